From an optimization exercise on the open Yosys and OpenROAD flow, aimed at small area and a short achievable clock period; shortcuts taken in it are not production practice. At most, simulation tests tie the RTL to the original design; equivalence was not proved. The runs stand in the order in which they began. Some may have run side by side, so a run need not build on the results above it, and the first need not be the original design. Some runs may be left out. An edit can pass the tests and still lose a function that they never use. Only the layout flow was run in runs 2 to 7, 9, 13, 14, 19, 21 to 23 and 25; the RTL was not checked for function there. Power and IR drop assume default switching activity.

$ cat flow/run.sh
#!/bin/bash
# synth_recipe.tcl (not shown) runs the flow's synth.tcl, then flattens the netlist and writes it again
# the make line also repeats each setting of config.mk as NAME=value (left out here)
make -C /OpenROAD-flow-scripts/flow DESIGN_CONFIG=/design/flow/config.mk WORK_HOME=/design/flow/orfs CLKGATE_MAP_FILE= SYNTH_SCRIPT=/design/flow/synth_recipe.tcl finish
$ cat flow/config.mk
export PLATFORM = sky130hd
export DESIGN_NAME = lab4_2
export DESIGN_NICKNAME = lab4_2
export VERILOG_FILES = /design/flow/design.v
export SDC_FILE = /design/flow/constraint.sdc
export NUM_CORES = 4
export LEC_CHECK = 0
export CAP_MARGIN = 20
export CORE_MARGIN = 2
export CORE_UTILIZATION = 40
export SLEW_MARGIN = 20
$ cat flow/constraint.sdc
create_clock -name core_clock -period 13.0 [get_ports {CLK}]
set_input_delay 2.6000 -clock core_clock [delete_from_list [all_inputs] [get_ports {CLK}]]
set_output_delay 2.6000 -clock core_clock [all_outputs]
set_load 0.01 [all_outputs]
$ cat flow/design.v
`timescale 1ns / 1ps
module lab4_2(
  input [1:0] mode,
  input [2:0] n_gasoline_pumps,       
  input [2:0] n_diesel_pumps,         
  input [3:0] fuel_amount,            
  input fuel_type,                    
  input CLK, 
  input rst,                          
  output reg [0:5] pump_status,                 
  output reg is_gasoline_queue_not_full,        
  output reg is_diesel_queue_not_full,          
  output reg [3:0] n_cars_in_gasoline_queue,    
  output reg [3:0] n_cars_in_diesel_queue,      
  output reg [7:0] total_gasoline_needed,       
  output reg [7:0] total_diesel_needed,         
  output reg invalid_gasoline_car,              
  output reg invalid_diesel_car,                
  output reg invalid_setup_params               
);
reg [3:0] memoryForPump [0:5];
reg [3:0] queueForDiesel [7:0];
reg [3:0] queueForGasoline [7:0];
reg [3:0] frontForGasoline;
reg [3:0] backForGasoline;
reg [3:0] backForDiesel;
reg [3:0] frontForDiesel;
reg [2:0] gasolinePump;
reg [2:0] dieselPump;
reg setupDoneFlag;
reg added;
integer j;
always@(posedge CLK)
	begin
	if(rst)
		begin
		added = 0;
		memoryForPump[0] = 0;
		memoryForPump[1] = 0;
		memoryForPump[2] = 0;
		memoryForPump[3] = 0;
		memoryForPump[4] = 0;
		memoryForPump[5] = 0;
		pump_status = 6'b000000;
		is_gasoline_queue_not_full = 0;
		is_diesel_queue_not_full = 0;
		n_cars_in_gasoline_queue = 4'b1111;
		n_cars_in_diesel_queue = 4'b1111;
		total_gasoline_needed = 8'b11111111;
		total_diesel_needed = 8'b11111111;
		invalid_gasoline_car = 0;
		invalid_diesel_car = 0;
		invalid_setup_params = 0;
		queueForDiesel[7] = 0;
		queueForDiesel[6] = 0;
		queueForDiesel[5] = 0;
		queueForDiesel[4] = 0;
		queueForDiesel[3] = 0;
		queueForDiesel[2] = 0;
		queueForDiesel[1] = 0;
		queueForDiesel[0] = 0;
		queueForGasoline[7] = 0;
		queueForGasoline[6] = 0;
		queueForGasoline[5] = 0;
		queueForGasoline[4] = 0;
		queueForGasoline[3] = 0;
		queueForGasoline[2] = 0;
		queueForGasoline[1] = 0;
		queueForGasoline[0] = 0;
		frontForDiesel = 0;
		backForDiesel = 7;
		frontForGasoline = 0;
		backForGasoline = 7;
		setupDoneFlag = 0;
		gasolinePump = 0;
		dieselPump = 0;
		end
	else if(mode == 2'b10 || mode == 2'b11)
		begin
			if(n_gasoline_pumps > 6)
				begin
				invalid_diesel_car =0;
				invalid_gasoline_car=0;
				invalid_setup_params = 1;
				end
			else if(n_diesel_pumps > 6)
				begin
				invalid_diesel_car =0;
				invalid_gasoline_car=0;
				invalid_setup_params = 1;
				end
			else if(n_diesel_pumps+n_gasoline_pumps == 0 || n_diesel_pumps+n_gasoline_pumps > 6)
				begin
				invalid_diesel_car =0;
				invalid_gasoline_car=0;
				invalid_setup_params = 1;
				end
			else 
				begin
				for(j=0;j<6;j=j+1)
					begin
					pump_status[j] = 0;
					end
				invalid_setup_params = 0;
				invalid_diesel_car =0;
				invalid_gasoline_car=0;
				for(j=0;j<6;j=j+1)
					begin
						if(j < (n_gasoline_pumps+n_diesel_pumps))
							begin
							pump_status[j] = 1;
							end
					end
				queueForDiesel[7] = 0;
				queueForDiesel[6] = 0;
				queueForDiesel[5] = 0;
				queueForDiesel[4] = 0;
				queueForDiesel[3] = 0;
				queueForDiesel[2] = 0;
				queueForDiesel[1] = 0;
				queueForDiesel[0] = 0;
				queueForGasoline[7] = 0;
				queueForGasoline[6] = 0;
				queueForGasoline[5] = 0;
				queueForGasoline[4] = 0;
				queueForGasoline[3] = 0;
				queueForGasoline[2] = 0;
				queueForGasoline[1] = 0;
				queueForGasoline[0] = 0;
				memoryForPump[0] = 0;
				memoryForPump[1] = 0;
				memoryForPump[2] = 0;
				memoryForPump[3] = 0;
				memoryForPump[4] = 0;
				memoryForPump[5] = 0;
				if(n_diesel_pumps == 0)
					begin
						n_cars_in_diesel_queue = 4'b1111;
						total_diesel_needed = 8'b11111111;
						is_gasoline_queue_not_full= 1;
						n_cars_in_gasoline_queue = 0;
						is_diesel_queue_not_full= 0;
						total_gasoline_needed = 0;
						setupDoneFlag=1;
					end
				else if(n_gasoline_pumps == 0)
					begin
						n_cars_in_gasoline_queue = 4'b1111;
						total_gasoline_needed = 8'b11111111;
						is_gasoline_queue_not_full=0;
						is_diesel_queue_not_full=1;
						n_cars_in_diesel_queue = 0;
						total_diesel_needed = 0;
						setupDoneFlag=1;
					end
				else
					begin
						is_gasoline_queue_not_full=1;
						is_diesel_queue_not_full=1;
						n_cars_in_gasoline_queue = 0;
						n_cars_in_diesel_queue = 0;
						total_gasoline_needed = 0;
						total_diesel_needed = 0;
						setupDoneFlag=1;
					end
				gasolinePump = n_gasoline_pumps;
				dieselPump = n_diesel_pumps;
				frontForGasoline = 0;
				frontForDiesel = 0;
				backForGasoline = 7;
				backForDiesel = 7;
				end
		end
	else if(mode == 2'b00)
		begin
		if(setupDoneFlag)
			begin
			invalid_setup_params = 0;
			invalid_gasoline_car = 0;
			invalid_diesel_car = 0;
			for(j=0;j<6;j=j+1)
				begin
				if(j<gasolinePump)
					begin
					if(pump_status[j] == 0)
						begin
						memoryForPump[j] = memoryForPump[j] - 1;
						total_gasoline_needed = total_gasoline_needed - 1;
						if(memoryForPump[j] == 0) 
							begin
							pump_status[j] = 1;
							end
						end
					else if(pump_status[j] == 1)
						begin
							if(n_cars_in_gasoline_queue>0)
							begin
							pump_status[j] = 0;
							memoryForPump[j] = queueForGasoline[frontForGasoline];
							frontForGasoline = (frontForGasoline+1);
							if(frontForGasoline == 8) frontForGasoline = 0;
							n_cars_in_gasoline_queue = n_cars_in_gasoline_queue - 1;
							is_gasoline_queue_not_full = 1;
							end
						end
					end	
				end
				for(j=0;j<6;j=j+1)
				begin
				if(j>=gasolinePump && (j < dieselPump+gasolinePump))
					begin
					if(pump_status[j] == 0)
						begin
						memoryForPump[j] = memoryForPump[j] - 1;
						total_diesel_needed = total_diesel_needed - 1;
						if(memoryForPump[j] == 0)
							begin
							pump_status[j] = 1;
							end
						end
					else if(pump_status[j] == 1)
						begin
						if(n_cars_in_diesel_queue>0)
							begin
							pump_status[j] = 0;
							memoryForPump[j] = queueForDiesel[frontForDiesel];
							frontForDiesel = (frontForDiesel+1);
							if(frontForDiesel == 8) frontForDiesel = 0;
							n_cars_in_diesel_queue = n_cars_in_diesel_queue -1 ;
							is_diesel_queue_not_full = 1;
							end
						end
					end			
				end
			end
		end
	else if(mode == 2'b01)
		begin
		invalid_gasoline_car = 0;
		invalid_diesel_car = 0;
		added = 0;	
		if(setupDoneFlag)
			begin
			if(gasolinePump == 0 && fuel_type == 0) invalid_gasoline_car = 1;
			else if(fuel_type == 0 && fuel_amount == 0) invalid_gasoline_car = 1;
			else if(fuel_type == 0 && fuel_amount > 8) invalid_gasoline_car = 1;
			else if(dieselPump == 0 && fuel_type == 1) invalid_diesel_car = 1;
			else if(fuel_type == 1 && fuel_amount == 0) invalid_diesel_car = 1;
			else if(fuel_type == 1 && fuel_amount > 8) invalid_diesel_car = 1;
			for(j=0;j<6;j=j+1)
				begin
				if(j<gasolinePump)
					begin
					if(pump_status[j] == 0)
						begin
						memoryForPump[j] = memoryForPump[j] - 1;
						total_gasoline_needed = total_gasoline_needed - 1;
						if(memoryForPump[j] == 0) 
							begin
							pump_status[j] = 1;
							end
						end
					else if(pump_status[j] == 1)
						begin
							if(n_cars_in_gasoline_queue>0)
							begin
							pump_status[j] = 0;
							memoryForPump[j] = queueForGasoline[frontForGasoline];
							frontForGasoline = (frontForGasoline+1);
							if(frontForGasoline == 8) frontForGasoline = 0;
							n_cars_in_gasoline_queue = n_cars_in_gasoline_queue - 1;
							is_gasoline_queue_not_full = 1;
							end
							else if(n_cars_in_gasoline_queue == 0 && added == 0 && fuel_type == 0 && invalid_gasoline_car == 0)
							begin
							pump_status[j] =0;
							memoryForPump[j] = fuel_amount;
							total_gasoline_needed = total_gasoline_needed + fuel_amount;
							added = 1;
							end
						end
					end
				end
			for(j=0;j<6;j=j+1)
				begin
				if(j>=gasolinePump && (j < dieselPump+gasolinePump))
					begin
					if(pump_status[j] == 0)
						begin
						memoryForPump[j] = memoryForPump[j] - 1;
						total_diesel_needed = total_diesel_needed - 1;
						if(memoryForPump[j] == 0)
							begin
							pump_status[j] = 1;
							end
						end
					else if(pump_status[j] == 1)
						begin
						if(n_cars_in_diesel_queue>0)
							begin
							pump_status[j] = 0;
							memoryForPump[j] = queueForDiesel[frontForDiesel];
							frontForDiesel = (frontForDiesel+1);
							if(frontForDiesel == 8) frontForDiesel = 0;
							n_cars_in_diesel_queue = n_cars_in_diesel_queue -1 ;
							is_diesel_queue_not_full = 1;
							end
						else if(n_cars_in_diesel_queue == 0 && added == 0 && fuel_type == 1 && invalid_diesel_car == 0)
							begin
							pump_status[j] = 0;
							memoryForPump[j] = fuel_amount;
							total_diesel_needed = total_diesel_needed + fuel_amount;
							added = 1;
							end
						end
					end	
				end
			if(fuel_type == 0 && n_cars_in_gasoline_queue == 8) invalid_gasoline_car=1;
			else if(fuel_type == 1 && n_cars_in_diesel_queue == 8) invalid_diesel_car = 1;
			if(fuel_type == 0 && invalid_gasoline_car == 0 && added == 0) 
				begin
				backForGasoline = (backForGasoline+1);
				if(backForGasoline == 8) backForGasoline = 0;
				queueForGasoline[backForGasoline] = fuel_amount;
				total_gasoline_needed = total_gasoline_needed +fuel_amount;
				n_cars_in_gasoline_queue = n_cars_in_gasoline_queue + 1;
				if(n_cars_in_gasoline_queue == 8) is_gasoline_queue_not_full = 0;
				else is_gasoline_queue_not_full = 1;
				end
			else if(fuel_type == 1 && invalid_diesel_car == 0 && added == 0)
				begin
				backForDiesel = (backForDiesel+1);
				if(backForDiesel == 8) backForDiesel = 0;
				queueForDiesel[backForDiesel] = fuel_amount;
				total_diesel_needed = total_diesel_needed + fuel_amount;
				n_cars_in_diesel_queue = n_cars_in_diesel_queue + 1;
				if(n_cars_in_diesel_queue == 8) is_diesel_queue_not_full = 0;
				else is_diesel_queue_not_full = 1;
				end					
			end
		end	
	end
endmodule
==> impl_results.md, run 1 <==
* Headroom to the max-slew limit at 0.0892
* # IOs at 50
* Max_cap viols at 0
* Reg2reg setup slack at 1.26 ns
* Most common cell in the netlist: nand2_1
* Worst Setup End Kind: flip-flop
* Drt pass-1 iters at 10
* Routed WL at 123,000 um
* Crit share post-route at 0.949
* Global-route wire length before repair at 184,000 um
* PwrDens at 107 nW/um^2
* Initial antenna violation count at 6
* CTS root buf: clkbuf_16
* Clk buf depth at 2
* Vias in the first global route at 29.3k
* Worst-Margin Slew at 1.35 ns
* Finished Core Util at 0.433
* WL met1 at 50,500 um
* Max IR drop VDD at 0.0909 mV
* Post-route insts no fill at 4,865
* Fin nets at 4,201
* Crit path arrival time at 12.70 ns
* Resize count post-CTS at 0
* Footprint of the multi-input gates at 23,600 um^2
* Hold Path Class: flip-flop to flip-flop
* CTS buffer count at 17
* Critical path class: input pin to flip-flop
* Initial Util at 0.404
* GP Congestion at 1.02
* Status: complete, no violations
* Tot GR Track Use at 0.324
* Post-Syn Nets at 4,272
* Top post-synthesis cells by count: nand2_1 (428), nor2_1 (349), a21oi_1 (286)
* ANT nets after route at 0
* Met2 WL at 50,600 um
* Clock Pin Slew Worst Setup and Hold Paths at 0.08 ns
* Required time of the critical path at 13.37 ns
* Mean Syn Cell Area at 7.11 um^2
* Maximum fanout along the worst path at 17
* Vias at 32.3k
* Num rows at 97
* Number of DRC markers in iteration 0 at 4,265
* Async SR Flop Fraction at 0
* Sequential-to-total area share from yosys stat at 0.103
* Fmax at 0.0811 GHz
* Clock sink count at 146
* Crit path largest cell delay at 0.62 ns
* Crit path launch type: input pin
* Worst path slowest cell: a222oi_1
* Hold_buf cts at 0
* # DRC at 0
* Ys Warns at 4
* Metal3 WL at 14,100 um
* Vias per cell at 6.63
* Cell count after synthesis at 3,982
* Number of flops mapped to enable cells by yosys at 0
* Largest net degree at the start of global routing at 89
* Core area at 70,000 um^2
* Placed Cells at 4,832
* Top area cells in the synthesized netlist: ha_1 (11%), dfxtp_1 (10%), nand2_1 (5.7%), xnor2_1 (5.1%), a21oi_1 (5.1%)
* Highest Signal Layer: met5
* Sequential Area at 2920 um^2
* Most frequent CP cell: ha_1
* Synth top area share at 0.114
* Tmin final at 12.33 ns
* RSZ-0062 raised after global routing: no
* Htree depth at 4
* Cell Area, Synth at 28,300 um^2
* Die Wd at 270 um
* FILL cells at 7,329
* Post-detail-place hpwl at 92,900 um
* Area Overhead vs Synth at 7.16%
* Fin. max-slew vios at 0
* Fin Hold WS at 0.508 ns
* P_leak at 11.3 nW
* Synth area leader: ha_1
* Library cells used by synthesis at 129
* IO Port Bufs at 49
* Yosys reg bits at 146
* Total grt overflow at 0
* Setup Buffers After CTS at 0
* Final Hold Viols at 0
* Die area at 72,900 um^2
* WL per Instance at 25.3 um
* Worst Setup Slack, final at 0.669 ns
* CTS tree: done
* Die H at 270 um
* Final Skew at 0.0182 ns
* Clock latency on the worst-skew pair at 0.50 ns
* Pre-CTS worst setup slack at 0.354 ns
* Layout cells sized above 1 at 0.0869
* Ys flop type: dfxtp_1
* Setup tns final at 0 ns
* Final setup fails at 0
-- through the flow --
step | total power [mW] | area (um^2)
global route | 3.45 | 30300
global placement | 2.64 | 29700
detailed placement | 2.64 | 29700
finish | 3.23 | 30300
CTS | 3.17 | 30300
floorplan | 2.07 | 28300
-- where the power goes --
group	total, mW	internal (mW)	switching [mW]
Combinational	2.17	0.779	1.39
Sequential	0.547	0.475	0.0717
Clock	0.515	0.268	0.246
-- path summary, 6_finish.rpt --
check                                                      endpoint                          from  depth (start not counted)
worst max-delay path            total_diesel_needed[7]$_SDFFE_PP1P_                fuel_amount[0]                         39
worst min-delay path                     dieselPump[0]$_SDFFE_PP0P_    dieselPump[0]$_SDFFE_PP0P_                          2
worst max register to register  total_diesel_needed[7]$_SDFFE_PP1P_  gasolinePump[1]$_SDFFE_PP0P_                         45
worst min register to register           dieselPump[0]$_SDFFE_PP0P_    dieselPump[0]$_SDFFE_PP0P_                          2
-- area by class of cell --
cell class,count,share of cell area
multi-input combinational,3382,0.778
sequential,146,0.0964
antenna,1,0.0000825
inverter,206,0.0255
tap,940,0.0388
clock buffer,17,0.0140
timing repair buffer,158,0.0424
clock inverter,15,0.00495
-- worst max-delay path, delay by kind of cell --
| family | cells | cell delay, ns |
|---|---|---|
| XOR/XNOR | 3 | 0.48 |
| buffers and inverters | 5 | 1.18 |
| AO/OA/AOI/OAI | 12 | 2.63 |
| AND/OR/NAND/NOR | 11 | 3.07 |
| adder cells (fa/ha/maj) | 7 | 2.58 |
| multiplexers | 1 | 0.15 |
-- routing by layer --
layer,vias up,track usage
li1,14800,-
met2,1935,0.482
met5,-,0
met4,6,0.174
met1,15100,0.431
met3,407,0.0756
-- cell usage in the layout (no fill, tap or decap), types with 36 or more instances in the layout --
cell type | synthesis | routed
mux2_2 | 40 | 40
nor3_1 | 120 | 119
xor2_1 | 60 | 60
nor2_1 | 349 | 346
and3_1 | 40 | 40
nand2_1 | 428 | 428
a22oi_1 | 41 | 41
nand4_1 | 48 | 48
buf_4 | 10 | 110
nor2b_1 | 42 | 40
or3_1 | 36 | 36
o211ai_1 | 42 | 42
xnor2_1 | 165 | 165
clkdlybuf4s50_1 | 0 | 44
inv_1 | 197 | 197
dfxtp_1 | 146 | 146
a31oi_1 | 65 | 65
o21ai_0 | 226 | 224
ha_1 | 259 | 259
nand3_1 | 125 | 125
a21oi_1 | 286 | 286
a222oi_1 | 52 | 52
a221oi_1 | 93 | 93
mux2i_1 | 130 | 130
-- registers in the layout (all words and copies together) (netlist names), 6 cells and up --
signal	flops
queueForDiesel	32
memoryForPump	24
queueForGasoline	32
total_diesel_needed	8
total_gasoline_needed	8
pump_status	6
-- logic make-up after synthesis --
group	Yosys count	share of synthesized area
AOI/OAI and AO/OA	1300	0.329
xor gates and xnor gates	230	0.0725
and+or+nand+nor	1404	0.242
buffers and inverters	454	0.0644
muxes	173	0.0634
DFF	146	0.103
adders and majority gates	275	0.126
==> run 2, diff against run 1 <==
==> flow/design.v (replaced) <==
`timescale 1ns / 1ps
module lab4_2(
  input [1:0] mode,
  input [2:0] n_gasoline_pumps,
  input [2:0] n_diesel_pumps,
  input [3:0] fuel_amount,
  input fuel_type,
  input CLK,
  input rst,
  output [0:5] pump_status,
  output is_gasoline_queue_not_full,
  output is_diesel_queue_not_full,
  output [3:0] n_cars_in_gasoline_queue,
  output [3:0] n_cars_in_diesel_queue,
  output [7:0] total_gasoline_needed,
  output [7:0] total_diesel_needed,
  output reg invalid_gasoline_car,
  output reg invalid_diesel_car,
  output reg invalid_setup_params
);
reg [2:0] g;             
reg [2:0] s;             
reg [5:0] idle;          
reg [2:0] rem [0:5];     
reg [2:0] qg [0:7];      
reg [2:0] qd [0:7];      
reg [2:0] fg, fd;        
reg [3:0] cg, cd;        
reg [7:0] tg, td;        
wire g_none = (g == 3'd0);
wire d_none = (s == g);
wire set_up = (s != 3'd0);
assign n_cars_in_gasoline_queue = cg | {4{g_none}};
assign n_cars_in_diesel_queue   = cd | {4{d_none}};
assign total_gasoline_needed    = tg | {8{g_none}};
assign total_diesel_needed      = td | {8{d_none}};
assign is_gasoline_queue_not_full = ~g_none & ~cg[3];
assign is_diesel_queue_not_full   = ~d_none & ~cd[3];
reg [5:0] gas, inuse;
integer j, k;
always @* begin
  for (j = 0; j < 6; j = j + 1) begin
    gas[j]   = (g > j);
    inuse[j] = (s > j);
  end
end
wire [5:0] dsl = inuse & ~gas;
genvar gj;
generate for (gj = 0; gj < 6; gj = gj + 1) begin : ps
  assign pump_status[gj] = idle[gj] & inuse[gj];
end endgenerate
wire add_mode = (mode == 2'b01);
wire amt_ok = (fuel_amount != 4'd0) && (fuel_amount <= 4'd8);
wire [2:0] amt_m1 = fuel_amount[2:0] - 3'd1;
wire vg0 = add_mode & ~fuel_type & amt_ok & ~g_none;
wire vd0 = add_mode &  fuel_type & amt_ok & ~d_none;
wire [5:0] ig_m = idle & gas;
wire [5:0] id_m = idle & dsl;
wire [5:0] bg_m = ~idle & gas;
wire [5:0] bd_m = ~idle & dsl;
reg [2:0] rk_g [0:5];
reg [2:0] rk_d [0:5];
reg [2:0] n_ig, n_id, n_bg, n_bd;
always @* begin
  n_ig = 0; n_id = 0; n_bg = 0; n_bd = 0;
  for (j = 0; j < 6; j = j + 1) begin
    rk_g[j] = n_ig;
    rk_d[j] = n_id;
    n_ig = n_ig + ig_m[j];
    n_id = n_id + id_m[j];
    n_bg = n_bg + bg_m[j];
    n_bd = n_bd + bd_m[j];
  end
end
reg [2:0] rg [0:5];
reg [2:0] rd [0:5];
always @* begin
  for (k = 0; k < 6; k = k + 1) begin
    rg[k] = qg[fg + k];
    rd[k] = qd[fd + k];
  end
end
wire direct_g = vg0 & ({1'b0, n_ig} > cg);
wire direct_d = vd0 & ({1'b0, n_id} > cd);
wire full_g = cg[3] & (n_ig == 3'd0);
wire full_d = cd[3] & (n_id == 3'd0);
wire acc_g = vg0 & ~full_g;
wire acc_d = vd0 & ~full_d;
wire enq_g = acc_g & ~direct_g;
wire enq_d = acc_d & ~direct_d;
wire [2:0] deq_g = ({1'b0, n_ig} < cg) ? n_ig : cg[2:0];
wire [2:0] deq_d = ({1'b0, n_id} < cd) ? n_id : cd[2:0];
wire valid_setup = ({1'b0, n_gasoline_pumps} + {1'b0, n_diesel_pumps} != 4'd0) &&
                   ({1'b0, n_gasoline_pumps} + {1'b0, n_diesel_pumps} <= 4'd6);
always @(posedge CLK) begin
  if (rst) begin
    g <= 0;
    s <= 0;
    invalid_gasoline_car <= 0;
    invalid_diesel_car <= 0;
    invalid_setup_params <= 0;
  end else if (mode[1]) begin
    invalid_gasoline_car <= 0;
    invalid_diesel_car <= 0;
    invalid_setup_params <= ~valid_setup;
    if (valid_setup) begin
      g <= n_gasoline_pumps;
      s <= n_gasoline_pumps + n_diesel_pumps;
      idle <= 6'b111111;
      cg <= 0;
      cd <= 0;
      tg <= 0;
      td <= 0;
    end
  end else begin
    if (set_up) begin
      if (!mode[0]) invalid_setup_params <= 0;
      invalid_gasoline_car <= add_mode & ~fuel_type & ~acc_g;
      invalid_diesel_car   <= add_mode &  fuel_type & ~acc_d;
    end else if (mode[0]) begin
      invalid_gasoline_car <= 0;
      invalid_diesel_car <= 0;
    end
    for (j = 0; j < 6; j = j + 1) begin
      if (bg_m[j] | bd_m[j]) begin
        if (rem[j] == 3'd0) idle[j] <= 1'b1;
        else rem[j] <= rem[j] - 3'd1;
      end else if (ig_m[j]) begin
        if ({1'b0, rk_g[j]} < cg) begin
          idle[j] <= 1'b0;
          rem[j] <= rg[rk_g[j]];
        end else if (({1'b0, rk_g[j]} == cg) & vg0) begin
          idle[j] <= 1'b0;
          rem[j] <= amt_m1;
        end
      end else if (id_m[j]) begin
        if ({1'b0, rk_d[j]} < cd) begin
          idle[j] <= 1'b0;
          rem[j] <= rd[rk_d[j]];
        end else if (({1'b0, rk_d[j]} == cd) & vd0) begin
          idle[j] <= 1'b0;
          rem[j] <= amt_m1;
        end
      end
    end
    fg <= fg + deq_g;
    fd <= fd + deq_d;
    cg <= cg - deq_g + enq_g;
    cd <= cd - deq_d + enq_d;
    if (enq_g) qg[fg + cg[2:0]] <= amt_m1;
    if (enq_d) qd[fd + cd[2:0]] <= amt_m1;
    tg <= tg - n_bg + (acc_g ? fuel_amount : 4'd0);
    td <= td - n_bd + (acc_d ? fuel_amount : 4'd0);
  end
end
endmodule
==> impl_results.md, run 2 <==
* Die area at 30,800 um^2 (-58%)
* N_diodes at 0 (-1)
* GP Congestion at 0.897 (-12%)
* Synth area leader: edfxtp_1
* Mean Syn Cell Area at 9.76 um^2 (+37%)
* Tot GR Track Use at 0.223 (-0.101)
* PwrDens at 191 nW/um^2 (+79%)
* Sequential-to-total area share from yosys stat at 0.286 (+0.182)
* Top post-synthesis cells by count: inv_1 (125), nor2_1 (110), ha_1 (104)
* Sequential Area at 3360 um^2 (+15%)
* Dpl cell area at 12,600 um^2 (-58%)
* Setup tns final at 0 ns (unchanged)
* Final setup fails at 0 (unchanged)
* Hold_buf cts at 0 (unchanged)
* IO Port Bufs at 49 (unchanged)
* Initial antenna violation count at 0 (-6)
* Top area cells in the synthesized netlist: edfxtp_1 (26%), ha_1 (11%), mux4_2 (9.2%), fa_1 (5.3%), inv_1 (4.0%)
* Htree depth at 4 (unchanged)
* Cell Area, Synth at 11,800 um^2 (-58%)
* Simple-gate portion of the synthesized area at 0.156 (-0.0863)
* Status: complete, no violations
* Tmin final at 8.24 ns (-4.09 ns)
* Hold Path Class: flip-flop to flip-flop
* Ys flop type: edfxtp_1
* Setup Buffers After CTS at 0 (unchanged)
* Max_cap viols at 0 (unchanged)
* Crit path arrival time at 8.41 ns (-4.29 ns)
* Clock latency on the worst-skew pair at 0.43 ns (-0.07 ns)
* Maximum fanout along the worst path at 19 (+2)
* Number of flops mapped to enable cells by yosys at 102 (+102)
* Post-Synth Adder-Cell Area at 0.163 (+0.0374)
* Cell count after synthesis at 1,206 (-70%)
* CTS root buf: clkbuf_16
* Fin. max-slew vios at 0 (unchanged)
* CTS tree: done
* Most common cell in the netlist: inv_1
* Commonest non-fill, non-tap cell in the layout: inv_1
* Die Wd at 176 um (-35%)
* Most frequent cells in the layout: inv_1 (125), nor2_1 (110), ha_1 (104)
* Number of DRC markers in iteration 0 at 957 (-78%)
* Yosys reg bits at 117 (-20%)
* Clk buf depth at 2 (unchanged)
* Clock Pin Slew Worst Setup and Hold Paths at 0.07 ns (about the same)
* RSZ-0062 raised after global routing: no
* Footprint of the multi-input gates at 7720 um^2 (-67%)
* Most frequent CP cell: ha_1
* ANT nets after route at 0 (unchanged)
* CTS buffer count at 17 (unchanged)
* # DRC at 0 (unchanged)
* Mux cell area share after synthesis at 0.164 (+0.101)
* Routed WL at 33,700 um (-73%)
* Initial Util at 0.408 (+0.00385)
* Async SR Flop Fraction at 0 (unchanged)
* Clock sink count at 117 (-20%)
* Post-Syn Nets at 1,356 (-68%)
* Main combinational cell family by area after synthesis: multiplexers
* Worst path slowest cell: clkdlybuf4s50_1
* Final Hold Viols at 0 (unchanged)
* Required time of the critical path at 13.17 ns (-0.20 ns)
* Post-synthesis compound-gate area fraction at 0.128 (-0.201)
* Layout cells sized above 1 at 0.0969 (+0.00998)
* Finished Core Util at 0.455 (+0.0217)
* Crit path largest cell delay at 0.81 ns (+0.19 ns)
* Library cells used by synthesis at 75 (-42%)
* Ys Warns at 6 (+2)
* Crit path launch type: input pin
* Headroom to the max-slew limit at 0.272 (+0.183)
* Critical path class: input pin to flip-flop
* Worst Setup End Kind: flip-flop
* Total grt overflow at 0 (unchanged)
* Resize count post-CTS at 0 (unchanged)
* Largest net degree at the start of global routing at 45 (-49%)
* FILL cells at 2,747 (-63%)
* Reg2reg setup slack at 4.77 ns (+3.51 ns)
* Synth top area share at 0.260 (+0.146)
* Vias at 9,564 (-70%)
* WL per Instance at 20.6 um (-18%)
* Worst-Margin Slew at 1.08 ns (-0.275 ns)
* Cell Chain, Critical Path: clkdlybuf4s50_1 > inv_1 > ha_1 > nor2b_1 > xnor2_1 > nand4_1 > nor2_1 > nand2_1 > ha_1 > fa_1 > fa_1 > inv_1 > ha_1 > a21o_1 > a21o_1 > a21oi_1 > o21bai_1 > a21oi_1 > xnor2_1 > nor2_1
* Crit share post-route at 0.634 (-0.315)
* Drt pass-1 iters at 5 (-5)
* Vias per cell at 5.86 (-12%)
* Design area at 13,100 um^2 (-57%)
* Num rows at 62 (-36%)
* # IOs at 50 (unchanged)
* Vias in the first global route at 9,161 (-69%)
* Final Skew at 0.0167 ns (-0.00155 ns)
* P_leak at 5.26 nW (-54%)
* Max IR drop VDD at 0.101 mV (+11%)
* Core area at 28,900 um^2 (-59%)
* Fmax at 0.121 GHz (+50%)
* XOR/XNOR Fraction of Synth Area at 0.0455 (-0.0270)
* Die H at 176 um (-35%)
* Global-route wire length before repair at 52,800 um (-71%)
* Area Overhead vs Synth at 11.5%
* Post-detail-place hpwl at 25,800 um (-72%)
* Total power at 2.50 mW (-23%)
* Fin nets at 1,386 (-67%)
==> run 2: cell types whose count changed in the layout (fill, tap and decap cells not counted), sizes merged, moves of 131 or more <==
cell | before | now
dfxtp | 146 | 15
nor2 | 363 | 110
ha | 259 | 104
o21ai | 268 | 56
a21oi | 299 | 60
nand2 | 430 | 98
==> run 2: final timing paths <==
kind              cells after the start                                 to                         startpoint
setup / recovery                     20                td[7]$_SDFFCE_PP0P_                     fuel_amount[0]
hold / removal                        2  invalid_gasoline_car$_SDFFE_PN0P_  invalid_gasoline_car$_SDFFE_PN0P_
hold reg to reg                       2  invalid_gasoline_car$_SDFFE_PN0P_  invalid_gasoline_car$_SDFFE_PN0P_
setup reg to reg                     24                tg[6]$_SDFFCE_PP0P_                  g[2]$_SDFFE_PP0P_
==> run 2: worst max-delay path, delay by kind of cell <==
kind                       cells  cell delay (ns)
adders and majority gates      5             2.06
buffers and inverters          3             1.36
and+or+nand+nor                5             1.23
AOI/OAI and AO/OA              5             0.81
xor gates and xnor gates       2             0.36
==> run 2: routing by layer <==
metal  part of all wire  global-route usage  up-vias
li1                   -                   -     4461
met1               0.44               0.305     4650
met2               0.46               0.352      383
met3              0.076              0.0448       70
met4              0.030              0.0785        0
met5                  0                   0        -
==> run 2: per-stage QoR <==
stage / hold WS [ns] / setup slack, ns / instances
after floorplan: 0.524 / 5.81 / 1206
after global placement: 0.492 / 4.52 / 1601
after detailed placement: 0.505 / 4.32 / 1601
after CTS: 0.523 / 4.78 / 1633
after global routing: 0.580 / 4.25 / 1633
final: 0.509 / 4.76 / 1633
==> run 2: area by class of cell <==
cell class | instances | share of cell area
multi-input combinational | 917 | 0.589
sequential | 117 | 0.256
timing repair buffer | 57 | 0.0419
tap | 384 | 0.0366
inverter | 126 | 0.0360
clock buffer | 17 | 0.0324
clock inverter | 15 | 0.00829
==> run 2: where the power goes <==
group | leakage, nW | total [mW] | internal (mW) | switching, mW
logic | 3.94 | 1.47 | 0.668 | 0.800
registers | 1.07 | 0.597 | 0.508 | 0.0886
clock network | 0.256 | 0.439 | 0.244 | 0.195
total | 5.26 | 2.50 | 1.42 | 1.08
==> run 2: kinds of logic (layout without fill, tap and decap cells) <==
logic type               count (synthesis)  after routing
AO/OA/AOI/OAI                          233            233
XOR/XNOR                                53             53
adder cells (fa/ha/maj)                135            135
buffers and inverters                  172            215
flip-flops                             117            117
multiplexers                           116            116
AND/OR/NAND/NOR                        380            380
==> run 3, diff against run 2 <==
==> flow/design.v (replaced) <==
`timescale 1ns / 1ps
module lab4_2(
  input [1:0] mode,
  input [2:0] n_gasoline_pumps,
  input [2:0] n_diesel_pumps,
  input [3:0] fuel_amount,
  input fuel_type,
  input CLK,
  input rst,
  output [0:5] pump_status,
  output is_gasoline_queue_not_full,
  output is_diesel_queue_not_full,
  output [3:0] n_cars_in_gasoline_queue,
  output [3:0] n_cars_in_diesel_queue,
  output [7:0] total_gasoline_needed,
  output [7:0] total_diesel_needed,
  output reg invalid_gasoline_car,
  output reg invalid_diesel_car,
  output reg invalid_setup_params
);
reg [2:0] g;             
reg [2:0] s;             
reg [5:0] idle;          
reg [2:0] rem [0:5];     
reg [2:0] qg [0:7];      
reg [2:0] qd [0:7];      
reg [3:0] cg, cd;        
reg [7:0] tg, td;        
wire g_none = (g == 3'd0);
wire d_none = (s == g);
wire set_up = (s != 3'd0);
assign n_cars_in_gasoline_queue = cg | {4{g_none}};
assign n_cars_in_diesel_queue   = cd | {4{d_none}};
assign total_gasoline_needed    = tg | {8{g_none}};
assign total_diesel_needed      = td | {8{d_none}};
assign is_gasoline_queue_not_full = ~g_none & ~cg[3];
assign is_diesel_queue_not_full   = ~d_none & ~cd[3];
reg [5:0] gas, inuse;
integer j, k;
always @* begin
  for (j = 0; j < 6; j = j + 1) begin
    gas[j]   = (g > j);
    inuse[j] = (s > j);
  end
end
wire [5:0] dsl = inuse & ~gas;
genvar gj;
generate for (gj = 0; gj < 6; gj = gj + 1) begin : ps
  assign pump_status[gj] = idle[gj] & inuse[gj];
end endgenerate
wire proc = ~mode[1];    
wire add_mode = (mode == 2'b01);
wire amt_ok = fuel_amount[3] ? (fuel_amount[2:0] == 3'd0) : (fuel_amount[2:0] != 3'd0);
wire [2:0] amt = fuel_amount[2:0];
wire vg0 = add_mode & ~fuel_type & amt_ok & ~g_none;
wire vd0 = add_mode &  fuel_type & amt_ok & ~d_none;
wire [5:0] ig_m = idle & gas & {6{proc}};
wire [5:0] id_m = idle & dsl & {6{proc}};
wire [5:0] busy = ~idle & inuse;
wire [5:0] bg_m = busy & gas;
wire [5:0] bd_m = busy & dsl;
function [2:0] popc6(input [5:0] v);
  popc6 = {2'b0, v[0]} + v[1] + v[2] + v[3] + v[4] + v[5];
endfunction
wire [2:0] n_ig = popc6(ig_m);
wire [2:0] n_id = popc6(id_m);
wire [2:0] n_bg = popc6(bg_m & {6{proc}});
wire [2:0] n_bd = popc6(bd_m & {6{proc}});
reg [2:0] hg [0:5];      
reg [2:0] hd [0:5];
reg [2:0] lg [0:7];
reg [2:0] ld [0:7];
reg [5:0] vg, vd;        
reg [5:0] wg, wd;        
reg [5:0] tq_g, tq_d;    
reg [5:0] tn_g, tn_d;    
always @* begin
  for (k = 0; k < 8; k = k + 1) begin
    lg[k] = qg[k];
    ld[k] = qd[k];
  end
  for (k = 0; k < 6; k = k + 1) begin
    vg[k] = (cg > k);
    vd[k] = (cd > k);
    wg[k] = (cg > k) | (vg0 & (cg == k));
    wd[k] = (cd > k) | (vd0 & (cd == k));
  end
  for (j = 0; j < 6; j = j + 1) begin
    hg[j] = lg[0];
    hd[j] = ld[0];
    tq_g[j] = ig_m[j] & vg[0];
    tq_d[j] = id_m[j] & vd[0];
    tn_g[j] = ig_m[j] & ~vg[0] & wg[0];
    tn_d[j] = id_m[j] & ~vd[0] & wd[0];
    if (ig_m[j]) begin
      for (k = 0; k < 7; k = k + 1) lg[k] = lg[k + 1];
      for (k = 0; k < 5; k = k + 1) begin vg[k] = vg[k + 1]; wg[k] = wg[k + 1]; end
      vg[5] = 1'b0; wg[5] = 1'b0;
    end
    if (id_m[j]) begin
      for (k = 0; k < 7; k = k + 1) ld[k] = ld[k + 1];
      for (k = 0; k < 5; k = k + 1) begin vd[k] = vd[k + 1]; wd[k] = wd[k + 1]; end
      vd[5] = 1'b0; wd[5] = 1'b0;
    end
  end
end
wire direct_g = |tn_g;
wire direct_d = |tn_d;
wire full_g = cg[3] & (n_ig == 3'd0);
wire full_d = cd[3] & (n_id == 3'd0);
wire acc_g = vg0 & ~full_g;
wire acc_d = vd0 & ~full_d;
wire enq_g = acc_g & ~direct_g;
wire enq_d = acc_d & ~direct_d;
wire [3:0] left_g = ({1'b0, n_ig} < cg) ? cg - n_ig : 4'd0;
wire [3:0] left_d = ({1'b0, n_id} < cd) ? cd - n_id : 4'd0;
wire [3:0] setup_sum = {1'b0, n_gasoline_pumps} + {1'b0, n_diesel_pumps};
wire valid_setup = (setup_sum != 4'd0) && (setup_sum <= 4'd6);
wire do_setup = mode[1] & valid_setup;
always @(posedge CLK) begin
  if (rst) begin
    g <= 0;
    s <= 0;
    invalid_gasoline_car <= 0;
    invalid_diesel_car <= 0;
    invalid_setup_params <= 0;
  end else if (mode[1]) begin
    invalid_gasoline_car <= 0;
    invalid_diesel_car <= 0;
    invalid_setup_params <= ~valid_setup;
    if (valid_setup) begin
      g <= n_gasoline_pumps;
      s <= setup_sum[2:0];
    end
  end else begin
    if (set_up) begin
      if (!mode[0]) invalid_setup_params <= 0;
      invalid_gasoline_car <= add_mode & ~fuel_type & ~acc_g;
      invalid_diesel_car   <= add_mode &  fuel_type & ~acc_d;
    end else if (mode[0]) begin
      invalid_gasoline_car <= 0;
      invalid_diesel_car <= 0;
    end
  end
end
always @(posedge CLK) begin
  for (j = 0; j < 6; j = j + 1) begin
    if (do_setup) idle[j] <= 1'b1;
    else if (busy[j]) begin
      if (proc & (rem[j] == 3'd1)) idle[j] <= 1'b1;
    end else if (tq_g[j] | tq_d[j] | tn_g[j] | tn_d[j]) idle[j] <= 1'b0;
    if (busy[j]) rem[j] <= rem[j] - proc;
    else rem[j] <= tq_g[j] ? hg[j] : tq_d[j] ? hd[j] : amt;
  end
  for (k = 0; k < 8; k = k + 1) begin
    qg[k] <= (enq_g && left_g == k) ? amt : lg[k];
    qd[k] <= (enq_d && left_d == k) ? amt : ld[k];
  end
  cg <= do_setup ? 4'd0 : left_g + enq_g;
  cd <= do_setup ? 4'd0 : left_d + enq_d;
  tg <= do_setup ? 8'd0 : tg - n_bg + (acc_g ? fuel_amount : 4'd0);
  td <= do_setup ? 8'd0 : td - n_bd + (acc_d ? fuel_amount : 4'd0);
end
endmodule
==> impl_results.md, run 3 <==
* Crit path arrival time at 10.04 ns (+1.63 ns)
* Internal power at 1.21 mW (-15%)
* Ys Warns at 8 (+2)
* Synth top area share at 0.186 (-0.0744)
* Yosys reg bits at 105 (-10%)
* Die H at 167 um (-4.7%)
* Total grt overflow at 0 (unchanged)
* Tot GR Track Use at 0.246 (+0.0233)
* Max_cap viols at 0 (unchanged)
* Required time of the critical path at 13.26 ns (+0.09 ns)
* CTS root buf: clkbuf_16
* Commonest non-fill, non-tap cell in the layout: nand2_1
* Htree depth at 3 (-1)
* Power share of the clock group at 0.130 (-0.045)
* Fin. max-slew vios at 0 (unchanged)
* Resize count post-CTS at 0 (unchanged)
* Worst-Margin Slew at 0.984 ns (-0.0924 ns)
* Routed WL at 34,800 um (+3.3%)
* Drt pass-1 iters at 26 (+21)
* Largest net degree at the start of global routing at 37 (-18%)
* Fin Hold WS at 0.471 ns (-0.0381 ns)
* PwrDens at 195 nW/um^2 (+2.2%)
* Max IR drop VDD at 0.0799 mV (-21%)
* Post-route insts no fill at 1,700 (+4.1%)
* Number of DRC markers in iteration 0 at 1,146 (+20%)
* Clock Pin Slew Worst Setup and Hold Paths at 0.08 ns (about the same)
* Vias at 10.5k (+9.8%)
* Ys flop type: dfxtp_1
* Cell count after synthesis at 1,370 (+14%)
* Fin nets at 1,453 (+4.8%)
* Initial antenna violation count at 0 (unchanged)
* Post-detail-place hpwl at 25,600 um (-0.71%)
* GP Congestion at 0.927 (+3.3%)
* N_diodes at 0 (unchanged)
* Reg power frac at 0.266 (+0.028)
* Post-Syn Nets at 1,463 (+7.9%)
* CTS buffer count at 9 (-8)
* Async SR Flop Fraction at 0 (unchanged)
* Critical path class: input pin to flip-flop
* Library cells used by synthesis at 87 (+16%)
* Hold_buf cts at 0 (unchanged)
* Vias in the first global route at 9,925 (+8.3%)
* Final Skew at 0.00625 ns (-0.0104 ns)
* Core area at 26,100 um^2 (-9.4%)
* Headroom to the max-slew limit at 0.338 (+0.0657)
* Sw Ratio at 0.470 (+0.0372)
* Setup tns final at 0 ns (unchanged)
* Clock latency on the worst-skew pair at 0.38 ns (-0.05 ns)
* Clock sink count at 105 (-10%)
* Sequential Area at 2160 um^2 (-36%)
* Status: complete, no violations
* Worst Setup End Kind: flip-flop
* Tmin final at 9.77 ns (+1.54 ns)
* Sequential-to-total area share from yosys stat at 0.203 (-0.0830)
* Psw at 1.07 mW (-1.3%)
* Maximum fanout along the worst path at 26 (+7)
* Top area cells in the synthesized netlist: dfxtp_1 (19%), mux2i_1 (8.1%), nand2_1 (5.9%), ha_1 (5.7%), fa_1 (5.4%)
* CTS tree: done
* Number of flops mapped to enable cells by yosys at 6 (-94%)
* Crit share post-route at 0.752 (+0.118)
* Area Overhead vs Synth at 9.44%
* Most frequent cells in the layout: nand2_1 (167), nor2_1 (116), dfxtp_1 (99)
* Footprint of the multi-input gates at 7830 um^2 (+1.4%)
* Final setup fails at 0 (unchanged)
* P_leak at 4.64 nW (-12%)
* Synth area leader: dfxtp_1
* Crit path launch type: input pin
* FILL cells at 2,630 (-4.3%)
* Most common cell in the netlist: nand2_1
* Vias per cell at 6.18 (+5.5%)
* Dpl cell area at 11,400 um^2 (-9.7%)
* Mean Syn Cell Area at 7.79 um^2 (-20%)
* Top post-synthesis cells by count: nand2_1 (167), nor2_1 (116), dfxtp_1 (99)
* IO Port Bufs at 49 (unchanged)
* # DRC at 0 (unchanged)
* Placed Cells at 1,684 (+5.2%)
* Fmax at 0.102 GHz (-16%)
* WL per Instance at 20.5 um (-0.76%)
* Initial Util at 0.408 (about the same)
* Die Wd at 167 um (-4.7%)
* Finished Core Util at 0.447 (-0.00806)
* RSZ-0062 raised after global routing: no
* Clk buf depth at 2 (unchanged)
* Hold Path Class: flip-flop to flip-flop
* Cell Area, Synth at 10,700 um^2 (-9.4%)
* Num rows at 59 (-4.8%)
* Logic gate share of total power at 0.604 (+0.018)
* Layout cells sized above 1 at 0.105 (+0.00788)
* Global-route wire length before repair at 55,200 um (+4.7%)
* Final Hold Viols at 0 (unchanged)
* # IOs at 50 (unchanged)
* Setup Buffers After CTS at 0 (unchanged)
* Design area at 11,700 um^2 (-11%)
* ANT nets after route at 0 (unchanged)
* Die area at 28,000 um^2 (-9.2%)
run 3: power groups by stage:
| stage | clock, mW | combinational (mW) | sequential, mW |
|---|---|---|---|
| global placement | 0 | 1.34 | 0.606 |
| finish | 0.296 | 1.37 | 0.606 |
| CTS | 0.300 | 1.36 | 0.597 |
| detailed placement | 0 | 1.36 | 0.603 |
| floorplan | 0 | 1.06 | 0.516 |
| global route | 0.311 | 1.53 | 0.616 |
run 3: critical path, stage by stage:
cell and delay [ns]:
clkdlybuf4s50_1 0.41, buf_4 0.22, nand2b_1 0.27, a21oi_1 0.18, nand3_1 0.52, inv_1 0.89, fa_1 0.55, ha_1 0.21
inv_1 0.06, fa_1 0.46, a41oi_1 0.50, nand2_1 0.14, fa_1 0.46, fa_1 0.40, fa_1 0.57, inv_1 0.06
ha_1 0.29, a21o_1 0.16, a21oi_1 0.17, nor2b_1 0.08, nor3b_1 0.34, o21bai_1 0.12, a21oi_1 0.19, xnor2_1 0.13
nor2_1 0.05
run 3: final timing paths:
path	start	to	slack [ns]	cells after the start
setup / recovery	mode[1]	td[7]$_SDFF_PP0_	3.23	25
hold / removal	invalid_gasoline_car$_SDFFE_PP0P_	invalid_gasoline_car$_SDFFE_PP0P_	0.47	2
setup reg to reg	g[2]$_SDFFE_PP0P_	td[7]$_SDFF_PP0_	5.05	24
hold reg to reg	invalid_gasoline_car$_SDFFE_PP0P_	invalid_gasoline_car$_SDFFE_PP0P_	0.47	2
run 3: final cells by class:
type | count | share of cell area
clock inverters | 6 | 0.00461
well taps | 335 | 0.0359
repair buffers | 64 | 0.0517
clock buffers | 10 | 0.0214
multi-input cells | 1086 | 0.671
flip-flops and latches | 105 | 0.185
inverters | 94 | 0.0304
run 3: metal layers:
| layer | vias to the layer above | routed length, um | track usage |
|---|---|---|---|
| met4 | 0 | 996 | 0.0832 |
| met3 | 65 | 2840 | 0.0385 |
| met1 | 4983 | 15600 | 0.343 |
| met2 | 481 | 15400 | 0.388 |
| met5 | - | 0 | 0 |
| li1 | 4975 | - | - |
run 3: through the flow:
stage	power (mW)	worst slack [ns]
floorplan	1.58	3.61
global placement	1.95	3.05
detailed placement	1.96	2.86
CTS	2.26	3.26
global route	2.46	2.78
finish	2.28	3.23
run 3: logic make-up after synthesis:
family,share of synthesized area
compound gates,0.233
xor+xnor,0.0263
fa+ha+maj,0.117
buf+inv,0.0654
flops,0.203
mux,0.137
simple gates,0.219
==> run 4, diff against run 3 <==
==> flow/design.v (replaced) <==
`timescale 1ns / 1ps
module lab4_2(
  input [1:0] mode,
  input [2:0] n_gasoline_pumps,
  input [2:0] n_diesel_pumps,
  input [3:0] fuel_amount,
  input fuel_type,
  input CLK,
  input rst,
  output [0:5] pump_status,
  output is_gasoline_queue_not_full,
  output is_diesel_queue_not_full,
  output [3:0] n_cars_in_gasoline_queue,
  output [3:0] n_cars_in_diesel_queue,
  output [7:0] total_gasoline_needed,
  output [7:0] total_diesel_needed,
  output reg invalid_gasoline_car,
  output reg invalid_diesel_car,
  output reg invalid_setup_params
);
reg [2:0] g;             
reg [2:0] s;             
reg [5:0] idle;          
reg [2:0] rem [0:5];     
wire [3:0] cg, cd;       
wire [7:0] tg, td;       
integer j;
wire g_none = (g == 3'd0);
wire d_none = (s == g);
wire set_up = (s != 3'd0);
assign n_cars_in_gasoline_queue = cg | {4{g_none}};
assign n_cars_in_diesel_queue   = cd | {4{d_none}};
assign total_gasoline_needed    = tg | {8{g_none}};
assign total_diesel_needed      = td | {8{d_none}};
assign is_gasoline_queue_not_full = ~g_none & ~cg[3];
assign is_diesel_queue_not_full   = ~d_none & ~cd[3];
reg [5:0] gas, inuse;
always @* begin
  for (j = 0; j < 6; j = j + 1) begin
    gas[j]   = (g > j);
    inuse[j] = (s > j);
  end
end
wire [5:0] dsl = inuse & ~gas;
genvar gj;
generate for (gj = 0; gj < 6; gj = gj + 1) begin : ps
  assign pump_status[gj] = idle[gj] & inuse[gj];
end endgenerate
wire proc = ~mode[1];    
wire amt_ok = fuel_amount[3] ? (fuel_amount[2:0] == 3'd0) : (fuel_amount[2:0] != 3'd0);
wire [2:0] amt = fuel_amount[2:0];
wire vg0 = mode[0] & ~fuel_type & amt_ok & ~g_none;
wire vd0 = mode[0] &  fuel_type & amt_ok & ~d_none;
wire [5:0] busy = ~idle & inuse;
wire [3:0] setup_sum = {1'b0, n_gasoline_pumps} + {1'b0, n_diesel_pumps};
wire valid_setup = (setup_sum != 4'd0) && (setup_sum <= 4'd6);
wire do_setup = mode[1] & valid_setup;
wire [5:0] tq_g, tq_d, tn_g, tn_d;
wire [17:0] hg, hd;
wire acc_g, acc_d;
lab4_2_fuel fuel_g (
  .CLK(CLK), .proc(proc), .clear(do_setup), .take_m(idle & gas),
  .busy_m(busy & gas), .v(vg0), .amount(fuel_amount),
  .tq(tq_g), .tn(tn_g), .h(hg), .acc(acc_g), .cnt(cg), .total(tg));
lab4_2_fuel fuel_d (
  .CLK(CLK), .proc(proc), .clear(do_setup), .take_m(idle & dsl),
  .busy_m(busy & dsl), .v(vd0), .amount(fuel_amount),
  .tq(tq_d), .tn(tn_d), .h(hd), .acc(acc_d), .cnt(cd), .total(td));
always @(posedge CLK) begin
  if (rst) begin
    g <= 0;
    s <= 0;
    invalid_gasoline_car <= 0;
    invalid_diesel_car <= 0;
    invalid_setup_params <= 0;
  end else if (mode[1]) begin
    invalid_gasoline_car <= 0;
    invalid_diesel_car <= 0;
    invalid_setup_params <= ~valid_setup;
    if (valid_setup) begin
      g <= n_gasoline_pumps;
      s <= setup_sum[2:0];
    end
  end else begin
    if (set_up) begin
      if (!mode[0]) invalid_setup_params <= 0;
      invalid_gasoline_car <= mode[0] & ~fuel_type & ~acc_g;
      invalid_diesel_car   <= mode[0] &  fuel_type & ~acc_d;
    end else if (mode[0]) begin
      invalid_gasoline_car <= 0;
      invalid_diesel_car <= 0;
    end
  end
end
reg [5:0] idle_run;
reg [2:0] rem_run [0:5];
always @* begin
  for (j = 0; j < 6; j = j + 1) begin
    if (busy[j]) begin
      idle_run[j] = (rem[j] == 3'd1);
      rem_run[j] = rem[j] - 3'd1;
    end else begin
      idle_run[j] = idle[j] & ~(tq_g[j] | tq_d[j] | tn_g[j] | tn_d[j]);
      rem_run[j] = tq_g[j] ? hg[3*j +: 3] : tq_d[j] ? hd[3*j +: 3] : amt;
    end
  end
end
always @(posedge CLK) begin
  for (j = 0; j < 6; j = j + 1) begin
    if (proc) begin
      idle[j] <= idle_run[j];
      rem[j] <= rem_run[j];
    end else if (do_setup) idle[j] <= 1'b1;
  end
end
endmodule
module lab4_2_fuel (
  input CLK,
  input proc,                
  input clear,               
  input [5:0] take_m,        
  input [5:0] busy_m,        
  input v,                   
  input [3:0] amount,
  output reg [5:0] tq,       
  output reg [5:0] tn,       
  output reg [17:0] h,       
  output acc,                
  output reg [3:0] cnt,
  output reg [7:0] total
);
reg [2:0] q [0:7];
integer j, k;
reg [5:0] t;
reg [5:0] r;
reg [6:0] seen;
always @* begin
  for (k = 0; k < 6; k = k + 1) t[k] = (cnt > k);
  r = 6'b1;
  seen[0] = 1'b0;
  for (j = 0; j < 6; j = j + 1) begin
    tq[j] = take_m[j] & t[0];
    h[3*j +: 3] = 3'd0;
    for (k = 0; k <= j; k = k + 1)
      h[3*j +: 3] = h[3*j +: 3] | ({3{r[k]}} & q[k]);
    seen[j + 1] = seen[j] | (take_m[j] & ~t[0]);
    if (take_m[j]) begin
      t = {1'b0, t[5:1]};
      r = {r[4:0], 1'b0};
    end
  end
end
wire none_left = seen[6];    
always @* begin
  for (j = 0; j < 6; j = j + 1) tn[j] = take_m[j] & ~tq[j] & ~seen[j] & v;
end
wire [2:0] n = {2'b0, take_m[0]} + take_m[1] + take_m[2] + take_m[3] + take_m[4] + take_m[5];
wire [2:0] nb = {2'b0, busy_m[0]} + busy_m[1] + busy_m[2] + busy_m[3] + busy_m[4] + busy_m[5];
wire full = cnt[3] & (take_m == 6'd0);
assign acc = v & ~full;
wire enq = acc & ~none_left;
wire [3:0] left = none_left ? 4'd0 : cnt - n;
wire [3:0] left1 = none_left ? 4'd1 : cnt - n + 4'd1;
reg [2:0] a [0:7];
reg [2:0] b [0:7];
reg [2:0] c [0:7];
always @* begin
  for (k = 0; k < 8; k = k + 1) a[k] = (n[0] && k < 7) ? q[k + 1] : q[k];
  for (k = 0; k < 8; k = k + 1) b[k] = (n[1] && k < 6) ? a[k + 2] : a[k];
  for (k = 0; k < 8; k = k + 1) c[k] = (n[2] && k < 4) ? b[k + 4] : b[k];
end
wire [3:0] dlo = {1'b0, total[2:0]} - {1'b0, nb};
wire [4:0] thi = total[7:3];
wire [4:0] thi_m1 = thi - 5'd1;
wire [7:0] base = {dlo[3] ? thi_m1 : thi, dlo[2:0]};
wire [4:0] slo = {1'b0, base[3:0]} + {1'b0, amount};
wire [3:0] bhi_p1 = base[7:4] + 4'd1;
wire [7:0] with_car = {slo[4] ? bhi_p1 : base[7:4], slo[3:0]};
always @(posedge CLK) begin
  if (proc) begin
    for (k = 0; k < 8; k = k + 1)
      q[k] <= (enq && left == k) ? amount[2:0] : c[k];
    cnt <= enq ? left1 : left;
    total <= acc ? with_car : base;
  end else if (clear) begin
    cnt <= 4'd0;
    total <= 8'd0;
  end
end
endmodule
==> impl_results.md, run 4 <==
* Status: complete, no violations
* Max_cap viols at 0 (unchanged)
* Fin nets at 1,259 (-13%)
* Design area at 11,300 um^2 (-3.5%)
* Dpl cell area at 11,000 um^2 (-3.5%)
* Post-Synth Adder-Cell Area at 0.0940 (-0.0225)
* Core area at 25,300 um^2 (-3.4%)
* Vias in the first global route at 8,645 (-13%)
* Die area at 27,100 um^2 (-3.3%)
* Synth top area share at 0.280 (+0.0938)
* Reg2reg setup slack at 6.73 ns (+1.68 ns)
* GP Congestion at 0.948 (+2.3%)
* Commonest non-fill, non-tap cell in the layout: nand2_1
* Worst Min Path Start: invalid_diesel_car$_SDFFE_PP0P_
* Routed WL at 31,400 um (-9.7%)
* Cell count after synthesis at 1,179 (-14%)
* Tot GR Track Use at 0.236 (-0.00986)
* Ys Warns at 8 (unchanged)
* Maximum fanout along the worst path at 36 (+38%)
* Htree depth at 3 (unchanged)
* Clock Pin Slew Worst Setup and Hold Paths at 0.08 ns (about the same)
* Crit path arrival time at 6.31 ns (-3.73 ns)
* Clk buf depth at 2 (unchanged)
* Simple-gate portion of the synthesized area at 0.178 (-0.0412)
* IO Port Bufs at 49 (unchanged)
* Library cells used by synthesis at 92 (+5.7%)
* Layout cells sized above 1 at 0.0887 (-0.0161)
* # IOs at 50 (unchanged)
* Area Overhead vs Synth at 9.22%
* Drt pass-1 iters at 6 (-77%)
* Mux cell area share after synthesis at 0.125 (-0.0115)
* Tmin final at 6.27 ns (-3.51 ns)
* Crit share post-route at 0.482 (-0.270)
* PwrDens at 190 nW/um^2 (-2.8%)
* Die H at 165 um (-1.6%)
* Resize count post-CTS at 0 (unchanged)
* Initial antenna violation count at 0 (unchanged)
* WL per Instance at 20.7 um (+1.4%)
* Main combinational cell family by area after synthesis: compound AO/OA/AOI/OAI gates
* Setup tns final at 0 ns (unchanged)
* Post-synthesis compound-gate area fraction at 0.209 (-0.0241)
* Most frequent cells in the layout: nand2_1 (129), nor2_1 (103), edfxtp_1 (96)
* RSZ-0062 raised after global routing: no
* N_diodes at 0 (unchanged)
* Final Skew at 0.00872 ns (+0.00247 ns)
* Top area cells in the synthesized netlist: edfxtp_1 (28%), mux2i_1 (7.4%), ha_1 (5.7%), nand2_1 (4.7%), mux2_2 (3.8%)
* Number of flops mapped to enable cells by yosys at 96 (+90)
* Yosys reg bits at 105 (unchanged)
* Final setup fails at 0 (unchanged)
* Clock sink count at 105 (unchanged)
* Worst Setup End Kind: flip-flop
* CP Launch Point: g[1]$_SDFFE_PP0P_
* Finished Core Util at 0.446 (-0.000809)
* Mean Syn Cell Area at 8.75 um^2 (+12%)
* Vias at 9,207 (-12%)
* Hold Path Class: flip-flop to flip-flop
* Critical path class: flip-flop to flip-flop
* Headroom to the max-slew limit at 0.416 (+0.0779)
* Total grt overflow at 0 (unchanged)
* Ys flop type: edfxtp_1
* Placed Cells at 1,498 (-11%)
* # DRC at 0 (unchanged)
* XOR/XNOR Fraction of Synth Area at 0.0357 (+0.00940)
* Initial Util at 0.408 (about the same)
* Crit path launch type: flip-flop
* Async SR Flop Fraction at 0 (unchanged)
* Die Wd at 165 um (-1.6%)
* Top post-synthesis cells by count: nand2_1 (129), nor2_1 (103), edfxtp_1 (96)
* Final Hold Viols at 0 (unchanged)
* Post-route insts no fill at 1,514 (-11%)
* FILL cells at 2,492 (-5.2%)
* Max IR drop VDD at 0.112 mV (+40%)
* Sequential-to-total area share from yosys stat at 0.297 (+0.0944)
* Worst-Margin Slew at 0.870 ns (-0.114 ns)
* Setup Buffers After CTS at 0 (unchanged)
* CTS root buf: clkbuf_16
* Num rows at 58 (-1.7%)
* Fin Hold WS at 0.465 ns (-0.00602 ns)
* Required time of the critical path at 13.05 ns (-0.21 ns)
* Cell Area, Synth at 10,300 um^2 (-3.3%)
* Most common cell in the netlist: nand2_1
* Global-route wire length before repair at 49,600 um (-10%)
* Synth area leader: edfxtp_1
* Post-Syn Nets at 1,259 (-14%)
* Vias per cell at 6.08 (-1.6%)
* CTS tree: done
* CTS buffer count at 9 (unchanged)
* Fmax at 0.160 GHz (+56%)
* Post-detail-place hpwl at 22,800 um (-11%)
* P_leak at 4.41 nW (-4.9%)
* Reg2reg start: g[1]$_SDFFE_PP0P_
* Fin. max-slew vios at 0 (unchanged)
* Largest net degree at the start of global routing at 54 (+46%)
* Number of DRC markers in iteration 0 at 1,119 (-2.4%)
* Clock latency on the worst-skew pair at 0.37 ns (about the same)
* Hold_buf cts at 0 (unchanged)
* ANT nets after route at 0 (unchanged)
==> run 4: final cells by class <==
type	instances	area [um^2]	area share
inverters	82	308	0.0273
clock buffers	9	225	0.0200
multi-input cells	921	6620	0.588
repair buffers	60	573	0.0509
clock inverters	7	61.3	0.00544
well taps	330	413	0.0367
flip-flops and latches	105	3060	0.272
==> run 4: worst paths after layout <==
kind,to,depth (start not counted)
setup reg to reg,fuel_d.q[1][0]$_DFFE_PP_,15
setup / recovery,fuel_d.q[1][0]$_DFFE_PP_,15
hold reg to reg,invalid_diesel_car$_SDFFE_PP0P_,2
hold / removal,invalid_diesel_car$_SDFFE_PP0P_,2
==> run 4: logic make-up after synthesis <==
kind of cell | Yosys count
xor gates and xnor gates | 42
muxes | 117
DFF | 105
adders and majority gates | 67
buffers and inverters | 153
AOI/OAI and AO/OA | 308
and+or+nand+nor | 387
==> run 4: through the flow <==
stage / worst slack [ns] / total power [mW]
6_report: 6.73 / 2.13
5_1_grt: 6.31 / 2.30
3_5_place_dp: 6.84 / 1.83
2_1_floorplan: 7.64 / 1.51
4_1_cts: 6.81 / 2.12
3_3_place_gp: 6.93 / 1.83
==> run 4: where the power goes <==
group / internal [mW] / switching (mW) / total, mW
clock network: 0.135 / 0.147 / 0.282
logic: 0.510 / 0.673 / 1.18
registers: 0.511 / 0.159 / 0.670
==> run 4: critical path: stages (launching register included) <==
cell and delay [ns]:
dfxtp_1 0.51, nor3_2 0.66, and2_1 0.44, ha_1 0.48, fa_1 0.58, fa_1 0.44, fa_1 0.49, buf_4 0.35
inv_1 0.10, maj3_1 0.34, a21oi_1 0.18, xnor2_1 0.18, nand2_1 0.24, a2111oi_2 0.43, nand2_1 0.22, a21oi_1 0.30
==> run 4: per-layer routing <==
layer  routed length (um)  vias to the layer above  GRT usage
met5                    0                        -          0
met2                14300                      383      0.378
li1                     -                     4364          -
met3                 1940                       71     0.0367
met1                14100                     4389      0.322
met4                 1070                        0     0.0889
==> run 5, diff against run 4 <==
--- a/flow/design.v
+++ b/flow/design.v
@@ -18,30 +18,22 @@
   output reg invalid_diesel_car,
   output reg invalid_setup_params
 );
-reg [2:0] g;             
-reg [2:0] s;             
+reg [5:0] gas;           
+reg [5:0] dsl;           
+reg g_none, d_none;      
 reg [5:0] idle;          
 reg [2:0] rem [0:5];     
 wire [3:0] cg, cd;       
 wire [7:0] tg, td;       
 integer j;
-wire g_none = (g == 3'd0);
-wire d_none = (s == g);
-wire set_up = (s != 3'd0);
+wire set_up = gas[0] | dsl[0];
+wire [5:0] inuse = gas | dsl;
 assign n_cars_in_gasoline_queue = cg | {4{g_none}};
 assign n_cars_in_diesel_queue   = cd | {4{d_none}};
 assign total_gasoline_needed    = tg | {8{g_none}};
 assign total_diesel_needed      = td | {8{d_none}};
 assign is_gasoline_queue_not_full = ~g_none & ~cg[3];
 assign is_diesel_queue_not_full   = ~d_none & ~cd[3];
-reg [5:0] gas, inuse;
-always @* begin
-  for (j = 0; j < 6; j = j + 1) begin
-    gas[j]   = (g > j);
-    inuse[j] = (s > j);
-  end
-end
-wire [5:0] dsl = inuse & ~gas;
 genvar gj;
 generate for (gj = 0; gj < 6; gj = gj + 1) begin : ps
   assign pump_status[gj] = idle[gj] & inuse[gj];
@@ -55,21 +47,30 @@
 wire [3:0] setup_sum = {1'b0, n_gasoline_pumps} + {1'b0, n_diesel_pumps};
 wire valid_setup = (setup_sum != 4'd0) && (setup_sum <= 4'd6);
 wire do_setup = mode[1] & valid_setup;
+reg [5:0] gas_new, use_new;
+always @* begin
+  for (j = 0; j < 6; j = j + 1) begin
+    gas_new[j] = (n_gasoline_pumps > j);
+    use_new[j] = (setup_sum > j);
+  end
+end
 wire [5:0] tq_g, tq_d, tn_g, tn_d;
 wire [17:0] hg, hd;
 wire acc_g, acc_d;
 lab4_2_fuel fuel_g (
   .CLK(CLK), .proc(proc), .clear(do_setup), .take_m(idle & gas),
-  .busy_m(busy & gas), .v(vg0), .amount(fuel_amount),
+  .busy_m(~idle & gas), .v(vg0), .amount(fuel_amount),
   .tq(tq_g), .tn(tn_g), .h(hg), .acc(acc_g), .cnt(cg), .total(tg));
 lab4_2_fuel fuel_d (
   .CLK(CLK), .proc(proc), .clear(do_setup), .take_m(idle & dsl),
-  .busy_m(busy & dsl), .v(vd0), .amount(fuel_amount),
+  .busy_m(~idle & dsl), .v(vd0), .amount(fuel_amount),
   .tq(tq_d), .tn(tn_d), .h(hd), .acc(acc_d), .cnt(cd), .total(td));
 always @(posedge CLK) begin
   if (rst) begin
-    g <= 0;
-    s <= 0;
+    gas <= 0;
+    dsl <= 0;
+    g_none <= 1;
+    d_none <= 1;
     invalid_gasoline_car <= 0;
     invalid_diesel_car <= 0;
     invalid_setup_params <= 0;
@@ -78,8 +79,10 @@
     invalid_diesel_car <= 0;
     invalid_setup_params <= ~valid_setup;
     if (valid_setup) begin
-      g <= n_gasoline_pumps;
-      s <= setup_sum[2:0];
+      gas <= gas_new;
+      dsl <= use_new & ~gas_new;
+      g_none <= (n_gasoline_pumps == 3'd0);
+      d_none <= (n_diesel_pumps == 3'd0);
     end
   end else begin
     if (set_up) begin
@@ -132,21 +135,21 @@
 reg [2:0] q [0:7];
 integer j, k;
 reg [5:0] t;
-reg [5:0] r;
+reg [2:0] l [0:5];
 reg [6:0] seen;
 always @* begin
-  for (k = 0; k < 6; k = k + 1) t[k] = (cnt > k);
-  r = 6'b1;
+  for (k = 0; k < 6; k = k + 1) begin
+    t[k] = (cnt > k);
+    l[k] = q[k];
+  end
   seen[0] = 1'b0;
   for (j = 0; j < 6; j = j + 1) begin
     tq[j] = take_m[j] & t[0];
-    h[3*j +: 3] = 3'd0;
-    for (k = 0; k <= j; k = k + 1)
-      h[3*j +: 3] = h[3*j +: 3] | ({3{r[k]}} & q[k]);
+    h[3*j +: 3] = l[0];
     seen[j + 1] = seen[j] | (take_m[j] & ~t[0]);
     if (take_m[j]) begin
       t = {1'b0, t[5:1]};
-      r = {r[4:0], 1'b0};
+      for (k = 0; k < 5; k = k + 1) l[k] = l[k + 1];
     end
   end
 end
@@ -154,13 +157,32 @@
 always @* begin
   for (j = 0; j < 6; j = j + 1) tn[j] = take_m[j] & ~tq[j] & ~seen[j] & v;
 end
-wire [2:0] n = {2'b0, take_m[0]} + take_m[1] + take_m[2] + take_m[3] + take_m[4] + take_m[5];
-wire [2:0] nb = {2'b0, busy_m[0]} + busy_m[1] + busy_m[2] + busy_m[3] + busy_m[4] + busy_m[5];
-wire full = cnt[3] & (take_m == 6'd0);
+function [6:0] cnt6(input [5:0] m);
+  reg [3:0] a, b;
+  integer x, y;
+  begin
+    a = {m[0] & m[1] & m[2],
+         (m[0] & m[1] & ~m[2]) | (m[0] & ~m[1] & m[2]) | (~m[0] & m[1] & m[2]),
+         (m[0] & ~m[1] & ~m[2]) | (~m[0] & m[1] & ~m[2]) | (~m[0] & ~m[1] & m[2]),
+         ~m[0] & ~m[1] & ~m[2]};
+    b = {m[3] & m[4] & m[5],
+         (m[3] & m[4] & ~m[5]) | (m[3] & ~m[4] & m[5]) | (~m[3] & m[4] & m[5]),
+         (m[3] & ~m[4] & ~m[5]) | (~m[3] & m[4] & ~m[5]) | (~m[3] & ~m[4] & m[5]),
+         ~m[3] & ~m[4] & ~m[5]};
+    cnt6 = 7'd0;
+    for (x = 0; x < 4; x = x + 1)
+      for (y = 0; y < 4; y = y + 1)
+        cnt6[x + y] = cnt6[x + y] | (a[x] & b[y]);
+  end
+endfunction
+wire [6:0] n_oh = cnt6(take_m);
+wire [6:0] nb_oh = cnt6(busy_m);
+wire [2:0] n = {n_oh[4] | n_oh[5] | n_oh[6], n_oh[2] | n_oh[3] | n_oh[6], n_oh[1] | n_oh[3] | n_oh[5]};
+wire full = cnt[3] & n_oh[0];
 assign acc = v & ~full;
 wire enq = acc & ~none_left;
-wire [3:0] left = none_left ? 4'd0 : cnt - n;
-wire [3:0] left1 = none_left ? 4'd1 : cnt - n + 4'd1;
+wire [3:0] left = cnt - n;      
+wire [3:0] left1 = left + 4'd1;
 reg [2:0] a [0:7];
 reg [2:0] b [0:7];
 reg [2:0] c [0:7];
@@ -169,18 +191,20 @@
   for (k = 0; k < 8; k = k + 1) b[k] = (n[1] && k < 6) ? a[k + 2] : a[k];
   for (k = 0; k < 8; k = k + 1) c[k] = (n[2] && k < 4) ? b[k + 4] : b[k];
 end
-wire [3:0] dlo = {1'b0, total[2:0]} - {1'b0, nb};
-wire [4:0] thi = total[7:3];
-wire [4:0] thi_m1 = thi - 5'd1;
-wire [7:0] base = {dlo[3] ? thi_m1 : thi, dlo[2:0]};
+reg [7:0] base;
+always @* begin
+  base = total;
+  for (k = 1; k < 7; k = k + 1)
+    if (nb_oh[k]) base = total - k;
+end
 wire [4:0] slo = {1'b0, base[3:0]} + {1'b0, amount};
 wire [3:0] bhi_p1 = base[7:4] + 4'd1;
 wire [7:0] with_car = {slo[4] ? bhi_p1 : base[7:4], slo[3:0]};
 always @(posedge CLK) begin
   if (proc) begin
     for (k = 0; k < 8; k = k + 1)
-      q[k] <= (enq && left == k) ? amount[2:0] : c[k];
-    cnt <= enq ? left1 : left;
+      q[k] <= (none_left || k >= left) ? amount[2:0] : c[k];
+    cnt <= enq ? (none_left ? 4'd1 : left1) : (none_left ? 4'd0 : left);
     total <= acc ? with_car : base;
   end else if (clear) begin
     cnt <= 4'd0;
==> impl_results.md, run 5 <==
* Initial Util at 0.405 (-0.00315)
* Synth area leader: edfxtp_1
* PwrDens at 195 nW/um^2 (+2.6%)
* ANT nets after route at 0 (unchanged)
* Met1 Track Usage GR at 0.302 (-0.0198)
* Yosys reg bits at 113 (+7.6%)
* Hold Path Class: flip-flop to flip-flop
* Final Hold Viols at 0 (unchanged)
* CTS buffer count at 17 (+8)
* Most frequent cells in the layout: nand2_1 (151), nor2_1 (148), o21ai_0 (97)
* Max_cap viols at 0 (unchanged)
* Tot GR Track Use at 0.220 (-0.0165)
* Post-route insts no fill at 1,780 (+18%)
* GP Congestion at 0.893 (-5.8%)
* Core area at 28,600 um^2 (+13%)
* Fin. max-slew vios at 0 (unchanged)
* Synth top area share at 0.249 (-0.0310)
* Largest net degree at the start of global routing at 61 (+13%)
* Crit path arrival time at 5.65 ns (-0.66 ns)
* Clock Pin Slew Worst Setup and Hold Paths at 0.06 ns (-0.02 ns)
* Crit share post-route at 0.422 (-0.0601)
* Async SR Flop Fraction at 0 (unchanged)
* Fin nets at 1,461 (+16%)
* Number of DRC markers in iteration 0 at 1,176 (+5.1%)
* Final setup fails at 0 (unchanged)
* # IOs at 50 (unchanged)
* WL per Instance at 18.7 um (-9.7%)
* Top post-synthesis cells by count: nand2_1 (151), nor2_1 (148), o21ai_0 (98)
* N_diodes at 0 (unchanged)
* Vias in the first global route at 10.1k (+17%)
* Top area cells in the synthesized netlist: edfxtp_1 (25%), ha_1 (6.1%), mux2i_1 (5.4%), nand2_1 (4.9%), nor2_1 (4.8%)
* Die Wd at 174 um (+5.9%)
* Worst-Margin Slew at 0.973 ns (+0.103 ns)
* Clk buf depth at 2 (unchanged)
* Global-route wire length before repair at 53,800 um (+8.6%)
* P_leak at 5.02 nW (+14%)
* Setup tns final at 0 ns (unchanged)
* Worst Setup End Kind: flip-flop
* Fmax at 0.182 GHz (+14%)
* Library cells used by synthesis at 105 (+14%)
* Ys flop type: edfxtp_1
* Resize count post-CTS at 0 (unchanged)
* Total grt overflow at 0 (unchanged)
* Die area at 30,400 um^2 (+12%)
* Cell count after synthesis at 1,388 (+18%)
* Vias at 10.5k (+14%)
* Initial antenna violation count at 0 (unchanged)
* Most common cell in the netlist: nand2_1
* Tmin final at 5.49 ns (-0.781 ns)
* Sequential-to-total area share from yosys stat at 0.278 (-0.0191)
* Layout cells sized above 1 at 0.115 (+0.0266)
* Critical path class: input pin to flip-flop
* Vias per cell at 5.90 (-2.9%)
* Maximum fanout along the worst path at 15 (-58%)
* Die H at 174 um (+5.9%)
* Crit path launch type: input pin
* RSZ-0062 raised after global routing: no
* GR Util met3 at 0.0221 (-0.0146)
* Routed WL at 33,300 um (+6.2%)
* Drt pass-1 iters at 6 (unchanged)
* Placed Cells at 1,749 (+17%)
* Post-Syn Nets at 1,465 (+16%)
* CTS root buf: clkbuf_16
* Footprint of the multi-input gates at 7700 um^2 (+16%)
* Ys Warns at 9 (+1)
* Required time of the critical path at 13.16 ns (+0.11 ns)
* Htree depth at 4 (+1)
* Number of flops mapped to enable cells by yosys at 96 (unchanged)
* Area Overhead vs Synth at 10.4%
* IO Port Bufs at 49 (unchanged)
* Post-detail-place hpwl at 24,300 um (+6.5%)
* Max IR drop VDD at 0.0944 mV (-15%)
* Mean Syn Cell Area at 8.36 um^2 (-4.5%)
* Headroom to the max-slew limit at 0.351 (-0.0646)
* Cell Area, Synth at 11,600 um^2 (+12%)
* Commonest non-fill, non-tap cell in the layout: nand2_1
* Fin Hold WS at 0.542 ns (+0.0774 ns)
* Total power at 2.49 mW (+17%)
* Num rows at 62 (+6.9%)
* Hold_buf cts at 0 (unchanged)
* Clock latency on the worst-skew pair at 0.42 ns (+0.05 ns)
* Status: complete, no violations
* FILL cells at 2,792 (+12%)
* Clock sink count at 113 (+7.6%)
* CTS tree: done
* Sequential Area at 3220 um^2 (+5.2%)
* Most used routing layer: met2
* Met2 usage at 0.359 (-0.0188)
* # DRC at 0 (unchanged)
* Final Skew at 0.00992 ns (+0.00120 ns)
* Setup Buffers After CTS at 0 (unchanged)
==> run 5: path summary, 6_finish.rpt <==
check,cells past startpoint,slack (ns),endpoint,start
max,10,7.51,fuel_d.total[7]$_SDFFCE_PP0P_,fuel_amount[1]
max reg2reg,14,7.86,fuel_d.q[6][1]$_DFFE_PN_,idle[0]$_SDFFCE_PP1P_
min,2,0.54,invalid_setup_params$_SDFFE_PP0P_,invalid_setup_params$_SDFFE_PP0P_
min reg2reg,2,0.54,invalid_setup_params$_SDFFE_PP0P_,invalid_setup_params$_SDFFE_PP0P_
==> run 5: cell type report <==
cell class	instances	area share
clock buffer	18	0.0335
clock inverter	13	0.0113
inverter	70	0.0205
multi-input combinational	1123	0.601
sequential	113	0.252
tap	384	0.0375
timing repair buffer	59	0.0441
==> run 5: cell families after synthesis <==
logic type,after synthesis,share of synthesized area
XOR/XNOR,51,0.0434
flip-flops,113,0.278
AO/OA/AOI/OAI,418,0.258
multiplexers,88,0.0790
AND/OR/NAND/NOR,502,0.210
adder cells (fa/ha/maj),64,0.0718
buffers and inverters,152,0.0595
==> run 5: per-layer routing <==
metal	up-vias	routed length [um]
li1	5086	-
met1	5051	15600
met2	317	15400
met3	52	1470
met4	0	835
met5	-	0
==> run 5: stage by stage <==
stage	area, um^2	setup WS, ns	utilization
detailed placement	12200	7.12	0.427
global placement	12200	7.15	0.427
finish	12800	7.51	0.448
CTS	12800	7.55	0.447
global route	12800	7.23	0.448
floorplan	11600	7.85	-
==> run 5: power by group <==
part,total (mW),switching [mW],internal (mW)
Clock,0.476,0.180,0.297
Sequential,0.755,0.170,0.585
Combinational,1.26,0.728,0.532
Total,2.49,1.08,1.41
==> run 5: worst max-delay path: stages <==
cell	delay, ns
clkdlybuf4s50_1	0.39
buf_4	0.22
nor3_1	0.26
xnor2_1	0.15
nand2_1	0.09
nor3b_1	0.63
nand2_1	0.49
a21oi_1	0.47
and4bb_1	0.27
mux2i_1	0.07
==> run 6, diff against run 5 <==
==> flow/flow/run.sh (new file) <==
#!/bin/bash
# Own layout flow: the standard flow, with two changes:
#  - synthesis maps with an area-oriented ABC script (flow/area.abc) instead
#    of ORFS's speed script; everything else in synthesis is the standard flow's
#    synth_recipe.tcl unchanged (same registers, names and cell types);
#  - the timing repair steps aim for a setup slack margin (SETUP_MARGIN below)
#    so that the critical paths get sized up after the area-oriented mapping.
# Each tool's full output goes to a log file in this folder.
set -euo pipefail
here=$(pwd)
SETUP_MARGIN=${SETUP_MARGIN:-8}
{
  echo "proc abc {args} {"
  echo "  set i [lsearch -exact \$args -script]"
  echo "  if {\$i >= 0} { set args [lreplace \$args [expr {\$i + 1}] [expr {\$i + 1}] $here/flow/area.abc] }"
  echo "  yosys abc {*}\$args"
  echo "}"
  cat synth_recipe.tcl
} > own_synth.tcl
bash standard.sh SYNTH_SCRIPT=$here/own_synth.tcl SETUP_SLACK_MARGIN=$SETUP_MARGIN finish > flow_make.log 2>&1
cp -r orfs/logs/*/*/base orfs_logs 2>/dev/null || true
==> flow/flow/area.abc (new file) <==
strash
ifraig
scorr
dc2
strash
&get -n
&dch -f
&nf -R 1000
&put
buffer -c
topo
stime -c
upsize -c
dnsize -c
==> flow/standard.sh (new file) <==
#!/bin/bash
# synth_recipe.tcl (not shown) runs the flow's synth.tcl, then flattens the netlist and writes it again
# the make line also repeats each setting of config.mk as NAME=value (left out here)
make -C /OpenROAD-flow-scripts/flow DESIGN_CONFIG=/design/flow/config.mk WORK_HOME=/design/flow/orfs CLKGATE_MAP_FILE= SYNTH_SCRIPT=/design/flow/synth_recipe.tcl "${@:-finish}"
removed: flow/run.sh
==> impl_results.md, run 6 <==
* Status: complete, no violations
* Worst Setup Slack, final at 8.16 ns (+0.645 ns)
* Library cells used by synthesis at 88 (-16%)
* Max_cap viols at 0 (unchanged)
* Finished Core Util at 0.466 (+0.0182)
* # DRC at 0 (unchanged)
* # IOs at 50 (unchanged)
* Crit path arrival time at 5.01 ns (-0.64 ns)
* Layout cells sized above 1 at 0.120 (+0.00479)
* Tmin final at 4.84 ns (-0.645 ns)
* CP Launch Point: fuel_amount[0]
* Post-Syn Nets at 1,387 (-5.3%)
* R2R cell count at 17 (+3)
* Sequential-to-total area share from yosys stat at 0.302 (+0.0244)
* WL per Instance at 19.2 um (+2.3%)
* Num rows at 59 (-4.8%)
* Hold Path Class: flip-flop to flip-flop
* Final setup fails at 0 (unchanged)
* Clock Pin Slew Worst Setup and Hold Paths at 0.06 ns (about the same)
* Routed WL at 32,400 um (-2.8%)
* Fin Hold WS at 0.519 ns (-0.0229 ns)
* Hold_buf cts at 0 (unchanged)
* Yosys reg bits at 113 (unchanged)
* Final Skew at 0.00996 ns (+0.0000389 ns)
* Pre-CTS worst setup slack at 7.08 ns (-0.0348 ns)
* Ys Warns at 9 (unchanged)
* Cell count after synthesis at 1,310 (-5.6%)
* Reg2reg start: idle[2]$_SDFFCE_PP1P_
* Fmax at 0.207 GHz (+13%)
* Crit path launch type: input pin
* N_diodes at 0 (unchanged)
* CTS buffer count at 17 (unchanged)
* IO Port Bufs at 49 (unchanged)
* PwrDens at 213 nW/um^2 (+9.5%)
* Fin. max-slew vios at 0 (unchanged)
* P_leak at 4.86 nW (-3.3%)
* Final Hold Viols at 0 (unchanged)
* CTS root buf: clkbuf_16
* ANT nets after route at 0 (unchanged)
* Htree depth at 4 (unchanged)
* CTS tree: done
* Cell Area, Synth at 10,700 um^2 (-8.1%)
* Total grt overflow at 0 (unchanged)
* CP endpoint: fuel_g.total[7]$_SDFFCE_PP0P_
* Die H at 167 um (-4.0%)
* Initial antenna violation count at 0 (unchanged)
* Clock latency on the worst-skew pair at 0.43 ns (about the same)
* Dpl cell area at 11,400 um^2 (-7.1%)
* Vias per cell at 5.87 (-0.57%)
* Placed Cells at 1,645 (-5.9%)
* Required time of the critical path at 13.17 ns (about the same)
* Maximum fanout along the worst path at 14 (-1)
* Vias in the first global route at 9,153 (-9.6%)
* Critical path class: input pin to flip-flop
* Setup tns final at 0 ns (unchanged)
* Ys flop type: edfxtp_1
* Mean Syn Cell Area at 8.14 um^2 (-2.6%)
* Drt pass-1 iters at 17 (+11)
* Clk buf depth at 2 (unchanged)
* Global-route wire length before repair at 50,800 um (-5.6%)
* Worst-Margin Slew at 0.942 ns (-0.0310 ns)
* Async SR Flop Fraction at 0 (unchanged)
* GP Congestion at 0.895 (+0.27%)
* Max IR drop VDD at 0.138 mV (+46%)
* Die area at 28,000 um^2 (-7.9%)
* FILL cells at 2,571 (-7.9%)
* Synth top area share at 0.270 (+0.0218)
* RSZ-0062 raised after global routing: no
* Initial Util at 0.408 (+0.00283)
* Total power at 2.59 mW (+4.1%)
* Worst Setup End Kind: flip-flop
* Number of DRC markers in iteration 0 at 1,194 (+1.5%)
* Synth area leader: edfxtp_1
* Most frequent cells in the layout: nand2_1 (151), nor2_1 (145), a21oi_1 (130)
* Clock sink count at 113 (unchanged)
* Top post-synthesis cells by count: nand2_1 (154), nor2_1 (148), a21oi_1 (130)
* FF-to-FF End: fuel_d.q[1][2]$_DFFE_PP_
* Design area at 12,200 um^2 (-5.0%)
* Fin nets at 1,421 (-2.7%)
* Largest net degree at the start of global routing at 61 (unchanged)
* Number of flops mapped to enable cells by yosys at 96 (unchanged)
* Tot GR Track Use at 0.229 (+0.00948)
* Core area at 26,100 um^2 (-8.7%)
* Top area cells in the synthesized netlist: edfxtp_1 (27%), mux2i_1 (6.9%), ha_1 (6.7%), a21oi_1 (6.1%), nand2_1 (5.4%)
* Area Overhead vs Synth at 14.1%
* Post-route insts no fill at 1,692 (-4.9%)
* Crit share post-route at 0.372 (-0.0496)
* Headroom to the max-slew limit at 0.372 (+0.0207)
* Vias at 9,930 (-5.5%)
* Die Wd at 167 um (-4.0%)
* Commonest non-fill, non-tap cell in the layout: nand2_1
* Reg2reg setup slack at 8.30 ns (+0.44 ns)
* Post-detail-place hpwl at 23,900 um (-1.7%)
* Most common cell in the netlist: nand2_1
## run 6: how the worst min path moves through the flow
stage                                 startpoint                                 to  slack [ns]  cells after the start
3_3_place_gp                 dsl[5]$_SDFFE_PP0P_                dsl[5]$_SDFFE_PP0P_        0.51                      2
3_5_place_dp   invalid_setup_params$_SDFFE_PP0P_  invalid_setup_params$_SDFFE_PP0P_        0.51                      2
5_1_grt        invalid_setup_params$_SDFFE_PP0P_  invalid_setup_params$_SDFFE_PP0P_        0.54                      2
6_report       invalid_setup_params$_SDFFE_PP0P_  invalid_setup_params$_SDFFE_PP0P_        0.52                      2
2_1_floorplan                dsl[1]$_SDFFE_PP0P_                dsl[1]$_SDFFE_PP0P_        0.47                      2
4_1_cts        invalid_setup_params$_SDFFE_PP0P_  invalid_setup_params$_SDFFE_PP0P_        0.52                      2
## run 6: report_power, final
group	switching (mW)	total [mW]	internal [mW]
Clock	0.195	0.479	0.285
Sequential	0.158	0.755	0.596
Combinational	0.823	1.36	0.536
## run 6: what timing repair did
item | in CTS | in global routing
resized for setup | 11 | 18
setup endpoints to repair | 69 | 99
setup buffers | 2 | 13
pin swaps | 1 | 2
## run 6: cell families after synthesis
logic type                 synth area share
muxes                                0.0847
AOI/OAI and AO/OA                     0.238
DFF                                   0.302
and+or+nand+nor                       0.214
adders and majority gates            0.0763
xor gates and xnor gates             0.0401
buffers and inverters                0.0447
## run 6: area by class of cell
cell class | count | area (um^2) | area share
multi-input cells | 1082 | 7050 | 0.579
flip-flops and latches | 113 | 3220 | 0.265
repair buffers | 70 | 661 | 0.0543
clock buffers | 18 | 429 | 0.0353
well taps | 335 | 419 | 0.0344
inverters | 60 | 229 | 0.0188
clock inverters | 14 | 160 | 0.0132
## run 6: critical path, cell delays in order
cell and delay [ns]:
clkdlybuf4s50_1 0.47, buf_6 0.20, nor3_2 0.07, xor2_1 0.16, or4b_4 0.60, a21oi_1 0.15, buf_4 0.22, o21a_1 0.19
nand4_1 0.13, o21ai_1 0.15, a21oi_1 0.06
## run 6: routing by layer
layer	vias to the layer above	share of wire	track usage	wire length, um
met3	55	0.061	0.0317	1960
met2	380	0.45	0.353	14500
li1	4846	-	-	-
met5	-	0	0	0
met1	4649	0.47	0.330	15100
met4	0	0.026	0.0813	834
==> run 7, diff against run 6 <==
--- a/flow/design.v
+++ b/flow/design.v
@@ -21,7 +21,7 @@
 reg [5:0] gas;           
 reg [5:0] dsl;           
 reg g_none, d_none;      
-reg [5:0] idle;          
+reg [5:0] st;            
 reg [2:0] rem [0:5];     
 wire [3:0] cg, cd;       
 wire [7:0] tg, td;       
@@ -36,14 +36,14 @@
 assign is_diesel_queue_not_full   = ~d_none & ~cd[3];
 genvar gj;
 generate for (gj = 0; gj < 6; gj = gj + 1) begin : ps
-  assign pump_status[gj] = idle[gj] & inuse[gj];
+  assign pump_status[gj] = st[gj];
 end endgenerate
 wire proc = ~mode[1];    
 wire amt_ok = fuel_amount[3] ? (fuel_amount[2:0] == 3'd0) : (fuel_amount[2:0] != 3'd0);
 wire [2:0] amt = fuel_amount[2:0];
 wire vg0 = mode[0] & ~fuel_type & amt_ok & ~g_none;
 wire vd0 = mode[0] &  fuel_type & amt_ok & ~d_none;
-wire [5:0] busy = ~idle & inuse;
+wire [5:0] busy = ~st & inuse;
 wire [3:0] setup_sum = {1'b0, n_gasoline_pumps} + {1'b0, n_diesel_pumps};
 wire valid_setup = (setup_sum != 4'd0) && (setup_sum <= 4'd6);
 wire do_setup = mode[1] & valid_setup;
@@ -58,12 +58,12 @@
 wire [17:0] hg, hd;
 wire acc_g, acc_d;
 lab4_2_fuel fuel_g (
-  .CLK(CLK), .proc(proc), .clear(do_setup), .take_m(idle & gas),
-  .busy_m(~idle & gas), .v(vg0), .amount(fuel_amount),
+  .CLK(CLK), .proc(proc), .clear(do_setup), .take_m(st & gas),
+  .busy_m(~st & gas), .v(vg0), .amount(fuel_amount),
   .tq(tq_g), .tn(tn_g), .h(hg), .acc(acc_g), .cnt(cg), .total(tg));
 lab4_2_fuel fuel_d (
-  .CLK(CLK), .proc(proc), .clear(do_setup), .take_m(idle & dsl),
-  .busy_m(~idle & dsl), .v(vd0), .amount(fuel_amount),
+  .CLK(CLK), .proc(proc), .clear(do_setup), .take_m(st & dsl),
+  .busy_m(~st & dsl), .v(vd0), .amount(fuel_amount),
   .tq(tq_d), .tn(tn_d), .h(hd), .acc(acc_d), .cnt(cd), .total(td));
 always @(posedge CLK) begin
   if (rst) begin
@@ -95,26 +95,25 @@
     end
   end
 end
-reg [5:0] idle_run;
+reg [5:0] st_run;
 reg [2:0] rem_run [0:5];
 always @* begin
   for (j = 0; j < 6; j = j + 1) begin
     if (busy[j]) begin
-      idle_run[j] = (rem[j] == 3'd1);
+      st_run[j] = (rem[j] == 3'd1);
       rem_run[j] = rem[j] - 3'd1;
     end else begin
-      idle_run[j] = idle[j] & ~(tq_g[j] | tq_d[j] | tn_g[j] | tn_d[j]);
+      st_run[j] = st[j] & ~(tq_g[j] | tq_d[j] | tn_g[j] | tn_d[j]);
       rem_run[j] = tq_g[j] ? hg[3*j +: 3] : tq_d[j] ? hd[3*j +: 3] : amt;
     end
   end
 end
 always @(posedge CLK) begin
-  for (j = 0; j < 6; j = j + 1) begin
-    if (proc) begin
-      idle[j] <= idle_run[j];
-      rem[j] <= rem_run[j];
-    end else if (do_setup) idle[j] <= 1'b1;
-  end
+  if (rst) st <= 6'd0;
+  else if (proc) st <= st_run;
+  else if (do_setup) st <= use_new;
+  for (j = 0; j < 6; j = j + 1)
+    if (proc) rem[j] <= rem_run[j];
 end
 endmodule
 module lab4_2_fuel (
@@ -130,9 +129,11 @@
   output reg [17:0] h,       
   output acc,                
   output reg [3:0] cnt,
-  output reg [7:0] total
+  output [7:0] total
 );
 reg [2:0] q [0:7];
+reg [6:0] tot;           
+assign total = {1'b0, tot};
 integer j, k;
 reg [5:0] t;
 reg [2:0] l [0:5];
@@ -177,8 +178,8 @@
 endfunction
 wire [6:0] n_oh = cnt6(take_m);
 wire [6:0] nb_oh = cnt6(busy_m);
-wire [2:0] n = {n_oh[4] | n_oh[5] | n_oh[6], n_oh[2] | n_oh[3] | n_oh[6], n_oh[1] | n_oh[3] | n_oh[5]};
-wire full = cnt[3] & n_oh[0];
+wire [2:0] n = {2'b0, take_m[0]} + take_m[1] + take_m[2] + take_m[3] + take_m[4] + take_m[5];
+wire full = cnt[3] & (take_m == 6'd0);
 assign acc = v & ~full;
 wire enq = acc & ~none_left;
 wire [3:0] left = cnt - n;      
@@ -191,24 +192,25 @@
   for (k = 0; k < 8; k = k + 1) b[k] = (n[1] && k < 6) ? a[k + 2] : a[k];
   for (k = 0; k < 8; k = k + 1) c[k] = (n[2] && k < 4) ? b[k + 4] : b[k];
 end
-reg [7:0] base;
-always @* begin
-  base = total;
-  for (k = 1; k < 7; k = k + 1)
-    if (nb_oh[k]) base = total - k;
-end
-wire [4:0] slo = {1'b0, base[3:0]} + {1'b0, amount};
-wire [3:0] bhi_p1 = base[7:4] + 4'd1;
-wire [7:0] with_car = {slo[4] ? bhi_p1 : base[7:4], slo[3:0]};
+wire [2:0] nb = {2'b0, busy_m[0]} + busy_m[1] + busy_m[2] + busy_m[3] + busy_m[4] + busy_m[5];
+wire [3:0] p = {1'b0, tot[2:0]} - {1'b0, nb};             
+wire [4:0] sw = {p[3], p} + {2'b0, amount[2:0]};            
+wire [3:0] thi = tot[6:3];
+wire [3:0] thi_m1 = thi - 4'd1;
+wire [3:0] thi_p1 = thi + 4'd1;
+wire up_w = (sw[4:3] == 2'b01) | ((sw[4:3] == 2'b00) & amount[3]);
+wire dn_w = (sw[4:3] == 2'b11) & ~amount[3];
+wire [6:0] with_car = {up_w ? thi_p1 : dn_w ? thi_m1 : thi, sw[2:0]};
+wire [6:0] base = {p[3] ? thi_m1 : thi, p[2:0]};
 always @(posedge CLK) begin
   if (proc) begin
     for (k = 0; k < 8; k = k + 1)
       q[k] <= (none_left || k >= left) ? amount[2:0] : c[k];
     cnt <= enq ? (none_left ? 4'd1 : left1) : (none_left ? 4'd0 : left);
-    total <= acc ? with_car : base;
+    tot <= acc ? with_car : base;
   end else if (clear) begin
     cnt <= 4'd0;
-    total <= 8'd0;
+    tot <= 7'd0;
   end
 end
 endmodule
==> flow/flow/run.sh (replaced) <==
#!/bin/bash
# Own layout flow: the standard flow (standard.sh), with three changes:
#  - synthesis maps with an area-oriented ABC script (flow/area.abc) instead
#    of ORFS's speed script; everything else in synthesis is the standard flow's
#    synth_recipe.tcl unchanged (same registers, names and cell types);
#  - Yosys's full-adder extraction is left out (ADDER_MAP_FILE empty), so ABC
#    maps the adders along with the rest of the logic;
#  - ports are buffered with buf_2 cells, and timing repair may resize
#    cells across footprints (MATCH_CELL_FOOTPRINT 0);
#  - the timing repair steps aim for a setup slack margin (SETUP_MARGIN) so
#    that the critical paths get sized up after the area-oriented mapping.
# Each tool's full output goes to a log file in this folder.
set -euo pipefail
here=$(pwd)
SETUP_MARGIN=${SETUP_MARGIN:-9}
{
  echo "proc abc {args} {"
  echo "  set i [lsearch -exact \$args -script]"
  echo "  if {\$i >= 0} { set args [lreplace \$args [expr {\$i + 1}] [expr {\$i + 1}] $here/flow/area.abc] }"
  echo "  yosys abc {*}\$args"
  echo "}"
  cat synth_recipe.tcl
} > own_synth.tcl
bash standard.sh SYNTH_SCRIPT=$here/own_synth.tcl ADDER_MAP_FILE= SETUP_SLACK_MARGIN=$SETUP_MARGIN MATCH_CELL_FOOTPRINT=0 "BUFFER_PORTS_ARGS=-inputs -outputs -buffer_cell sky130_fd_sc_hd__buf_2" finish > flow_make.log 2>&1
==> flow/flow/area.abc (replaced) <==
strash
ifraig
scorr
dc2
strash
&get -n
&dch -f
&nf -R 1000
&put
--- a/flow/config.mk
+++ b/flow/config.mk
@@ -8,4 +8,5 @@
 export CAP_MARGIN = 20
 export CORE_MARGIN = 2
 export CORE_UTILIZATION = 40
+export CTS_BUF_LIST = sky130_fd_sc_hd__clkbuf_4 sky130_fd_sc_hd__clkbuf_8
 export SLEW_MARGIN = 20
==> impl_results.md, run 7 <==
* Status: complete, no violations
* Critical path class: input pin to flip-flop
* Top area cells in the synthesized netlist: edfxtp_1 (30%), mux2i_1 (8.6%), o21ai_0 (6.8%), nand2_1 (6.2%), a21oi_1 (6.1%)
* Required time of the critical path at 13.30 ns (+0.13 ns)
* CTS buffer count at 9 (-8)
* WL per Instance at 19.9 um (+3.9%)
* Crit path launch type: input pin
* Number of flops mapped to enable cells by yosys at 88 (-8.3%)
* Clock latency on the worst-skew pair at 0.41 ns (-0.02 ns)
* Global-route wire length before repair at 44,200 um (-13%)
* Most frequent CP cell: nor3_4
* Clock sink count at 111 (-1.8%)
* Final setup fails at 0 (unchanged)
* Fin. max-slew vios at 0 (unchanged)
* Initial antenna violation count at 0 (unchanged)
* N_diodes at 0 (unchanged)
* Maximum fanout along the worst path at 3 (-11)
* RSZ-0062 raised after global routing: yes
* Most common cell in the netlist: nand2_1
* Max IR drop VDD at 0.151 mV (+9.3%)
* Crit share post-route at 0.334 (-0.0379)
* Most frequent cells in the layout: nand2_1 (126), nor2_1 (121), o21ai_0 (92), a21oi_1 (92), edfxtp_1 (88)
* Vias at 8,622 (-13%)
* Area Overhead vs Synth at 30.3%
* Min-Delay Path Depth at 2 (unchanged)
* Fin Hold WS at 0.532 ns (+0.0131 ns)
* Hold_buf cts at 0 (unchanged)
* Vias in the first global route at 7,740 (-15%)
* IO Port Bufs at 49 (unchanged)
* Pre-CTS worst setup slack at 7.62 ns (+0.532 ns)
* FILL cells at 2,038 (-21%)
* Hold Path Class: flip-flop to flip-flop
* Async SR Flop Fraction at 0 (unchanged)
* Psw at 559 uW (-52%)
* Worst Setup End Kind: flip-flop
* Placed Cells at 1,380 (-16%)
* Vias per cell at 5.79 (-1.3%)
* Tmin final at 4.35 ns (-0.492 ns)
* Final Skew at 0.0101 ns (+0.000128 ns)
* Routed WL at 29,600 um (-8.6%)
* Reg2reg setup slack at 8.92 ns (+0.62 ns)
* Cell Chain, Critical Path: buf_16 > nor3_4 > xor2_2 > buf_4 > nor3_4 > nand2_2 > a211oi_4 > o21ai_2 > nor3_2 > a31oi_1 > nand3_1 > o31ai_2 > a221oi_1 > nor2_1
* Footprint of the multi-input gates at 6460 um^2 (-8.4%)
* Synth area leader: edfxtp_1
* Htree depth at 3 (-1)
* Largest net degree at the start of global routing at 61 (unchanged)
* Fmax at 0.230 GHz (+11%)
* Reg power frac at 0.382 (+0.091)
* Post-Syn Nets at 1,064 (-23%)
* Number of DRC markers in iteration 0 at 766 (-36%)
* Ys flop type: edfxtp_1
* Layout cells sized above 1 at 0.261 (+0.141)
* P_leak at 4.05 nW (-17%)
* Commonest non-fill, non-tap cell in the layout: nand2_1
* Yosys reg bits at 111 (-1.8%)
* Post-route insts no fill at 1,488 (-12%)
* GP Congestion at 0.886 (-1.0%)
* Internal power at 822 uW (-42%)
* Die H at 152 um (-9.4%)
* Sequential Area at 3130 um^2 (-2.9%)
* FF-to-FF End: fuel_d.q[0][2]$_DFFE_PP_
* Mean Syn Cell Area at 8.31 um^2 (+2.1%)
* Drt pass-1 iters at 5 (-12)
* Worst path slowest cell: a211oi_4
* Synth top area share at 0.303 (+0.0329)
* CTS tree: done
* Library cells used by synthesis at 45 (-49%)
* ANT nets after route at 0 (unchanged)
* Clock Pin Slew Worst Setup and Hold Paths at 0.12 ns (+0.06 ns)
* Reg2reg start: st[0]$_SDFFE_PP0P_
* Die Wd at 152 um (-9.4%)
* Core area at 21,600 um^2 (-17%)
* Total power at 1.38 mW (-47%)
* Crit path largest cell delay at 0.28 ns (-0.32 ns)
* CP Launch Point: fuel_amount[2]
* Die area at 23,000 um^2 (-18%)
* Sw Ratio at 0.405 (-0.0488)
* R2R cell count at 18 (+1)
* CTS root buf: clkbuf_8
* Worst Setup Slack, final at 8.65 ns (+0.492 ns)
* Cell count after synthesis at 1,049 (-20%)
* Num rows at 54 (-8.5%)
* Ys Warns at 9 (unchanged)
* Post-detail-place hpwl at 19,600 um (-18%)
* Setup tns final at 0 ns (unchanged)
* Top post-synthesis cells by count: nand2_1 (143), nor2_1 (140), o21ai_0 (119)
* # DRC at 0 (unchanged)
* Total grt overflow at 0 (unchanged)
* Initial Util at 0.403 (-0.00496)
* Fin nets at 1,218 (-14%)
* CP endpoint: st[4]$_SDFFE_PP0P_
* Final Hold Viols at 0 (unchanged)
* Max_cap viols at 0 (unchanged)
* PwrDens at 122 nW/um^2 (-43%)
* # IOs at 50 (unchanged)
* Sequential-to-total area share from yosys stat at 0.356 (+0.0538)
* Crit path arrival time at 4.64 ns (-0.37 ns)
* Worst-Margin Slew at 0.803 ns (-0.139 ns)
* Cell Area, Synth at 8710 um^2 (-18%)
* Logic gate share of total power at 0.465 (-0.059)
* Clk buf depth at 2 (unchanged)
* Power share of the clock group at 0.153 (-0.032)
* Tot GR Track Use at 0.253 (+0.0234)
* Headroom to the max-slew limit at 0.463 (+0.0914)
[run 7: changes by cell type in the layout (fill, tap and decap cells not counted), sizes merged, moves of 14 or more]
cell | previous run | this run
inv | 58 | 7
o22ai | 29 | 9
a21oi | 136 | 107
mux2 | 12 | 30
xnor2 | 23 | 43
buf | 21 | 140
nor2 | 157 | 141
ha | 57 | 0
nor3 | 39 | 21
clkdlybuf4s50 | 47 | 0
maj3 | 0 | 15
nand2 | 157 | 143
[run 7: stage by stage]
stage	instance area [um^2]	util
floorplan	9100	-
global placement	9710	0.449
detailed placement	9710	0.449
CTS	10500	0.483
global route	11400	0.525
finish	11400	0.525
[run 7: how the worst min path moves through the flow]
stage,startpoint,to,slack (ns)
floorplan,dsl[3]$_SDFFE_PP0P_,dsl[3]$_SDFFE_PP0P_,0.48
global placement,invalid_setup_params$_SDFFE_PP0P_,invalid_setup_params$_SDFFE_PP0P_,0.50
detailed placement,invalid_setup_params$_SDFFE_PP0P_,invalid_setup_params$_SDFFE_PP0P_,0.51
CTS,invalid_setup_params$_SDFFE_PP0P_,invalid_setup_params$_SDFFE_PP0P_,0.53
global route,invalid_setup_params$_SDFFE_PP0P_,invalid_setup_params$_SDFFE_PP0P_,0.59
finish,invalid_setup_params$_SDFFE_PP0P_,invalid_setup_params$_SDFFE_PP0P_,0.53
[run 7: kinds of logic after synthesis]
kind of cell | Yosys count | share of synthesized area
buf+inv | 15 | 0.00732
mux | 105 | 0.125
compound gates | 318 | 0.209
simple gates | 420 | 0.217
fa+ha+maj | 15 | 0.0172
xor+xnor | 65 | 0.0685
flops | 111 | 0.356
[run 7: area by class of cell]
class,count,share of cell area
clock buffers,9,0.0109
clock inverters,7,0.00485
inverters,13,0.00496
multi-input cells,924,0.569
flip-flops and latches,111,0.276
well taps,280,0.0309
repair buffers,144,0.104
[run 7: timing repair]
action	CTS	global route
hold endpoints to repair	0	0
gates cloned	3	1
setup buffers	29	59
pin swaps	24	47
gates resized for setup	71	105
setup endpoints to repair	139	111
[run 7: critical path: cells and delay by family]
family                    cells  cell delay, ns
buffers and inverters         2            0.26
AOI/OAI and AO/OA             5            0.78
xor gates and xnor gates      1            0.09
and+or+nand+nor               6            0.88
[run 7: per-layer routing]
layer,part of all wire,global-route usage
met1,0.45,0.359
met2,0.47,0.399
met3,0.061,0.0443
met4,0.020,0.0648
met5,0,0
[run 7: power by group through the flow]
stage	combinational [mW]	clock, mW	sequential (mW)
after floorplan	0.391	0	0.514
after global placement	0.495	0	0.538
after detailed placement	0.500	0	0.539
after CTS	0.554	0.214	0.526
after global routing	0.703	0.227	0.534
final	0.643	0.211	0.527
==> run 8, diff against run 7 <==
--- a/flow/design.v
+++ b/flow/design.v
@@ -21,7 +21,7 @@
 reg [5:0] gas;           
 reg [5:0] dsl;           
 reg g_none, d_none;      
-reg [5:0] st;            
+reg [5:0] idle;          
 reg [2:0] rem [0:5];     
 wire [3:0] cg, cd;       
 wire [7:0] tg, td;       
@@ -36,14 +36,14 @@
 assign is_diesel_queue_not_full   = ~d_none & ~cd[3];
 genvar gj;
 generate for (gj = 0; gj < 6; gj = gj + 1) begin : ps
-  assign pump_status[gj] = st[gj];
+  assign pump_status[gj] = idle[gj] & inuse[gj];
 end endgenerate
 wire proc = ~mode[1];    
 wire amt_ok = fuel_amount[3] ? (fuel_amount[2:0] == 3'd0) : (fuel_amount[2:0] != 3'd0);
 wire [2:0] amt = fuel_amount[2:0];
 wire vg0 = mode[0] & ~fuel_type & amt_ok & ~g_none;
 wire vd0 = mode[0] &  fuel_type & amt_ok & ~d_none;
-wire [5:0] busy = ~st & inuse;
+wire [5:0] busy = ~idle & inuse;
 wire [3:0] setup_sum = {1'b0, n_gasoline_pumps} + {1'b0, n_diesel_pumps};
 wire valid_setup = (setup_sum != 4'd0) && (setup_sum <= 4'd6);
 wire do_setup = mode[1] & valid_setup;
@@ -58,12 +58,12 @@
 wire [17:0] hg, hd;
 wire acc_g, acc_d;
 lab4_2_fuel fuel_g (
-  .CLK(CLK), .proc(proc), .clear(do_setup), .take_m(st & gas),
-  .busy_m(~st & gas), .v(vg0), .amount(fuel_amount),
+  .CLK(CLK), .proc(proc), .clear(do_setup), .take_m(idle & gas),
+  .busy_m(~idle & gas), .v(vg0), .amount(fuel_amount),
   .tq(tq_g), .tn(tn_g), .h(hg), .acc(acc_g), .cnt(cg), .total(tg));
 lab4_2_fuel fuel_d (
-  .CLK(CLK), .proc(proc), .clear(do_setup), .take_m(st & dsl),
-  .busy_m(~st & dsl), .v(vd0), .amount(fuel_amount),
+  .CLK(CLK), .proc(proc), .clear(do_setup), .take_m(idle & dsl),
+  .busy_m(~idle & dsl), .v(vd0), .amount(fuel_amount),
   .tq(tq_d), .tn(tn_d), .h(hd), .acc(acc_d), .cnt(cd), .total(td));
 always @(posedge CLK) begin
   if (rst) begin
@@ -95,25 +95,26 @@
     end
   end
 end
-reg [5:0] st_run;
+reg [5:0] idle_run;
 reg [2:0] rem_run [0:5];
 always @* begin
   for (j = 0; j < 6; j = j + 1) begin
     if (busy[j]) begin
-      st_run[j] = (rem[j] == 3'd1);
+      idle_run[j] = (rem[j] == 3'd1);
       rem_run[j] = rem[j] - 3'd1;
     end else begin
-      st_run[j] = st[j] & ~(tq_g[j] | tq_d[j] | tn_g[j] | tn_d[j]);
+      idle_run[j] = idle[j] & ~(tq_g[j] | tq_d[j] | tn_g[j] | tn_d[j]);
       rem_run[j] = tq_g[j] ? hg[3*j +: 3] : tq_d[j] ? hd[3*j +: 3] : amt;
     end
   end
 end
 always @(posedge CLK) begin
-  if (rst) st <= 6'd0;
-  else if (proc) st <= st_run;
-  else if (do_setup) st <= use_new;
-  for (j = 0; j < 6; j = j + 1)
-    if (proc) rem[j] <= rem_run[j];
+  for (j = 0; j < 6; j = j + 1) begin
+    if (proc) begin
+      idle[j] <= idle_run[j];
+      rem[j] <= rem_run[j];
+    end else if (do_setup) idle[j] <= 1'b1;
+  end
 end
 endmodule
 module lab4_2_fuel (
@@ -129,11 +130,9 @@
   output reg [17:0] h,       
   output acc,                
   output reg [3:0] cnt,
-  output [7:0] total
+  output reg [7:0] total
 );
 reg [2:0] q [0:7];
-reg [6:0] tot;           
-assign total = {1'b0, tot};
 integer j, k;
 reg [5:0] t;
 reg [2:0] l [0:5];
@@ -178,8 +177,8 @@
 endfunction
 wire [6:0] n_oh = cnt6(take_m);
 wire [6:0] nb_oh = cnt6(busy_m);
-wire [2:0] n = {2'b0, take_m[0]} + take_m[1] + take_m[2] + take_m[3] + take_m[4] + take_m[5];
-wire full = cnt[3] & (take_m == 6'd0);
+wire [2:0] n = {n_oh[4] | n_oh[5] | n_oh[6], n_oh[2] | n_oh[3] | n_oh[6], n_oh[1] | n_oh[3] | n_oh[5]};
+wire full = cnt[3] & n_oh[0];
 assign acc = v & ~full;
 wire enq = acc & ~none_left;
 wire [3:0] left = cnt - n;      
@@ -192,25 +191,25 @@
   for (k = 0; k < 8; k = k + 1) b[k] = (n[1] && k < 6) ? a[k + 2] : a[k];
   for (k = 0; k < 8; k = k + 1) c[k] = (n[2] && k < 4) ? b[k + 4] : b[k];
 end
-wire [2:0] nb = {2'b0, busy_m[0]} + busy_m[1] + busy_m[2] + busy_m[3] + busy_m[4] + busy_m[5];
-wire [3:0] p = {1'b0, tot[2:0]} - {1'b0, nb};             
+wire [2:0] nb = {nb_oh[4] | nb_oh[5] | nb_oh[6], nb_oh[2] | nb_oh[3] | nb_oh[6], nb_oh[1] | nb_oh[3] | nb_oh[5]};
+wire [3:0] p = {1'b0, total[2:0]} - {1'b0, nb};           
 wire [4:0] sw = {p[3], p} + {2'b0, amount[2:0]};            
-wire [3:0] thi = tot[6:3];
-wire [3:0] thi_m1 = thi - 4'd1;
-wire [3:0] thi_p1 = thi + 4'd1;
+wire [4:0] thi = total[7:3];
+wire [4:0] thi_m1 = thi - 5'd1;
+wire [4:0] thi_p1 = thi + 5'd1;
 wire up_w = (sw[4:3] == 2'b01) | ((sw[4:3] == 2'b00) & amount[3]);
 wire dn_w = (sw[4:3] == 2'b11) & ~amount[3];
-wire [6:0] with_car = {up_w ? thi_p1 : dn_w ? thi_m1 : thi, sw[2:0]};
-wire [6:0] base = {p[3] ? thi_m1 : thi, p[2:0]};
+wire [7:0] with_car = {up_w ? thi_p1 : dn_w ? thi_m1 : thi, sw[2:0]};
+wire [7:0] base = {p[3] ? thi_m1 : thi, p[2:0]};
 always @(posedge CLK) begin
   if (proc) begin
     for (k = 0; k < 8; k = k + 1)
       q[k] <= (none_left || k >= left) ? amount[2:0] : c[k];
     cnt <= enq ? (none_left ? 4'd1 : left1) : (none_left ? 4'd0 : left);
-    tot <= acc ? with_car : base;
+    total <= acc ? with_car : base;
   end else if (clear) begin
     cnt <= 4'd0;
-    tot <= 7'd0;
+    total <= 8'd0;
   end
 end
 endmodule
==> flow/flow/run.sh (replaced) <==
#!/bin/bash
# Own layout flow: the standard flow (standard.sh), with three changes:
#  - synthesis maps with an area-oriented ABC script (flow/area.abc) instead
#    of ORFS's speed script; everything else in synthesis is the standard flow's
#    synth_recipe.tcl unchanged (same registers, names and cell types);
#  - Yosys's full-adder extraction is left out (ADDER_MAP_FILE empty), so ABC
#    maps the adders along with the rest of the logic;
#  - the timing repair steps aim for a setup slack margin (SETUP_MARGIN) so
#    that the critical paths get sized up after the area-oriented mapping.
# Each tool's full output goes to a log file in this folder.
set -euo pipefail
here=$(pwd)
SETUP_MARGIN=${SETUP_MARGIN:-8.5}
{
  echo "proc abc {args} {"
  echo "  set i [lsearch -exact \$args -script]"
  echo "  if {\$i >= 0} { set args [lreplace \$args [expr {\$i + 1}] [expr {\$i + 1}] $here/flow/area.abc] }"
  echo "  yosys abc {*}\$args"
  echo "}"
  cat synth_recipe.tcl
} > own_synth.tcl
bash standard.sh SYNTH_SCRIPT=$here/own_synth.tcl ADDER_MAP_FILE= SETUP_SLACK_MARGIN=$SETUP_MARGIN finish > flow_make.log 2>&1
--- a/flow/config.mk
+++ b/flow/config.mk
@@ -8,5 +8,4 @@
 export CAP_MARGIN = 20
 export CORE_MARGIN = 2
 export CORE_UTILIZATION = 40
-export CTS_BUF_LIST = sky130_fd_sc_hd__clkbuf_4 sky130_fd_sc_hd__clkbuf_8
 export SLEW_MARGIN = 20
==> impl_results.md, run 8 <==
* Design area at 11,200 um^2 (-1.5%)
* GP Congestion at 0.930 (+5.0%)
* Vias per cell at 6.09 (+5.2%)
* Synth area leader: edfxtp_1
* Tot GR Track Use at 0.248 (-0.00495)
* Worst Path Buf+Inv at 2 (unchanged)
* WL per Instance at 20.0 um (+0.27%)
* Cell count after synthesis at 1,074 (+2.4%)
* ANT nets after route at 0 (unchanged)
* Internal power at 1.29 mW (+57%)
* P_leak at 4.13 nW (+2.1%)
* Synth top area share at 0.323 (+0.0193)
* CTS root buf: clkbuf_16
* Crit path arrival time at 1.85 ns (-2.79 ns)
* Worst Setup End Kind: output pin
* Power share of the clock group at 0.244 (+0.091)
* Setup tns final at 0 ns (unchanged)
* CTS tree: done
* Global-route wire length before repair at 46,100 um (+4.3%)
* Footprint of the multi-input gates at 6030 um^2 (-6.6%)
* IO Port Bufs at 49 (unchanged)
* Final setup fails at 0 (unchanged)
* Die area at 23,600 um^2 (+2.5%)
* Maximum fanout along the worst path at 18 (+15)
* Main combinational cell family by area after synthesis: simple AND/OR/NAND/NOR gates
* Fmax at 0.224 GHz (-2.4%)
* Critical path class: flip-flop to output pin
* Post-Syn Nets at 1,089 (+2.3%)
* Post-detail-place hpwl at 20,400 um (+4.3%)
* Sequential-to-total area share from yosys stat at 0.361 (+0.00457)
* CTS buffer count at 17 (+8)
* Initial Util at 0.408 (+0.00520)
* Async SR Flop Fraction at 0 (unchanged)
* Worst Setup Slack, final at 8.55 ns (-0.106 ns)
* Sw Ratio at 0.411 (+0.00668)
* # IOs at 50 (unchanged)
* Routed WL at 29,400 um (-0.68%)
* Cell Chain, Critical Path: buf_4 > nand2_4 > nand2_1 > clkdlybuf4s50_1
* Num rows at 54 (unchanged)
* Yosys reg bits at 113 (+1.8%)
* Crit path largest cell delay at 0.50 ns (+0.22 ns)
* Total power at 2.19 mW (+58%)
* Top Family by Delay on Critical Path: buffers and inverters
* Clk buf depth at 2 (unchanged)
* Clock latency on the worst-skew pair at 0.43 ns (+0.02 ns)
* Mean Syn Cell Area at 8.32 um^2 (+0.17%)
* Post-Synth Adder-Cell Area at 0.0146 (-0.00267)
* # DRC at 0 (unchanged)
* Htree depth at 4 (+1)
* Max IR drop VDD at 0.0967 mV (-36%)
* Final Hold Viols at 0 (unchanged)
* Fin Hold WS at 0.507 ns (-0.0250 ns)
* Post-synthesis compound-gate area fraction at 0.222 (+0.0130)
* Sequential Area at 3230 um^2 (+3.2%)
* Largest net degree at the start of global routing at 57 (-6.6%)
* Status: complete, no violations
* Hold_buf cts at 0 (unchanged)
* Worst-Margin Slew at 0.985 ns (+0.182 ns)
* Logic gate share of total power at 0.451 (-0.014)
* Psw at 900 uW (+61%)
* Most common cell in the netlist: nor2_1
* Most frequent cells in the layout: nor2_1 (138), nand2_1 (125), edfxtp_1 (96)
* Top post-synthesis cells by count: nor2_1 (155), nand2_1 (135), o21ai_0 (101)
* Number of flops mapped to enable cells by yosys at 96 (+9.1%)
* Mux cell area share after synthesis at 0.115 (-0.0101)
* Simple-gate portion of the synthesized area at 0.229 (+0.0120)
* XOR/XNOR Fraction of Synth Area at 0.0549 (-0.0136)
* Clock Pin Slew Worst Setup and Hold Paths at 0.06 ns (-0.06 ns)
* Vias in the first global route at 8,384 (+8.3%)
* Ys Warns at 9 (unchanged)
* Total grt overflow at 0 (unchanged)
* Crit path launch type: flip-flop
* Vias at 8,982 (+4.2%)
* Die Wd at 153 um (+1.2%)
* Ys flop type: edfxtp_1
* Required time of the critical path at 10.40 ns (-2.90 ns)
* Dpl cell area at 9910 um^2 (+2.0%)
* Max_cap viols at 0 (unchanged)
* Clock sink count at 113 (+1.8%)
* Core area at 21,900 um^2 (+1.3%)
* Placed Cells at 1,416 (+2.6%)
* Number of DRC markers in iteration 0 at 928 (+21%)
* Drt pass-1 iters at 5 (unchanged)
* Top area cells in the synthesized netlist: edfxtp_1 (32%), mux2i_1 (9.0%), nor2_1 (6.5%), nand2_1 (5.7%), o21ai_0 (5.7%)
* Library cells used by synthesis at 44 (-2.2%)
* Reg power frac at 0.306 (-0.076)
* Cell Area, Synth at 8940 um^2 (+2.6%)
* Fin. max-slew vios at 0 (unchanged)
* Fin nets at 1,196 (-1.8%)
* Finished Core Util at 0.511 (-0.0141)
* Area Overhead vs Synth at 25.2%
* Worst path slowest cell: clkdlybuf4s50_1
* Hold Path Class: flip-flop to flip-flop
* Initial antenna violation count at 0 (unchanged)
* N_diodes at 0 (unchanged)
* Pre-CTS worst setup slack at 7.10 ns (-0.516 ns)
* Crit share post-route at 0.343 (+0.00819)
* FILL cells at 2,108 (+3.4%)
* RSZ-0062 raised after global routing: yes
* PwrDens at 196 nW/um^2 (+61%)
* Die H at 153 um (+1.2%)
* Headroom to the max-slew limit at 0.338 (-0.125)
* Post-route insts no fill at 1,474 (-0.94%)
* Final Skew at 0.0151 ns (+0.00501 ns)
* Tmin final at 4.45 ns (+0.106 ns)
* Layout cells sized above 1 at 0.123 (-0.138)
* Commonest non-fill, non-tap cell in the layout: nor2_1
-- run 8: cell types whose count changed after synthesis, moves of 6 or more --
cell,delta
a21boi_0,-6
a21oi_1,-16
a221oi_1,+8
dfxtp_1,-6
edfxtp_1,+8
mux2_1,-10
nand2_1,-8
nand3_1,+7
nor2_1,+15
nor3_1,+23
o21ai_0,-18
o22ai_1,+22
xnor2_1,-8
-- run 8: worst register-to-register path: stages (launching register included) --
cell and delay (ns):
edfxtp_1 0.51, buf_4 0.21, nand2b_1 0.16, or2_0 0.27, nand2_1 0.10, nand2_1 0.07, nor2_1 0.28, o22ai_1 0.19
a31oi_1 0.32, clkinv_1 0.19, maj3_1 0.42, xnor2_1 0.19, maj3_1 0.38, maj3_2 0.36, o21ai_0 0.18, a31oi_1 0.07
a211oi_1 0.23
-- run 8: cells by family after synthesis --
| kind of cell | count (synthesis) |
|---|---|
| AO/OA/AOI/OAI | 328 |
| XOR/XNOR | 56 |
| adder cells (fa/ha/maj) | 13 |
| buffers and inverters | 10 |
| flip-flops | 113 |
| multiplexers | 100 |
| AND/OR/NAND/NOR | 454 |
-- run 8: metal layers --
metal  GRT usage  vias up  wire length, um
li1            -     4295                -
met4      0.0756        0              545
met2       0.392      349            13500
met3      0.0439       35             1860
met1       0.346     4303            13500
met5           0        -                0
-- run 8: worst paths after layout --
kind	from	end	slack, ns	cells after the start
max	idle[1]$_SDFFCE_PP1P_	pump_status[1]	8.55	4
max reg2reg	idle[3]$_SDFFCE_PP1P_	fuel_g.total[6]$_SDFFCE_PP0P_	8.71	16
min reg2reg	invalid_setup_params$_SDFFE_PP0P_	invalid_setup_params$_SDFFE_PP0P_	0.51	2
min	invalid_setup_params$_SDFFE_PP0P_	invalid_setup_params$_SDFFE_PP0P_	0.51	2
-- run 8: area by class of cell --
type	instances	area share
Timing Repair Buffer	87	0.0782
Clock inverter	12	0.0190
Multi-Input combinational cell	952	0.539
Inverter	10	0.00459
Sequential cell	113	0.289
Tap cell	280	0.0313
Clock buffer	20	0.0390
-- run 8: power by group through the flow --
stage	registers (mW)	logic, mW	clock network [mW]
after floorplan	0.624	0.656	0
after global placement	0.676	0.873	0
after detailed placement	0.676	0.881	0
after CTS	0.669	0.928	0.536
after global routing	0.682	1.09	0.551
final	0.669	0.986	0.533
-- run 8: repair_timing --
action	CTS	global route
resized for setup	67	61
gates cloned	2	1
setup buffers	17	6
setup endpoints to repair	123	95
pin swaps	6	2
==> run 9, diff against run 8 <==
==> flow/design.v (replaced) <==
`timescale 1ns / 1ps
module lab4_2(
  input [1:0] mode,
  input [2:0] n_gasoline_pumps,
  input [2:0] n_diesel_pumps,
  input [3:0] fuel_amount,
  input fuel_type,
  input CLK,
  input rst,
  output [0:5] pump_status,
  output is_gasoline_queue_not_full,
  output is_diesel_queue_not_full,
  output [3:0] n_cars_in_gasoline_queue,
  output [3:0] n_cars_in_diesel_queue,
  output [7:0] total_gasoline_needed,
  output [7:0] total_diesel_needed,
  output reg invalid_gasoline_car,
  output reg invalid_diesel_car,
  output reg invalid_setup_params
);
reg [5:0] gas;           
reg [5:0] dsl;           
reg g_none, d_none;      
reg [5:0] st;            
reg [17:0] rem;          
wire [3:0] cg, cd;       
wire [7:0] tg, td;       
genvar gj;
generate for (gj = 0; gj < 6; gj = gj + 1) begin : ps
  assign pump_status[gj] = st[gj];
end endgenerate
assign n_cars_in_gasoline_queue = cg | {4{g_none}};
assign n_cars_in_diesel_queue   = cd | {4{d_none}};
assign total_gasoline_needed    = tg | {8{g_none}};
assign total_diesel_needed      = td | {8{d_none}};
assign is_gasoline_queue_not_full = ~g_none & ~cg[3];
assign is_diesel_queue_not_full   = ~d_none & ~cd[3];
wire [5:0] busy, fin, tq_g, tq_d;
wire [5:0] take_g, take_d, busy_g, busy_d;
wire [17:0] hg, hd, rem_m1, lq;
lab4_2_pump_calc pc (.gas(gas), .dsl(dsl), .st(st), .rem(rem), .tq_g(tq_g), .tq_d(tq_d),
  .hg(hg), .hd(hd), .busy(busy), .fin(fin), .rem_m1(rem_m1), .lq(lq),
  .take_g(take_g), .take_d(take_d), .busy_g(busy_g), .busy_d(busy_d));
integer j;
wire proc = ~mode[1];    
wire amt_ok = fuel_amount[3] ? (fuel_amount[2:0] == 3'd0) : (fuel_amount[2:0] != 3'd0);
wire vg0 = mode[0] & ~fuel_type & amt_ok & ~g_none;    
wire vd0 = mode[0] &  fuel_type & amt_ok & ~d_none;
wire [3:0] setup_sum = {1'b0, n_gasoline_pumps} + {1'b0, n_diesel_pumps};
wire valid_setup = (setup_sum != 4'd0) && (setup_sum <= 4'd6);
wire do_setup = mode[1] & valid_setup;
reg [5:0] gas_new, use_new;
always @* begin
  for (j = 0; j < 6; j = j + 1) begin
    gas_new[j] = (n_gasoline_pumps > j);
    use_new[j] = (setup_sum > j);
  end
end
wire acc_g, acc_d;
wire [5:0] tn_g, tn_d;
lab4_2_fuel fuel_g (
  .CLK(CLK), .proc(proc), .clear(do_setup), .take_m(take_g), .busy_m(busy_g), .v(vg0),
  .amount(fuel_amount), .tq(tq_g), .h(hg), .acc(acc_g), .tn(tn_g), .cnt(cg), .total(tg));
lab4_2_fuel fuel_d (
  .CLK(CLK), .proc(proc), .clear(do_setup), .take_m(take_d), .busy_m(busy_d), .v(vd0),
  .amount(fuel_amount), .tq(tq_d), .h(hd), .acc(acc_d), .tn(tn_d), .cnt(cd), .total(td));
wire set_up = gas[0] | dsl[0];
wire [5:0] tq = tq_g | tq_d;
wire [5:0] tn = tn_g | tn_d;
always @(posedge CLK) begin
  if (rst) begin
    gas <= 0;
    dsl <= 0;
    g_none <= 1;
    d_none <= 1;
    st <= 0;
    invalid_gasoline_car <= 0;
    invalid_diesel_car <= 0;
    invalid_setup_params <= 0;
  end else if (mode[1]) begin
    invalid_gasoline_car <= 0;
    invalid_diesel_car <= 0;
    invalid_setup_params <= ~valid_setup;
    if (valid_setup) begin
      gas <= gas_new;
      dsl <= use_new & ~gas_new;
      g_none <= (n_gasoline_pumps == 3'd0);
      d_none <= (n_diesel_pumps == 3'd0);
      st <= use_new;
    end
  end else begin
    for (j = 0; j < 6; j = j + 1)
      st[j] <= busy[j] ? fin[j] : st[j] & ~(tq[j] | tn[j]);
    if (set_up) begin
      if (!mode[0]) invalid_setup_params <= 0;
      invalid_gasoline_car <= mode[0] & ~fuel_type & ~acc_g;
      invalid_diesel_car   <= mode[0] &  fuel_type & ~acc_d;
    end else if (mode[0]) begin
      invalid_gasoline_car <= 0;
      invalid_diesel_car <= 0;
    end
  end
  for (j = 0; j < 6; j = j + 1)
    if (busy[j]) rem[3*j +: 3] <= proc ? rem_m1[3*j +: 3] : rem[3*j +: 3];
    else rem[3*j +: 3] <= tq[j] ? lq[3*j +: 3] : fuel_amount[2:0];
end
endmodule
module lab4_2_pump_calc (
  input [5:0] gas, dsl, st,
  input [17:0] rem,
  input [5:0] tq_g, tq_d,
  input [17:0] hg, hd,
  output [5:0] busy,
  output reg [5:0] fin,        
  output reg [17:0] rem_m1,
  output reg [17:0] lq,        
  output [5:0] take_g, take_d, busy_g, busy_d
);
integer j;
assign busy = ~st & (gas | dsl);
assign take_g = st & gas;
assign take_d = st & dsl;
assign busy_g = ~st & gas;
assign busy_d = ~st & dsl;
always @* begin
  for (j = 0; j < 6; j = j + 1) begin
    fin[j] = (rem[3*j +: 3] == 3'd1);
    rem_m1[3*j +: 3] = rem[3*j +: 3] - 3'd1;
    lq[3*j +: 3] = tq_g[j] ? hg[3*j +: 3] : hd[3*j +: 3];
  end
end
endmodule
module lab4_2_fuel (
  input CLK,
  input proc,                
  input clear,               
  input [5:0] take_m,        
  input [5:0] busy_m,        
  input v,                   
  input [3:0] amount,
  output [5:0] tq,           
  output [17:0] h,           
  output acc,                
  output [5:0] tn,           
  output reg [3:0] cnt,
  output [7:0] total
);
reg [23:0] q;
reg [6:0] tot;
assign total = {1'b0, tot};
wire none_left, full;
wire [5:0] cand;
wire [23:0] c;
wire [7:0] ins;
wire [3:0] cnt_a, cnt_b;
wire [3:0] p, thi, thi_m1, thi_p1;
integer k;
lab4_2_fuel_calc calc (.take_m(take_m), .busy_m(busy_m), .q(q), .cnt(cnt), .tot(tot),
  .tq(tq), .cand(cand), .h(h), .none_left(none_left), .full(full), .c(c), .ins(ins),
  .cnt_a(cnt_a), .cnt_b(cnt_b), .p(p), .thi(thi), .thi_m1(thi_m1), .thi_p1(thi_p1));
assign acc = v & ~full;
wire enq = acc & ~none_left;
assign tn = cand & {6{v}};
wire [4:0] sw = {p[3], p} + {2'b0, amount[2:0]};            
wire up_w = (sw[4:3] == 2'b01) | ((sw[4:3] == 2'b00) & amount[3]);
wire dn_w = (sw[4:3] == 2'b11) & ~amount[3];
wire [6:0] with_car = {up_w ? thi_p1 : dn_w ? thi_m1 : thi, sw[2:0]};
wire [6:0] base = {p[3] ? thi_m1 : thi, p[2:0]};
always @(posedge CLK) begin
  if (proc) begin
    for (k = 0; k < 8; k = k + 1)
      q[3*k +: 3] <= ins[k] ? amount[2:0] : c[3*k +: 3];
    cnt <= enq ? cnt_b : cnt_a;
    tot <= acc ? with_car : base;
  end else if (clear) begin
    cnt <= 4'd0;
    tot <= 7'd0;
  end
end
endmodule
module lab4_2_fuel_calc (
  input [5:0] take_m,
  input [5:0] busy_m,
  input [23:0] q,
  input [3:0] cnt,
  input [6:0] tot,
  output reg [5:0] tq,
  output reg [5:0] cand,
  output reg [17:0] h,
  output none_left,          
  output full,               
  output [23:0] c,           
  output reg [7:0] ins,      
  output [3:0] cnt_a,        
  output [3:0] cnt_b,
  output [3:0] p,            
  output [3:0] thi, thi_m1, thi_p1
);
integer j, k;
reg [5:0] t;
reg [2:0] l [0:5];
reg [6:0] seen;
always @* begin
  for (k = 0; k < 6; k = k + 1) begin
    t[k] = (cnt > k);
    l[k] = q[3*k +: 3];
  end
  seen[0] = 1'b0;
  for (j = 0; j < 6; j = j + 1) begin
    tq[j] = take_m[j] & t[0];
    cand[j] = take_m[j] & ~t[0] & ~seen[j];
    h[3*j +: 3] = l[0];
    seen[j + 1] = seen[j] | (take_m[j] & ~t[0]);
    if (take_m[j]) begin
      t = {1'b0, t[5:1]};
      for (k = 0; k < 5; k = k + 1) l[k] = l[k + 1];
    end
  end
end
assign none_left = seen[6];
assign full = cnt[3] & (take_m == 6'd0);
wire [2:0] n = {2'b0, take_m[0]} + take_m[1] + take_m[2] + take_m[3] + take_m[4] + take_m[5];
wire [2:0] nb = {2'b0, busy_m[0]} + busy_m[1] + busy_m[2] + busy_m[3] + busy_m[4] + busy_m[5];
wire [3:0] left = cnt - n;      
assign cnt_a = none_left ? 4'd0 : left;
assign cnt_b = none_left ? 4'd1 : left + 4'd1;
always @* for (k = 0; k < 8; k = k + 1) ins[k] = none_left || k >= left;
reg [2:0] a [0:7];
reg [2:0] b [0:7];
reg [2:0] d [0:7];
always @* begin
  for (k = 0; k < 8; k = k + 1) a[k] = (n[0] && k < 7) ? q[3*(k + 1) +: 3] : q[3*k +: 3];
  for (k = 0; k < 8; k = k + 1) b[k] = (n[1] && k < 6) ? a[k + 2] : a[k];
  for (k = 0; k < 8; k = k + 1) d[k] = (n[2] && k < 4) ? b[k + 4] : b[k];
end
genvar gk;
generate for (gk = 0; gk < 8; gk = gk + 1) begin : cq
  assign c[3*gk +: 3] = d[gk];
end endgenerate
assign p = {1'b0, tot[2:0]} - {1'b0, nb};
assign thi = tot[6:3];
assign thi_m1 = thi - 4'd1;
assign thi_p1 = thi + 4'd1;
endmodule
--- a/flow/flow/run.sh
+++ b/flow/flow/run.sh
@@ -5,12 +5,14 @@
 #    synth_recipe.tcl unchanged (same registers, names and cell types);
 #  - Yosys's full-adder extraction is left out (ADDER_MAP_FILE empty), so ABC
 #    maps the adders along with the rest of the logic;
+#  - ports are buffered with buf_2 cells, and timing repair may resize
+#    cells across footprints (MATCH_CELL_FOOTPRINT 0);
 #  - the timing repair steps aim for a setup slack margin (SETUP_MARGIN) so
 #    that the critical paths get sized up after the area-oriented mapping.
 # Each tool's full output goes to a log file in this folder.
 set -euo pipefail
 here=$(pwd)
-SETUP_MARGIN=${SETUP_MARGIN:-8.5}
+SETUP_MARGIN=${SETUP_MARGIN:-9}
 {
   echo "proc abc {args} {"
   echo "  set i [lsearch -exact \$args -script]"
@@ -19,4 +21,4 @@
   echo "}"
   cat synth_recipe.tcl
 } > own_synth.tcl
-bash standard.sh SYNTH_SCRIPT=$here/own_synth.tcl ADDER_MAP_FILE= SETUP_SLACK_MARGIN=$SETUP_MARGIN finish > flow_make.log 2>&1
+bash standard.sh SYNTH_SCRIPT=$here/own_synth.tcl ADDER_MAP_FILE= SETUP_SLACK_MARGIN=$SETUP_MARGIN MATCH_CELL_FOOTPRINT=0 "BUFFER_PORTS_ARGS=-inputs -outputs -buffer_cell sky130_fd_sc_hd__buf_2" finish > flow_make.log 2>&1
--- a/flow/config.mk
+++ b/flow/config.mk
@@ -8,4 +8,6 @@
 export CAP_MARGIN = 20
 export CORE_MARGIN = 2
 export CORE_UTILIZATION = 40
+export CTS_BUF_LIST = sky130_fd_sc_hd__clkbuf_4 sky130_fd_sc_hd__clkbuf_8
 export SLEW_MARGIN = 20
+export SYNTH_HIERARCHICAL = 1
==> impl_results.md, run 9 <==
* Synth area leader: edfxtp_1
* Maximum fanout along the worst path at 8 (-10)
* Synth top area share at 0.267 (-0.0553)
* Clock Pin Slew Worst Setup and Hold Paths at 0.12 ns (+0.06 ns)
* Async SR Flop Fraction at 0 (unchanged)
* CTS tree: done
* Sequential-to-total area share from yosys stat at 0.314 (-0.0468)
* Mean Syn Cell Area at 8.34 um^2 (+0.28%)
* Fin nets at 1,334 (+12%)
* Most frequent cells in the layout: nor2_1 (147), o21ai_0 (93), mux2_1 (89)
* Routed WL at 31,700 um (+7.6%)
* Reg2reg start: gas[2]$_SDFFE_PP0P_
* Setup tns final at 0 ns (unchanged)
* Initial antenna violation count at 1 (+1)
* Most common cell in the netlist: nor2_1
* Worst Setup End Kind: flip-flop
* Tot GR Track Use at 0.229 (-0.0189)
* Number of DRC markers in iteration 0 at 614 (-34%)
* Global-route wire length before repair at 47,200 um (+2.3%)
* Cell count after synthesis at 1,185 (+10%)
* Yosys reg bits at 111 (-1.8%)
* Required time of the critical path at 13.30 ns (+2.90 ns)
* Htree depth at 3 (-1)
* IO Port Bufs at 49 (unchanged)
* Die Wd at 161 um (+5.0%)
* Vias per cell at 5.61 (-8.0%)
* Total grt overflow at 0 (unchanged)
* Crit path launch type: input pin
* Max_cap viols at 0 (unchanged)
* Hold Path Class: flip-flop to flip-flop
* N_diodes at 0 (unchanged)
* Crit path arrival time at 4.36 ns (+2.51 ns)
* Post-route insts no fill at 1,648 (+12%)
* Layout cells sized above 1 at 0.245 (+0.122)
* Number of flops mapped to enable cells by yosys at 88 (-8.3%)
* RSZ-0062 raised after global routing: yes
* Num rows at 57 (+5.6%)
* Ys flop type: edfxtp_1
* Top post-synthesis cells by count: nor2_1 (158), o21ai_0 (112), a21oi_1 (104)
* Vias at 9,241 (+2.9%)
* Worst Hold Path EP: dsl[1]$_SDFFE_PP0P_
* Clk buf depth at 2 (unchanged)
* Core area at 24,300 um^2 (+11%)
* Die area at 26,000 um^2 (+10%)
* Post-detail-place hpwl at 19,600 um (-4.3%)
* Total power at 1.80 mW (-17%)
* Post-Syn Nets at 1,200 (+10%)
* Final setup fails at 0 (unchanged)
* Hold_buf cts at 0 (unchanged)
* Max IR drop VDD at 0.102 mV (+5.4%)
* Commonest non-fill, non-tap cell in the layout: nor2_1
* Critical path class: input pin to flip-flop
* CTS buffer count at 9 (-8)
* Initial Util at 0.407 (-0.00167)
* Headroom to the max-slew limit at 0.326 (-0.0123)
* PwrDens at 145 nW/um^2 (-26%)
* ANT nets after route at 0 (unchanged)
* Drt pass-1 iters at 8 (+3)
* Clock latency on the worst-skew pair at 0.41 ns (-0.02 ns)
* CTS root buf: clkbuf_8
* Min-Delay Path Depth at 2 (unchanged)
* Area Overhead vs Synth at 26.1%
* Fmax at 0.246 GHz (+9.5%)
* # IOs at 50 (unchanged)
* Cell Area, Synth at 9890 um^2 (+11%)
* Vias in the first global route at 8,568 (+2.2%)
* R2R cell count at 14 (-2)
* Clock sink count at 111 (-1.8%)
* WL per Instance at 19.2 um (-3.8%)
* Worst-Margin Slew at 1.01 ns (+0.0225 ns)
* Final Hold Viols at 0 (unchanged)
* GP Congestion at 0.892 (-4.1%)
* Fin. max-slew vios at 0 (unchanged)
* FILL cells at 2,259 (+7.2%)
* Crit share post-route at 0.313 (-0.0298)
* # DRC at 0 (unchanged)
* Final Skew at 0.0160 ns (+0.000933 ns)
* Die H at 161 um (+5.0%)
* Placed Cells at 1,539 (+8.7%)
* Worst Min Path Start: dsl[1]$_SDFFE_PP0P_
* Reg2reg setup slack at 9.08 ns (+0.37 ns)
* Top area cells in the synthesized netlist: edfxtp_1 (27%), mux2_1 (10%), mux2i_1 (7.8%), nor2_1 (6.0%), o21ai_0 (5.7%)
* Status: complete, no violations
* P_leak at 4.82 nW (+17%)
* Tmin final at 4.07 ns (-0.387 ns)
* Ys Warns at 15 (+6)
* FF-to-FF End: fuel_g.tot[5]$_SDFFCE_PN0P_
* Largest net degree at the start of global routing at 78 (+37%)
* Library cells used by synthesis at 40 (-9.1%)
[run 9: cell count changes after synthesis, moves of 13 or more]
cell / previous run / this run
nand2_1: 135 / 88
a22oi_1: 15 / 2
and2_0: 17 / 34
xnor2_1: 35 / 53
a211oi_1: 19 / 5
mux2_1: 20 / 90
buf_4: 0 / 24
a21oi_1: 91 / 104
o22ai_1: 31 / 0
nor2b_1: 8 / 31
clkinv_1: 10 / 62
[run 9: what timing repair did]
action | in CTS | in global routing
gates resized for setup | 95 | 124
setup buffers | 28 | 51
pin swaps | 30 | 58
setup endpoints to repair | 140 | 102
gates cloned | 10 | 4
[run 9: kinds of logic after synthesis]
family	Yosys count	synth area share
AND/OR/NAND/NOR	440	0.213
AO/OA/AOI/OAI	272	0.153
multiplexers	167	0.180
flip-flops	111	0.314
XOR/XNOR	86	0.0762
buffers and inverters	86	0.0418
adder cells (fa/ha/maj)	21	0.0213
other	2	0.000759
[run 9: worst max-delay path by stage]
| stage | from | endpoint | depth (start not counted) |
|---|---|---|---|
| floorplan | n_diesel_pumps[1] | fuel_d.cnt[0]$_SDFFCE_PN0P_ | 8 |
| global placement | fuel_amount[2] | fuel_d.cnt[0]$_SDFFCE_PN0P_ | 9 |
| detailed placement | fuel_amount[2] | fuel_d.cnt[0]$_SDFFCE_PN0P_ | 9 |
| CTS | dsl[0]$_SDFFE_PP0P_ | fuel_d.q[15]$_DFFE_PP_ | 16 |
| global route | n_gasoline_pumps[1] | dsl[5]$_SDFFE_PP0P_ | 11 |
| finish | n_gasoline_pumps[0] | d_none$_SDFFE_PP1P_ | 11 |
[run 9: layout make-up]
cell class / instances / area (um^2) / share of cell area
Multi-Input combinational cell: 999 / 7360 / 0.590
Timing Repair Buffer: 135 / 1070 / 0.0860
Sequential cell: 111 / 3150 / 0.253
Timing Repair inverter: 1 / 8.76 / 0.000702
Inverter: 62 / 275 / 0.0221
Clock buffer: 10 / 131 / 0.0105
Clock inverter: 6 / 73.8 / 0.00592
Tap cell: 324 / 405 / 0.0325
[run 9: report_power, final]
group          switching [mW]  internal, mW
registers              0.0851         0.482
clock network           0.142        0.0949
logic                   0.537         0.464
[run 9: critical path, cell delays in order]
cell     delay, ns
buf_4         0.14
nand2_4       0.08
o21ai_4       0.07
or3_4         0.40
mux2i_1       0.16
nor2_2        0.19
nand2_4       0.15
buf_6         0.18
buf_4         0.13
a21oi_1       0.17
o41ai_2       0.09
[run 9: modules after synthesis, one instance, submodules excluded]
module            cells inside  area, um^2
lab4_2                     241        2140
lab4_2_fuel                134        1730
lab4_2_fuel_calc           299        1870
lab4_2_pump_calc            78         571
[run 9: layer usage]
layer / GRT usage / part of all wire / vias to the layer above
met5: 0 / 0 / -
li1: - / - / 4479
met2: 0.380 / 0.48 / 288
met1: 0.316 / 0.44 / 4420
met4: 0.0666 / 0.024 / 0
met3: 0.0241 / 0.053 / 54
[run 9: stage by stage]
stage	hold WS (ns)	util	area, um^2	setup WS [ns]
after floorplan	0.430	-	10200	8.79
after global placement	0.457	0.438	10700	8.10
after detailed placement	0.457	0.438	10700	8.00
after CTS	0.501	0.474	11500	8.94
after global routing	0.522	0.513	12500	8.89
final	0.507	0.513	12500	8.93
==> run 10, diff against run 9 <==
==> flow/design.v (replaced) <==
`timescale 1ns / 1ps
module lab4_2(
  input [1:0] mode,
  input [2:0] n_gasoline_pumps,
  input [2:0] n_diesel_pumps,
  input [3:0] fuel_amount,
  input fuel_type,
  input CLK,
  input rst,
  output [0:5] pump_status,
  output is_gasoline_queue_not_full,
  output is_diesel_queue_not_full,
  output [3:0] n_cars_in_gasoline_queue,
  output [3:0] n_cars_in_diesel_queue,
  output [7:0] total_gasoline_needed,
  output [7:0] total_diesel_needed,
  output reg invalid_gasoline_car,
  output reg invalid_diesel_car,
  output reg invalid_setup_params
);
reg [5:0] gas;           
reg [5:0] dsl;           
reg g_none, d_none;      
reg [5:0] st;            
reg [2:0] rem [0:5];     
wire [3:0] cg, cd;       
wire [7:0] tg, td;       
integer j;
wire set_up = gas[0] | dsl[0];
wire [5:0] inuse = gas | dsl;
assign n_cars_in_gasoline_queue = cg | {4{g_none}};
assign n_cars_in_diesel_queue   = cd | {4{d_none}};
assign total_gasoline_needed    = tg | {8{g_none}};
assign total_diesel_needed      = td | {8{d_none}};
assign is_gasoline_queue_not_full = ~g_none & ~cg[3];
assign is_diesel_queue_not_full   = ~d_none & ~cd[3];
genvar gj;
generate for (gj = 0; gj < 6; gj = gj + 1) begin : ps
  assign pump_status[gj] = st[gj];
end endgenerate
wire proc = ~mode[1];    
wire amt_ok = fuel_amount[3] ? (fuel_amount[2:0] == 3'd0) : (fuel_amount[2:0] != 3'd0);
wire [2:0] amt = fuel_amount[2:0];
wire vg0 = mode[0] & ~fuel_type & amt_ok & ~g_none;
wire vd0 = mode[0] &  fuel_type & amt_ok & ~d_none;
wire [5:0] busy = ~st & inuse;
wire [3:0] setup_sum = {1'b0, n_gasoline_pumps} + {1'b0, n_diesel_pumps};
wire valid_setup = (setup_sum != 4'd0) && (setup_sum <= 4'd6);
wire do_setup = mode[1] & valid_setup;
reg [5:0] gas_new, use_new;
always @* begin
  for (j = 0; j < 6; j = j + 1) begin
    gas_new[j] = (n_gasoline_pumps > j);
    use_new[j] = (setup_sum > j);
  end
end
wire [5:0] tq_g, tq_d, tn_g, tn_d;
wire [17:0] hg, hd;
wire acc_g, acc_d;
lab4_2_fuel fuel_g (
  .CLK(CLK), .proc(proc), .clear(do_setup), .take_m(st & gas),
  .busy_m(~st & gas), .v(vg0), .amount(fuel_amount),
  .tq(tq_g), .tn(tn_g), .h(hg), .acc(acc_g), .cnt(cg), .total(tg));
lab4_2_fuel fuel_d (
  .CLK(CLK), .proc(proc), .clear(do_setup), .take_m(st & dsl),
  .busy_m(~st & dsl), .v(vd0), .amount(fuel_amount),
  .tq(tq_d), .tn(tn_d), .h(hd), .acc(acc_d), .cnt(cd), .total(td));
always @(posedge CLK) begin
  if (rst) begin
    gas <= 0;
    dsl <= 0;
    g_none <= 1;
    d_none <= 1;
    invalid_gasoline_car <= 0;
    invalid_diesel_car <= 0;
    invalid_setup_params <= 0;
  end else if (mode[1]) begin
    invalid_gasoline_car <= 0;
    invalid_diesel_car <= 0;
    invalid_setup_params <= ~valid_setup;
    if (valid_setup) begin
      gas <= gas_new;
      dsl <= use_new & ~gas_new;
      g_none <= (n_gasoline_pumps == 3'd0);
      d_none <= (n_diesel_pumps == 3'd0);
    end
  end else begin
    if (set_up) begin
      if (!mode[0]) invalid_setup_params <= 0;
      invalid_gasoline_car <= mode[0] & ~fuel_type & ~acc_g;
      invalid_diesel_car   <= mode[0] &  fuel_type & ~acc_d;
    end else if (mode[0]) begin
      invalid_gasoline_car <= 0;
      invalid_diesel_car <= 0;
    end
  end
end
reg [5:0] st_run;
reg [2:0] rem_run [0:5];
always @* begin
  for (j = 0; j < 6; j = j + 1) begin
    if (busy[j]) begin
      st_run[j] = (rem[j] == 3'd1);
      rem_run[j] = rem[j] - {2'b0, proc};    
    end else begin
      st_run[j] = st[j] & ~(tq_g[j] | tq_d[j] | tn_g[j] | tn_d[j]);
      rem_run[j] = tq_g[j] ? hg[3*j +: 3] : tq_d[j] ? hd[3*j +: 3] : amt;
    end
  end
end
always @(posedge CLK) begin
  if (rst) st <= 6'd0;
  else if (proc) st <= st_run;
  else if (do_setup) st <= use_new;
  for (j = 0; j < 6; j = j + 1)
    rem[j] <= rem_run[j];      
end
endmodule
module lab4_2_fuel (
  input CLK,
  input proc,                
  input clear,               
  input [5:0] take_m,        
  input [5:0] busy_m,        
  input v,                   
  input [3:0] amount,
  output reg [5:0] tq,       
  output reg [5:0] tn,       
  output reg [17:0] h,       
  output acc,                
  output reg [3:0] cnt,
  output [7:0] total
);
reg [2:0] q [0:7];
reg [6:0] tot;           
assign total = {1'b0, tot};
integer j, k;
reg [5:0] t;
reg [2:0] l [0:5];
reg [6:0] seen;
always @* begin
  for (k = 0; k < 6; k = k + 1) begin
    t[k] = (cnt > k);
    l[k] = q[k];
  end
  seen[0] = 1'b0;
  for (j = 0; j < 6; j = j + 1) begin
    tq[j] = take_m[j] & t[0];
    h[3*j +: 3] = l[0];
    seen[j + 1] = seen[j] | (take_m[j] & ~t[0]);
    if (take_m[j]) begin
      t = {1'b0, t[5:1]};
      for (k = 0; k < 5; k = k + 1) l[k] = l[k + 1];
    end
  end
end
wire none_left = seen[6];    
always @* begin
  for (j = 0; j < 6; j = j + 1) tn[j] = take_m[j] & ~tq[j] & ~seen[j] & v;
end
function [6:0] cnt6(input [5:0] m);
  reg [3:0] a, b;
  integer x, y;
  begin
    a = {m[0] & m[1] & m[2],
         (m[0] & m[1] & ~m[2]) | (m[0] & ~m[1] & m[2]) | (~m[0] & m[1] & m[2]),
         (m[0] & ~m[1] & ~m[2]) | (~m[0] & m[1] & ~m[2]) | (~m[0] & ~m[1] & m[2]),
         ~m[0] & ~m[1] & ~m[2]};
    b = {m[3] & m[4] & m[5],
         (m[3] & m[4] & ~m[5]) | (m[3] & ~m[4] & m[5]) | (~m[3] & m[4] & m[5]),
         (m[3] & ~m[4] & ~m[5]) | (~m[3] & m[4] & ~m[5]) | (~m[3] & ~m[4] & m[5]),
         ~m[3] & ~m[4] & ~m[5]};
    cnt6 = 7'd0;
    for (x = 0; x < 4; x = x + 1)
      for (y = 0; y < 4; y = y + 1)
        cnt6[x + y] = cnt6[x + y] | (a[x] & b[y]);
  end
endfunction
wire [6:0] n_oh = cnt6(take_m);
wire [6:0] nb_oh = cnt6(busy_m);
wire [2:0] n = {2'b0, take_m[0]} + take_m[1] + take_m[2] + take_m[3] + take_m[4] + take_m[5];
wire full = cnt[3] & (take_m == 6'd0);
assign acc = v & ~full;
wire enq = acc & ~none_left;
wire [3:0] left = cnt - n;      
wire [3:0] left1 = left + 4'd1;
reg [2:0] a [0:7];
reg [2:0] b [0:7];
reg [2:0] c [0:7];
always @* begin
  for (k = 0; k < 8; k = k + 1) a[k] = (n[0] && k < 7) ? q[k + 1] : q[k];
  for (k = 0; k < 8; k = k + 1) b[k] = (n[1] && k < 6) ? a[k + 2] : a[k];
  for (k = 0; k < 8; k = k + 1) c[k] = (n[2] && k < 4) ? b[k + 4] : b[k];
end
wire [2:0] nb = {2'b0, busy_m[0]} + busy_m[1] + busy_m[2] + busy_m[3] + busy_m[4] + busy_m[5];
wire [3:0] p = {1'b0, tot[2:0]} - {1'b0, nb};             
wire [4:0] sw = {p[3], p} + {2'b0, amount[2:0]};            
wire [3:0] thi = tot[6:3];
wire [3:0] thi_m1 = thi - 4'd1;
wire [3:0] thi_p1 = thi + 4'd1;
wire up_w = (sw[4:3] == 2'b01) | ((sw[4:3] == 2'b00) & amount[3]);
wire dn_w = (sw[4:3] == 2'b11) & ~amount[3];
wire [6:0] with_car = {up_w ? thi_p1 : dn_w ? thi_m1 : thi, sw[2:0]};
wire [6:0] base = {p[3] ? thi_m1 : thi, p[2:0]};
always @(posedge CLK) begin
  if (proc) begin
    for (k = 0; k < 8; k = k + 1)
      q[k] <= (none_left || k >= left) ? amount[2:0] : c[k];
    cnt <= enq ? (none_left ? 4'd1 : left1) : (none_left ? 4'd0 : left);
    tot <= acc ? with_car : base;
  end else if (clear) begin
    cnt <= 4'd0;
    tot <= 7'd0;
  end
end
endmodule
--- a/flow/config.mk
+++ b/flow/config.mk
@@ -10,4 +10,3 @@
 export CORE_UTILIZATION = 40
 export CTS_BUF_LIST = sky130_fd_sc_hd__clkbuf_4 sky130_fd_sc_hd__clkbuf_8
 export SLEW_MARGIN = 20
-export SYNTH_HIERARCHICAL = 1
==> impl_results.md, run 10 <==
* Design area at 10,500 um^2 (-15%)
* Top post-synthesis cells by count: nand2_1 (140), nor2_1 (140), a21oi_1 (124)
* Status: complete, no violations
* Die H at 150 um (-6.8%)
* Cell Chain, Critical Path: buf_12 > buf_12 > nor3_4 > xor2_2 > or3_4 > a221oi_4 > nand2_2 > buf_4 > buf_6 > buf_6 > o211ai_1 > nand2_1 > a31oi_1 > a21oi_1
* Sequential-to-total area share from yosys stat at 0.342 (+0.0281)
* Global-route wire length before repair at 44,000 um (-6.7%)
* Number of DRC markers in iteration 0 at 612 (-0.33%)
* Initial Util at 0.407 (about the same)
* Worst Setup Slack, final at 8.50 ns (-0.431 ns)
* Core area at 21,000 um^2 (-14%)
* Final Hold Viols at 0 (unchanged)
* Fin. max-slew vios at 0 (unchanged)
* Htree depth at 3 (unchanged)
* Post-route insts no fill at 1,453 (-12%)
* PwrDens at 131 nW/um^2 (-9.8%)
* WL per Instance at 19.7 um (+2.4%)
* Tot GR Track Use at 0.252 (+0.0233)
* N_diodes at 0 (unchanged)
* Mean Syn Cell Area at 8.06 um^2 (-3.4%)
* Cell Area, Synth at 8550 um^2 (-14%)
* Finished Core Util at 0.502 (-0.0111)
* Worst path slowest cell: or3_4
* CTS tree: done
* Placed Cells at 1,389 (-9.7%)
* Tmin final at 4.50 ns (+0.431 ns)
* Hold Path Class: flip-flop to flip-flop
* Layout cells sized above 1 at 0.198 (-0.0477)
* Critical path class: input pin to flip-flop
* Fin nets at 1,188 (-11%)
* Clock sink count at 111 (unchanged)
* ANT nets after route at 0 (unchanged)
* Maximum fanout along the worst path at 3 (-5)
* Reg2reg start: st[3]$_SDFFE_PP0P_
* CP Launch Point: fuel_amount[1]
* CTS root buf: clkbuf_8
* Ys Warns at 9 (-6)
* Crit path arrival time at 4.77 ns (+0.41 ns)
* Pre-CTS worst setup slack at 7.93 ns (-0.0723 ns)
* Library cells used by synthesis at 49 (+23%)
* RSZ-0062 raised after global routing: yes
* Synth area leader: edfxtp_1
* Async SR Flop Fraction at 0 (unchanged)
* Clock latency on the worst-skew pair at 0.40 ns (about the same)
* Crit path launch type: input pin
* Worst Setup End Kind: flip-flop
* Die area at 22,600 um^2 (-13%)
* Final setup fails at 0 (unchanged)
* Largest net degree at the start of global routing at 53 (-32%)
* Vias in the first global route at 8,035 (-6.2%)
* Required time of the critical path at 13.27 ns (-0.03 ns)
* Yosys reg bits at 111 (unchanged)
* Max_cap viols at 0 (unchanged)
* Commonest non-fill, non-tap cell in the layout: nor2_1
* # IOs at 50 (unchanged)
* Total grt overflow at 0 (unchanged)
* Area Overhead vs Synth at 23.4%
* Routed WL at 28,600 um (-9.7%)
* Headroom to the max-slew limit at 0.265 (-0.0612)
* Synth top area share at 0.246 (-0.0214)
* CTS buffer count at 9 (unchanged)
* Drt pass-1 iters at 5 (-3)
* IO Port Bufs at 49 (unchanged)
* Crit share post-route at 0.346 (+0.0331)
* Die Wd at 150 um (-6.8%)
* Post-Syn Nets at 1,076 (-10%)
* Setup tns final at 0 ns (unchanged)
* Worst Min Path Start: invalid_setup_params$_SDFFE_PP0P_
* Worst-Margin Slew at 1.09 ns (+0.0837 ns)
* Fmax at 0.222 GHz (-9.6%)
* Crit path largest cell delay at 0.38 ns (-0.02 ns)
* Cell count after synthesis at 1,061 (-10%)
* Initial antenna violation count at 0 (-1)
* Number of flops mapped to enable cells by yosys at 70 (-20%)
* Max IR drop VDD at 0.0501 mV (-51%)
* # DRC at 0 (unchanged)
* Final Skew at 0.0152 ns (-0.000816 ns)
* Dpl cell area at 9440 um^2 (-12%)
* GP Congestion at 0.935 (+4.9%)
* Clock Pin Slew Worst Setup and Hold Paths at 0.11 ns (about the same)
* Clk buf depth at 2 (unchanged)
* FILL cells at 2,015 (-11%)
* Post-detail-place hpwl at 18,900 um (-3.1%)
* Most frequent cells in the layout: nor2_1 (125), nand2_1 (124), a21oi_1 (115)
* P_leak at 3.88 nW (-19%)
* Vias at 8,692 (-5.9%)
* Top area cells in the synthesized netlist: edfxtp_1 (25%), dfxtp_1 (9.6%), mux2i_1 (9.4%), a21oi_1 (7.3%), o21ai_0 (6.4%)
* Vias per cell at 5.98 (+6.7%)
* Num rows at 53 (-7.0%)
* Reg2reg setup slack at 8.80 ns (-0.28 ns)
* Ys flop type: edfxtp_1
==> run 10: changes by cell type after synthesis, moves of 10 or more <==
cell	previous run	this run
mux2_1	90	18
clkinv_1	62	10
nand2_1	88	140
buf_4	24	2
a21oi_1	104	124
dfxtp_1	23	41
edfxtp_1	88	70
nor2_1	158	140
and2_0	34	18
a211oi_1	5	19
nor2b_1	31	20
xor2_1	33	23
==> run 10: cells by family (layout without fill, tap and decap cells) <==
logic type / Yosys count / count (layout) / share of synthesized area
AND/OR/NAND/NOR: 425 / 427 / 0.223
buffers and inverters: 12 / 127 / 0.00615
multiplexers: 98 / 98 / 0.117
AO/OA/AOI/OAI: 333 / 333 / 0.225
adder cells (fa/ha/maj): 15 / 15 / 0.0176
flip-flops: 111 / 111 / 0.342
XOR/XNOR: 67 / 67 / 0.0686
==> run 10: stage by stage <==
step | total power, mW | hold slack [ns]
4_1_cts | 1.35 | 0.523
5_1_grt | 1.47 | 0.551
3_3_place_gp | 1.08 | 0.488
6_report | 1.38 | 0.520
2_1_floorplan | 0.939 | 0.465
3_5_place_dp | 1.08 | 0.507
==> run 10: metal layers <==
layer | up-vias | part of all wire | GRT usage
met4 | 0 | 0.030 | 0.0901
met3 | 49 | 0.067 | 0.0294
li1 | 4147 | - | -
met5 | - | 0 | 0
met1 | 4175 | 0.45 | 0.356
met2 | 321 | 0.45 | 0.398
==> run 10: worst max-delay path: cells and delay by family <==
kind	cells	cell delay (ns)
AOI/OAI and AO/OA	4	0.69
xor gates and xnor gates	1	0.13
buffers and inverters	5	0.58
and+or+nand+nor	4	0.77
==> run 10: path summary, 6_finish.rpt <==
check	end	cells past startpoint
setup / recovery	st[3]$_SDFFE_PP0P_	14
hold / removal	invalid_setup_params$_SDFFE_PP0P_	2
setup reg to reg	fuel_g.q[0][0]$_DFFE_PP_	12
hold reg to reg	invalid_setup_params$_SDFFE_PP0P_	2
==> run 10: report_power, final <==
group          switching [mW]  total, mW  internal (mW)  leakage (nW)
logic                   0.358      0.617          0.259          2.76
registers              0.0767      0.541          0.465          1.03
clock network           0.129      0.218         0.0895        0.0934
==> run 10: final cells by class <==
cell class / instances / area [um^2] / share of cell area
Clock buffer: 9 / 124 / 0.0117
Clock inverter: 7 / 72.6 / 0.00688
Inverter: 10 / 52.6 / 0.00498
Multi-Input combinational cell: 940 / 6230 / 0.591
Sequential cell: 111 / 2940 / 0.279
Tap cell: 275 / 344 / 0.0326
Timing Repair Buffer: 101 / 778 / 0.0738
==> run 10: repair_timing <==
| action | CTS | global route |
|---|---|---|
| setup endpoints to repair | 138 | 112 |
| hold endpoints to repair | 0 | 0 |
| pin swaps | 21 | 15 |
| buffers inserted | 33 | 11 |
| hold buffers | 0 | 0 |
| gates resized for setup | 82 | 56 |
| gates cloned | 4 | 0 |
==> run 11, diff against run 10 <==
--- a/flow/flow/run.sh
+++ b/flow/flow/run.sh
@@ -12,7 +12,7 @@
 # Each tool's full output goes to a log file in this folder.
 set -euo pipefail
 here=$(pwd)
-SETUP_MARGIN=${SETUP_MARGIN:-9}
+SETUP_MARGIN=${SETUP_MARGIN:-8}
 {
   echo "proc abc {args} {"
   echo "  set i [lsearch -exact \$args -script]"
==> impl_results.md, run 11 <==
* Post-detail-place hpwl at 19,200 um (+1.4%)
* Worst-Margin Slew at 1.01 ns (-0.0810 ns)
* Library cells used by synthesis at 49 (unchanged)
* Vias per cell at 5.98 (-0.10%)
* CTS tree: done
* Global-route wire length before repair at 42,400 um (-3.6%)
* Fmax at 0.209 GHz (-5.9%)
* Sequential-to-total area share from yosys stat at 0.342 (unchanged)
* Clock sink count at 111 (unchanged)
* Critical path class: input pin to flip-flop
* Routed WL at 27,000 um (-5.5%)
* Worst Setup Slack, final at 8.22 ns (-0.280 ns)
* Cell count after synthesis at 1,061 (unchanged)
* P_leak at 3.44 nW (-11%)
* Synth top area share at 0.246 (unchanged)
* Commonest non-fill, non-tap cell in the layout: nor2_1
* Worst path slowest cell: nor3_2
* Ys flop type: edfxtp_1
* Largest net degree at the start of global routing at 52 (-1.9%)
* Core area at 21,000 um^2 (unchanged)
* Tot GR Track Use at 0.241 (-0.0108)
* Htree depth at 3 (unchanged)
* Maximum fanout along the worst path at 26 (+23)
* Crit path largest cell delay at 0.43 ns (+0.05 ns)
* CTS buffer count at 9 (unchanged)
* Max_cap viols at 0 (unchanged)
* Clock Pin Slew Worst Setup and Hold Paths at 0.11 ns (about the same)
* Post-Syn Nets at 1,076 (unchanged)
* Most frequent cells in the layout: nor2_1 (136), nand2_1 (134), a21oi_1 (121)
* Status: complete, no violations
* N_diodes at 0 (unchanged)
* Top post-synthesis cells by count: nand2_1 (140), nor2_1 (140), a21oi_1 (124)
* Final Hold Viols at 0 (unchanged)
* ANT nets after route at 0 (unchanged)
* Final Skew at 0.0132 ns (-0.00202 ns)
* Area Overhead vs Synth at 11.4%
* Drt pass-1 iters at 6 (+1)
* Crit path launch type: input pin
* # DRC at 0 (unchanged)
* Fin. max-slew vios at 0 (unchanged)
* Cell Chain, Critical Path: buf_2 > buf_4 > nor3_1 > xor2_1 > nor3_2 > nor3b_1 > nor2b_1 > o21ai_0 > nor2_1 > o21ai_0 > nand3_1 > o21ai_0 > a222oi_1 > nor2_1
* Hold_buf cts at 0 (unchanged)
* Number of DRC markers in iteration 0 at 751 (+23%)
* Cell Area, Synth at 8550 um^2 (unchanged)
* CTS root buf: clkbuf_8
* Required time of the critical path at 13.29 ns (+0.02 ns)
* Initial Util at 0.407 (unchanged)
* Layout cells sized above 1 at 0.0933 (-0.104)
* Crit share post-route at 0.368 (+0.0216)
* PwrDens at 134 nW/um^2 (+2.4%)
* Initial antenna violation count at 0 (unchanged)
* Max IR drop VDD at 0.0423 mV (-15%)
* Clk buf depth at 2 (unchanged)
* Yosys reg bits at 111 (unchanged)
* Tmin final at 4.78 ns (+0.280 ns)
* Vias in the first global route at 7,840 (-2.4%)
* RSZ-0062 raised after global routing: yes
* WL per Instance at 19.1 um (-2.7%)
* Mean Syn Cell Area at 8.06 um^2 (unchanged)
* Fin Hold WS at 0.501 ns (-0.0197 ns)
* Vias at 8,432 (-3.0%)
* Clock latency on the worst-skew pair at 0.40 ns (about the same)
* Synth area leader: edfxtp_1
* Setup tns final at 0 ns (unchanged)
* Fin nets at 1,146 (-3.5%)
* Async SR Flop Fraction at 0 (unchanged)
* Worst Setup End Kind: flip-flop
* Reg2reg setup slack at 8.24 ns (-0.56 ns)
* Num rows at 53 (unchanged)
* Die H at 150 um (unchanged)
* IO Port Bufs at 49 (unchanged)
* Final setup fails at 0 (unchanged)
* Ys Warns at 9 (unchanged)
* Headroom to the max-slew limit at 0.319 (+0.0546)
* Die Wd at 150 um (unchanged)
* GP Congestion at 0.879 (-6.0%)
* Total grt overflow at 0 (unchanged)
* Top area cells in the synthesized netlist: edfxtp_1 (25%), dfxtp_1 (9.6%), mux2i_1 (9.4%), a21oi_1 (7.3%), o21ai_0 (6.4%)
* Most frequent CP cell: o21ai_0
* # IOs at 50 (unchanged)
* Crit path arrival time at 5.07 ns (+0.30 ns)
* Hold Path Class: flip-flop to flip-flop
* Die area at 22,600 um^2 (unchanged)
* Number of flops mapped to enable cells by yosys at 70 (unchanged)
* Pre-CTS worst setup slack at 7.18 ns (-0.745 ns)
[run 11: cell counts after synthesis]
No cell type changed its count.
[run 11: worst paths after layout]
path | start | end | cells after the start
hold reg to reg | invalid_setup_params$_SDFFE_PP0P_ | invalid_setup_params$_SDFFE_PP0P_ | 2
setup / recovery | fuel_amount[1] | st[5]$_SDFFE_PP0P_ | 14
hold / removal | invalid_setup_params$_SDFFE_PP0P_ | invalid_setup_params$_SDFFE_PP0P_ | 2
setup reg to reg | st[1]$_SDFFE_PP0P_ | fuel_d.q[0][0]$_DFFE_PP_ | 17
[run 11: cell type report]
type / instances / area [um^2]
clock buffers: 10 / 131
clock inverters: 6 / 36.3
fillers: 2114 / 11500
inverters: 10 / 41.3
multi-input cells: 939 / 5710
flip-flops and latches: 111 / 2930
well taps: 275 / 344
repair buffers: 60 / 328
[run 11: through the flow]
step                power [mW]  area (um^2)  cells  utilization
floorplan                0.914         8580   1061            -
global placement          1.06         9230   1392        0.439
detailed placement        1.06         9230   1392        0.439
CTS                       1.26         9440   1411        0.449
global route              1.36         9520   1411        0.453
finish                    1.27         9520   1411        0.453
[run 11: power by group]
part | total (mW) | switching [mW] | internal [mW]
clock | 0.199 | 0.128 | 0.0712
combinational | 0.530 | 0.319 | 0.210
sequential | 0.544 | 0.0788 | 0.465
[run 11: layer usage]
metal,vias to the layer above,part of all wire,track usage
li1,4055,-,-
met1,3994,0.45,0.335
met2,325,0.45,0.383
met3,58,0.066,0.0318
met4,0,0.032,0.0920
met5,-,0,0
[run 11: kinds of logic after synthesis]
group	Yosys count	share of synthesized area
buffers and inverters	12	0.00615
AOI/OAI and AO/OA	333	0.225
DFF	111	0.342
adders and majority gates	15	0.0176
xor gates and xnor gates	67	0.0686
and+or+nand+nor	425	0.223
muxes	98	0.117
[run 11: worst max-delay path, delay by kind of cell]
kind	cells	cell delay, ns
AO/OA/AOI/OAI	4	0.52
XOR/XNOR	1	0.14
buffers and inverters	2	0.34
AND/OR/NAND/NOR	7	1.46
[run 11: repair_timing]
action,4_1_cts,5_1_grt
endpoints found under the setup margin,61,62
hold endpoints to repair,0,0
pin swaps,2,0
cloned,1,0
gates resized for setup,21,23
buffers inserted,2,0
==> run 12, diff against run 11 <==
--- a/flow/flow/run.sh
+++ b/flow/flow/run.sh
@@ -12,7 +12,7 @@
 # Each tool's full output goes to a log file in this folder.
 set -euo pipefail
 here=$(pwd)
-SETUP_MARGIN=${SETUP_MARGIN:-8}
+SETUP_MARGIN=${SETUP_MARGIN:-8.5}
 {
   echo "proc abc {args} {"
   echo "  set i [lsearch -exact \$args -script]"
--- a/flow/config.mk
+++ b/flow/config.mk
@@ -7,6 +7,7 @@
 export LEC_CHECK = 0
 export CAP_MARGIN = 20
 export CORE_MARGIN = 2
-export CORE_UTILIZATION = 40
+export CORE_UTILIZATION = 55
 export CTS_BUF_LIST = sky130_fd_sc_hd__clkbuf_4 sky130_fd_sc_hd__clkbuf_8
+export CTS_CLUSTER_SIZE = 12
 export SLEW_MARGIN = 20
==> impl_results.md, run 12 <==
* Die H at 129 um (-14%)
* Synth area leader: edfxtp_1
* Final Skew at 0.0138 ns (+0.000592 ns)
* Total power at 1.28 mW (+0.84%)
* Ys flop type: edfxtp_1
* Hold Path Class: flip-flop to flip-flop
* Worst Path Buf+Inv at 2 (unchanged)
* Fmax at 0.221 GHz (+5.6%)
* Status: complete, no violations
* Critical path class: input pin to flip-flop
* Max IR drop VDD at 0.101 mV (+140%)
* Cell count after synthesis at 1,061 (unchanged)
* N_diodes at 0 (unchanged)
* R2R cell count at 14 (-3)
* Area Overhead vs Synth at 14.3%
* # DRC at 0 (unchanged)
* Vias per cell at 6.29 (+5.3%)
* Post-detail-place hpwl at 18,100 um (-5.9%)
* Yosys reg bits at 111 (unchanged)
* Footprint of the multi-input gates at 5870 um^2 (+2.7%)
* Initial antenna violation count at 0 (unchanged)
* Maximum fanout along the worst path at 7 (-73%)
* Number of flops mapped to enable cells by yosys at 70 (unchanged)
* Largest net degree at the start of global routing at 52 (unchanged)
* GP Congestion at 0.978 (+11%)
* # IOs at 50 (unchanged)
* Vias in the first global route at 7,478 (-4.6%)
* Logic gate share of total power at 0.427 (+0.011)
* CTS tree: done
* Max_cap viols at 0 (unchanged)
* Top Family by Delay on Critical Path: simple AND/OR/NAND/NOR gates
* Crit path arrival time at 4.80 ns (-0.27 ns)
* Sequential-to-total area share from yosys stat at 0.342 (unchanged)
* Num rows at 45 (-15%)
* Min-Delay Path Depth at 2 (unchanged)
* Power share of the clock group at 0.153 (-0.004)
* RSZ-0062 raised after global routing: yes
* Final Hold Viols at 0 (unchanged)
* Die Wd at 129 um (-14%)
* FILL cells at 1,376 (-35%)
* Internal power at 760 uW (+1.8%)
* Number of DRC markers in iteration 0 at 702 (-6.5%)
* Tot GR Track Use at 0.306 (+0.0643)
* Async SR Flop Fraction at 0 (unchanged)
* Sequential Area at 2940 um^2 (+0.30%)
* Fin. max-slew vios at 0 (unchanged)
* Clock Pin Slew Worst Setup and Hold Paths at 0.10 ns (about the same)
* Crit. path cell count at 15 (+1)
* Drt pass-1 iters at 6 (unchanged)
* Clk buf depth at 2 (unchanged)
* Routed WL at 25,600 um (-5.1%)
* Clock latency on the worst-skew pair at 0.40 ns (about the same)
* Fin nets at 1,163 (+1.5%)
* Final setup fails at 0 (unchanged)
* Tmin final at 4.52 ns (-0.255 ns)
* Headroom to the max-slew limit at 0.326 (+0.00681)
* Cell Chain, Critical Path: buf_8 > buf_12 > nor3_4 > xor2_2 > or3_4 > a221oi_4 > nand2_1 > a31oi_1 > o21ai_1 > nand2_1 > nand2_1 > nand3_1 > o21ai_1 > a222oi_1 > nor2_1
* Mean Syn Cell Area at 8.06 um^2 (unchanged)
* P_leak at 3.63 nW (+5.7%)
* IO Port Bufs at 49 (unchanged)
* Initial Util at 0.562 (+0.156)
* Most frequent CP cell: nand2_1
* PwrDens at 131 nW/um^2 (-1.8%)
* Cell Area, Synth at 8550 um^2 (unchanged)
* Hold_buf cts at 0 (unchanged)
* Reg power frac at 0.420 (-0.007)
* WL per Instance at 19.1 um (-0.18%)
* Crit share post-route at 0.348 (-0.0196)
* Required time of the critical path at 13.28 ns (about the same)
* Die area at 16,600 um^2 (-27%)
* ANT nets after route at 0 (unchanged)
* Finished Core Util at 0.643 (+0.190)
* CTS buffer count at 9 (unchanged)
* Worst Setup End Kind: flip-flop
* Worst-Margin Slew at 1.00 ns (-0.0101 ns)
* CTS root buf: clkbuf_8
* Sw Ratio at 0.408 (-0.00542)
* Vias at 8,437 (+0.059%)
* Library cells used by synthesis at 49 (unchanged)
* Psw at 524 uW (-0.48%)
* Ys Warns at 9 (unchanged)
* Synth top area share at 0.246 (unchanged)
* Clock sink count at 111 (unchanged)
* Global-route wire length before repair at 39,600 um (-6.8%)
* Layout cells sized above 1 at 0.132 (+0.0385)
* Setup tns final at 0 ns (unchanged)
* Top area cells in the synthesized netlist: edfxtp_1 (25%), dfxtp_1 (9.6%), mux2i_1 (9.4%), a21oi_1 (7.3%), o21ai_0 (6.4%)
* Total grt overflow at 0 (unchanged)
* Post-Syn Nets at 1,076 (unchanged)
* Crit path largest cell delay at 0.38 ns (-0.05 ns)
* Core area at 15,200 um^2 (-28%)
* Worst path slowest cell: or3_4
* Crit path launch type: input pin
* Most frequent cells in the layout: nand2_1 (132), nor2_1 (132), a21oi_1 (118)
* Top post-synthesis cells by count: nand2_1 (140), nor2_1 (140), a21oi_1 (124)
* Htree depth at 3 (unchanged)
run 12: cell counts after synthesis:
Identical to the previous run, type by type.
run 12: routing by layer:
layer | GRT usage | share of wire | wire length [um]
met1 | 0.445 | 0.46 | 11700
met2 | 0.461 | 0.44 | 11300
met3 | 0.0507 | 0.074 | 1900
met4 | 0.106 | 0.026 | 672
met5 | 0 | 0 | 0
run 12: worst min-delay path, delay by kind of cell, from the launching register on:
kind / cells / cell delay, ns
AOI/OAI and AO/OA: 2 / 0.14
DFF: 1 / 0.33
run 12: timing repair:
| action | in CTS | in global routing |
|---|---|---|
| setup endpoints to repair | 109 | 84 |
| resized for setup | 48 | 47 |
| pin swaps | 6 | 12 |
| cloned | 1 | 1 |
| setup buffers | 6 | 15 |
run 12: logic make-up (layout without fill, tap and decap cells):
group           Yosys count  count (layout)  share of synthesized area
buf+inv                  12             103                    0.00615
xor+xnor                 67              67                     0.0686
mux                      98              98                      0.117
compound gates          333             333                      0.225
flops                   111             111                      0.342
fa+ha+maj                15              15                     0.0176
simple gates            425             426                      0.223
run 12: worst paths after layout:
check | start | to | slack, ns
max | fuel_amount[1] | st[5]$_SDFFE_PP0P_ | 8.48
min | rem[4][1]$_DFF_P_ | rem[4][1]$_DFF_P_ | 0.51
max reg2reg | gas[0]$_SDFFE_PP0P_ | fuel_g.q[0][0]$_DFFE_PP_ | 8.69
min reg2reg | rem[4][1]$_DFF_P_ | rem[4][1]$_DFF_P_ | 0.51
run 12: layout make-up:
type	count	share of cell area
timing repair buffer	77	0.0527
multi-input combinational	939	0.600
inverter	10	0.00461
clock inverter	6	0.00448
sequential	111	0.301
tap	188	0.0241
clock buffer	10	0.0134
run 12: power groups by stage:
| stage | combinational, mW | clock (mW) | sequential (mW) |
|---|---|---|---|
| finish | 0.548 | 0.196 | 0.539 |
| global route | 0.604 | 0.210 | 0.549 |
| CTS | 0.522 | 0.200 | 0.537 |
| detailed placement | 0.510 | 0 | 0.544 |
| global placement | 0.508 | 0 | 0.543 |
| floorplan | 0.397 | 0 | 0.519 |
run 12: through the flow:
stage	hold slack, ns	setup slack [ns]	cells	cell area (um^2)
final	0.508	8.48	1341	9780
after global routing	0.553	8.25	1341	9780
after detailed placement	0.494	7.30	1302	9130
after CTS	0.509	8.50	1325	9500
after global placement	0.485	7.30	1302	9130
after floorplan	0.465	8.50	1061	8620
==> run 13, diff against run 12 <==
--- a/flow/design.v
+++ b/flow/design.v
@@ -54,17 +54,17 @@
     use_new[j] = (setup_sum > j);
   end
 end
-wire [5:0] tq_g, tq_d, tn_g, tn_d;
+wire [5:0] tq_g, tq_d, cand_g, cand_d;
 wire [17:0] hg, hd;
 wire acc_g, acc_d;
 lab4_2_fuel fuel_g (
   .CLK(CLK), .proc(proc), .clear(do_setup), .take_m(st & gas),
   .busy_m(~st & gas), .v(vg0), .amount(fuel_amount),
-  .tq(tq_g), .tn(tn_g), .h(hg), .acc(acc_g), .cnt(cg), .total(tg));
+  .tq(tq_g), .cand(cand_g), .h(hg), .acc(acc_g), .cnt(cg), .total(tg));
 lab4_2_fuel fuel_d (
   .CLK(CLK), .proc(proc), .clear(do_setup), .take_m(st & dsl),
   .busy_m(~st & dsl), .v(vd0), .amount(fuel_amount),
-  .tq(tq_d), .tn(tn_d), .h(hd), .acc(acc_d), .cnt(cd), .total(td));
+  .tq(tq_d), .cand(cand_d), .h(hd), .acc(acc_d), .cnt(cd), .total(td));
 always @(posedge CLK) begin
   if (rst) begin
     gas <= 0;
@@ -95,23 +95,21 @@
     end
   end
 end
-reg [5:0] st_run;
+reg [5:0] fin;
 reg [2:0] rem_run [0:5];
 always @* begin
   for (j = 0; j < 6; j = j + 1) begin
-    if (busy[j]) begin
-      st_run[j] = (rem[j] == 3'd1);
-      rem_run[j] = rem[j] - {2'b0, proc};    
-    end else begin
-      st_run[j] = st[j] & ~(tq_g[j] | tq_d[j] | tn_g[j] | tn_d[j]);
-      rem_run[j] = tq_g[j] ? hg[3*j +: 3] : tq_d[j] ? hd[3*j +: 3] : amt;
-    end
-  end
-end
-always @(posedge CLK) begin
-  if (rst) st <= 6'd0;
-  else if (proc) st <= st_run;
-  else if (do_setup) st <= use_new;
+    fin[j] = (rem[j] == 3'd1);
+    if (busy[j]) rem_run[j] = rem[j] - {2'b0, proc};    
+    else rem_run[j] = tq_g[j] ? hg[3*j +: 3] : tq_d[j] ? hd[3*j +: 3] : amt;
+  end
+end
+wire [5:0] st_next;
+lab4_2_st_sel st_sel (.rst(rst), .proc(proc), .do_setup(do_setup), .use_new(use_new),
+  .st(st), .busy(busy), .fin(fin), .tq(tq_g | tq_d), .cand_g(cand_g), .cand_d(cand_d),
+  .vg(vg0), .vd(vd0), .st_next(st_next));
+always @(posedge CLK) begin
+  st <= st_next;
   for (j = 0; j < 6; j = j + 1)
     rem[j] <= rem_run[j];      
 end
@@ -125,7 +123,7 @@
   input v,                   
   input [3:0] amount,
   output reg [5:0] tq,       
-  output reg [5:0] tn,       
+  output reg [5:0] cand,     
   output reg [17:0] h,       
   output acc,                
   output reg [3:0] cnt,
@@ -156,32 +154,10 @@
 end
 wire none_left = seen[6];    
 always @* begin
-  for (j = 0; j < 6; j = j + 1) tn[j] = take_m[j] & ~tq[j] & ~seen[j] & v;
-end
-function [6:0] cnt6(input [5:0] m);
-  reg [3:0] a, b;
-  integer x, y;
-  begin
-    a = {m[0] & m[1] & m[2],
-         (m[0] & m[1] & ~m[2]) | (m[0] & ~m[1] & m[2]) | (~m[0] & m[1] & m[2]),
-         (m[0] & ~m[1] & ~m[2]) | (~m[0] & m[1] & ~m[2]) | (~m[0] & ~m[1] & m[2]),
-         ~m[0] & ~m[1] & ~m[2]};
-    b = {m[3] & m[4] & m[5],
-         (m[3] & m[4] & ~m[5]) | (m[3] & ~m[4] & m[5]) | (~m[3] & m[4] & m[5]),
-         (m[3] & ~m[4] & ~m[5]) | (~m[3] & m[4] & ~m[5]) | (~m[3] & ~m[4] & m[5]),
-         ~m[3] & ~m[4] & ~m[5]};
-    cnt6 = 7'd0;
-    for (x = 0; x < 4; x = x + 1)
-      for (y = 0; y < 4; y = y + 1)
-        cnt6[x + y] = cnt6[x + y] | (a[x] & b[y]);
-  end
-endfunction
-wire [6:0] n_oh = cnt6(take_m);
-wire [6:0] nb_oh = cnt6(busy_m);
+  for (j = 0; j < 6; j = j + 1) cand[j] = take_m[j] & ~tq[j] & ~seen[j];
+end
 wire [2:0] n = {2'b0, take_m[0]} + take_m[1] + take_m[2] + take_m[3] + take_m[4] + take_m[5];
 wire full = cnt[3] & (take_m == 6'd0);
-assign acc = v & ~full;
-wire enq = acc & ~none_left;
 wire [3:0] left = cnt - n;      
 wire [3:0] left1 = left + 4'd1;
 reg [2:0] a [0:7];
@@ -206,11 +182,45 @@
   if (proc) begin
     for (k = 0; k < 8; k = k + 1)
       q[k] <= (none_left || k >= left) ? amount[2:0] : c[k];
-    cnt <= enq ? (none_left ? 4'd1 : left1) : (none_left ? 4'd0 : left);
-    tot <= acc ? with_car : base;
-  end else if (clear) begin
-    cnt <= 4'd0;
-    tot <= 7'd0;
-  end
-end
-endmodule
+  end
+end
+wire [3:0] cnt_next;
+wire [6:0] tot_next;
+lab4_2_fuel_sel fsel (.proc(proc), .clear(clear), .v(v), .full(full),
+  .none_left(none_left), .cnt(cnt), .cnt_a(none_left ? 4'd0 : left),
+  .cnt_b(none_left ? 4'd1 : left1), .tot(tot), .base(base), .with_car(with_car),
+  .acc(acc), .cnt_next(cnt_next), .tot_next(tot_next));
+always @(posedge CLK) begin
+  cnt <= cnt_next;
+  tot <= tot_next;
+end
+endmodule
+module lab4_2_st_sel (
+  input rst, proc, do_setup,
+  input [5:0] use_new, st, busy, fin, tq, cand_g, cand_d,
+  input vg, vd,
+  output reg [5:0] st_next
+);
+integer j;
+always @* begin
+  for (j = 0; j < 6; j = j + 1) begin
+    if (rst) st_next[j] = 1'b0;
+    else if (proc) st_next[j] = busy[j] ? fin[j] : st[j] & ~(tq[j] | (cand_g[j] & vg) | (cand_d[j] & vd));
+    else if (do_setup) st_next[j] = use_new[j];
+    else st_next[j] = st[j];
+  end
+end
+endmodule
+module lab4_2_fuel_sel (
+  input proc, clear, v, full, none_left,
+  input [3:0] cnt, cnt_a, cnt_b,
+  input [6:0] tot, base, with_car,
+  output acc,
+  output [3:0] cnt_next,
+  output [6:0] tot_next
+);
+assign acc = v & ~full;
+wire enq = acc & ~none_left;
+assign cnt_next = proc ? (enq ? cnt_b : cnt_a) : clear ? 4'd0 : cnt;
+assign tot_next = proc ? (acc ? with_car : base) : clear ? 7'd0 : tot;
+endmodule
--- a/flow/config.mk
+++ b/flow/config.mk
@@ -8,6 +8,7 @@
 export CAP_MARGIN = 20
 export CORE_MARGIN = 2
 export CORE_UTILIZATION = 55
-export CTS_BUF_LIST = sky130_fd_sc_hd__clkbuf_4 sky130_fd_sc_hd__clkbuf_8
-export CTS_CLUSTER_SIZE = 12
+export CTS_BUF_LIST = sky130_fd_sc_hd__clkbuf_8
+export CTS_CLUSTER_SIZE = 10
 export SLEW_MARGIN = 20
+export SYNTH_HIERARCHICAL = 1
==> impl_results.md, run 13 <==
* Footprint of the multi-input gates at 6670 um^2 (+14%)
* Fin nets at 1,294 (+11%)
* PwrDens at 177 nW/um^2 (+35%)
* Ys flop type: dfxtp_1
* P_leak at 3.84 nW (+5.7%)
* Vias in the first global route at 8,091 (+8.2%)
* Clock latency on the worst-skew pair at 0.40 ns (about the same)
* Cell Area, Synth at 9120 um^2 (+6.7%)
* RSZ-0062 raised after global routing: yes
* Worst-Margin Slew at 0.874 ns (-0.126 ns)
* Setup tns final at 0 ns (unchanged)
* Area Overhead vs Synth at 14.7%
* Global-route wire length before repair at 42,300 um (+7.0%)
* Worst Min Path Start: invalid_setup_params$_SDFFE_PP0P_
* Commonest non-fill, non-tap cell in the layout: nor2_1
* Vias at 8,987 (+6.5%)
* Die Wd at 133 um (+3.2%)
* Post-Syn Nets at 1,206 (+12%)
* Hold_buf cts at 0 (unchanged)
* # IOs at 50 (unchanged)
* CTS root buf: clkbuf_8
* Required time of the critical path at 13.29 ns (about the same)
* Library cells used by synthesis at 43 (-12%)
* Initial Util at 0.556 (-0.00653)
* CP Launch Point: fuel_amount[0]
* Most frequent cells in the layout: nor2_1 (146), nand2_1 (141), o21ai_0 (121)
* Top area cells in the synthesized netlist: edfxtp_1 (16%), dfxtp_1 (14%), mux2i_1 (7.0%), o21ai_0 (7.0%), nor2_1 (6.5%)
* Fin. max-slew vios at 0 (unchanged)
* Crit path launch type: input pin
* # DRC at 0 (unchanged)
* CTS tree: done
* Num rows at 47 (+4.4%)
* FILL cells at 1,542 (+12%)
* IO Port Bufs at 49 (unchanged)
* Total grt overflow at 0 (unchanged)
* Final setup fails at 0 (unchanged)
* Initial antenna violation count at 0 (unchanged)
* Max IR drop VDD at 0.103 mV (+2.5%)
* Crit share post-route at 0.340 (-0.00817)
* Post-detail-place hpwl at 18,400 um (+1.6%)
* Total power at 1.86 mW (+45%)
* Ys Warns at 16 (+7)
* Die area at 17,600 um^2 (+6.5%)
* WL per Instance at 17.8 um (-6.8%)
* Final Skew at 0.0166 ns (+0.00277 ns)
* Drt pass-1 iters at 6 (unchanged)
* Layout cells sized above 1 at 0.132 (-0.000210)
* Synth top area share at 0.158 (-0.0878)
* CTS buffer count at 9 (unchanged)
* Synth area leader: edfxtp_1
* Number of DRC markers in iteration 0 at 598 (-15%)
* Reg2reg start: gas[2]$_SDFFE_PP0P_
* Fmax at 0.226 GHz (+2.4%)
* Tmin final at 4.42 ns (-0.106 ns)
* Vias per cell at 5.98 (-5.0%)
* ANT nets after route at 0 (unchanged)
* Status: complete, no violations
* Hold Path Class: flip-flop to flip-flop
* Mean Syn Cell Area at 7.66 um^2 (-5.0%)
* N_diodes at 0 (unchanged)
* Yosys reg bits at 111 (unchanged)
* GP Congestion at 0.862 (-12%)
* Crit path arrival time at 4.70 ns (-0.10 ns)
* Sequential Area at 2720 um^2 (-7.6%)
* Number of flops mapped to enable cells by yosys at 48 (-31%)
* Sequential-to-total area share from yosys stat at 0.296 (-0.0455)
* Max_cap viols at 0 (unchanged)
* Routed WL at 26,800 um (+4.5%)
* Worst Setup End Kind: flip-flop
* Core area at 16,400 um^2 (+7.9%)
* Critical path class: input pin to flip-flop
* Die H at 133 um (+3.2%)
* Headroom to the max-slew limit at 0.414 (+0.0880)
* Clock sink count at 111 (unchanged)
* Tot GR Track Use at 0.299 (-0.00633)
* Final Hold Viols at 0 (unchanged)
* Most common cell in the netlist: nor2_1
* Clk buf depth at 2 (unchanged)
* Cell count after synthesis at 1,191 (+12%)
* Largest net degree at the start of global routing at 43 (-17%)
* Clock Pin Slew Worst Setup and Hold Paths at 0.11 ns (about the same)
* Htree depth at 3 (unchanged)
* Top post-synthesis cells by count: nor2_1 (157), nand2_1 (143), o21ai_0 (127)
* Maximum fanout along the worst path at 27 (+20)
* Async SR Flop Fraction at 0 (unchanged)
==> run 13: modules after synthesis (local to each module, per instance) <==
module | cells | flops+latches | cell area, um^2
lab4_2 | 301 | 41 | 2320
lab4_2_fuel | 375 | 35 | 3050
lab4_2_fuel_sel | 49 | 0 | 216
lab4_2_st_sel | 42 | 0 | 263
==> run 13: power breakdown <==
part	total (mW)	internal (mW)	leakage (nW)	switching [mW]
combinational	1.06	0.453	2.75	0.610
sequential	0.597	0.481	0.993	0.115
clock	0.197	0.0675	0.0942	0.130
total	1.86	1.00	3.84	0.855
==> run 13: kinds of logic (layout without fill, tap and decap cells) <==
kind of cell             Yosys count  after routing  share of synthesized area
other                              2              2                   0.000823
buffers and inverters             47            136                     0.0202
AO/OA/AOI/OAI                    331            331                      0.214
XOR/XNOR                          87             87                     0.0836
multiplexers                      92             92                      0.105
AND/OR/NAND/NOR                  503            507                      0.261
flip-flops                       111            111                      0.296
adder cells (fa/ha/maj)           18             18                     0.0198
==> run 13: final timing paths <==
| path | end | slack, ns | cells past startpoint |
|---|---|---|---|
| max | fuel_g.tot[5]$_DFF_P_ | 8.58 | 11 |
| min | invalid_setup_params$_SDFFE_PP0P_ | 0.49 | 2 |
| max reg2reg | fuel_g.tot[5]$_DFF_P_ | 8.78 | 21 |
| min reg2reg | invalid_setup_params$_SDFFE_PP0P_ | 0.49 | 2 |
==> run 13: final cells by class <==
type / count / share of cell area
tap: 220 / 0.0263
clock buffer: 9 / 0.0118
sequential: 111 / 0.260
timing repair inverter: 2 / 0.00120
multi-input combinational: 1037 / 0.638
timing repair buffer: 73 / 0.0414
inverter: 45 / 0.0183
clock inverter: 7 / 0.00347
==> run 13: metal layers <==
| layer | track usage | routed length (um) |
|---|---|---|
| met5 | 0 | 0 |
| met1 | 0.453 | 12900 |
| met4 | 0.0920 | 524 |
| met3 | 0.0326 | 1760 |
| met2 | 0.447 | 11500 |
==> run 13: stage by stage <==
step	setup WS [ns]	cells	hold WS [ns]	utilization	instance area (um^2)
after floorplan	8.45	1191	0.431	-	9190
after global placement	7.53	1462	0.460	0.592	9720
after detailed placement	7.47	1462	0.471	0.592	9720
after CTS	8.45	1493	0.493	0.620	10200
after global routing	8.34	1504	0.509	0.638	10500
final	8.58	1504	0.492	0.638	10500
==> run 13: critical path, cell delays in order <==
cell and delay, ns:
buf_4 0.23, nor2b_1 0.21, maj3_1 0.42, a21boi_2 0.19, nand2_1 0.10, nand2_1 0.10, o21ai_1 0.15, or3_1 0.36
o311a_1 0.13, nor2_1 0.10, o21ai_0 0.09
==> run 13: timing repair <==
item,4_1_cts,5_1_grt
hold endpoints to repair,0,0
cloned,5,1
setup buffers,10,10
gates resized for setup,50,59
setup endpoints to repair,93,89
pin swaps,11,8
==> run 14, diff against run 13 <==
--- a/flow/design.v
+++ b/flow/design.v
@@ -164,9 +164,9 @@
 reg [2:0] b [0:7];
 reg [2:0] c [0:7];
 always @* begin
-  for (k = 0; k < 8; k = k + 1) a[k] = (n[0] && k < 7) ? q[k + 1] : q[k];
-  for (k = 0; k < 8; k = k + 1) b[k] = (n[1] && k < 6) ? a[k + 2] : a[k];
-  for (k = 0; k < 8; k = k + 1) c[k] = (n[2] && k < 4) ? b[k + 4] : b[k];
+  for (k = 0; k < 8; k = k + 1) a[k] = (proc && n[0] && k < 7) ? q[k + 1] : q[k];
+  for (k = 0; k < 8; k = k + 1) b[k] = (proc && n[1] && k < 6) ? a[k + 2] : a[k];
+  for (k = 0; k < 8; k = k + 1) c[k] = (proc && n[2] && k < 4) ? b[k + 4] : b[k];
 end
 wire [2:0] nb = {2'b0, busy_m[0]} + busy_m[1] + busy_m[2] + busy_m[3] + busy_m[4] + busy_m[5];
 wire [3:0] p = {1'b0, tot[2:0]} - {1'b0, nb};             
@@ -178,12 +178,9 @@
 wire dn_w = (sw[4:3] == 2'b11) & ~amount[3];
 wire [6:0] with_car = {up_w ? thi_p1 : dn_w ? thi_m1 : thi, sw[2:0]};
 wire [6:0] base = {p[3] ? thi_m1 : thi, p[2:0]};
-always @(posedge CLK) begin
-  if (proc) begin
-    for (k = 0; k < 8; k = k + 1)
-      q[k] <= (none_left || k >= left) ? amount[2:0] : c[k];
-  end
-end
+always @(posedge CLK)
+  for (k = 0; k < 8; k = k + 1)
+    q[k] <= (proc && (none_left || k >= left)) ? amount[2:0] : c[k];
 wire [3:0] cnt_next;
 wire [6:0] tot_next;
 lab4_2_fuel_sel fsel (.proc(proc), .clear(clear), .v(v), .full(full),
--- a/flow/config.mk
+++ b/flow/config.mk
@@ -8,7 +8,7 @@
 export CAP_MARGIN = 20
 export CORE_MARGIN = 2
 export CORE_UTILIZATION = 55
-export CTS_BUF_LIST = sky130_fd_sc_hd__clkbuf_8
-export CTS_CLUSTER_SIZE = 10
+export CTS_BUF_LIST = sky130_fd_sc_hd__clkbuf_8 sky130_fd_sc_hd__clkbuf_16
+export CTS_CLUSTER_DIAMETER = 40
 export SLEW_MARGIN = 20
 export SYNTH_HIERARCHICAL = 1
==> impl_results.md, run 14 <==
* Status: complete, no violations
* Drt pass-1 iters at 5 (-1)
* Worst path slowest cell: maj3_1
* Most frequent cells in the layout: nor2_1 (160), nand2_1 (143), o21ai_0 (127)
* Critical path class: input pin to flip-flop
* Final Skew at 0.0142 ns (-0.00237 ns)
* Initial antenna violation count at 0 (unchanged)
* Crit. path cell count at 12 (+1)
* CTS root buf: clkbuf_16
* Worst Path Buf+Inv at 2 (+1)
* Dpl cell area at 9460 um^2 (-2.7%)
* Vias in the first global route at 7,837 (-3.1%)
* Clock latency on the worst-skew pair at 0.37 ns (-0.03 ns)
* CP endpoint: fuel_d.tot[6]$_DFF_P_
* Required time of the critical path at 13.25 ns (-0.04 ns)
* Fmax at 0.227 GHz (+0.12%)
* Crit share post-route at 0.339 (-0.000405)
* Yosys reg bits at 111 (unchanged)
* Max_cap viols at 0 (unchanged)
* Worst Setup End Kind: flip-flop
* N_diodes at 0 (unchanged)
* Ys flop type: dfxtp_1
* Number of flops mapped to enable cells by yosys at 18 (-63%)
* Clock sink count at 111 (unchanged)
* Cell Area, Synth at 8870 um^2 (-2.8%)
* Post-Syn Nets at 1,226 (+1.7%)
* Top post-synthesis cells by count: nor2_1 (165), nand2_1 (143), o21ai_0 (131)
* Min-Delay Path Depth at 2 (unchanged)
* Max IR drop VDD at 0.112 mV (+8.9%)
* ANT nets after route at 0 (unchanged)
* Fin nets at 1,315 (+1.6%)
* Synth top area share at 0.210 (+0.0519)
* # DRC at 0 (unchanged)
* Layout cells sized above 1 at 0.110 (-0.0220)
* WL per Instance at 16.3 um (-8.4%)
* Vias per cell at 5.82 (-2.6%)
* Die area at 17,200 um^2 (-2.7%)
* Hold_buf cts at 0 (unchanged)
* Crit path launch type: input pin
* Area Overhead vs Synth at 15.1%
* Cell count after synthesis at 1,211 (+1.7%)
* Worst-Margin Slew at 1.00 ns (+0.128 ns)
* Finished Core Util at 0.645 (+0.00713)
* CP Launch Point: fuel_amount[0]
* Post-detail-place hpwl at 17,700 um (-3.5%)
* Library cells used by synthesis at 41 (-4.7%)
* Cell Chain, Critical Path: buf_4 > clkinv_1 > nor2_1 > maj3_1 > a21boi_1 > nand2_1 > nor2_2 > mux2_1 > nand2_1 > o21ai_0 > nor2_1 > o21ai_0
* Clk buf depth at 2 (unchanged)
* Reg2reg setup slack at 8.82 ns (+0.04 ns)
* Htree depth at 3 (unchanged)
* Main combinational cell family by area after synthesis: simple AND/OR/NAND/NOR gates
* Crit path largest cell delay at 0.41 ns (about the same)
* Vias at 8,850 (-1.5%)
* # IOs at 50 (unchanged)
* Initial Util at 0.560 (+0.00438)
* Sequential-to-total area share from yosys stat at 0.271 (-0.0254)
* Simple-gate portion of the synthesized area at 0.263 (+0.00179)
* Largest net degree at the start of global routing at 36 (-16%)
* Async SR Flop Fraction at 0 (unchanged)
* FF-to-FF End: fuel_d.tot[6]$_DFF_P_
* Mean Syn Cell Area at 7.32 um^2 (-4.4%)
* CTS buffer count at 9 (unchanged)
* Post-Synth Adder-Cell Area at 0.0203 (+0.000563)
* RSZ-0062 raised after global routing: yes
* Mux cell area share after synthesis at 0.113 (+0.00807)
* Final setup fails at 0 (unchanged)
* Hold Path Class: flip-flop to flip-flop
* IO Port Bufs at 49 (unchanged)
* Routed WL at 24,800 um (-7.3%)
* Synth area leader: dfxtp_1
* Tot GR Track Use at 0.289 (-0.0102)
* Top area cells in the synthesized netlist: dfxtp_1 (21%), o21ai_0 (7.4%), mux2i_1 (7.2%), a21oi_1 (7.1%), nor2_1 (7.0%)
* Total power at 1.97 mW (+6.1%)
* Clock Pin Slew Worst Setup and Hold Paths at 0.08 ns (-0.03 ns)
* Die H at 131 um (-1.4%)
* Fin. max-slew vios at 0 (unchanged)
* Top Family by Delay on Critical Path: simple AND/OR/NAND/NOR gates
* PwrDens at 193 nW/um^2 (+8.8%)
* Headroom to the max-slew limit at 0.328 (-0.0859)
* Design area at 10,200 um^2 (-2.5%)
* Reg2reg start: dsl[2]$_SDFFE_PP0P_
* Maximum fanout along the worst path at 21 (-22%)
* Tmin final at 4.41 ns (-0.00527 ns)
* Core area at 15,800 um^2 (-3.5%)
* Total grt overflow at 0 (unchanged)
* Worst Setup Slack, final at 8.59 ns (+0.00527 ns)
* Setup tns final at 0 ns (unchanged)
* Most common cell in the netlist: nor2_1
* Num rows at 46 (-2.1%)
* P_leak at 3.92 nW (+2.1%)
* R2R cell count at 21 (unchanged)
* Number of DRC markers in iteration 0 at 583 (-2.5%)
* Crit path arrival time at 4.66 ns (-0.04 ns)
* CTS tree: done
* Global-route wire length before repair at 39,100 um (-7.6%)
* Commonest non-fill, non-tap cell in the layout: nor2_1
* Post-synthesis compound-gate area fraction at 0.224 (+0.0103)
* XOR/XNOR Fraction of Synth Area at 0.0859 (+0.00238)
* Final Hold Viols at 0 (unchanged)
* Pre-CTS worst setup slack at 7.60 ns (+0.133 ns)
* GP Congestion at 0.889 (+3.1%)
* Die Wd at 131 um (-1.4%)
* Ys Warns at 16 (unchanged)
## run 14: worst register-to-register path, cell delays in order (launching register included)
cell,delay (ns)
dfxtp_1,0.37
nor2b_2,0.22
xor2_1,0.23
xnor2_2,0.19
xnor2_2,0.16
nand2b_1,0.13
a21boi_1,0.24
xnor2_1,0.19
xnor2_2,0.17
xnor2_1,0.13
maj3_1,0.39
xnor2_1,0.23
clkinv_1,0.13
nand2_1,0.10
a21boi_1,0.21
nand2_1,0.13
nor2_2,0.19
mux2_1,0.33
nand2_1,0.06
o21ai_0,0.08
nor2_1,0.11
o21ai_0,0.09
## run 14: kinds of logic (layout without fill, tap and decap cells)
family          after synthesis  in the layout
simple gates                499            499
compound gates              347            347
flops                       111            111
mux                          96             96
xor+xnor                     87             87
buf+inv                      51            145
fa+ha+maj                    18             18
other cells                   2              2
## run 14: per-layer routing
layer	global-route usage	vias to the layer above	part of all wire
li1	-	4467	-
met1	0.417	4090	0.49
met2	0.446	259	0.43
met3	0.0440	34	0.060
met4	0.0895	0	0.021
met5	0	-	0
## run 14: worst min-delay path by stage
stage	from	endpoint	slack (ns)
final	dsl[4]$_SDFFE_PP0P_	dsl[4]$_SDFFE_PP0P_	0.49
after CTS	dsl[4]$_SDFFE_PP0P_	dsl[4]$_SDFFE_PP0P_	0.50
after detailed placement	invalid_setup_params$_SDFFE_PP0P_	invalid_setup_params$_SDFFE_PP0P_	0.48
after global routing	dsl[3]$_SDFFE_PP0P_	dsl[3]$_SDFFE_PP0P_	0.54
after floorplan	dsl[4]$_SDFFE_PP0P_	dsl[4]$_SDFFE_PP0P_	0.43
after global placement	dsl[4]$_SDFFE_PP0P_	dsl[4]$_SDFFE_PP0P_	0.48
## run 14: report_power, final
group          internal (mW)  total [mW]  switching, mW
clock                  0.172       0.318          0.146
sequential             0.470       0.601          0.131
combinational          0.451        1.05          0.600
total                   1.09        1.97          0.877
## run 14: per-stage QoR
| step | hold WS (ns) | std cells |
|---|---|---|
| 2_1_floorplan | 0.432 | 1211 |
| 3_3_place_gp | 0.476 | 1484 |
| 3_5_place_dp | 0.485 | 1484 |
| 4_1_cts | 0.495 | 1509 |
| 5_1_grt | 0.538 | 1521 |
| 6_report | 0.495 | 1521 |
## run 14: what timing repair did
item                                    4_1_cts  5_1_grt
setup buffers                                 8       11
endpoints found under the setup margin       74       69
gates resized for setup                      30       42
cloned                                        1        1
pin swaps                                     3        4
## run 14: layout make-up
class | count | area, um^2
timing repair inverter | 1 | 7.51
sequential | 111 | 2400
clock inverter | 7 | 103
multi-input combinational | 1049 | 6480
clock buffer | 9 | 225
fill | 1490 | 5620
inverter | 49 | 199
tap | 216 | 270
timing repair buffer | 79 | 517
## run 14: per-module statistics from Yosys, one instance, submodules excluded
module           cells inside  times used  area [um^2]
lab4_2_fuel_sel            49           2          216
lab4_2                    301           1         2320
lab4_2_fuel               385           2         2930
lab4_2_st_sel              42           1          263
==> run 15, diff against run 14 <==
--- a/flow/design.v
+++ b/flow/design.v
@@ -54,17 +54,17 @@
     use_new[j] = (setup_sum > j);
   end
 end
-wire [5:0] tq_g, tq_d, cand_g, cand_d;
+wire [5:0] tq_g, tq_d, tn_g, tn_d;
 wire [17:0] hg, hd;
 wire acc_g, acc_d;
 lab4_2_fuel fuel_g (
   .CLK(CLK), .proc(proc), .clear(do_setup), .take_m(st & gas),
   .busy_m(~st & gas), .v(vg0), .amount(fuel_amount),
-  .tq(tq_g), .cand(cand_g), .h(hg), .acc(acc_g), .cnt(cg), .total(tg));
+  .tq(tq_g), .tn(tn_g), .h(hg), .acc(acc_g), .cnt(cg), .total(tg));
 lab4_2_fuel fuel_d (
   .CLK(CLK), .proc(proc), .clear(do_setup), .take_m(st & dsl),
   .busy_m(~st & dsl), .v(vd0), .amount(fuel_amount),
-  .tq(tq_d), .cand(cand_d), .h(hd), .acc(acc_d), .cnt(cd), .total(td));
+  .tq(tq_d), .tn(tn_d), .h(hd), .acc(acc_d), .cnt(cd), .total(td));
 always @(posedge CLK) begin
   if (rst) begin
     gas <= 0;
@@ -95,21 +95,23 @@
     end
   end
 end
-reg [5:0] fin;
+reg [5:0] st_run;
 reg [2:0] rem_run [0:5];
 always @* begin
   for (j = 0; j < 6; j = j + 1) begin
-    fin[j] = (rem[j] == 3'd1);
-    if (busy[j]) rem_run[j] = rem[j] - {2'b0, proc};    
-    else rem_run[j] = tq_g[j] ? hg[3*j +: 3] : tq_d[j] ? hd[3*j +: 3] : amt;
-  end
-end
-wire [5:0] st_next;
-lab4_2_st_sel st_sel (.rst(rst), .proc(proc), .do_setup(do_setup), .use_new(use_new),
-  .st(st), .busy(busy), .fin(fin), .tq(tq_g | tq_d), .cand_g(cand_g), .cand_d(cand_d),
-  .vg(vg0), .vd(vd0), .st_next(st_next));
+    if (busy[j]) begin
+      st_run[j] = (rem[j] == 3'd1);
+      rem_run[j] = rem[j] - {2'b0, proc};    
+    end else begin
+      st_run[j] = st[j] & ~(tq_g[j] | tq_d[j] | tn_g[j] | tn_d[j]);
+      rem_run[j] = tq_g[j] ? hg[3*j +: 3] : tq_d[j] ? hd[3*j +: 3] : amt;
+    end
+  end
+end
 always @(posedge CLK) begin
-  st <= st_next;
+  if (rst) st <= 6'd0;
+  else if (proc) st <= st_run;
+  else if (do_setup) st <= use_new;
   for (j = 0; j < 6; j = j + 1)
     rem[j] <= rem_run[j];      
 end
@@ -123,7 +125,7 @@
   input v,                   
   input [3:0] amount,
   output reg [5:0] tq,       
-  output reg [5:0] cand,     
+  output reg [5:0] tn,       
   output reg [17:0] h,       
   output acc,                
   output reg [3:0] cnt,
@@ -154,10 +156,32 @@
 end
 wire none_left = seen[6];    
 always @* begin
-  for (j = 0; j < 6; j = j + 1) cand[j] = take_m[j] & ~tq[j] & ~seen[j];
-end
+  for (j = 0; j < 6; j = j + 1) tn[j] = take_m[j] & ~tq[j] & ~seen[j] & v;
+end
+function [6:0] cnt6(input [5:0] m);
+  reg [3:0] a, b;
+  integer x, y;
+  begin
+    a = {m[0] & m[1] & m[2],
+         (m[0] & m[1] & ~m[2]) | (m[0] & ~m[1] & m[2]) | (~m[0] & m[1] & m[2]),
+         (m[0] & ~m[1] & ~m[2]) | (~m[0] & m[1] & ~m[2]) | (~m[0] & ~m[1] & m[2]),
+         ~m[0] & ~m[1] & ~m[2]};
+    b = {m[3] & m[4] & m[5],
+         (m[3] & m[4] & ~m[5]) | (m[3] & ~m[4] & m[5]) | (~m[3] & m[4] & m[5]),
+         (m[3] & ~m[4] & ~m[5]) | (~m[3] & m[4] & ~m[5]) | (~m[3] & ~m[4] & m[5]),
+         ~m[3] & ~m[4] & ~m[5]};
+    cnt6 = 7'd0;
+    for (x = 0; x < 4; x = x + 1)
+      for (y = 0; y < 4; y = y + 1)
+        cnt6[x + y] = cnt6[x + y] | (a[x] & b[y]);
+  end
+endfunction
+wire [6:0] n_oh = cnt6(take_m);
+wire [6:0] nb_oh = cnt6(busy_m);
 wire [2:0] n = {2'b0, take_m[0]} + take_m[1] + take_m[2] + take_m[3] + take_m[4] + take_m[5];
 wire full = cnt[3] & (take_m == 6'd0);
+assign acc = v & ~full;
+wire enq = acc & ~none_left;
 wire [3:0] left = cnt - n;      
 wire [3:0] left1 = left + 4'd1;
 reg [2:0] a [0:7];
@@ -181,43 +205,13 @@
 always @(posedge CLK)
   for (k = 0; k < 8; k = k + 1)
     q[k] <= (proc && (none_left || k >= left)) ? amount[2:0] : c[k];
-wire [3:0] cnt_next;
-wire [6:0] tot_next;
-lab4_2_fuel_sel fsel (.proc(proc), .clear(clear), .v(v), .full(full),
-  .none_left(none_left), .cnt(cnt), .cnt_a(none_left ? 4'd0 : left),
-  .cnt_b(none_left ? 4'd1 : left1), .tot(tot), .base(base), .with_car(with_car),
-  .acc(acc), .cnt_next(cnt_next), .tot_next(tot_next));
 always @(posedge CLK) begin
-  cnt <= cnt_next;
-  tot <= tot_next;
+  if (proc) begin
+    cnt <= enq ? (none_left ? 4'd1 : left1) : (none_left ? 4'd0 : left);
+    tot <= acc ? with_car : base;
+  end else if (clear) begin
+    cnt <= 4'd0;
+    tot <= 7'd0;
+  end
 end
 endmodule
-module lab4_2_st_sel (
-  input rst, proc, do_setup,
-  input [5:0] use_new, st, busy, fin, tq, cand_g, cand_d,
-  input vg, vd,
-  output reg [5:0] st_next
-);
-integer j;
-always @* begin
-  for (j = 0; j < 6; j = j + 1) begin
-    if (rst) st_next[j] = 1'b0;
-    else if (proc) st_next[j] = busy[j] ? fin[j] : st[j] & ~(tq[j] | (cand_g[j] & vg) | (cand_d[j] & vd));
-    else if (do_setup) st_next[j] = use_new[j];
-    else st_next[j] = st[j];
-  end
-end
-endmodule
-module lab4_2_fuel_sel (
-  input proc, clear, v, full, none_left,
-  input [3:0] cnt, cnt_a, cnt_b,
-  input [6:0] tot, base, with_car,
-  output acc,
-  output [3:0] cnt_next,
-  output [6:0] tot_next
-);
-assign acc = v & ~full;
-wire enq = acc & ~none_left;
-assign cnt_next = proc ? (enq ? cnt_b : cnt_a) : clear ? 4'd0 : cnt;
-assign tot_next = proc ? (acc ? with_car : base) : clear ? 7'd0 : tot;
-endmodule
==> flow/config.mk (replaced) <==
export PLATFORM = sky130hd
export DESIGN_NAME = lab4_2
export DESIGN_NICKNAME = lab4_2
export VERILOG_FILES = /design/flow/design.v
export SDC_FILE = /design/flow/constraint.sdc
export NUM_CORES = 4
export LEC_CHECK = 0
export CAP_MARGIN = 20
export CORE_MARGIN = 2
export CORE_UTILIZATION = 70
export CTS_BUF_LIST = sky130_fd_sc_hd__clkbuf_4 sky130_fd_sc_hd__clkbuf_8
export CTS_CLUSTER_SIZE = 12
export SLEW_MARGIN = 20
==> impl_results.md, run 15 <==
* Crit path largest cell delay at 0.39 ns (-0.02 ns)
* Htree depth at 3 (unchanged)
* Reg2reg setup slack at 8.68 ns (-0.14 ns)
* Status: complete, no violations
* Initial antenna violation count at 0 (unchanged)
* Cell count after synthesis at 1,059 (-13%)
* N_diodes at 0 (unchanged)
* FF-to-FF End: fuel_d.q[0][1]$_DFFE_PP_
* Die Wd at 113 um (-14%)
* Die H at 113 um (-14%)
* Pre-CTS worst setup slack at 7.72 ns (+0.121 ns)
* Clock latency on the worst-skew pair at 0.42 ns (+0.05 ns)
* Setup tns final at 0 ns (unchanged)
* Final setup fails at 0 (unchanged)
* Top area cells in the synthesized netlist: dfxtp_1 (17%), edfxtp_1 (14%), mux2i_1 (9.9%), a21oi_1 (7.2%), o21ai_0 (6.6%)
* R2R cell count at 19 (-9.5%)
* Yosys reg bits at 111 (unchanged)
* Reg2reg start: st[1]$_SDFFE_PP0P_
* Initial Util at 0.721 (+0.160)
* Post-Syn Nets at 1,074 (-12%)
* # IOs at 50 (unchanged)
* ANT nets after route at 0 (unchanged)
* Hold_buf cts at 0 (unchanged)
* Hold Path Class: flip-flop to flip-flop
* Sequential-to-total area share from yosys stat at 0.316 (+0.0451)
* Total grt overflow at 0 (unchanged)
* Required time of the critical path at 13.15 ns (-0.10 ns)
* Max_cap viols at 0 (unchanged)
* Synth area leader: dfxtp_1
* Fmax at 0.225 GHz (-0.56%)
* Die area at 12,700 um^2 (-26%)
* Mean Syn Cell Area at 7.84 um^2 (+7.0%)
* Worst-Margin Slew at 0.790 ns (-0.212 ns)
* FILL cells at 809 (-46%)
* Most frequent cells in the layout: nor2_1 (133), a21oi_1 (114), nand2_1 (112)
* RSZ-0062 raised after global routing: yes
* Number of DRC markers in iteration 0 at 1,178 (+100%)
* Cell Area, Synth at 8300 um^2 (-6.4%)
* GP Congestion at 1.01 (+14%)
* Library cells used by synthesis at 49 (+20%)
* Placed Cells at 1,252 (-16%)
* Worst path slowest cell: maj3_1
* Largest net degree at the start of global routing at 69 (+92%)
* Fin nets at 1,163 (-12%)
* WL per Instance at 19.4 um (+19%)
* Worst Path Buf+Inv at 2 (unchanged)
* Most common cell in the netlist: nor2_1
* Tot GR Track Use at 0.387 (+0.0976)
* Final Skew at 0.0201 ns (+0.00590 ns)
* Ys Warns at 9 (-7)
* Clk buf depth at 2 (unchanged)
* CP Launch Point: fuel_amount[0]
* Headroom to the max-slew limit at 0.473 (+0.145)
* Num rows at 39 (-15%)
* Worst Setup End Kind: flip-flop
* Critical path class: input pin to flip-flop
* Final Hold Viols at 0 (unchanged)
* CTS buffer count at 9 (unchanged)
* Async SR Flop Fraction at 0 (unchanged)
* Crit. path cell count at 11 (-1)
* P_leak at 3.57 nW (-8.9%)
* Crit path launch type: input pin
* Ys flop type: dfxtp_1
* Layout cells sized above 1 at 0.132 (+0.0223)
* Commonest non-fill, non-tap cell in the layout: nor2_1
* Core area at 11,500 um^2 (-27%)
* Synth top area share at 0.171 (-0.0387)
* Area Overhead vs Synth at 14.3%
* Clock Pin Slew Worst Setup and Hold Paths at 0.10 ns (+0.02 ns)
* Worst Setup Slack, final at 8.56 ns (-0.0247 ns)
* Global-route wire length before repair at 39,600 um (+1.2%)
* Top Family by Delay on Critical Path: adder cells
* Vias per cell at 6.79 (+17%)
* # DRC at 0 (unchanged)
* Vias in the first global route at 7,812 (-0.32%)
* Number of flops mapped to enable cells by yosys at 40 (+22)
* Maximum fanout along the worst path at 16 (-24%)
* CP endpoint: fuel_g.tot[5]$_SDFFCE_PP0P_
* Tmin final at 4.44 ns (+0.0247 ns)
* Routed WL at 25,200 um (+1.6%)
* CTS tree: done
* Crit path arrival time at 4.58 ns (-0.08 ns)
* Max IR drop VDD at 0.152 mV (+36%)
* Top post-synthesis cells by count: nor2_1 (138), nand2_1 (120), a21oi_1 (119)
* Post-detail-place hpwl at 17,300 um (-2.2%)
* IO Port Bufs at 49 (unchanged)
* Clock sink count at 111 (unchanged)
* Cell Chain, Critical Path: buf_6 > clkinvlp_4 > nor2_1 > maj3_2 > maj3_1 > maj3_2 > nand2_4 > a21oi_1 > a21oi_1 > xnor2_1 > nor2_1
* Vias at 8,804 (-0.52%)
* Post-route insts no fill at 1,296 (-15%)
* Fin. max-slew vios at 0 (unchanged)
* PwrDens at 148 nW/um^2 (-23%)
* CTS root buf: clkbuf_8
* Drt pass-1 iters at 24 (+19)
* Crit share post-route at 0.341 (+0.00190)
==> run 15: final cells by class <==
type | count | area, um^2 | area share
Inverter | 19 | 75.1 | 0.00791
Clock buffer | 9 | 124 | 0.0131
Timing Repair Buffer | 80 | 490 | 0.0517
Sequential cell | 111 | 2640 | 0.278
Clock inverter | 7 | 86.3 | 0.00910
Tap cell | 143 | 179 | 0.0189
Multi-Input combinational cell | 927 | 5890 | 0.621
==> run 15: worst min path at each step <==
stage,start,endpoint,cells after the start
2_1_floorplan,dsl[4]$_SDFFE_PP0P_,dsl[4]$_SDFFE_PP0P_,2
3_3_place_gp,rem[3][1]$_DFF_P_,rem[3][1]$_DFF_P_,2
3_5_place_dp,rem[0][1]$_DFF_P_,rem[0][1]$_DFF_P_,2
4_1_cts,invalid_gasoline_car$_SDFFE_PP0P_,invalid_gasoline_car$_SDFFE_PP0P_,2
5_1_grt,rem[5][1]$_DFF_P_,rem[5][1]$_DFF_P_,2
6_report,invalid_gasoline_car$_SDFFE_PP0P_,invalid_gasoline_car$_SDFFE_PP0P_,2
==> run 15: per-layer routing <==
layer,up-vias,GRT usage,wire length [um]
met5,-,0,0
li1,4096,-,-
met3,98,0.0771,2830
met4,0,0.159,1020
met1,4047,0.517,9980
met2,563,0.618,11400
==> run 15: worst register-to-register path, delay by kind of cell (launching register included) <==
| family | cells | cell delay, ns |
|---|---|---|
| xor+xnor | 4 | 0.82 |
| compound gates | 5 | 0.79 |
| buf+inv | 1 | 0.16 |
| fa+ha+maj | 1 | 0.42 |
| simple gates | 8 | 1.49 |
| flops | 1 | 0.40 |
==> run 15: repair_timing <==
item	CTS	global route
setup buffers	6	22
gates cloned	0	0
endpoints found under the setup margin	76	85
endpoints found under the hold margin	0	0
pin swaps	3	8
gates resized for setup	44	35
==> run 15: metrics by stage <==
stage               utilization  total power [mW]  hold slack [ns]  cell area [um^2]
floorplan                     -             0.974            0.460              8340
global placement          0.762              1.11            0.499              8770
detailed placement        0.762              1.13            0.510              8770
CTS                       0.798              1.37            0.526              9190
global route              0.824              1.49            0.542              9490
finish                    0.824              1.40            0.527              9490
==> run 15: cells by family (layout without fill, tap and decap cells) <==
family / count (synthesis) / in the layout / synth area share
muxes: 93 / 93 / 0.114
xor gates and xnor gates: 69 / 69 / 0.0761
adders and majority gates: 12 / 12 / 0.0145
AOI/OAI and AO/OA: 343 / 343 / 0.242
DFF: 111 / 111 / 0.316
and+or+nand+nor: 410 / 410 / 0.227
buffers and inverters: 21 / 115 / 0.0104
==> run 15: power by group <==
group          internal (mW)  switching [mW]  leakage (nW)
Combinational          0.250           0.357          2.47
Sequential             0.463           0.105         0.995
Clock                 0.0935           0.134         0.104
Total                  0.807           0.596          3.57
==> run 16, diff against run 15 <==
==> flow/config.mk (replaced) <==
export PLATFORM = sky130hd
export DESIGN_NAME = lab4_2
export DESIGN_NICKNAME = lab4_2
export VERILOG_FILES = /design/flow/design.v
export SDC_FILE = /design/flow/constraint.sdc
export NUM_CORES = 4
export LEC_CHECK = 0
export CAP_MARGIN = 20
export CORE_MARGIN = 2
export CORE_UTILIZATION = 55
export CTS_BUF_LIST = sky130_fd_sc_hd__clkbuf_8 sky130_fd_sc_hd__clkbuf_16
export CTS_CLUSTER_DIAMETER = 40
export SLEW_MARGIN = 20
==> impl_results.md, run 16 <==
* Status: complete, no violations
* Top Family by Delay on Critical Path: adder cells
* CP endpoint: fuel_g.tot[5]$_SDFFCE_PP0P_
* Cell count after synthesis at 1,059 (unchanged)
* Pre-CTS worst setup slack at 7.72 ns (-0.00247 ns)
* Synth area leader: dfxtp_1
* Max IR drop VDD at 0.112 mV (-27%)
* Post-Syn Nets at 1,074 (unchanged)
* Tmin final at 4.41 ns (-0.0288 ns)
* RSZ-0062 raised after global routing: yes
* # IOs at 50 (unchanged)
* Initial Util at 0.567 (-0.154)
* Htree depth at 3 (unchanged)
* Largest net degree at the start of global routing at 37 (-46%)
* Worst Min Path Start: invalid_gasoline_car$_SDFFE_PP0P_
* Crit path largest cell delay at 0.34 ns (-0.05 ns)
* Yosys reg bits at 111 (unchanged)
* Worst Setup Slack, final at 8.59 ns (+0.0288 ns)
* Reg2reg setup slack at 8.67 ns (about the same)
* Clock Pin Slew Worst Setup and Hold Paths at 0.08 ns (-0.02 ns)
* Reg2reg start: st[1]$_SDFFE_PP0P_
* Headroom to the max-slew limit at 0.450 (-0.0236)
* Library cells used by synthesis at 49 (unchanged)
* Final Skew at 0.0145 ns (-0.00554 ns)
* Num rows at 44 (+13%)
* R2R cell count at 18 (-1)
* Clock sink count at 111 (unchanged)
* Initial antenna violation count at 0 (unchanged)
* Worst path slowest cell: maj3_2
* Routed WL at 25,600 um (+1.8%)
* Worst Path Buf+Inv at 2 (unchanged)
* Synth top area share at 0.171 (unchanged)
* P_leak at 3.53 nW (-1.2%)
* Setup tns final at 0 ns (unchanged)
* WL per Instance at 19.3 um (-0.76%)
* Worst Setup End Kind: flip-flop
* Hold Path Class: flip-flop to flip-flop
* Most frequent cells in the layout: nor2_1 (133), a21oi_1 (115), nand2_1 (112)
* Max_cap viols at 0 (unchanged)
* Crit path arrival time at 4.51 ns (-0.07 ns)
* Vias per cell at 6.28 (-7.5%)
* Total grt overflow at 0 (unchanged)
* IO Port Bufs at 49 (unchanged)
* Die Wd at 127 um (+12%)
* FILL cells at 1,308 (+62%)
* Die H at 127 um (+12%)
* Async SR Flop Fraction at 0 (unchanged)
* GP Congestion at 0.947 (-6.2%)
* Fin Hold WS at 0.526 ns (-0.00126 ns)
* Most common cell in the netlist: nor2_1
* Global-route wire length before repair at 40,300 um (+1.7%)
* Crit path launch type: input pin
* Core area at 14,600 um^2 (+27%)
* Placed Cells at 1,294 (+3.4%)
* Maximum fanout along the worst path at 16 (unchanged)
* Tot GR Track Use at 0.318 (-0.0685)
* Crit. path cell count at 11 (unchanged)
* Area Overhead vs Synth at 15.4%
* Post-detail-place hpwl at 18,200 um (+4.8%)
* Crit share post-route at 0.339 (-0.00221)
* Vias at 8,352 (-5.1%)
* Final Hold Viols at 0 (unchanged)
* Top area cells in the synthesized netlist: dfxtp_1 (17%), edfxtp_1 (14%), mux2i_1 (9.9%), a21oi_1 (7.2%), o21ai_0 (6.6%)
* Design area at 9580 um^2 (+0.99%)
* Cell Chain, Critical Path: buf_6 > clkinvlp_4 > nor2_1 > maj3_2 > maj3_2 > maj3_2 > nand2_4 > a21oi_1 > a21oi_1 > xnor2_1 > nor2_1
* PwrDens at 152 nW/um^2 (+2.5%)
* Final setup fails at 0 (unchanged)
* Critical path class: input pin to flip-flop
* Fmax at 0.227 GHz (+0.65%)
* FF-to-FF End: fuel_d.q[0][2]$_DFFE_PP_
* # DRC at 0 (unchanged)
* Number of flops mapped to enable cells by yosys at 40 (unchanged)
* Sequential-to-total area share from yosys stat at 0.316 (unchanged)
* Worst-Margin Slew at 0.825 ns (+0.0354 ns)
* CTS tree: done
* Ys flop type: dfxtp_1
* Commonest non-fill, non-tap cell in the layout: nor2_1
* Mean Syn Cell Area at 7.84 um^2 (unchanged)
* Post-route insts no fill at 1,329 (+2.5%)
* ANT nets after route at 0 (unchanged)
* Required time of the critical path at 13.10 ns (-0.05 ns)
* Top post-synthesis cells by count: nor2_1 (138), nand2_1 (120), a21oi_1 (119)
* Layout cells sized above 1 at 0.127 (-0.00519)
* CTS root buf: clkbuf_16
* Number of DRC markers in iteration 0 at 795 (-33%)
* CP Launch Point: fuel_amount[0]
* Fin nets at 1,155 (-0.69%)
* Clk buf depth at 2 (unchanged)
* Vias in the first global route at 7,359 (-5.8%)
* Drt pass-1 iters at 5 (-79%)
* Hold_buf cts at 0 (unchanged)
* N_diodes at 0 (unchanged)
* Dpl cell area at 8830 um^2 (+0.67%)
* Cell Area, Synth at 8300 um^2 (unchanged)
* Fin. max-slew vios at 0 (unchanged)
* Clock latency on the worst-skew pair at 0.38 ns (-0.04 ns)
* CTS buffer count at 9 (unchanged)
* Ys Warns at 9 (unchanged)
* Most frequent CP cell: maj3_2
* Die area at 16,100 um^2 (+26%)
## run 16: layer usage
metal / up-vias / global-route usage / wire [um]
li1: 4077 / - / -
met1: 3852 / 0.459 / 11500
met2: 373 / 0.484 / 11200
met3: 50 / 0.0548 / 2160
met4: 0 / 0.107 / 735
met5: - / 0 / 0
## run 16: cell type report
type,count,area (um^2),share of cell area
multi-input combinational,927,5880,0.613
sequential,111,2640,0.276
timing repair buffer,72,457,0.0477
tap,184,230,0.0240
clock buffer,9,225,0.0235
clock inverter,7,76.3,0.00797
inverter,19,75.1,0.00784
## run 16: worst reg2reg max path, stage by stage (launching register included)
cell,delay [ns]
dfxtp_4,0.45
and2_4,0.19
nor2_1,0.09
or3_1,0.36
nand2_1,0.12
xor2_2,0.20
xor2_1,0.23
nor2_1,0.08
a31oi_2,0.25
xnor2_2,0.19
xor2_1,0.22
o21ai_0,0.20
maj3_1,0.44
and2_0,0.22
or2_4,0.29
nor3_4,0.15
o21ai_2,0.15
o211ai_1,0.12
o21ai_0,0.11
## run 16: worst min-delay path by stage
stage / endpoint / depth (start not counted)
after global placement: rem[3][1]$_DFF_P_ / 2
after floorplan: dsl[4]$_SDFFE_PP0P_ / 2
after CTS: rem[3][1]$_DFF_P_ / 2
final: invalid_gasoline_car$_SDFFE_PP0P_ / 2
after global routing: invalid_diesel_car$_SDFFE_PP0P_ / 2
after detailed placement: rem[3][1]$_DFF_P_ / 2
## run 16: per-stage QoR
| stage | power (mW) | utilization |
|---|---|---|
| 2_1_floorplan | 0.974 | - |
| 3_5_place_dp | 1.13 | 0.603 |
| 4_1_cts | 1.43 | 0.637 |
| 5_1_grt | 1.55 | 0.654 |
| 3_3_place_gp | 1.13 | 0.603 |
| 6_report | 1.45 | 0.654 |
## run 16: repair_timing
action                                  in CTS  in global routing
cloned                                       0                  0
gates resized for setup                     47                 31
pin swaps                                    5                  8
setup buffers                                6                 13
endpoints found under the setup margin      95                 82
## run 16: cells by family (layout without fill, tap and decap cells)
kind of cell               Yosys count  after routing  synth area share
AOI/OAI and AO/OA                  343            343             0.242
buffers and inverters               21            107            0.0104
adders and majority gates           12             12            0.0145
DFF                                111            111             0.316
muxes                               93             93             0.114
xor gates and xnor gates            69             69            0.0761
and+or+nand+nor                    410            410             0.227
## run 16: power breakdown
| group | internal (mW) | switching, mW | leakage (nW) |
|---|---|---|---|
| logic | 0.252 | 0.351 | 2.38 |
| clock network | 0.137 | 0.148 | 0.149 |
| registers | 0.463 | 0.103 | 0.995 |
| total | 0.852 | 0.601 | 3.53 |
==> run 17, diff against run 16 <==
--- a/flow/flow/run.sh
+++ b/flow/flow/run.sh
@@ -12,7 +12,7 @@
 # Each tool's full output goes to a log file in this folder.
 set -euo pipefail
 here=$(pwd)
-SETUP_MARGIN=${SETUP_MARGIN:-8.5}
+SETUP_MARGIN=${SETUP_MARGIN:-8.2}
 {
   echo "proc abc {args} {"
   echo "  set i [lsearch -exact \$args -script]"
==> impl_results.md, run 17 <==
* Total grt overflow at 0 (unchanged)
* Final setup fails at 0 (unchanged)
* FF-to-FF End: fuel_d.q[2][1]$_DFF_P_
* Commonest non-fill, non-tap cell in the layout: nor2_1
* Fmax at 0.212 GHz (-6.6%)
* Max IR drop VDD at 0.103 mV (-7.7%)
* Largest net degree at the start of global routing at 69 (+86%)
* Worst Min Path Start: rem[0][1]$_DFF_P_
* CTS tree: done
* Worst-Margin Slew at 0.938 ns (+0.113 ns)
* ANT nets after route at 0 (unchanged)
* Number of flops mapped to enable cells by yosys at 40 (unchanged)
* Most common cell in the netlist: nor2_1
* Crit path arrival time at 4.81 ns (+0.30 ns)
* IO Port Bufs at 49 (unchanged)
* GP Congestion at 0.982 (+3.6%)
* WL met1 at 11,400 um (-0.83%)
* Ys Warns at 9 (unchanged)
* Num rows at 44 (unchanged)
* # IOs at 50 (unchanged)
* Yosys reg bits at 111 (unchanged)
* CP Launch Point: fuel_amount[0]
* Die Wd at 127 um (unchanged)
* Required time of the critical path at 13.09 ns (about the same)
* Crit share post-route at 0.363 (+0.0238)
* Drt pass-1 iters at 6 (+1)
* Post-Syn Nets at 1,074 (unchanged)
* RSZ-0062 raised after global routing: yes
* Post-route insts no fill at 1,318 (-0.83%)
* Min-Delay Path Depth at 2 (unchanged)
* Final Hold Viols at 0 (unchanged)
* Vias in the first global route at 7,618 (+3.5%)
* Htree depth at 3 (unchanged)
* WL per Instance at 19.6 um (+1.4%)
* Crit path largest cell delay at 0.40 ns (+0.06 ns)
* # DRC at 0 (unchanged)
* Reg2reg setup slack at 8.44 ns (-0.23 ns)
* Critical path class: input pin to flip-flop
* Worst Path Buf+Inv at 2 (unchanged)
* Area Overhead vs Synth at 12.5%
* Ys flop type: dfxtp_1
* Die area at 16,100 um^2 (unchanged)
* Async SR Flop Fraction at 0 (unchanged)
* Clk buf depth at 2 (unchanged)
* Cell count after synthesis at 1,059 (unchanged)
* Met2 WL at 11,300 um (+0.77%)
* CTS root buf: clkbuf_16
* Clock sink count at 111 (unchanged)
* PwrDens at 153 nW/um^2 (+0.93%)
* Most frequent CP cell: maj3_1
* Routed WL at 25,800 um (+0.56%)
* Maximum fanout along the worst path at 16 (unchanged)
* Worst Setup End Kind: flip-flop
* Top Family by Delay on Critical Path: adder cells
* Status: complete, no violations
* Tmin final at 4.72 ns (+0.309 ns)
* Vias per cell at 6.34 (+0.96%)
* Tot GR Track Use at 0.321 (+0.00264)
* CTS buffer count at 9 (unchanged)
* R2R cell count at 16 (-2)
* Number of DRC markers in iteration 0 at 733 (-7.8%)
* Mean Syn Cell Area at 7.84 um^2 (unchanged)
* Global-route wire length before repair at 40,800 um (+1.3%)
* Initial Util at 0.567 (unchanged)
* Clock latency on the worst-skew pair at 0.37 ns (about the same)
* Sequential-to-total area share from yosys stat at 0.316 (unchanged)
* Synth area leader: dfxtp_1
* Fin nets at 1,144 (-0.95%)
* Die H at 127 um (unchanged)
* Placed Cells at 1,296 (+0.15%)
* Worst path slowest cell: maj3_1
* Metal3 WL at 2020 um (-6.5%)
* Final Skew at 0.00839 ns (-0.00615 ns)
* Cell Area, Synth at 8300 um^2 (unchanged)
* Setup tns final at 0 ns (unchanged)
* Cell Chain, Critical Path: buf_4 > clkinvlp_4 > nor2_1 > maj3_1 > maj3_1 > maj3_1 > nand2_2 > a21oi_1 > a21oi_1 > xnor2_1 > nor2_1
* Clock Pin Slew Worst Setup and Hold Paths at 0.08 ns (about the same)
* Layout cells sized above 1 at 0.0996 (-0.0270)
* Synth top area share at 0.171 (unchanged)
* Core area at 14,600 um^2 (unchanged)
* Max_cap viols at 0 (unchanged)
* Library cells used by synthesis at 49 (unchanged)
* Most frequent cells in the layout: nor2_1 (135), a21oi_1 (115), nand2_1 (112)
* Post-detail-place hpwl at 18,600 um (+2.1%)
* Headroom to the max-slew limit at 0.370 (-0.0799)
* Highest Signal Layer: met4
* Top post-synthesis cells by count: nor2_1 (138), nand2_1 (120), a21oi_1 (119)
* Initial antenna violation count at 0 (unchanged)
* Reg2reg start: st[1]$_SDFFE_PP0P_
* P_leak at 3.44 nW (-2.5%)
* Crit path launch type: input pin
* Hold Path Class: flip-flop to flip-flop
* Top area cells in the synthesized netlist: dfxtp_1 (17%), edfxtp_1 (14%), mux2i_1 (9.9%), a21oi_1 (7.2%), o21ai_0 (6.6%)
* Worst Hold Path EP: rem[0][1]$_DFF_P_
* Vias at 8,362 (+0.12%)
* Fin. max-slew vios at 0 (unchanged)
* N_diodes at 0 (unchanged)
==> run 17: cell types whose count changed in the layout (fill, tap and decap cells not counted), sizes merged <==
cell      previous run  this run
buf                 71        60
clkinv              19        21
clkinvlp             1         2
inv                  6         3
==> run 17: worst max path at each step <==
stage                                  endpoint  depth (start not counted)
floorplan              fuel_d.q[0][1]$_DFFE_PP_                         18
global placement       fuel_g.q[0][0]$_DFFE_PP_                         16
detailed placement     fuel_d.q[0][1]$_DFFE_PP_                         18
CTS                    fuel_d.q[0][1]$_DFFE_PP_                         18
global route                dsl[4]$_SDFFE_PP0P_                         11
finish              fuel_g.tot[5]$_SDFFCE_PP0P_                         11
==> run 17: stage by stage <==
step | util | setup slack (ns) | hold slack (ns) | power (mW) | instance area, um^2
6_report | 0.638 | 8.28 | 0.514 | 1.43 | 9340
5_1_grt | 0.638 | 8.10 | 0.556 | 1.53 | 9340
4_1_cts | 0.629 | 8.20 | 0.515 | 1.41 | 9220
3_3_place_gp | 0.602 | 7.60 | 0.502 | 1.12 | 8810
2_1_floorplan | - | 8.23 | 0.460 | 0.970 | 8310
3_5_place_dp | 0.602 | 7.41 | 0.503 | 1.13 | 8810
==> run 17: timing repair <==
action,4_1_cts,5_1_grt
hold endpoints to repair,0,0
hold buffers,0,0
buffers inserted,5,1
endpoints found under the setup margin,77,67
resized for setup,24,35
pin swaps,1,1
==> run 17: logic make-up (layout without fill, tap and decap cells) <==
group | count (synthesis) | count (layout) | share of synthesized area
multiplexers | 93 | 93 | 0.114
AND/OR/NAND/NOR | 410 | 410 | 0.227
flip-flops | 111 | 111 | 0.316
XOR/XNOR | 69 | 69 | 0.0761
buffers and inverters | 21 | 96 | 0.0104
AO/OA/AOI/OAI | 343 | 343 | 0.242
adder cells (fa/ha/maj) | 12 | 12 | 0.0145
==> run 17: tightest hold or removal path, stage by stage (launching register included) <==
cell and delay (ns):
dfxtp_1 0.32, o21ai_0 0.07, a31oi_1 0.08
==> run 17: power by group <==
group	internal (mW)	switching, mW
clock	0.133	0.141
sequential	0.464	0.102
combinational	0.241	0.349
==> run 17: cell type report <==
cell class | instances | area (um^2)
clock buffers | 9 | 225
well taps | 184 | 230
repair buffers | 61 | 340
clock inverters | 7 | 57.6
flip-flops and latches | 111 | 2630
fillers | 1345 | 5310
multi-input cells | 927 | 5780
inverters | 19 | 78.8
==> run 17: per-layer routing <==
layer	vias to the layer above	track usage
met4	0	0.134
met3	76	0.0650
li1	4052	-
met1	3892	0.443
met5	-	0
met2	342	0.491
==> run 18, diff against run 17 <==
--- a/flow/flow/run.sh
+++ b/flow/flow/run.sh
@@ -12,7 +12,7 @@
 # Each tool's full output goes to a log file in this folder.
 set -euo pipefail
 here=$(pwd)
-SETUP_MARGIN=${SETUP_MARGIN:-8.2}
+SETUP_MARGIN=${SETUP_MARGIN:-8.8}
 {
   echo "proc abc {args} {"
   echo "  set i [lsearch -exact \$args -script]"
==> impl_results.md, run 18 <==
* Commonest non-fill, non-tap cell in the layout: nor2_1
* Mean Syn Cell Area at 7.84 um^2 (unchanged)
* Crit path largest cell delay at 0.44 ns (+0.04 ns)
* CTS tree: done
* Area Overhead vs Synth at 22.5%
* Global-route wire length before repair at 41,400 um (+1.4%)
* Required time of the critical path at 13.25 ns (+0.16 ns)
* Post-detail-place hpwl at 18,300 um (-1.1%)
* Worst path slowest cell: or3_4
* Core area at 14,600 um^2 (unchanged)
* Cell count after synthesis at 1,059 (unchanged)
* CTS root buf: clkbuf_16
* Synth top area share at 0.171 (unchanged)
* Fmax at 0.236 GHz (+11%)
* Clk buf depth at 2 (unchanged)
* Logic gate share of total power at 0.427 (+0.014)
* Headroom to the max-slew limit at 0.509 (+0.140)
* Max IR drop VDD at 0.125 mV (+21%)
* Final setup fails at 0 (unchanged)
* Max_cap viols at 0 (unchanged)
* Setup tns final at 0 ns (unchanged)
* Post-Syn Nets at 1,074 (unchanged)
* Synth area leader: dfxtp_1
* Fin. max-slew vios at 0 (unchanged)
* Fin nets at 1,188 (+3.8%)
* Die area at 16,100 um^2 (unchanged)
* Cell Area, Synth at 8300 um^2 (unchanged)
* Clock sink count at 111 (unchanged)
* Maximum fanout along the worst path at 6 (-10)
* Power share of the clock group at 0.196 (+0.005)
* Vias in the first global route at 7,715 (+1.3%)
* N_diodes at 0 (unchanged)
* Top post-synthesis cells by count: nor2_1 (138), nand2_1 (120), a21oi_1 (119)
* Number of flops mapped to enable cells by yosys at 40 (unchanged)
* Most frequent cells in the layout: nor2_1 (125), nand2_1 (109), a21oi_1 (109)
* Hold_buf cts at 0 (unchanged)
* P_leak at 3.78 nW (+9.9%)
* Yosys reg bits at 111 (unchanged)
* Status: complete, no violations
* Most common cell in the netlist: nor2_1
* Largest net degree at the start of global routing at 43 (-38%)
* Crit path arrival time at 4.48 ns (-0.33 ns)
* # IOs at 50 (unchanged)
* # DRC at 0 (unchanged)
* IO Port Bufs at 49 (unchanged)
* Sw Ratio at 0.411 (-0.00354)
* Num rows at 44 (unchanged)
* Vias at 8,666 (+3.6%)
* PwrDens at 149 nW/um^2 (-2.5%)
* Psw at 624 uW (+5.3%)
* Final Skew at 0.00464 ns (-0.00375 ns)
* Initial Util at 0.567 (unchanged)
* Drt pass-1 iters at 5 (-1)
* Fin Hold WS at 0.520 ns (+0.00550 ns)
* Layout cells sized above 1 at 0.184 (+0.0846)
* ANT nets after route at 0 (unchanged)
* Die H at 127 um (unchanged)
* Critical path class: input pin to flip-flop
* GP Congestion at 0.963 (-1.9%)
* CTS buffer count at 9 (unchanged)
* FILL cells at 1,243 (-7.6%)
* Top Family by Delay on Critical Path: simple AND/OR/NAND/NOR gates
* Worst Path Buf+Inv at 1 (-1)
* Internal power at 895 uW (+6.9%)
* Clock latency on the worst-skew pair at 0.37 ns (about the same)
* Cell Chain, Critical Path: buf_16 > nor3_4 > xor2_1 > or3_4 > or3_1 > nor3_1 > a211o_1 > a21oi_1 > a221oi_1 > nor2_1
* Initial antenna violation count at 0 (unchanged)
* Worst Setup End Kind: flip-flop
* Tot GR Track Use at 0.327 (+0.00623)
* Vias per cell at 6.36 (+0.29%)
* Total grt overflow at 0 (unchanged)
* Tmin final at 4.23 ns (-0.483 ns)
* Htree depth at 3 (unchanged)
* Async SR Flop Fraction at 0 (unchanged)
* WL per Instance at 19.7 um (+0.88%)
* Library cells used by synthesis at 49 (unchanged)
* RSZ-0062 raised after global routing: yes
* Crit path launch type: input pin
* Reg power frac at 0.377 (-0.019)
* Top area cells in the synthesized netlist: dfxtp_1 (17%), edfxtp_1 (14%), mux2i_1 (9.9%), a21oi_1 (7.2%), o21ai_0 (6.6%)
* Routed WL at 26,900 um (+4.3%)
* Die Wd at 127 um (unchanged)
* Crit share post-route at 0.326 (-0.0371)
* Final Hold Viols at 0 (unchanged)
* Hold Path Class: flip-flop to flip-flop
* Clock Pin Slew Worst Setup and Hold Paths at 0.08 ns (about the same)
* Worst-Margin Slew at 0.736 ns (-0.202 ns)
* Number of DRC markers in iteration 0 at 745 (+1.6%)
* Sequential-to-total area share from yosys stat at 0.316 (unchanged)
* Ys flop type: dfxtp_1
* Ys Warns at 9 (unchanged)
[run 18: cell counts after synthesis]
Identical to the previous run, type by type.
[run 18: metal layers]
metal  track usage  vias up  routed length, um
li1              -     4156                  -
met2         0.512      379              12200
met5             0        -                  0
met4         0.114        0                838
met1         0.441     4068              11700
met3        0.0818       63               2190
[run 18: per-stage QoR]
| stage | power [mW] | area, um^2 | util | std cells | setup slack [ns] |
|---|---|---|---|---|---|
| after floorplan | 0.986 | 8480 | - | 1059 | 8.59 |
| after CTS | 1.47 | 9730 | 0.665 | 1336 | 8.71 |
| after global routing | 1.62 | 10200 | 0.694 | 1362 | 8.65 |
| after global placement | 1.14 | 8970 | 0.613 | 1295 | 7.91 |
| after detailed placement | 1.15 | 8970 | 0.613 | 1295 | 7.88 |
| final | 1.52 | 10200 | 0.694 | 1362 | 8.77 |
[run 18: worst paths after layout]
check                      from                       end  slack (ns)  cells after the start
max reg2reg  st[1]$_SDFFE_PP0P_  fuel_d.q[1][1]$_DFFE_PP_        8.89                     18
min reg2reg   rem[0][1]$_DFF_P_         rem[0][1]$_DFF_P_        0.52                      2
max              fuel_amount[2]        st[5]$_SDFFE_PP0P_        8.77                     10
min           rem[0][1]$_DFF_P_         rem[0][1]$_DFF_P_        0.52                      2
[run 18: final cells by class]
class | count | area, um^2 | share of cell area
timing repair buffer | 102 | 764 | 0.0752
inverter | 19 | 81.3 | 0.00800
tap | 184 | 230 | 0.0226
multi-input combinational | 930 | 6130 | 0.603
clock inverter | 7 | 85.1 | 0.00837
clock buffer | 9 | 225 | 0.0221
sequential | 111 | 2660 | 0.261
[run 18: worst register-to-register path: stages, from the launching register on]
cell	delay (ns)
dfxtp_4	0.43
buf_12	0.14
and2_4	0.16
nor2_2	0.07
or3_4	0.35
nand2_2	0.09
xor2_2	0.18
xor2_1	0.20
nor2_1	0.07
a31oi_2	0.24
xnor2_2	0.21
xor2_2	0.21
o21ai_2	0.11
maj3_2	0.36
and2_4	0.18
or2_4	0.28
nor3_4	0.20
buf_6	0.16
nand2b_1	0.18
[run 18: cell families (layout without fill, tap and decap cells)]
kind of cell    Yosys count  in the layout  share of synthesized area
compound gates          343            343                      0.242
xor+xnor                 69             69                     0.0761
fa+ha+maj                12             12                     0.0145
buf+inv                  21            137                     0.0104
flops                   111            111                      0.316
mux                      93             93                      0.114
simple gates            410            413                      0.227
[run 18: power by group through the flow]
| stage | combinational [mW] | clock (mW) | sequential, mW |
|---|---|---|---|
| finish | 0.649 | 0.297 | 0.573 |
| global route | 0.721 | 0.314 | 0.584 |
| CTS | 0.600 | 0.300 | 0.567 |
| detailed placement | 0.573 | 0 | 0.573 |
| global placement | 0.568 | 0 | 0.572 |
| floorplan | 0.454 | 0 | 0.532 |
[run 18: repair_timing]
action                     4_1_cts  5_1_grt
cloned                           1        2
gates resized for setup         73       50
setup endpoints to repair      115      101
buffers inserted                24       24
pin swaps                       27       18
==> run 19, diff against run 18 <==
--- a/flow/design.v
+++ b/flow/design.v
@@ -183,7 +183,6 @@
 assign acc = v & ~full;
 wire enq = acc & ~none_left;
 wire [3:0] left = cnt - n;      
-wire [3:0] left1 = left + 4'd1;
 reg [2:0] a [0:7];
 reg [2:0] b [0:7];
 reg [2:0] c [0:7];
@@ -207,7 +206,7 @@
     q[k] <= (proc && (none_left || k >= left)) ? amount[2:0] : c[k];
 always @(posedge CLK) begin
   if (proc) begin
-    cnt <= enq ? (none_left ? 4'd1 : left1) : (none_left ? 4'd0 : left);
+    cnt <= none_left ? 4'd0 : left + enq;
     tot <= acc ? with_car : base;
   end else if (clear) begin
     cnt <= 4'd0;
--- a/flow/flow/run.sh
+++ b/flow/flow/run.sh
@@ -12,7 +12,7 @@
 # Each tool's full output goes to a log file in this folder.
 set -euo pipefail
 here=$(pwd)
-SETUP_MARGIN=${SETUP_MARGIN:-8.8}
+SETUP_MARGIN=${SETUP_MARGIN:-8.5}
 {
   echo "proc abc {args} {"
   echo "  set i [lsearch -exact \$args -script]"
==> impl_results.md, run 19 <==
* Status: complete, no violations
* Final Hold Viols at 0 (unchanged)
* Tot GR Track Use at 0.315 (-0.0120)
* Core area at 14,600 um^2 (unchanged)
* Number of flops mapped to enable cells by yosys at 40 (unchanged)
* Cell Area, Synth at 8280 um^2 (-0.20%)
* Setup tns final at 0 ns (unchanged)
* Drt pass-1 iters at 5 (unchanged)
* GP Congestion at 0.971 (+0.76%)
* Clock latency on the worst-skew pair at 0.37 ns (about the same)
* Async SR Flop Fraction at 0 (unchanged)
* Required time of the critical path at 13.22 ns (-0.03 ns)
* Total power at 1.66 mW (+9.2%)
* Layout cells sized above 1 at 0.137 (-0.0470)
* Fmax at 0.225 GHz (-4.9%)
* Cell Chain, Critical Path: buf_2 > buf_8 > or2_0 > o21ai_0 > a21oi_1 > a211oi_1 > a21oi_1
* Number of DRC markers in iteration 0 at 643 (-14%)
* Die area at 16,100 um^2 (-0.19%)
* Final setup fails at 0 (unchanged)
* PwrDens at 172 nW/um^2 (+15%)
* Worst Setup End Kind: flip-flop
* N_diodes at 0 (unchanged)
* Max IR drop VDD at 0.116 mV (-7.0%)
* CTS tree: done
* Most frequent cells in the layout: nor2_1 (164), a21oi_1 (117), nand2_1 (107)
* Worst-Margin Slew at 1.05 ns (+0.316 ns)
* Htree depth at 3 (unchanged)
* Routed WL at 25,500 um (-5.1%)
* IO Port Bufs at 49 (unchanged)
* Crit path launch type: input pin
* Fin nets at 1,183 (-0.42%)
* Crit share post-route at 0.342 (+0.0166)
* Headroom to the max-slew limit at 0.299 (-0.210)
* Ys Warns at 9 (unchanged)
* R2R cell count at 18 (unchanged)
* Critical path class: input pin to flip-flop
* Area Overhead vs Synth at 16.7%
* Most common cell in the netlist: nor2_1
* Worst path slowest cell: or2_0
* P_leak at 3.68 nW (-2.5%)
* Hold_buf cts at 0 (unchanged)
* Most frequent CP cell: a21oi_1
* Mean Syn Cell Area at 7.69 um^2 (-1.9%)
* Global-route wire length before repair at 40,400 um (-2.3%)
* Pre-CTS worst setup slack at 7.68 ns (-0.195 ns)
* Num rows at 44 (unchanged)
* Total grt overflow at 0 (unchanged)
* Top post-synthesis cells by count: nor2_1 (172), a21oi_1 (120), nand2_1 (114)
* Worst Setup Slack, final at 8.55 ns (-0.216 ns)
* Yosys reg bits at 111 (unchanged)
* WL per Instance at 18.8 um (-4.7%)
* # IOs at 50 (unchanged)
* Post-Syn Nets at 1,092 (+1.7%)
* Commonest non-fill, non-tap cell in the layout: nor2_1
* Die Wd at 127 um (about the same)
* Cell count after synthesis at 1,077 (+1.7%)
* Ys flop type: dfxtp_1
* Clk buf depth at 2 (unchanged)
* Crit path largest cell delay at 0.56 ns (+0.12 ns)
* Synth area leader: dfxtp_1
* Post-route insts no fill at 1,357 (-0.37%)
* Placed Cells at 1,311 (+1.2%)
* Hold Path Class: flip-flop to flip-flop
* RSZ-0062 raised after global routing: yes
* ANT nets after route at 0 (unchanged)
* Post-detail-place hpwl at 18,000 um (-2.1%)
* Top area cells in the synthesized netlist: dfxtp_1 (17%), edfxtp_1 (15%), mux2i_1 (8.6%), nor2_1 (7.8%), a21oi_1 (7.3%)
* Initial Util at 0.566 (-0.00111)
* Clock sink count at 111 (unchanged)
* Min-Delay Path Depth at 2 (unchanged)
* Crit path arrival time at 4.67 ns (+0.19 ns)
* Library cells used by synthesis at 49 (unchanged)
* Die H at 127 um (about the same)
* Clock Pin Slew Worst Setup and Hold Paths at 0.08 ns (about the same)
* Max_cap viols at 0 (unchanged)
* Vias per cell at 6.17 (-3.1%)
* CTS buffer count at 9 (unchanged)
* Maximum fanout along the worst path at 49 (+43)
* Synth top area share at 0.172 (+0.000336)
* Initial antenna violation count at 0 (unchanged)
* CTS root buf: clkbuf_16
* Final Skew at 0.00807 ns (+0.00344 ns)
* Vias in the first global route at 7,800 (+1.1%)
* Sequential-to-total area share from yosys stat at 0.317 (+0.000621)
* Tmin final at 4.45 ns (+0.216 ns)
* Vias at 8,369 (-3.4%)
* Fin. max-slew vios at 0 (unchanged)
* Largest net degree at the start of global routing at 49 (+14%)
* # DRC at 0 (unchanged)
[run 19: cell types whose count changed after synthesis, moves of 4 or more]
cell,change
nand3_1,-10
a211oi_1,-9
mux2_1,+6
nor2b_1,+4
mux2i_1,-11
nor2_1,+34
nand2b_1,-10
nor3_1,+14
nand2_1,-6
o31ai_1,+4
a221oi_1,-5
xnor2_1,+7
[run 19: final timing paths]
path | from | slack (ns) | endpoint
hold reg to reg | rem[0][1]$_DFF_P_ | 0.52 | rem[0][1]$_DFF_P_
setup reg to reg | st[1]$_SDFFE_PP0P_ | 8.70 | fuel_g.q[0][0]$_DFFE_PP_
setup / recovery | mode[1] | 8.55 | fuel_d.q[1][1]$_DFFE_PP_
hold / removal | rem[0][1]$_DFF_P_ | 0.52 | rem[0][1]$_DFF_P_
[run 19: area by class of cell]
class,instances,area [um^2]
Clock inverter,5,45.0
Inverter,17,75.1
Tap cell,184,230
Fill cell,1351,4980
Clock buffer,11,264
Multi-Input combinational cell,948,5910
Timing Repair Buffer,81,502
Sequential cell,111,2640
[run 19: metrics by stage]
step	area (um^2)	hold slack [ns]	util
floorplan	8360	0.475	-
global placement	8840	0.507	0.604
detailed placement	8840	0.508	0.604
CTS	9420	0.520	0.643
global route	9670	0.548	0.660
finish	9670	0.520	0.660
[run 19: kinds of logic (layout without fill, tap and decap cells)]
kind of cell	Yosys count	count (layout)	share of synthesized area
adder cells (fa/ha/maj)	11	11	0.0133
AND/OR/NAND/NOR	434	435	0.236
AO/OA/AOI/OAI	338	338	0.235
multiplexers	88	88	0.109
buffers and inverters	19	114	0.00952
XOR/XNOR	76	76	0.0804
flip-flops	111	111	0.317
[run 19: repair_timing]
item | in CTS | in global routing
setup endpoints to repair | 93 | 96
resized for setup | 40 | 43
gates cloned | 0 | 1
setup buffers | 15 | 14
pin swaps | 5 | 6
[run 19: report_power, final]
| part | internal [mW] | switching, mW |
|---|---|---|
| registers | 0.486 | 0.123 |
| clock network | 0.150 | 0.141 |
| logic | 0.309 | 0.449 |
[run 19: worst max-delay path: cells and delay by family]
kind	cells	cell delay, ns
AO/OA/AOI/OAI	4	0.73
buffers and inverters	2	0.74
AND/OR/NAND/NOR	1	0.56
[run 19: metal layers]
layer / GRT usage / vias up / share of wire
met2: 0.513 / 290 / 0.46
met4: 0.110 / 0 / 0.028
met5: 0 / - / 0
met3: 0.0553 / 52 / 0.062
li1: - / 4115 / -
met1: 0.424 / 3912 / 0.45
==> run 20, diff against run 19 <==
--- a/flow/design.v
+++ b/flow/design.v
@@ -183,6 +183,7 @@
 assign acc = v & ~full;
 wire enq = acc & ~none_left;
 wire [3:0] left = cnt - n;      
+wire [3:0] left1 = left + 4'd1;
 reg [2:0] a [0:7];
 reg [2:0] b [0:7];
 reg [2:0] c [0:7];
@@ -206,7 +207,7 @@
     q[k] <= (proc && (none_left || k >= left)) ? amount[2:0] : c[k];
 always @(posedge CLK) begin
   if (proc) begin
-    cnt <= none_left ? 4'd0 : left + enq;
+    cnt <= enq ? (none_left ? 4'd1 : left1) : (none_left ? 4'd0 : left);
     tot <= acc ? with_car : base;
   end else if (clear) begin
     cnt <= 4'd0;
--- a/flow/flow/run.sh
+++ b/flow/flow/run.sh
@@ -5,7 +5,7 @@
 #    synth_recipe.tcl unchanged (same registers, names and cell types);
 #  - Yosys's full-adder extraction is left out (ADDER_MAP_FILE empty), so ABC
 #    maps the adders along with the rest of the logic;
-#  - ports are buffered with buf_2 cells, and timing repair may resize
+#  - ports are buffered with buf_1 cells, and timing repair may resize
 #    cells across footprints (MATCH_CELL_FOOTPRINT 0);
 #  - the timing repair steps aim for a setup slack margin (SETUP_MARGIN) so
 #    that the critical paths get sized up after the area-oriented mapping.
@@ -21,4 +21,4 @@
   echo "}"
   cat synth_recipe.tcl
 } > own_synth.tcl
-bash standard.sh SYNTH_SCRIPT=$here/own_synth.tcl ADDER_MAP_FILE= SETUP_SLACK_MARGIN=$SETUP_MARGIN MATCH_CELL_FOOTPRINT=0 "BUFFER_PORTS_ARGS=-inputs -outputs -buffer_cell sky130_fd_sc_hd__buf_2" finish > flow_make.log 2>&1
+bash standard.sh SYNTH_SCRIPT=$here/own_synth.tcl ADDER_MAP_FILE= SETUP_SLACK_MARGIN=$SETUP_MARGIN MATCH_CELL_FOOTPRINT=0 "BUFFER_PORTS_ARGS=-inputs -outputs -buffer_cell sky130_fd_sc_hd__buf_1" finish > flow_make.log 2>&1
==> impl_results.md, run 20 <==
* Status: complete, no violations
* Async SR Flop Fraction at 0 (unchanged)
* Routed WL at 25,900 um (+1.4%)
* N_diodes at 0 (unchanged)
* Clock sink count at 111 (unchanged)
* Area Overhead vs Synth at 18.6%
* Largest net degree at the start of global routing at 44 (-10%)
* Most frequent cells in the layout: nor2_1 (130), a21oi_1 (113), nand2_1 (112)
* Post-detail-place hpwl at 17,800 um (-1.1%)
* Final Hold Viols at 0 (unchanged)
* Finished Core Util at 0.672 (+0.0120)
* Reg2reg setup slack at 8.66 ns (-0.04 ns)
* Hold Path Class: flip-flop to flip-flop
* Clock latency on the worst-skew pair at 0.36 ns (about the same)
* Min-Delay Path Depth at 2 (unchanged)
* Crit path arrival time at 4.57 ns (-0.10 ns)
* Crit path largest cell delay at 0.61 ns (+0.05 ns)
* Synth top area share at 0.171 (-0.000336)
* Total grt overflow at 0 (unchanged)
* Synth area leader: dfxtp_1
* Max IR drop VDD at 0.115 mV (-1.2%)
* CP endpoint: fuel_g.tot[5]$_SDFFCE_PP0P_
* Vias in the first global route at 7,229 (-7.3%)
* P_leak at 3.66 nW (-0.55%)
* Num rows at 44 (unchanged)
* Headroom to the max-slew limit at 0.482 (+0.183)
* ANT nets after route at 0 (unchanged)
* Global-route wire length before repair at 39,400 um (-2.4%)
* Required time of the critical path at 13.11 ns (-0.11 ns)
* Final Skew at 0.00959 ns (+0.00151 ns)
* Crit share post-route at 0.343 (+0.000917)
* IO Port Bufs at 49 (unchanged)
* Sequential-to-total area share from yosys stat at 0.316 (-0.000621)
* Fmax at 0.224 GHz (-0.27%)
* Htree depth at 3 (unchanged)
* Post-Syn Nets at 1,074 (-1.6%)
* Worst path slowest cell: or4b_4
* CTS root buf: clkbuf_16
* Max_cap viols at 0 (unchanged)
* Footprint of the multi-input gates at 5940 um^2 (+0.53%)
* Number of flops mapped to enable cells by yosys at 40 (unchanged)
* Vias at 8,510 (+1.7%)
* Top area cells in the synthesized netlist: dfxtp_1 (17%), edfxtp_1 (14%), mux2i_1 (9.9%), a21oi_1 (7.2%), o21ai_0 (6.6%)
* CTS tree: done
* Sequential Area at 2640 um^2 (-0.28%)
* GR Util met3 at 0.0527 (-0.00253)
* RSZ-0062 raised after global routing: yes
* Fin nets at 1,190 (+0.59%)
* Most common cell in the netlist: nor2_1
* # DRC at 0 (unchanged)
* Setup tns final at 0 ns (unchanged)
* Commonest non-fill, non-tap cell in the layout: nor2_1
* FILL cells at 1,308 (-3.2%)
* Maximum fanout along the worst path at 5 (-90%)
* Die H at 127 um (about the same)
* Met1 Track Usage GR at 0.448 (+0.0235)
* PwrDens at 147 nW/um^2 (-14%)
* CTS buffer count at 9 (unchanged)
* Clk buf depth at 2 (unchanged)
* Library cells used by synthesis at 49 (unchanged)
* Vias per cell at 6.24 (+1.2%)
* Ys Warns at 9 (unchanged)
* Hold_buf cts at 0 (unchanged)
* Tmin final at 4.46 ns (+0.0119 ns)
* Critical path class: input pin to flip-flop
* Tot GR Track Use at 0.309 (-0.00574)
* Worst-Margin Slew at 0.778 ns (-0.274 ns)
* FF-to-FF End: fuel_d.q[1][1]$_DFFE_PP_
* R2R cell count at 17 (-1)
* Layout cells sized above 1 at 0.120 (-0.0169)
* Crit path launch type: input pin
* Cell Chain, Critical Path: buf_8 > buf_12 > nor3_4 > xor2_2 > or4b_4 > a41oi_4 > nand2_4 > a21oi_2 > a21oi_2 > xnor2_1 > nor2_1
* Final setup fails at 0 (unchanged)
* # IOs at 50 (unchanged)
* Cell Area, Synth at 8300 um^2 (+0.20%)
* GP Congestion at 0.932 (-4.0%)
* CP Launch Point: fuel_amount[0]
* Post-route insts no fill at 1,364 (+0.52%)
* Clock Pin Slew Worst Setup and Hold Paths at 0.08 ns (about the same)
* Drt pass-1 iters at 6 (+1)
* Most used routing layer: met2
* Number of DRC markers in iteration 0 at 758 (+18%)
* Pre-CTS worst setup slack at 7.58 ns (-0.102 ns)
* Die area at 16,100 um^2 (+0.19%)
* Mean Syn Cell Area at 7.84 um^2 (+1.9%)
* Top post-synthesis cells by count: nor2_1 (138), nand2_1 (120), a21oi_1 (119)
* Die Wd at 127 um (about the same)
* Worst Setup Slack, final at 8.54 ns (-0.0119 ns)
* Cell count after synthesis at 1,059 (-1.7%)
* Reg2reg start: st[1]$_SDFFE_PP0P_
* Yosys reg bits at 111 (unchanged)
* Worst Setup End Kind: flip-flop
* Fin. max-slew vios at 0 (unchanged)
* Met2 usage at 0.480 (-0.0328)
* Core area at 14,600 um^2 (unchanged)
* Most frequent CP cell: a21oi_2
* Initial Util at 0.567 (+0.00111)
* Initial antenna violation count at 0 (unchanged)
* Ys flop type: dfxtp_1
* WL per Instance at 19.0 um (+0.84%)
* Placed Cells at 1,297 (-1.1%)
[run 20: power by group]
part	leakage (nW)	internal, mW	switching [mW]
registers	0.994	0.464	0.102
clock network	0.138	0.131	0.137
logic	2.53	0.258	0.354
[run 20: how the worst min path moves through the flow]
stage	start	to	slack [ns]
final	rem[5][1]$_DFF_P_	rem[5][1]$_DFF_P_	0.52
after global routing	rem[3][1]$_DFF_P_	rem[3][1]$_DFF_P_	0.54
after CTS	rem[5][1]$_DFF_P_	rem[5][1]$_DFF_P_	0.52
after detailed placement	invalid_diesel_car$_SDFFE_PP0P_	invalid_diesel_car$_SDFFE_PP0P_	0.51
after global placement	rem[5][1]$_DFF_P_	rem[5][1]$_DFF_P_	0.49
after floorplan	dsl[4]$_SDFFE_PP0P_	dsl[4]$_SDFFE_PP0P_	0.46
[run 20: kinds of logic (layout without fill, tap and decap cells)]
| group | Yosys count | in the layout | share of synthesized area |
|---|---|---|---|
| and+or+nand+nor | 410 | 410 | 0.227 |
| AOI/OAI and AO/OA | 343 | 343 | 0.242 |
| DFF | 111 | 111 | 0.316 |
| muxes | 93 | 93 | 0.114 |
| xor gates and xnor gates | 69 | 69 | 0.0761 |
| buffers and inverters | 21 | 142 | 0.0104 |
| adders and majority gates | 12 | 12 | 0.0145 |
[run 20: area by class of cell]
cell class              instances  share of cell area
well taps                     184              0.0234
repair buffers                107              0.0700
multi-input cells             927               0.604
clock buffers                   9              0.0229
clock inverters                 7             0.00458
inverters                      19             0.00788
flip-flops and latches        111               0.268
[run 20: what timing repair did]
action                                  in CTS  in global routing
endpoints found under the setup margin      98                 89
gates cloned                                 0                  1
resized for setup                           54                 47
pin swaps                                    8                 17
setup buffers                               10                 40
endpoints found under the hold margin        0                  0
[run 20: worst max-delay path: cells and delay by family]
kind | cells | cell delay (ns)
AO/OA/AOI/OAI | 3 | 0.50
XOR/XNOR | 2 | 0.26
buffers and inverters | 2 | 0.23
AND/OR/NAND/NOR | 4 | 0.99
[run 20: routing by layer]
metal | vias to the layer above | part of all wire
met5 | - | 0
met4 | 0 | 0.022
met3 | 39 | 0.071
met2 | 332 | 0.45
met1 | 3991 | 0.46
li1 | 4148 | -
[run 20: per-stage QoR]
stage	power (mW)	hold slack, ns	area [um^2]
2_1_floorplan	0.974	0.460	8340
5_1_grt	1.54	0.538	9840
6_report	1.45	0.516	9840
3_3_place_gp	1.12	0.495	8790
3_5_place_dp	1.12	0.505	8790
4_1_cts	1.41	0.516	9330
==> run 21, diff against run 20 <==
--- a/flow/design.v
+++ b/flow/design.v
@@ -194,7 +194,12 @@
 end
 wire [2:0] nb = {2'b0, busy_m[0]} + busy_m[1] + busy_m[2] + busy_m[3] + busy_m[4] + busy_m[5];
 wire [3:0] p = {1'b0, tot[2:0]} - {1'b0, nb};             
-wire [4:0] sw = {p[3], p} + {2'b0, amount[2:0]};            
+reg [4:0] sw;
+always @* begin
+  sw = 5'd0;
+  for (k = 0; k < 8; k = k + 1)
+    if (amount[2:0] == k) sw = sw | ({p[3], p} + k);
+end
 wire [3:0] thi = tot[6:3];
 wire [3:0] thi_m1 = thi - 4'd1;
 wire [3:0] thi_p1 = thi + 4'd1;
--- a/flow/flow/run.sh
+++ b/flow/flow/run.sh
@@ -5,7 +5,7 @@
 #    synth_recipe.tcl unchanged (same registers, names and cell types);
 #  - Yosys's full-adder extraction is left out (ADDER_MAP_FILE empty), so ABC
 #    maps the adders along with the rest of the logic;
-#  - ports are buffered with buf_1 cells, and timing repair may resize
+#  - ports are buffered with buf_2 cells, and timing repair may resize
 #    cells across footprints (MATCH_CELL_FOOTPRINT 0);
 #  - the timing repair steps aim for a setup slack margin (SETUP_MARGIN) so
 #    that the critical paths get sized up after the area-oriented mapping.
@@ -21,4 +21,4 @@
   echo "}"
   cat synth_recipe.tcl
 } > own_synth.tcl
-bash standard.sh SYNTH_SCRIPT=$here/own_synth.tcl ADDER_MAP_FILE= SETUP_SLACK_MARGIN=$SETUP_MARGIN MATCH_CELL_FOOTPRINT=0 "BUFFER_PORTS_ARGS=-inputs -outputs -buffer_cell sky130_fd_sc_hd__buf_1" finish > flow_make.log 2>&1
+bash standard.sh SYNTH_SCRIPT=$here/own_synth.tcl ADDER_MAP_FILE= SETUP_SLACK_MARGIN=$SETUP_MARGIN MATCH_CELL_FOOTPRINT=0 "BUFFER_PORTS_ARGS=-inputs -outputs -buffer_cell sky130_fd_sc_hd__buf_2" finish > flow_make.log 2>&1
==> impl_results.md, run 21 <==
* Pre-CTS worst setup slack at 7.18 ns (-0.401 ns)
* Die H at 129 um (+1.7%)
* Vias per cell at 6.33 (+1.4%)
* CTS buffer count at 9 (unchanged)
* Post-Syn Nets at 1,143 (+6.4%)
* Tmin final at 4.62 ns (+0.154 ns)
* Die area at 16,700 um^2 (+3.5%)
* Critical path class: input pin to flip-flop
* Power share of the clock group at 0.169 (-0.016)
* Initial Util at 0.564 (-0.00306)
* Required time of the critical path at 13.23 ns (+0.12 ns)
* Hold_buf cts at 0 (unchanged)
* Ys flop type: dfxtp_1
* Die Wd at 129 um (+1.7%)
* Htree depth at 3 (unchanged)
* Hold Path Class: flip-flop to flip-flop
* Setup tns final at 0 ns (unchanged)
* Number of DRC markers in iteration 0 at 1,108 (+46%)
* Clk buf depth at 2 (unchanged)
* Crit path arrival time at 4.85 ns (+0.28 ns)
* Num rows at 45 (+2.3%)
* Crit path largest cell delay at 0.35 ns (-0.26 ns)
* Final Hold Viols at 0 (unchanged)
* # IOs at 50 (unchanged)
* Async SR Flop Fraction at 0 (unchanged)
* Final setup fails at 0 (unchanged)
* Global-route wire length before repair at 44,000 um (+12%)
* N_diodes at 0 (unchanged)
* Worst Path Buf+Inv at 1 (-1)
* Top post-synthesis cells by count: nor2_1 (158), a21oi_1 (139), nand2_1 (122)
* Fmax at 0.217 GHz (-3.3%)
* Clock sink count at 111 (unchanged)
* Crit share post-route at 0.355 (+0.0119)
* Top area cells in the synthesized netlist: dfxtp_1 (17%), edfxtp_1 (14%), mux2i_1 (9.7%), a21oi_1 (8.1%), nor2_1 (6.9%)
* Cell Chain, Critical Path: buf_16 > nor3_4 > xor2_2 > or3_4 > a221o_1 > a311o_1 > nor4b_2 > a31oi_1 > nand4_1 > a21oi_1 > a221oi_1 > nor2_1
* IO Port Bufs at 49 (unchanged)
* Max_cap viols at 0 (unchanged)
* Library cells used by synthesis at 54 (+10%)
* Internal power at 913 uW (+7.2%)
* Number of flops mapped to enable cells by yosys at 40 (unchanged)
* PwrDens at 155 nW/um^2 (+5.4%)
* Fin. max-slew vios at 0 (unchanged)
* CTS tree: done
* Worst Setup End Kind: flip-flop
* Crit path launch type: input pin
* Layout cells sized above 1 at 0.170 (+0.0495)
* RSZ-0062 raised after global routing: yes
* Reg power frac at 0.350 (-0.042)
* Worst Setup Slack, final at 8.38 ns (-0.154 ns)
* Maximum fanout along the worst path at 7 (+2)
* Clock latency on the worst-skew pair at 0.36 ns (about the same)
* Core area at 15,300 um^2 (+4.2%)
* Drt pass-1 iters at 6 (unchanged)
* Final Skew at 0.00787 ns (-0.00171 ns)
* Area Overhead vs Synth at 22.1%
* WL per Instance at 19.8 um (+4.4%)
* Headroom to the max-slew limit at 0.416 (-0.0654)
* Status: complete, no violations
* Sequential-to-total area share from yosys stat at 0.305 (-0.0111)
* Psw at 711 uW (+20%)
* Max IR drop VDD at 0.0935 mV (-19%)
* Routed WL at 28,800 um (+11%)
* Cell Area, Synth at 8600 um^2 (+3.6%)
* Vias in the first global route at 8,151 (+13%)
* Total grt overflow at 0 (unchanged)
* Most frequent cells in the layout: nor2_1 (141), a21oi_1 (134), nand2_1 (112)
* Ys Warns at 9 (unchanged)
* Synth top area share at 0.165 (-0.00600)
* Fin nets at 1,252 (+5.2%)
* Total power at 1.62 mW (+12%)
* ANT nets after route at 0 (unchanged)
* Mean Syn Cell Area at 7.62 um^2 (-2.7%)
* Sw Ratio at 0.438 (+0.0273)
* Yosys reg bits at 111 (unchanged)
* Vias at 9,194 (+8.0%)
* P_leak at 4.09 nW (+12%)
* Largest net degree at the start of global routing at 54 (+23%)
* Post-detail-place hpwl at 19,400 um (+9.2%)
* Worst-Margin Slew at 0.867 ns (+0.0889 ns)
* Logic gate share of total power at 0.481 (+0.057)
* Cell count after synthesis at 1,128 (+6.5%)
* Commonest non-fill, non-tap cell in the layout: nor2_1
* Synth area leader: dfxtp_1
* Top Family by Delay on Critical Path: compound AO/OA/AOI/OAI gates
* Fin Hold WS at 0.525 ns (+0.00975 ns)
* Tot GR Track Use at 0.341 (+0.0313)
* Initial antenna violation count at 0 (unchanged)
* # DRC at 0 (unchanged)
* Clock Pin Slew Worst Setup and Hold Paths at 0.08 ns (about the same)
* Worst path slowest cell: or3_4
* Most common cell in the netlist: nor2_1
* CTS root buf: clkbuf_16
* GP Congestion at 0.942 (+1.1%)
## run 21: worst min-delay path, cell delays in order, from the launching register on
cell and delay [ns]:
dfxtp_1 0.33, o21ai_0 0.07, a31oi_1 0.08
## run 21: area by class of cell
class                      count  area (um^2)
tap                          211          264
inverter                      21         86.3
fill                        1290         4760
sequential                   111         2640
multi-input combinational    995         6460
timing repair buffer          99          773
clock inverter                 6         41.3
clock buffer                  10          239
## run 21: power by group through the flow
stage / Sequential (mW) / Combinational, mW / Clock, mW
3_5_place_dp: 0.569 / 0.638 / 0
6_report: 0.568 / 0.781 / 0.275
2_1_floorplan: 0.532 / 0.496 / 0
4_1_cts: 0.563 / 0.691 / 0.277
3_3_place_gp: 0.566 / 0.638 / 0
5_1_grt: 0.580 / 0.854 / 0.290
## run 21: layer usage
layer | routed length (um) | GRT usage
met1 | 12400 | 0.471
met4 | 1060 | 0.141
met2 | 12900 | 0.528
met5 | 0 | 0
met3 | 2430 | 0.0611
## run 21: path summary, 6_finish.rpt
kind                       startpoint                          end  slack (ns)  cells after the start
setup / recovery       fuel_amount[0]           st[5]$_SDFFE_PP0P_        8.38                     12
hold / removal      rem[0][1]$_DFF_P_            rem[0][1]$_DFF_P_        0.53                      2
setup reg to reg  dsl[0]$_SDFFE_PP0P_  fuel_d.tot[5]$_SDFFCE_PP0P_        8.50                     19
hold reg to reg     rem[0][1]$_DFF_P_            rem[0][1]$_DFF_P_        0.53                      2
## run 21: cell families (layout without fill, tap and decap cells)
family                   count (synthesis)  in the layout  share of synthesized area
AND/OR/NAND/NOR                        453            454                      0.242
AO/OA/AOI/OAI                          371            371                      0.250
flip-flops                             111            111                      0.305
multiplexers                            96             96                      0.114
XOR/XNOR                                64             64                     0.0668
buffers and inverters                   23            136                     0.0109
adder cells (fa/ha/maj)                 10             10                     0.0116
## run 21: stage by stage
stage / util / std cells / area (um^2)
global placement: 0.603 / 1392 / 9200
floorplan: - / 1128 / 8660
CTS: 0.655 / 1431 / 9990
detailed placement: 0.603 / 1392 / 9200
finish: 0.688 / 1453 / 10500
global route: 0.688 / 1453 / 10500
## run 21: what timing repair did
item | 4_1_cts | 5_1_grt
pin swaps | 18 | 30
buffers inserted | 19 | 22
endpoints found under the setup margin | 79 | 68
hold endpoints to repair | 0 | 0
gates cloned | 4 | 0
gates resized for setup | 71 | 73
==> run 22, diff against run 21 <==
--- a/flow/design.v
+++ b/flow/design.v
@@ -54,17 +54,17 @@
     use_new[j] = (setup_sum > j);
   end
 end
-wire [5:0] tq_g, tq_d, tn_g, tn_d;
+wire [5:0] tq_g, tq_d, cand_g, cand_d;
 wire [17:0] hg, hd;
 wire acc_g, acc_d;
 lab4_2_fuel fuel_g (
   .CLK(CLK), .proc(proc), .clear(do_setup), .take_m(st & gas),
   .busy_m(~st & gas), .v(vg0), .amount(fuel_amount),
-  .tq(tq_g), .tn(tn_g), .h(hg), .acc(acc_g), .cnt(cg), .total(tg));
+  .tq(tq_g), .cand(cand_g), .h(hg), .acc(acc_g), .cnt(cg), .total(tg));
 lab4_2_fuel fuel_d (
   .CLK(CLK), .proc(proc), .clear(do_setup), .take_m(st & dsl),
   .busy_m(~st & dsl), .v(vd0), .amount(fuel_amount),
-  .tq(tq_d), .tn(tn_d), .h(hd), .acc(acc_d), .cnt(cd), .total(td));
+  .tq(tq_d), .cand(cand_d), .h(hd), .acc(acc_d), .cnt(cd), .total(td));
 always @(posedge CLK) begin
   if (rst) begin
     gas <= 0;
@@ -95,23 +95,21 @@
     end
   end
 end
-reg [5:0] st_run;
+reg [5:0] fin;
 reg [2:0] rem_run [0:5];
 always @* begin
   for (j = 0; j < 6; j = j + 1) begin
-    if (busy[j]) begin
-      st_run[j] = (rem[j] == 3'd1);
-      rem_run[j] = rem[j] - {2'b0, proc};    
-    end else begin
-      st_run[j] = st[j] & ~(tq_g[j] | tq_d[j] | tn_g[j] | tn_d[j]);
-      rem_run[j] = tq_g[j] ? hg[3*j +: 3] : tq_d[j] ? hd[3*j +: 3] : amt;
-    end
-  end
-end
+    fin[j] = (rem[j] == 3'd1);
+    if (busy[j]) rem_run[j] = rem[j] - {2'b0, proc};    
+    else rem_run[j] = tq_g[j] ? hg[3*j +: 3] : tq_d[j] ? hd[3*j +: 3] : amt;
+  end
+end
+wire [5:0] st_next;
+lab4_2_st_sel st_sel (.rst(rst), .proc(proc), .do_setup(do_setup), .use_new(use_new),
+  .st(st), .busy(busy), .fin(fin), .tq(tq_g | tq_d), .cand_g(cand_g), .cand_d(cand_d),
+  .vg(vg0), .vd(vd0), .st_next(st_next));
 always @(posedge CLK) begin
-  if (rst) st <= 6'd0;
-  else if (proc) st <= st_run;
-  else if (do_setup) st <= use_new;
+  st <= st_next;
   for (j = 0; j < 6; j = j + 1)
     rem[j] <= rem_run[j];      
 end
@@ -125,7 +123,7 @@
   input v,                   
   input [3:0] amount,
   output reg [5:0] tq,       
-  output reg [5:0] tn,       
+  output reg [5:0] cand,     
   output reg [17:0] h,       
   output acc,                
   output reg [3:0] cnt,
@@ -156,32 +154,10 @@
 end
 wire none_left = seen[6];    
 always @* begin
-  for (j = 0; j < 6; j = j + 1) tn[j] = take_m[j] & ~tq[j] & ~seen[j] & v;
-end
-function [6:0] cnt6(input [5:0] m);
-  reg [3:0] a, b;
-  integer x, y;
-  begin
-    a = {m[0] & m[1] & m[2],
-         (m[0] & m[1] & ~m[2]) | (m[0] & ~m[1] & m[2]) | (~m[0] & m[1] & m[2]),
-         (m[0] & ~m[1] & ~m[2]) | (~m[0] & m[1] & ~m[2]) | (~m[0] & ~m[1] & m[2]),
-         ~m[0] & ~m[1] & ~m[2]};
-    b = {m[3] & m[4] & m[5],
-         (m[3] & m[4] & ~m[5]) | (m[3] & ~m[4] & m[5]) | (~m[3] & m[4] & m[5]),
-         (m[3] & ~m[4] & ~m[5]) | (~m[3] & m[4] & ~m[5]) | (~m[3] & ~m[4] & m[5]),
-         ~m[3] & ~m[4] & ~m[5]};
-    cnt6 = 7'd0;
-    for (x = 0; x < 4; x = x + 1)
-      for (y = 0; y < 4; y = y + 1)
-        cnt6[x + y] = cnt6[x + y] | (a[x] & b[y]);
-  end
-endfunction
-wire [6:0] n_oh = cnt6(take_m);
-wire [6:0] nb_oh = cnt6(busy_m);
+  for (j = 0; j < 6; j = j + 1) cand[j] = take_m[j] & ~tq[j] & ~seen[j];
+end
 wire [2:0] n = {2'b0, take_m[0]} + take_m[1] + take_m[2] + take_m[3] + take_m[4] + take_m[5];
 wire full = cnt[3] & (take_m == 6'd0);
-assign acc = v & ~full;
-wire enq = acc & ~none_left;
 wire [3:0] left = cnt - n;      
 wire [3:0] left1 = left + 4'd1;
 reg [2:0] a [0:7];
@@ -194,29 +170,56 @@
 end
 wire [2:0] nb = {2'b0, busy_m[0]} + busy_m[1] + busy_m[2] + busy_m[3] + busy_m[4] + busy_m[5];
 wire [3:0] p = {1'b0, tot[2:0]} - {1'b0, nb};             
-reg [4:0] sw;
-always @* begin
-  sw = 5'd0;
-  for (k = 0; k < 8; k = k + 1)
-    if (amount[2:0] == k) sw = sw | ({p[3], p} + k);
-end
 wire [3:0] thi = tot[6:3];
 wire [3:0] thi_m1 = thi - 4'd1;
 wire [3:0] thi_p1 = thi + 4'd1;
-wire up_w = (sw[4:3] == 2'b01) | ((sw[4:3] == 2'b00) & amount[3]);
-wire dn_w = (sw[4:3] == 2'b11) & ~amount[3];
-wire [6:0] with_car = {up_w ? thi_p1 : dn_w ? thi_m1 : thi, sw[2:0]};
 wire [6:0] base = {p[3] ? thi_m1 : thi, p[2:0]};
 always @(posedge CLK)
   for (k = 0; k < 8; k = k + 1)
     q[k] <= (proc && (none_left || k >= left)) ? amount[2:0] : c[k];
+wire [3:0] cnt_next;
+wire [6:0] tot_next;
+lab4_2_fuel_sel fsel (.proc(proc), .clear(clear), .v(v), .full(full),
+  .none_left(none_left), .cnt(cnt), .cnt_a(none_left ? 4'd0 : left),
+  .cnt_b(none_left ? 4'd1 : left1), .tot(tot), .base(base), .p(p), .amount(amount),
+  .thi(thi), .thi_m1(thi_m1), .thi_p1(thi_p1),
+  .acc(acc), .cnt_next(cnt_next), .tot_next(tot_next));
 always @(posedge CLK) begin
-  if (proc) begin
-    cnt <= enq ? (none_left ? 4'd1 : left1) : (none_left ? 4'd0 : left);
-    tot <= acc ? with_car : base;
-  end else if (clear) begin
-    cnt <= 4'd0;
-    tot <= 7'd0;
-  end
-end
-endmodule
+  cnt <= cnt_next;
+  tot <= tot_next;
+end
+endmodule
+module lab4_2_st_sel (
+  input rst, proc, do_setup,
+  input [5:0] use_new, st, busy, fin, tq, cand_g, cand_d,
+  input vg, vd,
+  output reg [5:0] st_next
+);
+integer j;
+always @* begin
+  for (j = 0; j < 6; j = j + 1) begin
+    if (rst) st_next[j] = 1'b0;
+    else if (proc) st_next[j] = busy[j] ? fin[j] : st[j] & ~(tq[j] | (cand_g[j] & vg) | (cand_d[j] & vd));
+    else if (do_setup) st_next[j] = use_new[j];
+    else st_next[j] = st[j];
+  end
+end
+endmodule
+module lab4_2_fuel_sel (
+  input proc, clear, v, full, none_left,
+  input [3:0] cnt, cnt_a, cnt_b,
+  input [6:0] tot, base,
+  input [3:0] p, amount, thi, thi_m1, thi_p1,
+  output acc,
+  output [3:0] cnt_next,
+  output [6:0] tot_next
+);
+assign acc = v & ~full;
+wire enq = acc & ~none_left;
+assign cnt_next = proc ? (enq ? cnt_b : cnt_a) : clear ? 4'd0 : cnt;
+wire [4:0] sw = {p[3], p} + {2'b0, amount[2:0]};            
+wire up_w = (sw[4:3] == 2'b01) | ((sw[4:3] == 2'b00) & amount[3]);
+wire dn_w = (sw[4:3] == 2'b11) & ~amount[3];
+wire [6:0] with_car = {up_w ? thi_p1 : dn_w ? thi_m1 : thi, sw[2:0]};
+assign tot_next = proc ? (acc ? with_car : base) : clear ? 7'd0 : tot;
+endmodule
--- a/flow/flow/run.sh
+++ b/flow/flow/run.sh
@@ -1,7 +1,8 @@
 #!/bin/bash
 # Own layout flow: the standard flow (standard.sh), with three changes:
-#  - synthesis maps with an area-oriented ABC script (flow/area.abc) instead
-#    of ORFS's speed script; everything else in synthesis is the standard flow's
+#  - synthesis maps the two small next-state selection modules (whose
+#    inputs arrive late) with ORFS's speed script and the rest with an
+#    area-oriented ABC script (flow/area.abc); everything else in synthesis is the standard flow's
 #    synth_recipe.tcl unchanged (same registers, names and cell types);
 #  - Yosys's full-adder extraction is left out (ADDER_MAP_FILE empty), so ABC
 #    maps the adders along with the rest of the logic;
@@ -15,6 +16,7 @@
 SETUP_MARGIN=${SETUP_MARGIN:-8.5}
 {
   echo "proc abc {args} {"
+  echo "  yosys abc {*}\$args lab4_2_st_sel lab4_2_fuel_sel"
   echo "  set i [lsearch -exact \$args -script]"
   echo "  if {\$i >= 0} { set args [lreplace \$args [expr {\$i + 1}] [expr {\$i + 1}] $here/flow/area.abc] }"
   echo "  yosys abc {*}\$args"
--- a/flow/config.mk
+++ b/flow/config.mk
@@ -11,3 +11,4 @@
 export CTS_BUF_LIST = sky130_fd_sc_hd__clkbuf_8 sky130_fd_sc_hd__clkbuf_16
 export CTS_CLUSTER_DIAMETER = 40
 export SLEW_MARGIN = 20
+export SYNTH_HIERARCHICAL = 1
==> impl_results.md, run 22 <==
* Fin. max-slew vios at 0 (unchanged)
* Fin nets at 1,367 (+9.2%)
* Most frequent cells in the layout: nand2_1 (156), nor2_1 (138), o21ai_0 (118)
* FILL cells at 1,560 (+21%)
* Worst Setup Slack, final at 8.61 ns (+0.229 ns)
* Setup tns final at 0 ns (unchanged)
* N_diodes at 0 (unchanged)
* RSZ-0062 raised after global routing: yes
* Met2 WL at 11,800 um (-8.6%)
* Vias per cell at 5.96 (-5.8%)
* Post-detail-place hpwl at 18,600 um (-4.4%)
* Final Skew at 0.0116 ns (+0.00372 ns)
* Routed WL at 26,600 um (-7.6%)
* Headroom to the max-slew limit at 0.440 (+0.0243)
* Cell Area, Synth at 9410 um^2 (+9.4%)
* Finished Core Util at 0.644 (-0.0441)
* ANT nets after route at 0 (unchanged)
* Design area at 10,700 um^2 (+2.1%)
* Die H at 135 um (+4.4%)
* Ys Warns at 16 (+7)
* Tmin final at 4.39 ns (-0.229 ns)
* # IOs at 50 (unchanged)
* Max IR drop VDD at 0.114 mV (+22%)
* Core area at 16,600 um^2 (+9.1%)
* Highest Signal Layer: met4
* Clock Pin Slew Worst Setup and Hold Paths at 0.08 ns (about the same)
* Top post-synthesis cells by count: nand2_1 (157), nor2_1 (143), o21ai_0 (119)
* Area Overhead vs Synth at 13.9%
* Clk buf depth at 2 (unchanged)
* Metal3 WL at 1690 um (-30%)
* Worst Setup End Kind: flip-flop
* Crit path arrival time at 4.64 ns (-0.21 ns)
* Die area at 18,200 um^2 (+9.1%)
* Cell count after synthesis at 1,267 (+12%)
* Worst-Margin Slew at 0.834 ns (-0.0323 ns)
* Yosys reg bits at 111 (unchanged)
* # DRC at 0 (unchanged)
* Min-Delay Path Depth at 2 (unchanged)
* Placed Cells at 1,533 (+10%)
* Tot GR Track Use at 0.285 (-0.0555)
* Sequential-to-total area share from yosys stat at 0.255 (-0.0496)
* Ys flop type: dfxtp_1
* GP Congestion at 0.856 (-9.2%)
* Initial Util at 0.565 (+0.00162)
* Worst Hold Path EP: invalid_setup_params$_SDFFE_PP0P_
* Most common cell in the netlist: nand2_1
* Hold Path Class: flip-flop to flip-flop
* Global-route wire length before repair at 41,900 um (-4.7%)
* Crit path launch type: input pin
* Synth top area share at 0.198 (+0.0326)
* Final Hold Viols at 0 (unchanged)
* P_leak at 4.09 nW (about the same)
* Largest net degree at the start of global routing at 32 (-41%)
* Total power at 2.19 mW (+35%)
* Max_cap viols at 0 (unchanged)
* Hold_buf cts at 0 (unchanged)
* Layout cells sized above 1 at 0.122 (-0.0476)
* Final setup fails at 0 (unchanged)
* Die Wd at 135 um (+4.4%)
* Mean Syn Cell Area at 7.43 um^2 (-2.6%)
* Vias in the first global route at 8,450 (+3.7%)
* Top area cells in the synthesized netlist: dfxtp_1 (20%), mux2i_1 (8.1%), o21ai_0 (6.3%), a21oi_1 (6.3%), nand2_1 (6.3%)
* R2R cell count at 17 (-2)
* Dpl cell area at 9940 um^2 (+8.0%)
* Num rows at 47 (+4.4%)
* Vias at 9,400 (+2.2%)
* Htree depth at 3 (unchanged)
* Drt pass-1 iters at 8 (+2)
* WL met1 at 12,700 um (+2.2%)
* CTS tree: done
* CP Launch Point: n_gasoline_pumps[0]
* Crit share post-route at 0.338 (-0.0176)
* Library cells used by synthesis at 57 (+5.6%)
* Clock latency on the worst-skew pair at 0.37 ns (about the same)
* Required time of the critical path at 13.25 ns (+0.02 ns)
* Total grt overflow at 0 (unchanged)
* Commonest non-fill, non-tap cell in the layout: nand2_1
* Critical path class: input pin to flip-flop
* Synth area leader: dfxtp_1
* WL per Instance at 16.9 um (-15%)
* Worst Min Path Start: invalid_setup_params$_SDFFE_PP0P_
* Clock sink count at 111 (unchanged)
* Post-Syn Nets at 1,282 (+12%)
* FF-to-FF End: fuel_g.q[1][2]$_DFFE_PP_
* IO Port Bufs at 49 (unchanged)
* Number of flops mapped to enable cells by yosys at 18 (-55%)
* CTS buffer count at 9 (unchanged)
* Fmax at 0.228 GHz (+5.2%)
* CTS root buf: clkbuf_16
* Async SR Flop Fraction at 0 (unchanged)
* Pre-CTS worst setup slack at 7.27 ns (+0.0880 ns)
* Fin Hold WS at 0.490 ns (-0.0357 ns)
* Reg2reg setup slack at 8.79 ns (+0.29 ns)
* PwrDens at 204 nW/um^2 (+32%)
* Status: complete, no violations
* Maximum fanout along the worst path at 11 (+4)
* Number of DRC markers in iteration 0 at 707 (-36%)
* Post-route insts no fill at 1,577 (+8.5%)
* Reg2reg start: gas[0]$_SDFFE_PP0P_
* Initial antenna violation count at 0 (unchanged)
run 22: how the worst max path moves through the flow:
| stage | depth (start not counted) | to |
|---|---|---|
| after floorplan | 16 | fuel_d.q[1][2]$_DFFE_PP_ |
| after detailed placement | 9 | fuel_d.tot[6]$_DFF_P_ |
| after CTS | 9 | fuel_d.q[1][2]$_DFFE_PP_ |
| after global placement | 9 | fuel_d.tot[6]$_DFF_P_ |
| after global routing | 12 | dsl[4]$_SDFFE_PP0P_ |
| final | 13 | st[0]$_DFF_P_ |
run 22: repair_timing:
| action | CTS | global route |
|---|---|---|
| setup endpoints to repair | 95 | 66 |
| resized for setup | 35 | 39 |
| gates cloned | 1 | 3 |
| pin swaps | 3 | 7 |
| buffers inserted | 14 | 10 |
run 22: critical path: stages:
cell	delay, ns
buf_2	0.14
nand2_1	0.09
o21ai_0	0.27
nor3_2	0.10
clkinv_1	0.09
nand2_1	0.09
o21a_1	0.21
nand3_4	0.15
clkinvlp_4	0.13
buf_4	0.21
nor2b_1	0.18
a211oi_2	0.07
a311oi_1	0.29
run 22: routing by layer:
layer | track usage | vias to the layer above
met1 | 0.405 | 4383
met2 | 0.455 | 264
met5 | 0 | -
met3 | 0.0398 | 28
li1 | - | 4725
met4 | 0.0749 | 0
run 22: area by class of cell:
cell class / instances / area [um^2] / share of cell area
Timing Repair Buffer: 83 / 556 / 0.0518
Clock inverter: 7 / 78.8 / 0.00735
Tap cell: 220 / 275 / 0.0257
Multi-Input combinational cell: 1089 / 6940 / 0.647
Inverter: 57 / 233 / 0.0217
Timing Repair inverter: 1 / 7.51 / 0.000700
Sequential cell: 111 / 2400 / 0.224
Clock buffer: 9 / 225 / 0.0210
run 22: cells by family (layout without fill, tap and decap cells):
group                      after synthesis  count (layout)  share of synthesized area
buffers and inverters                   69             157                     0.0298
xor gates and xnor gates                87              87                     0.0810
other                                    2               2                   0.000798
DFF                                    111             111                      0.255
and+or+nand+nor                        507             509                      0.257
AOI/OAI and AO/OA                      369             369                      0.242
muxes                                  108             108                      0.119
adders and majority gates               14              14                     0.0149
run 22: Yosys stat by module (local to each module, per instance):
module / cells inside / flip-flops and latches / times used
lab4_2: 301 / 41 / 1
lab4_2_st_sel: 44 / 0 / 1
lab4_2_fuel: 364 / 35 / 2
lab4_2_fuel_sel: 97 / 0 / 2
run 22: power breakdown:
part	switching, mW	internal (mW)	leakage (nW)
Combinational	0.740	0.561	2.99
Clock	0.142	0.152	0.151
Sequential	0.125	0.471	0.949
==> run 23, diff against run 22 <==
--- a/flow/flow/run.sh
+++ b/flow/flow/run.sh
@@ -13,7 +13,7 @@
 # Each tool's full output goes to a log file in this folder.
 set -euo pipefail
 here=$(pwd)
-SETUP_MARGIN=${SETUP_MARGIN:-8.5}
+SETUP_MARGIN=${SETUP_MARGIN:-9.1}
 {
   echo "proc abc {args} {"
   echo "  yosys abc {*}\$args lab4_2_st_sel lab4_2_fuel_sel"
==> impl_results.md, run 23 <==
* Ys flop type: dfxtp_1
* Commonest non-fill, non-tap cell in the layout: nand2_1
* Cell Area, Synth at 9410 um^2 (unchanged)
* Library cells used by synthesis at 57 (unchanged)
* Fin Hold WS at 0.502 ns (+0.0123 ns)
* Pre-CTS worst setup slack at 7.35 ns (+0.0810 ns)
* Metal3 WL at 2830 um (+67%)
* Vias per cell at 6.24 (+4.6%)
* Top area cells in the synthesized netlist: dfxtp_1 (20%), mux2i_1 (8.1%), o21ai_0 (6.3%), a21oi_1 (6.3%), nand2_1 (6.3%)
* Yosys reg bits at 111 (unchanged)
* CTS buffer count at 9 (unchanged)
* Clock sink count at 111 (unchanged)
* Fmax at 0.240 GHz (+5.1%)
* Worst Setup End Kind: flip-flop
* Clk buf depth at 2 (unchanged)
* Most frequent cells in the layout: nand2_1 (147), nor2_1 (121), a21oi_1 (102)
* Initial antenna violation count at 0 (unchanged)
* Fin. max-slew vios at 0 (unchanged)
* P_leak at 4.76 nW (+16%)
* Worst Min Path Start: gas[4]$_SDFFE_PP0P_
* Tmin final at 4.17 ns (-0.213 ns)
* Total power at 2.48 mW (+13%)
* Layout cells sized above 1 at 0.279 (+0.156)
* Sequential-to-total area share from yosys stat at 0.255 (unchanged)
* Critical path class: input pin to flip-flop
* Required time of the critical path at 13.27 ns (+0.02 ns)
* Total grt overflow at 0 (unchanged)
* Met2 WL at 15,300 um (+30%)
* Global-route wire length before repair at 48,100 um (+15%)
* Crit path launch type: input pin
* Htree depth at 3 (unchanged)
* Status: complete, no violations
* # IOs at 50 (unchanged)
* N_diodes at 0 (unchanged)
* Final Hold Viols at 0 (unchanged)
* Clock Pin Slew Worst Setup and Hold Paths at 0.08 ns (about the same)
* Final Skew at 0.00690 ns (-0.00470 ns)
* Crit share post-route at 0.321 (-0.0164)
* Crit path arrival time at 4.44 ns (-0.20 ns)
* Initial Util at 0.565 (unchanged)
* Max_cap viols at 0 (unchanged)
* Final setup fails at 0 (unchanged)
* Worst Hold Path EP: gas[4]$_SDFFE_PP0P_
* Die Wd at 135 um (unchanged)
* ANT nets after route at 0 (unchanged)
* WL per Instance at 19.8 um (+17%)
* Vias at 10.4k (+11%)
* Headroom to the max-slew limit at 0.447 (+0.00605)
* Post-detail-place hpwl at 18,900 um (+1.8%)
* Reg2reg start: dsl[1]$_SDFFE_PP0P_
* WL met1 at 13,600 um (+7.6%)
* Most common cell in the netlist: nand2_1
* Setup tns final at 0 ns (unchanged)
* Routed WL at 33,000 um (+24%)
* RSZ-0062 raised after global routing: yes
* Fin nets at 1,457 (+6.6%)
* Highest Signal Layer: met4
* CTS tree: done
* Number of flops mapped to enable cells by yosys at 18 (unchanged)
* Cell count after synthesis at 1,267 (unchanged)
* PwrDens at 197 nW/um^2 (-3.4%)
* Tot GR Track Use at 0.336 (+0.0506)
* Largest net degree at the start of global routing at 32 (unchanged)
* Top post-synthesis cells by count: nand2_1 (157), nor2_1 (143), o21ai_0 (119)
* Synth top area share at 0.198 (unchanged)
* Clock latency on the worst-skew pair at 0.37 ns (about the same)
* Mean Syn Cell Area at 7.43 um^2 (unchanged)
* Min-Delay Path Depth at 2 (unchanged)
* Die area at 18,200 um^2 (unchanged)
* Post-Syn Nets at 1,282 (unchanged)
* R2R cell count at 16 (-1)
* GP Congestion at 0.875 (+2.3%)
* CTS root buf: clkbuf_16
* Maximum fanout along the worst path at 4 (-7)
* Worst Setup Slack, final at 8.83 ns (+0.213 ns)
* Hold Path Class: flip-flop to flip-flop
* Area Overhead vs Synth at 33.8%
* Synth area leader: dfxtp_1
* Ys Warns at 16 (unchanged)
* # DRC at 0 (unchanged)
* IO Port Bufs at 49 (unchanged)
* Vias in the first global route at 9,102 (+7.7%)
* Worst-Margin Slew at 0.827 ns (-0.00710 ns)
* Max IR drop VDD at 0.142 mV (+25%)
* Die H at 135 um (unchanged)
* FF-to-FF End: fuel_d.tot[5]$_DFF_P_
* Reg2reg setup slack at 8.91 ns (+0.12 ns)
* Num rows at 47 (unchanged)
* Drt pass-1 iters at 8 (unchanged)
* Number of DRC markers in iteration 0 at 856 (+21%)
* Core area at 16,600 um^2 (unchanged)
* Async SR Flop Fraction at 0 (unchanged)
run 23: cell counts after synthesis:
No cell type changed its count.
run 23: logic make-up (layout without fill, tap and decap cells):
family	count (synthesis)	count (layout)	share of synthesized area
and+or+nand+nor	507	514	0.257
AOI/OAI and AO/OA	369	369	0.242
DFF	111	111	0.255
muxes	108	108	0.119
xor gates and xnor gates	87	87	0.0810
buffers and inverters	69	242	0.0298
adders and majority gates	14	14	0.0149
other	2	2	0.000798
run 23: layout make-up:
type                       count  area, um^2
sequential                   111        2430
timing repair inverter         4        30.0
multi-input combinational   1094        7880
clock inverter                 7        76.3
timing repair buffer         165        1450
clock buffer                   9         225
inverter                      57         229
tap                          220         275
fill                        1231        4060
run 23: what timing repair did:
item / 4_1_cts / 5_1_grt
buffers inserted: 72 / 33
hold buffers: 0 / 0
pin swaps: 60 / 51
gates resized for setup: 195 / 119
gates cloned: 14 / 1
setup endpoints to repair: 124 / 96
run 23: worst max-delay path by stage:
| stage | slack, ns | end | start | depth (start not counted) |
|---|---|---|---|---|
| floorplan | 8.77 | fuel_d.tot[5]$_DFF_P_ | n_gasoline_pumps[1] | 10 |
| global placement | 7.43 | fuel_d.q[1][2]$_DFFE_PP_ | mode[1] | 8 |
| detailed placement | 7.35 | fuel_d.q[1][2]$_DFFE_PP_ | mode[1] | 8 |
| CTS | 8.94 | fuel_g.q[6][1]$_DFF_P_ | st[3]$_DFF_P_ | 15 |
| global route | 8.73 | fuel_d.tot[5]$_DFF_P_ | dsl[1]$_SDFFE_PP0P_ | 16 |
| finish | 8.83 | dsl[4]$_SDFFE_PP0P_ | n_diesel_pumps[1] | 11 |
run 23: through the flow:
step,area [um^2],cells,utilization
after detailed placement,10100,1531,0.607
after floorplan,9600,1267,-
after global placement,10100,1531,0.607
after global routing,12600,1667,0.756
final,12600,1667,0.756
after CTS,11800,1633,0.712
run 23: Yosys stat by module, one instance, submodules excluded:
module,area (um^2),flip-flops and latches,copies in the design,cells
lab4_2,2320,41,1,301
lab4_2_fuel,2770,35,2,364
lab4_2_st_sel,300,0,1,44
lab4_2_fuel_sel,628,0,2,97
run 23: layer usage:
layer | up-vias | track usage
met2 | 496 | 0.536
met5 | - | 0
met1 | 4912 | 0.455
met4 | 0 | 0.118
met3 | 91 | 0.0623
li1 | 4897 | -
run 23: report_power, final:
part	total, mW	switching [mW]	leakage, nW	internal, mW
Clock	0.301	0.149	0.145	0.152
Combinational	1.55	0.862	3.66	0.690
Sequential	0.631	0.160	0.952	0.471
run 23: worst max-delay path, cell delays in order:
cell	delay, ns
buf_12	0.11
xor2_4	0.18
xnor2_2	0.25
nor2_1	0.12
nand2_2	0.13
nand3_4	0.13
buf_4	0.17
a21oi_4	0.14
a21boi_4	0.22
nand2_1	0.10
o21ai_0	0.28
==> run 24, diff against run 23 <==
--- a/flow/design.v
+++ b/flow/design.v
@@ -20,13 +20,14 @@
 );
 reg [5:0] gas;           
 reg [5:0] dsl;           
-reg g_none, d_none;      
 reg [5:0] st;            
 reg [2:0] rem [0:5];     
 wire [3:0] cg, cd;       
 wire [7:0] tg, td;       
 integer j;
 wire set_up = gas[0] | dsl[0];
+wire g_none = ~gas[0];    
+wire d_none = ~|dsl;
 wire [5:0] inuse = gas | dsl;
 assign n_cars_in_gasoline_queue = cg | {4{g_none}};
 assign n_cars_in_diesel_queue   = cd | {4{d_none}};
@@ -54,23 +55,21 @@
     use_new[j] = (setup_sum > j);
   end
 end
-wire [5:0] tq_g, tq_d, cand_g, cand_d;
+wire [5:0] tq_g, tq_d, tn_g, tn_d;
 wire [17:0] hg, hd;
 wire acc_g, acc_d;
 lab4_2_fuel fuel_g (
   .CLK(CLK), .proc(proc), .clear(do_setup), .take_m(st & gas),
   .busy_m(~st & gas), .v(vg0), .amount(fuel_amount),
-  .tq(tq_g), .cand(cand_g), .h(hg), .acc(acc_g), .cnt(cg), .total(tg));
+  .tq(tq_g), .tn(tn_g), .h(hg), .acc(acc_g), .cnt(cg), .total(tg));
 lab4_2_fuel fuel_d (
   .CLK(CLK), .proc(proc), .clear(do_setup), .take_m(st & dsl),
   .busy_m(~st & dsl), .v(vd0), .amount(fuel_amount),
-  .tq(tq_d), .cand(cand_d), .h(hd), .acc(acc_d), .cnt(cd), .total(td));
+  .tq(tq_d), .tn(tn_d), .h(hd), .acc(acc_d), .cnt(cd), .total(td));
 always @(posedge CLK) begin
   if (rst) begin
     gas <= 0;
     dsl <= 0;
-    g_none <= 1;
-    d_none <= 1;
     invalid_gasoline_car <= 0;
     invalid_diesel_car <= 0;
     invalid_setup_params <= 0;
@@ -81,8 +80,6 @@
     if (valid_setup) begin
       gas <= gas_new;
       dsl <= use_new & ~gas_new;
-      g_none <= (n_gasoline_pumps == 3'd0);
-      d_none <= (n_diesel_pumps == 3'd0);
     end
   end else begin
     if (set_up) begin
@@ -95,21 +92,23 @@
     end
   end
 end
-reg [5:0] fin;
+reg [5:0] st_run;
 reg [2:0] rem_run [0:5];
 always @* begin
   for (j = 0; j < 6; j = j + 1) begin
-    fin[j] = (rem[j] == 3'd1);
-    if (busy[j]) rem_run[j] = rem[j] - {2'b0, proc};    
-    else rem_run[j] = tq_g[j] ? hg[3*j +: 3] : tq_d[j] ? hd[3*j +: 3] : amt;
+    if (busy[j]) begin
+      st_run[j] = (rem[j] == 3'd1);
+      rem_run[j] = rem[j] - {2'b0, proc};    
+    end else begin
+      st_run[j] = st[j] & ~(tq_g[j] | tq_d[j] | tn_g[j] | tn_d[j]);
+      rem_run[j] = tq_g[j] ? hg[3*j +: 3] : tq_d[j] ? hd[3*j +: 3] : amt;
+    end
   end
 end
-wire [5:0] st_next;
-lab4_2_st_sel st_sel (.rst(rst), .proc(proc), .do_setup(do_setup), .use_new(use_new),
-  .st(st), .busy(busy), .fin(fin), .tq(tq_g | tq_d), .cand_g(cand_g), .cand_d(cand_d),
-  .vg(vg0), .vd(vd0), .st_next(st_next));
 always @(posedge CLK) begin
-  st <= st_next;
+  if (rst) st <= 6'd0;
+  else if (proc) st <= st_run;
+  else if (do_setup) st <= use_new;
   for (j = 0; j < 6; j = j + 1)
     rem[j] <= rem_run[j];      
 end
@@ -123,7 +122,7 @@
   input v,                   
   input [3:0] amount,
   output reg [5:0] tq,       
-  output reg [5:0] cand,     
+  output reg [5:0] tn,       
   output reg [17:0] h,       
   output acc,                
   output reg [3:0] cnt,
@@ -154,10 +153,12 @@
 end
 wire none_left = seen[6];    
 always @* begin
-  for (j = 0; j < 6; j = j + 1) cand[j] = take_m[j] & ~tq[j] & ~seen[j];
+  for (j = 0; j < 6; j = j + 1) tn[j] = take_m[j] & ~tq[j] & ~seen[j] & v;
 end
 wire [2:0] n = {2'b0, take_m[0]} + take_m[1] + take_m[2] + take_m[3] + take_m[4] + take_m[5];
 wire full = cnt[3] & (take_m == 6'd0);
+assign acc = v & ~full;
+wire enq = acc & ~none_left;
 wire [3:0] left = cnt - n;      
 wire [3:0] left1 = left + 4'd1;
 reg [2:0] a [0:7];
@@ -170,56 +171,24 @@
 end
 wire [2:0] nb = {2'b0, busy_m[0]} + busy_m[1] + busy_m[2] + busy_m[3] + busy_m[4] + busy_m[5];
 wire [3:0] p = {1'b0, tot[2:0]} - {1'b0, nb};             
+wire [4:0] sw = {p[3], p} + {2'b0, amount[2:0]};            
 wire [3:0] thi = tot[6:3];
 wire [3:0] thi_m1 = thi - 4'd1;
 wire [3:0] thi_p1 = thi + 4'd1;
+wire up_w = (sw[4:3] == 2'b01) | ((sw[4:3] == 2'b00) & amount[3]);
+wire dn_w = (sw[4:3] == 2'b11) & ~amount[3];
+wire [6:0] with_car = {up_w ? thi_p1 : dn_w ? thi_m1 : thi, sw[2:0]};
 wire [6:0] base = {p[3] ? thi_m1 : thi, p[2:0]};
 always @(posedge CLK)
   for (k = 0; k < 8; k = k + 1)
     q[k] <= (proc && (none_left || k >= left)) ? amount[2:0] : c[k];
-wire [3:0] cnt_next;
-wire [6:0] tot_next;
-lab4_2_fuel_sel fsel (.proc(proc), .clear(clear), .v(v), .full(full),
-  .none_left(none_left), .cnt(cnt), .cnt_a(none_left ? 4'd0 : left),
-  .cnt_b(none_left ? 4'd1 : left1), .tot(tot), .base(base), .p(p), .amount(amount),
-  .thi(thi), .thi_m1(thi_m1), .thi_p1(thi_p1),
-  .acc(acc), .cnt_next(cnt_next), .tot_next(tot_next));
 always @(posedge CLK) begin
-  cnt <= cnt_next;
-  tot <= tot_next;
-end
-endmodule
-module lab4_2_st_sel (
-  input rst, proc, do_setup,
-  input [5:0] use_new, st, busy, fin, tq, cand_g, cand_d,
-  input vg, vd,
-  output reg [5:0] st_next
-);
-integer j;
-always @* begin
-  for (j = 0; j < 6; j = j + 1) begin
-    if (rst) st_next[j] = 1'b0;
-    else if (proc) st_next[j] = busy[j] ? fin[j] : st[j] & ~(tq[j] | (cand_g[j] & vg) | (cand_d[j] & vd));
-    else if (do_setup) st_next[j] = use_new[j];
-    else st_next[j] = st[j];
+  if (proc) begin
+    cnt <= enq ? (none_left ? 4'd1 : left1) : (none_left ? 4'd0 : left);
+    tot <= acc ? with_car : base;
+  end else if (clear) begin
+    cnt <= 4'd0;
+    tot <= 7'd0;
   end
 end
 endmodule
-module lab4_2_fuel_sel (
-  input proc, clear, v, full, none_left,
-  input [3:0] cnt, cnt_a, cnt_b,
-  input [6:0] tot, base,
-  input [3:0] p, amount, thi, thi_m1, thi_p1,
-  output acc,
-  output [3:0] cnt_next,
-  output [6:0] tot_next
-);
-assign acc = v & ~full;
-wire enq = acc & ~none_left;
-assign cnt_next = proc ? (enq ? cnt_b : cnt_a) : clear ? 4'd0 : cnt;
-wire [4:0] sw = {p[3], p} + {2'b0, amount[2:0]};            
-wire up_w = (sw[4:3] == 2'b01) | ((sw[4:3] == 2'b00) & amount[3]);
-wire dn_w = (sw[4:3] == 2'b11) & ~amount[3];
-wire [6:0] with_car = {up_w ? thi_p1 : dn_w ? thi_m1 : thi, sw[2:0]};
-assign tot_next = proc ? (acc ? with_car : base) : clear ? 7'd0 : tot;
-endmodule
--- a/flow/flow/run.sh
+++ b/flow/flow/run.sh
@@ -1,8 +1,7 @@
 #!/bin/bash
 # Own layout flow: the standard flow (standard.sh), with three changes:
-#  - synthesis maps the two small next-state selection modules (whose
-#    inputs arrive late) with ORFS's speed script and the rest with an
-#    area-oriented ABC script (flow/area.abc); everything else in synthesis is the standard flow's
+#  - synthesis maps with an area-oriented ABC script (flow/area.abc) instead
+#    of ORFS's speed script; everything else in synthesis is the standard flow's
 #    synth_recipe.tcl unchanged (same registers, names and cell types);
 #  - Yosys's full-adder extraction is left out (ADDER_MAP_FILE empty), so ABC
 #    maps the adders along with the rest of the logic;
@@ -13,10 +12,9 @@
 # Each tool's full output goes to a log file in this folder.
 set -euo pipefail
 here=$(pwd)
-SETUP_MARGIN=${SETUP_MARGIN:-9.1}
+SETUP_MARGIN=${SETUP_MARGIN:-8.5}
 {
   echo "proc abc {args} {"
-  echo "  yosys abc {*}\$args lab4_2_st_sel lab4_2_fuel_sel"
   echo "  set i [lsearch -exact \$args -script]"
   echo "  if {\$i >= 0} { set args [lreplace \$args [expr {\$i + 1}] [expr {\$i + 1}] $here/flow/area.abc] }"
   echo "  yosys abc {*}\$args"
--- a/flow/config.mk
+++ b/flow/config.mk
@@ -11,4 +11,3 @@
 export CTS_BUF_LIST = sky130_fd_sc_hd__clkbuf_8 sky130_fd_sc_hd__clkbuf_16
 export CTS_CLUSTER_DIAMETER = 40
 export SLEW_MARGIN = 20
-export SYNTH_HIERARCHICAL = 1
==> impl_results.md, run 24 <==
* Routed WL at 25,900 um (-21%)
* Clock Pin Slew Worst Setup and Hold Paths at 0.07 ns (about the same)
* FF-to-FF End: fuel_g.q[0][0]$_DFFE_PP_
* Htree depth at 3 (unchanged)
* Post-Syn Nets at 1,068 (-17%)
* P_leak at 3.52 nW (-26%)
* Headroom to the max-slew limit at 0.354 (-0.0927)
* Crit path arrival time at 4.65 ns (+0.21 ns)
* Fmax at 0.227 GHz (-5.3%)
* Initial Util at 0.564 (-0.00140)
* Critical path class: input pin to flip-flop
* Ys flop type: dfxtp_1
* CTS buffer count at 9 (unchanged)
* Final Skew at 0.00976 ns (+0.00286 ns)
* Library cells used by synthesis at 56 (-1.8%)
* Commonest non-fill, non-tap cell in the layout: nor2_1
* Clock latency on the worst-skew pair at 0.36 ns (about the same)
* Final setup fails at 0 (unchanged)
* Worst path slowest cell: or4b_1
* Worst Setup End Kind: flip-flop
* Fin. max-slew vios at 0 (unchanged)
* GP Congestion at 0.941 (+7.5%)
* Clock sink count at 109 (-1.8%)
* Cell Chain, Critical Path: clkbuf_4 > nor3_2 > xnor2_1 > nand3_2 > or4b_1 > nand4b_1 > a31oi_1 > a21oi_2 > nor2_1 > a221oi_1 > nor2_1
* Total grt overflow at 0 (unchanged)
* Global-route wire length before repair at 40,800 um (-15%)
* Number of DRC markers in iteration 0 at 669 (-22%)
* Cell count after synthesis at 1,053 (-17%)
* # DRC at 0 (unchanged)
* Vias at 8,354 (-20%)
* Hold_buf cts at 0 (unchanged)
* Ys Warns at 9 (-7)
* IO Port Bufs at 49 (unchanged)
* ANT nets after route at 0 (unchanged)
* Reg2reg setup slack at 8.73 ns (-0.18 ns)
* Tot GR Track Use at 0.319 (-0.0165)
* CTS tree: done
* Sequential-to-total area share from yosys stat at 0.314 (+0.0586)
* Layout cells sized above 1 at 0.139 (-0.140)
* Max_cap viols at 0 (unchanged)
* Top post-synthesis cells by count: nor2_1 (143), nand2_1 (136), a21oi_1 (109)
* Async SR Flop Fraction at 0 (unchanged)
* Vias in the first global route at 7,571 (-17%)
* CTS root buf: clkbuf_16
* Max IR drop VDD at 0.121 mV (-15%)
* Pre-CTS worst setup slack at 7.70 ns (+0.352 ns)
* Required time of the critical path at 13.24 ns (-0.03 ns)
* Worst Min Path Start: rem[4][1]$_DFF_P_
* Fin nets at 1,154 (-21%)
* Maximum fanout along the worst path at 15 (+11)
* Cell Area, Synth at 8230 um^2 (-13%)
* Drt pass-1 iters at 5 (-3)
* Die Wd at 126 um (-6.3%)
* R2R cell count at 16 (unchanged)
* Number of flops mapped to enable cells by yosys at 40 (+22)
* WL per Instance at 19.5 um (-1.3%)
* Fin Hold WS at 0.520 ns (+0.0179 ns)
* Largest net degree at the start of global routing at 73 (+130%)
* Reg2reg start: st[0]$_SDFFE_PP0P_
* FILL cells at 1,313 (+6.7%)
* Most frequent cells in the layout: nor2_1 (130), nand2_1 (124), a21oi_1 (106)
* Tmin final at 4.41 ns (+0.235 ns)
* RSZ-0062 raised after global routing: yes
* Min-Delay Path Depth at 2 (unchanged)
* Final Hold Viols at 0 (unchanged)
* Initial antenna violation count at 0 (unchanged)
* PwrDens at 163 nW/um^2 (-17%)
* Crit path launch type: input pin
* Setup tns final at 0 ns (unchanged)
* # IOs at 50 (unchanged)
* Worst Setup Slack, final at 8.59 ns (-0.235 ns)
* Yosys reg bits at 109 (-1.8%)
* CP endpoint: st[5]$_SDFFE_PP0P_
* Sequential Area at 2600 um^2 (+7.0%)
* Crit share post-route at 0.339 (+0.0181)
* Top area cells in the synthesized netlist: dfxtp_1 (17%), edfxtp_1 (15%), mux2i_1 (9.4%), a21oi_1 (6.6%), nor2_1 (6.5%)
* Synth top area share at 0.168 (-0.0300)
* Clk buf depth at 2 (unchanged)
* CP Launch Point: fuel_amount[1]
* Die H at 126 um (-6.3%)
* Status: complete, no violations
* N_diodes at 0 (unchanged)
* Crit path largest cell delay at 0.50 ns (+0.22 ns)
* Num rows at 44 (-6.4%)
* Area Overhead vs Synth at 16.5%
* Vias per cell at 6.29 (+0.87%)
* Most frequent CP cell: nor2_1
* Synth area leader: dfxtp_1
* Footprint of the multi-input gates at 5870 um^2 (-25%)
* Worst-Margin Slew at 0.959 ns (+0.132 ns)
* Core area at 14,600 um^2 (-12%)
* Die area at 16,000 um^2 (-12%)
* Mean Syn Cell Area at 7.81 um^2 (+5.2%)
* Hold Path Class: flip-flop to flip-flop
* Most common cell in the netlist: nor2_1
* Finished Core Util at 0.657 (-0.0993)
* Post-detail-place hpwl at 18,500 um (-2.3%)
[run 24: worst min-delay path by stage]
stage,to,slack [ns]
6_report,rem[4][1]$_DFF_P_,0.52
3_5_place_dp,rem[4][1]$_DFF_P_,0.51
2_1_floorplan,dsl[4]$_SDFFE_PP0P_,0.46
4_1_cts,rem[4][1]$_DFF_P_,0.52
5_1_grt,gas[3]$_SDFFE_PP0P_,0.56
3_3_place_gp,gas[3]$_SDFFE_PP0P_,0.50
[run 24: repair_timing]
item                                    in CTS  in global routing
resized for setup                           48                 53
buffers inserted                            10                 15
pin swaps                                    6                 11
endpoints found under the setup margin      85                 73
[run 24: area by class of cell]
type	instances	area share
Inverter	16	0.00705
Clock buffer	9	0.0235
Timing Repair Buffer	77	0.0513
Sequential cell	109	0.271
Clock inverter	7	0.0104
Tap cell	184	0.0240
Multi-Input combinational cell	926	0.613
[run 24: per-stage QoR]
stage	instance area [um^2]	total power [mW]	std cells
2_1_floorplan	8250	1.03	1053
3_3_place_gp	8730	1.19	1287
3_5_place_dp	8730	1.20	1287
4_1_cts	9310	1.52	1313
5_1_grt	9580	1.67	1328
6_report	9580	1.56	1328
[run 24: critical path, delay by kind of cell]
family	cells	cell delay (ns)
XOR/XNOR	1	0.18
AO/OA/AOI/OAI	3	0.50
buffers and inverters	1	0.24
AND/OR/NAND/NOR	6	1.11
[run 24: layer usage]
metal	up-vias	GRT usage	routed length, um
met1	3881	0.446	11600
met2	357	0.499	11800
met3	52	0.0582	1930
li1	4064	-	-
met4	0	0.112	669
met5	-	0	0
[run 24: report_power, final]
part / switching [mW] / internal [mW] / total [mW]
Combinational: 0.402 / 0.280 / 0.682
Clock: 0.133 / 0.170 / 0.304
Sequential: 0.110 / 0.466 / 0.575
Total: 0.645 / 0.916 / 1.56
[run 24: cells by family after synthesis]
family,Yosys count,share of synthesized area
XOR/XNOR,68,0.0757
buffers and inverters,18,0.00913
flip-flops,109,0.314
AND/OR/NAND/NOR,428,0.237
multiplexers,87,0.107
adder cells (fa/ha/maj),10,0.0122
AO/OA/AOI/OAI,333,0.245
==> run 25, diff against run 24 <==
--- a/flow/design.v
+++ b/flow/design.v
@@ -18,16 +18,24 @@
   output reg invalid_diesel_car,
   output reg invalid_setup_params
 );
-reg [5:0] gas;           
-reg [5:0] dsl;           
+reg [2:0] g;             
+reg [2:0] s;             
+reg [5:0] gas, dsl;      
+always @* begin : roles
+  integer i;
+  for (i = 0; i < 6; i = i + 1) begin
+    gas[i] = (g > i);
+    dsl[i] = (s > i) & ~(g > i);
+  end
+end
 reg [5:0] st;            
 reg [2:0] rem [0:5];     
 wire [3:0] cg, cd;       
 wire [7:0] tg, td;       
 integer j;
-wire set_up = gas[0] | dsl[0];
-wire g_none = ~gas[0];    
-wire d_none = ~|dsl;
+wire set_up = (s != 3'd0);
+wire g_none = (g == 3'd0);    
+wire d_none = (s == g);
 wire [5:0] inuse = gas | dsl;
 assign n_cars_in_gasoline_queue = cg | {4{g_none}};
 assign n_cars_in_diesel_queue   = cd | {4{d_none}};
@@ -68,8 +76,8 @@
   .tq(tq_d), .tn(tn_d), .h(hd), .acc(acc_d), .cnt(cd), .total(td));
 always @(posedge CLK) begin
   if (rst) begin
-    gas <= 0;
-    dsl <= 0;
+    g <= 0;
+    s <= 0;
     invalid_gasoline_car <= 0;
     invalid_diesel_car <= 0;
     invalid_setup_params <= 0;
@@ -78,8 +86,8 @@
     invalid_diesel_car <= 0;
     invalid_setup_params <= ~valid_setup;
     if (valid_setup) begin
-      gas <= gas_new;
-      dsl <= use_new & ~gas_new;
+      g <= n_gasoline_pumps;
+      s <= setup_sum[2:0];
     end
   end else begin
     if (set_up) begin
==> impl_results.md, run 25 <==
* Vias at 8,491 (+1.6%)
* Async SR Flop Fraction at 0 (unchanged)
* Max_cap viols at 0 (unchanged)
* Ys flop type: dfxtp_1
* Sw Ratio at 0.438 (+0.0247)
* Status: complete, no violations
* Vias per cell at 6.26 (-0.53%)
* Headroom to the max-slew limit at 0.484 (+0.130)
* Worst path slowest cell: dfxtp_2
* Crit path arrival time at 1.86 ns (-2.79 ns)
* Crit path launch type: flip-flop
* Ys Warns at 9 (unchanged)
* Synth top area share at 0.155 (-0.0127)
* Commonest non-fill, non-tap cell in the layout: nor2_1
* Final Skew at 0.0100 ns (+0.000253 ns)
* Mux cell area share after synthesis at 0.128 (+0.0205)
* ANT nets after route at 0 (unchanged)
* Layout cells sized above 1 at 0.167 (+0.0281)
* Worst-Margin Slew at 0.768 ns (-0.191 ns)
* Max IR drop VDD at 0.0991 mV (-18%)
* Library cells used by synthesis at 47 (-16%)
* Fmax at 0.224 GHz (-1.0%)
* Die Wd at 126 um (-0.61%)
* Clock Pin Slew Worst Setup and Hold Paths at 0.08 ns (about the same)
* Post-Syn Nets at 1,073 (+0.47%)
* # DRC at 0 (unchanged)
* CTS tree: done
* Top area cells in the synthesized netlist: dfxtp_1 (16%), edfxtp_1 (15%), mux2i_1 (11%), nor2_1 (7.9%), o21ai_0 (6.3%)
* Hold Path Class: flip-flop to flip-flop
* Crit share post-route at 0.343 (+0.00352)
* N_diodes at 0 (unchanged)
* # IOs at 50 (unchanged)
* Cell Chain, Critical Path: o22ai_1 > a221oi_2 > o211ai_1 > buf_4 > nand2b_1 > clkinv_1 > buf_2
* Drt pass-1 iters at 5 (unchanged)
* Post-Synth Adder-Cell Area at 0.0148 (+0.00262)
* Die area at 15,800 um^2 (-1.2%)
* Synth area leader: dfxtp_1
* Worst Path Buf+Inv at 3 (+2)
* P_leak at 3.58 nW (+1.7%)
* Htree depth at 3 (unchanged)
* Logic gate share of total power at 0.497 (+0.060)
* Required time of the critical path at 10.40 ns (-2.84 ns)
* Internal power at 941 uW (+2.7%)
* Final Hold Viols at 0 (unchanged)
* Post-detail-place hpwl at 18,500 um (+0.26%)
* XOR/XNOR Fraction of Synth Area at 0.0819 (+0.00619)
* Setup tns final at 0 ns (unchanged)
* Routed WL at 26,000 um (about the same)
* Largest net degree at the start of global routing at 46 (-37%)
* Maximum fanout along the worst path at 14 (-1)
* Most common cell in the netlist: nor2_1
* Design area at 9760 um^2 (+1.8%)
* Num rows at 44 (unchanged)
* Post-route insts no fill at 1,357 (+2.2%)
* PwrDens at 172 nW/um^2 (+5.4%)
* CTS root buf: clkbuf_16
* Dpl cell area at 8680 um^2 (-0.57%)
* Placed Cells at 1,297 (+0.78%)
* Clk buf depth at 2 (unchanged)
* Sequential-to-total area share from yosys stat at 0.303 (-0.0108)
* Tmin final at 4.46 ns (+0.0457 ns)
* Global-route wire length before repair at 40,400 um (-0.88%)
* Reg power frac at 0.337 (-0.032)
* Post-synthesis compound-gate area fraction at 0.230 (-0.0154)
* Main combinational cell family by area after synthesis: simple AND/OR/NAND/NOR gates
* WL per Instance at 19.1 um (-2.0%)
* Fin nets at 1,183 (+2.5%)
* Clock sink count at 103 (-5.5%)
* Number of flops mapped to enable cells by yosys at 40 (unchanged)
* Clock latency on the worst-skew pair at 0.37 ns (about the same)
* Cell count after synthesis at 1,058 (+0.47%)
* Initial antenna violation count at 0 (unchanged)
* Total power at 1.67 mW (+7.2%)
* Psw at 733 uW (+14%)
* Worst Setup End Kind: output pin
* CTS buffer count at 9 (unchanged)
* Core area at 14,500 um^2 (-0.75%)
* Die H at 126 um (-0.61%)
* IO Port Bufs at 49 (unchanged)
* Mean Syn Cell Area at 7.68 um^2 (-1.7%)
* Vias in the first global route at 7,601 (+0.40%)
* Yosys reg bits at 103 (-5.5%)
* Most frequent cells in the layout: nor2_1 (157), nand2_1 (119), o21ai_0 (93), a21oi_1 (93), mux2i_1 (88)
* Tot GR Track Use at 0.319 (about the same)
* Simple-gate portion of the synthesized area at 0.230 (-0.00641)
* Top post-synthesis cells by count: nor2_1 (172), nand2_1 (126), o21ai_0 (102)
* Number of DRC markers in iteration 0 at 804 (+20%)
* GP Congestion at 0.976 (+3.6%)
* RSZ-0062 raised after global routing: yes
* Crit path largest cell delay at 0.47 ns (-0.03 ns)
* Critical path class: flip-flop to output pin
* Hold_buf cts at 0 (unchanged)
* Cell Area, Synth at 8120 um^2 (-1.2%)
* Initial Util at 0.561 (-0.00280)
* Power share of the clock group at 0.166 (-0.029)
* Final setup fails at 0 (unchanged)
* Fin. max-slew vios at 0 (unchanged)
* Area Overhead vs Synth at 20.1%
* Total grt overflow at 0 (unchanged)
* Top Family by Delay on Critical Path: compound AO/OA/AOI/OAI gates
-- run 25: worst paths after layout --
kind | start | end | slack [ns] | cells past startpoint
worst min-delay path | invalid_diesel_car$_SDFFE_PP0P_ | invalid_diesel_car$_SDFFE_PP0P_ | 0.46 | 2
worst max register to register | st[1]$_SDFFE_PP0P_ | fuel_g.q[0][1]$_DFFE_PP_ | 8.65 | 16
worst max-delay path | s[2]$_SDFFE_PP0P_ | is_diesel_queue_not_full | 8.54 | 7
worst min register to register | invalid_diesel_car$_SDFFE_PP0P_ | invalid_diesel_car$_SDFFE_PP0P_ | 0.46 | 2
-- run 25: power groups by stage --
| stage | logic, mW | clock network (mW) | registers, mW |
|---|---|---|---|
| floorplan | 0.558 | 0 | 0.525 |
| global placement | 0.713 | 0 | 0.562 |
| detailed placement | 0.717 | 0 | 0.563 |
| CTS | 0.761 | 0.280 | 0.558 |
| global route | 0.917 | 0.289 | 0.576 |
| finish | 0.833 | 0.277 | 0.564 |
-- run 25: tightest hold or removal path, cell delays in order (launching register included) --
cell	delay [ns]
dfxtp_1	0.31
nand2_1	0.05
a211oi_1	0.05
-- run 25: cell type report --
cell class              instances  area, um^2
clock buffers                   9         225
clock inverters                 7        67.6
fillers                      1284        4720
inverters                      23         105
multi-input cells             930        5980
flip-flops and latches        103        2480
well taps                     184         230
repair buffers                101         666
-- run 25: kinds of logic (layout without fill, tap and decap cells) --
kind of cell,Yosys count,count (layout)
flip-flops,103,103
AND/OR/NAND/NOR,425,425
buffers and inverters,25,140
XOR/XNOR,76,76
adder cells (fa/ha/maj),12,12
multiplexers,102,102
AO/OA/AOI/OAI,315,315
-- run 25: per-stage QoR --
step	setup slack, ns	util	hold slack, ns
CTS	8.47	0.644	0.464
global route	8.43	0.674	0.498
finish	8.54	0.674	0.460
floorplan	8.34	-	0.464
global placement	7.45	0.600	0.452
detailed placement	7.26	0.600	0.454
-- run 25: per-layer routing --
layer  vias to the layer above  GRT usage  part of all wire
li1                       4115          -                 -
met1                      3976      0.437              0.45
met2                       346      0.516              0.46
met3                        54     0.0599             0.067
met4                         0     0.0948             0.026
met5                         -          0                 0
-- run 25: what timing repair did --
item / 4_1_cts / 5_1_grt
endpoints found under the setup margin: 113 / 92
hold endpoints to repair: 0 / 0
pin swaps: 6 / 16
setup buffers: 14 / 30
gates resized for setup: 62 / 48
==> run 26, diff against run 25 <==
==> flow/design.v: back to that of run 15 <==
--- a/flow/flow/run.sh
+++ b/flow/flow/run.sh
@@ -21,4 +21,4 @@
   echo "}"
   cat synth_recipe.tcl
 } > own_synth.tcl
-bash standard.sh SYNTH_SCRIPT=$here/own_synth.tcl ADDER_MAP_FILE= SETUP_SLACK_MARGIN=$SETUP_MARGIN MATCH_CELL_FOOTPRINT=0 "BUFFER_PORTS_ARGS=-inputs -outputs -buffer_cell sky130_fd_sc_hd__buf_2" finish > flow_make.log 2>&1
+bash standard.sh SYNTH_SCRIPT=$here/own_synth.tcl ADDER_MAP_FILE= SETUP_SLACK_MARGIN=$SETUP_MARGIN MATCH_CELL_FOOTPRINT=0 SKIP_CTS_REPAIR_TIMING=1 "BUFFER_PORTS_ARGS=-inputs -outputs -buffer_cell sky130_fd_sc_hd__buf_2" finish > flow_make.log 2>&1
==> impl_results.md, run 26 <==
* CTS buffer count at 9 (unchanged)
* Post-detail-place hpwl at 18,200 um (-1.9%)
* Global-route wire length before repair at 39,800 um (-1.5%)
* Top area cells in the synthesized netlist: dfxtp_1 (17%), edfxtp_1 (14%), mux2i_1 (9.9%), a21oi_1 (7.2%), o21ai_0 (6.6%)
* Tot GR Track Use at 0.314 (-0.00496)
* Library cells used by synthesis at 49 (+4.3%)
* Crit path launch type: flip-flop
* Drt pass-1 iters at 6 (+1)
* Total grt overflow at 0 (unchanged)
* CTS tree: done
* Crit share post-route at 0.342 (-0.000687)
* Clock sink count at 111 (+7.8%)
* # DRC at 0 (unchanged)
* Clk buf depth at 2 (unchanged)
* Initial antenna violation count at 0 (unchanged)
* Vias per cell at 6.30 (+0.61%)
* Layout cells sized above 1 at 0.129 (-0.0385)
* Die H at 127 um (+1.0%)
* Sequential Area at 2640 um^2 (+6.3%)
* Ys Warns at 9 (unchanged)
* Clock Pin Slew Worst Setup and Hold Paths at 0.08 ns (about the same)
* Die area at 16,100 um^2 (+2.1%)
* Tmin final at 4.45 ns (-0.00893 ns)
* Core area at 14,600 um^2 (+1.1%)
* Number of DRC markers in iteration 0 at 851 (+5.8%)
* Maximum fanout along the worst path at 12 (-2)
* Final Skew at 0.0141 ns (+0.00414 ns)
* Synth top area share at 0.171 (+0.0160)
* Commonest non-fill, non-tap cell in the layout: nor2_1
* Final Hold Viols at 0 (unchanged)
* Cell Area, Synth at 8300 um^2 (+2.2%)
* Top post-synthesis cells by count: nor2_1 (138), nand2_1 (120), a21oi_1 (119)
* Initial Util at 0.567 (+0.00563)
* Design area at 9590 um^2 (-1.7%)
* Fmax at 0.225 GHz (+0.20%)
* Cell count after synthesis at 1,059 (+0.095%)
* Worst Setup End Kind: flip-flop
* Fin. max-slew vios at 0 (unchanged)
* IO Port Bufs at 49 (unchanged)
* WL per Instance at 19.2 um (+0.45%)
* Clock latency on the worst-skew pair at 0.38 ns (about the same)
* Setup tns final at 0 ns (unchanged)
* Final setup fails at 0 (unchanged)
* Mean Syn Cell Area at 7.84 um^2 (+2.1%)
* Footprint of the multi-input gates at 5840 um^2 (-2.4%)
* Fin nets at 1,161 (-1.9%)
* Max_cap viols at 0 (unchanged)
* Vias in the first global route at 7,230 (-4.9%)
* Critical path class: flip-flop to flip-flop
* Number of flops mapped to enable cells by yosys at 40 (unchanged)
* Htree depth at 3 (unchanged)
* P_leak at 3.59 nW (+0.33%)
* Sequential-to-total area share from yosys stat at 0.316 (+0.0129)
* Num rows at 44 (unchanged)
* FILL cells at 1,304 (+1.6%)
* Max IR drop VDD at 0.112 mV (+13%)
* Dpl cell area at 8830 um^2 (+1.7%)
* Ys flop type: dfxtp_1
* ANT nets after route at 0 (unchanged)
* Synth area leader: dfxtp_1
* Worst-Margin Slew at 0.829 ns (+0.0611 ns)
* # IOs at 50 (unchanged)
* Routed WL at 25,600 um (-1.2%)
* Headroom to the max-slew limit at 0.447 (-0.0368)
* Hold Path Class: flip-flop to flip-flop
* RSZ-0062 raised after global routing: yes
* Most common cell in the netlist: nor2_1
* N_diodes at 0 (unchanged)
* Crit path arrival time at 4.55 ns (+2.69 ns)
* Area Overhead vs Synth at 15.6%
* Largest net degree at the start of global routing at 37 (-20%)
* Status: complete, no violations
* GP Congestion at 0.947 (-2.9%)
* PwrDens at 152 nW/um^2 (-12%)
* Most frequent cells in the layout: nor2_1 (133), a21oi_1 (115), nand2_1 (111)
* CTS root buf: clkbuf_16
* Die Wd at 127 um (+1.0%)
* Yosys reg bits at 111 (+7.8%)
* Async SR Flop Fraction at 0 (unchanged)
* Required time of the critical path at 13.10 ns (+2.70 ns)
* Vias at 8,404 (-1.0%)
* Post-Syn Nets at 1,074 (+0.093%)
[run 26: cell count changes in the layout (fill, tap and decap cells not counted), moves of 11 or more]
cell / delta
nor2_1: -24
dfxtp_1: +11
or2_0: +28
o21ai_0: +13
buf_4: -23
a21oi_1: +22
nand2b_1: -12
[run 26: worst paths after layout]
path	depth (start not counted)	startpoint	slack [ns]	endpoint
worst max-delay path	18	st[1]$_SDFFE_PP0P_	8.55	fuel_d.q[0][2]$_DFFE_PP_
worst min-delay path	2	invalid_gasoline_car$_SDFFE_PP0P_	0.53	invalid_gasoline_car$_SDFFE_PP0P_
worst max register to register	18	st[1]$_SDFFE_PP0P_	8.55	fuel_d.q[0][2]$_DFFE_PP_
worst min register to register	2	invalid_gasoline_car$_SDFFE_PP0P_	0.53	invalid_gasoline_car$_SDFFE_PP0P_
[run 26: cells by family (layout without fill, tap and decap cells)]
logic type | Yosys count | in the layout | share of synthesized area
simple gates | 410 | 410 | 0.227
xor+xnor | 69 | 69 | 0.0761
mux | 93 | 93 | 0.114
buf+inv | 21 | 113 | 0.0104
fa+ha+maj | 12 | 12 | 0.0145
compound gates | 343 | 343 | 0.242
flops | 111 | 111 | 0.316
[run 26: layout make-up]
| type | count | area share |
|---|---|---|
| Clock buffer | 9 | 0.0235 |
| Clock inverter | 7 | 0.00796 |
| Inverter | 19 | 0.00783 |
| Multi-Input combinational cell | 927 | 0.609 |
| Sequential cell | 111 | 0.275 |
| Tap cell | 184 | 0.0240 |
| Timing Repair Buffer | 78 | 0.0531 |
[run 26: power breakdown]
| group | internal [mW] | switching [mW] | total, mW |
|---|---|---|---|
| logic | 0.251 | 0.353 | 0.603 |
| registers | 0.463 | 0.102 | 0.565 |
| clock network | 0.137 | 0.148 | 0.285 |
| total | 0.851 | 0.602 | 1.45 |
[run 26: worst max-delay path: stages, from the launching register on]
cell	delay [ns]
dfxtp_4	0.44
and2_4	0.24
nor2_1	0.11
or3_1	0.36
nand2_1	0.12
xor2_2	0.20
xor2_1	0.23
nor2_1	0.09
a31oi_2	0.29
xnor2_2	0.20
xor2_1	0.26
o21ai_1	0.17
maj3_1	0.42
and2_0	0.22
or2_4	0.29
nor3_4	0.14
o21ai_2	0.14
o211ai_1	0.12
o21ai_0	0.11
[run 26: routing by layer]
metal | routed length (um) | part of all wire | vias up | track usage
met1 | 11600 | 0.45 | 3898 | 0.458
met4 | 799 | 0.031 | 0 | 0.109
met2 | 11100 | 0.43 | 363 | 0.470
met5 | 0 | 0 | - | 0
li1 | - | - | 4086 | -
met3 | 2220 | 0.086 | 57 | 0.0569
[run 26: per-stage QoR]
| step | setup slack (ns) | hold WS (ns) | power, mW | util | cells |
|---|---|---|---|---|---|
| floorplan | 8.44 | 0.460 | 0.974 | - | 1059 |
| global placement | 7.83 | 0.501 | 1.13 | 0.603 | 1294 |
| detailed placement | 7.72 | 0.508 | 1.13 | 0.603 | 1294 |
| CTS | 7.67 | 0.524 | 1.42 | 0.624 | 1310 |
| global route | 8.39 | 0.549 | 1.55 | 0.655 | 1335 |
| finish | 8.55 | 0.526 | 1.45 | 0.655 | 1335 |
==> run 27, diff against run 26 <==
--- a/flow/flow/run.sh
+++ b/flow/flow/run.sh
@@ -21,4 +21,4 @@
   echo "}"
   cat synth_recipe.tcl
 } > own_synth.tcl
-bash standard.sh SYNTH_SCRIPT=$here/own_synth.tcl ADDER_MAP_FILE= SETUP_SLACK_MARGIN=$SETUP_MARGIN MATCH_CELL_FOOTPRINT=0 SKIP_CTS_REPAIR_TIMING=1 "BUFFER_PORTS_ARGS=-inputs -outputs -buffer_cell sky130_fd_sc_hd__buf_2" finish > flow_make.log 2>&1
+bash standard.sh SYNTH_SCRIPT=$here/own_synth.tcl ADDER_MAP_FILE= SETUP_SLACK_MARGIN=$SETUP_MARGIN MATCH_CELL_FOOTPRINT=0 TNS_END_PERCENT=20 "BUFFER_PORTS_ARGS=-inputs -outputs -buffer_cell sky130_fd_sc_hd__buf_2" finish > flow_make.log 2>&1
==> impl_results.md, run 27 <==
* Psw at 601 uW (-0.17%)
* N_diodes at 0 (unchanged)
* CTS tree: done
* Worst Hold Path EP: rem[0][1]$_DFF_P_
* Clk buf depth at 2 (unchanged)
* # IOs at 50 (unchanged)
* Worst Setup End Kind: flip-flop
* Worst-Margin Slew at 0.789 ns (-0.0400 ns)
* Logic gate share of total power at 0.419 (+0.004)
* Top area cells in the synthesized netlist: dfxtp_1 (17%), edfxtp_1 (14%), mux2i_1 (9.9%), a21oi_1 (7.2%), o21ai_0 (6.6%)
* ANT nets after route at 0 (unchanged)
* Synth area leader: dfxtp_1
* PwrDens at 150 nW/um^2 (-1.2%)
* Most common cell in the netlist: nor2_1
* Cell Chain, Critical Path: buf_6 > clkinvlp_4 > buf_4 > nor2_1 > maj3_1 > maj3_2 > maj3_2 > o21ai_0 > nand2_1
* P_leak at 3.59 nW (about the same)
* Fin. max-slew vios at 0 (unchanged)
* Htree depth at 3 (unchanged)
* Tot GR Track Use at 0.317 (+0.00293)
* Yosys reg bits at 111 (unchanged)
* Sequential Area at 2640 um^2 (about the same)
* Placed Cells at 1,293 (-0.077%)
* Global-route wire length before repair at 40,300 um (+1.4%)
* Post-route insts no fill at 1,338 (+0.22%)
* Initial antenna violation count at 0 (unchanged)
* Maximum fanout along the worst path at 16 (+4)
* Post-detail-place hpwl at 18,300 um (+0.77%)
* FF-to-FF End: fuel_g.q[1][0]$_DFFE_PP_
* Vias per cell at 6.36 (+0.99%)
* Setup tns final at 0 ns (unchanged)
* Min-Delay Path Depth at 2 (unchanged)
* Async SR Flop Fraction at 0 (unchanged)
* Max_cap viols at 0 (unchanged)
* Internal power at 848 uW (-0.45%)
* Num rows at 44 (unchanged)
* Area Overhead vs Synth at 16.6%
* RSZ-0062 raised after global routing: yes
* Crit share post-route at 0.339 (-0.00328)
* Ys flop type: dfxtp_1
* Die area at 16,100 um^2 (unchanged)
* Drt pass-1 iters at 6 (unchanged)
* Footprint of the multi-input gates at 5940 um^2 (+1.8%)
* Reg2reg start: st[0]$_SDFFE_PP0P_
* Synth top area share at 0.171 (unchanged)
* Final Hold Viols at 0 (unchanged)
* Sw Ratio at 0.415 (+0.000661)
* Max IR drop VDD at 0.0915 mV (-18%)
* Top post-synthesis cells by count: nor2_1 (138), nand2_1 (120), a21oi_1 (119)
* Largest net degree at the start of global routing at 39 (+5.4%)
* GP Congestion at 0.968 (+2.2%)
* IO Port Bufs at 49 (unchanged)
* WL per Instance at 19.4 um (+0.74%)
* Fmax at 0.227 GHz (+0.97%)
* Reg power frac at 0.390 (about the same)
* Clock sink count at 111 (unchanged)
* Vias in the first global route at 7,374 (+2.0%)
* Commonest non-fill, non-tap cell in the layout: nor2_1
* Power share of the clock group at 0.191 (-0.005)
* Total grt overflow at 0 (unchanged)
* Library cells used by synthesis at 49 (unchanged)
* Number of DRC markers in iteration 0 at 610 (-28%)
* Headroom to the max-slew limit at 0.474 (+0.0267)
* FILL cells at 1,336 (+2.5%)
* Post-Syn Nets at 1,074 (unchanged)
* Cell Area, Synth at 8300 um^2 (unchanged)
* Die H at 127 um (unchanged)
* Routed WL at 25,900 um (+0.97%)
* Reg2reg setup slack at 8.62 ns (+0.07 ns)
* CTS root buf: clkbuf_16
* Ys Warns at 9 (unchanged)
* Core area at 14,600 um^2 (unchanged)
* Worst Min Path Start: rem[0][1]$_DFF_P_
* Tmin final at 4.40 ns (-0.0426 ns)
* Final Skew at 0.0106 ns (-0.00351 ns)
* Most frequent CP cell: maj3_2
* Crit path arrival time at 4.50 ns (-0.05 ns)
* Vias at 8,506 (+1.2%)
* Crit path launch type: input pin
* Hold Path Class: flip-flop to flip-flop
* Layout cells sized above 1 at 0.138 (+0.00920)
* Clock Pin Slew Worst Setup and Hold Paths at 0.08 ns (about the same)
* Worst path slowest cell: maj3_1
* Status: complete, no violations
* Fin nets at 1,164 (+0.26%)
* Die Wd at 127 um (unchanged)
* Initial Util at 0.567 (unchanged)
* Sequential-to-total area share from yosys stat at 0.316 (unchanged)
* Number of flops mapped to enable cells by yosys at 40 (unchanged)
* R2R cell count at 16 (-2)
* Crit path largest cell delay at 0.40 ns (-0.04 ns)
* Cell count after synthesis at 1,059 (unchanged)
* CTS buffer count at 9 (unchanged)
* Clock latency on the worst-skew pair at 0.37 ns (about the same)
* # DRC at 0 (unchanged)
* Mean Syn Cell Area at 7.84 um^2 (unchanged)
* Most frequent cells in the layout: nor2_1 (133), a21oi_1 (116), nand2_1 (111)
* Critical path class: input pin to flip-flop
* Final setup fails at 0 (unchanged)
* Required time of the critical path at 13.10 ns (about the same)
==> run 27: worst max-delay path by stage <==
stage	start	to	cells after the start
4_1_cts	fuel_amount[0]	fuel_g.tot[5]$_SDFFCE_PP0P_	11
3_3_place_gp	st[0]$_SDFFE_PP0P_	fuel_g.q[0][0]$_DFFE_PP_	16
6_report	fuel_amount[0]	fuel_d.tot[3]$_SDFFCE_PP0P_	9
3_5_place_dp	st[0]$_SDFFE_PP0P_	fuel_g.q[0][0]$_DFFE_PP_	16
5_1_grt	st[0]$_SDFFE_PP0P_	fuel_g.q[1][0]$_DFFE_PP_	16
2_1_floorplan	fuel_amount[0]	fuel_g.tot[5]$_SDFFCE_PP0P_	10
==> run 27: through the flow <==
stage | hold WS [ns] | util | cell area (um^2) | power, mW | setup WS (ns)
after floorplan | 0.460 | - | 8330 | 0.971 | 8.33
after global placement | 0.502 | 0.602 | 8810 | 1.12 | 7.35
after detailed placement | 0.508 | 0.602 | 8810 | 1.13 | 7.29
after CTS | 0.518 | 0.633 | 9260 | 1.42 | 8.15
after global routing | 0.546 | 0.661 | 9670 | 1.54 | 8.45
final | 0.519 | 0.661 | 9670 | 1.45 | 8.60
==> run 27: worst max-delay path: cells and delay by family <==
family          cells  cell delay, ns
simple gates        2            0.21
buf+inv             3            0.41
compound gates      1            0.18
fa+ha+maj           3            1.09
==> run 27: kinds of logic after synthesis <==
kind of cell / after synthesis / synth area share
adder cells (fa/ha/maj): 12 / 0.0145
AO/OA/AOI/OAI: 343 / 0.242
buffers and inverters: 21 / 0.0104
XOR/XNOR: 69 / 0.0761
AND/OR/NAND/NOR: 410 / 0.227
multiplexers: 93 / 0.114
flip-flops: 111 / 0.316
==> run 27: final cells by class <==
cell class	instances	share of cell area
sequential	111	0.273
timing repair buffer	81	0.0517
inverter	19	0.00815
multi-input combinational	927	0.615
clock inverter	7	0.00569
clock buffer	9	0.0233
tap	184	0.0238
==> run 27: power by group through the flow <==
stage	clock [mW]	sequential [mW]	combinational [mW]
after floorplan	0	0.531	0.440
after global placement	0	0.565	0.557
after detailed placement	0	0.566	0.560
after CTS	0.281	0.560	0.577
after global routing	0.295	0.576	0.673
final	0.277	0.565	0.606
==> run 27: what timing repair did <==
action	CTS	global route
setup endpoints to repair	106	107
pin swaps	2	10
setup buffers	7	22
hold buffers	0	0
gates resized for setup	34	63
==> run 27: routing by layer <==
metal  GRT usage  wire, um  up-vias
met3      0.0553      1920       45
met4       0.116       656        0
met1       0.449     11700     4022
met2       0.488     11600      356
met5           0         0        -
li1            -         -     4083
==> run 28, diff against run 27 <==
==> flow/flow/run.sh (replaced) <==
#!/bin/bash
# Own layout flow: the standard flow (standard.sh), with three changes:
#  - synthesis maps with an area-oriented ABC script (flow/area.abc, which
#    then sizes gates for a 3.5 ns target) instead of ORFS's speed script; everything else in synthesis is the standard flow's
#    synth_recipe.tcl unchanged (same registers, names and cell types);
#  - Yosys's full-adder extraction is left out (ADDER_MAP_FILE empty), so ABC
#    maps the adders along with the rest of the logic;
#  - ports are buffered with buf_2 cells, and timing repair may resize
#    cells across footprints (MATCH_CELL_FOOTPRINT 0);
#  - the timing repair steps aim for a setup slack margin (SETUP_MARGIN) so
#    that the critical paths get sized up after the area-oriented mapping.
# Each tool's full output goes to a log file in this folder.
set -euo pipefail
here=$(pwd)
SETUP_MARGIN=${SETUP_MARGIN:-8.5}
{
  echo "proc abc {args} {"
  echo "  set i [lsearch -exact \$args -script]"
  echo "  if {\$i >= 0} { set args [lreplace \$args [expr {\$i + 1}] [expr {\$i + 1}] $here/flow/area.abc] }"
  echo "  set i [lsearch -exact \$args -D]"
  echo "  if {\$i >= 0} { set args [lreplace \$args [expr {\$i + 1}] [expr {\$i + 1}] 3500] }"
  echo "  yosys abc {*}\$args"
  echo "}"
  cat synth_recipe.tcl
} > own_synth.tcl
bash standard.sh SYNTH_SCRIPT=$here/own_synth.tcl ADDER_MAP_FILE= SETUP_SLACK_MARGIN=$SETUP_MARGIN MATCH_CELL_FOOTPRINT=0 "BUFFER_PORTS_ARGS=-inputs -outputs -buffer_cell sky130_fd_sc_hd__buf_2" finish > flow_make.log 2>&1
==> flow/flow/area.abc (replaced) <==
strash
ifraig
scorr
dc2
strash
&get -n
&dch -f
&nf -R 1000
&put
topo
stime -c
buffer -c
upsize -c
dnsize -c
==> impl_results.md, run 28 <==
* Status: complete, no violations
* Crit path launch type: input pin
* Worst Setup End Kind: flip-flop
* # IOs at 50 (unchanged)
* Final Skew at 0.00813 ns (-0.00251 ns)
* Initial antenna violation count at 0 (unchanged)
* Critical path class: input pin to flip-flop
* Top post-synthesis cells by count: nor2_1 (136), nand2_1 (118), a21oi_1 (115)
* Fmax at 0.226 GHz (-0.61%)
* Cell Area, Synth at 8710 um^2 (+5.0%)
* CTS buffer count at 9 (unchanged)
* Top Family by Delay on Critical Path: simple AND/OR/NAND/NOR gates
* Die area at 16,900 um^2 (+4.8%)
* Crit path largest cell delay at 0.59 ns (+0.19 ns)
* Routed WL at 26,200 um (+1.2%)
* Max_cap viols at 0 (unchanged)
* Design area at 9660 um^2 (-0.10%)
* N_diodes at 0 (unchanged)
* Crit path arrival time at 4.67 ns (+0.17 ns)
* Initial Util at 0.556 (-0.0103)
* ANT nets after route at 0 (unchanged)
* Vias in the first global route at 7,492 (+1.6%)
* Global-route wire length before repair at 40,900 um (+1.5%)
* GP Congestion at 0.938 (-3.2%)
* R2R cell count at 18 (+2)
* FILL cells at 1,492 (+12%)
* Placed Cells at 1,329 (+2.8%)
* Number of DRC markers in iteration 0 at 643 (+5.4%)
* Worst-Margin Slew at 0.726 ns (-0.0633 ns)
* Crit. path cell count at 9 (unchanged)
* Vias at 8,260 (-2.9%)
* RSZ-0062 raised after global routing: yes
* Required time of the critical path at 13.24 ns (+0.14 ns)
* Largest net degree at the start of global routing at 53 (+36%)
* Die H at 130 um (+2.4%)
* Layout cells sized above 1 at 0.174 (+0.0359)
* Post-Syn Nets at 1,138 (+6.0%)
* Htree depth at 3 (unchanged)
* Final Hold Viols at 0 (unchanged)
* Fin nets at 1,156 (-0.69%)
* Sequential Area at 2640 um^2 (+0.14%)
* Met2 WL at 12,100 um (+4.2%)
* CTS root buf: clkbuf_16
* Max IR drop VDD at 0.105 mV (+15%)
* Commonest non-fill, non-tap cell in the layout: nor2_1
* Hold Path Class: flip-flop to flip-flop
* P_leak at 3.63 nW (+1.2%)
* Library cells used by synthesis at 75 (+53%)
* Clock sink count at 111 (unchanged)
* Setup tns final at 0 ns (unchanged)
* Core area at 15,700 um^2 (+6.9%)
* Num rows at 46 (+4.5%)
* Die Wd at 130 um (+2.4%)
* Worst path slowest cell: or4b_4
* Headroom to the max-slew limit at 0.514 (+0.0404)
* Drt pass-1 iters at 5 (-1)
* Footprint of the multi-input gates at 5940 um^2 (about the same)
* Crit share post-route at 0.341 (+0.00207)
* WL per Instance at 19.2 um (-0.57%)
* Maximum fanout along the worst path at 15 (-1)
* Tmin final at 4.43 ns (+0.0269 ns)
* Clock latency on the worst-skew pair at 0.36 ns (about the same)
* Worst Path Buf+Inv at 1 (-2)
* Post-detail-place hpwl at 19,200 um (+4.6%)
* Post-route insts no fill at 1,362 (+1.8%)
* Sequential-to-total area share from yosys stat at 0.301 (-0.0149)
* Area Overhead vs Synth at 10.9%
* Metal3 WL at 1730 um (-9.5%)
* Synth area leader: dfxtp_1
* Number of flops mapped to enable cells by yosys at 40 (unchanged)
* Finished Core Util at 0.617 (-0.0433)
* Async SR Flop Fraction at 0 (unchanged)
* Cell count after synthesis at 1,123 (+6.0%)
* Ys Warns at 9 (unchanged)
* IO Port Bufs at 49 (unchanged)
* Final setup fails at 0 (unchanged)
* Most common cell in the netlist: nor2_1
* # DRC at 0 (unchanged)
* Clk buf depth at 2 (unchanged)
* Total grt overflow at 0 (unchanged)
* Synth top area share at 0.163 (-0.00809)
* Cell Chain, Critical Path: buf_4 > nor3_4 > xor2_1 > or4b_4 > nor3_1 > a211o_1 > a21oi_1 > a221oi_1 > nor2_1
* Dpl cell area at 9010 um^2 (+2.3%)
* Min-Delay Path Depth at 2 (unchanged)
* Ys flop type: dfxtp_1
* Yosys reg bits at 111 (unchanged)
* Top area cells in the synthesized netlist: dfxtp_1 (16%), edfxtp_1 (14%), mux2i_1 (9.4%), a21oi_1 (6.6%), nor2_1 (5.9%)
* Most frequent cells in the layout: nor2_1 (134), a21oi_1 (114), nand2_1 (111)
* PwrDens at 150 nW/um^2 (about the same)
* Vias per cell at 6.06 (-4.6%)
* CTS tree: done
* Tot GR Track Use at 0.317 (-0.000528)
* Highest Signal Layer: met4
* Mean Syn Cell Area at 7.76 um^2 (-1.0%)
* WL met1 at 11,700 um (-0.26%)
* Fin. max-slew vios at 0 (unchanged)
* Clock Pin Slew Worst Setup and Hold Paths at 0.08 ns (about the same)
-- run 28: path summary, 6_finish.rpt --
kind                                      from                                end  slack, ns
max                             fuel_amount[1]                 st[5]$_SDFFE_PP0P_       8.57
min          invalid_gasoline_car$_SDFFE_PP0P_  invalid_gasoline_car$_SDFFE_PP0P_       0.52
max reg2reg                 st[1]$_SDFFE_PP0P_           fuel_d.q[0][2]$_DFFE_PP_       8.71
min reg2reg  invalid_gasoline_car$_SDFFE_PP0P_  invalid_gasoline_car$_SDFFE_PP0P_       0.52
-- run 28: per-layer routing --
metal,vias to the layer above,GRT usage
met1,3882,0.437
met4,0,0.108
met2,257,0.500
met5,-,0
met3,42,0.0607
li1,4079,-
-- run 28: through the flow --
stage	setup slack (ns)	power (mW)	hold slack, ns
floorplan	8.51	1.00	0.466
CTS	8.51	1.44	0.518
finish	8.57	1.45	0.521
global placement	7.65	1.15	0.499
detailed placement	7.62	1.16	0.503
global route	8.48	1.55	0.552
-- run 28: cell type report --
class | count | area share
clock buffers | 9 | 0.0233
clock inverters | 7 | 0.00609
inverters | 19 | 0.00816
multi-input cells | 927 | 0.615
flip-flops and latches | 111 | 0.273
well taps | 216 | 0.0280
repair buffers | 73 | 0.0461
-- run 28: worst min-delay path: cells and delay by family, from the launching register on --
| kind | cells | cell delay (ns) |
|---|---|---|
| flops | 1 | 0.31 |
| simple gates | 1 | 0.05 |
| compound gates | 1 | 0.12 |
-- run 28: logic make-up after synthesis --
family | Yosys count | share of synthesized area
simple gates | 410 | 0.220
xor+xnor | 69 | 0.0768
compound gates | 343 | 0.237
flops | 111 | 0.301
buf+inv | 85 | 0.0412
fa+ha+maj | 12 | 0.0151
mux | 93 | 0.108
-- run 28: timing repair --
action	CTS	global route
setup buffers	7	10
pin swaps	2	4
cloned	0	0
hold buffers	0	0
endpoints found under the setup margin	95	65
gates resized for setup	38	30
-- run 28: report_power, final --
| group | switching [mW] | leakage [nW] | internal, mW |
|---|---|---|---|
| combinational | 0.350 | 2.50 | 0.257 |
| sequential | 0.104 | 0.995 | 0.463 |
| clock | 0.140 | 0.142 | 0.133 |
==> run 29, diff against run 28 <==
--- a/flow/design.v
+++ b/flow/design.v
@@ -20,13 +20,14 @@
 );
 reg [5:0] gas;           
 reg [5:0] dsl;           
-reg g_none, d_none;      
 reg [5:0] st;            
 reg [2:0] rem [0:5];     
 wire [3:0] cg, cd;       
 wire [7:0] tg, td;       
 integer j;
 wire set_up = gas[0] | dsl[0];
+wire g_none = ~gas[0];    
+wire d_none = ~|dsl;
 wire [5:0] inuse = gas | dsl;
 assign n_cars_in_gasoline_queue = cg | {4{g_none}};
 assign n_cars_in_diesel_queue   = cd | {4{d_none}};
@@ -69,8 +70,6 @@
   if (rst) begin
     gas <= 0;
     dsl <= 0;
-    g_none <= 1;
-    d_none <= 1;
     invalid_gasoline_car <= 0;
     invalid_diesel_car <= 0;
     invalid_setup_params <= 0;
@@ -81,8 +80,6 @@
     if (valid_setup) begin
       gas <= gas_new;
       dsl <= use_new & ~gas_new;
-      g_none <= (n_gasoline_pumps == 3'd0);
-      d_none <= (n_diesel_pumps == 3'd0);
     end
   end else begin
     if (set_up) begin
@@ -158,26 +155,6 @@
 always @* begin
   for (j = 0; j < 6; j = j + 1) tn[j] = take_m[j] & ~tq[j] & ~seen[j] & v;
 end
-function [6:0] cnt6(input [5:0] m);
-  reg [3:0] a, b;
-  integer x, y;
-  begin
-    a = {m[0] & m[1] & m[2],
-         (m[0] & m[1] & ~m[2]) | (m[0] & ~m[1] & m[2]) | (~m[0] & m[1] & m[2]),
-         (m[0] & ~m[1] & ~m[2]) | (~m[0] & m[1] & ~m[2]) | (~m[0] & ~m[1] & m[2]),
-         ~m[0] & ~m[1] & ~m[2]};
-    b = {m[3] & m[4] & m[5],
-         (m[3] & m[4] & ~m[5]) | (m[3] & ~m[4] & m[5]) | (~m[3] & m[4] & m[5]),
-         (m[3] & ~m[4] & ~m[5]) | (~m[3] & m[4] & ~m[5]) | (~m[3] & ~m[4] & m[5]),
-         ~m[3] & ~m[4] & ~m[5]};
-    cnt6 = 7'd0;
-    for (x = 0; x < 4; x = x + 1)
-      for (y = 0; y < 4; y = y + 1)
-        cnt6[x + y] = cnt6[x + y] | (a[x] & b[y]);
-  end
-endfunction
-wire [6:0] n_oh = cnt6(take_m);
-wire [6:0] nb_oh = cnt6(busy_m);
 wire [2:0] n = {2'b0, take_m[0]} + take_m[1] + take_m[2] + take_m[3] + take_m[4] + take_m[5];
 wire full = cnt[3] & (take_m == 6'd0);
 assign acc = v & ~full;
==> impl_results.md, run 29 <==
* Library cells used by synthesis at 74 (-1.3%)
* Most frequent cells in the layout: nor2_1 (131), nand2_1 (129), a21oi_1 (107)
* Initial Util at 0.563 (+0.00676)
* Crit path largest cell delay at 0.50 ns (-0.09 ns)
* Vias in the first global route at 7,465 (-0.36%)
* Post-synthesis compound-gate area fraction at 0.237 (-0.000392)
* Area Overhead vs Synth at 10.3%
* Required time of the critical path at 13.09 ns (-0.15 ns)
* Footprint of the multi-input gates at 5850 um^2 (-1.6%)
* Cell Area, Synth at 8590 um^2 (-1.4%)
* Maximum fanout along the worst path at 41 (+26)
* Worst path slowest cell: buf_4
* Post-detail-place hpwl at 19,600 um (+2.3%)
* Critical path class: input pin to flip-flop
* Post-Syn Nets at 1,126 (-1.1%)
* Die H at 129 um (-0.66%)
* Total grt overflow at 0 (unchanged)
* Cell count after synthesis at 1,111 (-1.1%)
* Hold Path Class: flip-flop to flip-flop
* Yosys reg bits at 109 (-1.8%)
* Sequential-to-total area share from yosys stat at 0.301 (-0.000539)
* Worst-Margin Slew at 0.864 ns (+0.138 ns)
* P_leak at 3.48 nW (-4.2%)
* Clock latency on the worst-skew pair at 0.37 ns (about the same)
* Sequential Area at 2590 um^2 (-1.8%)
* Status: complete, no violations
* Initial antenna violation count at 0 (unchanged)
* Commonest non-fill, non-tap cell in the layout: nor2_1
* Ys Warns at 9 (unchanged)
* N_diodes at 0 (unchanged)
* XOR/XNOR Fraction of Synth Area at 0.0751 (-0.00171)
* CP Launch Point: mode[1]
* Htree depth at 3 (unchanged)
* Top area cells in the synthesized netlist: dfxtp_1 (16%), edfxtp_1 (14%), mux2i_1 (9.0%), a21oi_1 (6.2%), nor2_1 (5.9%)
* Fmax at 0.226 GHz (+0.31%)
* Core area at 15,300 um^2 (-2.5%)
* Reg2reg start: dsl[1]$_SDFFE_PP0P_
* PwrDens at 162 nW/um^2 (+8.3%)
* Vias per cell at 6.23 (+2.7%)
* Worst Setup Slack, final at 8.58 ns (+0.0138 ns)
* Ys flop type: dfxtp_1
* Mean Syn Cell Area at 7.73 um^2 (-0.28%)
* Num rows at 45 (-2.2%)
* Worst Min Path Start: invalid_diesel_car$_SDFFE_PP0P_
* Most frequent CP cell: a21oi_1
* CTS tree: done
* Post-Synth Adder-Cell Area at 0.0127 (-0.00241)
* WL per Instance at 19.8 um (+2.7%)
* Post-route insts no fill at 1,345 (-1.2%)
* IO Port Bufs at 49 (unchanged)
* Max IR drop VDD at 0.105 mV (-0.72%)
* Crit path launch type: input pin
* Final Hold Viols at 0 (unchanged)
* Tmin final at 4.42 ns (-0.0138 ns)
* Total power at 1.54 mW (+6.2%)
* Setup tns final at 0 ns (unchanged)
* Main combinational cell family by area after synthesis: compound AO/OA/AOI/OAI gates
* Die area at 16,600 um^2 (-1.3%)
* RSZ-0062 raised after global routing: yes
* Design area at 9480 um^2 (-1.9%)
* Placed Cells at 1,316 (-0.98%)
* # IOs at 50 (unchanged)
* Drt pass-1 iters at 5 (unchanged)
* Vias at 8,376 (+1.4%)
* Clk buf depth at 2 (unchanged)
* Synth top area share at 0.161 (-0.00243)
* Crit share post-route at 0.340 (-0.00107)
* Largest net degree at the start of global routing at 42 (-21%)
* Number of DRC markers in iteration 0 at 723 (+12%)
* Simple-gate portion of the synthesized area at 0.236 (+0.0158)
* Dpl cell area at 8890 um^2 (-1.3%)
* Clock Pin Slew Worst Setup and Hold Paths at 0.08 ns (about the same)
* Headroom to the max-slew limit at 0.420 (-0.0938)
* Number of flops mapped to enable cells by yosys at 40 (unchanged)
* # DRC at 0 (unchanged)
* Final Skew at 0.0116 ns (+0.00351 ns)
* Pre-CTS worst setup slack at 7.77 ns (+0.154 ns)
* Tot GR Track Use at 0.320 (+0.00300)
* Max_cap viols at 0 (unchanged)
* Fin nets at 1,144 (-1.0%)
* Layout cells sized above 1 at 0.147 (-0.0264)
* Final setup fails at 0 (unchanged)
* Async SR Flop Fraction at 0 (unchanged)
* GP Congestion at 0.933 (-0.48%)
* Die Wd at 129 um (-0.66%)
* Fin Hold WS at 0.512 ns (-0.00849 ns)
* Clock sink count at 109 (-1.8%)
* Synth area leader: dfxtp_1
* CTS root buf: clkbuf_16
* CTS buffer count at 9 (unchanged)
* Cell Chain, Critical Path: clkbuf_4 > buf_4 > or2b_1 > nand2_1 > o22ai_1 > a21oi_1 > nor2_1 > a21oi_1
* Finished Core Util at 0.621 (+0.00399)
* Top post-synthesis cells by count: nor2_1 (136), nand2_1 (132), a21oi_1 (107)
* Crit path arrival time at 4.51 ns (-0.16 ns)
* ANT nets after route at 0 (unchanged)
* Routed WL at 26,600 um (+1.4%)
* Fin. max-slew vios at 0 (unchanged)
* Global-route wire length before repair at 41,100 um (+0.49%)
* Most common cell in the netlist: nor2_1
* Mux cell area share after synthesis at 0.103 (-0.00565)
* FILL cells at 1,427 (-4.4%)
* Worst Setup End Kind: flip-flop
run 29: changes by cell type after synthesis, sizes merged, moves of 5 or more:
cell / change
nor2: +5
nor2b: +6
or2: -28
nand3: -10
o221ai: +5
o21ai: -11
mux2i: -5
a21oi: -10
nand2b: +18
nand2: +16
a221oi: +6
run 29: worst paths after layout:
path / endpoint / slack (ns) / cells past startpoint
min: invalid_diesel_car$_SDFFE_PP0P_ / 0.51 / 2
max: fuel_g.q[0][2]$_DFFE_PP_ / 8.58 / 8
max reg2reg: fuel_d.q[1][0]$_DFFE_PP_ / 8.69 / 19
min reg2reg: invalid_diesel_car$_SDFFE_PP0P_ / 0.51 / 2
run 29: layout make-up:
class	instances	area share
inverter	16	0.00713
timing repair buffer	67	0.0416
clock buffer	9	0.0238
sequential	109	0.274
tap	211	0.0279
multi-input combinational	926	0.617
clock inverter	7	0.00911
run 29: cell families (layout without fill, tap and decap cells):
| family | after synthesis | count (layout) |
|---|---|---|
| muxes | 87 | 87 |
| xor gates and xnor gates | 68 | 68 |
| adders and majority gates | 10 | 10 |
| DFF | 109 | 109 |
| buffers and inverters | 76 | 99 |
| AOI/OAI and AO/OA | 333 | 333 |
| and+or+nand+nor | 428 | 428 |
run 29: where the power goes:
| part | internal [mW] | leakage [nW] | switching [mW] | total (mW) |
|---|---|---|---|---|
| sequential | 0.465 | 0.977 | 0.116 | 0.581 |
| clock | 0.138 | 0.144 | 0.148 | 0.286 |
| combinational | 0.277 | 2.36 | 0.394 | 0.671 |
| total | 0.881 | 3.48 | 0.658 | 1.54 |
run 29: repair_timing:
item | in CTS | in global routing
cloned | 0 | 0
setup endpoints to repair | 57 | 82
setup buffers | 4 | 9
hold buffers | 0 | 0
endpoints found under the hold margin | 0 | 0
resized for setup | 20 | 29
pin swaps | 2 | 7
run 29: critical path: cells and delay by family:
kind	cells	cell delay, ns
AO/OA/AOI/OAI	3	0.31
AND/OR/NAND/NOR	3	0.68
buffers and inverters	2	0.90
run 29: metal layers:
layer / vias to the layer above / part of all wire / GRT usage
met2: 321 / 0.44 / 0.490
met5: - / 0 / 0
met4: 0 / 0.025 / 0.102
met1: 3957 / 0.46 / 0.465
li1: 4053 / - / -
met3: 45 / 0.071 / 0.0474
==> run 30, diff against run 29 <==
--- a/flow/design.v
+++ b/flow/design.v
@@ -160,7 +160,6 @@
 assign acc = v & ~full;
 wire enq = acc & ~none_left;
 wire [3:0] left = cnt - n;      
-wire [3:0] left1 = left + 4'd1;
 reg [2:0] a [0:7];
 reg [2:0] b [0:7];
 reg [2:0] c [0:7];
@@ -184,7 +183,7 @@
     q[k] <= (proc && (none_left || k >= left)) ? amount[2:0] : c[k];
 always @(posedge CLK) begin
   if (proc) begin
-    cnt <= enq ? (none_left ? 4'd1 : left1) : (none_left ? 4'd0 : left);
+    cnt <= none_left ? 4'd0 : left + enq;    
     tot <= acc ? with_car : base;
   end else if (clear) begin
     cnt <= 4'd0;
==> impl_results.md, run 30 <==
* Library cells used by synthesis at 76 (+2.7%)
* Clock latency on the worst-skew pair at 0.36 ns (about the same)
* Min-Delay Path Depth at 2 (unchanged)
* Cell count after synthesis at 1,139 (+2.5%)
* Clock Pin Slew Worst Setup and Hold Paths at 0.07 ns (about the same)
* Design area at 9640 um^2 (+1.7%)
* Cell Area, Synth at 8740 um^2 (+1.7%)
* Reg power frac at 0.371 (-0.007)
* Die area at 16,900 um^2 (+1.7%)
* Reg2reg start: st[1]$_SDFFE_PP0P_
* Top post-synthesis cells by count: nor2_1 (148), nand2_1 (120), a21oi_1 (117)
* Worst Path Buf+Inv at 1 (-1)
* Final setup fails at 0 (unchanged)
* Yosys reg bits at 109 (unchanged)
* Setup tns final at 0 ns (unchanged)
* Crit path largest cell delay at 0.36 ns (-0.14 ns)
* Max IR drop VDD at 0.0996 mV (-4.7%)
* Number of DRC markers in iteration 0 at 586 (-19%)
* CTS tree: done
* Die Wd at 130 um (+0.84%)
* Metal3 WL at 1700 um (-9.5%)
* Highest Signal Layer: met4
* XOR/XNOR Fraction of Synth Area at 0.0739 (-0.00128)
* Num rows at 46 (+2.2%)
* Layout cells sized above 1 at 0.155 (+0.00777)
* WL per Instance at 18.7 um (-5.6%)
* Met2 WL at 11,600 um (-1.5%)
* Max_cap viols at 0 (unchanged)
* Mux cell area share after synthesis at 0.112 (+0.00898)
* Fin nets at 1,171 (+2.4%)
* Vias in the first global route at 7,335 (-1.7%)
* CTS root buf: clkbuf_16
* Most common cell in the netlist: nor2_1
* Maximum fanout along the worst path at 21 (-49%)
* Ys flop type: dfxtp_1
* Top Family by Delay on Critical Path: simple AND/OR/NAND/NOR gates
* Drt pass-1 iters at 6 (+1)
* Area Overhead vs Synth at 10.3% (about the same)
* Most frequent cells in the layout: nor2_1 (146), a21oi_1 (117), nand2_1 (114)
* Dpl cell area at 9010 um^2 (+1.3%)
* Global-route wire length before repair at 39,600 um (-3.7%)
* Final Skew at 0.00927 ns (-0.00237 ns)
* Async SR Flop Fraction at 0 (unchanged)
* Post-synthesis compound-gate area fraction at 0.235 (-0.00174)
* Reg2reg setup slack at 8.74 ns (+0.05 ns)
* ANT nets after route at 0 (unchanged)
* FF-to-FF End: fuel_g.q[0][1]$_DFFE_PP_
* Logic gate share of total power at 0.447 (+0.011)
* N_diodes at 0 (unchanged)
* Worst Min Path Start: gas[3]$_SDFFE_PP0P_
* Htree depth at 3 (unchanged)
* Clock sink count at 109 (unchanged)
* Total grt overflow at 0 (unchanged)
* Post-Syn Nets at 1,154 (+2.5%)
* R2R cell count at 18 (-1)
* Crit share post-route at 0.334 (-0.00563)
* Vias at 8,300 (-0.91%)
* Number of flops mapped to enable cells by yosys at 40 (unchanged)
* Simple-gate portion of the synthesized area at 0.225 (-0.0113)
* # IOs at 50 (unchanged)
* Commonest non-fill, non-tap cell in the layout: nor2_1
* Required time of the critical path at 13.09 ns (about the same)
* Finished Core Util at 0.614 (-0.00753)
* RSZ-0062 raised after global routing: no
* Crit path launch type: input pin
* Hold_buf cts at 0 (unchanged)
* Most frequent CP cell: nor3_1
* Power share of the clock group at 0.182 (-0.004)
* Worst Setup End Kind: flip-flop
* Synth top area share at 0.158 (-0.00274)
* Crit path arrival time at 4.43 ns (-0.08 ns)
* Routed WL at 25,700 um (-3.3%)
* Core area at 15,700 um^2 (+3.0%)
* Psw at 654 uW (-0.53%)
* Sw Ratio at 0.416 (-0.0118)
* Pre-CTS worst setup slack at 7.59 ns (-0.187 ns)
* Post-detail-place hpwl at 18,500 um (-5.6%)
* Main combinational cell family by area after synthesis: compound AO/OA/AOI/OAI gates
* Fmax at 0.230 GHz (+1.7%)
* Tmin final at 4.34 ns (-0.0732 ns)
* Vias per cell at 6.03 (-3.2%)
* Clk buf depth at 2 (unchanged)
* Worst Setup Slack, final at 8.66 ns (+0.0732 ns)
* WL met1 at 11,800 um (-3.4%)
* Critical path class: input pin to flip-flop
* CTS buffer count at 9 (unchanged)
* Worst path slowest cell: a41o_1
* Internal power at 919 uW (+4.4%)
* Initial Util at 0.556 (-0.00680)
* Ys Warns at 9 (unchanged)
* Cell Chain, Critical Path: clkbuf_4 > nor3_2 > xnor2_2 > nand3_2 > a41o_1 > nor3_1 > xor2_1 > nor3_1
* Sequential-to-total area share from yosys stat at 0.295 (-0.00512)
* Worst-Margin Slew at 0.858 ns (-0.00637 ns)
* Worst Hold Path EP: gas[3]$_SDFFE_PP0P_
* Synth area leader: dfxtp_1
* CP Launch Point: fuel_amount[1]
* Top area cells in the synthesized netlist: dfxtp_1 (16%), edfxtp_1 (14%), mux2i_1 (9.5%), a21oi_1 (6.7%), nor2_1 (6.4%)
* # DRC at 0 (unchanged)
* GP Congestion at 0.941 (+0.83%)
* Headroom to the max-slew limit at 0.426 (+0.00561)
* PwrDens at 163 nW/um^2 (+0.55%)
* Mean Syn Cell Area at 7.68 um^2 (-0.77%)
* Hold Path Class: flip-flop to flip-flop
* Final Hold Viols at 0 (unchanged)
* IO Port Bufs at 49 (unchanged)
* Fin. max-slew vios at 0 (unchanged)
* Initial antenna violation count at 0 (unchanged)
* Largest net degree at the start of global routing at 63 (+50%)
* Status: complete, no violations
* Die H at 130 um (+0.84%)
* P_leak at 3.79 nW (+8.9%)
* Post-Synth Adder-Cell Area at 0.0153 (+0.00265)
* Tot GR Track Use at 0.302 (-0.0183)
[run 30: changes by cell type after synthesis, sizes merged, moves of 6 or more]
| cell | delta |
|---|---|
| a21oi | +10 |
| a221oi | -7 |
| buf | +6 |
| mux2i | +6 |
| nand2 | -11 |
| nand3 | +8 |
| nor2 | +7 |
| nor2b | -6 |
| o211ai | -6 |
| o21ai | +17 |
[run 30: stage by stage]
| step | power (mW) | cells | hold WS [ns] |
|---|---|---|---|
| CTS | 1.56 | 1360 | 0.512 |
| detailed placement | 1.27 | 1341 | 0.499 |
| global placement | 1.26 | 1341 | 0.494 |
| global route | 1.68 | 1377 | 0.536 |
| finish | 1.57 | 1377 | 0.514 |
| floorplan | 1.10 | 1139 | 0.453 |
[run 30: power groups by stage]
stage / Combinational [mW] / Sequential, mW / Clock, mW
6_report: 0.703 / 0.583 / 0.286
2_1_floorplan: 0.565 / 0.536 / 0
4_1_cts: 0.687 / 0.580 / 0.288
3_3_place_gp: 0.676 / 0.585 / 0
5_1_grt: 0.789 / 0.595 / 0.298
3_5_place_dp: 0.679 / 0.587 / 0
[run 30: per-layer routing]
metal	vias to the layer above	track usage
li1	4113	-
met1	3833	0.424
met2	305	0.482
met3	49	0.0381
met4	0	0.101
met5	-	0
[run 30: how the worst max path moves through the flow]
| stage | end | slack [ns] | depth (start not counted) |
|---|---|---|---|
| detailed placement | fuel_d.q[0][1]$_DFFE_PP_ | 7.59 | 18 |
| global route | fuel_g.q[0][1]$_DFFE_PP_ | 8.50 | 18 |
| floorplan | fuel_g.tot[3]$_SDFFCE_PP0P_ | 8.52 | 8 |
| finish | fuel_g.cnt[1]$_SDFFCE_PP0P_ | 8.66 | 8 |
| global placement | fuel_d.q[0][1]$_DFFE_PP_ | 7.77 | 18 |
| CTS | fuel_g.cnt[1]$_SDFFCE_PP0P_ | 8.47 | 9 |
[run 30: final cells by class]
cell class / count / area (um^2)
Clock inverter: 6 / 56.3
Sequential cell: 109 / 2610
Tap cell: 216 / 270
Fill cell: 1504 / 6070
Inverter: 17 / 73.8
Clock buffer: 10 / 239
Multi-Input combinational cell: 944 / 5950
Timing Repair Buffer: 75 / 449
[run 30: logic make-up after synthesis]
family / Yosys count
XOR/XNOR: 68
AND/OR/NAND/NOR: 422
buffers and inverters: 86
flip-flops: 109
adder cells (fa/ha/maj): 12
multiplexers: 96
AO/OA/AOI/OAI: 346
[run 30: timing repair]
item / in CTS / in global routing
resized for setup: 27 / 30
pin swaps: 2 / 5
endpoints found under the setup margin: 84 / 84
setup buffers: 3 / 17
[run 30: worst reg2reg max path, stage by stage, from the launching register on]
cell and delay [ns]:
dfxtp_4 0.48, nand2_8 0.17, nand2_1 0.16, nand3_1 0.15
nand2_2 0.10, xor2_2 0.19, xor2_1 0.26, nor2_1 0.08
a31oi_2 0.24, xnor2_1 0.24, xor2_1 0.27, o21ai_2 0.10
maj3_4 0.37, xor2_1 0.16, nand2_1 0.09, nand2_2 0.07
nand2b_4 0.17, a21oi_2 0.10, or4_1 0.60

==> re-timing with driven ports <==
The flow's constraints put no driver on any port. The routed layouts listed below were extracted and timed again, unchanged, in two steps. Step 1 sets driving cells, clkbuf_16 on the clock port and buf_2 on the other inputs (assumed; they add their load-dependent delay and slew). Step 2 adds t to the input delays and takes it off the output delays; t is the mean of the earliest and latest rising clock arrival at the registers after step 1. Input paths then give back, and output paths get back, about the clock's delay inside the block. Slacks: no drivers / after step 1 / after step 2; pairs: no drivers / after step 1.
run | t, ns | slack for setup (ns) | worst setup path at the end
run 1 | 0.556 | 0.669 / 0.689 / 0.133 | input to register
run 2 | 0.474 | 4.763 / 4.767 / 4.308 | input to register
run 3 | 0.421 | 3.227 / 3.253 / 2.832 | input to register
run 4 | 0.411 | 6.734 / 6.734 / 6.734 | register to register
run 5 | 0.464 | 7.515 / 7.536 / 7.072 | input to register
run 6 | 0.475 | 8.160 / 8.143 / 7.712 | input to register
run 7 | 0.448 | 8.652 / 8.562 / 8.114 | input to register
run 8 | 0.473 | 8.545 / 8.498 / 8.127 | input to register
run 9 | 0.438 | 8.933 / 8.915 / 8.477 | input to register
run 10 | 0.436 | 8.502 / 8.499 / 8.062 | input to register
run 11 | 0.438 | 8.222 / 8.242 / 7.806 | input to register
run 12 | 0.430 | 8.477 / 8.478 / 8.048 | input to register
run 13 | 0.434 | 8.583 / 8.600 / 8.166 | input to register
run 14 | 0.411 | 8.588 / 8.604 / 8.193 | input to register
run 15 | 0.445 | 8.564 / 8.567 / 8.122 | input to register
run 16 | 0.411 | 8.592 / 8.601 / 8.189 | input to register
run 17 | 0.411 | 8.283 / 8.307 / 7.896 | input to register
run 18 | 0.413 | 8.766 / 8.750 / 8.336 | input to register
run 19 | 0.410 | 8.550 / 8.574 / 8.164 | input to register
run 20 | 0.405 | 8.538 / 8.546 / 8.141 | input to register
run 21 | 0.406 | 8.383 / 8.296 / 7.890 | input to register
run 22 | 0.408 | 8.612 / 8.632 / 8.224 | input to register
run 23 | 0.417 | 8.825 / 8.822 / 8.405 | input to register
run 24 | 0.402 | 8.590 / 8.614 / 8.212 | input to register
run 25 | 0.403 | 8.544 / 8.502 / 8.189 | input to register
run 26 | 0.411 | 8.553 / 8.553 / 8.167 | input to register
run 27 | 0.412 | 8.596 / 8.610 / 8.197 | input to register
run 28 | 0.407 | 8.569 / 8.594 / 8.187 | input to register
run 29 | 0.409 | 8.583 / 8.603 / 8.193 | input to register
run 30 | 0.400 | 8.656 / 8.635 / 8.283 | input to register
After both steps every run listed still meets setup and hold. The setup slack of run 7, which loses most, moves by -0.090 ns with the drivers and by -0.538 ns with both steps.
